This is an optimization exercise on Yosys and OpenROAD, whose aim is small area and a short achievable clock period, not a production implementation. RTL that was checked went through simulation tests only; none was proved equivalent to the original. The runs stand in the order in which they began. Some may have run side by side, so a run need not build on the results above it, and the first need not be the original design. Not every run is shown, and edits may drop behaviour that the tests do not exercise. For runs 2 to 9, 11 to 18 and 25, only the layout was checked, not whether the RTL still works. Power is estimated from default activity; no workload was simulated.

==> design.v <==
`default_nettype none
module ecliptic_bitoperation
  (
   input wire          clk,
   input wire [31:0]   src1,
   input wire [31:0]   src2,
   input wire [1:0]    op,
   input wire          req,
   output logic [31:0] res,
   output logic        ack,
   input wire          nrst
   );
  logic [31:0]         sgnj_res, sgnjn_res, sgnjx_res;
  always_comb begin: bit_operation
    sgnj_res = {src2[$high(src2)], src1[$high(src1)-1:0]};
    sgnjn_res = {~src2[$high(src2)], src1[$high(src1)-1:0]};
    sgnjx_res = {src1[$high(src1)] ^ src2[$high(src2)], src1[$high(src1)-1:0]};
  end
  always_ff @(posedge clk) begin
    if (~nrst) begin
      res <= '0;
      ack <= '0;
    end else begin
      if (req) begin
        case (op)
          2'b00: res <= sgnj_res;
          2'b01: res <= sgnjn_res;
          2'b10: res <= sgnjx_res;
          default: res <= src1;
        endcase
        ack <= 'b1;
      end else begin
        res <= '0;
        ack <= '0;
      end
    end
  end
endmodule
`default_nettype wire
`default_nettype none
module ecliptic_classification
  (
   input wire         clk,
   input wire [31:0]  src,
   input wire         req,
   output logic [9:0] res,
   output logic       ack,
   input wire         nrst
   );
  logic               infinite, zero, subnormal, normal;
  logic               ninf, nnml, nsnml, nzero;
  logic               pzero, psnml, pnml, pinf;
  logic               snan, qnan;
  always_comb begin: fp_classification
    qnan = (&src[30:23]) & src[22];
    snan = (&src[30:23]) & ~src[22] & (|src[21:0]);
    infinite = (&src[30:23]) & ~(|src[22:0]);
    zero = ~(|src[30:0]);
    subnormal = ~(|src[30:23]) & (|src[22:0]);
    normal = (~zero & ~subnormal & ~infinite & ~qnan & ~snan);
    ninf  =  src[31] & infinite;
    pinf  = ~src[31] & infinite;
    nzero =  src[31] & zero;
    pzero = ~src[31] & zero;
    nsnml =  src[31] & subnormal;
    psnml = ~src[31] & subnormal;
    nnml  =  src[31] & normal;
    pnml  = ~src[31] & normal;
  end
  always_ff @(posedge clk) begin
    if (~nrst) begin
      ack <= '0;
      res <= '0;
    end else begin
      if (req) begin
        ack <= 'b1;
        res <= {qnan, snan, pinf, pnml, psnml, pzero, nzero, nsnml, nnml, ninf};
      end else begin
        ack <= '0;
        res <= '0;
      end
    end
  end
endmodule
`default_nettype wire
`default_nettype none
module ecliptic_comparison
  (
   input wire          clk,
   input wire [31:0]   src1,
   input wire [31:0]   src2,
   input wire          req,
   input wire [2:0]    op,
   output logic [31:0] res,
   output logic        invalid,
   output logic        ack,
   input wire          nrst
   );
  logic                nan_src1, nan_src2;
  logic                snan_src1, snan_src2;
  logic [31:0]         min_n, max_n;
  logic                lt_n, eq_n, le_n;
  always_comb begin: fp_comparison_min_max
    nan_src1 = (&src1[30:23]) & (|src1[22:0]);
    nan_src2 = (&src2[30:23]) & (|src2[22:0]);
    snan_src1 = (&src1[30:23]) & ~src1[22] & (|src1[21:0]);
    snan_src2 = (&src2[30:23]) & ~src2[22] & (|src2[21:0]);
    if (nan_src1 & nan_src2) begin
      min_n = 32'h7fc00000;
      max_n = 32'h7fc00000;
      lt_n = '0;
    end else if (nan_src1) begin
      min_n = src2;
      max_n = src2;
      lt_n = '0;
    end else if (nan_src2) begin
      min_n = src1;
      max_n = src1;
      lt_n = '0;
    end else begin
      case ({src1[$high(src1)], src2[$high(src2)]})
        2'b00, 2'b11: begin
          if (src1[30:23] == src2[30:23]) begin
            if (src1[22:0] < src2[22:0]) begin
              min_n = (src1[31]) ? src2 : src1;
              max_n = (src1[31]) ? src1 : src2;
              lt_n = (src1[31]) ? 'b0 : 'b1;
            end else begin
              min_n = (src1[31]) ? src1 : src2;
              max_n = (src1[31]) ? src2 : src1;
              lt_n = (src1[31]) ? 'b1 : 'b0;
            end
          end else begin
            if (src1[30:23] < src2[30:23]) begin
              min_n = (src1[31]) ? src2 : src1;
              max_n = (src1[31]) ? src1 : src2;
              lt_n = (src1[31]) ? 'b0 : 'b1;
            end else begin
              min_n = (src1[31]) ? src1 : src2;
              max_n = (src1[31]) ? src2 : src1;
              lt_n = (src1[31]) ? 'b1 : 'b0;
            end
          end
        end
        2'b01: begin
          min_n = src2;
          max_n = src1;
          lt_n = 'b0;
        end
        2'b10: begin
          min_n = src1;
          max_n = src2;
          lt_n = 'b1;
        end
      endcase
    end
    if (nan_src1 | nan_src2) begin
      eq_n = '0;
    end else begin
      if (~(|src1[30:0]) & ~(|src2[30:0])) begin: corner_case_zero
        eq_n = 'b1;
      end else if (~|(src1 ^ src2)) begin
        eq_n = 'b1;
      end else begin
        eq_n = 'b0;
      end
    end
    lt_n = lt_n & ~eq_n;
    le_n = lt_n;
  end
  always_ff @(posedge clk) begin
    if (~nrst) begin
      res <= '0;
      ack <= '0;
      invalid <= '0;
    end else begin
      if (req) begin
        case (op)
          3'b000: res <= {31'd0, le_n | eq_n};
          3'b001: res <= {31'd0, lt_n};
          3'b010: res <= {31'd0, eq_n};
          3'b100: res <= min_n;
          3'b101: res <= max_n;
          default: res <= '0;
        endcase
        ack <= 'b1;
        if (op == 3'b000 || op == 3'b001) begin
          invalid <= nan_src1 | nan_src2;
        end else if (op == 3'b010) begin
          invalid <= snan_src1 | snan_src2;
        end else if (op == 3'b100 || op == 3'b101) begin
          invalid <= snan_src1 | snan_src2;
        end else begin
          invalid <= '0;
        end
      end else begin
        res <= '0;
        ack <= '0;
        invalid <= '0;
      end
    end
  end
endmodule
`default_nettype wire
`default_nettype none
module ecliptic_converter_to_word
  (
   input wire          clk,
   input wire          req,
   input wire [31:0]   src,
   input wire [1:0]    rm,
   input wire          res_unsigned,
   output logic        ack,
   output logic [31:0] res,
   output logic        invalid,
   output logic        inexact,
   input wire          nrst
   );
  logic                signflag;
  logic [7:0]          exponent;
  logic [23:0]         mantissa;
  logic                NaN;
  logic [32:0]         int_part;
  logic                guard, sticky;
  logic                big;
  logic [7:0]          lshift, rshift;
  logic [49:0]         shifted;
  logic                round_up;
  logic [32:0]         magnitude;
  logic                OoR;  
  logic [31:0]         res_n;
  logic                invalid_n, inexact_n;
  always_comb begin
    signflag = src[31];
    exponent = src[30:23];
    mantissa = {(|exponent), src[22:0]};
    NaN = (&exponent) & (|src[22:0]);
    big = '0;
    int_part = '0;
    guard = '0;
    sticky = '0;
    lshift = exponent - 8'd150;
    rshift = 8'd150 - exponent;
    shifted = '0;
    if (exponent >= 8'd150) begin
      if (lshift > 8'd8) begin
        big = 'b1;
      end else begin
        int_part = {9'd0, mantissa} << lshift;
      end
    end else if (rshift >= 8'd26) begin
      sticky = |mantissa;
    end else begin
      shifted = {mantissa, 26'd0} >> rshift;
      int_part = {9'd0, shifted[49:26]};
      guard = shifted[25];
      sticky = |shifted[24:0];
    end
    case (rm)
      2'b00: round_up = guard & (sticky | int_part[0]);
      2'b01: round_up = 'b0;
      2'b10: round_up = signflag & (guard | sticky);
      default: round_up = ~signflag & (guard | sticky);
    endcase
    magnitude = int_part + {32'd0, round_up};
    if (big) begin
      OoR = 'b1;
    end else if (res_unsigned) begin
      OoR = (signflag) ? (|magnitude) : magnitude[32];
    end else begin
      OoR = (signflag) ? (magnitude > 33'h080000000) : (magnitude > 33'h07fffffff);
    end
    invalid_n = NaN | OoR;
    inexact_n = ~invalid_n & (guard | sticky);
    if (invalid_n) begin
      if (res_unsigned) begin
        res_n = (signflag & ~NaN) ? 32'h00000000 : 32'hffffffff;
      end else begin
        res_n = (signflag & ~NaN) ? 32'h80000000 : 32'h7fffffff;
      end
    end else if (signflag) begin
      res_n = -magnitude[31:0];
    end else begin
      res_n = magnitude[31:0];
    end
  end
  always_ff @(posedge clk) begin
    if (~nrst) begin
      ack <= '0;
      res <= '0;
      invalid <= '0;
      inexact <= '0;
    end else begin
      if (req) begin
        ack <= 'b1;
        res <= res_n;
        invalid <= invalid_n;
        inexact <= inexact_n;
      end else begin
        ack <= '0;
        res <= '0;
        invalid <= '0;
        inexact <= '0;
      end
    end
  end
endmodule
module ecliptic_converter_to_float
  (
   input wire          clk,
   input wire          req,
   input wire [31:0]   src,
   input wire [1:0]    rm,
   input wire          src_unsigned,
   output logic        ack,
   output logic [31:0] res,
   output logic        inexact,
   input wire          nrst
   );
  logic                signflag;
  logic [7:0]          exponent;
  logic [4:0]          msb;
  logic [22:0]         mantissa;
  logic [31:0]         src_abs;
  logic [31:0]         normalized;
  logic                guard, sticky, round_up;
  logic [24:0]         rounded;
  logic [31:0]         res_n;
  always_comb begin
    signflag = (src_unsigned) ? 'b0 : src[31];
    if (signflag) begin
      src_abs = -src;
    end else begin
      src_abs = src;
    end
    msb = '0;
    for (int i = 0; i < 32; i++) begin
      if (src_abs[i]) begin
        msb = i[4:0];
      end
    end
    normalized = src_abs << (5'd31 - msb);
    guard = normalized[7];
    sticky = |normalized[6:0];
    case (rm)
      2'b00: round_up = guard & (sticky | normalized[8]);
      2'b01: round_up = 'b0;
      2'b10: round_up = signflag & (guard | sticky);
      default: round_up = ~signflag & (guard | sticky);
    endcase
    rounded = {1'b0, normalized[31:8]} + {24'd0, round_up};
    if (rounded[24]) begin
      exponent = {3'd0, msb} + 8'd128;
      mantissa = rounded[23:1];
    end else begin
      exponent = {3'd0, msb} + 8'd127;
      mantissa = rounded[22:0];
    end
    if (src_abs == 32'd0) begin
      res_n = '0;
    end else begin
      res_n = {signflag, exponent, mantissa};
    end
  end
  always_ff @(posedge clk) begin
    if (~nrst) begin
      ack <= '0;
      res <= '0;
      inexact <= '0;
    end else begin
      if (req) begin
        ack <= 'b1;
        res <= res_n;
        inexact <= guard | sticky;
      end else begin
        ack <= '0;
        res <= '0;
        inexact <= '0;
      end
    end
  end
endmodule
`default_nettype wire
`default_nettype none
module ecliptic_top
  (
   input wire          clk,
   input wire          nrst,
   input wire [31:0]   src1,
   input wire [31:0]   src2,
   input wire          bop_req,
   input wire [1:0]    bop_op,
   output logic [31:0] bop_res,
   output logic        bop_ack,
   input wire          cls_req,
   output logic [9:0]  cls_res,
   output logic        cls_ack,
   input wire          cmp_req,
   input wire [2:0]    cmp_op,
   output logic [31:0] cmp_res,
   output logic        cmp_invalid,
   output logic        cmp_ack,
   input wire          cvtw_req,
   input wire [1:0]    cvtw_rm,
   input wire          cvtw_unsigned,
   output logic [31:0] cvtw_res,
   output logic        cvtw_invalid,
   output logic        cvtw_inexact,
   output logic        cvtw_ack,
   input wire          cvts_req,
   input wire [1:0]    cvts_rm,
   input wire          cvts_unsigned,
   output logic [31:0] cvts_res,
   output logic        cvts_inexact,
   output logic        cvts_ack
   );
  ecliptic_bitoperation BOP
    (
     .clk(clk),
     .req(bop_req),
     .src1(src1),
     .src2(src2),
     .op(bop_op),
     .ack(bop_ack),
     .res(bop_res),
     .nrst(nrst)
     );
  ecliptic_classification CLS
    (
     .clk(clk),
     .req(cls_req),
     .src(src1),
     .ack(cls_ack),
     .res(cls_res),
     .nrst(nrst)
     );
  ecliptic_comparison CMP
    (
     .clk(clk),
     .req(cmp_req),
     .src1(src1),
     .src2(src2),
     .op(cmp_op),
     .ack(cmp_ack),
     .res(cmp_res),
     .invalid(cmp_invalid),
     .nrst(nrst)
     );
  ecliptic_converter_to_word CVTW
    (
     .clk(clk),
     .req(cvtw_req),
     .src(src1),
     .rm(cvtw_rm),
     .res_unsigned(cvtw_unsigned),
     .ack(cvtw_ack),
     .res(cvtw_res),
     .invalid(cvtw_invalid),
     .inexact(cvtw_inexact),
     .nrst(nrst)
     );
  ecliptic_converter_to_float CVTS
    (
     .clk(clk),
     .req(cvts_req),
     .src(src1),
     .rm(cvts_rm),
     .src_unsigned(cvts_unsigned),
     .ack(cvts_ack),
     .res(cvts_res),
     .inexact(cvts_inexact),
     .nrst(nrst)
     );
endmodule
`default_nettype wire
==> run.sh <==
#!/bin/bash
# synth_recipe.tcl (not shown) runs the flow's synth.tcl, then flattens the netlist and writes it again
# the make line also repeats each setting of config.mk as NAME=value (left out here)
make -C /OpenROAD-flow-scripts/flow DESIGN_CONFIG=/design/flow/config.mk WORK_HOME=/design/flow/orfs CLKGATE_MAP_FILE= SYNTH_SCRIPT=/design/flow/synth_recipe.tcl finish
==> config.mk <==
export PLATFORM = sky130hd
export DESIGN_NAME = ecliptic_top
export DESIGN_NICKNAME = ecliptic_top
export VERILOG_FILES = /design/flow/design.v
export SDC_FILE = /design/flow/constraint.sdc
export NUM_CORES = 4
export LEC_CHECK = 0
export CAP_MARGIN = 20
export CORE_MARGIN = 2
export CORE_UTILIZATION = 40
export SETUP_SLACK_MARGIN = 0.2
export SLEW_MARGIN = 20
==> constraint.sdc <==
create_clock -name core_clock -period 7.5 [get_ports {clk}]
set_input_delay 1.5000 -clock core_clock [delete_from_list [all_inputs] [get_ports {clk}]]
set_output_delay 1.5000 -clock core_clock [all_outputs]
set_load 0.01 [all_outputs]
==> summary.txt, run 1 <==
Outcome
  • Status: no timing/DRC/antenna violations

Clocking
  • Htree depth: 4
  • Sink Count: 147
  • Reg clk slew, reported paths: 0.07 ns
  • CTS tree: yes
  • Total CTS buffers: 17
  • Maximum clock insertion buffer count: 2
  • Root Driver: clkbuf_16
  • Hold buffers post-CTS: 0

Power and ir drop
  • Logic pwr share: between 50% and 60%
  • Int Pwr: 2.17 mW
  • Leakage: approximately 11 nW
  • IR drop worst, VDD: 130 uV
  • Switching Share: between 40% and 50%
  • Sequential fraction of design power: a little over a fifth
  • Tot Pwr: between 3 and 4 mW
  • Switch Pwr: 1.63 mW
  • Clk network pwr share: a little under a quarter
  • P per Cell Area: roughly 140 nW/um^2

Min path
  • Worst hold path type: in2reg
  • Hold Path Origin: src1[24]

Yosys
  • Top-count cell post-synth: nand2_1
  • Yosys warns: 5
  • Sequential element share of the synthesized area: approximately 15%
  • Cell count after synthesis: around 2.7k
  • Synth top area share: approximately 15%
  • Post-Syn Area: around 20,000 um^2
  • Netlist cell types: 123
  • Ys flop type: dfxtp_1
  • EDFF count, synth: 0
  • Post-synthesis register bit count: 147
  • Asr flop ratio synth: 0%
  • Top cell type by total area after synthesis: dfxtp_1
  • List of most frequent post-synthesis cells: 245 x nand2_1, 232 x a21oi_1, 192 x nor2_1
  • Synth top area cells: dfxtp_1 15%, a21oi_1 5.9%, a22oi_1 4.8%
  • Syn Area/Cell: between 7 and 8 um^2

Timing
  • Post-route minimum period: between 7 and 8 ns
  • Pin slew with the least headroom to its limit: 1.11 ns
  • Peak Freq: between 100 and 150 MHz
  • Final setup vio count: 0
  • Fin crit share: 95.9%
  • Slew headroom: between 20% and 30%
  • Unrepaired setup endpoints after global routing: no
  • Max-slew violations: 0
  • Final hold vios: 0

Drt
  • Drt total wl: roughly 100,000 um
  • DR vias/cell: between 6 and 7
  • Met3 WL: around 8400 um
  • Vias: 25.4k
  • DRT iter0 DRCs: slightly below 3k
  • Wirelength per Cell: between 20 and 30 um
  • Routed wl met2: around 45,000 um
  • Wire length on met1: a little over 40,000 um
  • First-pass DRT Iterations: 8
  • # DRC: 0
  • Max Used Layer: met4
  • Antenna-violating nets left: 0

Cells and area
  • Final net count: 3,384
  • Non-Filler Instances: 3,929
  • Layout cells sized above 1: a little over a quarter
  • Layout area overhead: 38.4%
  • # fillers: 4,728

Setup path
  • Worst Path Arrival: 7.62 ns
  • Startpoint Class: primary input
  • Worst Setup End Kind: flip-flop
  • Kind of critical path: in2reg
  • Worst EP required: around 7.9 ns
  • Origin of the worst setup path: src1[18]
  • Crit path max fanout: 31

Die
  • I/O pin cnt: between 200 and 250
  • # rows: 81
  • Die Span X: approximately 230 um
  • Initial core utilization: between 40% and 50%
  • Core ar.: approximately 49,000 um^2
  • DIE HEIGHT: 226 um
  • Full die area: around 51,000 um^2

Global routing
  • GRT overflow: 0
  • Global Route Usage Sum: between 30% and 40%
  • Maximum number of pins on one net before global-route repair: around 100
  • Vias in the first global route: around 24k
  • Initial antenna violation count: 1
  • First-pass GRT wire length: 149,000 um

Run
  • Max Cap Violations: 0

Placement
  • Placed insts: just under 4k
  • I/O Buffers: about 230
  • Placer Congestion: 1.01
  • Post-DP HPWL: approximately 78,000 um
path summary, 6_finish.rpt:
path,to,cells past startpoint
hold / removal,BOP.res[24],4
setup / recovery,CVTW.res[0],28
cell families after synthesis:
family / after synthesis / synth area share [%]
muxes: 142 / 9.58
xor gates and xnor gates: 117 / 5.32
and+or+nand+nor: 909 / 24.0
AOI/OAI and AO/OA: 1012 / 36.0
adders and majority gates: 51 / 3.23
DFF: 147 / 14.9
buffers and inverters: 322 / 7.00
layout make-up:
class	instances	area (um^2)	share of cell area, %
diodes	1	2.50	0.00916
clock buffers	19	443	1.62
clock inverters	13	139	0.508
inverters	72	288	1.05
multi-input cells	2231	16100	58.8
flip-flops and latches	147	2940	10.8
well taps	664	831	3.04
repair buffers	782	6610	24.2
per-stage QoR:
stage          hold slack [ns]  setup TNS [ns]  utilization [%]  setup slack, ns  cell area [um^2]
3_5_place_dp              2.07          -23.77             53.2           -0.498             26000
2_1_floorplan             1.60               0                -            0.204             19800
3_3_place_gp              2.07          -21.09             53.2           -0.424             26000
5_1_grt                   1.57               0             55.9            0.149             27300
6_report                  1.58               0             55.9            0.308             27300
4_1_cts                   1.55               0             54.5            0.216             26600
state kept, by name, indices dropped and copies added, names as in the netlist:
signal / cells
CVTW.invalid: 1
CVTW.res: 32
CVTS.res: 32
CVTS.ack: 1
CVTS.inexact: 1
CMP.invalid: 1
BOP.ack: 1
CLS.ack: 1
BOP.res: 32
CVTW.ack: 1
CMP.res: 32
CVTW.inexact: 1
CLS.res: 10
CMP.ack: 1
power by group through the flow:
| stage | Clock [mW] | Combinational (mW) | Sequential [mW] |
|---|---|---|---|
| 2_1_floorplan | 0 | 1.06 | 0.875 |
| 3_3_place_gp | 0 | 1.92 | 0.855 |
| 3_5_place_dp | 0 | 1.93 | 0.855 |
| 4_1_cts | 0.924 | 1.94 | 0.837 |
| 5_1_grt | 0.953 | 2.18 | 0.840 |
| 6_report | 0.911 | 2.06 | 0.837 |
routing by layer:
layer  track usage, %  vias to the layer above
met4             18.5                        0
met1             48.5                    12300
li1                 -                    11500
met5                0                        -
met3             7.82                      288
met2             61.2                     1419
worst max-delay path, cell delays in order:
cell,delay [ns]
clkdlybuf4s50_1,0.44
buf_4,0.16
buf_4,0.19
mux2_2,0.29
mux4_2,0.52
and3_4,0.21
or3_1,0.38
nor4_4,0.33
a31oi_1,0.12
o211ai_1,0.32
buf_4,0.18
nand2b_1,0.05
a21oi_1,0.12
nor2_1,0.07
ha_2,0.17
ha_2,0.19
inv_1,0.08
nor2_2,0.05
a22o_1,0.26
and3_4,0.22
or4_4,0.45
a311oi_4,0.25
o22ai_2,0.17
a2111oi_4,0.20
o22a_2,0.25
o31ai_4,0.08
buf_12,0.18
a21oi_1,0.14
placed cells by master (no fill, tap or decap), types with 22 or more instances in the layout:
cell,netlist,routed
or3_1,22,22
a21o_1,25,25
xnor2_1,78,72
clkdlybuf4s50_1,0,223
dfxtp_1,147,147
nor3_1,79,72
o22ai_1,36,33
nor4_1,40,34
nand2b_1,25,24
buf_4,9,532
nand4_1,47,47
mux2i_1,54,52
mux2_2,56,56
ha_1,51,43
nand2_1,245,242
a2bb2oi_1,23,23
a21oi_2,31,34
a211oi_1,36,33
o211ai_1,36,36
nor2_1,192,187
mux4_2,32,32
xor2_1,37,36
a21oi_1,232,229
and3_1,31,28
o21ai_0,164,154
a22oi_1,127,125
inv_1,63,61
a31oi_1,45,40
nand3_1,87,84
repair_timing:
item / CTS / global route
pin swaps: 3 / 37
gates resized for setup: 2 / 129
setup endpoints to repair: 35 / 65
cloned: 0 / 2
setup buffers: 3 / 14
==> run 2: changes to the inputs <==
==> design.v (replaced) <==
`default_nettype none
module ecliptic_bitoperation
  (
   input wire          clk,
   input wire [31:0]   src1,
   input wire [31:0]   src2,
   input wire [1:0]    op,
   input wire          req,
   output logic [31:0] res,
   output logic        ack,
   input wire          nrst
   );
  logic sign;
  always_comb begin
    case (op)
      2'b00: sign = src2[31];
      2'b01: sign = ~src2[31];
      2'b10: sign = src1[31] ^ src2[31];
      default: sign = src1[31];
    endcase
  end
  always_ff @(posedge clk) begin
    if (~nrst | ~req) begin
      res <= '0;
      ack <= '0;
    end else begin
      res <= {sign, src1[30:0]};
      ack <= 1'b1;
    end
  end
endmodule
`default_nettype wire
`default_nettype none
module ecliptic_classification
  (
   input wire         clk,
   input wire [31:0]  src,
   input wire         req,
   output logic [9:0] res,
   output logic       ack,
   input wire         nrst
   );
  logic exp_ones, exp_zero, man_zero, s;
  logic [9:0] cls;
  always_comb begin
    s = src[31];
    exp_ones = &src[30:23];
    exp_zero = ~|src[30:23];
    man_zero = ~|src[22:0];
    cls[0] =  s & exp_ones & man_zero;
    cls[1] =  s & ~exp_ones & ~exp_zero;
    cls[2] =  s & exp_zero & ~man_zero;
    cls[3] =  s & exp_zero & man_zero;
    cls[4] = ~s & exp_zero & man_zero;
    cls[5] = ~s & exp_zero & ~man_zero;
    cls[6] = ~s & ~exp_ones & ~exp_zero;
    cls[7] = ~s & exp_ones & man_zero;
    cls[8] = exp_ones & ~src[22] & ~man_zero;
    cls[9] = exp_ones & src[22];
  end
  always_ff @(posedge clk) begin
    if (~nrst | ~req) begin
      ack <= '0;
      res <= '0;
    end else begin
      ack <= 1'b1;
      res <= cls;
    end
  end
endmodule
`default_nettype wire
`default_nettype none
module ecliptic_comparison
  (
   input wire          clk,
   input wire [31:0]   src1,
   input wire [31:0]   src2,
   input wire          req,
   input wire [2:0]    op,
   output logic [31:0] res,
   output logic        invalid,
   output logic        ack,
   input wire          nrst
   );
  logic s1, s2, ones1, ones2, man1, man2;
  logic nan1, nan2, snan1, snan2, any_nan;
  logic mag_lt, mag_eq, both_zero;
  logic eq, lt, src1_first, pick1;
  logic [31:0] res_n;
  logic inv_n;
  logic [31:0] lt_t [0:5];
  logic [31:0] eq_t [0:5];
  always_comb begin
    for (int i = 0; i < 32; i++) begin
      if (i < 31) begin
        lt_t[0][i] = ~src1[i] & src2[i];
        eq_t[0][i] = ~(src1[i] ^ src2[i]);
      end else begin
        lt_t[0][i] = 1'b0;
        eq_t[0][i] = 1'b1;
      end
    end
    for (int l = 0; l < 5; l++) begin
      lt_t[l+1] = '0;
      eq_t[l+1] = '0;
      for (int i = 0; i < (16 >> l); i++) begin
        lt_t[l+1][i] = lt_t[l][2*i+1] | (eq_t[l][2*i+1] & lt_t[l][2*i]);
        eq_t[l+1][i] = eq_t[l][2*i+1] & eq_t[l][2*i];
      end
    end
    mag_lt = lt_t[5][0];
    mag_eq = eq_t[5][0];
    s1 = src1[31];
    s2 = src2[31];
    ones1 = &src1[30:23];
    ones2 = &src2[30:23];
    man1 = |src1[22:0];
    man2 = |src2[22:0];
    nan1 = ones1 & man1;
    nan2 = ones2 & man2;
    snan1 = ones1 & ~src1[22] & man1;
    snan2 = ones2 & ~src2[22] & man2;
    any_nan = nan1 | nan2;
    both_zero = ~|{src1[30:0], src2[30:0]};
    eq = ~any_nan & (both_zero | (mag_eq & (s1 == s2)));
    if (s1 != s2) lt = s1 & ~both_zero;
    else lt = s1 ? ~mag_lt & ~mag_eq : mag_lt;
    lt = lt & ~any_nan;
    src1_first = (s1 != s2) ? s1 : (s1 ^ mag_lt);
    pick1 = nan2 | (~nan1 & (src1_first ^ op[0]));
    res_n = '0;
    inv_n = 1'b0;
    case (op)
      3'b000: begin res_n[0] = lt | eq; inv_n = any_nan; end
      3'b001: begin res_n[0] = lt; inv_n = any_nan; end
      3'b010: begin res_n[0] = eq; inv_n = snan1 | snan2; end
      3'b100, 3'b101: begin
        res_n = (nan1 & nan2) ? 32'h7fc00000 : (pick1 ? src1 : src2);
        inv_n = snan1 | snan2;
      end
      default: ;
    endcase
  end
  always_ff @(posedge clk) begin
    if (~nrst | ~req) begin
      res <= '0;
      ack <= '0;
      invalid <= '0;
    end else begin
      res <= res_n;
      ack <= 1'b1;
      invalid <= inv_n;
    end
  end
endmodule
`default_nettype wire
`default_nettype none
module ecliptic_converter_to_word
  (
   input wire          clk,
   input wire          req,
   input wire [31:0]   src,
   input wire [1:0]    rm,
   input wire          res_unsigned,
   output logic        ack,
   output logic [31:0] res,
   output logic        invalid,
   output logic        inexact,
   input wire          nrst
   );
  logic        s;
  logic [7:0]  e;
  logic [22:0] m;
  logic        ge127, e126, e158, ge159, nan, man_zero;
  logic [4:0]  k;
  logic [23:0] mg;
  logic [54:0] f;
  logic [31:0] ip;
  logic        guard, sticky, round_up;
  logic        inv_pre, force_zero, neg, inc;
  logic        satpos;
  logic [31:0] sat, q_n;
  logic        act_n, invalid_n, inexact_n;
  always_comb begin
    s = src[31];
    e = src[30:23];
    m = src[22:0];
    man_zero = ~|m;
    ge127 = e[7] | (&e[6:0]);
    e126 = (e == 8'd126);
    e158 = (e == 8'd158);
    ge159 = e[7] & ((|e[6:5]) | (&e[4:0]));
    nan = (&e) & ~man_zero;
    k[0] = ~e[0];
    k[1] = e[1] ^ e[0];
    k[2] = e[2] ^ (&e[1:0]);
    k[3] = e[3] ^ (&e[2:0]);
    k[4] = e[4] ^ (&e[3:0]);
    mg = ge127 ? {1'b1, m} : 24'd0;
    f = {31'd0, mg} << k;
    ip = f[54:23];
    guard = f[22] | e126;
    sticky = (|f[21:0]) | (~ge127 & (~man_zero | ((|e) & ~e126)));
    case (rm)
      2'b00: round_up = guard & (sticky | ip[0]);
      2'b01: round_up = 1'b0;
      2'b10: round_up = s & (guard | sticky);
      default: round_up = ~s & (guard | sticky);
    endcase
    inv_pre = nan | ge159 |
              (e158 & (res_unsigned ? s : ~(s & man_zero))) |
              (res_unsigned & s & ge127);
    force_zero = res_unsigned & s & ~ge127;
    invalid_n = inv_pre | (force_zero & round_up);
    inexact_n = ~invalid_n & (guard | sticky);
    satpos = ~s | nan;
    sat = {res_unsigned ? satpos : ~satpos, {31{satpos}}};
    neg = s & ~inv_pre & ~force_zero;
    inc = round_up & ~inv_pre & ~force_zero;
    q_n = inv_pre ? sat : (ip ^ {32{neg}});
    act_n = neg ^ inc;
  end
  logic [31:0] q;
  logic        act;
  always_ff @(posedge clk) begin
    if (~nrst | ~req) begin
      ack <= '0;
      q <= '0;
      act <= '0;
      invalid <= '0;
      inexact <= '0;
    end else begin
      ack <= 1'b1;
      q <= q_n;
      act <= act_n;
      invalid <= invalid_n;
      inexact <= inexact_n;
    end
  end
  logic [31:0] pa [0:5];
  always_comb begin
    pa[0] = q;
    for (int l = 0; l < 5; l++) begin
      for (int i = 0; i < 32; i++) begin
        if ((i >> l) & 1) pa[l+1][i] = pa[l][i] & pa[l][((i >> l) << l) - 1];
        else pa[l+1][i] = pa[l][i];
      end
    end
    res[0] = q[0] ^ act;
    for (int i = 1; i < 32; i++) res[i] = q[i] ^ (act & pa[5][i-1]);
  end
endmodule
module ecliptic_converter_to_float
  (
   input wire          clk,
   input wire          req,
   input wire [31:0]   src,
   input wire [1:0]    rm,
   input wire          src_unsigned,
   output logic        ack,
   output logic [31:0] res,
   output logic        inexact,
   input wire          nrst
   );
  logic        s, zero;
  logic [31:0] b, a;
  logic [31:0] po [0:5];
  logic [31:0] zv [0:5];
  logic [5:0]  zc [0:5][0:31];
  logic [5:0]  lz;
  logic [32:0] n;
  logic        guard, sticky, round_up;
  logic [7:0]  e_n;
  always_comb begin
    s = ~src_unsigned & src[31];
    zero = ~|src;
    po[0] = src;
    for (int l = 0; l < 5; l++) begin
      for (int i = 0; i < 32; i++) begin
        if ((i >> l) & 1) po[l+1][i] = po[l][i] | po[l][((i >> l) << l) - 1];
        else po[l+1][i] = po[l][i];
      end
    end
    a[0] = src[0];
    for (int i = 1; i < 32; i++) a[i] = src[i] ^ (s & po[5][i-1]);
    b = src ^ {32{s}};
    for (int i = 0; i < 32; i++) begin
      zv[0][i] = b[i];
      zc[0][i] = '0;
    end
    for (int l = 0; l < 5; l++) begin
      zv[l+1] = '0;
      for (int i = 0; i < 32; i++) zc[l+1][i] = '0;
      for (int i = 0; i < (16 >> l); i++) begin
        zv[l+1][i] = zv[l][2*i+1] | zv[l][2*i];
        zc[l+1][i] = zv[l][2*i+1] ? zc[l][2*i+1] : (zc[l][2*i] | 6'(1 << l));
      end
    end
    lz = zv[5][0] ? zc[5][0] : 6'd32;
    n = {1'b0, a} << lz;
    guard = n[7];
    sticky = |n[6:0];
    case (rm)
      2'b00: round_up = guard & (sticky | n[8]);
      2'b01: round_up = 1'b0;
      2'b10: round_up = s & (guard | sticky);
      default: round_up = ~s & (guard | sticky);
    endcase
    e_n = zero ? 8'd0 : 8'd158 - {2'd0, lz};
  end
  logic [22:0] man;
  logic [7:0]  ex;
  logic        c32, ru, sg;
  always_ff @(posedge clk) begin
    if (~nrst | ~req) begin
      ack <= '0;
      man <= '0;
      ex <= '0;
      c32 <= '0;
      ru <= '0;
      sg <= '0;
      inexact <= '0;
    end else begin
      ack <= 1'b1;
      man <= n[30:8];
      ex <= e_n;
      c32 <= n[32];
      ru <= round_up;
      sg <= s;
      inexact <= guard | sticky;
    end
  end
  logic [22:0] pm [0:5];
  logic [7:0]  pe [0:3];
  logic        ce;
  always_comb begin
    pm[0] = man;
    for (int l = 0; l < 5; l++) begin
      for (int i = 0; i < 23; i++) begin
        if ((i >> l) & 1) pm[l+1][i] = pm[l][i] & pm[l][((i >> l) << l) - 1];
        else pm[l+1][i] = pm[l][i];
      end
    end
    pe[0] = ex;
    for (int l = 0; l < 3; l++) begin
      for (int i = 0; i < 8; i++) begin
        if ((i >> l) & 1) pe[l+1][i] = pe[l][i] & pe[l][((i >> l) << l) - 1];
        else pe[l+1][i] = pe[l][i];
      end
    end
    ce = c32 | (ru & pm[5][22]);
    res[31] = sg;
    res[23] = ex[0] ^ ce;
    for (int i = 1; i < 8; i++) res[23+i] = ex[i] ^ (ce & pe[3][i-1]);
    res[0] = man[0] ^ ru;
    for (int i = 1; i < 23; i++) res[i] = man[i] ^ (ru & pm[5][i-1]);
  end
endmodule
`default_nettype wire
`default_nettype none
module ecliptic_top
  (
   input wire          clk,
   input wire          nrst,
   input wire [31:0]   src1,
   input wire [31:0]   src2,
   input wire          bop_req,
   input wire [1:0]    bop_op,
   output logic [31:0] bop_res,
   output logic        bop_ack,
   input wire          cls_req,
   output logic [9:0]  cls_res,
   output logic        cls_ack,
   input wire          cmp_req,
   input wire [2:0]    cmp_op,
   output logic [31:0] cmp_res,
   output logic        cmp_invalid,
   output logic        cmp_ack,
   input wire          cvtw_req,
   input wire [1:0]    cvtw_rm,
   input wire          cvtw_unsigned,
   output logic [31:0] cvtw_res,
   output logic        cvtw_invalid,
   output logic        cvtw_inexact,
   output logic        cvtw_ack,
   input wire          cvts_req,
   input wire [1:0]    cvts_rm,
   input wire          cvts_unsigned,
   output logic [31:0] cvts_res,
   output logic        cvts_inexact,
   output logic        cvts_ack
   );
  ecliptic_bitoperation BOP
    (
     .clk(clk),
     .req(bop_req),
     .src1(src1),
     .src2(src2),
     .op(bop_op),
     .ack(bop_ack),
     .res(bop_res),
     .nrst(nrst)
     );
  ecliptic_classification CLS
    (
     .clk(clk),
     .req(cls_req),
     .src(src1),
     .ack(cls_ack),
     .res(cls_res),
     .nrst(nrst)
     );
  ecliptic_comparison CMP
    (
     .clk(clk),
     .req(cmp_req),
     .src1(src1),
     .src2(src2),
     .op(cmp_op),
     .ack(cmp_ack),
     .res(cmp_res),
     .invalid(cmp_invalid),
     .nrst(nrst)
     );
  ecliptic_converter_to_word CVTW
    (
     .clk(clk),
     .req(cvtw_req),
     .src(src1),
     .rm(cvtw_rm),
     .res_unsigned(cvtw_unsigned),
     .ack(cvtw_ack),
     .res(cvtw_res),
     .invalid(cvtw_invalid),
     .inexact(cvtw_inexact),
     .nrst(nrst)
     );
  ecliptic_converter_to_float CVTS
    (
     .clk(clk),
     .req(cvts_req),
     .src(src1),
     .rm(cvts_rm),
     .src_unsigned(cvts_unsigned),
     .ack(cvts_ack),
     .res(cvts_res),
     .inexact(cvts_inexact),
     .nrst(nrst)
     );
endmodule
`default_nettype wire
==> summary.txt, run 2 <==
Yosys
  • Adder-Cell Fraction of Synth Area: 4.43% (+1.2 points)
  • Top-count cell post-synth: nand2_1
  • Sequential element share of the synthesized area: 25.9% (+11 points)
  • Post-Synth XOR/XNOR Area: 9.15% (+3.8 points)
  • Post-synthesis register bit count: 150 (+2.0%)
  • Cell count after synthesis: 1,563 (-42%)
  • EDFF count, synth: 0 (unchanged)
  • Top cell type by total area after synthesis: dfxtp_1
  • Netlist cell types: 87 (-29%)
  • Syn Area/Cell: 7.41 um^2 (+1.4%)
  • Multiplexer share of the synthesized area: 8.48% (-1.1 points)
  • Largest family of logic cells by synthesized area: simple AND/OR/NAND/NOR gates
  • Yosys warns: 13 (+8)
  • List of most frequent post-synthesis cells: 227 x nand2_1, 158 x nor2_1, 150 x dfxtp_1
  • Post-Syn Area: 11,600 um^2 (-41%)
  • Synth top area cells: dfxtp_1 26%, nand2_1 7.4%, xnor2_1 5.1%
  • Post-synthesis compound-gate area fraction: 21.6% (-14 points)
  • Synth top area share: 25.9% (+11 points)
  • Post-Synth Simple-Gate Area: 24.6% (+0.68 points)
  • Ys flop type: dfxtp_1
  • Asr flop ratio synth: 0% (unchanged)

Cells and area
  • Layout area overhead: 27.6%
  • Most common cell after layout, fill and taps aside: clkdlybuf4s50_1
  • Layout cells sized above 1: 7.55% (-20 points)
  • Area of the multi-input gates: 7940 um^2 (-51%)
  • Commonest cells after routing, fill and taps aside: 228 x clkdlybuf4s50_1, 227 x nand2_1, 158 x nor2_1
  • Non-Filler Instances: 2,132 (-46%)
  • Top flop regs: BOP.res: 32 flops, CMP.res: 32 flops, CVTW.q: 32 flops
  • # fillers: 2,813 (-41%)
  • Area taken by flip-flops and latches: 3000 um^2 (+2.0%)
  • Final net count: 1,858 (-45%)
  • Final Util: 51.6% (-4.3 points)
  • Ant diodes: 0 (-1)

Clocking
  • Htree depth: 4 (unchanged)
  • Reg clk slew, reported paths: 0.07 ns (about the same)
  • Maximum clock insertion buffer count: 2 (unchanged)
  • CTS tree: yes
  • Root Driver: clkbuf_16
  • Total CTS buffers: 17 (unchanged)
  • Hold buffers post-CTS: 0 (unchanged)
  • Sink Count: 150 (+2.0%)
  • Setup repair bufs after CTS: 0 (-3)
  • Cts repair resizes: 0 (-2)

Power and ir drop
  • IR drop worst, VDD: 111 uV (-15%)
  • Leakage: 5.82 nW (-45%)
  • P per Cell Area: 169 nW/um^2 (+21%)

Global routing
  • Initial antenna violation count: 0 (-1)
  • GRT overflow: 0 (unchanged)
  • Global Route Usage Sum: 28.6% (-9.5 points)
  • Vias in the first global route: 11.8k (-51%)
  • First-pass GRT wire length: 68,400 um (-54%)
  • Maximum number of pins on one net before global-route repair: 47 (-54%)

Drt
  • DR vias/cell: 5.87 (-9.3%)
  • # DRC: 0 (unchanged)
  • Antenna-violating nets left: 0 (unchanged)
  • DRT iter0 DRCs: 1,270 (-57%)
  • Drt total wl: 44,300 um (-56%)
  • First-pass DRT Iterations: 8 (unchanged)
  • Wirelength per Cell: 20.8 um (-18%)
  • Vias: 12.5k (-51%)

Timing
  • Unrepaired setup endpoints after global routing: no
  • Slew headroom: 31.6% (+5.6 points)
  • Final setup vio count: 0 (unchanged)
  • Final TNS setup: 0 ns (unchanged)
  • Max-slew violations: 0 (unchanged)
  • Fin crit share: 79.6% (-16 points)
  • Peak Freq: 168 MHz (+20%)
  • Pin slew with the least headroom to its limit: 1.03 ns (-0.0812 ns)
  • Post-route minimum period: 5.97 ns (-1.22 ns)
  • Final hold vios: 0 (unchanged)

Placement
  • I/O Buffers: 228 (unchanged)
  • Placer Congestion: 0.962 (-4.4%)
  • Post-DP HPWL: 33,400 um (-57%)
  • Placed insts: 2,099 (-46%)

Setup path
  • Kind of critical path: in2reg
  • Cell Chain, Critical Path: clkdlybuf4s50_1 -> or4_1 -> or3_1 -> a221o_1 -> o21a_1 -> o21a_4 -> nor2_8 -> inv_2 -> o41ai_1 -> o41ai_1 -> o22ai_1 -> nor2_1 -> nor4_1 -> a211oi_1
  • Delay of the slowest critical-path stage: 0.65 ns (+0.13 ns)
  • Critical path depth: 14 (-50%)
  • Startpoint Class: primary input
  • Worst EP required: 7.80 ns (-0.13 ns)
  • Origin of the worst setup path: src1[6]
  • Worst path top cell family by delay: compound AO/OA/AOI/OAI gates
  • Worst Setup End Kind: flip-flop
  • Buf/Inv on CP: 2 (-4)
  • CP Capture Point: CVTS.c32
  • Crit path max fanout: 31 (unchanged)
  • CP most frequent cell: o41ai_1
  • Worst Path Arrival: 6.27 ns (-1.35 ns)
  • Slowest CP cell: clkdlybuf4s50_1

Die
  • Full die area: 30,300 um^2 (-41%)
  • I/O pin cnt: 229 (unchanged)
  • # rows: 62 (-23%)
  • Core ar.: 28,600 um^2 (-41%)
  • Die Span X: 174 um (-23%)
  • DIE HEIGHT: 174 um (-23%)
  • Initial core utilization: 40.5% (+0.056 points)

Run
  • Max Cap Violations: 0 (unchanged)

Min path
  • Hold Path Origin: bop_op[0]
  • Worst hold path type: in2reg

Outcome
  • Status: no timing/DRC/antenna violations
## run 2: changes by cell type after synthesis, sizes merged, moves of 42 or more
cell	before	now
o21ai	178	106
mux2	56	14
a21oi	265	109
buf	107	31
a22oi	128	7
clkbuf	143	85
## run 2: metal layers
layer | global-route usage (%) | vias to the layer above | share of wire, %
li1 | - | 5935 | -
met1 | 39.7 | 5807 | 44
met2 | 44.0 | 683 | 43
met3 | 5.77 | 93 | 9.3
met4 | 10.0 | 0 | 3.0
met5 | 0 | - | 0
## run 2: power breakdown
group / internal, mW / switching, mW / total [mW]
Sequential: 0.835 / 0.0243 / 0.859
Clock: 0.440 / 0.385 / 0.825
Combinational: 0.332 / 0.478 / 0.810
## run 2: worst min path at each step
stage                     slack, ns  depth (start not counted)     endpoint
after global routing           1.67                          3  BOP.res[31]
final                          1.62                          3  BOP.res[31]
after detailed placement       2.08                          3  BOP.res[31]
after global placement         2.08                          3  BOP.res[31]
after CTS                      1.61                          3  BOP.res[31]
after floorplan                1.64                          2  BOP.res[31]
## run 2: cell type report
| cell class | count | share of cell area [%] |
|---|---|---|
| Sequential cell | 150 | 20.3 |
| Clock buffer | 18 | 2.97 |
| Timing Repair Buffer | 269 | 17.7 |
| Clock inverter | 14 | 0.770 |
| Multi-Input combinational cell | 1246 | 53.7 |
| Tap cell | 384 | 3.25 |
| Inverter | 51 | 1.30 |
## run 2: logic make-up (layout without fill, tap and decap cells)
kind of cell | after synthesis | after routing
AND/OR/NAND/NOR | 617 | 617
adder cells (fa/ha/maj) | 41 | 41
buffers and inverters | 167 | 352
XOR/XNOR | 121 | 121
multiplexers | 76 | 76
flip-flops | 150 | 150
AO/OA/AOI/OAI | 391 | 391
## run 2: worst min-delay path, delay by kind of cell
| family | cells | cell delay, ns |
|---|---|---|
| simple gates | 1 | 0.06 |
| compound gates | 1 | 0.05 |
| buf+inv | 1 | 0.41 |
## run 2: metrics by stage
| step | total power [mW] | instance area [um^2] | hold slack, ns | setup WS (ns) |
|---|---|---|---|---|
| 2_1_floorplan | 1.37 | 11600 | 1.64 | 1.99 |
| 3_3_place_gp | 1.67 | 14200 | 2.08 | 1.26 |
| 3_5_place_dp | 1.67 | 14200 | 2.08 | 1.22 |
| 4_1_cts | 2.49 | 14800 | 1.61 | 1.64 |
| 5_1_grt | 2.61 | 14800 | 1.67 | 1.23 |
| 6_report | 2.49 | 14800 | 1.62 | 1.53 |
==> run 3: changes to the inputs <==
--- a/config.mk
+++ b/config.mk
@@ -10,3 +10,3 @@
 export CORE_UTILIZATION = 40
-export SETUP_SLACK_MARGIN = 0.2
+export SETUP_SLACK_MARGIN = 3.5
 export SLEW_MARGIN = 20
==> summary.txt, run 3 <==
Min path
  • Min-Delay Endpoint: CMP.res[9]
  • Hold Path Origin: src1[9]
  • Hold Crit Depth: 3 (unchanged)
  • Worst hold path type: in2reg

Setup path
  • Kind of critical path: reg2out
  • Startpoint Class: flip-flop
  • Cell Chain, Critical Path: and4_4 -> and3_4 -> nand4_1 -> nor3_4 -> and4_4 -> nand3_4 -> nor2_4 -> and3_4 -> and3_4 -> nand4_1 -> or2_1 -> xnor2_2 -> buf_2
  • Slowest CP cell: dfxtp_2
  • CP most frequent cell: and3_4
  • Worst Path Arrival: 3.17 ns (-3.10 ns)
  • Worst path top cell family by delay: simple AND/OR/NAND/NOR gates
  • Delay of the slowest critical-path stage: 0.36 ns (-0.29 ns)
  • Worst EP required: 6.00 ns (-1.80 ns)
  • Critical path depth: 13 (-1)
  • Buf/Inv on CP: 1 (-1)
  • Crit path max fanout: 3 (-90%)
  • Worst Setup End Kind: output port

Die
  • Die Span X: 174 um (unchanged)
  • Core ar.: 28,600 um^2 (unchanged)
  • I/O pin cnt: 229 (unchanged)
  • Initial core utilization: 40.5% (unchanged)
  • # rows: 62 (unchanged)
  • DIE HEIGHT: 174 um (unchanged)
  • Full die area: 30,300 um^2 (unchanged)

Clocking
  • Root Driver: clkbuf_16
  • Maximum clock insertion buffer count: 2 (unchanged)
  • Htree depth: 4 (unchanged)
  • Reg clk slew, reported paths: 0.08 ns (about the same)
  • Total CTS buffers: 17 (unchanged)
  • CTS tree: yes
  • Sink Count: 150 (unchanged)

Cells and area
  • Layout cells sized above 1: 36.5% (+29 points)
  • Top flop regs: BOP.res: 32 flops, CMP.res: 32 flops, CVTW.q: 32 flops
  • Ant diodes: 0 (unchanged)
  • Final Util: 66.6% (+15 points)
  • Most common cell after layout, fill and taps aside: nand2_1
  • Commonest cells after routing, fill and taps aside: 182 x nand2_1, 162 x buf_4, 140 x clkdlybuf4s50_1
  • Layout area overhead: 64.6%
  • Final net count: 2,088 (+12%)

Global routing
  • GRT overflow: 0 (unchanged)
  • Maximum number of pins on one net before global-route repair: 47 (unchanged)
  • Initial antenna violation count: 0 (unchanged)
  • Vias in the first global route: 13.5k (+14%)
  • First-pass GRT wire length: 79,600 um (+16%)
  • Global Route Usage Sum: 33.6% (+5.0 points)

Power and ir drop
  • Clk network pwr share: 31.4% (-1.7 points)
  • P per Cell Area: 156 nW/um^2 (-7.6%)
  • Sequential fraction of design power: 29.1% (-5.4 points)
  • Int Pwr: 1.88 mW (+17%)
  • IR drop worst, VDD: 143 uV (+29%)
  • Switching Share: 36.7% (+1.2 points)
  • Switch Pwr: 1.09 mW (+23%)
  • Logic pwr share: 39.5% (+7.0 points)
  • Leakage: 7.91 nW (+36%)

Yosys
  • Asr flop ratio synth: 0% (unchanged)
  • Post-Syn Area: 11,600 um^2 (unchanged)
  • EDFF count, synth: 0 (unchanged)
  • Post-synthesis register bit count: 150 (unchanged)
  • Syn Area/Cell: 7.41 um^2 (unchanged)
  • Netlist cell types: 87 (unchanged)
  • Ys flop type: dfxtp_1
  • List of most frequent post-synthesis cells: 227 x nand2_1, 158 x nor2_1, 150 x dfxtp_1
  • Synth top area cells: dfxtp_1 26%, nand2_1 7.4%, xnor2_1 5.1%
  • Cell count after synthesis: 1,563 (unchanged)
  • Yosys warns: 13 (unchanged)
  • Sequential element share of the synthesized area: 25.9% (unchanged)
  • Synth top area share: 25.9% (unchanged)
  • Top-count cell post-synth: nand2_1
  • Top cell type by total area after synthesis: dfxtp_1

Run
  • Max Cap Violations: 0 (unchanged)

Timing
  • Final TNS setup: 0 ns (unchanged)
  • Post-route minimum period: 4.67 ns (-1.30 ns)
  • Pin slew with the least headroom to its limit: 1.00 ns (-0.0262 ns)
  • Unrepaired setup endpoints after global routing: yes
  • Fin crit share: 62.2% (-17 points)
  • Final hold vios: 0 (unchanged)
  • Peak Freq: 214 MHz (+28%)
  • Max-slew violations: 0 (unchanged)
  • Slew headroom: 33.1% (+1.5 points)
  • Final setup vio count: 0 (unchanged)

Drt
  • DRT iter0 DRCs: 1,357 (+6.9%)
  • Drt total wl: 54,200 um (+22%)
  • Wirelength per Cell: 22.9 um (+10%)
  • First-pass DRT Iterations: 6 (-2)
  • DR vias/cell: 6.04 (+2.8%)
  • # DRC: 0 (unchanged)
  • Antenna-violating nets left: 0 (unchanged)
  • Vias: 14.3k (+14%)

Outcome
  • Status: no timing/DRC/antenna violations

Placement
  • Post-DP HPWL: 34,800 um (+4.2%)
  • I/O Buffers: 228 (unchanged)
  • Placer Congestion: 0.947 (-1.6%)
-- run 3: cell count changes in the layout (fill, tap and decap cells not counted), moves of 18 or more --
cell / delta
buf_4: +122
clkdlybuf4s50_1: -88
buf_6: +76
o21ai_0: -52
nand2_1: -45
buf_2: +43
a21oi_1: -41
o21ai_1: +40
a21oi_2: +37
nor2_1: -29
nand2_2: +22
buf_12: +20
nand2_4: +20
nor3_1: -18
-- run 3: what timing repair did --
| action | CTS | global route |
|---|---|---|
| setup endpoints to repair | 148 | 147 |
| buffers inserted | 174 | 46 |
| pin swaps | 130 | 105 |
| resized for setup | 621 | 199 |
| hold buffers | 0 | 0 |
| cloned | 14 | 4 |
-- run 3: power groups by stage --
stage | clock, mW | sequential, mW | combinational [mW]
3_5_place_dp | 0 | 0.880 | 0.813
2_1_floorplan | 0 | 0.880 | 0.532
6_report | 0.935 | 0.866 | 1.17
5_1_grt | 0.976 | 0.870 | 1.23
4_1_cts | 0.943 | 0.863 | 1.05
3_3_place_gp | 0 | 0.879 | 0.810
-- run 3: final cells by class --
| type | count | area, um^2 |
|---|---|---|
| flip-flops and latches | 150 | 3020 |
| repair buffers | 490 | 4760 |
| clock inverters | 14 | 176 |
| multi-input cells | 1250 | 9860 |
| clock buffers | 18 | 439 |
| fillers | 2307 | 9560 |
| repair inverters | 5 | 52.6 |
| well taps | 384 | 480 |
| inverters | 51 | 280 |
-- run 3: how the worst max path moves through the flow --
stage / from / end / slack [ns]
after CTS: CVTW.q[2] / cvtw_res[31] / 2.83
after floorplan: cvts_unsigned / CVTS.man[12] / 2.70
after global routing: CVTW.q[1] / cvtw_res[31] / 2.70
after detailed placement: src1[26] / CVTS.man[17] / 1.20
final: CVTW.q[2] / cvtw_res[31] / 2.83
after global placement: src1[25] / CVTS.man[12] / 1.25
-- run 3: cell families after synthesis --
kind of cell	count (synthesis)	synth area share (%)
mux	76	8.48
fa+ha+maj	41	4.43
xor+xnor	121	9.15
flops	150	25.9
compound gates	391	21.6
buf+inv	167	5.76
simple gates	617	24.6
-- run 3: per-layer routing --
metal	global-route usage [%]	wire (um)
met2	51.8	23700
met1	45.5	22600
met5	0	0
met4	12.2	2110
met3	8.38	5750
-- run 3: through the flow --
stage	hold WS (ns)	setup WS (ns)	cells	total power, mW	cell area [um^2]
after detailed placement	2.08	1.20	2092	1.69	14500
after floorplan	1.64	2.70	1563	1.41	12200
final	1.37	2.83	2362	2.97	19100
after CTS	1.35	2.83	2312	2.86	18000
after global placement	2.08	1.25	2091	1.69	14500
after global routing	1.36	2.70	2362	3.08	19100
==> run 4: changes to the inputs <==
--- a/design.v
+++ b/design.v
@@ -42,6 +42,7 @@
    );
-  logic exp_ones, exp_zero, man_zero, s;
-  logic [9:0] cls;
+  localparam logic [2:0] K_ZERO = 3'd1, K_SUB = 3'd2, K_NORM = 3'd3,
+                         K_INF = 3'd4, K_SNAN = 3'd5, K_QNAN = 3'd6;
+  logic exp_ones, exp_zero, man_zero;
+  logic [2:0] kind_n;
   always_comb begin
-    s = src[31];
     exp_ones = &src[30:23];
@@ -49,22 +50,31 @@
     man_zero = ~|src[22:0];
-    cls[0] =  s & exp_ones & man_zero;
-    cls[1] =  s & ~exp_ones & ~exp_zero;
-    cls[2] =  s & exp_zero & ~man_zero;
-    cls[3] =  s & exp_zero & man_zero;
-    cls[4] = ~s & exp_zero & man_zero;
-    cls[5] = ~s & exp_zero & ~man_zero;
-    cls[6] = ~s & ~exp_ones & ~exp_zero;
-    cls[7] = ~s & exp_ones & man_zero;
-    cls[8] = exp_ones & ~src[22] & ~man_zero;
-    cls[9] = exp_ones & src[22];
+    if (exp_zero) kind_n = man_zero ? K_ZERO : K_SUB;
+    else if (~exp_ones) kind_n = K_NORM;
+    else if (man_zero) kind_n = K_INF;
+    else kind_n = src[22] ? K_QNAN : K_SNAN;
   end
+  logic       sg;
+  logic [2:0] kind;
   always_ff @(posedge clk) begin
     if (~nrst | ~req) begin
-      ack <= '0;
-      res <= '0;
+      sg <= '0;
+      kind <= '0;
     end else begin
-      ack <= 1'b1;
-      res <= cls;
+      sg <= src[31];
+      kind <= kind_n;
     end
   end
+  always_comb begin
+    ack = |kind;
+    res[0] =  sg & (kind == K_INF);
+    res[1] =  sg & (kind == K_NORM);
+    res[2] =  sg & (kind == K_SUB);
+    res[3] =  sg & (kind == K_ZERO);
+    res[4] = ~sg & (kind == K_ZERO);
+    res[5] = ~sg & (kind == K_SUB);
+    res[6] = ~sg & (kind == K_NORM);
+    res[7] = ~sg & (kind == K_INF);
+    res[8] = (kind == K_SNAN);
+    res[9] = (kind == K_QNAN);
+  end
 endmodule
@@ -91,3 +101,3 @@
   logic [31:0] lt_t [0:5];
-  logic [31:0] eq_t [0:5];
+  logic [31:0] gt_t [0:5];
   always_comb begin
@@ -96,6 +106,6 @@
         lt_t[0][i] = ~src1[i] & src2[i];
-        eq_t[0][i] = ~(src1[i] ^ src2[i]);
+        gt_t[0][i] = src1[i] & ~src2[i];
       end else begin
         lt_t[0][i] = 1'b0;
-        eq_t[0][i] = 1'b1;
+        gt_t[0][i] = 1'b0;
       end
@@ -104,6 +114,6 @@
       lt_t[l+1] = '0;
-      eq_t[l+1] = '0;
+      gt_t[l+1] = '0;
       for (int i = 0; i < (16 >> l); i++) begin
-        lt_t[l+1][i] = lt_t[l][2*i+1] | (eq_t[l][2*i+1] & lt_t[l][2*i]);
-        eq_t[l+1][i] = eq_t[l][2*i+1] & eq_t[l][2*i];
+        lt_t[l+1][i] = lt_t[l][2*i+1] | (~gt_t[l][2*i+1] & lt_t[l][2*i]);
+        gt_t[l+1][i] = gt_t[l][2*i+1] | (~lt_t[l][2*i+1] & gt_t[l][2*i]);
       end
@@ -111,3 +121,3 @@
     mag_lt = lt_t[5][0];
-    mag_eq = eq_t[5][0];
+    mag_eq = ~lt_t[5][0] & ~gt_t[5][0];
     s1 = src1[31];
@@ -177,2 +187,3 @@
   logic [54:0] f;
+  logic [21:0] smask;
   logic [31:0] ip;
@@ -202,3 +213,4 @@
     guard = f[22] | e126;
-    sticky = (|f[21:0]) | (~ge127 & (~man_zero | ((|e) & ~e126)));
+    smask = 22'h3fffff >> k;
+    sticky = (ge127 & |(m[21:0] & smask)) | (~ge127 & (~man_zero | ((|e) & ~e126)));
     case (rm)
@@ -239,14 +251,3 @@
   end
-  logic [31:0] pa [0:5];
-  always_comb begin
-    pa[0] = q;
-    for (int l = 0; l < 5; l++) begin
-      for (int i = 0; i < 32; i++) begin
-        if ((i >> l) & 1) pa[l+1][i] = pa[l][i] & pa[l][((i >> l) << l) - 1];
-        else pa[l+1][i] = pa[l][i];
-      end
-    end
-    res[0] = q[0] ^ act;
-    for (int i = 1; i < 32; i++) res[i] = q[i] ^ (act & pa[5][i-1]);
-  end
+  ecliptic_increment #(.W(32)) INC (.a(q), .cin(act), .y(res));
 endmodule
@@ -268,6 +269,8 @@
   logic [31:0] zv [0:5];
-  logic [5:0]  zc [0:5][0:31];
-  logic [5:0]  lz;
-  logic [32:0] n;
-  logic        guard, sticky, round_up;
+  logic [4:0]  zc [0:5][0:31];
+  logic [4:0]  lz;
+  logic [6:0]  smask;
+  logic [32:0] n [0:5];
+  logic        guard, sticky;
+  logic [7:0]  e_tab [0:31];
   logic [7:0]  e_n;
@@ -295,16 +298,13 @@
         zv[l+1][i] = zv[l][2*i+1] | zv[l][2*i];
-        zc[l+1][i] = zv[l][2*i+1] ? zc[l][2*i+1] : (zc[l][2*i] | 6'(1 << l));
+        zc[l+1][i] = zv[l][2*i+1] ? zc[l][2*i+1] : (zc[l][2*i] | 5'(1 << l));
       end
     end
-    lz = zv[5][0] ? zc[5][0] : 6'd32;
-    n = {1'b0, a} << lz;
-    guard = n[7];
-    sticky = |n[6:0];
-    case (rm)
-      2'b00: round_up = guard & (sticky | n[8]);
-      2'b01: round_up = 1'b0;
-      2'b10: round_up = s & (guard | sticky);
-      default: round_up = ~s & (guard | sticky);
-    endcase
-    e_n = zero ? 8'd0 : 8'd158 - {2'd0, lz};
+    lz = zc[5][0];
+    n[0] = {1'b0, a};
+    for (int l = 0; l < 5; l++) n[l+1] = lz[4-l] ? (n[l] << (16 >> l)) : n[l];
+    guard = n[5][7];
+    smask = 7'h7f >> lz;
+    sticky = |(a[6:0] & smask);
+    for (int i = 0; i < 32; i++) e_tab[i] = 8'(158 - i);
+    e_n = zero ? 8'd0 : e_tab[lz];
   end
@@ -312,3 +312,4 @@
   logic [7:0]  ex;
-  logic        c32, ru, sg;
+  logic        c32, g, st, sg;
+  logic [1:0]  mode;
   always_ff @(posedge clk) begin
@@ -319,15 +320,58 @@
       c32 <= '0;
-      ru <= '0;
+      g <= '0;
+      st <= '0;
       sg <= '0;
-      inexact <= '0;
+      mode <= '0;
     end else begin
       ack <= 1'b1;
-      man <= n[30:8];
+      man <= n[5][30:8];
       ex <= e_n;
-      c32 <= n[32];
-      ru <= round_up;
+      c32 <= n[5][32];
+      g <= guard;
+      st <= sticky;
       sg <= s;
-      inexact <= guard | sticky;
+      mode <= rm;
+    end
+  end
+  logic ru;
+  always_comb begin
+    case (mode)
+      2'b00: ru = g & (st | man[0]);
+      2'b01: ru = 1'b0;
+      2'b10: ru = sg & (g | st);
+      default: ru = ~sg & (g | st);
+    endcase
+    inexact = g | st;
+  end
+  ecliptic_float_round ROUND (.sg(sg), .ex(ex), .man(man), .ru(ru), .c32(c32), .res(res));
+endmodule
+module ecliptic_increment
+  #(parameter int W = 32)
+  (
+   input wire [W-1:0]  a,
+   input wire          cin,
+   output logic [W-1:0] y
+   );
+  logic [W-1:0] p [0:$clog2(W)];
+  always_comb begin
+    p[0] = a;
+    for (int l = 0; l < $clog2(W); l++) begin
+      for (int i = 0; i < W; i++) begin
+        if ((i >> l) & 1) p[l+1][i] = p[l][i] & p[l][((i >> l) << l) - 1];
+        else p[l+1][i] = p[l][i];
+      end
     end
+    y[0] = a[0] ^ cin;
+    for (int i = 1; i < W; i++) y[i] = a[i] ^ (cin & p[$clog2(W)][i-1]);
   end
+endmodule
+module ecliptic_float_round
+  (
+   input wire          sg,
+   input wire [7:0]    ex,
+   input wire [22:0]   man,
+   input wire          ru,
+   input wire          c32,
+   output logic [31:0] res
+   );
   logic [22:0] pm [0:5];
==> flow/run.sh (new file) <==
#!/bin/bash
# Standard ORFS layout, with plain buf_1 cells as the port buffers
# instead of the default clkdlybuf4s50_1 delay cells.
set -euo pipefail
export BUFFER_PORTS_ARGS="-buffer_cell sky130_fd_sc_hd__buf_1"
bash standard.sh > standard.log 2>&1
==> standard.sh (new file) <==
#!/bin/bash
# synth_recipe.tcl (not shown) runs the flow's synth.tcl, then flattens the netlist and writes it again
# the make line also repeats each setting of config.mk as NAME=value (left out here)
make -C /OpenROAD-flow-scripts/flow DESIGN_CONFIG=/design/flow/config.mk WORK_HOME=/design/flow/orfs CLKGATE_MAP_FILE= SYNTH_SCRIPT=/design/flow/synth_recipe.tcl "${@:-finish}"
--- a/config.mk
+++ b/config.mk
@@ -7,2 +7,3 @@
 export LEC_CHECK = 0
+export ABC_AREA = 1
 export CAP_MARGIN = 20
@@ -10,3 +11,4 @@
 export CORE_UTILIZATION = 40
-export SETUP_SLACK_MARGIN = 3.5
+export SETUP_SLACK_MARGIN = 4.0
 export SLEW_MARGIN = 20
+export SYNTH_HIERARCHICAL = 1
removed: run.sh
==> summary.txt, run 4 <==
Setup path
  • Kind of critical path: reg2out
  • Origin of the worst setup path: CVTS.g
  • Worst Setup End Kind: output port
  • Worst Path Arrival: 2.21 ns (-0.96 ns)
  • Crit path max fanout: 4 (+1)
  • Startpoint Class: flip-flop
  • Worst EP required: 6.00 ns (about the same)

Cells and area
  • Commonest cells after routing, fill and taps aside: 709 x nand2_1, 335 x nand3_1, 252 x inv_1
  • Ant diodes: 0 (unchanged)
  • Final Util: 52.7% (-14 points)
  • Post-route cell area: 18,100 um^2 (-5.2%)
  • Top flop regs: BOP.res: 32 flops, CMP.res: 32 flops, CVTW.q: 32 flops
  • Layout area overhead: 31.1%
  • # fillers: 3,489 (+51%)
  • Most common cell after layout, fill and taps aside: nand2_1
  • Final net count: 2,806 (+34%)
  • Non-Filler Instances: 3,179 (+35%)
  • Layout cells sized above 1: 22.0% (-15 points)

Global routing
  • Maximum number of pins on one net before global-route repair: 38 (-19%)
  • Initial antenna violation count: 1 (+1)
  • Global Route Usage Sum: 29.4% (-4.2 points)
  • Vias in the first global route: 15.3k (+13%)
  • GRT overflow: 0 (unchanged)
  • First-pass GRT wire length: 84,200 um (+5.7%)

Min path
  • Hold Crit Depth: 3 (unchanged)
  • Worst hold path type: in2reg
  • Hold Path Origin: cvts_rm[0]

Placement
  • I/O Buffers: 228 (unchanged)
  • Placed insts: 3,023 (+45%)
  • Post-DP HPWL: 36,900 um (+5.8%)
  • Placer Congestion: 0.900 (-5.0%)
  • Pre-CTS WS: 2.21 ns (+1.02 ns)
  • Placed Area: 14,900 um^2 (+3.3%)

Drt
  • # DRC: 0 (unchanged)
  • Drt total wl: 55,000 um (+1.6%)
  • Vias: 17.0k (+19%)
  • Antenna-violating nets left: 0 (unchanged)
  • DRT iter0 DRCs: 1,708 (+26%)
  • First-pass DRT Iterations: 6 (unchanged)
  • Wirelength per Cell: 17.3 um (-25%)
  • DR vias/cell: 5.34 (-11%)

Yosys
  • Synth top area cells: dfxtp_1 21%, nand2_1 21%, nand3_1 14%
  • Ys flop type: dfxtp_1
  • Netlist cell types: 60 (-31%)
  • Asr flop ratio synth: 0% (unchanged)
  • Syn Area/Cell: 5.77 um^2 (-22%)
  • List of most frequent post-synthesis cells: 758 x nand2_1, 378 x nand3_1, 265 x inv_1
  • Yosys warns: 23 (+10)
  • EDFF count, synth: 0 (unchanged)
  • Post-Syn Area: 13,800 um^2 (+19%)
  • Cell count after synthesis: 2,390 (+53%)
  • Top cell type by total area after synthesis: dfxtp_1
  • Top-count cell post-synth: nand2_1
  • Sequential element share of the synthesized area: 20.9% (-5.0 points)
  • Synth top area share: 20.9% (-5.0 points)
  • Post-synthesis register bit count: 144 (-4.0%)

Power and ir drop
  • IR drop worst, VDD: 144 uV (+1.0%)
  • Switch Pwr: 1.02 mW (-6.6%)
  • Logic pwr share: 36.7% (-2.8 points)
  • Tot Pwr: 2.67 mW (-10%)
  • Clk network pwr share: 32.0% (+0.6 points)
  • P per Cell Area: 147 nW/um^2 (-5.5%)
  • Sequential fraction of design power: 31.4% (+2.3 points)
  • Leakage: 8.68 nW (+9.7%)
  • Switching Share: 38.3% (+1.6 points)
  • Int Pwr: 1.64 mW (-13%)

Clocking
  • Maximum clock insertion buffer count: 2 (unchanged)
  • Sink Count: 144 (-4.0%)
  • Htree depth: 4 (unchanged)
  • Total CTS buffers: 17 (unchanged)
  • CTS tree: yes
  • Hold buffers post-CTS: 0 (unchanged)
  • Reg clk slew, reported paths: 0.06 ns (-0.02 ns)
  • Root Driver: clkbuf_16

Die
  • Core ar.: 34,300 um^2 (+20%)
  • DIE HEIGHT: 190 um (+8.9%)
  • Full die area: 36,000 um^2 (+19%)
  • I/O pin cnt: 229 (unchanged)
  • Initial core utilization: 40.2% (-0.24 points)
  • # rows: 68 (+9.7%)
  • Die Span X: 190 um (+8.9%)

Outcome
  • Status: no timing/DRC/antenna violations

Timing
  • Post-route minimum period: 3.71 ns (-0.953 ns)
  • Pin slew with the least headroom to its limit: 0.976 ns (-0.0245 ns)
  • Final hold vios: 0 (unchanged)
  • Final TNS setup: 0 ns (unchanged)
  • Slew headroom: 34.9% (+1.9 points)
  • Peak Freq: 269 MHz (+26%)
  • Final setup vio count: 0 (unchanged)
  • Unrepaired setup endpoints after global routing: yes
  • Worst setup margin: 3.79 ns (+0.953 ns)
  • Max-slew violations: 0 (unchanged)
  • Final hold slack: 1.24 ns (-0.125 ns)
  • Fin crit share: 49.5% (-13 points)

Run
  • Max Cap Violations: 0 (unchanged)
-- run 4: cell count changes after synthesis, sizes merged, moves of 45 or more --
| cell | previous run | this run |
|---|---|---|
| nand2 | 228 | 787 |
| nand3 | 61 | 430 |
| xnor2 | 68 | 6 |
| inv | 48 | 283 |
| clkbuf | 85 | 13 |
| mux2i | 46 | 0 |
| nor2 | 160 | 320 |
| buf | 31 | 76 |
-- run 4: Yosys stat by module (local to each module, per instance), a selection --
module | cells | cell area [um^2]
ecliptic_converter_to_float | 819 | 4190
ecliptic_comparison | 408 | 2500
ecliptic_classification | 67 | 375
ecliptic_converter_to_word | 654 | 3920
ecliptic_bitoperation | 113 | 1080
ecliptic_float_round | 135 | 744
-- run 4: worst paths after layout --
kind	end
setup / recovery	cvts_res[25]
hold / removal	CVTS.mode[0]
-- run 4: cell families after synthesis --
logic type,share of synthesized area [%]
and+or+nand+nor,54.4
buffers and inverters,12.1
AOI/OAI and AO/OA,9.94
DFF,20.9
xor gates and xnor gates,1.64
adders and majority gates,1.09
-- run 4: layout make-up --
cell class | instances | area (um^2) | area share (%)
clock buffers | 21 | 460 | 2.55
repair inverters | 3 | 25.0 | 0.138
multi-input cells | 1887 | 10300 | 56.9
flip-flops and latches | 144 | 2900 | 16.0
repair buffers | 373 | 2550 | 14.1
well taps | 455 | 569 | 3.15
inverters | 286 | 1170 | 6.48
clock inverters | 10 | 111 | 0.616
-- run 4: worst max-delay path: stages, from the launching register on --
cell and delay [ns]:
dfxtp_4 0.38, o21ai_2 0.07, o31ai_1 0.20, buf_4 0.17, nand2_2 0.05, inv_2 0.05
nand2_2 0.06, nor2_4 0.11, nand3_2 0.09, nand2_4 0.13, clkbuf_16 0.16, nand2_2 0.04
nand2_1 0.05, nand2_1 0.08, buf_2 0.15
-- run 4: metal layers --
layer / up-vias / global-route usage [%] / part of all wire [%]
met5: - / 0 / 0
met4: 0 / 9.45 / 2.3
met3: 95 / 5.15 / 8.2
met2: 814 / 44.6 / 44
met1: 7723 / 42.2 / 46
li1: 8357 / - / -
-- run 4: repair_timing --
action / CTS / global route
gates cloned: 15 / 13
setup buffers: 37 / 59
setup endpoints to repair: 148 / 148
pin swaps: 24 / 59
resized for setup: 148 / 238
-- run 4: power by group through the flow --
stage | logic, mW | clock network (mW) | registers [mW]
detailed placement | 0.776 | 0 | 0.851
finish | 0.977 | 0.852 | 0.836
global route | 1.07 | 0.892 | 0.840
global placement | 0.773 | 0 | 0.851
CTS | 0.863 | 0.866 | 0.835
floorplan | 0.546 | 0 | 0.848
==> run 5: changes to the inputs <==
--- a/config.mk
+++ b/config.mk
@@ -13,2 +13 @@
 export SLEW_MARGIN = 20
-export SYNTH_HIERARCHICAL = 1
==> summary.txt, run 5 <==
Global routing
  • GRT overflow: 0 (unchanged)
  • Global Route Usage Sum: 30.3% (+0.90 points)
  • Initial antenna violation count: 0 (-1)
  • Maximum number of pins on one net before global-route repair: 47 (+24%)
  • Vias in the first global route: 13.7k (-11%)
  • First-pass GRT wire length: 73,100 um (-13%)

Timing
  • Final TNS setup: 0 ns (unchanged)
  • Final hold slack: 1.26 ns (+0.0138 ns)
  • Final hold vios: 0 (unchanged)
  • Post-route minimum period: 4.03 ns (+0.319 ns)
  • Max-slew violations: 0 (unchanged)
  • Slew headroom: 35.2% (+0.27 points)
  • Unrepaired setup endpoints after global routing: yes
  • Fin crit share: 53.8% (+4.3 points)
  • Final setup vio count: 0 (unchanged)
  • Pin slew with the least headroom to its limit: 0.968 ns (-0.00758 ns)
  • Peak Freq: 248 MHz (-7.9%)
  • Worst setup margin: 3.47 ns (-0.319 ns)

Min path
  • Worst hold path type: in2reg
  • Min-Delay Endpoint: CVTS.mode[0]
  • Hold Crit Depth: 3 (unchanged)
  • Hold Path Origin: cvts_rm[0]

Drt
  • Wirelength per Cell: 19.0 um (+9.9%)
  • Vias: 15.7k (-7.7%)
  • Drt total wl: 53,000 um (-3.7%)
  • DR vias/cell: 5.63 (+5.3%)
  • DRT iter0 DRCs: 1,598 (-6.4%)
  • Antenna-violating nets left: 0 (unchanged)
  • First-pass DRT Iterations: 6 (unchanged)
  • # DRC: 0 (unchanged)

Cells and area
  • Most common cell after layout, fill and taps aside: nand2_1
  • Layout area overhead: 56.5%
  • Commonest cells after routing, fill and taps aside: 427 x nand2_1, 234 x nor2_1, 176 x buf_4
  • Top flop regs: BOP.res: 32 flops, CMP.res: 32 flops, CVTW.q: 32 flops
  • Layout cells sized above 1: 34.7% (+13 points)
  • Ant diodes: 0 (unchanged)
  • Post-route cell area: 18,000 um^2 (-0.26%)
  • # fillers: 2,657 (-24%)
  • Final net count: 2,487 (-11%)

Clocking
  • Total CTS buffers: 17 (unchanged)
  • Root Driver: clkbuf_16
  • Reg clk slew, reported paths: 0.06 ns (about the same)
  • Sink Count: 144 (unchanged)
  • Hold buffers post-CTS: 0 (unchanged)
  • CTS tree: yes
  • Maximum clock insertion buffer count: 2 (unchanged)
  • Htree depth: 4 (unchanged)

Yosys
  • EDFF count, synth: 0 (unchanged)
  • Post-Syn Area: 11,500 um^2 (-16%)
  • Sequential element share of the synthesized area: 25.0% (+4.1 points)
  • Synth top area share: 25.0% (+4.1 points)
  • Syn Area/Cell: 5.87 um^2 (+1.6%)
  • Netlist cell types: 56 (-6.7%)
  • Yosys warns: 17 (-26%)
  • Asr flop ratio synth: 0% (unchanged)
  • Cell count after synthesis: 1,965 (-18%)
  • Top-count cell post-synth: nand2_1
  • Ys flop type: dfxtp_1
  • Post-synthesis register bit count: 144 (unchanged)
  • Synth top area cells: dfxtp_1 25%, nand2_1 17%, nor2_1 9.3%
  • Top cell type by total area after synthesis: dfxtp_1
  • List of most frequent post-synthesis cells: 525 x nand2_1, 285 x nor2_1, 203 x nand3_1

Setup path
  • Worst Path Arrival: 2.53 ns (+0.32 ns)
  • Startpoint Class: flip-flop
  • Kind of critical path: reg2out
  • Worst EP required: 6.00 ns (about the same)
  • Worst Setup End Kind: output port
  • Crit path max fanout: 2 (-2)

Run
  • Max Cap Violations: 0 (unchanged)

Power and ir drop
  • Leakage: 8.21 nW (-5.4%)
  • P per Cell Area: 149 nW/um^2 (+1.1%)
  • IR drop worst, VDD: 120 uV (-17%)

Die
  • Initial core utilization: 40.4% (+0.14 points)
  • Full die area: 30,200 um^2 (-16%)
  • DIE HEIGHT: 174 um (-8.4%)
  • Core ar.: 28,500 um^2 (-17%)
  • Die Span X: 174 um (-8.4%)
  • # rows: 62 (-8.8%)
  • I/O pin cnt: 229 (unchanged)

Placement
  • Placer Congestion: 0.973 (+8.1%)
  • Post-DP HPWL: 32,800 um (-11%)
  • Pre-CTS WS: 1.83 ns (-0.379 ns)
  • I/O Buffers: 228 (unchanged)
  • Placed Area: 12,500 um^2 (-17%)

Outcome
  • Status: no timing/DRC/antenna violations
## run 5: changes by cell type after synthesis, moves of 16 or more
cell      before  now
or2_2          3   19
nand2_1      758  525
a211oi_1       1   22
nand3_1      378  203
clkbuf_1      13   37
inv_1        265  171
a211oi_2      16    0
o21ai_0       61  150
nand3_2       48    5
nor2_1       256  285
xor2_1        18   61
nor2_2        46    3
## run 5: critical path, cell delays in order (launching register included)
cell     delay [ns]
dfxtp_2        0.33
nand4_1        0.12
or3_4          0.38
buf_4          0.16
nor2_4         0.07
inv_1          0.05
nor2_2         0.09
inv_1          0.06
nor2_2         0.12
inv_2          0.07
nor3_4         0.15
nand2_2        0.11
nor2_4         0.10
xor2_1         0.15
buf_2          0.15
## run 5: how the worst max path moves through the flow
stage / endpoint / depth (start not counted) / slack (ns) / startpoint
6_report: cvtw_res[14] / 14 / 3.47 / CVTW.q[1]
5_1_grt: cvtw_res[31] / 13 / 3.32 / CVTW.q[1]
4_1_cts: cvtw_res[31] / 13 / 3.41 / CVTW.q[1]
3_5_place_dp: CVTS.man[1] / 21 / 1.83 / src1[31]
3_3_place_gp: CVTS.man[0] / 21 / 2.00 / src1[31]
2_1_floorplan: CVTS.ex[2] / 18 / 3.99 / src1[31]
## run 5: per-stage QoR
step / utilization (%) / instances / power, mW
global placement: 43.7 / 2488 / 1.50
finish: 63.2 / 2787 / 2.69
floorplan: - / 1965 / 1.31
global route: 63.2 / 2787 / 2.79
detailed placement: 43.7 / 2488 / 1.50
CTS: 52.4 / 2637 / 2.44
## run 5: what timing repair did
action | CTS | global route
pin swaps | 46 | 174
setup buffers | 102 | 137
gates cloned | 18 | 13
setup endpoints to repair | 148 | 151
resized for setup | 305 | 502
## run 5: cells by family (layout without fill, tap and decap cells)
group | Yosys count | in the layout | share of synthesized area (%)
mux | 3 | 3 | 0.261
compound gates | 324 | 324 | 15.8
fa+ha+maj | 12 | 12 | 1.30
simple gates | 1126 | 1142 | 41.9
flops | 144 | 144 | 25.0
xor+xnor | 70 | 70 | 5.32
buf+inv | 286 | 708 | 10.5
## run 5: metal layers
layer	part of all wire (%)	vias up	track usage, %
met5	0	-	0
met4	5.7	0	14.2
met3	10	232	5.92
met1	40	7116	39.8
met2	44	1043	48.0
li1	-	7287	-
## run 5: area by class of cell
| cell class | count | area, um^2 | area share (%) |
|---|---|---|---|
| inverter | 188 | 935 | 5.18 |
| multi-input combinational | 1551 | 9540 | 52.9 |
| timing repair inverter | 10 | 115 | 0.638 |
| sequential | 144 | 2910 | 16.1 |
| timing repair buffer | 481 | 3530 | 19.6 |
| tap | 384 | 480 | 2.66 |
| clock inverter | 6 | 60.1 | 0.333 |
| clock buffer | 23 | 478 | 2.65 |
## run 5: where the power goes
group	switching (mW)	internal (mW)	leakage (nW)	total [mW]
Combinational	0.650	0.387	6.76	1.04
Sequential	0.0277	0.808	1.19	0.836
Clock	0.341	0.475	0.261	0.815
==> run 6: changes to the inputs <==
--- a/config.mk
+++ b/config.mk
@@ -11,3 +11,4 @@
 export CORE_UTILIZATION = 40
-export SETUP_SLACK_MARGIN = 4.0
+export SETUP_SLACK_MARGIN = 3.0
 export SLEW_MARGIN = 20
+export SYNTH_HIERARCHICAL = 1
==> summary.txt, run 6 <==
Outcome
  • Status: no timing/DRC/antenna violations

Power and ir drop
  • Tot Pwr: 2.54 mW (-5.4%)
  • IR drop worst, VDD: 150 uV (+25%)
  • Leakage: 7.58 nW (-7.6%)
  • P per Cell Area: 162 nW/um^2 (+8.7%)

Cells and area
  • Top flop regs: BOP.res: 32 flops, CMP.res: 32 flops, CVTW.q: 32 flops
  • Layout area overhead: 13.8%
  • Layout cells sized above 1: 11.5% (-23 points)
  • # fillers: 3,785 (+42%)
  • Commonest cells after routing, fill and taps aside: 756 x nand2_1, 378 x nand3_1, 264 x inv_1
  • Most common cell after layout, fill and taps aside: nand2_1
  • Ant diodes: 0 (unchanged)
  • Final net count: 2,693 (+8.3%)

Setup path
  • Worst Setup End Kind: flip-flop
  • Crit path max fanout: 28 (+26)
  • Startpoint Class: primary input
  • Worst Path Arrival: 4.58 ns (+2.05 ns)
  • Worst EP required: 7.82 ns (+1.82 ns)
  • Kind of critical path: in2reg

Global routing
  • GRT overflow: 0 (unchanged)
  • Maximum number of pins on one net before global-route repair: 56 (+19%)
  • Vias in the first global route: 14.8k (+8.0%)
  • First-pass GRT wire length: 78,900 um (+7.9%)
  • Initial antenna violation count: 1 (+1)
  • Global Route Usage Sum: 27.4% (-2.9 points)

Min path
  • Hold Crit Depth: 3 (unchanged)
  • Worst hold path type: in2reg
  • Min-Delay Endpoint: CVTS.mode[0]
  • Hold Path Origin: cvts_rm[0]

Timing
  • Fin crit share: 56.7% (+2.9 points)
  • Final setup vio count: 0 (unchanged)
  • Post-route minimum period: 4.25 ns (+0.220 ns)
  • Peak Freq: 235 MHz (-5.2%)
  • Pin slew with the least headroom to its limit: 1.08 ns (+0.109 ns)
  • Final TNS setup: 0 ns (unchanged)
  • Worst setup margin: 3.25 ns (-0.220 ns)
  • Final hold vios: 0 (unchanged)
  • Unrepaired setup endpoints after global routing: yes
  • Max-slew violations: 0 (unchanged)
  • Slew headroom: 28.0% (-7.3 points)

Placement
  • Pre-CTS WS: 2.07 ns (+0.235 ns)
  • Placer Congestion: 0.948 (-2.5%)
  • I/O Buffers: 228 (unchanged)
  • Post-DP HPWL: 36,700 um (+12%)

Drt
  • First-pass DRT Iterations: 7 (+1)
  • Wirelength per Cell: 16.1 um (-16%)
  • Drt total wl: 49,300 um (-7.0%)
  • Antenna-violating nets left: 0 (unchanged)
  • DR vias/cell: 5.26 (-6.5%)
  • DRT iter0 DRCs: 1,390 (-13%)
  • # DRC: 0 (unchanged)
  • Vias: 16.1k (+2.9%)

Yosys
  • Top cell type by total area after synthesis: dfxtp_1
  • Asr flop ratio synth: 0% (unchanged)
  • Synth top area cells: dfxtp_1 21%, nand2_1 21%, nand3_1 14%
  • EDFF count, synth: 0 (unchanged)
  • Post-Syn Area: 13,800 um^2 (+20%)
  • Ys flop type: dfxtp_1
  • Yosys warns: 23 (+6)
  • Sequential element share of the synthesized area: 20.9% (-4.1 points)
  • Synth top area share: 20.9% (-4.1 points)
  • List of most frequent post-synthesis cells: 758 x nand2_1, 378 x nand3_1, 265 x inv_1
  • Post-synthesis register bit count: 144 (unchanged)
  • Netlist cell types: 60 (+7.1%)
  • Top-count cell post-synth: nand2_1
  • Cell count after synthesis: 2,390 (+22%)
  • Syn Area/Cell: 5.77 um^2 (-1.6%)

Die
  • Die Span X: 190 um (+9.2%)
  • Full die area: 36,000 um^2 (+19%)
  • # rows: 68 (+9.7%)
  • DIE HEIGHT: 190 um (+9.2%)
  • Initial core utilization: 40.2% (-0.14 points)
  • Core ar.: 34,300 um^2 (+20%)
  • I/O pin cnt: 229 (unchanged)

Run
  • Max Cap Violations: 0 (unchanged)

Clocking
  • Total CTS buffers: 17 (unchanged)
  • CTS tree: yes
  • Root Driver: clkbuf_16
  • Maximum clock insertion buffer count: 2 (unchanged)
  • Htree depth: 4 (unchanged)
  • Reg clk slew, reported paths: 0.06 ns (about the same)
  • Sink Count: 144 (unchanged)
## run 6: kinds of logic (layout without fill, tap and decap cells)
| group | Yosys count | after routing | synth area share, % |
|---|---|---|---|
| AO/OA/AOI/OAI | 214 | 215 | 9.94 |
| XOR/XNOR | 25 | 25 | 1.64 |
| adder cells (fa/ha/maj) | 12 | 12 | 1.09 |
| buffers and inverters | 375 | 595 | 12.1 |
| flip-flops | 144 | 144 | 20.9 |
| AND/OR/NAND/NOR | 1620 | 1621 | 54.4 |
## run 6: worst max path at each step
stage / startpoint / endpoint / cells past startpoint
floorplan: src1[23] / CVTW.invalid / 16
global placement: src1[31] / CVTS.ex[2] / 18
detailed placement: src1[31] / CVTS.man[18] / 13
CTS: src1[31] / CVTS.ex[4] / 21
global route: src1[31] / CVTS.ex[4] / 21
finish: src1[23] / CVTW.invalid / 18
## run 6: Yosys stat by module, one instance, submodules excluded, excerpt
| module | copies in the design | flip-flops and latches | cells inside |
|---|---|---|---|
| ecliptic_converter_to_float | 1 | 37 | 819 |
| ecliptic_comparison | 1 | 34 | 408 |
| ecliptic_float_round | 1 | 0 | 135 |
| ecliptic_classification | 1 | 4 | 67 |
| ecliptic_converter_to_word | 1 | 36 | 654 |
| ecliptic_bitoperation | 1 | 33 | 113 |
## run 6: layout make-up
class,instances,area (um^2),share of cell area (%)
clock inverter,14,178,1.13
tap,455,569,3.63
multi-input combinational,1873,9310,59.3
clock buffer,18,439,2.80
timing repair buffer,277,1240,7.88
sequential,144,2880,18.4
inverter,286,1090,6.92
## run 6: report_power, final
group	switching, mW	internal (mW)	leakage (nW)
clock	0.374	0.538	0.302
combinational	0.558	0.238	6.10
sequential	0.0310	0.804	1.18
## run 6: per-stage QoR
step | cells | instance area, um^2 | util (%) | hold slack (ns)
finish | 3067 | 15700 | 45.8 | 1.26
global route | 3067 | 15700 | 45.8 | 1.26
CTS | 3060 | 15600 | 45.5 | 1.25
global placement | 3025 | 14900 | 43.6 | 1.72
detailed placement | 3025 | 14900 | 43.6 | 1.72
floorplan | 2390 | 13800 | - | 1.61
## run 6: what timing repair did
action | in CTS | in global routing
endpoints found under the setup margin | 51 | 48
pin swaps | 2 | 1
hold buffers | 0 | 0
resized for setup | 9 | 11
setup buffers | 1 | 7
gates cloned | 2 | 0
## run 6: per-layer routing
| layer | vias up | part of all wire [%] | track usage [%] |
|---|---|---|---|
| met1 | 7202 | 48 | 39.0 |
| met2 | 736 | 41 | 41.4 |
| met5 | - | 0.026 | 0 |
| li1 | 8105 | - | - |
| met4 | 2 | 2.4 | 9.18 |
| met3 | 86 | 8.6 | 5.00 |
## run 6: worst max-delay path: stages
cell and delay [ns]:
clkbuf_4 0.29, ha_1 0.35, ha_2 0.73, inv_2 0.36
nand3_1 0.18, nand3_1 0.09, nand2_1 0.07, inv_1 0.03
nor2_1 0.10, nand3_1 0.09, nand2_1 0.06, nand2_1 0.06
nand2_1 0.14, nand3_1 0.15, nand2_2 0.12, nand3_2 0.09
nand2_1 0.08, nor2_2 0.03
==> run 7: changes to the inputs <==
--- a/config.mk
+++ b/config.mk
@@ -11,3 +11,3 @@
 export CORE_UTILIZATION = 40
-export SETUP_SLACK_MARGIN = 3.0
+export SETUP_SLACK_MARGIN = 3.5
 export SLEW_MARGIN = 20
==> summary.txt, run 7 <==
Outcome
  • Status: no timing/DRC/antenna violations

Cells and area
  • Non-Filler Instances: 3,081 (+0.46%)
  • Ant diodes: 0 (unchanged)
  • Final Util: 46.6% (+0.79 points)
  • Top flop regs: BOP.res: 32 flops, CMP.res: 32 flops, CVTW.q: 32 flops
  • Layout cells sized above 1: 12.8% (+1.3 points)
  • # fillers: 3,754 (-0.82%)
  • Most common cell after layout, fill and taps aside: nand2_1
  • Commonest cells after routing, fill and taps aside: 753 x nand2_1, 377 x nand3_1, 263 x inv_1
  • Post-route cell area: 16,000 um^2 (+1.7%)
  • Layout area overhead: 15.8%
  • Final net count: 2,707 (+0.52%)

Global routing
  • First-pass GRT wire length: 79,000 um (about the same)
  • Global Route Usage Sum: 27.4% (about the same)
  • Vias in the first global route: 14.8k (+0.20%)
  • Initial antenna violation count: 2 (+1)
  • Maximum number of pins on one net before global-route repair: 56 (unchanged)
  • GRT overflow: 0 (unchanged)

Yosys
  • Top cell type by total area after synthesis: dfxtp_1
  • Yosys warns: 23 (unchanged)
  • Synth top area share: 20.9% (unchanged)
  • Netlist cell types: 60 (unchanged)
  • Post-synthesis register bit count: 144 (unchanged)
  • Post-Syn Area: 13,800 um^2 (unchanged)
  • Sequential element share of the synthesized area: 20.9% (unchanged)
  • Ys flop type: dfxtp_1
  • Asr flop ratio synth: 0% (unchanged)
  • Syn Area/Cell: 5.77 um^2 (unchanged)
  • Top-count cell post-synth: nand2_1
  • List of most frequent post-synthesis cells: 758 x nand2_1, 378 x nand3_1, 265 x inv_1
  • Synth top area cells: dfxtp_1 21%, nand2_1 21%, nand3_1 14%
  • EDFF count, synth: 0 (unchanged)
  • Cell count after synthesis: 2,390 (unchanged)

Clocking
  • Reg clk slew, reported paths: 0.06 ns (about the same)
  • Sink Count: 144 (unchanged)
  • Total CTS buffers: 17 (unchanged)
  • CTS tree: yes
  • Root Driver: clkbuf_16
  • Htree depth: 4 (unchanged)
  • Maximum clock insertion buffer count: 2 (unchanged)

Setup path
  • Startpoint Class: primary input
  • Kind of critical path: in2reg
  • Worst Path Arrival: 4.19 ns (-0.39 ns)
  • Crit path max fanout: 25 (-11%)
  • Worst EP required: 7.82 ns (about the same)
  • Origin of the worst setup path: src1[23]
  • Worst Setup End Kind: flip-flop

Placement
  • Placer Congestion: 0.948 (unchanged)
  • Placed insts: 3,025 (unchanged)
  • Post-DP HPWL: 36,700 um (unchanged)
  • Placed Area: 14,900 um^2 (unchanged)
  • I/O Buffers: 228 (unchanged)
  • Pre-CTS WS: 2.07 ns (unchanged)

Power and ir drop
  • Logic pwr share: 31.8% (+0.5 points)
  • P per Cell Area: 160 nW/um^2 (-0.95%)
  • Sequential fraction of design power: 32.6% (-0.2 points)
  • Leakage: 7.72 nW (+1.8%)
  • Clk network pwr share: 35.6% (-0.3 points)
  • Tot Pwr: 2.56 mW (+0.75%)
  • Switch Pwr: 973 uW (+0.93%)
  • Switching Share: 38.0% (+0.067 points)
  • IR drop worst, VDD: 149 uV (-0.80%)
  • Int Pwr: 1.59 mW (+0.64%)

Timing
  • Max-slew violations: 0 (unchanged)
  • Unrepaired setup endpoints after global routing: yes
  • Final hold vios: 0 (unchanged)
  • Post-route minimum period: 3.87 ns (-0.382 ns)
  • Peak Freq: 258 MHz (+9.9%)
  • Final hold slack: 1.27 ns (+0.00300 ns)
  • Pin slew with the least headroom to its limit: 1.08 ns (-0.000515 ns)
  • Final setup vio count: 0 (unchanged)
  • Fin crit share: 51.6% (-5.1 points)
  • Final TNS setup: 0 ns (unchanged)
  • Worst setup margin: 3.63 ns (+0.382 ns)
  • Slew headroom: 28.0% (+0.034 points)

Die
  • Die Span X: 190 um (unchanged)
  • Full die area: 36,000 um^2 (unchanged)
  • I/O pin cnt: 229 (unchanged)
  • Core ar.: 34,300 um^2 (unchanged)
  • DIE HEIGHT: 190 um (unchanged)
  • # rows: 68 (unchanged)
  • Initial core utilization: 40.2% (unchanged)

Drt
  • First-pass DRT Iterations: 5 (-2)
  • Vias: 16.2k (+0.64%)
  • Antenna-violating nets left: 0 (unchanged)
  • DR vias/cell: 5.27 (+0.19%)
  • Wirelength per Cell: 16.3 um (+1.2%)
  • # DRC: 0 (unchanged)
  • DRT iter0 DRCs: 1,346 (-3.2%)
  • Drt total wl: 50,100 um (+1.7%)

Min path
  • Worst hold path type: in2reg
  • Hold Path Origin: cvts_rm[1]
  • Hold Crit Depth: 3 (unchanged)

Run
  • Max Cap Violations: 0 (unchanged)
run 7: cell types whose count changed in the layout (fill, tap and decap cells not counted), sizes merged:
cell and delta:
clkinvlp -1, nand2 +1, inv +1, clkbuf +1
buf +12
run 7: routing by layer:
| metal | vias to the layer above | GRT usage, % | part of all wire (%) |
|---|---|---|---|
| li1 | 8145 | - | - |
| met1 | 7319 | 39.0 | 48 |
| met2 | 678 | 41.5 | 42 |
| met3 | 91 | 5.20 | 8.2 |
| met4 | 2 | 8.83 | 2.4 |
| met5 | - | 0 | 0.026 |
run 7: what timing repair did:
item,4_1_cts,5_1_grt
setup endpoints to repair,78,84
buffers inserted,4,15
hold buffers,0,0
resized for setup,31,36
pin swaps,3,8
cloned,2,3
run 7: worst max-delay path, stage by stage:
cell and delay (ns):
clkbuf_8 0.25, ha_1 0.29, nand2_2 0.12, nor2_4 0.17, ha_4 0.27, inv_1 0.19, buf_4 0.26, o21ai_0 0.22
nand3_1 0.09, nor2_1 0.09, nand2_1 0.07, nand2_1 0.14, nand3_1 0.15, nand2_2 0.12, nand3_2 0.09, nand2_1 0.08
nor2_2 0.03
run 7: cell type report:
cell class / instances / area [um^2] / share of cell area, %
clock inverters: 14 / 178 / 1.11
repair buffers: 290 / 1400 / 8.77
clock buffers: 18 / 439 / 2.75
multi-input cells: 1874 / 9400 / 58.8
well taps: 455 / 569 / 3.56
flip-flops and latches: 144 / 2890 / 18.1
inverters: 286 / 1090 / 6.84
run 7: final timing paths:
kind | end
worst min-delay path | CVTS.mode[1]
worst max-delay path | CVTW.invalid
run 7: cells by family (layout without fill, tap and decap cells):
family	count (synthesis)	count (layout)	share of synthesized area, %
simple gates	1620	1622	54.4
buf+inv	375	608	12.1
compound gates	214	215	9.94
flops	144	144	20.9
xor+xnor	25	25	1.64
fa+ha+maj	12	12	1.09
run 7: power groups by stage:
stage	registers, mW	logic, mW	clock network, mW
floorplan	0.848	0.543	0
global placement	0.851	0.766	0
detailed placement	0.852	0.771	0
CTS	0.835	0.785	0.929
global route	0.840	0.905	0.963
finish	0.835	0.816	0.912
run 7: Yosys stat by module (local to each module, per instance), a selection:
| module | flip-flops and latches | cells inside |
|---|---|---|
| ecliptic_float_round | 0 | 135 |
| ecliptic_converter_to_word | 36 | 654 |
| ecliptic_converter_to_float | 37 | 819 |
| ecliptic_bitoperation | 33 | 113 |
| ecliptic_classification | 4 | 67 |
| ecliptic_comparison | 34 | 408 |
==> run 8: changes to the inputs <==
==> design.v (replaced) <==
`default_nettype none
module ecliptic_classification
  (
   input wire         sg,
   input wire [2:0]   kind,
   output logic [9:0] res,
   output logic       ack
   );
  always_comb begin
    ack = |kind;
    res[0] =  sg & (kind == 3'd4);
    res[1] =  sg & (kind == 3'd3);
    res[2] =  sg & (kind == 3'd2);
    res[3] =  sg & (kind == 3'd1);
    res[4] = ~sg & (kind == 3'd1);
    res[5] = ~sg & (kind == 3'd2);
    res[6] = ~sg & (kind == 3'd3);
    res[7] = ~sg & (kind == 3'd4);
    res[8] = (kind == 3'd5);
    res[9] = (kind == 3'd6);
  end
endmodule
`default_nettype wire
`default_nettype none
module ecliptic_increment
  #(parameter int W = 32)
  (
   input wire [W-1:0]   a,
   input wire           cin,
   output logic [W-1:0] y
   );
  logic [W-1:0] p [0:$clog2(W)];
  always_comb begin
    p[0] = a;
    for (int l = 0; l < $clog2(W); l++) begin
      for (int i = 0; i < W; i++) begin
        if ((i >> l) & 1) p[l+1][i] = p[l][i] & p[l][((i >> l) << l) - 1];
        else p[l+1][i] = p[l][i];
      end
    end
    y[0] = a[0] ^ cin;
    for (int i = 1; i < W; i++) y[i] = a[i] ^ (cin & p[$clog2(W)][i-1]);
  end
endmodule
module ecliptic_converter_to_float
  (
   input wire          sg,
   input wire [7:0]    ex,
   input wire [22:0]   man,
   input wire          c32,
   input wire          g,
   input wire          st,
   input wire [1:0]    rm,
   output logic [31:0] res,
   output logic        inexact
   );
  logic        ru;
  logic [22:0] pm [0:5];
  logic [7:0]  pe [0:3];
  logic        ce;
  always_comb begin
    case (rm)
      2'b00: ru = g & (st | man[0]);
      2'b01: ru = 1'b0;
      2'b10: ru = sg & (g | st);
      default: ru = ~sg & (g | st);
    endcase
    inexact = g | st;
    pm[0] = man;
    for (int l = 0; l < 5; l++) begin
      for (int i = 0; i < 23; i++) begin
        if ((i >> l) & 1) pm[l+1][i] = pm[l][i] & pm[l][((i >> l) << l) - 1];
        else pm[l+1][i] = pm[l][i];
      end
    end
    pe[0] = ex;
    for (int l = 0; l < 3; l++) begin
      for (int i = 0; i < 8; i++) begin
        if ((i >> l) & 1) pe[l+1][i] = pe[l][i] & pe[l][((i >> l) << l) - 1];
        else pe[l+1][i] = pe[l][i];
      end
    end
    ce = c32 | (ru & pm[5][22]);
    res[31] = sg;
    res[23] = ex[0] ^ ce;
    for (int i = 1; i < 8; i++) res[23+i] = ex[i] ^ (ce & pe[3][i-1]);
    res[0] = man[0] ^ ru;
    for (int i = 1; i < 23; i++) res[i] = man[i] ^ (ru & pm[5][i-1]);
  end
endmodule
`default_nettype wire
`default_nettype none
module ecliptic_top
  (
   input wire          clk,
   input wire          nrst,
   input wire [31:0]   src1,
   input wire [31:0]   src2,
   input wire          bop_req,
   input wire [1:0]    bop_op,
   output logic [31:0] bop_res,
   output logic        bop_ack,
   input wire          cls_req,
   output logic [9:0]  cls_res,
   output logic        cls_ack,
   input wire          cmp_req,
   input wire [2:0]    cmp_op,
   output logic [31:0] cmp_res,
   output logic        cmp_invalid,
   output logic        cmp_ack,
   input wire          cvtw_req,
   input wire [1:0]    cvtw_rm,
   input wire          cvtw_unsigned,
   output logic [31:0] cvtw_res,
   output logic        cvtw_invalid,
   output logic        cvtw_inexact,
   output logic        cvtw_ack,
   input wire          cvts_req,
   input wire [1:0]    cvts_rm,
   input wire          cvts_unsigned,
   output logic [31:0] cvts_res,
   output logic        cvts_inexact,
   output logic        cvts_ack
   );
  logic bop_sign;
  always_comb begin
    case (bop_op)
      2'b00: bop_sign = src2[31];
      2'b01: bop_sign = ~src2[31];
      2'b10: bop_sign = src1[31] ^ src2[31];
      default: bop_sign = src1[31];
    endcase
  end
  always_ff @(posedge clk) begin
    if (~nrst | ~bop_req) begin
      bop_res <= '0;
      bop_ack <= '0;
    end else begin
      bop_res <= {bop_sign, src1[30:0]};
      bop_ack <= 1'b1;
    end
  end
  logic [2:0] cls_kind_n, cls_kind;
  logic       cls_sg;
  always_comb begin
    if (~|src1[30:23]) cls_kind_n = (~|src1[22:0]) ? 3'd1 : 3'd2;    
    else if (~&src1[30:23]) cls_kind_n = 3'd3;                        
    else if (~|src1[22:0]) cls_kind_n = 3'd4;                         
    else cls_kind_n = src1[22] ? 3'd6 : 3'd5;                         
  end
  always_ff @(posedge clk) begin
    if (~nrst | ~cls_req) begin
      cls_sg <= '0;
      cls_kind <= '0;
    end else begin
      cls_sg <= src1[31];
      cls_kind <= cls_kind_n;
    end
  end
  ecliptic_classification CLS (.sg(cls_sg), .kind(cls_kind), .res(cls_res), .ack(cls_ack));
  logic cmp_s1, cmp_s2, cmp_ones1, cmp_ones2, cmp_man1, cmp_man2;
  logic cmp_nan1, cmp_nan2, cmp_snan1, cmp_snan2, cmp_any_nan;
  logic cmp_mag_lt, cmp_mag_eq, cmp_both_zero;
  logic cmp_eq, cmp_lt, cmp_src1_first, cmp_pick1;
  logic [31:0] cmp_res_n;
  logic cmp_inv_n;
  logic [31:0] cmp_lt_t [0:5];
  logic [31:0] cmp_gt_t [0:5];
  always_comb begin
    for (int i = 0; i < 32; i++) begin
      if (i < 31) begin
        cmp_lt_t[0][i] = ~src1[i] & src2[i];
        cmp_gt_t[0][i] = src1[i] & ~src2[i];
      end else begin
        cmp_lt_t[0][i] = 1'b0;
        cmp_gt_t[0][i] = 1'b0;
      end
    end
    for (int l = 0; l < 5; l++) begin
      cmp_lt_t[l+1] = '0;
      cmp_gt_t[l+1] = '0;
      for (int i = 0; i < (16 >> l); i++) begin
        cmp_lt_t[l+1][i] = cmp_lt_t[l][2*i+1] | (~cmp_gt_t[l][2*i+1] & cmp_lt_t[l][2*i]);
        cmp_gt_t[l+1][i] = cmp_gt_t[l][2*i+1] | (~cmp_lt_t[l][2*i+1] & cmp_gt_t[l][2*i]);
      end
    end
    cmp_mag_lt = cmp_lt_t[5][0];
    cmp_mag_eq = ~cmp_lt_t[5][0] & ~cmp_gt_t[5][0];
    cmp_s1 = src1[31];
    cmp_s2 = src2[31];
    cmp_ones1 = &src1[30:23];
    cmp_ones2 = &src2[30:23];
    cmp_man1 = |src1[22:0];
    cmp_man2 = |src2[22:0];
    cmp_nan1 = cmp_ones1 & cmp_man1;
    cmp_nan2 = cmp_ones2 & cmp_man2;
    cmp_snan1 = cmp_ones1 & ~src1[22] & cmp_man1;
    cmp_snan2 = cmp_ones2 & ~src2[22] & cmp_man2;
    cmp_any_nan = cmp_nan1 | cmp_nan2;
    cmp_both_zero = ~|{src1[30:0], src2[30:0]};
    cmp_eq = ~cmp_any_nan & (cmp_both_zero | (cmp_mag_eq & (cmp_s1 == cmp_s2)));
    if (cmp_s1 != cmp_s2) cmp_lt = cmp_s1 & ~cmp_both_zero;
    else cmp_lt = cmp_s1 ? ~cmp_mag_lt & ~cmp_mag_eq : cmp_mag_lt;
    cmp_lt = cmp_lt & ~cmp_any_nan;
    cmp_src1_first = (cmp_s1 != cmp_s2) ? cmp_s1 : (cmp_s1 ^ cmp_mag_lt);
    cmp_pick1 = cmp_nan2 | (~cmp_nan1 & (cmp_src1_first ^ cmp_op[0]));
    cmp_res_n = '0;
    cmp_inv_n = 1'b0;
    case (cmp_op)
      3'b000: begin cmp_res_n[0] = cmp_lt | cmp_eq; cmp_inv_n = cmp_any_nan; end
      3'b001: begin cmp_res_n[0] = cmp_lt; cmp_inv_n = cmp_any_nan; end
      3'b010: begin cmp_res_n[0] = cmp_eq; cmp_inv_n = cmp_snan1 | cmp_snan2; end
      3'b100, 3'b101: begin
        cmp_res_n = (cmp_nan1 & cmp_nan2) ? 32'h7fc00000 : (cmp_pick1 ? src1 : src2);
        cmp_inv_n = cmp_snan1 | cmp_snan2;
      end
      default: ;
    endcase
  end
  always_ff @(posedge clk) begin
    if (~nrst | ~cmp_req) begin
      cmp_res <= '0;
      cmp_ack <= '0;
      cmp_invalid <= '0;
    end else begin
      cmp_res <= cmp_res_n;
      cmp_ack <= 1'b1;
      cmp_invalid <= cmp_inv_n;
    end
  end
  logic        w_s;
  logic [7:0]  w_e;
  logic [22:0] w_m;
  logic        w_ge127, w_e126, w_e158, w_ge159, w_nan, w_man_zero;
  logic [4:0]  w_k;
  logic [23:0] w_mg;
  logic [54:0] w_f;
  logic [21:0] w_smask;
  logic [31:0] w_ip;
  logic        w_guard, w_sticky, w_round_up;
  logic        w_inv_pre, w_force_zero, w_neg, w_inc;
  logic        w_satpos;
  logic [31:0] w_sat, w_q_n;
  logic        w_act_n, w_invalid_n, w_inexact_n;
  always_comb begin
    w_s = src1[31];
    w_e = src1[30:23];
    w_m = src1[22:0];
    w_man_zero = ~|w_m;
    w_ge127 = w_e[7] | (&w_e[6:0]);
    w_e126 = (w_e == 8'd126);
    w_e158 = (w_e == 8'd158);
    w_ge159 = w_e[7] & ((|w_e[6:5]) | (&w_e[4:0]));
    w_nan = (&w_e) & ~w_man_zero;
    w_k[0] = ~w_e[0];
    w_k[1] = w_e[1] ^ w_e[0];
    w_k[2] = w_e[2] ^ (&w_e[1:0]);
    w_k[3] = w_e[3] ^ (&w_e[2:0]);
    w_k[4] = w_e[4] ^ (&w_e[3:0]);
    w_mg = w_ge127 ? {1'b1, w_m} : 24'd0;
    w_f = {31'd0, w_mg} << w_k;
    w_ip = w_f[54:23];
    w_guard = w_f[22] | w_e126;
    w_smask = 22'h3fffff >> w_k;
    w_sticky = (w_ge127 & |(w_m[21:0] & w_smask)) |
               (~w_ge127 & (~w_man_zero | ((|w_e) & ~w_e126)));
    case (cvtw_rm)
      2'b00: w_round_up = w_guard & (w_sticky | w_ip[0]);
      2'b01: w_round_up = 1'b0;
      2'b10: w_round_up = w_s & (w_guard | w_sticky);
      default: w_round_up = ~w_s & (w_guard | w_sticky);
    endcase
    w_inv_pre = w_nan | w_ge159 |
                (w_e158 & (cvtw_unsigned ? w_s : ~(w_s & w_man_zero))) |
                (cvtw_unsigned & w_s & w_ge127);
    w_force_zero = cvtw_unsigned & w_s & ~w_ge127;
    w_invalid_n = w_inv_pre | (w_force_zero & w_round_up);
    w_inexact_n = ~w_invalid_n & (w_guard | w_sticky);
    w_satpos = ~w_s | w_nan;
    w_sat = {cvtw_unsigned ? w_satpos : ~w_satpos, {31{w_satpos}}};
    w_neg = w_s & ~w_inv_pre & ~w_force_zero;
    w_inc = w_round_up & ~w_inv_pre & ~w_force_zero;
    w_q_n = w_inv_pre ? w_sat : (w_ip ^ {32{w_neg}});
    w_act_n = w_neg ^ w_inc;
  end
  logic [31:0] cvtw_q;
  logic        cvtw_act;
  always_ff @(posedge clk) begin
    if (~nrst | ~cvtw_req) begin
      cvtw_ack <= '0;
      cvtw_q <= '0;
      cvtw_act <= '0;
      cvtw_invalid <= '0;
      cvtw_inexact <= '0;
    end else begin
      cvtw_ack <= 1'b1;
      cvtw_q <= w_q_n;
      cvtw_act <= w_act_n;
      cvtw_invalid <= w_invalid_n;
      cvtw_inexact <= w_inexact_n;
    end
  end
  ecliptic_increment #(.W(32)) CVTW_INC (.a(cvtw_q), .cin(cvtw_act), .y(cvtw_res));
  logic        f_s, f_zero;
  logic [31:0] f_b, f_a;
  logic [31:0] f_po [0:5];
  logic [31:0] f_zv [0:5];
  logic [4:0]  f_zc [0:5][0:31];
  logic [4:0]  f_lz;
  logic [6:0]  f_smask;
  logic [32:0] f_n [0:5];
  logic        f_guard, f_sticky;
  logic [7:0]  f_e_tab [0:31];
  logic [7:0]  f_e_n;
  always_comb begin
    f_s = ~cvts_unsigned & src1[31];
    f_zero = ~|src1;
    f_po[0] = src1;
    for (int l = 0; l < 5; l++) begin
      for (int i = 0; i < 32; i++) begin
        if ((i >> l) & 1) f_po[l+1][i] = f_po[l][i] | f_po[l][((i >> l) << l) - 1];
        else f_po[l+1][i] = f_po[l][i];
      end
    end
    f_a[0] = src1[0];
    for (int i = 1; i < 32; i++) f_a[i] = src1[i] ^ (f_s & f_po[5][i-1]);
    f_b = src1 ^ {32{f_s}};
    for (int i = 0; i < 32; i++) begin
      f_zv[0][i] = f_b[i];
      f_zc[0][i] = '0;
    end
    for (int l = 0; l < 5; l++) begin
      f_zv[l+1] = '0;
      for (int i = 0; i < 32; i++) f_zc[l+1][i] = '0;
      for (int i = 0; i < (16 >> l); i++) begin
        f_zv[l+1][i] = f_zv[l][2*i+1] | f_zv[l][2*i];
        f_zc[l+1][i] = f_zv[l][2*i+1] ? f_zc[l][2*i+1] : (f_zc[l][2*i] | 5'(1 << l));
      end
    end
    f_lz = f_zc[5][0];
    f_n[0] = {1'b0, f_a};
    for (int l = 0; l < 5; l++) f_n[l+1] = f_lz[4-l] ? (f_n[l] << (16 >> l)) : f_n[l];
    f_guard = f_n[5][7];
    f_smask = 7'h7f >> f_lz;
    f_sticky = |(f_a[6:0] & f_smask);
    for (int i = 0; i < 32; i++) f_e_tab[i] = 8'(158 - i);
    f_e_n = f_zero ? 8'd0 : f_e_tab[f_lz];
  end
  logic [22:0] cvts_man;
  logic [7:0]  cvts_ex;
  logic        cvts_c32, cvts_g, cvts_st, cvts_sg;
  logic [1:0]  cvts_mode;
  always_ff @(posedge clk) begin
    if (~nrst | ~cvts_req) begin
      cvts_ack <= '0;
      cvts_man <= '0;
      cvts_ex <= '0;
      cvts_c32 <= '0;
      cvts_g <= '0;
      cvts_st <= '0;
      cvts_sg <= '0;
      cvts_mode <= '0;
    end else begin
      cvts_ack <= 1'b1;
      cvts_man <= f_n[5][30:8];
      cvts_ex <= f_e_n;
      cvts_c32 <= f_n[5][32];
      cvts_g <= f_guard;
      cvts_st <= f_sticky;
      cvts_sg <= f_s;
      cvts_mode <= cvts_rm;
    end
  end
  ecliptic_converter_to_float CVTS
    (.sg(cvts_sg), .ex(cvts_ex), .man(cvts_man), .c32(cvts_c32), .g(cvts_g), .st(cvts_st),
     .rm(cvts_mode), .res(cvts_res), .inexact(cvts_inexact));
endmodule
`default_nettype wire
==> summary.txt, run 8 <==
Yosys
  • Top cell type by total area after synthesis: dfxtp_1
  • Post-Syn Area: 12,300 um^2 (-11%)
  • EDFF count, synth: 0 (unchanged)
  • Synth top area share: 23.5% (+2.6 points)
  • Cell count after synthesis: 2,096 (-12%)
  • Ys flop type: dfxtp_1
  • Yosys warns: 20 (-13%)
  • Synth top area cells: dfxtp_1 24%, nand2_1 18%, nand3_1 11%
  • Syn Area/Cell: 5.85 um^2 (+1.3%)
  • Netlist cell types: 55 (-8.3%)
  • Top-count cell post-synth: nand2_1
  • Asr flop ratio synth: 0% (unchanged)
  • Post-synthesis register bit count: 144 (unchanged)
  • List of most frequent post-synthesis cells: 583 x nand2_1, 270 x nor2_1, 259 x nand3_1
  • Sequential element share of the synthesized area: 23.5% (+2.6 points)

Power and ir drop
  • Switching Share: 37.4% (-0.57 points)
  • Int Pwr: 1.58 mW (-0.55%)
  • Logic pwr share: 31.6% (-0.2 points)
  • Switch Pwr: 944 uW (-2.9%)
  • Sequential fraction of design power: 33.1% (+0.5 points)
  • P per Cell Area: 173 nW/um^2 (+7.8%)
  • Tot Pwr: 2.53 mW (-1.4%)
  • IR drop worst, VDD: 143 uV (-3.6%)
  • Clk network pwr share: 35.3% (-0.3 points)
  • Leakage: 6.50 nW (-16%)

Setup path
  • Delay of the slowest critical-path stage: 0.57 ns (+0.28 ns)
  • Critical path depth: 13 (-4)
  • Startpoint Class: primary input
  • Slowest CP cell: nor4_2
  • Buf/Inv on CP: 4 (+1)
  • Kind of critical path: in2reg
  • Cell Chain, Critical Path: clkbuf_2 -> buf_12 -> inv_1 -> buf_8 -> ha_1 -> nand3_1 -> nor4_2 -> o21ai_0 -> o21ai_0 -> nand3_1 -> nand2_1 -> nand3_1 -> a21oi_1
  • CP most frequent cell: nand3_1
  • Crit path max fanout: 24 (-4.0%)
  • Worst path top cell family by delay: simple AND/OR/NAND/NOR gates
  • Worst Setup End Kind: flip-flop
  • Worst Path Arrival: 4.46 ns (+0.27 ns)
  • Worst EP required: 7.86 ns (+0.04 ns)

Min path
  • Worst hold path type: in2reg
  • Hold Crit Depth: 3 (unchanged)

Drt
  • Met3 WL: 4200 um (+2.7%)
  • Vias: 14.9k (-8.4%)
  • Wirelength per Cell: 17.3 um (+6.4%)
  • Max Used Layer: met4
  • Drt total wl: 47,000 um (-6.1%)
  • DR vias/cell: 5.47 (+3.8%)
  • Antenna-violating nets left: 0 (unchanged)
  • # DRC: 0 (unchanged)
  • Routed wl met2: 20,300 um (-2.8%)
  • First-pass DRT Iterations: 9 (+4)
  • DRT iter0 DRCs: 1,407 (+4.5%)
  • Wire length on met1: 20,900 um (-13%)

Cells and area
  • # fillers: 3,315 (-12%)
  • Commonest cells after routing, fill and taps aside: 577 x nand2_1, 267 x nor2_1, 257 x nand3_1
  • Post-route cell area: 14,600 um^2 (-8.5%)
  • Layout area overhead: 19.2%
  • Most common cell after layout, fill and taps aside: nand2_1
  • Area of the multi-input gates: 8370 um^2 (-11%)
  • Final Util: 48.1% (+1.6 points)
  • Layout cells sized above 1: 10.7% (-2.1 points)
  • Non-Filler Instances: 2,719 (-12%)
  • Area taken by flip-flops and latches: 2880 um^2 (-0.30%)
  • Final net count: 2,404 (-11%)
  • Top flop regs: bop_res: 32 flops, cmp_res: 32 flops, cvtw_q: 32 flops

Run
  • Max Cap Violations: 0 (unchanged)

Timing
  • Unrepaired setup endpoints after global routing: yes
  • Final setup vio count: 0 (unchanged)
  • Post-route minimum period: 4.09 ns (+0.220 ns)
  • Slew headroom: 49.6% (+22 points)
  • Final hold vios: 0 (unchanged)
  • Max-slew violations: 0 (unchanged)
  • Fin crit share: 54.5% (+2.9 points)
  • Pin slew with the least headroom to its limit: 0.755 ns (-0.321 ns)
  • Peak Freq: 244 MHz (-5.4%)
  • Final TNS setup: 0 ns (unchanged)

Clocking
  • Maximum clock insertion buffer count: 2 (unchanged)
  • Reg clk slew, reported paths: 0.06 ns (about the same)
  • Htree depth: 4 (unchanged)
  • Root Driver: clkbuf_16
  • CTS tree: yes
  • Total CTS buffers: 17 (unchanged)
  • Sink Count: 144 (unchanged)
  • Hold buffers post-CTS: 0 (unchanged)

Die
  • Full die area: 32,100 um^2 (-11%)
  • Initial core utilization: 40.4% (+0.16 points)
  • Die Span X: 179 um (-5.6%)
  • Core ar.: 30,300 um^2 (-11%)
  • I/O pin cnt: 229 (unchanged)
  • # rows: 64 (-5.9%)
  • DIE HEIGHT: 179 um (-5.6%)

Placement
  • Placed insts: 2,631 (-13%)
  • Placed Area: 13,200 um^2 (-12%)
  • Placer Congestion: 0.957 (+0.91%)
  • I/O Buffers: 228 (unchanged)
  • Post-DP HPWL: 34,300 um (-6.6%)

Global routing
  • Global Route Usage Sum: 28.2% (+0.84 points)
  • Initial antenna violation count: 1 (-1)
  • GRT overflow: 0 (unchanged)
  • Maximum number of pins on one net before global-route repair: 53 (-5.4%)
  • First-pass GRT wire length: 70,600 um (-11%)
  • Vias in the first global route: 13.1k (-12%)

Outcome
  • Status: no timing/DRC/antenna violations
[run 8: cell count changes after synthesis, sizes merged, moves of 21 or more]
cell	before	now
nand2	787	603
nand3	430	272
inv	283	200
o21ai	86	153
a21oi	76	107
nor2	320	294
clkbuf	13	37
xor2	19	40
[run 8: power groups by stage]
stage          logic, mW  registers (mW)  clock network (mW)
4_1_cts            0.737           0.836               0.903
2_1_floorplan      0.509           0.850                   0
5_1_grt            0.885           0.841               0.936
3_5_place_dp       0.713           0.853                   0
6_report           0.798           0.837               0.891
3_3_place_gp       0.708           0.852                   0
[run 8: worst paths after layout]
check | from | endpoint | slack [ns]
max | src1[23] | cvtw_inexact | 3.41
min | cvts_rm[0] | cvts_mode[0] | 1.26
[run 8: Yosys stat by module (local to each module, per instance), excerpt]
module,flops+latches,times used,cells inside,cell area (um^2)
ecliptic_top,144,1,1742,10400
ecliptic_converter_to_float,0,1,141,777
ecliptic_classification,0,1,19,80.1
[run 8: metal layers]
layer	GRT usage [%]	up-vias
met5	0	-
met4	11.3	0
met3	5.87	105
met2	42.7	709
met1	39.0	6784
li1	-	7277
[run 8: kinds of logic (layout without fill, tap and decap cells)]
| group | count (synthesis) | in the layout | synth area share [%] |
|---|---|---|---|
| adder cells (fa/ha/maj) | 13 | 13 | 1.33 |
| buffers and inverters | 309 | 527 | 10.9 |
| AO/OA/AOI/OAI | 323 | 324 | 15.0 |
| other | 0 | 1 | 0 |
| AND/OR/NAND/NOR | 1252 | 1259 | 45.2 |
| flip-flops | 144 | 144 | 23.5 |
| multiplexers | 4 | 4 | 0.327 |
| XOR/XNOR | 51 | 51 | 3.77 |
[run 8: repair_timing]
item                                    in CTS  in global routing
cloned                                       5                 10
buffers inserted                            11                 29
endpoints found under the setup margin     100                101
pin swaps                                    3                 11
resized for setup                           39                 71
[run 8: metrics by stage]
stage          worst slack, ns  hold WS (ns)
3_5_place_dp              1.88          1.71
2_1_floorplan             3.67          1.61
4_1_cts                   3.46          1.25
5_1_grt                   3.42          1.25
6_report                  3.41          1.26
3_3_place_gp              2.02          1.70
[run 8: area by class of cell]
class | instances | area share [%]
antenna | 1 | 0.0171
timing repair buffer | 283 | 9.44
tap | 396 | 3.39
sequential | 144 | 19.7
timing repair inverter | 5 | 0.274
clock inverter | 13 | 1.11
inverter | 207 | 5.71
multi-input combinational | 1651 | 57.3
clock buffer | 19 | 3.03
==> run 9: changes to the inputs <==
--- a/config.mk
+++ b/config.mk
@@ -11,3 +11,3 @@
 export CORE_UTILIZATION = 40
-export SETUP_SLACK_MARGIN = 3.5
+export SETUP_SLACK_MARGIN = 3.75
 export SLEW_MARGIN = 20
==> summary.txt, run 9 <==
Min path
  • Worst hold path type: in2reg
  • Hold Crit Depth: 3 (unchanged)
  • Min-Delay Endpoint: cvts_mode[0]
  • Hold Path Origin: cvts_rm[0]

Drt
  • First-pass DRT Iterations: 6 (-3)
  • # DRC: 0 (unchanged)
  • DRT iter0 DRCs: 1,524 (+8.3%)
  • Antenna-violating nets left: 0 (unchanged)
  • Vias: 15.0k (+0.64%)
  • Drt total wl: 48,400 um (+2.8%)
  • Wirelength per Cell: 17.7 um (+2.0%)
  • DR vias/cell: 5.46 (-0.13%)

Timing
  • Final hold vios: 0 (unchanged)
  • Fin crit share: 49.0% (-5.6 points)
  • Worst setup margin: 3.83 ns (+0.418 ns)
  • Max-slew violations: 0 (unchanged)
  • Final TNS setup: 0 ns (unchanged)
  • Final setup vio count: 0 (unchanged)
  • Post-route minimum period: 3.67 ns (-0.418 ns)
  • Pin slew with the least headroom to its limit: 0.712 ns (-0.0427 ns)
  • Slew headroom: 52.3% (+2.7 points)
  • Peak Freq: 272 MHz (+11%)
  • Unrepaired setup endpoints after global routing: yes

Die
  • DIE HEIGHT: 179 um (unchanged)
  • Core ar.: 30,300 um^2 (unchanged)
  • Initial core utilization: 40.4% (unchanged)
  • # rows: 64 (unchanged)
  • I/O pin cnt: 229 (unchanged)
  • Die Span X: 179 um (unchanged)
  • Full die area: 32,100 um^2 (unchanged)

Yosys
  • Synth top area cells: dfxtp_1 24%, nand2_1 18%, nand3_1 11%
  • Top-count cell post-synth: nand2_1
  • List of most frequent post-synthesis cells: 583 x nand2_1, 270 x nor2_1, 259 x nand3_1
  • EDFF count, synth: 0 (unchanged)
  • Ys flop type: dfxtp_1
  • Yosys warns: 20 (unchanged)
  • Post-Syn Area: 12,300 um^2 (unchanged)
  • Top cell type by total area after synthesis: dfxtp_1
  • Post-synthesis register bit count: 144 (unchanged)
  • Synth top area share: 23.5% (unchanged)
  • Cell count after synthesis: 2,096 (unchanged)
  • Syn Area/Cell: 5.85 um^2 (unchanged)
  • Netlist cell types: 55 (unchanged)
  • Sequential element share of the synthesized area: 23.5% (unchanged)
  • Asr flop ratio synth: 0% (unchanged)

Setup path
  • Buf/Inv on CP: 6 (+2)
  • CP most frequent cell: nand2_1
  • Delay of the slowest critical-path stage: 0.38 ns (-0.19 ns)
  • Worst path top cell family by delay: buffers and inverters
  • Worst Setup End Kind: flip-flop
  • Worst EP required: 7.81 ns (-0.05 ns)
  • Crit path max fanout: 9 (-63%)
  • Worst Path Arrival: 3.98 ns (-0.48 ns)
  • Startpoint Class: primary input
  • Cell Chain, Critical Path: clkbuf_4 -> buf_12 -> ha_4 -> nand3_2 -> nor3_4 -> nor2_4 -> buf_6 -> clkinvlp_4 -> nand2_1 -> o21ai_0 -> o21ai_1 -> buf_4 -> o22ai_1 -> inv_1 -> nand2_1 -> nand2_1 -> nand3_1 -> a21oi_1
  • Kind of critical path: in2reg
  • Slowest CP cell: o21ai_0

Cells and area
  • Most common cell after layout, fill and taps aside: nand2_1
  • Top flop regs: bop_res: 32 flops, cmp_res: 32 flops, cvtw_q: 32 flops
  • Ant diodes: 0 (-1)
  • Post-route cell area: 15,100 um^2 (+3.5%)
  • # fillers: 3,213 (-3.1%)
  • Final net count: 2,426 (+0.92%)
  • Layout cells sized above 1: 13.7% (+3.0 points)
  • Non-Filler Instances: 2,740 (+0.77%)
  • Commonest cells after routing, fill and taps aside: 567 x nand2_1, 255 x nor2_1, 254 x nand3_1
  • Final Util: 49.8% (+1.7 points)
  • Layout area overhead: 23.3%

Global routing
  • First-pass GRT wire length: 73,000 um (+3.4%)
  • Global Route Usage Sum: 29.4% (+1.1 points)
  • Vias in the first global route: 13.4k (+2.6%)
  • Initial antenna violation count: 0 (-1)
  • Maximum number of pins on one net before global-route repair: 36 (-32%)
  • GRT overflow: 0 (unchanged)

Power and ir drop
  • Leakage: 6.71 nW (+3.4%)
  • P per Cell Area: 166 nW/um^2 (-3.9%)
  • IR drop worst, VDD: 118 uV (-18%)

Clocking
  • Sink Count: 144 (unchanged)
  • CTS tree: yes
  • Maximum clock insertion buffer count: 2 (unchanged)
  • Total CTS buffers: 17 (unchanged)
  • Root Driver: clkbuf_16
  • Htree depth: 4 (unchanged)
  • Reg clk slew, reported paths: 0.07 ns (about the same)

Placement
  • Post-DP HPWL: 34,500 um (+0.62%)
  • Placed Area: 13,200 um^2 (about the same)
  • Pre-CTS WS: 1.91 ns (+0.0291 ns)
  • Placer Congestion: 0.959 (+0.28%)
  • Placed insts: 2,633 (+0.076%)
  • I/O Buffers: 228 (unchanged)

Run
  • Max Cap Violations: 0 (unchanged)

Outcome
  • Status: no timing/DRC/antenna violations
## run 9: cell types whose count changed in the layout (fill, tap and decap cells not counted), moves of 6 or more
cell,delta
nor2_1,-12
o21ai_1,+8
nand2_2,+7
o21ai_0,-13
o21ai_2,+7
nand2_1,-10
buf_4,+13
nand2_8,+6
buf_1,-12
nor2_4,+7
## run 9: routing by layer
layer | vias to the layer above | part of all wire (%) | track usage, %
met5 | - | 0 | 0
met4 | 0 | 3.7 | 11.7
met3 | 110 | 8.9 | 5.28
met2 | 723 | 44 | 45.5
met1 | 6819 | 44 | 40.1
li1 | 7318 | - | -
## run 9: cell type report
class	count	area, um^2	area share, %
multi-input cells	1650	8600	56.9
well taps	396	495	3.28
repair inverters	5	51.3	0.339
clock inverters	13	115	0.761
repair buffers	306	1670	11.0
flip-flops and latches	144	2880	19.1
inverters	207	867	5.74
clock buffers	19	433	2.86
## run 9: per-module statistics from Yosys (local to each module, per instance), excerpt
module	cell area, um^2	copies in the design
ecliptic_top	10400	1
ecliptic_converter_to_float	777	1
ecliptic_classification	80.1	1
## run 9: timing repair
item | CTS | global route
setup endpoints to repair | 108 | 100
hold endpoints to repair | 0 | 0
resized for setup | 81 | 139
pin swaps | 12 | 28
buffers inserted | 29 | 28
hold buffers | 0 | 0
cloned | 10 | 8
## run 9: worst max path at each step
stage	startpoint	to	slack (ns)	depth (start not counted)
after global routing	cvts_unsigned	cvts_man[22]	3.71	20
final	src1[23]	cvtw_q[13]	3.83	18
after detailed placement	src1[31]	cvts_man[3]	1.91	18
after floorplan	src1[23]	cvtw_q[1]	3.77	13
after CTS	src1[23]	cvtw_q[2]	3.71	17
after global placement	src1[31]	cvts_man[3]	1.89	18
## run 9: metrics by stage
stage                     total power [mW]  hold slack [ns]
final                                 2.51             1.24
after global routing                  2.64             1.25
after CTS                             2.44             1.23
after detailed placement              1.57             1.70
after global placement                1.56             1.70
after floorplan                       1.36             1.61
## run 9: cells by family (layout without fill, tap and decap cells)
family | count (synthesis) | count (layout) | synth area share (%)
buffers and inverters | 309 | 550 | 10.9
adders and majority gates | 13 | 13 | 1.33
xor gates and xnor gates | 51 | 51 | 3.77
AOI/OAI and AO/OA | 323 | 324 | 15.0
and+or+nand+nor | 1252 | 1258 | 45.2
muxes | 4 | 4 | 0.327
DFF | 144 | 144 | 23.5
## run 9: power breakdown
group          leakage, nW  switching, mW  internal [mW]
sequential            1.18         0.0305          0.806
clock                0.260          0.367          0.455
combinational         5.28          0.576          0.277
==> run 10: changes to the inputs <==
--- a/design.v
+++ b/design.v
@@ -25,13 +25,12 @@
 module ecliptic_increment
-  #(parameter int W = 32)
   (
-   input wire [W-1:0]   a,
-   input wire           cin,
-   output logic [W-1:0] y
+   input wire [31:0]   a,
+   input wire          cin,
+   output logic [31:0] y
    );
-  logic [W-1:0] p [0:$clog2(W)];
+  logic [31:0] p [0:5];
   always_comb begin
     p[0] = a;
-    for (int l = 0; l < $clog2(W); l++) begin
-      for (int i = 0; i < W; i++) begin
+    for (int l = 0; l < 5; l++) begin
+      for (int i = 0; i < 32; i++) begin
         if ((i >> l) & 1) p[l+1][i] = p[l][i] & p[l][((i >> l) << l) - 1];
@@ -41,3 +40,3 @@
     y[0] = a[0] ^ cin;
-    for (int i = 1; i < W; i++) y[i] = a[i] ^ (cin & p[$clog2(W)][i-1]);
+    for (int i = 1; i < 32; i++) y[i] = a[i] ^ (cin & p[5][i-1]);
   end
@@ -302,3 +301,3 @@
   end
-  ecliptic_increment #(.W(32)) CVTW_INC (.a(cvtw_q), .cin(cvtw_act), .y(cvtw_res));
+  ecliptic_increment CVTW_INC (.a(cvtw_q), .cin(cvtw_act), .y(cvtw_res));
   logic        f_s, f_zero;
==> summary.txt, run 10 <==
Outcome
  • Status: no timing/DRC/antenna violations

Clocking
  • Hold buffers post-CTS: 0 (unchanged)
  • Reg clk slew, reported paths: 0.07 ns (about the same)
  • CTS tree: yes
  • Htree depth: 4 (unchanged)
  • Sink Count: 144 (unchanged)
  • Root Driver: clkbuf_16
  • Maximum clock insertion buffer count: 2 (unchanged)
  • Total CTS buffers: 17 (unchanged)

Die
  • Full die area: 32,100 um^2 (unchanged)
  • DIE HEIGHT: 179 um (unchanged)
  • # rows: 64 (unchanged)
  • I/O pin cnt: 229 (unchanged)
  • Initial core utilization: 40.4% (unchanged)
  • Die Span X: 179 um (unchanged)
  • Core ar.: 30,300 um^2 (unchanged)

Drt
  • Drt total wl: 48,400 um (unchanged)
  • # DRC: 0 (unchanged)
  • Vias: 15.0k (unchanged)
  • Wirelength per Cell: 17.7 um (unchanged)
  • First-pass DRT Iterations: 6 (unchanged)
  • DR vias/cell: 5.46 (unchanged)
  • Antenna-violating nets left: 0 (unchanged)
  • DRT iter0 DRCs: 1,524 (unchanged)

Yosys
  • EDFF count, synth: 0 (unchanged)
  • Cell count after synthesis: 2,096 (unchanged)
  • Synth top area share: 23.5% (unchanged)
  • Top-count cell post-synth: nand2_1
  • Synth top area cells: dfxtp_1 24%, nand2_1 18%, nand3_1 11%
  • Yosys warns: 20 (unchanged)
  • List of most frequent post-synthesis cells: 583 x nand2_1, 270 x nor2_1, 259 x nand3_1
  • Syn Area/Cell: 5.85 um^2 (unchanged)
  • Post-synthesis register bit count: 144 (unchanged)
  • Sequential element share of the synthesized area: 23.5% (unchanged)
  • Netlist cell types: 55 (unchanged)
  • Post-Syn Area: 12,300 um^2 (unchanged)
  • Ys flop type: dfxtp_1
  • Asr flop ratio synth: 0% (unchanged)
  • Top cell type by total area after synthesis: dfxtp_1

Timing
  • Unrepaired setup endpoints after global routing: yes
  • Final TNS setup: 0 ns (unchanged)
  • Fin crit share: 49.0% (unchanged)
  • Max-slew violations: 0 (unchanged)
  • Slew headroom: 52.3% (unchanged)
  • Post-route minimum period: 3.67 ns (unchanged)
  • Pin slew with the least headroom to its limit: 0.712 ns (unchanged)
  • Final setup vio count: 0 (unchanged)
  • Final hold vios: 0 (unchanged)
  • Final hold slack: 1.24 ns (unchanged)
  • Peak Freq: 272 MHz (unchanged)

Cells and area
  • Layout cells sized above 1: 13.7% (unchanged)
  • Layout area overhead: 23.3% (unchanged)
  • Ant diodes: 0 (unchanged)
  • Final net count: 2,426 (unchanged)
  • Commonest cells after routing, fill and taps aside: 567 x nand2_1, 255 x nor2_1, 254 x nand3_1
  • Most common cell after layout, fill and taps aside: nand2_1
  • Top flop regs: bop_res: 32 flops, cmp_res: 32 flops, cvtw_q: 32 flops

Global routing
  • First-pass GRT wire length: 73,000 um (unchanged)
  • Vias in the first global route: 13.4k (unchanged)
  • Global Route Usage Sum: 29.4% (unchanged)
  • Initial antenna violation count: 0 (unchanged)
  • Maximum number of pins on one net before global-route repair: 36 (unchanged)
  • GRT overflow: 0 (unchanged)

Min path
  • Worst hold path type: in2reg

Setup path
  • Crit path max fanout: 9 (unchanged)
  • Worst Path Arrival: 3.98 ns (about the same)
  • CP most frequent cell: nand2_1
  • Startpoint Class: primary input
  • Worst EP required: 7.81 ns (about the same)
  • Kind of critical path: in2reg
  • Delay of the slowest critical-path stage: 0.38 ns (about the same)
  • Cell Chain, Critical Path: clkbuf_4 -> buf_12 -> ha_4 -> nand3_2 -> nor3_4 -> nor2_4 -> buf_6 -> clkinvlp_4 -> nand2_1 -> o21ai_0 -> o21ai_1 -> buf_4 -> o22ai_1 -> inv_1 -> nand2_1 -> nand2_1 -> nand3_1 -> a21oi_1
  • Worst Setup End Kind: flip-flop
  • Worst path top cell family by delay: buffers and inverters
  • Buf/Inv on CP: 6 (unchanged)
  • Slowest CP cell: o21ai_0

Power and ir drop
  • Leakage: 6.71 nW (unchanged)
  • IR drop worst, VDD: 118 uV (unchanged)
  • P per Cell Area: 166 nW/um^2 (unchanged)

Placement
  • Post-DP HPWL: 34,500 um (unchanged)
  • I/O Buffers: 228 (unchanged)
  • Placer Congestion: 0.959 (unchanged)

Run
  • Max Cap Violations: 0 (unchanged)
==> run 10: power by group <==
group	total (mW)	internal [mW]	switching (mW)
sequential	0.837	0.806	0.0305
combinational	0.853	0.277	0.576
clock	0.822	0.455	0.367
total	2.51	1.54	0.973
==> run 10: cell families (layout without fill, tap and decap cells) <==
kind of cell	count (synthesis)	in the layout	share of synthesized area, %
and+or+nand+nor	1252	1258	45.2
AOI/OAI and AO/OA	323	324	15.0
buffers and inverters	309	550	10.9
DFF	144	144	23.5
xor gates and xnor gates	51	51	3.77
adders and majority gates	13	13	1.33
muxes	4	4	0.327
==> run 10: final cells by class <==
class,instances,area (um^2)
clock inverters,13,115
flip-flops and latches,144,2880
repair buffers,306,1670
fillers,3213,15200
repair inverters,5,51.3
well taps,396,495
multi-input cells,1650,8600
inverters,207,867
clock buffers,19,433
==> run 10: through the flow <==
step           cells  instance area, um^2  total power, mW  setup WS (ns)  util, %
3_3_place_gp    2633                13200             1.56           1.89     43.4
4_1_cts         2704                14300             2.44           3.71     47.1
2_1_floorplan   2096                12300             1.36           3.77        -
3_5_place_dp    2633                13200             1.57           1.91     43.4
5_1_grt         2740                15100             2.64           3.71     49.8
6_report        2740                15100             2.51           3.83     49.8
==> run 10: final timing paths <==
kind       start            to  slack [ns]  cells past startpoint
min   cvts_rm[0]  cvts_mode[0]        1.24                      3
max     src1[23]    cvtw_q[13]        3.83                     18
==> run 10: timing repair <==
| item | CTS | global route |
|---|---|---|
| gates cloned | 10 | 8 |
| endpoints found under the setup margin | 108 | 100 |
| setup buffers | 29 | 28 |
| pin swaps | 12 | 28 |
| resized for setup | 81 | 139 |
==> run 10: tightest hold or removal path: stages <==
cell	delay, ns
buf_1	0.07
inv_1	0.04
nor2_1	0.03
==> run 10: per-layer routing <==
metal	share of wire (%)	global-route usage (%)	vias to the layer above
met5	0	0	-
met4	3.7	11.7	0
met3	8.9	5.28	110
met2	44	45.5	723
met1	44	40.1	6819
li1	-	-	7318
==> run 10: Yosys stat by module (local to each module, per instance) <==
module	area [um^2]	cells inside	times used
ecliptic_top	10400	1742	1
ecliptic_increment	988	194	1
ecliptic_converter_to_float	777	141	1
ecliptic_classification	80.1	19	1
==> run 11: changes to the inputs <==
--- a/design.v
+++ b/design.v
@@ -48,3 +48,3 @@
    input wire [22:0]   man,
-   input wire          c32,
+   input wire          c,
    input wire          g,
@@ -55,6 +55,5 @@
    );
-  logic        ru;
+  logic        ru, cin, ce;
   logic [22:0] pm [0:5];
   logic [7:0]  pe [0:3];
-  logic        ce;
   always_comb begin
@@ -67,2 +66,3 @@
     inexact = g | st;
+    cin = c | ru;
     pm[0] = man;
@@ -81,3 +81,3 @@
     end
-    ce = c32 | (ru & pm[5][22]);
+    ce = cin & pm[5][22];
     res[31] = sg;
@@ -85,4 +85,4 @@
     for (int i = 1; i < 8; i++) res[23+i] = ex[i] ^ (ce & pe[3][i-1]);
-    res[0] = man[0] ^ ru;
-    for (int i = 1; i < 23; i++) res[i] = man[i] ^ (ru & pm[5][i-1]);
+    res[0] = man[0] ^ cin;
+    for (int i = 1; i < 23; i++) res[i] = man[i] ^ (cin & pm[5][i-1]);
   end
@@ -233,5 +233,5 @@
   logic        w_ge127, w_e126, w_e158, w_ge159, w_nan, w_man_zero;
-  logic [4:0]  w_k;
+  logic        w_e127;
   logic [23:0] w_mg;
-  logic [54:0] w_f;
+  logic [55:0] w_f;
   logic [21:0] w_smask;
@@ -253,12 +253,8 @@
     w_nan = (&w_e) & ~w_man_zero;
-    w_k[0] = ~w_e[0];
-    w_k[1] = w_e[1] ^ w_e[0];
-    w_k[2] = w_e[2] ^ (&w_e[1:0]);
-    w_k[3] = w_e[3] ^ (&w_e[2:0]);
-    w_k[4] = w_e[4] ^ (&w_e[3:0]);
+    w_e127 = (w_e == 8'd127);
     w_mg = w_ge127 ? {1'b1, w_m} : 24'd0;
-    w_f = {31'd0, w_mg} << w_k;
-    w_ip = w_f[54:23];
-    w_guard = w_f[22] | w_e126;
-    w_smask = 22'h3fffff >> w_k;
+    w_f = {31'd0, w_mg, 1'b0} << w_e[4:0];
+    w_ip = w_e127 ? 32'd1 : w_f[54:23];
+    w_guard = w_e127 ? w_m[22] : (w_f[22] | w_e126);
+    w_smask = w_e127 ? 22'h3fffff : (22'h1fffff >> w_e[4:0]);
     w_sticky = (w_ge127 & |(w_m[21:0] & w_smask)) |
@@ -302,5 +298,4 @@
   ecliptic_increment CVTW_INC (.a(cvtw_q), .cin(cvtw_act), .y(cvtw_res));
-  logic        f_s, f_zero;
-  logic [31:0] f_b, f_a;
-  logic [31:0] f_po [0:5];
+  logic        f_s, f_zero, f_bzero;
+  logic [31:0] f_b;
   logic [31:0] f_zv [0:5];
@@ -308,6 +303,7 @@
   logic [4:0]  f_lz;
+  logic [31:0] f_t [0:5];
   logic [6:0]  f_smask;
-  logic [32:0] f_n [0:5];
-  logic        f_guard, f_sticky;
-  logic [7:0]  f_e_tab [0:31];
+  logic [7:0]  f_cmask;
+  logic        f_guard, f_sticky, f_carry;
+  logic [7:0]  f_ze [0:5][0:31];
   logic [7:0]  f_e_n;
@@ -316,11 +312,2 @@
     f_zero = ~|src1;
-    f_po[0] = src1;
-    for (int l = 0; l < 5; l++) begin
-      for (int i = 0; i < 32; i++) begin
-        if ((i >> l) & 1) f_po[l+1][i] = f_po[l][i] | f_po[l][((i >> l) << l) - 1];
-        else f_po[l+1][i] = f_po[l][i];
-      end
-    end
-    f_a[0] = src1[0];
-    for (int i = 1; i < 32; i++) f_a[i] = src1[i] ^ (f_s & f_po[5][i-1]);
     f_b = src1 ^ {32{f_s}};
@@ -339,9 +326,17 @@
     f_lz = f_zc[5][0];
-    f_n[0] = {1'b0, f_a};
-    for (int l = 0; l < 5; l++) f_n[l+1] = f_lz[4-l] ? (f_n[l] << (16 >> l)) : f_n[l];
-    f_guard = f_n[5][7];
+    f_bzero = ~f_zv[5][0];
+    f_t[0] = src1;
+    for (int l = 0; l < 5; l++) f_t[l+1] = f_lz[4-l] ? (f_t[l] << (16 >> l)) : f_t[l];
     f_smask = 7'h7f >> f_lz;
-    f_sticky = |(f_a[6:0] & f_smask);
-    for (int i = 0; i < 32; i++) f_e_tab[i] = 8'(158 - i);
-    f_e_n = f_zero ? 8'd0 : f_e_tab[f_lz];
+    f_cmask = 8'hff >> f_lz;
+    f_sticky = |(src1[6:0] & f_smask);
+    f_guard = ~f_lz[4] & ~f_lz[3] & (f_t[5][7] ^ (f_s & f_sticky));
+    f_carry = f_s & ~|(src1[7:0] & f_cmask);
+    for (int i = 0; i < 32; i++) f_ze[0][i] = 8'(127 + i);
+    for (int l = 0; l < 5; l++) begin
+      for (int i = 0; i < 32; i++) f_ze[l+1][i] = '0;
+      for (int i = 0; i < (16 >> l); i++)
+        f_ze[l+1][i] = f_zv[l][2*i+1] ? f_ze[l][2*i+1] : f_ze[l][2*i];
+    end
+    f_e_n = f_zero ? 8'd0 : (f_bzero ? 8'd126 : f_ze[5][0]);
   end
@@ -349,3 +344,3 @@
   logic [7:0]  cvts_ex;
-  logic        cvts_c32, cvts_g, cvts_st, cvts_sg;
+  logic        cvts_c, cvts_g, cvts_st, cvts_sg;
   logic [1:0]  cvts_mode;
@@ -356,3 +351,3 @@
       cvts_ex <= '0;
-      cvts_c32 <= '0;
+      cvts_c <= '0;
       cvts_g <= '0;
@@ -363,5 +358,5 @@
       cvts_ack <= 1'b1;
-      cvts_man <= f_n[5][30:8];
+      cvts_man <= f_t[5][30:8] ^ {23{f_s}};
       cvts_ex <= f_e_n;
-      cvts_c32 <= f_n[5][32];
+      cvts_c <= f_carry;
       cvts_g <= f_guard;
@@ -373,3 +368,3 @@
   ecliptic_converter_to_float CVTS
-    (.sg(cvts_sg), .ex(cvts_ex), .man(cvts_man), .c32(cvts_c32), .g(cvts_g), .st(cvts_st),
+    (.sg(cvts_sg), .ex(cvts_ex), .man(cvts_man), .c(cvts_c), .g(cvts_g), .st(cvts_st),
      .rm(cvts_mode), .res(cvts_res), .inexact(cvts_inexact));
--- a/config.mk
+++ b/config.mk
@@ -11,3 +11,4 @@
 export CORE_UTILIZATION = 40
-export SETUP_SLACK_MARGIN = 3.75
+export CTS_BUF_LIST = sky130_fd_sc_hd__clkbuf_8
+export SETUP_SLACK_MARGIN = 3.9
 export SLEW_MARGIN = 20
==> summary.txt, run 11 <==
Yosys
  • Syn Area/Cell: 5.67 um^2 (-3.1%)
  • Post-synthesis compound-gate area fraction: 15.2% (+0.20 points)
  • Adder-Cell Fraction of Synth Area: 0.306% (-1.0 points)
  • Multiplexer share of the synthesized area: 0.163% (-0.16 points)
  • Synth top area share: 23.5% (about the same)
  • List of most frequent post-synthesis cells: 658 x nand2_1, 281 x nand3_1, 255 x nor2_1
  • Yosys warns: 19 (-5.0%)
  • Post-synthesis register bit count: 144 (unchanged)
  • Synth top area cells: dfxtp_1 24%, nand2_1 20%, nand3_1 11%
  • Top-count cell post-synth: nand2_1
  • Ys flop type: dfxtp_1
  • Cell count after synthesis: 2,163 (+3.2%)
  • Sequential element share of the synthesized area: 23.5% (about the same)
  • Post-Synth Simple-Gate Area: 47.8% (+2.6 points)
  • Asr flop ratio synth: 0% (unchanged)
  • Netlist cell types: 58 (+5.5%)
  • Largest family of logic cells by synthesized area: simple AND/OR/NAND/NOR gates
  • Top cell type by total area after synthesis: dfxtp_1
  • Post-Syn Area: 12,300 um^2 (about the same)
  • Post-Synth XOR/XNOR Area: 2.20% (-1.6 points)
  • EDFF count, synth: 0 (unchanged)

Placement
  • I/O Buffers: 228 (unchanged)
  • Post-DP HPWL: 35,400 um (+2.6%)
  • Placed Area: 13,200 um^2 (+0.35%)
  • Placer Congestion: 0.988 (+2.9%)

Timing
  • Slew headroom: 38.3% (-14 points)
  • Pin slew with the least headroom to its limit: 0.922 ns (+0.209 ns)
  • Unrepaired setup endpoints after global routing: yes
  • Max-slew violations: 0 (unchanged)
  • Final TNS setup: 0 ns (unchanged)
  • Post-route minimum period: 3.54 ns (-0.136 ns)
  • Final hold vios: 0 (unchanged)
  • Final setup vio count: 0 (unchanged)
  • Peak Freq: 283 MHz (+3.9%)
  • Fin crit share: 47.2% (-1.8 points)

Clocking
  • Htree depth: 4 (unchanged)
  • Reg clk slew, reported paths: 0.09 ns (+0.02 ns)
  • Root Driver: clkbuf_8
  • Hold buffers post-CTS: 0 (unchanged)
  • CTS tree: yes
  • Sink Count: 144 (unchanged)
  • Maximum clock insertion buffer count: 2 (unchanged)
  • Total CTS buffers: 17 (unchanged)

Setup path
  • Worst Path Arrival: 3.90 ns (-0.08 ns)
  • Crit path max fanout: 8 (-1)
  • Worst Setup End Kind: flip-flop
  • Startpoint Class: primary input
  • Worst EP required: 7.87 ns (+0.06 ns)
  • Kind of critical path: in2reg

Power and ir drop
  • Tot Pwr: 2.27 mW (-9.8%)
  • P per Cell Area: 141 nW/um^2 (-15%)
  • Logic pwr share: 35.0% (+1.0 points)
  • Sequential fraction of design power: 36.5% (+3.2 points)
  • IR drop worst, VDD: 96.4 uV (-18%)
  • Clk network pwr share: 28.5% (-4.2 points)
  • Switching Share: 39.4% (+0.62 points)
  • Int Pwr: 1.37 mW (-11%)
  • Leakage: 7.21 nW (+7.4%)
  • Switch Pwr: 892 uW (-8.4%)

Global routing
  • GRT overflow: 0 (unchanged)
  • First-pass GRT wire length: 76,300 um (+4.5%)
  • Maximum number of pins on one net before global-route repair: 40 (+11%)
  • Global Route Usage Sum: 30.8% (+1.4 points)
  • Initial antenna violation count: 1 (+1)
  • Vias in the first global route: 14.0k (+4.5%)

Min path
  • Hold Crit Depth: 3 (unchanged)
  • Min-Delay Endpoint: cvts_mode[0]
  • Worst hold path type: in2reg
  • Hold Path Origin: cvts_rm[0]

Drt
  • DRT iter0 DRCs: 1,566 (+2.8%)
  • # DRC: 0 (unchanged)
  • First-pass DRT Iterations: 8 (+2)
  • Vias: 15.8k (+5.9%)
  • Drt total wl: 52,100 um (+7.7%)
  • Wirelength per Cell: 18.2 um (+3.0%)
  • Antenna-violating nets left: 0 (unchanged)
  • DR vias/cell: 5.54 (+1.3%)

Cells and area
  • Most common cell after layout, fill and taps aside: nand2_1
  • Post-route cell area: 16,100 um^2 (+6.2%)
  • Commonest cells after routing, fill and taps aside: 627 x nand2_1, 265 x nand3_1, 235 x nor2_1
  • Layout cells sized above 1: 17.9% (+4.2 points)
  • Top flop regs: bop_res: 32 flops, cmp_res: 32 flops, cvtw_q: 32 flops
  • Layout area overhead: 30.9%
  • Final net count: 2,538 (+4.6%)

Die
  • Initial core utilization: 40.4% (about the same)
  • DIE HEIGHT: 179 um (about the same)
  • Die Span X: 179 um (about the same)
  • Full die area: 32,100 um^2 (about the same)
  • I/O pin cnt: 229 (unchanged)
  • Core ar.: 30,300 um^2 (unchanged)
  • # rows: 64 (unchanged)

Run
  • Max Cap Violations: 0 (unchanged)

Outcome
  • Status: no timing/DRC/antenna violations
==> run 11: through the flow <==
| step | util, % | instances | hold slack, ns | worst slack (ns) |
|---|---|---|---|---|
| 3_3_place_gp | 43.6 | 2698 | 1.70 | 2.01 |
| 6_report | 52.9 | 2863 | 1.21 | 3.96 |
| 2_1_floorplan | - | 2163 | 1.61 | 3.93 |
| 5_1_grt | 52.9 | 2862 | 1.19 | 3.81 |
| 3_5_place_dp | 43.6 | 2698 | 1.70 | 1.90 |
| 4_1_cts | 48.7 | 2797 | 1.19 | 3.87 |
==> run 11: per-layer routing <==
metal,track usage [%],part of all wire [%],vias up
met1,42.1,44,7339
met2,47.1,44,722
met3,7.00,8.8,115
met5,0,0.015,-
met4,11.3,3.3,2
li1,-,-,7671
==> run 11: final cells by class <==
type / instances / area [um^2]
diodes: 1 / 2.50
well taps: 396 / 495
clock buffers: 20 / 275
fillers: 3208 / 14300
repair inverters: 8 / 48.8
multi-input cells: 1714 / 8840
inverters: 208 / 928
flip-flops and latches: 144 / 2910
clock inverters: 12 / 124
repair buffers: 360 / 2430
==> run 11: worst max-delay path: stages <==
cell and delay, ns:
clkbuf_2 0.11, buf_12 0.14, nand2_8 0.10, buf_16 0.17, xor2_2 0.16, nand2_2 0.15, nor3_4 0.05, buf_6 0.13
buf_6 0.13, buf_4 0.15, a21oi_4 0.26, buf_4 0.18, nand2_1 0.07, nand2_1 0.09, nand2_1 0.07, nand3_1 0.10
nand3_1 0.10, a21oi_1 0.17, nor2_1 0.07
==> run 11: power by group through the flow <==
stage | Sequential, mW | Combinational [mW] | Clock (mW)
after floorplan | 0.842 | 0.425 | 0
after global placement | 0.843 | 0.607 | 0
after detailed placement | 0.843 | 0.609 | 0
after CTS | 0.826 | 0.687 | 0.657
after global routing | 0.831 | 0.866 | 0.682
final | 0.827 | 0.793 | 0.646
==> run 11: kinds of logic after synthesis <==
| family | after synthesis |
|---|---|
| AND/OR/NAND/NOR | 1334 |
| adder cells (fa/ha/maj) | 3 |
| flip-flops | 144 |
| AO/OA/AOI/OAI | 333 |
| XOR/XNOR | 30 |
| multiplexers | 2 |
| buffers and inverters | 317 |
==> run 11: modules after synthesis (local to each module, per instance) <==
module | cells inside | copies in the design | area, um^2
ecliptic_classification | 19 | 1 | 80.1
ecliptic_converter_to_float | 190 | 1 | 947
ecliptic_increment | 194 | 1 | 988
ecliptic_top | 1760 | 1 | 10200
==> run 11: worst max path at each step <==
stage,start,end
after CTS,cvts_man[18],cvts_res[24]
after detailed placement,src1[31],cvts_man[3]
after global placement,src1[31],cvts_man[15]
after floorplan,src1[7],cvtw_q[12]
final,src1[31],cvts_man[19]
after global routing,src1[24],cvtw_invalid
==> run 11: timing repair <==
item                       4_1_cts  5_1_grt
setup endpoints to repair      147      125
gates resized for setup        166      194
pin swaps                       20       58
setup buffers                   50       50
gates cloned                    17       15
==> run 12: changes to the inputs <==
--- a/config.mk
+++ b/config.mk
@@ -12,3 +12,3 @@
 export CTS_BUF_LIST = sky130_fd_sc_hd__clkbuf_8
-export SETUP_SLACK_MARGIN = 3.9
+export SETUP_SLACK_MARGIN = 3.75
 export SLEW_MARGIN = 20
==> summary.txt, run 12 <==
Outcome
  • Status: no timing/DRC/antenna violations

Yosys
  • Top cell type by total area after synthesis: dfxtp_1
  • List of most frequent post-synthesis cells: 658 x nand2_1, 281 x nand3_1, 255 x nor2_1
  • Netlist cell types: 58 (unchanged)
  • Ys flop type: dfxtp_1
  • EDFF count, synth: 0 (unchanged)
  • Yosys warns: 19 (unchanged)
  • Sequential element share of the synthesized area: 23.5% (unchanged)
  • Asr flop ratio synth: 0% (unchanged)
  • Syn Area/Cell: 5.67 um^2 (unchanged)
  • Synth top area share: 23.5% (unchanged)
  • Post-Syn Area: 12,300 um^2 (unchanged)
  • Synth top area cells: dfxtp_1 24%, nand2_1 20%, nand3_1 11%
  • Post-synthesis register bit count: 144 (unchanged)
  • Top-count cell post-synth: nand2_1
  • Cell count after synthesis: 2,163 (unchanged)

Power and ir drop
  • P per Cell Area: 147 nW/um^2 (+4.0%)
  • Leakage: 6.88 nW (-4.5%)
  • IR drop worst, VDD: 115 uV (+20%)

Clocking
  • Hold buffers post-CTS: 0 (unchanged)
  • Root Driver: clkbuf_8
  • Total CTS buffers: 17 (unchanged)
  • Sink Count: 144 (unchanged)
  • Htree depth: 4 (unchanged)
  • Reg clk slew, reported paths: 0.09 ns (about the same)
  • CTS tree: yes
  • Maximum clock insertion buffer count: 2 (unchanged)

Drt
  • DR vias/cell: 5.43 (-1.9%)
  • First-pass DRT Iterations: 6 (-2)
  • Wirelength per Cell: 17.8 um (-2.4%)
  • Vias: 15.3k (-3.3%)
  • Drt total wl: 50,100 um (-3.9%)
  • # DRC: 0 (unchanged)
  • DRT iter0 DRCs: 1,295 (-17%)
  • Antenna-violating nets left: 0 (unchanged)

Cells and area
  • Ant diodes: 0 (-1)
  • Final net count: 2,496 (-1.7%)
  • Top flop regs: bop_res: 32 flops, cmp_res: 32 flops, cvtw_q: 32 flops
  • Area of the multi-input gates: 8510 um^2 (-3.7%)
  • Layout cells sized above 1: 13.9% (-4.0 points)
  • Commonest cells after routing, fill and taps aside: 640 x nand2_1, 275 x nand3_1, 240 x nor2_1
  • # fillers: 3,283 (+2.3%)
  • Most common cell after layout, fill and taps aside: nand2_1
  • Area taken by flip-flops and latches: 2900 um^2 (-0.13%)
  • Layout area overhead: 23.7%
  • Final Util: 50.0% (-2.9 points)

Placement
  • Placer Congestion: 1.01 (+2.4%)
  • Pre-CTS WS: 1.82 ns (-0.0808 ns)
  • I/O Buffers: 228 (unchanged)
  • Post-DP HPWL: 35,600 um (+0.63%)

Timing
  • Slew headroom: 43.2% (+4.9 points)
  • Final TNS setup: 0 ns (unchanged)
  • Fin crit share: 49.0% (+1.9 points)
  • Final hold vios: 0 (unchanged)
  • Final hold slack: 1.19 ns (-0.0145 ns)
  • Peak Freq: 272 MHz (-3.8%)
  • Post-route minimum period: 3.68 ns (+0.141 ns)
  • Max-slew violations: 0 (unchanged)
  • Final setup vio count: 0 (unchanged)
  • Unrepaired setup endpoints after global routing: yes
  • Pin slew with the least headroom to its limit: 0.849 ns (-0.0730 ns)
  • Worst setup margin: 3.82 ns (-0.141 ns)

Global routing
  • Vias in the first global route: 13.7k (-2.7%)
  • First-pass GRT wire length: 75,000 um (-1.8%)
  • GRT overflow: 0 (unchanged)
  • Initial antenna violation count: 1 (unchanged)
  • Global Route Usage Sum: 30.2% (-0.51 points)
  • Maximum number of pins on one net before global-route repair: 49 (+23%)

Setup path
  • Delay of the slowest critical-path stage: 0.37 ns (+0.11 ns)
  • Kind of critical path: in2reg
  • Worst Setup End Kind: flip-flop
  • Startpoint Class: primary input
  • Cell Chain, Critical Path: clkbuf_2 -> clkinvlp_4 -> buf_4 -> nand4_1 -> nor3_1 -> nand4_1 -> nor2_4 -> inv_1 -> nand2_2 -> nand3_1 -> nor2_2 -> buf_8 -> xor2_1 -> nand2_1 -> a21oi_1
  • Worst Path Arrival: 4.00 ns (+0.10 ns)
  • Worst EP required: 7.83 ns (-0.04 ns)
  • CP most frequent cell: nand4_1
  • Slowest CP cell: a21oi_1
  • Crit path max fanout: 26 (+18)

Die
  • I/O pin cnt: 229 (unchanged)
  • Full die area: 32,100 um^2 (unchanged)
  • Core ar.: 30,300 um^2 (unchanged)
  • # rows: 64 (unchanged)
  • DIE HEIGHT: 179 um (unchanged)
  • Initial core utilization: 40.4% (unchanged)
  • Die Span X: 179 um (unchanged)

Min path
  • Hold Crit Depth: 3 (unchanged)
  • Worst hold path type: in2reg
  • Hold Path Origin: cvts_rm[0]
  • Min-Delay Endpoint: cvts_mode[0]

Run
  • Max Cap Violations: 0 (unchanged)
## run 12: cell counts after synthesis
No cell type changed its count.
## run 12: worst max-delay path by stage
stage            startpoint           end  slack (ns)
3_5_place_dp       src1[31]   cvts_man[5]        1.82
3_3_place_gp       src1[31]  cvts_man[16]        1.84
5_1_grt        cvts_man[17]  cvts_res[24]        3.67
4_1_cts        cvts_mode[0]  cvts_res[24]        3.75
6_report            src1[1]    cvtw_q[31]        3.82
2_1_floorplan      src1[24]  cvts_man[20]        3.85
## run 12: timing repair
action,in CTS,in global routing
pin swaps,9,27
setup buffers,28,46
gates resized for setup,101,124
cloned,8,7
hold endpoints to repair,0,0
setup endpoints to repair,125,106
## run 12: layer usage
metal / vias to the layer above / wire (um) / track usage (%)
met2: 712 / 22200 / 47.2
met5: - / 0 / 0
met3: 91 / 4400 / 6.91
met1: 6960 / 22200 / 40.9
met4: 0 / 1330 / 10.2
li1: 7559 / - / -
## run 12: final cells by class
class                           instances  area share (%)
Sequential cell                       144            19.1
Timing Repair Buffer                  328            12.7
Inverter                              208            5.85
Clock buffer                           18            1.63
Tap cell                              396            3.27
Multi-Input combinational cell       1707            56.1
Timing Repair inverter                  5           0.182
Clock inverter                         14            1.19
## run 12: worst max-delay path, delay by kind of cell
kind / cells / cell delay, ns
AOI/OAI and AO/OA: 1 / 0.37
xor gates and xnor gates: 1 / 0.16
buffers and inverters: 5 / 0.86
and+or+nand+nor: 8 / 1.11
## run 12: cell families (layout without fill, tap and decap cells)
kind of cell,Yosys count,after routing,synth area share [%]
and+or+nand+nor,1334,1338,47.8
AOI/OAI and AO/OA,333,334,15.2
buffers and inverters,317,573,10.8
DFF,144,144,23.5
xor gates and xnor gates,30,30,2.20
adders and majority gates,3,3,0.306
muxes,2,2,0.163
## run 12: report_power, final
group	internal (mW)	switching [mW]	total, mW	leakage [nW]
sequential	0.801	0.0260	0.827	1.18
combinational	0.225	0.484	0.709	5.48
clock	0.344	0.346	0.690	0.216
total	1.37	0.856	2.23	6.88
## run 12: through the flow
| step | area [um^2] | power, mW | cells |
|---|---|---|---|
| after floorplan | 12300 | 1.27 | 2163 |
| after global placement | 13200 | 1.45 | 2699 |
| after detailed placement | 13200 | 1.45 | 2699 |
| after CTS | 14200 | 2.17 | 2767 |
| after global routing | 15200 | 2.34 | 2820 |
| final | 15200 | 2.23 | 2820 |
## run 12: per-module statistics from Yosys, one instance, submodules excluded
module,cells inside,flops+latches
ecliptic_converter_to_float,190,0
ecliptic_increment,194,0
ecliptic_classification,19,0
ecliptic_top,1760,144
==> run 13: changes to the inputs <==
--- a/design.v
+++ b/design.v
@@ -30,13 +30,11 @@
    );
-  logic [31:0] p [0:5];
+  logic [31:0] p;
   always_comb begin
-    p[0] = a;
-    for (int l = 0; l < 5; l++) begin
-      for (int i = 0; i < 32; i++) begin
-        if ((i >> l) & 1) p[l+1][i] = p[l][i] & p[l][((i >> l) << l) - 1];
-        else p[l+1][i] = p[l][i];
-      end
-    end
+    p = a;
+    for (int d = 1; d < 32; d = d * 2)
+      for (int i = 2 * d - 1; i < 32; i = i + 2 * d) p[i] = p[i] & p[i-d];
+    for (int d = 8; d >= 1; d = d / 2)
+      for (int i = 3 * d - 1; i < 32; i = i + 2 * d) p[i] = p[i] & p[i-d];
     y[0] = a[0] ^ cin;
-    for (int i = 1; i < 32; i++) y[i] = a[i] ^ (cin & p[5][i-1]);
+    for (int i = 1; i < 32; i++) y[i] = a[i] ^ (cin & p[i-1]);
   end
@@ -55,5 +53,4 @@
    );
-  logic        ru, cin, ce;
-  logic [22:0] pm [0:5];
-  logic [7:0]  pe [0:3];
+  logic        ru, cin;
+  logic [30:0] p;
   always_comb begin
@@ -67,22 +64,10 @@
     cin = c | ru;
-    pm[0] = man;
-    for (int l = 0; l < 5; l++) begin
-      for (int i = 0; i < 23; i++) begin
-        if ((i >> l) & 1) pm[l+1][i] = pm[l][i] & pm[l][((i >> l) << l) - 1];
-        else pm[l+1][i] = pm[l][i];
-      end
-    end
-    pe[0] = ex;
-    for (int l = 0; l < 3; l++) begin
-      for (int i = 0; i < 8; i++) begin
-        if ((i >> l) & 1) pe[l+1][i] = pe[l][i] & pe[l][((i >> l) << l) - 1];
-        else pe[l+1][i] = pe[l][i];
-      end
-    end
-    ce = cin & pm[5][22];
+    p = {ex, man};
+    for (int d = 1; d < 31; d = d * 2)
+      for (int i = 2 * d - 1; i < 31; i = i + 2 * d) p[i] = p[i] & p[i-d];
+    for (int d = 8; d >= 1; d = d / 2)
+      for (int i = 3 * d - 1; i < 31; i = i + 2 * d) p[i] = p[i] & p[i-d];
     res[31] = sg;
-    res[23] = ex[0] ^ ce;
-    for (int i = 1; i < 8; i++) res[23+i] = ex[i] ^ (ce & pe[3][i-1]);
     res[0] = man[0] ^ cin;
-    for (int i = 1; i < 23; i++) res[i] = man[i] ^ (cin & pm[5][i-1]);
+    for (int i = 1; i < 31; i++) res[i] = (i < 23 ? man[i] : ex[i-23]) ^ (cin & p[i-1]);
   end
==> summary.txt, run 13 <==
Yosys
  • Synth top area share: 24.3% (+0.79 points)
  • Syn Area/Cell: 5.74 um^2 (+1.3%)
  • Top cell type by total area after synthesis: dfxtp_1
  • Yosys warns: 16 (-3)
  • Asr flop ratio synth: 0% (unchanged)
  • Synth top area cells: dfxtp_1 24%, nand2_1 19%, nand3_1 11%
  • EDFF count, synth: 0 (unchanged)
  • Post-synthesis register bit count: 144 (unchanged)
  • Netlist cell types: 57 (-1.7%)
  • Cell count after synthesis: 2,067 (-4.4%)
  • Top-count cell post-synth: nand2_1
  • Sequential element share of the synthesized area: 24.3% (+0.79 points)
  • List of most frequent post-synthesis cells: 605 x nand2_1, 270 x nor2_1, 262 x nand3_1
  • Ys flop type: dfxtp_1
  • Post-Syn Area: 11,900 um^2 (-3.2%)

Drt
  • DR vias/cell: 5.49 (+1.1%)
  • Drt total wl: 49,600 um (-1.0%)
  • First-pass DRT Iterations: 8 (+2)
  • Antenna-violating nets left: 0 (unchanged)
  • Wirelength per Cell: 18.1 um (+2.1%)
  • DRT iter0 DRCs: 1,488 (+15%)
  • Vias: 15.0k (-2.0%)
  • # DRC: 0 (unchanged)

Clocking
  • Reg clk slew, reported paths: 0.08 ns (about the same)
  • Hold buffers post-CTS: 0 (unchanged)
  • CTS tree: yes
  • Htree depth: 4 (unchanged)
  • Root Driver: clkbuf_8
  • Sink Count: 144 (unchanged)
  • Total CTS buffers: 17 (unchanged)
  • Maximum clock insertion buffer count: 2 (unchanged)

Power and ir drop
  • Leakage: 6.72 nW (-2.4%)
  • IR drop worst, VDD: 81.0 uV (-30%)
  • Tot Pwr: 2.29 mW (+2.7%)
  • P per Cell Area: 153 nW/um^2 (+4.5%)

Placement
  • Placed insts: 2,606 (-3.4%)
  • I/O Buffers: 228 (unchanged)
  • Placer Congestion: 0.981 (-3.0%)
  • Pre-CTS WS: 1.94 ns (+0.120 ns)
  • Placed Area: 12,900 um^2 (-2.4%)
  • Post-DP HPWL: 35,500 um (-0.35%)

Cells and area
  • Ant diodes: 0 (unchanged)
  • Final net count: 2,415 (-3.2%)
  • Final Util: 50.7% (+0.74 points)
  • Non-Filler Instances: 2,734 (-3.0%)
  • Layout cells sized above 1: 13.7% (-0.21 points)
  • Top flop regs: bop_res: 32 flops, cmp_res: 32 flops, cvtw_q: 32 flops
  • Commonest cells after routing, fill and taps aside: 590 x nand2_1, 260 x nand3_1, 260 x nor2_1
  • Post-route cell area: 14,900 um^2 (-1.7%)
  • Layout area overhead: 25.7%
  • Most common cell after layout, fill and taps aside: nand2_1
  • # fillers: 3,132 (-4.6%)

Global routing
  • Met3 Use GR: 5.66% (-1.2 points)
  • GRT overflow: 0 (unchanged)
  • Global Route Usage Sum: 30.6% (+0.40 points)
  • Initial antenna violation count: 1 (unchanged)
  • Maximum number of pins on one net before global-route repair: 42 (-14%)
  • First-pass GRT wire length: 74,300 um (-0.86%)
  • Vias in the first global route: 13.2k (-3.6%)
  • Grt met2 use: 46.8% (-0.43 points)
  • Most Crowded Layer GR: met2
  • Met1 Use GR: 42.8% (+1.9 points)

Outcome
  • Status: no timing/DRC/antenna violations

Setup path
  • CP Capture Point: cvts_man[5]
  • Worst Setup End Kind: flip-flop
  • Crit path max fanout: 14 (-46%)
  • Startpoint Class: primary input
  • Worst Path Arrival: 4.04 ns (+0.04 ns)
  • Kind of critical path: in2reg
  • Origin of the worst setup path: src1[25]
  • Worst EP required: 7.88 ns (+0.05 ns)

Min path
  • Hold Path Origin: cvts_rm[0]
  • Worst hold path type: in2reg

Die
  • DIE HEIGHT: 176 um (-1.6%)
  • Die Span X: 176 um (-1.6%)
  • I/O pin cnt: 229 (unchanged)
  • Core ar.: 29,400 um^2 (-3.1%)
  • Initial core utilization: 40.4% (-0.048 points)
  • Full die area: 31,100 um^2 (-3.2%)
  • # rows: 63 (-1.6%)

Timing
  • Unrepaired setup endpoints after global routing: yes
  • Final setup vio count: 0 (unchanged)
  • Worst setup margin: 3.84 ns (+0.0141 ns)
  • Fin crit share: 48.8% (-0.19 points)
  • Final hold slack: 1.20 ns (+0.0122 ns)
  • Max-slew violations: 0 (unchanged)
  • Final TNS setup: 0 ns (unchanged)
  • Final hold vios: 0 (unchanged)
  • Slew headroom: 44.3% (+1.1 points)
  • Post-route minimum period: 3.66 ns (-0.0141 ns)
  • Pin slew with the least headroom to its limit: 0.833 ns (-0.0159 ns)
  • Peak Freq: 273 MHz (+0.39%)

Run
  • Max Cap Violations: 0 (unchanged)
[run 13: changes by cell type in the layout (fill, tap and decap cells not counted), moves of 10 or more]
cell     change
inv_1       -33
nand3_1     -15
dfxtp_1     +10
o21ai_1     +13
nand2_1     -50
nor2_1      +20
o21ai_0     -18
nand4_1     -20
[run 13: kinds of logic (layout without fill, tap and decap cells)]
| group | Yosys count | after routing | share of synthesized area (%) |
|---|---|---|---|
| AOI/OAI and AO/OA | 339 | 341 | 16.0 |
| adders and majority gates | 2 | 2 | 0.211 |
| and+or+nand+nor | 1258 | 1264 | 46.4 |
| DFF | 144 | 144 | 24.3 |
| xor gates and xnor gates | 44 | 44 | 3.25 |
| buffers and inverters | 278 | 547 | 9.66 |
| muxes | 2 | 2 | 0.169 |
[run 13: report_power, final]
group          total, mW  internal (mW)  switching [mW]  leakage [nW]
Combinational      0.725          0.241           0.484          5.30
Clock              0.737          0.401           0.335         0.235
Sequential         0.824          0.800          0.0238          1.18
[run 13: modules after synthesis, one instance, submodules excluded]
| module | area (um^2) | copies in the design | cells inside | flops+latches |
|---|---|---|---|---|
| ecliptic_increment | 732 | 1 | 127 | 0 |
| ecliptic_converter_to_float | 807 | 1 | 161 | 0 |
| ecliptic_classification | 80.1 | 1 | 19 | 0 |
| ecliptic_top | 10200 | 1 | 1760 | 144 |
[run 13: how the worst min path moves through the flow]
stage / depth (start not counted) / endpoint
after floorplan: 2 / cvts_mode[0]
after global placement: 3 / cvts_mode[1]
after detailed placement: 3 / cvts_mode[0]
after CTS: 3 / cvts_mode[0]
after global routing: 3 / cvts_mode[0]
final: 3 / cvts_mode[0]
[run 13: final cells by class]
class | count | area (um^2) | share of cell area, %
well taps | 390 | 488 | 3.27
clock buffers | 21 | 289 | 1.94
repair inverters | 4 | 26.3 | 0.176
inverters | 173 | 753 | 5.05
multi-input cells | 1653 | 8250 | 55.3
flip-flops and latches | 144 | 2880 | 19.3
clock inverters | 11 | 175 | 1.17
repair buffers | 338 | 2050 | 13.7
[run 13: repair_timing]
| item | in CTS | in global routing |
|---|---|---|
| cloned | 11 | 7 |
| pin swaps | 9 | 17 |
| resized for setup | 99 | 92 |
| setup endpoints to repair | 100 | 107 |
| setup buffers | 32 | 46 |
[run 13: per-layer routing]
metal  share of wire, %  vias to the layer above
met5              0.085                        -
met4                3.7                        2
met3                9.5                      125
met2                 42                      743
met1                 44                     6834
li1                   -                     7311
[run 13: critical path: stages]
cell and delay (ns):
clkbuf_2 0.18, buf_12 0.18, clkinvlp_4 0.12, nand2_1 0.22, o21ai_1 0.17, nand3_4 0.18, inv_12 0.04, buf_4 0.13
o21ai_4 0.29, inv_4 0.10, a21oi_4 0.17, buf_4 0.17, nand2_1 0.06, o21ai_0 0.10, nand2_1 0.11, nand2_1 0.07
nand2_1 0.06, a21oi_1 0.14, nor2_1 0.06
==> run 14: changes to the inputs <==
--- a/config.mk
+++ b/config.mk
@@ -12,3 +12,3 @@
 export CTS_BUF_LIST = sky130_fd_sc_hd__clkbuf_8
-export SETUP_SLACK_MARGIN = 3.75
+export SETUP_SLACK_MARGIN = 3.6
 export SLEW_MARGIN = 20
==> summary.txt, run 14 <==
Power and ir drop
  • Tot Pwr: 2.25 mW (-1.8%)
  • IR drop worst, VDD: 77.4 uV (-4.4%)
  • Sequential fraction of design power: 36.7% (+0.6 points)
  • P per Cell Area: 156 nW/um^2 (+1.8%)
  • Switch Pwr: 828 uW (-1.8%)
  • Int Pwr: 1.42 mW (-1.8%)
  • Logic pwr share: 30.6% (-1.1 points)
  • Switching Share: 36.9% (about the same)
  • Clk network pwr share: 32.7% (+0.5 points)
  • Leakage: 6.47 nW (-3.7%)

Timing
  • Final hold slack: 1.20 ns (-0.000520 ns)
  • Final setup vio count: 0 (unchanged)
  • Slew headroom: 41.8% (-2.5 points)
  • Pin slew with the least headroom to its limit: 0.869 ns (+0.0367 ns)
  • Peak Freq: 265 MHz (-3.1%)
  • Post-route minimum period: 3.78 ns (+0.115 ns)
  • Fin crit share: 50.4% (+1.5 points)
  • Final hold vios: 0 (unchanged)
  • Final TNS setup: 0 ns (unchanged)
  • Worst setup margin: 3.72 ns (-0.115 ns)
  • Max-slew violations: 0 (unchanged)
  • Unrepaired setup endpoints after global routing: yes

Clocking
  • CTS tree: yes
  • Hold buffers post-CTS: 0 (unchanged)
  • Total CTS buffers: 17 (unchanged)
  • Root Driver: clkbuf_8
  • Reg clk slew, reported paths: 0.09 ns (about the same)
  • Htree depth: 4 (unchanged)
  • Maximum clock insertion buffer count: 2 (unchanged)
  • Sink Count: 144 (unchanged)

Min path
  • Hold Path Origin: cvts_rm[0]
  • Worst hold path type: in2reg

Setup path
  • Kind of critical path: in2reg
  • Cell Chain, Critical Path: buf_1 -> clkinv_2 -> nand4_1 -> nor3_1 -> nand4_1 -> nor2_4 -> inv_1 -> nand2_2 -> nor2_1 -> nor2_1 -> nand2_1 -> a211oi_1
  • Buf/Inv on CP: 3 (-4)
  • Delay of the slowest critical-path stage: 0.52 ns (+0.23 ns)
  • Worst Setup End Kind: flip-flop
  • CP Capture Point: cmp_res[31]
  • Slowest CP cell: nand2_1
  • Worst Path Arrival: 4.16 ns (+0.12 ns)
  • Worst path top cell family by delay: simple AND/OR/NAND/NOR gates
  • Startpoint Class: primary input
  • Origin of the worst setup path: src1[2]
  • Critical path depth: 12 (-7)
  • Crit path max fanout: 22 (+8)
  • Worst EP required: 7.88 ns (about the same)

Cells and area
  • Top flop regs: bop_res: 32 flops, cmp_res: 32 flops, cvtw_q: 32 flops
  • Final Util: 48.9% (-1.8 points)
  • Non-Filler Instances: 2,702 (-1.2%)
  • # fillers: 3,155 (+0.73%)
  • Area of the multi-input gates: 8130 um^2 (-1.5%)
  • Area taken by flip-flops and latches: 2880 um^2 (unchanged)
  • Post-route cell area: 14,400 um^2 (-3.5%)
  • Commonest cells after routing, fill and taps aside: 596 x nand2_1, 263 x nor2_1, 261 x nand3_1
  • Ant diodes: 0 (unchanged)
  • Final net count: 2,383 (-1.3%)
  • Layout area overhead: 21.3%
  • Most common cell after layout, fill and taps aside: nand2_1
  • Layout cells sized above 1: 11.2% (-2.5 points)

Drt
  • # DRC: 0 (unchanged)
  • DRT iter0 DRCs: 1,499 (+0.74%)
  • Vias: 14.8k (-1.7%)
  • DR vias/cell: 5.46 (-0.58%)
  • Wirelength per Cell: 17.9 um (-1.1%)
  • Drt total wl: 48,500 um (-2.2%)
  • First-pass DRT Iterations: 6 (-2)
  • Antenna-violating nets left: 0 (unchanged)

Placement
  • Pre-CTS WS: 1.94 ns (unchanged)
  • Placer Congestion: 0.981 (unchanged)
  • Post-DP HPWL: 35,500 um (unchanged)
  • Placed insts: 2,606 (unchanged)
  • Placed Area: 12,900 um^2 (unchanged)
  • I/O Buffers: 228 (unchanged)

Yosys
  • Netlist cell types: 57 (unchanged)
  • Cell count after synthesis: 2,067 (unchanged)
  • Synth top area share: 24.3% (unchanged)
  • List of most frequent post-synthesis cells: 605 x nand2_1, 270 x nor2_1, 262 x nand3_1
  • Asr flop ratio synth: 0% (unchanged)
  • Yosys warns: 16 (unchanged)
  • Sequential element share of the synthesized area: 24.3% (unchanged)
  • EDFF count, synth: 0 (unchanged)
  • Post-Syn Area: 11,900 um^2 (unchanged)
  • Synth top area cells: dfxtp_1 24%, nand2_1 19%, nand3_1 11%
  • Top-count cell post-synth: nand2_1
  • Ys flop type: dfxtp_1
  • Top cell type by total area after synthesis: dfxtp_1
  • Syn Area/Cell: 5.74 um^2 (unchanged)
  • Post-synthesis register bit count: 144 (unchanged)

Global routing
  • Global Route Usage Sum: 30.1% (-0.51 points)
  • First-pass GRT wire length: 72,900 um (-1.9%)
  • Initial antenna violation count: 1 (unchanged)
  • Vias in the first global route: 13.1k (-0.80%)
  • GRT overflow: 0 (unchanged)
  • Maximum number of pins on one net before global-route repair: 43 (+2.4%)

Die
  • Core ar.: 29,400 um^2 (unchanged)
  • I/O pin cnt: 229 (unchanged)
  • Initial core utilization: 40.4% (unchanged)
  • DIE HEIGHT: 176 um (unchanged)
  • Full die area: 31,100 um^2 (unchanged)
  • Die Span X: 176 um (unchanged)
  • # rows: 63 (unchanged)

Run
  • Max Cap Violations: 0 (unchanged)

Outcome
  • Status: no timing/DRC/antenna violations
## run 14: cell types whose count changed in the layout (fill, tap and decap cells not counted), moves of 5 or more
cell     before  now
o21ai_1      21   16
nand2_2      23   17
buf_4        81   63
o21ai_0     105  114
buf_12       13    7
nand2_1     590  596
## run 14: worst min-delay path, cell delays in order
cell and delay [ns]:
buf_1 0.07, inv_1 0.04, nor2_1 0.03
## run 14: logic make-up after synthesis
logic type	after synthesis	synth area share [%]
fa+ha+maj	2	0.211
xor+xnor	44	3.25
mux	2	0.169
flops	144	24.3
simple gates	1258	46.4
compound gates	339	16.0
buf+inv	278	9.66
## run 14: worst min-delay path by stage
stage | depth (start not counted) | end | slack, ns
detailed placement | 3 | cvts_mode[0] | 1.70
global route | 3 | cvts_mode[0] | 1.21
floorplan | 2 | cvts_mode[0] | 1.61
global placement | 3 | cvts_mode[1] | 1.70
finish | 3 | cvts_mode[0] | 1.20
CTS | 3 | cvts_mode[0] | 1.18
## run 14: repair_timing
item	in CTS	in global routing
endpoints found under the setup margin	99	93
resized for setup	63	71
pin swaps	6	7
gates cloned	7	6
buffers inserted	19	32
## run 14: per-layer routing
| layer | up-vias | global-route usage [%] | share of wire (%) |
|---|---|---|---|
| met5 | - | 0 | 0.068 |
| met4 | 2 | 12.0 | 3.5 |
| met3 | 117 | 6.93 | 9.1 |
| met2 | 711 | 45.7 | 43 |
| met1 | 6674 | 41.2 | 45 |
| li1 | 7249 | - | - |
## run 14: Yosys stat by module (local to each module, per instance)
module | times used | flip-flops and latches | area [um^2] | cells inside
ecliptic_converter_to_float | 1 | 0 | 807 | 161
ecliptic_classification | 1 | 0 | 80.1 | 19
ecliptic_increment | 1 | 0 | 732 | 127
ecliptic_top | 1 | 144 | 10200 | 1760
## run 14: power groups by stage
| stage | logic, mW | registers (mW) | clock network (mW) |
|---|---|---|---|
| finish | 0.687 | 0.824 | 0.735 |
| global route | 0.757 | 0.829 | 0.777 |
| CTS | 0.640 | 0.824 | 0.744 |
| detailed placement | 0.609 | 0.842 | 0 |
| global placement | 0.608 | 0.841 | 0 |
| floorplan | 0.419 | 0.842 | 0 |
## run 14: final cells by class
class	instances	share of cell area, %
repair inverters	4	0.157
clock inverters	11	1.22
flip-flops and latches	144	20.0
multi-input cells	1651	56.5
inverters	173	5.11
clock buffers	21	2.01
repair buffers	308	11.6
well taps	390	3.39
==> run 15: changes to the inputs <==
--- a/design.v
+++ b/design.v
@@ -220,7 +220,9 @@
   logic [23:0] w_mg;
+  logic [87:0] w_y;
   logic [55:0] w_f;
+  logic [31:0] w_ipx;
+  logic        w_ip0;
   logic [21:0] w_smask;
-  logic [31:0] w_ip;
   logic        w_guard, w_sticky, w_round_up;
-  logic        w_inv_pre, w_force_zero, w_neg, w_inc;
+  logic        w_inv_pre, w_force_zero, w_inc;
   logic        w_satpos;
@@ -240,5 +242,7 @@
     w_mg = w_ge127 ? {1'b1, w_m} : 24'd0;
-    w_f = {31'd0, w_mg, 1'b0} << w_e[4:0];
-    w_ip = w_e127 ? 32'd1 : w_f[54:23];
-    w_guard = w_e127 ? w_m[22] : (w_f[22] | w_e126);
+    w_y = {{31{w_s}}, w_mg ^ {24{w_s}}, w_s, {32{w_s}}} << w_e[4:0];
+    w_f = w_y[87:32];
+    w_ipx = w_e127 ? {{31{w_s}}, ~w_s} : w_f[54:23];
+    w_ip0 = w_ipx[0] ^ w_s;
+    w_guard = w_e127 ? w_m[22] : ((w_f[22] ^ w_s) | w_e126);
     w_smask = w_e127 ? 22'h3fffff : (22'h1fffff >> w_e[4:0]);
@@ -247,3 +251,3 @@
     case (cvtw_rm)
-      2'b00: w_round_up = w_guard & (w_sticky | w_ip[0]);
+      2'b00: w_round_up = w_guard & (w_sticky | w_ip0);
       2'b01: w_round_up = 1'b0;
@@ -260,6 +264,5 @@
     w_sat = {cvtw_unsigned ? w_satpos : ~w_satpos, {31{w_satpos}}};
-    w_neg = w_s & ~w_inv_pre & ~w_force_zero;
-    w_inc = w_round_up & ~w_inv_pre & ~w_force_zero;
-    w_q_n = w_inv_pre ? w_sat : (w_ip ^ {32{w_neg}});
-    w_act_n = w_neg ^ w_inc;
+    w_inc = w_round_up & ~w_force_zero;
+    w_q_n = w_inv_pre ? w_sat : w_ipx;
+    w_act_n = ~w_inv_pre & (w_s ^ w_inc);
   end
==> summary.txt, run 15 <==
Drt
  • Wirelength per Cell: 17.7 um (-1.2%)
  • Drt total wl: 46,800 um (-3.4%)
  • Antenna-violating nets left: 0 (unchanged)
  • First-pass DRT Iterations: 6 (unchanged)
  • DR vias/cell: 5.50 (+0.67%)
  • # DRC: 0 (unchanged)
  • Vias: 14.5k (-1.6%)
  • DRT iter0 DRCs: 1,427 (-4.8%)

Yosys
  • Asr flop ratio synth: 0% (unchanged)
  • Synth top area share: 24.5% (+0.20 points)
  • EDFF count, synth: 0 (unchanged)
  • Ys flop type: dfxtp_1
  • Yosys warns: 16 (unchanged)
  • Top-count cell post-synth: nand2_1
  • Sequential element share of the synthesized area: 24.5% (+0.20 points)
  • Post-synthesis register bit count: 144 (unchanged)
  • Post-Syn Area: 11,800 um^2 (-0.82%)
  • Synth top area cells: dfxtp_1 25%, nand2_1 16%, nand3_1 12%
  • Cell count after synthesis: 2,012 (-2.7%)
  • Netlist cell types: 54 (-5.3%)
  • Syn Area/Cell: 5.85 um^2 (+1.9%)
  • Top cell type by total area after synthesis: dfxtp_1
  • List of most frequent post-synthesis cells: 513 x nand2_1, 272 x nand3_1, 260 x nor2_1

Cells and area
  • Top flop regs: bop_res: 32 flops, cmp_res: 32 flops, cvtw_q: 32 flops
  • Most common cell after layout, fill and taps aside: nand2_1
  • Final net count: 2,327 (-2.3%)
  • Layout cells sized above 1: 11.9% (+0.72 points)
  • Non-Filler Instances: 2,642 (-2.2%)
  • Commonest cells after routing, fill and taps aside: 503 x nand2_1, 265 x nand3_1, 255 x nor2_1
  • Layout area overhead: 21.2% (about the same)

Clocking
  • Reg clk slew, reported paths: 0.09 ns (about the same)
  • Maximum clock insertion buffer count: 2 (unchanged)
  • Root Driver: clkbuf_8
  • Sink Count: 144 (unchanged)
  • Total CTS buffers: 17 (unchanged)
  • Htree depth: 4 (unchanged)
  • Hold buffers post-CTS: 0 (unchanged)
  • CTS tree: yes

Global routing
  • First-pass GRT wire length: 70,700 um (-3.1%)
  • Global Route Usage Sum: 29.0% (-1.1 points)
  • Vias in the first global route: 13.0k (-0.34%)
  • Maximum number of pins on one net before global-route repair: 40 (-7.0%)
  • Initial antenna violation count: 3 (+2)
  • GRT overflow: 0 (unchanged)

Timing
  • Final TNS setup: 0 ns (unchanged)
  • Final setup vio count: 0 (unchanged)
  • Post-route minimum period: 3.82 ns (+0.0373 ns)
  • Peak Freq: 262 MHz (-0.98%)
  • Final hold vios: 0 (unchanged)
  • Pin slew with the least headroom to its limit: 1.09 ns (+0.222 ns)
  • Fin crit share: 50.9% (+0.50 points)
  • Worst setup margin: 3.68 ns (-0.0373 ns)
  • Slew headroom: 26.5% (-15 points)
  • Max-slew violations: 0 (unchanged)
  • Unrepaired setup endpoints after global routing: no

Die
  • Die Span X: 176 um (-0.40%)
  • Initial core utilization: 40.8% (+0.42 points)
  • DIE HEIGHT: 176 um (-0.40%)
  • I/O pin cnt: 229 (unchanged)
  • # rows: 62 (-1.6%)
  • Core ar.: 28,900 um^2 (-1.9%)
  • Full die area: 30,800 um^2 (-0.80%)

Power and ir drop
  • Leakage: 6.37 nW (-1.6%)
  • Switching Share: 37.1% (+0.24 points)
  • Switch Pwr: 851 uW (+2.8%)
  • Sequential fraction of design power: 36.2% (-0.5 points)
  • IR drop worst, VDD: 134 uV (+73%)
  • Int Pwr: 1.44 mW (+1.7%)
  • P per Cell Area: 161 nW/um^2 (+3.0%)
  • Tot Pwr: 2.29 mW (+2.1%)
  • Logic pwr share: 31.7% (+1.1 points)
  • Clk network pwr share: 32.1% (-0.6 points)

Setup path
  • Worst EP required: 7.79 ns (-0.09 ns)
  • Crit path max fanout: 8 (-64%)
  • Kind of critical path: in2reg
  • Startpoint Class: primary input
  • Worst Path Arrival: 4.11 ns (-0.05 ns)
  • Worst Setup End Kind: flip-flop

Run
  • Max Cap Violations: 0 (unchanged)

Min path
  • Hold Path Origin: cvts_rm[0]
  • Min-Delay Endpoint: cvts_mode[0]
  • Hold Crit Depth: 3 (unchanged)
  • Worst hold path type: in2reg

Placement
  • Placed insts: 2,539 (-2.6%)
  • I/O Buffers: 228 (unchanged)
  • Pre-CTS WS: 2.04 ns (+0.101 ns)
  • Placer Congestion: 0.964 (-1.8%)
  • Post-DP HPWL: 33,500 um (-5.7%)

Outcome
  • Status: no timing/DRC/antenna violations
==> run 15: cell types whose count changed in the layout (fill, tap and decap cells not counted), sizes merged, moves of 7 or more <==
cell / previous run / this run
nor3: 17 / 25
nand4: 26 / 12
nand2: 628 / 533
o21ai: 139 / 173
or2: 7 / 14
nand3: 267 / 277
a21oi: 132 / 95
xor2: 37 / 27
inv: 159 / 174
a31oi: 3 / 20
buf: 297 / 289
==> run 15: routing by layer <==
metal,vias to the layer above,GRT usage [%],share of wire [%]
met4,0,11.6,3.7
met2,773,43.2,42
li1,7151,-,-
met5,-,0,0
met3,135,8.38,11
met1,6463,39.4,44
==> run 15: per-module statistics from Yosys (local to each module, per instance) <==
module                       flip-flops and latches  area (um^2)
ecliptic_top                                    144        10100
ecliptic_increment                                0          732
ecliptic_converter_to_float                       0          807
ecliptic_classification                           0         80.1
==> run 15: stage by stage <==
stage	instance area [um^2]	utilization (%)	hold slack (ns)
finish	14300	49.4	1.22
global placement	12700	44.2	1.73
floorplan	11800	-	1.61
CTS	13600	47.1	1.20
global route	14300	49.4	1.22
detailed placement	12700	44.2	1.74
==> run 15: cell families after synthesis <==
logic type,Yosys count,synth area share (%)
buffers and inverters,285,10.0
AND/OR/NAND/NOR,1168,44.1
adder cells (fa/ha/maj),2,0.213
XOR/XNOR,34,2.53
AO/OA/AOI/OAI,376,18.3
flip-flops,144,24.5
multiplexers,3,0.255
==> run 15: worst max-delay path by stage <==
stage	start	end	slack, ns	depth (start not counted)
2_1_floorplan	src1[25]	cvtw_invalid	3.91	22
3_3_place_gp	src1[26]	cvts_man[0]	2.09	19
3_5_place_dp	src1[26]	cvts_man[0]	2.04	19
4_1_cts	src1[27]	cmp_res[26]	3.63	18
5_1_grt	src1[11]	cvts_man[9]	3.57	19
6_report	src1[15]	cvts_ex[1]	3.68	9
==> run 15: final cells by class <==
type | instances | area [um^2]
clock buffer | 18 | 248
fill | 3153 | 14600
multi-input combinational | 1593 | 8060
timing repair inverter | 3 | 17.5
antenna | 2 | 5.00
timing repair buffer | 302 | 1600
tap | 384 | 480
inverter | 182 | 756
sequential | 144 | 2880
clock inverter | 14 | 213
==> run 15: power by group through the flow <==
stage	registers, mW	clock network [mW]	logic (mW)
3_3_place_gp	0.848	0	0.634
6_report	0.831	0.735	0.727
4_1_cts	0.830	0.748	0.665
2_1_floorplan	0.847	0	0.448
3_5_place_dp	0.848	0	0.636
5_1_grt	0.835	0.778	0.799
==> run 15: worst max-delay path, cell delays in order <==
cell,delay (ns)
clkbuf_2,0.18
inv_2,0.25
nand2_1,0.14
nor4_1,0.37
nand4_1,0.16
nor2_1,0.17
nand2_1,0.18
o21ai_0,0.89
a31oi_1,0.26
==> run 15: repair_timing <==
| action | CTS | global route |
|---|---|---|
| buffers inserted | 16 | 37 |
| hold endpoints to repair | 0 | 0 |
| endpoints found under the setup margin | 125 | 108 |
| resized for setup | 61 | 81 |
| cloned | 9 | 7 |
| pin swaps | 8 | 11 |
==> run 16: changes to the inputs <==
--- a/config.mk
+++ b/config.mk
@@ -10,3 +10,3 @@
 export CORE_MARGIN = 2
-export CORE_UTILIZATION = 40
+export CORE_UTILIZATION = 60
 export CTS_BUF_LIST = sky130_fd_sc_hd__clkbuf_8
==> summary.txt, run 16 <==
Power and ir drop
  • Leakage: 6.41 nW (+0.64%)
  • IR drop worst, VDD: 116 uV (-13%)
  • Tot Pwr: 2.17 mW (-5.4%)
  • P per Cell Area: 153 nW/um^2 (-4.9%)

Cells and area
  • Layout area overhead: 20.7%
  • Commonest cells after routing, fill and taps aside: 504 x nand2_1, 263 x nand3_1, 253 x nor2_1
  • Non-Filler Instances: 2,530 (-4.2%)
  • # fillers: 1,714 (-46%)
  • Final Util: 73.4% (+24 points)
  • Final net count: 2,337 (+0.43%)
  • Area taken by flip-flops and latches: 2880 um^2 (unchanged)
  • Post-route cell area: 14,200 um^2 (-0.45%)
  • Top flop regs: bop_res: 32 flops, cmp_res: 32 flops, cvtw_q: 32 flops
  • Area of the multi-input gates: 8130 um^2 (+0.85%)
  • Layout cells sized above 1: 12.6% (+0.75 points)
  • Ant diodes: 0 (-2)
  • Most common cell after layout, fill and taps aside: nand2_1

Placement
  • Placer Congestion: 1.06 (+10%)
  • Placed insts: 2,416 (-4.8%)
  • Pre-CTS WS: 1.92 ns (-0.124 ns)
  • Post-DP HPWL: 30,300 um (-9.5%)
  • I/O Buffers: 228 (unchanged)
  • Placed Area: 12,600 um^2 (-1.4%)

Min path
  • Worst hold path type: in2reg
  • Hold Crit Depth: 3 (unchanged)
  • Hold Path Origin: cvts_rm[0]

Die
  • DIE HEIGHT: 144 um (-18%)
  • # rows: 51 (-18%)
  • Full die area: 20,700 um^2 (-33%)
  • Core ar.: 19,300 um^2 (-33%)
  • Die Span X: 144 um (-18%)
  • Initial core utilization: 60.9% (+20 points)
  • I/O pin cnt: 229 (unchanged)

Clocking
  • Root Driver: clkbuf_8
  • Htree depth: 4 (unchanged)
  • CTS tree: yes
  • Reg clk slew, reported paths: 0.09 ns (about the same)
  • Hold buffers post-CTS: 0 (unchanged)
  • Total CTS buffers: 17 (unchanged)
  • Maximum clock insertion buffer count: 2 (unchanged)
  • Sink Count: 144 (unchanged)

Yosys
  • Netlist cell types: 54 (unchanged)
  • Synth top area cells: dfxtp_1 25%, nand2_1 16%, nand3_1 12%
  • Post-Syn Area: 11,800 um^2 (unchanged)
  • EDFF count, synth: 0 (unchanged)
  • Cell count after synthesis: 2,012 (unchanged)
  • Top-count cell post-synth: nand2_1
  • Yosys warns: 16 (unchanged)
  • Sequential element share of the synthesized area: 24.5% (unchanged)
  • List of most frequent post-synthesis cells: 513 x nand2_1, 272 x nand3_1, 260 x nor2_1
  • Top cell type by total area after synthesis: dfxtp_1
  • Ys flop type: dfxtp_1
  • Syn Area/Cell: 5.85 um^2 (unchanged)
  • Post-synthesis register bit count: 144 (unchanged)
  • Synth top area share: 24.5% (unchanged)
  • Asr flop ratio synth: 0% (unchanged)

Timing
  • Peak Freq: 258 MHz (-1.4%)
  • Slew headroom: 45.0% (+19 points)
  • Final hold slack: 1.26 ns (+0.0353 ns)
  • Fin crit share: 51.6% (+0.75 points)
  • Post-route minimum period: 3.87 ns (+0.0559 ns)
  • Max-slew violations: 0 (unchanged)
  • Pin slew with the least headroom to its limit: 0.819 ns (-0.272 ns)
  • Final hold vios: 0 (unchanged)
  • Final TNS setup: 0 ns (unchanged)
  • Final setup vio count: 0 (unchanged)
  • Worst setup margin: 3.63 ns (-0.0559 ns)
  • Unrepaired setup endpoints after global routing: yes

Drt
  • DR vias/cell: 6.03 (+9.7%)
  • Vias: 15.2k (+5.0%)
  • Wirelength per Cell: 17.4 um (-1.7%)
  • Antenna-violating nets left: 0 (unchanged)
  • # DRC: 0 (unchanged)
  • Drt total wl: 44,100 um (-5.8%)
  • First-pass DRT Iterations: 8 (+2)
  • DRT iter0 DRCs: 2,232 (+56%)

Setup path
  • Crit path max fanout: 17 (+9)
  • Kind of critical path: in2reg
  • Startpoint Class: primary input
  • Worst EP required: 7.92 ns (+0.13 ns)
  • Origin of the worst setup path: src1[31]
  • Worst Path Arrival: 4.29 ns (+0.18 ns)
  • Worst Setup End Kind: flip-flop

Run
  • Max Cap Violations: 0 (unchanged)

Global routing
  • First-pass GRT wire length: 64,000 um (-9.5%)
  • Global Route Usage Sum: 39.2% (+10 points)
  • Maximum number of pins on one net before global-route repair: 36 (-10%)
  • Vias in the first global route: 12.7k (-2.4%)
  • Initial antenna violation count: 0 (-3)
  • GRT overflow: 0 (unchanged)

Outcome
  • Status: no timing/DRC/antenna violations
[run 16: cell counts after synthesis]
No cell type changed its count.
[run 16: final cells by class]
class	count	area share, %
Multi-Input combinational cell	1598	57.2
Sequential cell	144	20.3
Timing Repair Buffer	307	12.2
Inverter	182	5.32
Tap cell	265	2.34
Clock buffer	18	1.74
Clock inverter	13	0.811
Timing Repair inverter	3	0.106
[run 16: final timing paths]
check | endpoint | slack (ns)
max | cvts_man[20] | 3.63
min | cvts_mode[0] | 1.26
[run 16: metal layers]
metal | routed length, um | share of wire (%) | global-route usage [%] | up-vias
met5 | 0 | 0 | 0 | -
met4 | 2500 | 5.7 | 19.2 | 0
met3 | 5850 | 13 | 9.11 | 232
met2 | 18800 | 43 | 60.9 | 1165
met1 | 17000 | 39 | 51.3 | 6667
li1 | - | - | - | 7185
[run 16: critical path, stage by stage]
cell and delay (ns):
buf_4 0.19, inv_8 0.11, nor2_4 0.13, buf_12 0.15, nor2_1 0.06, a21oi_2 0.20
nand2_1 0.15, nor2_4 0.23, nand2_8 0.13, nor2_8 0.19, buf_4 0.15, nand2_1 0.05
o21ai_1 0.16, or2_1 0.16, nand3_1 0.14, nand3_1 0.15, nand3_1 0.12, nand3_1 0.10
nand2_1 0.06, nor2_1 0.13
[run 16: cells by family (layout without fill, tap and decap cells)]
| group | Yosys count | count (layout) | share of synthesized area [%] |
|---|---|---|---|
| xor+xnor | 34 | 34 | 2.53 |
| compound gates | 376 | 376 | 18.3 |
| flops | 144 | 144 | 24.5 |
| buf+inv | 285 | 523 | 10.0 |
| mux | 3 | 3 | 0.255 |
| fa+ha+maj | 2 | 2 | 0.213 |
| simple gates | 1168 | 1183 | 44.1 |
[run 16: report_power, final]
group | switching (mW) | total (mW) | internal (mW)
Clock | 0.331 | 0.600 | 0.268
Sequential | 0.0247 | 0.828 | 0.804
Combinational | 0.500 | 0.742 | 0.242
[run 16: Yosys stat by module, one instance, submodules excluded]
module | copies in the design | flip-flops and latches | cells inside
ecliptic_top | 1 | 144 | 1705
ecliptic_converter_to_float | 1 | 0 | 161
ecliptic_increment | 1 | 0 | 127
ecliptic_classification | 1 | 0 | 19
[run 16: what timing repair did]
action                                  CTS  global route
pin swaps                                 8            13
resized for setup                        55            86
cloned                                    9            13
setup buffers                            12            49
endpoints found under the setup margin  117            95
==> run 17: changes to the inputs <==
--- a/config.mk
+++ b/config.mk
@@ -8,8 +8,8 @@
 export ABC_AREA = 1
-export CAP_MARGIN = 20
+export CAP_MARGIN = 5
 export CORE_MARGIN = 2
-export CORE_UTILIZATION = 60
+export CORE_UTILIZATION = 40
 export CTS_BUF_LIST = sky130_fd_sc_hd__clkbuf_8
 export SETUP_SLACK_MARGIN = 3.6
-export SLEW_MARGIN = 20
+export SLEW_MARGIN = 5
 export SYNTH_HIERARCHICAL = 1
==> summary.txt, run 17 <==
Timing
  • Max-slew violations: 0 (unchanged)
  • Final TNS setup: 0 ns (unchanged)
  • Fin crit share: 50.9% (-0.75 points)
  • Post-route minimum period: 3.82 ns (-0.0559 ns)
  • Peak Freq: 262 MHz (+1.5%)
  • Slew headroom: 26.5% (-19 points)
  • Unrepaired setup endpoints after global routing: no
  • Pin slew with the least headroom to its limit: 1.09 ns (+0.272 ns)
  • Worst setup margin: 3.68 ns (+0.0559 ns)
  • Final setup vio count: 0 (unchanged)
  • Final hold vios: 0 (unchanged)

Clocking
  • Htree depth: 4 (unchanged)
  • Root Driver: clkbuf_8
  • Total CTS buffers: 17 (unchanged)
  • CTS tree: yes
  • Sink Count: 144 (unchanged)
  • Hold buffers post-CTS: 0 (unchanged)
  • Maximum clock insertion buffer count: 2 (unchanged)
  • Reg clk slew, reported paths: 0.09 ns (about the same)

Yosys
  • Post-Syn Area: 11,800 um^2 (unchanged)
  • Top cell type by total area after synthesis: dfxtp_1
  • List of most frequent post-synthesis cells: 513 x nand2_1, 272 x nand3_1, 260 x nor2_1
  • Cell count after synthesis: 2,012 (unchanged)
  • Ys flop type: dfxtp_1
  • Post-synthesis register bit count: 144 (unchanged)
  • Yosys warns: 16 (unchanged)
  • Synth top area share: 24.5% (unchanged)
  • Netlist cell types: 54 (unchanged)
  • Asr flop ratio synth: 0% (unchanged)
  • Top-count cell post-synth: nand2_1
  • Sequential element share of the synthesized area: 24.5% (unchanged)
  • Synth top area cells: dfxtp_1 25%, nand2_1 16%, nand3_1 12%
  • Syn Area/Cell: 5.85 um^2 (unchanged)
  • EDFF count, synth: 0 (unchanged)

Global routing
  • Maximum number of pins on one net before global-route repair: 40 (+11%)
  • Global Route Usage Sum: 29.0% (-10 points)
  • First-pass GRT wire length: 70,700 um (+11%)
  • Initial antenna violation count: 3 (+3)
  • Vias in the first global route: 13.0k (+2.5%)
  • GRT overflow: 0 (unchanged)

Power and ir drop
  • Leakage: 6.37 nW (-0.63%)
  • Switch Pwr: 851 uW (-0.59%)
  • Clk network pwr share: 32.1% (+4.5 points)
  • Logic pwr share: 31.7% (-2.5 points)
  • P per Cell Area: 161 nW/um^2 (+5.2%)
  • IR drop worst, VDD: 134 uV (+16%)
  • Sequential fraction of design power: 36.2% (-2.0 points)
  • Switching Share: 37.1% (-2.3 points)
  • Int Pwr: 1.44 mW (+9.7%)

Placement
  • Placed insts: 2,539 (+5.1%)
  • I/O Buffers: 228 (unchanged)
  • Post-DP HPWL: 33,500 um (+10%)
  • Pre-CTS WS: 2.04 ns (+0.124 ns)
  • Placer Congestion: 0.964 (-9.1%)

Drt
  • # DRC: 0 (unchanged)
  • Vias: 14.5k (-4.8%)
  • DR vias/cell: 5.50 (-8.8%)
  • Drt total wl: 46,800 um (+6.2%)
  • DRT iter0 DRCs: 1,427 (-36%)
  • Antenna-violating nets left: 0 (unchanged)
  • First-pass DRT Iterations: 6 (-2)
  • Wirelength per Cell: 17.7 um (+1.7%)

Die
  • DIE HEIGHT: 176 um (+22%)
  • Full die area: 30,800 um^2 (+48%)
  • # rows: 62 (+22%)
  • I/O pin cnt: 229 (unchanged)
  • Core ar.: 28,900 um^2 (+49%)
  • Initial core utilization: 40.8% (-20 points)
  • Die Span X: 176 um (+22%)

Setup path
  • Startpoint Class: primary input
  • Origin of the worst setup path: src1[15]
  • CP Capture Point: cvts_ex[1]
  • Worst EP required: 7.79 ns (-0.13 ns)
  • Crit path max fanout: 8 (-9)
  • Worst Path Arrival: 4.11 ns (-0.18 ns)
  • Kind of critical path: in2reg
  • Worst Setup End Kind: flip-flop

Cells and area
  • Commonest cells after routing, fill and taps aside: 503 x nand2_1, 265 x nand3_1, 255 x nor2_1
  • Layout area overhead: 21.2%
  • Layout cells sized above 1: 11.9% (-0.75 points)
  • Final net count: 2,327 (-0.43%)
  • Non-Filler Instances: 2,642 (+4.4%)
  • # fillers: 3,153 (+84%)
  • Top flop regs: bop_res: 32 flops, cmp_res: 32 flops, cvtw_q: 32 flops
  • Most common cell after layout, fill and taps aside: nand2_1

Run
  • Max Cap Violations: 0 (unchanged)

Min path
  • Worst hold path type: in2reg

Outcome
  • Status: no timing/DRC/antenna violations
## run 17: cell counts after synthesis
No cell type changed its count.
## run 17: power by group through the flow
stage	Combinational, mW	Clock [mW]	Sequential [mW]
after floorplan	0.448	0	0.847
after global placement	0.634	0	0.848
after detailed placement	0.636	0	0.848
after CTS	0.665	0.748	0.830
after global routing	0.799	0.778	0.835
final	0.727	0.735	0.831
## run 17: layout make-up
| type | count | area (um^2) | area share, % |
|---|---|---|---|
| multi-input cells | 1593 | 8060 | 56.5 |
| flip-flops and latches | 144 | 2880 | 20.2 |
| repair buffers | 302 | 1600 | 11.2 |
| inverters | 182 | 756 | 5.30 |
| well taps | 384 | 480 | 3.37 |
| clock buffers | 18 | 248 | 1.74 |
| clock inverters | 14 | 213 | 1.49 |
| repair inverters | 3 | 17.5 | 0.123 |
| diodes | 2 | 5.00 | 0.0351 |
## run 17: how the worst min path moves through the flow
stage / start / to / slack [ns] / depth (start not counted)
2_1_floorplan: cvts_rm[0] / cvts_mode[0] / 1.61 / 2
3_3_place_gp: cvts_rm[0] / cvts_mode[0] / 1.73 / 3
3_5_place_dp: cvts_rm[0] / cvts_mode[0] / 1.74 / 3
4_1_cts: cvts_rm[0] / cvts_mode[0] / 1.20 / 3
5_1_grt: cvts_rm[0] / cvts_mode[0] / 1.22 / 3
6_report: cvts_rm[0] / cvts_mode[0] / 1.22 / 3
## run 17: critical path: stages
cell	delay, ns
clkbuf_2	0.18
inv_2	0.25
nand2_1	0.14
nor4_1	0.37
nand4_1	0.16
nor2_1	0.17
nand2_1	0.18
o21ai_0	0.89
a31oi_1	0.26
## run 17: cells by family (layout without fill, tap and decap cells)
group | count (synthesis) | in the layout | synth area share [%]
AND/OR/NAND/NOR | 1168 | 1178 | 44.1
AO/OA/AOI/OAI | 376 | 376 | 18.3
buffers and inverters | 285 | 519 | 10.0
flip-flops | 144 | 144 | 24.5
XOR/XNOR | 34 | 34 | 2.53
multiplexers | 3 | 3 | 0.255
adder cells (fa/ha/maj) | 2 | 2 | 0.213
other | 0 | 2 | 0
## run 17: timing repair
item | 4_1_cts | 5_1_grt
setup buffers | 16 | 37
endpoints found under the hold margin | 0 | 0
gates resized for setup | 61 | 81
gates cloned | 9 | 7
pin swaps | 8 | 11
endpoints found under the setup margin | 125 | 108
## run 17: layer usage
metal | up-vias | wire length (um) | track usage [%]
li1 | 7151 | - | -
met1 | 6463 | 20500 | 39.4
met2 | 773 | 19600 | 43.2
met3 | 135 | 5000 | 8.38
met4 | 0 | 1740 | 11.6
met5 | - | 0 | 0
## run 17: Yosys stat by module, one instance, submodules excluded
module / times used / cell area [um^2] / cells
ecliptic_converter_to_float: 1 / 807 / 161
ecliptic_top: 1 / 10100 / 1705
ecliptic_classification: 1 / 80.1 / 19
ecliptic_increment: 1 / 732 / 127
## run 17: per-stage QoR
stage | utilization [%] | power (mW) | hold WS, ns | cell area [um^2]
2_1_floorplan | - | 1.30 | 1.61 | 11800
6_report | 49.4 | 2.29 | 1.22 | 14300
3_5_place_dp | 44.2 | 1.48 | 1.74 | 12700
4_1_cts | 47.1 | 2.24 | 1.20 | 13600
5_1_grt | 49.4 | 2.41 | 1.22 | 14300
3_3_place_gp | 44.2 | 1.48 | 1.73 | 12700
==> run 18: changes to the inputs <==
--- a/design.v
+++ b/design.v
@@ -25,49 +25,22 @@
 module ecliptic_increment
+  #(parameter int W = 32)
   (
-   input wire [31:0]   a,
-   input wire          cin,
-   output logic [31:0] y
+   input wire [W-1:0]   a,
+   input wire           cin,
+   output logic [W-1:0] y
    );
-  logic [31:0] p;
+  logic [W-1:0] p;
   always_comb begin
     p = a;
-    for (int d = 1; d < 32; d = d * 2)
-      for (int i = 2 * d - 1; i < 32; i = i + 2 * d) p[i] = p[i] & p[i-d];
-    for (int d = 8; d >= 1; d = d / 2)
-      for (int i = 3 * d - 1; i < 32; i = i + 2 * d) p[i] = p[i] & p[i-d];
+    p[0] = a[0] & cin;
+    for (int d = 1; d < W; d = d * 2)
+      for (int i = 2 * d - 1; i < W; i = i + 2 * d) p[i] = p[i] & p[i-d];
+    for (int d = 16; d >= 2; d = d / 2)
+      for (int i = 3 * d - 1; i < W; i = i + 2 * d) p[i] = p[i] & p[i-d];
     y[0] = a[0] ^ cin;
-    for (int i = 1; i < 32; i++) y[i] = a[i] ^ (cin & p[i-1]);
-  end
-endmodule
-module ecliptic_converter_to_float
-  (
-   input wire          sg,
-   input wire [7:0]    ex,
-   input wire [22:0]   man,
-   input wire          c,
-   input wire          g,
-   input wire          st,
-   input wire [1:0]    rm,
-   output logic [31:0] res,
-   output logic        inexact
-   );
-  logic        ru, cin;
-  logic [30:0] p;
-  always_comb begin
-    case (rm)
-      2'b00: ru = g & (st | man[0]);
-      2'b01: ru = 1'b0;
-      2'b10: ru = sg & (g | st);
-      default: ru = ~sg & (g | st);
-    endcase
-    inexact = g | st;
-    cin = c | ru;
-    p = {ex, man};
-    for (int d = 1; d < 31; d = d * 2)
-      for (int i = 2 * d - 1; i < 31; i = i + 2 * d) p[i] = p[i] & p[i-d];
-    for (int d = 8; d >= 1; d = d / 2)
-      for (int i = 3 * d - 1; i < 31; i = i + 2 * d) p[i] = p[i] & p[i-d];
-    res[31] = sg;
-    res[0] = man[0] ^ cin;
-    for (int i = 1; i < 31; i++) res[i] = (i < 23 ? man[i] : ex[i-23]) ^ (cin & p[i-1]);
+    y[1] = cin ? (a[1] ^ a[0]) : a[1];
+    for (int i = 2; i < W; i++) begin
+      if (i % 2 == 0) y[i] = a[i] ^ p[i-1];
+      else y[i] = p[i-2] ? (a[i] ^ a[i-1]) : a[i];
+    end
   end
@@ -285,3 +258,3 @@
   end
-  ecliptic_increment CVTW_INC (.a(cvtw_q), .cin(cvtw_act), .y(cvtw_res));
+  ecliptic_increment #(.W(32)) CVTW_INC (.a(cvtw_q), .cin(cvtw_act), .y(cvtw_res));
   logic        f_s, f_zero, f_bzero;
@@ -330,6 +303,15 @@
   end
-  logic [22:0] cvts_man;
-  logic [7:0]  cvts_ex;
-  logic        cvts_c, cvts_g, cvts_st, cvts_sg;
-  logic [1:0]  cvts_mode;
+  logic f_lsb, f_round_up, f_cin;
+  always_comb begin
+    f_lsb = f_t[5][8] ^ f_s;
+    case (cvts_rm)
+      2'b00: f_round_up = f_guard & (f_sticky | f_lsb);
+      2'b01: f_round_up = 1'b0;
+      2'b10: f_round_up = f_s & (f_guard | f_sticky);
+      default: f_round_up = ~f_s & (f_guard | f_sticky);
+    endcase
+    f_cin = f_carry | f_round_up;
+  end
+  logic [30:0] cvts_mag;
+  logic        cvts_cin, cvts_sg;
   always_ff @(posedge clk) begin
@@ -337,23 +319,16 @@
       cvts_ack <= '0;
-      cvts_man <= '0;
-      cvts_ex <= '0;
-      cvts_c <= '0;
-      cvts_g <= '0;
-      cvts_st <= '0;
+      cvts_mag <= '0;
+      cvts_cin <= '0;
       cvts_sg <= '0;
-      cvts_mode <= '0;
+      cvts_inexact <= '0;
     end else begin
       cvts_ack <= 1'b1;
-      cvts_man <= f_t[5][30:8] ^ {23{f_s}};
-      cvts_ex <= f_e_n;
-      cvts_c <= f_carry;
-      cvts_g <= f_guard;
-      cvts_st <= f_sticky;
+      cvts_mag <= {f_e_n, f_t[5][30:8] ^ {23{f_s}}};
+      cvts_cin <= f_cin;
       cvts_sg <= f_s;
-      cvts_mode <= cvts_rm;
+      cvts_inexact <= f_guard | f_sticky;
     end
   end
-  ecliptic_converter_to_float CVTS
-    (.sg(cvts_sg), .ex(cvts_ex), .man(cvts_man), .c(cvts_c), .g(cvts_g), .st(cvts_st),
-     .rm(cvts_mode), .res(cvts_res), .inexact(cvts_inexact));
+  ecliptic_increment #(.W(31)) CVTS_INC (.a(cvts_mag), .cin(cvts_cin), .y(cvts_res[30:0]));
+  assign cvts_res[31] = cvts_sg;
 endmodule
--- a/config.mk
+++ b/config.mk
@@ -8,3 +8,3 @@
 export ABC_AREA = 1
-export CAP_MARGIN = 5
+export CAP_MARGIN = 20
 export CORE_MARGIN = 2
@@ -13,3 +13,3 @@
 export SETUP_SLACK_MARGIN = 3.6
-export SLEW_MARGIN = 5
+export SLEW_MARGIN = 20
 export SYNTH_HIERARCHICAL = 1
==> summary.txt, run 18 <==
Outcome
  • Status: no timing/DRC/antenna violations

Cells and area
  • Ant diodes: 0 (-2)
  • Top flop regs: bop_res: 32 flops, cmp_res: 32 flops, cvtw_q: 32 flops
  • Layout cells sized above 1: 13.5% (+1.6 points)
  • Final Util: 49.8% (+0.33 points)
  • Commonest cells after routing, fill and taps aside: 575 x nand2_1, 229 x nand3_1, 205 x buf_1
  • Layout area overhead: 22.0%
  • Non-Filler Instances: 2,562 (-3.0%)
  • Final net count: 2,277 (-2.1%)
  • Most common cell after layout, fill and taps aside: nand2_1
  • # fillers: 3,040 (-3.6%)

Drt
  • DRT iter0 DRCs: 1,471 (+3.1%)
  • # DRC: 0 (unchanged)
  • Antenna-violating nets left: 0 (unchanged)
  • Drt total wl: 46,700 um (-0.19%)
  • Wirelength per Cell: 18.2 um (+2.9%)
  • First-pass DRT Iterations: 6 (unchanged)
  • DR vias/cell: 5.65 (+2.8%)
  • Vias: 14.5k (-0.34%)

Placement
  • Placed insts: 2,467 (-2.8%)
  • Placer Congestion: 0.955 (-0.88%)
  • I/O Buffers: 228 (unchanged)
  • Post-DP HPWL: 32,700 um (-2.4%)

Timing
  • Final TNS setup: 0 ns (unchanged)
  • Final hold slack: 1.26 ns (+0.0374 ns)
  • Final hold vios: 0 (unchanged)
  • Unrepaired setup endpoints after global routing: yes
  • Pin slew with the least headroom to its limit: 0.920 ns (-0.172 ns)
  • Max-slew violations: 0 (unchanged)
  • Final setup vio count: 0 (unchanged)
  • Fin crit share: 50.7% (-0.14 points)
  • Slew headroom: 38.6% (+12 points)
  • Peak Freq: 263 MHz (+0.28%)
  • Post-route minimum period: 3.81 ns (-0.0107 ns)

Die
  • # rows: 62 (unchanged)
  • Core ar.: 28,800 um^2 (-0.27%)
  • Full die area: 30,700 um^2 (-0.27%)
  • Die Span X: 175 um (-0.14%)
  • Initial core utilization: 40.8% (about the same)
  • DIE HEIGHT: 175 um (-0.14%)
  • I/O pin cnt: 229 (unchanged)

Yosys
  • Yosys warns: 16 (unchanged)
  • Post-Syn Area: 11,700 um^2 (-0.28%)
  • Cell count after synthesis: 1,946 (-3.3%)
  • Syn Area/Cell: 6.03 um^2 (+3.1%)
  • EDFF count, synth: 0 (unchanged)
  • Synth top area cells: dfxtp_1 24%, nand2_1 19%, nand3_1 9.9%
  • Ys flop type: dfxtp_1
  • Sequential element share of the synthesized area: 24.1% (-0.44 points)
  • Post-synthesis register bit count: 141 (-2.1%)
  • Asr flop ratio synth: 0% (unchanged)
  • List of most frequent post-synthesis cells: 585 x nand2_1, 233 x nand3_1, 198 x nor2_1
  • Netlist cell types: 61 (+13%)
  • Synth top area share: 24.1% (-0.44 points)
  • Top-count cell post-synth: nand2_1
  • Top cell type by total area after synthesis: dfxtp_1

Setup path
  • Slowest CP cell: buf_1
  • Delay of the slowest critical-path stage: 0.51 ns (-0.38 ns)
  • Cell Chain, Critical Path: buf_1 -> nand2_1 -> nand2_1 -> nand2_1 -> nor2_2 -> inv_2 -> nor2_4 -> buf_4 -> nor2_4 -> inv_4 -> nand2_4 -> buf_4 -> a31oi_2 -> o21ai_1 -> o21ai_1 -> nand2_1 -> nand3_1 -> nand2_1 -> nor2_2
  • Worst Setup End Kind: flip-flop
  • Kind of critical path: in2reg
  • CP most frequent cell: nand2_1
  • Crit path max fanout: 9 (+1)
  • Worst Path Arrival: 4.22 ns (+0.11 ns)
  • Worst EP required: 7.91 ns (+0.12 ns)
  • Startpoint Class: primary input

Global routing
  • GRT overflow: 0 (unchanged)
  • Initial antenna violation count: 0 (-3)
  • Global Route Usage Sum: 28.5% (-0.56 points)
  • Vias in the first global route: 12.7k (-2.5%)
  • First-pass GRT wire length: 69,400 um (-1.8%)
  • Maximum number of pins on one net before global-route repair: 51 (+28%)

Clocking
  • Htree depth: 4 (unchanged)
  • Sink Count: 141 (-2.1%)
  • CTS tree: yes
  • Maximum clock insertion buffer count: 2 (unchanged)
  • Root Driver: clkbuf_8
  • Total CTS buffers: 17 (unchanged)
  • Hold buffers post-CTS: 0 (unchanged)
  • Reg clk slew, reported paths: 0.08 ns (about the same)

Power and ir drop
  • Clk network pwr share: 31.4% (-0.7 points)
  • Switching Share: 37.4% (+0.33 points)
  • Tot Pwr: 2.24 mW (-2.5%)
  • Int Pwr: 1.40 mW (-3.0%)
  • Leakage: 6.57 nW (+3.3%)
  • P per Cell Area: 156 nW/um^2 (-2.9%)
  • Logic pwr share: 32.5% (+0.8 points)
  • Switch Pwr: 837 uW (-1.6%)
  • Sequential fraction of design power: 36.1% (about the same)
  • IR drop worst, VDD: 123 uV (-7.9%)

Min path
  • Worst hold path type: in2reg
  • Hold Crit Depth: 3 (unchanged)

Run
  • Max Cap Violations: 0 (unchanged)
[run 18: cell types whose count changed in the layout (fill, tap and decap cells not counted), moves of 10 or more]
cell	previous run	this run
inv_1	142	101
o21ai_2	6	16
ha_1	2	30
nand2_1	503	575
a21oi_1	89	74
nor2_1	255	193
nand3_1	265	229
[run 18: per-module statistics from Yosys, one instance, submodules excluded, excerpt]
module	area [um^2]	flip-flops and latches
ecliptic_classification	80.1	0
ecliptic_top	10100	141
[run 18: per-stage QoR]
step / worst slack [ns] / cell area, um^2
6_report: 3.69 / 14300
3_5_place_dp: 1.82 / 12700
4_1_cts: 3.59 / 13500
3_3_place_gp: 1.97 / 12700
2_1_floorplan: 3.84 / 11700
5_1_grt: 3.54 / 14300
[run 18: layout make-up]
cell class                      count  area (um^2)  area share [%]
Clock buffer                       18          248            1.73
Multi-Input combinational cell   1563         8210            57.3
Inverter                          138          617            4.31
Tap cell                          384          480            3.36
Sequential cell                   141         2820            19.7
Timing Repair Buffer              302         1750            12.2
Clock inverter                     14          191            1.34
Timing Repair inverter              2         10.0          0.0699
[run 18: routing by layer]
layer | vias to the layer above | GRT usage [%] | share of wire (%)
met1 | 6575 | 41.0 | 44
met2 | 838 | 41.7 | 41
met4 | 0 | 10.3 | 3.3
met3 | 114 | 5.80 | 11
met5 | - | 0 | 0
li1 | 6946 | - | -
[run 18: final timing paths]
check                 start     endpoint  slack, ns
setup / recovery   src1[22]  cvts_mag[5]       3.69
hold / removal    bop_op[0]  bop_res[31]       1.26
[run 18: worst max-delay path: cells and delay by family]
family	cells	cell delay, ns
AND/OR/NAND/NOR	11	1.17
buffers and inverters	5	1.02
AO/OA/AOI/OAI	3	0.50
[run 18: power groups by stage]
stage / logic, mW / clock network, mW / registers, mW
CTS: 0.652 / 0.713 / 0.807
global placement: 0.619 / 0 / 0.824
detailed placement: 0.622 / 0 / 0.824
finish: 0.727 / 0.703 / 0.807
floorplan: 0.438 / 0 / 0.826
global route: 0.798 / 0.742 / 0.811
[run 18: timing repair]
| action | CTS | global route |
|---|---|---|
| pin swaps | 4 | 18 |
| hold endpoints to repair | 0 | 0 |
| setup buffers | 8 | 38 |
| gates cloned | 6 | 11 |
| resized for setup | 64 | 113 |
| setup endpoints to repair | 93 | 97 |
[run 18: kinds of logic after synthesis]
family	synth area share, %
and+or+nand+nor	41.8
AOI/OAI and AO/OA	18.2
buffers and inverters	9.08
DFF	24.1
xor gates and xnor gates	2.83
adders and majority gates	3.20
muxes	0.896
==> run 19: changes to the inputs <==
--- a/design.v
+++ b/design.v
@@ -37,10 +37,6 @@
       for (int i = 2 * d - 1; i < W; i = i + 2 * d) p[i] = p[i] & p[i-d];
-    for (int d = 16; d >= 2; d = d / 2)
+    for (int d = 16; d >= 1; d = d / 2)
       for (int i = 3 * d - 1; i < W; i = i + 2 * d) p[i] = p[i] & p[i-d];
     y[0] = a[0] ^ cin;
-    y[1] = cin ? (a[1] ^ a[0]) : a[1];
-    for (int i = 2; i < W; i++) begin
-      if (i % 2 == 0) y[i] = a[i] ^ p[i-1];
-      else y[i] = p[i-2] ? (a[i] ^ a[i-1]) : a[i];
-    end
+    for (int i = 1; i < W; i++) y[i] = a[i] ^ p[i-1];
   end
==> summary.txt, run 19 <==
Outcome
  • Status: no timing/DRC/antenna violations

Setup path
  • Crit path max fanout: 19 (+10)
  • Delay of the slowest critical-path stage: 0.67 ns (+0.16 ns)
  • Startpoint Class: primary input
  • Worst Setup End Kind: flip-flop
  • CP most frequent cell: nand2_1
  • Kind of critical path: in2reg
  • Worst EP required: 7.80 ns (-0.11 ns)
  • Worst Path Arrival: 4.18 ns (-0.04 ns)
  • Slowest CP cell: o21ai_0
  • Cell Chain, Critical Path: clkbuf_2 -> buf_12 -> inv_1 -> nand2_1 -> nor2_1 -> nand2_1 -> nor4_1 -> nand2_1 -> o21ai_0 -> a21oi_1

Yosys
  • Synth top area share: 24.8% (+0.70 points)
  • Syn Area/Cell: 6.05 um^2 (+0.28%)
  • Ys flop type: dfxtp_1
  • Sequential element share of the synthesized area: 24.8% (+0.70 points)
  • Netlist cell types: 58 (-4.9%)
  • Yosys warns: 16 (unchanged)
  • List of most frequent post-synthesis cells: 525 x nand2_1, 229 x nand3_1, 214 x nor2_1
  • Asr flop ratio synth: 0% (unchanged)
  • Post-synthesis register bit count: 141 (unchanged)
  • Top cell type by total area after synthesis: dfxtp_1
  • Synth top area cells: dfxtp_1 25%, nand2_1 17%, nand3_1 10%
  • Top-count cell post-synth: nand2_1
  • Post-Syn Area: 11,400 um^2 (-2.8%)
  • Cell count after synthesis: 1,886 (-3.1%)
  • EDFF count, synth: 0 (unchanged)

Global routing
  • First-pass GRT wire length: 68,300 um (-1.6%)
  • Global Route Usage Sum: 28.6% (+0.11 points)
  • GRT overflow: 0 (unchanged)
  • Initial antenna violation count: 1 (+1)
  • Maximum number of pins on one net before global-route repair: 54 (+5.9%)
  • Vias in the first global route: 12.4k (-2.6%)

Min path
  • Min-Delay Endpoint: bop_res[31]
  • Hold Crit Depth: 3 (unchanged)
  • Worst hold path type: in2reg
  • Hold Path Origin: bop_op[0]

Timing
  • Post-route minimum period: 3.88 ns (+0.0775 ns)
  • Max-slew violations: 0 (unchanged)
  • Pin slew with the least headroom to its limit: 0.829 ns (-0.0909 ns)
  • Final setup vio count: 0 (unchanged)
  • Final hold slack: 1.28 ns (+0.0183 ns)
  • Peak Freq: 258 MHz (-2.0%)
  • Slew headroom: 44.2% (+5.6 points)
  • Unrepaired setup endpoints after global routing: yes
  • Final TNS setup: 0 ns (unchanged)
  • Final hold vios: 0 (unchanged)
  • Fin crit share: 51.8% (+1.0 points)

Clocking
  • Hold buffers post-CTS: 0 (unchanged)
  • Maximum clock insertion buffer count: 2 (unchanged)
  • CTS tree: yes
  • Reg clk slew, reported paths: 0.09 ns (about the same)
  • Sink Count: 141 (unchanged)
  • Root Driver: clkbuf_8
  • Total CTS buffers: 17 (unchanged)
  • Htree depth: 4 (unchanged)

Placement
  • Post-DP HPWL: 32,300 um (-1.1%)
  • Placer Congestion: 0.962 (+0.67%)
  • I/O Buffers: 228 (unchanged)

Drt
  • Wirelength per Cell: 18.3 um (+0.62%)
  • DR vias/cell: 5.61 (-0.73%)
  • # DRC: 0 (unchanged)
  • Antenna-violating nets left: 0 (unchanged)
  • DRT iter0 DRCs: 1,367 (-7.1%)
  • First-pass DRT Iterations: 5 (-1)
  • Vias: 14.0k (-3.6%)
  • Drt total wl: 45,700 um (-2.3%)

Die
  • # rows: 61 (-1.6%)
  • DIE HEIGHT: 173 um (-1.4%)
  • Initial core utilization: 40.8% (+0.052 points)
  • Die Span X: 173 um (-1.4%)
  • Core ar.: 27,900 um^2 (-2.9%)
  • I/O pin cnt: 229 (unchanged)
  • Full die area: 29,900 um^2 (-2.7%)

Cells and area
  • Layout area overhead: 22.7%
  • Layout cells sized above 1: 13.6% (+0.11 points)
  • Commonest cells after routing, fill and taps aside: 512 x nand2_1, 228 x nand3_1, 209 x nor2_1
  • Final net count: 2,208 (-3.0%)
  • Top flop regs: bop_res: 32 flops, cmp_res: 32 flops, cvtw_q: 32 flops
  • Most common cell after layout, fill and taps aside: nand2_1

Run
  • Max Cap Violations: 0 (unchanged)

Power and ir drop
  • IR drop worst, VDD: 97.4 uV (-21%)
  • P per Cell Area: 162 nW/um^2 (+3.9%)
  • Leakage: 6.46 nW (-1.7%)
run 19: report_power, final:
group	switching, mW	leakage [nW]	internal (mW)
Clock	0.334	0.229	0.416
Combinational	0.479	5.08	0.234
Sequential	0.0217	1.16	0.786
run 19: routing by layer:
| layer | wire, um | GRT usage, % | vias up |
|---|---|---|---|
| met5 | 0 | 0 | - |
| met4 | 1580 | 10.3 | 0 |
| met3 | 4530 | 6.27 | 101 |
| met2 | 19400 | 43.2 | 764 |
| met1 | 20100 | 39.8 | 6356 |
| li1 | - | - | 6732 |
run 19: timing repair:
item	in CTS	in global routing
pin swaps	4	16
setup endpoints to repair	99	96
gates resized for setup	71	114
cloned	6	12
setup buffers	8	31
run 19: area by class of cell:
class	instances	area, um^2
Fill cell	2964	13900
Multi-Input combinational cell	1514	7920
Sequential cell	141	2820
Timing Repair Buffer	292	1700
Inverter	128	578
Tap cell	378	473
Clock buffer	19	262
Clock inverter	12	209
Timing Repair inverter	3	20.0
Antenna cell	1	2.50
run 19: worst max-delay path by stage:
stage                     slack [ns]            to          start
after floorplan                 3.84  cvts_mag[10]       src1[30]
after global placement          1.80      cvts_cin  cvts_unsigned
after detailed placement        1.71      cvts_cin  cvts_unsigned
after CTS                       3.57      cvts_cin       src1[31]
after global routing            3.52      cvts_cin       src1[27]
final                           3.62  cvts_mag[24]       src1[25]
run 19: worst max-delay path, delay by kind of cell:
family                 cells  cell delay, ns
buffers and inverters      3            0.47
AND/OR/NAND/NOR            5            1.40
AO/OA/AOI/OAI              2            0.81
run 19: metrics by stage:
stage / util, % / power (mW) / instance area, um^2 / setup slack (ns) / instances
final: 50.1 / 2.27 / 14000 / 3.62 / 2488
after global routing: 50.1 / 2.39 / 14000 / 3.52 / 2487
after CTS: 47.1 / 2.21 / 13200 / 3.57 / 2444
after detailed placement: 44.1 / 1.43 / 12300 / 1.71 / 2399
after global placement: 44.1 / 1.43 / 12300 / 1.80 / 2399
after floorplan: - / 1.25 / 11400 / 3.84 / 1886
run 19: logic make-up (layout without fill, tap and decap cells):
kind of cell | count (synthesis) | after routing | share of synthesized area, %
compound gates | 356 | 356 | 18.4
xor+xnor | 40 | 40 | 3.07
fa+ha+maj | 29 | 29 | 3.18
buf+inv | 239 | 454 | 9.00
flops | 141 | 141 | 24.8
mux | 6 | 6 | 0.527
other cells | 0 | 1 | 0
simple gates | 1075 | 1083 | 41.1
run 19: Yosys stat by module, one instance, submodules excluded, a selection:
| module | flip-flops and latches | cell area (um^2) |
|---|---|---|
| ecliptic_top | 141 | 10100 |
| ecliptic_classification | 0 | 80.1 |
==> run 20: changes to the inputs <==
--- a/config.mk
+++ b/config.mk
@@ -12,2 +12,3 @@
 export CTS_BUF_LIST = sky130_fd_sc_hd__clkbuf_8
+export GPL_TIMING_DRIVEN = 0
 export SETUP_SLACK_MARGIN = 3.6
==> summary.txt, run 20 <==
Outcome
  • Status: no timing/DRC/antenna violations

Yosys
  • Cell count after synthesis: 1,886 (unchanged)
  • Synth top area share: 24.8% (unchanged)
  • Post-synthesis register bit count: 141 (unchanged)
  • Post-Syn Area: 11,400 um^2 (unchanged)
  • Sequential element share of the synthesized area: 24.8% (unchanged)
  • List of most frequent post-synthesis cells: 525 x nand2_1, 229 x nand3_1, 214 x nor2_1
  • Syn Area/Cell: 6.05 um^2 (unchanged)
  • Synth top area cells: dfxtp_1 25%, nand2_1 17%, nand3_1 10%
  • Top-count cell post-synth: nand2_1
  • Ys flop type: dfxtp_1
  • Netlist cell types: 58 (unchanged)
  • EDFF count, synth: 0 (unchanged)
  • Asr flop ratio synth: 0% (unchanged)
  • Top cell type by total area after synthesis: dfxtp_1
  • Yosys warns: 16 (unchanged)

Drt
  • First-pass DRT Iterations: 6 (+1)
  • DR vias/cell: 5.53 (-1.5%)
  • Vias: 14.0k (+0.54%)
  • Wirelength per Cell: 18.4 um (+0.36%)
  • DRT iter0 DRCs: 1,368 (+0.073%)
  • Antenna-violating nets left: 0 (unchanged)
  • Drt total wl: 46,800 um (+2.4%)
  • # DRC: 0 (unchanged)

Placement
  • I/O Buffers: 217 (-4.8%)
  • Post-DP HPWL: 36,700 um (+14%)
  • Placer Congestion: 0.969 (+0.74%)

Cells and area
  • Top flop regs: bop_res: 32 flops, cmp_res: 32 flops, cvtw_q: 32 flops
  • Area of the multi-input gates: 7720 um^2 (-2.5%)
  • Area taken by flip-flops and latches: 2820 um^2 (about the same)
  • Most common cell after layout, fill and taps aside: nand2_1
  • # fillers: 3,116 (+5.1%)
  • Layout cells sized above 1: 13.1% (-0.46 points)
  • Layout area overhead: 18.8%
  • Commonest cells after routing, fill and taps aside: 518 x nand2_1, 220 x buf_1, 216 x nand3_1
  • Final net count: 2,258 (+2.3%)

Die
  • I/O pin cnt: 229 (unchanged)
  • Full die area: 29,900 um^2 (unchanged)
  • # rows: 61 (unchanged)
  • Initial core utilization: 40.8% (unchanged)
  • DIE HEIGHT: 173 um (unchanged)
  • Die Span X: 173 um (unchanged)
  • Core ar.: 27,900 um^2 (unchanged)

Timing
  • Final setup vio count: 0 (unchanged)
  • Final hold slack: 1.26 ns (-0.0145 ns)
  • Pin slew with the least headroom to its limit: 0.893 ns (+0.0637 ns)
  • Post-route minimum period: 3.82 ns (-0.0654 ns)
  • Unrepaired setup endpoints after global routing: yes
  • Final TNS setup: 0 ns (unchanged)
  • Peak Freq: 262 MHz (+1.7%)
  • Max-slew violations: 0 (unchanged)
  • Slew headroom: 40.5% (-3.7 points)
  • Fin crit share: 50.9% (-0.87 points)
  • Final hold vios: 0 (unchanged)

Global routing
  • GRT overflow: 0 (unchanged)
  • Global Route Usage Sum: 30.6% (+2.0 points)
  • First-pass GRT wire length: 72,200 um (+5.8%)
  • Maximum number of pins on one net before global-route repair: 17 (-69%)
  • Initial antenna violation count: 2 (+1)
  • Vias in the first global route: 13.0k (+5.4%)

Min path
  • Worst hold path type: in2reg

Power and ir drop
  • Switch Pwr: 840 uW (+0.70%)
  • Clk network pwr share: 29.1% (-3.9 points)
  • Leakage: 6.34 nW (-1.9%)
  • Int Pwr: 1.26 mW (-12%)
  • P per Cell Area: 155 nW/um^2 (-4.3%)
  • IR drop worst, VDD: 99.0 uV (+1.7%)
  • Logic pwr share: 32.6% (+1.2 points)
  • Sequential fraction of design power: 38.4% (+2.8 points)
  • Switching Share: 39.9% (+3.2 points)

Clocking
  • Htree depth: 4 (unchanged)
  • Maximum clock insertion buffer count: 2 (unchanged)
  • Root Driver: clkbuf_8
  • Hold buffers post-CTS: 0 (unchanged)
  • Sink Count: 141 (unchanged)
  • Total CTS buffers: 17 (unchanged)
  • Reg clk slew, reported paths: 0.09 ns (about the same)
  • CTS tree: yes

Setup path
  • Kind of critical path: in2reg
  • Worst Setup End Kind: flip-flop
  • Startpoint Class: primary input
  • Worst EP required: 7.88 ns (+0.08 ns)
  • Crit path max fanout: 10 (-9)
  • Worst Path Arrival: 4.20 ns (+0.02 ns)

Run
  • Max Cap Violations: 0 (unchanged)
==> run 20: cell counts after synthesis <==
No cell type changed its count.
==> run 20: layer usage <==
layer / track usage [%] / share of wire, % / vias up / wire (um)
li1: - / - / 6827 / -
met1: 41.8 / 45 / 6390 / 20800
met2: 46.3 / 42 / 704 / 19800
met3: 7.23 / 9.5 / 106 / 4440
met4: 12.3 / 3.6 / 2 / 1670
met5: 0 / 0.028 / - / 13
==> run 20: kinds of logic (layout without fill, tap and decap cells) <==
logic type / count (synthesis) / in the layout / share of synthesized area [%]
AOI/OAI and AO/OA: 356 / 356 / 18.4
xor gates and xnor gates: 40 / 40 / 3.07
adders and majority gates: 29 / 29 / 3.18
buffers and inverters: 239 / 513 / 9.00
DFF: 141 / 141 / 24.8
muxes: 6 / 6 / 0.527
other: 0 / 1 / 0
and+or+nand+nor: 1075 / 1075 / 41.1
==> run 20: final timing paths <==
check,start,endpoint,slack (ns),cells past startpoint
setup / recovery,src1[29],cvts_mag[22],3.68,18
hold / removal,bop_op[0],bop_res[31],1.26,3
==> run 20: critical path, cell delays in order <==
cell and delay, ns:
clkbuf_2 0.19, inv_4 0.12, nand2_1 0.09, o21ai_2 0.23, nand2_2 0.15, inv_2 0.11
nand2_1 0.08, inv_1 0.11, nand2_4 0.10, clkbuf_2 0.21, o21ai_0 0.44, nand2_1 0.12
o211ai_2 0.07, nand2_1 0.11, o21ai_2 0.23, nand2_1 0.11, a21oi_1 0.15, nor2_1 0.07
==> run 20: timing repair <==
action	in CTS	in global routing
gates cloned	0	0
resized for setup	20	110
buffers inserted	3	22
endpoints found under the setup margin	83	96
pin swaps	0	12
==> run 20: area by class of cell <==
| class | instances | share of cell area (%) |
|---|---|---|
| antenna | 1 | 0.0185 |
| buffer | 111 | 4.45 |
| clock buffer | 17 | 1.73 |
| clock inverter | 15 | 1.03 |
| inverter | 128 | 3.85 |
| multi-input combinational | 1506 | 57.0 |
| sequential | 141 | 20.8 |
| tap | 378 | 3.49 |
| timing repair buffer | 242 | 7.58 |
==> run 20: stage by stage <==
stage | worst slack [ns] | total power [mW] | utilization, % | instance area (um^2) | std cells
after floorplan | 3.84 | 1.25 | - | 11400 | 1886
after global placement | 2.82 | 1.46 | 45.4 | 12700 | 2481
after detailed placement | 2.81 | 1.46 | 45.4 | 12700 | 2481
after CTS | 3.60 | 2.07 | 47.0 | 13100 | 2516
after global routing | 3.56 | 2.22 | 48.5 | 13500 | 2538
final | 3.68 | 2.10 | 48.5 | 13500 | 2539
==> run 20: modules after synthesis (local to each module, per instance), excerpt <==
module / flip-flops and latches / cell area (um^2) / cells inside / copies in the design
ecliptic_top: 141 / 10100 / 1694 / 1
ecliptic_classification: 0 / 80.1 / 19 / 1
==> run 20: power groups by stage <==
stage	clock network [mW]	registers, mW	logic, mW
6_report	0.611	0.807	0.685
5_1_grt	0.651	0.812	0.754
4_1_cts	0.619	0.807	0.647
3_5_place_dp	0	0.824	0.640
3_3_place_gp	0	0.823	0.638
2_1_floorplan	0	0.826	0.427
==> run 21: changes to the inputs <==
--- a/config.mk
+++ b/config.mk
@@ -12,3 +12,3 @@
 export CTS_BUF_LIST = sky130_fd_sc_hd__clkbuf_8
-export GPL_TIMING_DRIVEN = 0
+export CTS_CLUSTER_SIZE = 30
 export SETUP_SLACK_MARGIN = 3.6
==> summary.txt, run 21 <==
Global routing
  • Grt met2 use: 43.2% (-3.2 points)
  • Most Crowded Layer GR: met2
  • First-pass GRT wire length: 68,300 um (-5.5%)
  • Global Route Usage Sum: 28.6% (-2.0 points)
  • Vias in the first global route: 12.4k (-5.1%)
  • GRT overflow: 0 (unchanged)
  • Initial antenna violation count: 1 (-1)
  • Met3 Use GR: 6.27% (-0.97 points)
  • Met1 Use GR: 39.8% (-1.9 points)
  • Maximum number of pins on one net before global-route repair: 54 (+37)

Outcome
  • Status: no timing/DRC/antenna violations

Power and ir drop
  • IR drop worst, VDD: 97.4 uV (-1.7%)
  • P per Cell Area: 162 nW/um^2 (+4.5%)
  • Switching Share: 36.8% (-3.2 points)
  • Clk network pwr share: 33.0% (+3.9 points)
  • Switch Pwr: 834 uW (-0.69%)
  • Leakage: 6.46 nW (+2.0%)
  • Logic pwr share: 31.4% (-1.2 points)
  • Int Pwr: 1.44 mW (+14%)
  • Sequential fraction of design power: 35.6% (-2.8 points)

Yosys
  • Top-count cell post-synth: nand2_1
  • Post-Synth XOR/XNOR Area: 3.07% (unchanged)
  • Asr flop ratio synth: 0% (unchanged)
  • EDFF count, synth: 0 (unchanged)
  • Ys flop type: dfxtp_1
  • Largest family of logic cells by synthesized area: simple AND/OR/NAND/NOR gates
  • Post-synthesis compound-gate area fraction: 18.4% (unchanged)
  • Adder-Cell Fraction of Synth Area: 3.18% (unchanged)
  • Netlist cell types: 58 (unchanged)
  • Sequential element share of the synthesized area: 24.8% (unchanged)
  • Post-Syn Area: 11,400 um^2 (unchanged)
  • List of most frequent post-synthesis cells: 525 x nand2_1, 229 x nand3_1, 214 x nor2_1
  • Top cell type by total area after synthesis: dfxtp_1
  • Post-Synth Simple-Gate Area: 41.1% (unchanged)
  • Multiplexer share of the synthesized area: 0.527% (unchanged)
  • Post-synthesis register bit count: 141 (unchanged)
  • Synth top area share: 24.8% (unchanged)
  • Cell count after synthesis: 1,886 (unchanged)
  • Synth top area cells: dfxtp_1 25%, nand2_1 17%, nand3_1 10%
  • Yosys warns: 16 (unchanged)
  • Syn Area/Cell: 6.05 um^2 (unchanged)

Drt
  • Antenna-violating nets left: 0 (unchanged)
  • First-pass DRT Iterations: 5 (-1)
  • Wirelength per Cell: 18.3 um (-0.36%)
  • Vias: 14.0k (-0.54%)
  • DR vias/cell: 5.61 (+1.5%)
  • DRT iter0 DRCs: 1,367 (-0.073%)
  • Drt total wl: 45,700 um (-2.4%)
  • # DRC: 0 (unchanged)

Setup path
  • Worst Setup End Kind: flip-flop
  • Startpoint Class: primary input
  • Worst Path Arrival: 4.18 ns (-0.02 ns)
  • Crit path max fanout: 19 (+9)
  • Worst EP required: 7.80 ns (-0.08 ns)
  • Kind of critical path: in2reg

Clocking
  • Hold buffers post-CTS: 0 (unchanged)
  • Htree depth: 4 (unchanged)
  • CTS tree: yes
  • Total CTS buffers: 17 (unchanged)
  • Reg clk slew, reported paths: 0.09 ns (about the same)
  • Maximum clock insertion buffer count: 2 (unchanged)
  • Root Driver: clkbuf_8
  • Sink Count: 141 (unchanged)

Timing
  • Unrepaired setup endpoints after global routing: yes
  • Max-slew violations: 0 (unchanged)
  • Final setup vio count: 0 (unchanged)
  • Pin slew with the least headroom to its limit: 0.829 ns (-0.0637 ns)
  • Final TNS setup: 0 ns (unchanged)
  • Worst setup margin: 3.62 ns (-0.0654 ns)
  • Post-route minimum period: 3.88 ns (+0.0654 ns)
  • Peak Freq: 258 MHz (-1.7%)
  • Slew headroom: 44.2% (+3.7 points)
  • Final hold slack: 1.28 ns (+0.0145 ns)
  • Final hold vios: 0 (unchanged)
  • Fin crit share: 51.8% (+0.87 points)

Die
  • Full die area: 29,900 um^2 (unchanged)
  • Initial core utilization: 40.8% (unchanged)
  • # rows: 61 (unchanged)
  • DIE HEIGHT: 173 um (unchanged)
  • I/O pin cnt: 229 (unchanged)
  • Die Span X: 173 um (unchanged)
  • Core ar.: 27,900 um^2 (unchanged)

Min path
  • Worst hold path type: in2reg
  • Hold Path Origin: bop_op[0]
  • Hold Crit Depth: 3 (unchanged)
  • Min-Delay Endpoint: bop_res[31]

Cells and area
  • Layout area overhead: 22.7%
  • Commonest cells after routing, fill and taps aside: 512 x nand2_1, 228 x nand3_1, 209 x nor2_1
  • Final net count: 2,208 (-2.2%)
  • Top flop regs: bop_res: 32 flops, cmp_res: 32 flops, cvtw_q: 32 flops
  • # fillers: 2,964 (-4.9%)
  • Most common cell after layout, fill and taps aside: nand2_1
  • Layout cells sized above 1: 13.6% (+0.46 points)

Run
  • Max Cap Violations: 0 (unchanged)

Placement
  • Placer Congestion: 0.962 (-0.73%)
  • Pre-CTS WS: 1.71 ns (-1.10 ns)
  • I/O Buffers: 228 (+5.1%)
  • Post-DP HPWL: 32,300 um (-12%)
==> run 21: cell count changes in the layout (fill, tap and decap cells not counted), moves of 8 or more <==
cell / change
clkbuf_2: -12
nand3_1: +12
nand3_2: -14
buf_1: -17
buf_12: +13
clkbuf_1: -31
nand2_4: +8
buf_2: -16
==> run 21: metal layers <==
layer / wire length [um] / vias up
met1: 20100 / 6356
met3: 4530 / 101
li1: - / 6732
met4: 1580 / 0
met5: 0 / -
met2: 19400 / 764
==> run 21: cell type report <==
class / instances / area (um^2) / share of cell area, %
Clock buffer: 19 / 262 / 1.87
Clock inverter: 12 / 209 / 1.49
Timing Repair inverter: 3 / 20.0 / 0.143
Sequential cell: 141 / 2820 / 20.2
Multi-Input combinational cell: 1514 / 7920 / 56.6
Inverter: 128 / 578 / 4.13
Tap cell: 378 / 473 / 3.38
Timing Repair Buffer: 292 / 1700 / 12.2
Antenna cell: 1 / 2.50 / 0.0179
==> run 21: metrics by stage <==
stage	instances	instance area [um^2]	power (mW)	util (%)
3_5_place_dp	2399	12300	1.43	44.1
3_3_place_gp	2399	12300	1.43	44.1
6_report	2488	14000	2.27	50.1
4_1_cts	2444	13200	2.21	47.1
2_1_floorplan	1886	11400	1.25	-
5_1_grt	2487	14000	2.39	50.1
==> run 21: kinds of logic after synthesis <==
kind of cell | Yosys count
AND/OR/NAND/NOR | 1075
buffers and inverters | 239
multiplexers | 6
AO/OA/AOI/OAI | 356
flip-flops | 141
XOR/XNOR | 40
adder cells (fa/ha/maj) | 29
==> run 21: power by group through the flow <==
stage               logic [mW]  registers [mW]  clock network, mW
floorplan                0.427           0.826                  0
global placement         0.605           0.825                  0
detailed placement       0.607           0.825                  0
CTS                      0.634           0.808              0.764
global route             0.782           0.812              0.791
finish                   0.713           0.808              0.750
==> run 21: how the worst max path moves through the flow <==
stage	startpoint	end	slack, ns
final	src1[25]	cvts_mag[24]	3.62
after global routing	src1[27]	cvts_cin	3.52
after CTS	src1[31]	cvts_cin	3.57
after detailed placement	cvts_unsigned	cvts_cin	1.71
after global placement	cvts_unsigned	cvts_cin	1.80
after floorplan	src1[30]	cvts_mag[10]	3.84
==> run 21: critical path, stage by stage <==
cell and delay [ns]:
clkbuf_2 0.16, buf_12 0.19, inv_1 0.12, nand2_1 0.11, nor2_1 0.20, nand2_1 0.08
nor4_1 0.64, nand2_1 0.37, o21ai_0 0.67, a21oi_1 0.14
==> run 21: modules after synthesis, one instance, submodules excluded, a selection <==
module,flip-flops and latches,cells
ecliptic_classification,0,19
ecliptic_top,141,1694
==> run 21: timing repair <==
| item | CTS | global route |
|---|---|---|
| gates cloned | 6 | 12 |
| setup endpoints to repair | 99 | 96 |
| resized for setup | 71 | 114 |
| pin swaps | 4 | 16 |
| setup buffers | 8 | 31 |
==> run 22: changes to the inputs <==
--- a/config.mk
+++ b/config.mk
@@ -12,4 +12,4 @@
 export CTS_BUF_LIST = sky130_fd_sc_hd__clkbuf_8
-export CTS_CLUSTER_SIZE = 30
-export SETUP_SLACK_MARGIN = 3.6
+export GPL_TIMING_DRIVEN = 0
+export SETUP_SLACK_MARGIN = 3.8
 export SLEW_MARGIN = 20
==> summary.txt, run 22 <==
Yosys
  • EDFF count, synth: 0 (unchanged)
  • Post-synthesis compound-gate area fraction: 18.4% (unchanged)
  • Asr flop ratio synth: 0% (unchanged)
  • Syn Area/Cell: 6.05 um^2 (unchanged)
  • Synth top area share: 24.8% (unchanged)
  • Ys flop type: dfxtp_1
  • Netlist cell types: 58 (unchanged)
  • Adder-Cell Fraction of Synth Area: 3.18% (unchanged)
  • Synth top area cells: dfxtp_1 25%, nand2_1 17%, nand3_1 10%
  • List of most frequent post-synthesis cells: 525 x nand2_1, 229 x nand3_1, 214 x nor2_1
  • Largest family of logic cells by synthesized area: simple AND/OR/NAND/NOR gates
  • Sequential element share of the synthesized area: 24.8% (unchanged)
  • Cell count after synthesis: 1,886 (unchanged)
  • Top cell type by total area after synthesis: dfxtp_1
  • Multiplexer share of the synthesized area: 0.527% (unchanged)
  • Post-Synth Simple-Gate Area: 41.1% (unchanged)
  • Post-Syn Area: 11,400 um^2 (unchanged)
  • Post-synthesis register bit count: 141 (unchanged)
  • Post-Synth XOR/XNOR Area: 3.07% (unchanged)
  • Top-count cell post-synth: nand2_1
  • Yosys warns: 16 (unchanged)

Timing
  • Slew headroom: 38.2% (-6.0 points)
  • Peak Freq: 270 MHz (+4.8%)
  • Max-slew violations: 0 (unchanged)
  • Fin crit share: 49.4% (-2.4 points)
  • Unrepaired setup endpoints after global routing: yes
  • Post-route minimum period: 3.71 ns (-0.177 ns)
  • Final hold vios: 0 (unchanged)
  • Worst setup margin: 3.79 ns (+0.177 ns)
  • Pin slew with the least headroom to its limit: 0.927 ns (+0.0983 ns)
  • Final TNS setup: 0 ns (unchanged)
  • Final setup vio count: 0 (unchanged)

Die
  • I/O pin cnt: 229 (unchanged)
  • Die Span X: 173 um (unchanged)
  • Initial core utilization: 40.8% (unchanged)
  • Core ar.: 27,900 um^2 (unchanged)
  • DIE HEIGHT: 173 um (unchanged)
  • Full die area: 29,900 um^2 (unchanged)
  • # rows: 61 (unchanged)

Setup path
  • Kind of critical path: in2reg
  • Origin of the worst setup path: src1[31]
  • Cell Chain, Critical Path: buf_12 -> clkinv_8 -> nor2_4 -> buf_4 -> nand3_1 -> o21ai_2 -> nand2_2 -> inv_2 -> nand2_1 -> inv_2 -> nand2_4 -> buf_2 -> o21ai_0 -> nand2_2 -> o211ai_2 -> nand2_2 -> o21ai_4 -> nand2_2 -> nand3_1 -> nand2_1 -> nor2_1
  • Worst EP required: 7.91 ns (+0.11 ns)
  • Startpoint Class: primary input
  • Slowest CP cell: o21ai_0
  • Buf/Inv on CP: 6 (+3)
  • Worst path top cell family by delay: simple AND/OR/NAND/NOR gates
  • Crit path max fanout: 10 (-9)
  • CP most frequent cell: nand2_2
  • Worst Setup End Kind: flip-flop
  • Delay of the slowest critical-path stage: 0.48 ns (-0.19 ns)
  • Worst Path Arrival: 4.12 ns (-0.06 ns)

Clocking
  • Root Driver: clkbuf_8
  • CTS tree: yes
  • Hold buffers post-CTS: 0 (unchanged)
  • Maximum clock insertion buffer count: 2 (unchanged)
  • Total CTS buffers: 17 (unchanged)
  • Sink Count: 141 (unchanged)
  • Htree depth: 4 (unchanged)
  • Reg clk slew, reported paths: 0.09 ns (about the same)

Drt
  • Antenna-violating nets left: 0 (unchanged)
  • Wirelength per Cell: 18.7 um (+2.1%)
  • First-pass DRT Iterations: 6 (+1)
  • DRT iter0 DRCs: 1,311 (-4.1%)
  • DR vias/cell: 5.54 (-1.2%)
  • # DRC: 0 (unchanged)
  • Drt total wl: 48,400 um (+5.9%)
  • Vias: 14.3k (+2.6%)

Cells and area
  • Area taken by flip-flops and latches: 2830 um^2 (+0.18%)
  • Layout cells sized above 1: 21.7% (+8.2 points)
  • # fillers: 2,993 (+0.98%)
  • Final net count: 2,302 (+4.3%)
  • Non-Filler Instances: 2,582 (+3.8%)
  • Top flop regs: bop_res: 32 flops, cmp_res: 32 flops, cvtw_q: 32 flops
  • Layout area overhead: 29.9%
  • Commonest cells after routing, fill and taps aside: 493 x nand2_1, 201 x buf_1, 200 x nor2_1
  • Ant diodes: 0 (-1)
  • Area of the multi-input gates: 8410 um^2 (+6.2%)
  • Most common cell after layout, fill and taps aside: nand2_1

Global routing
  • GRT overflow: 0 (unchanged)
  • Global Route Usage Sum: 30.7% (+2.2 points)
  • Initial antenna violation count: 0 (-1)
  • First-pass GRT wire length: 72,600 um (+6.4%)
  • Maximum number of pins on one net before global-route repair: 17 (-69%)
  • Vias in the first global route: 13.1k (+6.1%)

Outcome
  • Status: no timing/DRC/antenna violations

Power and ir drop
  • Leakage: 6.82 nW (+5.5%)
  • IR drop worst, VDD: 98.1 uV (+0.77%)
  • P per Cell Area: 147 nW/um^2 (-9.4%)

Placement
  • Placer Congestion: 0.969 (+0.74%)
  • Placed insts: 2,481 (+3.4%)
  • Post-DP HPWL: 36,700 um (+14%)
  • Pre-CTS WS: 2.81 ns (+1.10 ns)
  • I/O Buffers: 217 (-4.8%)

Min path
  • Worst hold path type: in2reg
  • Hold Path Origin: bop_op[0]

Run
  • Max Cap Violations: 0 (unchanged)
-- run 22: path summary, 6_finish.rpt --
| kind | end | depth (start not counted) |
|---|---|---|
| max | cvts_mag[22] | 21 |
| min | bop_res[31] | 3 |
-- run 22: timing repair --
action	CTS	global route
gates cloned	0	4
buffers inserted	14	51
resized for setup	81	329
endpoints found under the setup margin	109	110
pin swaps	9	82
endpoints found under the hold margin	0	0
-- run 22: cells by family (layout without fill, tap and decap cells) --
| family | count (synthesis) | after routing |
|---|---|---|
| XOR/XNOR | 40 | 40 |
| AO/OA/AOI/OAI | 356 | 356 |
| flip-flops | 141 | 141 |
| multiplexers | 6 | 6 |
| buffers and inverters | 239 | 557 |
| adder cells (fa/ha/maj) | 29 | 29 |
| AND/OR/NAND/NOR | 1075 | 1075 |
-- run 22: per-module statistics from Yosys (local to each module, per instance), a selection --
module | cells inside | copies in the design
ecliptic_classification | 19 | 1
ecliptic_top | 1694 | 1
-- run 22: layout make-up --
type | count | area share (%)
clock inverters | 15 | 0.946
multi-input cells | 1506 | 56.7
well taps | 378 | 3.19
repair buffers | 286 | 9.76
inverters | 128 | 3.79
clock buffers | 17 | 1.58
plain buffers | 111 | 4.91
flip-flops and latches | 141 | 19.1
-- run 22: tightest hold or removal path: stages --
cell and delay [ns]:
buf_1 0.08, nand2_1 0.06, a31oi_1 0.06
-- run 22: report_power, final --
part	internal [mW]	switching, mW	leakage (nW)	total [mW]
combinational	0.250	0.510	5.48	0.760
clock	0.267	0.341	0.185	0.608
sequential	0.786	0.0236	1.16	0.810
total	1.30	0.875	6.82	2.18
-- run 22: metrics by stage --
stage	hold slack [ns]	utilization, %	area, um^2	power (mW)
4_1_cts	1.25	47.8	13400	2.08
5_1_grt	1.28	53.0	14800	2.29
6_report	1.27	53.0	14800	2.18
3_3_place_gp	1.75	45.4	12700	1.46
3_5_place_dp	1.76	45.4	12700	1.46
2_1_floorplan	1.64	-	11400	1.25
-- run 22: metal layers --
| layer | up-vias | GRT usage, % | wire [um] |
|---|---|---|---|
| met2 | 740 | 46.6 | 20800 |
| met1 | 6541 | 42.2 | 21300 |
| met3 | 115 | 6.66 | 4420 |
| met5 | - | 0 | 0 |
| li1 | 6916 | - | - |
| met4 | 0 | 12.7 | 1860 |
==> run 23: changes to the inputs <==
--- a/config.mk
+++ b/config.mk
@@ -12,4 +12,5 @@
 export CTS_BUF_LIST = sky130_fd_sc_hd__clkbuf_8
+export GPL_ROUTABILITY_DRIVEN = 0
 export GPL_TIMING_DRIVEN = 0
-export SETUP_SLACK_MARGIN = 3.8
+export SETUP_SLACK_MARGIN = 3.6
 export SLEW_MARGIN = 20
==> summary.txt, run 23 <==
Outcome
  • Status: no timing/DRC/antenna violations

Timing
  • Final setup vio count: 0 (unchanged)
  • Slew headroom: 45.5% (+7.3 points)
  • Fin crit share: 50.6% (+1.1 points)
  • Final TNS setup: 0 ns (unchanged)
  • Unrepaired setup endpoints after global routing: yes
  • Peak Freq: 264 MHz (-2.2%)
  • Pin slew with the least headroom to its limit: 0.818 ns (-0.109 ns)
  • Post-route minimum period: 3.79 ns (+0.0851 ns)
  • Max-slew violations: 0 (unchanged)
  • Worst setup margin: 3.71 ns (-0.0851 ns)
  • Final hold vios: 0 (unchanged)

Global routing
  • GRT overflow: 0 (unchanged)
  • Global Route Usage Sum: 29.2% (-1.5 points)
  • First-pass GRT wire length: 70,000 um (-3.7%)
  • Maximum number of pins on one net before global-route repair: 17 (unchanged)
  • Initial antenna violation count: 1 (+1)
  • Vias in the first global route: 13.0k (-0.78%)

Die
  • # rows: 61 (unchanged)
  • Initial core utilization: 40.8% (unchanged)
  • Die Span X: 173 um (unchanged)
  • DIE HEIGHT: 173 um (unchanged)
  • I/O pin cnt: 229 (unchanged)
  • Core ar.: 27,900 um^2 (unchanged)
  • Full die area: 29,900 um^2 (unchanged)

Setup path
  • Worst Path Arrival: 4.16 ns (+0.04 ns)
  • Startpoint Class: primary input
  • Worst EP required: 7.86 ns (-0.05 ns)
  • Crit path max fanout: 10 (unchanged)
  • Kind of critical path: in2reg
  • Worst Setup End Kind: flip-flop

Cells and area
  • Final Util: 48.3% (-4.8 points)
  • Final net count: 2,255 (-2.0%)
  • Area taken by flip-flops and latches: 2820 um^2 (-0.18%)
  • Commonest cells after routing, fill and taps aside: 520 x nand2_1, 225 x nand3_1, 222 x buf_1
  • Top flop regs: bop_res: 32 flops, cmp_res: 32 flops, cvtw_q: 32 flops
  • Layout cells sized above 1: 12.0% (-9.8 points)
  • Ant diodes: 0 (unchanged)
  • Layout area overhead: 18.3%
  • # fillers: 3,028 (+1.2%)
  • Area of the multi-input gates: 7670 um^2 (-8.7%)
  • Most common cell after layout, fill and taps aside: nand2_1
  • Non-Filler Instances: 2,534 (-1.9%)

Placement
  • Pre-CTS WS: 2.82 ns (+0.00867 ns)
  • Placed insts: 2,481 (unchanged)
  • I/O Buffers: 217 (unchanged)
  • Post-DP HPWL: 35,400 um (-3.5%)

Drt
  • Wirelength per Cell: 17.8 um (-4.9%)
  • Antenna-violating nets left: 0 (unchanged)
  • # DRC: 0 (unchanged)
  • Met3 WL: 4660 um (+5.2%)
  • First-pass DRT Iterations: 6 (unchanged)
  • Vias: 14.1k (-1.6%)
  • Routed wl met2: 18,800 um (-9.7%)
  • Wire length on met1: 19,800 um (-6.8%)
  • DRT iter0 DRCs: 1,462 (+12%)
  • Max Used Layer: met4
  • Drt total wl: 45,100 um (-6.7%)
  • DR vias/cell: 5.56 (+0.27%)

Clocking
  • Htree depth: 4 (unchanged)
  • CTS tree: yes
  • Maximum clock insertion buffer count: 2 (unchanged)
  • Reg clk slew, reported paths: 0.09 ns (about the same)
  • Sink Count: 141 (unchanged)
  • Hold buffers post-CTS: 0 (unchanged)
  • Root Driver: clkbuf_8
  • Total CTS buffers: 17 (unchanged)

Yosys
  • Cell count after synthesis: 1,886 (unchanged)
  • List of most frequent post-synthesis cells: 525 x nand2_1, 229 x nand3_1, 214 x nor2_1
  • Synth top area share: 24.8% (unchanged)
  • Post-Syn Area: 11,400 um^2 (unchanged)
  • Synth top area cells: dfxtp_1 25%, nand2_1 17%, nand3_1 10%
  • Asr flop ratio synth: 0% (unchanged)
  • Top-count cell post-synth: nand2_1
  • Syn Area/Cell: 6.05 um^2 (unchanged)
  • Sequential element share of the synthesized area: 24.8% (unchanged)
  • Post-synthesis register bit count: 141 (unchanged)
  • EDFF count, synth: 0 (unchanged)
  • Netlist cell types: 58 (unchanged)
  • Yosys warns: 16 (unchanged)
  • Ys flop type: dfxtp_1
  • Top cell type by total area after synthesis: dfxtp_1

Power and ir drop
  • Leakage: 6.31 nW (-7.4%)
  • Tot Pwr: 2.12 mW (-2.6%)
  • P per Cell Area: 157 nW/um^2 (+7.0%)
  • IR drop worst, VDD: 97.5 uV (-0.60%)

Min path
  • Worst hold path type: in2reg

Run
  • Max Cap Violations: 0 (unchanged)
## run 23: cell types whose count changed in the layout (fill, tap and decap cells not counted), moves of 14 or more
| cell | change |
|---|---|
| o21ai_2 | -18 |
| buf_4 | -41 |
| buf_2 | -14 |
| nand3_2 | -33 |
| buf_1 | +21 |
| ha_1 | +14 |
| nand3_1 | +36 |
| nand2_2 | -19 |
| nand2_1 | +27 |
## run 23: report_power, final
part	switching, mW	leakage [nW]	internal (mW)
Combinational	0.468	4.97	0.209
Sequential	0.0210	1.16	0.786
Clock	0.334	0.185	0.304
Total	0.823	6.31	1.30
## run 23: cells by family (layout without fill, tap and decap cells)
group                      after synthesis  after routing  synth area share, %
and+or+nand+nor                       1075           1075                 41.1
AOI/OAI and AO/OA                      356            356                 18.4
buffers and inverters                  239            509                 9.00
DFF                                    141            141                 24.8
xor gates and xnor gates                40             40                 3.07
adders and majority gates               29             29                 3.18
muxes                                    6              6                0.527
## run 23: Yosys stat by module (local to each module, per instance), a selection
module / flip-flops and latches / cells / copies in the design
ecliptic_classification: 0 / 19 / 1
ecliptic_top: 141 / 1694 / 1
## run 23: timing repair
item / 4_1_cts / 5_1_grt
setup endpoints to repair: 62 / 91
endpoints found under the hold margin: 0 / 0
pin swaps: 0 / 12
gates resized for setup: 19 / 94
buffers inserted: 3 / 19
## run 23: final timing paths
| check | cells after the start | slack, ns | start | to |
|---|---|---|---|---|
| setup / recovery | 21 | 3.71 | src1[29] | cvts_mag[21] |
| hold / removal | 3 | 1.27 | bop_op[0] | bop_res[31] |
## run 23: metal layers
| layer | vias to the layer above | track usage, % |
|---|---|---|
| met5 | - | 0 |
| met4 | 0 | 13.9 |
| met3 | 119 | 6.13 |
| met2 | 809 | 43.8 |
| met1 | 6338 | 39.8 |
| li1 | 6818 | - |
## run 23: area by class of cell
type | instances | share of cell area [%]
flip-flops and latches | 141 | 20.9
repair buffers | 239 | 7.41
well taps | 378 | 3.51
multi-input cells | 1506 | 56.9
clock buffers | 18 | 1.84
inverters | 128 | 3.80
plain buffers | 111 | 4.56
clock inverters | 13 | 1.05
## run 23: stage by stage
step                      cell area (um^2)  hold WS (ns)
after global routing                 13500          1.30
after detailed placement             12700          1.77
final                                13500          1.27
after floorplan                      11400          1.64
after CTS                            13100          1.27
after global placement               12700          1.75
## run 23: worst max-delay path, cell delays in order
cell	delay (ns)
clkbuf_2	0.18
inv_4	0.12
nand2_1	0.09
o21ai_2	0.23
nand2_2	0.14
inv_2	0.11
nand2_1	0.07
clkbuf_4	0.22
nor2_4	0.18
inv_2	0.10
nand2_4	0.14
inv_4	0.07
buf_6	0.15
o211ai_1	0.13
nand3_1	0.14
o211ai_1	0.12
o21ai_2	0.12
inv_2	0.06
nand2_1	0.06
a21oi_1	0.15
nor2_1	0.06
==> run 24: changes to the inputs <==
--- a/config.mk
+++ b/config.mk
@@ -14,3 +14,3 @@
 export GPL_TIMING_DRIVEN = 0
-export SETUP_SLACK_MARGIN = 3.6
+export SETUP_SLACK_MARGIN = 3.45
 export SLEW_MARGIN = 20
==> summary.txt, run 24 <==
Setup path
  • Kind of critical path: in2reg
  • Delay of the slowest critical-path stage: 0.26 ns (+0.03 ns)
  • Worst EP required: 7.88 ns (+0.02 ns)
  • Slowest CP cell: o21ai_2
  • Worst Path Arrival: 4.33 ns (+0.17 ns)
  • Startpoint Class: primary input
  • Worst Setup End Kind: flip-flop
  • Cell Chain, Critical Path: clkbuf_2 -> inv_2 -> nand2_1 -> o21ai_2 -> nand2_2 -> inv_2 -> nand2_1 -> buf_2 -> nor2_4 -> inv_2 -> nand2_4 -> inv_4 -> buf_6 -> o21ai_1 -> nand2_1 -> nand3_1 -> nand3_1 -> nand3_1 -> nand2_1 -> nor2_1
  • CP most frequent cell: nand2_1
  • Crit path max fanout: 10 (unchanged)

Timing
  • Max-slew violations: 0 (unchanged)
  • Slew headroom: 42.9% (-2.6 points)
  • Post-route minimum period: 3.95 ns (+0.160 ns)
  • Peak Freq: 253 MHz (-4.0%)
  • Pin slew with the least headroom to its limit: 0.857 ns (+0.0388 ns)
  • Final TNS setup: 0 ns (unchanged)
  • Final hold vios: 0 (unchanged)
  • Final setup vio count: 0 (unchanged)
  • Unrepaired setup endpoints after global routing: yes
  • Fin crit share: 52.7% (+2.1 points)

Yosys
  • Synth top area cells: dfxtp_1 25%, nand2_1 17%, nand3_1 10%
  • Post-Syn Area: 11,400 um^2 (unchanged)
  • Ys flop type: dfxtp_1
  • Syn Area/Cell: 6.05 um^2 (unchanged)
  • Yosys warns: 16 (unchanged)
  • Top cell type by total area after synthesis: dfxtp_1
  • List of most frequent post-synthesis cells: 525 x nand2_1, 229 x nand3_1, 214 x nor2_1
  • Sequential element share of the synthesized area: 24.8% (unchanged)
  • Asr flop ratio synth: 0% (unchanged)
  • EDFF count, synth: 0 (unchanged)
  • Cell count after synthesis: 1,886 (unchanged)
  • Synth top area share: 24.8% (unchanged)
  • Post-synthesis register bit count: 141 (unchanged)
  • Netlist cell types: 58 (unchanged)
  • Top-count cell post-synth: nand2_1

Cells and area
  • Top flop regs: bop_res: 32 flops, cmp_res: 32 flops, cvtw_q: 32 flops
  • Final net count: 2,242 (-0.58%)
  • Area taken by flip-flops and latches: 2820 um^2 (unchanged)
  • Post-route cell area: 13,300 um^2 (-1.7%)
  • # fillers: 3,050 (+0.73%)
  • Layout area overhead: 16.3%
  • Non-Filler Instances: 2,522 (-0.47%)
  • Commonest cells after routing, fill and taps aside: 522 x nand2_1, 228 x buf_1, 227 x nand3_1
  • Most common cell after layout, fill and taps aside: nand2_1
  • Final Util: 47.5% (-0.83 points)
  • Area of the multi-input gates: 7590 um^2 (-1.1%)
  • Layout cells sized above 1: 9.99% (-2.0 points)

Die
  • Core ar.: 27,900 um^2 (unchanged)
  • # rows: 61 (unchanged)
  • Initial core utilization: 40.8% (unchanged)
  • DIE HEIGHT: 173 um (unchanged)
  • Full die area: 29,900 um^2 (unchanged)
  • Die Span X: 173 um (unchanged)
  • I/O pin cnt: 229 (unchanged)

Power and ir drop
  • Leakage: 6.21 nW (-1.7%)
  • IR drop worst, VDD: 96.0 uV (-1.6%)
  • P per Cell Area: 159 nW/um^2 (+0.98%)

Drt
  • Max Used Layer: met4
  • # DRC: 0 (unchanged)
  • DRT iter0 DRCs: 1,530 (+4.7%)
  • Wire length on met1: 19,800 um (about the same)
  • First-pass DRT Iterations: 7 (+1)
  • Vias: 14.1k (-0.11%)
  • Antenna-violating nets left: 0 (unchanged)
  • Wirelength per Cell: 17.8 um (+0.18%)
  • Met3 WL: 4610 um (-0.90%)
  • Drt total wl: 45,000 um (-0.29%)
  • DR vias/cell: 5.58 (+0.37%)
  • Routed wl met2: 18,600 um (-0.87%)

Global routing
  • First-pass GRT wire length: 70,000 um (about the same)
  • GRT overflow: 0 (unchanged)
  • Vias in the first global route: 13.0k (-0.21%)
  • Maximum number of pins on one net before global-route repair: 17 (unchanged)
  • Initial antenna violation count: 1 (unchanged)
  • Global Route Usage Sum: 29.2% (about the same)

Clocking
  • Total CTS buffers: 17 (unchanged)
  • Root Driver: clkbuf_8
  • CTS tree: yes
  • Hold buffers post-CTS: 0 (unchanged)
  • Reg clk slew, reported paths: 0.09 ns (about the same)
  • Htree depth: 4 (unchanged)
  • Maximum clock insertion buffer count: 2 (unchanged)
  • Sink Count: 141 (unchanged)

Placement
  • Placed Area: 12,700 um^2 (unchanged)
  • I/O Buffers: 217 (unchanged)
  • Placed insts: 2,481 (unchanged)
  • Post-DP HPWL: 35,400 um (unchanged)

Min path
  • Worst hold path type: in2reg
  • Hold Crit Depth: 3 (unchanged)
  • Min-Delay Endpoint: bop_res[31]
  • Hold Path Origin: bop_op[0]

Run
  • Max Cap Violations: 0 (unchanged)

Outcome
  • Status: no timing/DRC/antenna violations
[run 24: cell counts after synthesis]
Identical to the previous run, type by type.
[run 24: layer usage]
metal / GRT usage (%) / vias to the layer above
met5: 0 / -
met4: 14.0 / 0
met3: 6.02 / 128
met2: 43.6 / 818
met1: 40.0 / 6327
li1: - / 6796
[run 24: final cells by class]
cell class	count	share of cell area (%)
Antenna cell	1	0.0189
Buffer	111	4.34
Clock buffer	18	1.87
Clock inverter	13	1.07
Inverter	128	3.80
Multi-Input combinational cell	1506	57.3
Sequential cell	141	21.3
Tap cell	378	3.57
Timing Repair Buffer	226	6.76
[run 24: how the worst max path moves through the flow]
stage | startpoint | to | slack, ns | cells past startpoint
final | src1[28] | cvts_mag[22] | 3.55 | 20
after global routing | src1[23] | cvtw_invalid | 3.41 | 23
after CTS | src1[29] | cvts_mag[22] | 3.46 | 20
after detailed placement | src1[1] | cmp_res[10] | 2.82 | 17
after global placement | src1[13] | cmp_res[10] | 2.87 | 17
after floorplan | src1[30] | cvts_mag[10] | 3.84 | 20
[run 24: power by group]
| part | leakage (nW) | internal (mW) | switching [mW] |
|---|---|---|---|
| Sequential | 1.16 | 0.786 | 0.0208 |
| Clock | 0.185 | 0.304 | 0.331 |
| Combinational | 4.87 | 0.201 | 0.463 |
| Total | 6.21 | 1.29 | 0.815 |
[run 24: per-module statistics from Yosys, one instance, submodules excluded, excerpt]
module                   flip-flops and latches  times used  cell area, um^2  cells inside
ecliptic_classification                       0           1             80.1            19
ecliptic_top                                141           1            10100          1694
[run 24: critical path: cells and delay by family]
| family | cells | cell delay (ns) |
|---|---|---|
| simple gates | 11 | 1.37 |
| buf+inv | 7 | 0.98 |
| compound gates | 2 | 0.46 |
[run 24: kinds of logic after synthesis]
| group | Yosys count | share of synthesized area, % |
|---|---|---|
| flops | 141 | 24.8 |
| buf+inv | 239 | 9.00 |
| fa+ha+maj | 29 | 3.18 |
| mux | 6 | 0.527 |
| compound gates | 356 | 18.4 |
| xor+xnor | 40 | 3.07 |
| simple gates | 1075 | 41.1 |
[run 24: what timing repair did]
action	4_1_cts	5_1_grt
pin swaps	0	1
setup endpoints to repair	22	87
setup buffers	0	9
resized for setup	5	53
[run 24: stage by stage]
stage	worst slack (ns)	hold slack [ns]	total power, mW
2_1_floorplan	3.84	1.64	1.25
3_3_place_gp	2.87	1.75	1.45
3_5_place_dp	2.82	1.77	1.46
4_1_cts	3.46	1.27	2.09
5_1_grt	3.41	1.30	2.22
6_report	3.55	1.28	2.11
==> run 25: changes to the inputs <==
--- a/design.v
+++ b/design.v
@@ -37,6 +37,10 @@
       for (int i = 2 * d - 1; i < W; i = i + 2 * d) p[i] = p[i] & p[i-d];
-    for (int d = 16; d >= 1; d = d / 2)
+    for (int d = 16; d >= 2; d = d / 2)
       for (int i = 3 * d - 1; i < W; i = i + 2 * d) p[i] = p[i] & p[i-d];
     y[0] = a[0] ^ cin;
-    for (int i = 1; i < W; i++) y[i] = a[i] ^ p[i-1];
+    y[1] = cin ? (a[1] ^ a[0]) : a[1];
+    for (int i = 2; i < W; i++) begin
+      if (i % 2 == 0) y[i] = a[i] ^ p[i-1];
+      else y[i] = p[i-2] ? (a[i] ^ a[i-1]) : a[i];
+    end
   end
@@ -238,3 +242,5 @@
   logic [31:0] cvtw_q;
-  logic        cvtw_act;
+  logic        cvtw_act, cvtw_mid;
+  logic        w_mid_n;
+  assign w_mid_n = w_act_n & (&w_q_n[15:0]);
   always_ff @(posedge clk) begin
@@ -244,2 +250,3 @@
       cvtw_act <= '0;
+      cvtw_mid <= '0;
       cvtw_invalid <= '0;
@@ -250,2 +257,3 @@
       cvtw_act <= w_act_n;
+      cvtw_mid <= w_mid_n;
       cvtw_invalid <= w_invalid_n;
@@ -254,3 +262,4 @@
   end
-  ecliptic_increment #(.W(32)) CVTW_INC (.a(cvtw_q), .cin(cvtw_act), .y(cvtw_res));
+  ecliptic_increment #(.W(16)) CVTW_INC_LO (.a(cvtw_q[15:0]), .cin(cvtw_act), .y(cvtw_res[15:0]));
+  ecliptic_increment #(.W(16)) CVTW_INC_HI (.a(cvtw_q[31:16]), .cin(cvtw_mid), .y(cvtw_res[31:16]));
   logic        f_s, f_zero, f_bzero;
@@ -310,4 +319,7 @@
   end
-  logic [30:0] cvts_mag;
-  logic        cvts_cin, cvts_sg;
+  logic [30:0] cvts_mag, f_mag;
+  logic        cvts_cin, cvts_mid, cvts_sg;
+  logic        f_mid;
+  assign f_mag = {f_e_n, f_t[5][30:8] ^ {23{f_s}}};
+  assign f_mid = f_cin & (&f_mag[15:0]);
   always_ff @(posedge clk) begin
@@ -317,2 +329,3 @@
       cvts_cin <= '0;
+      cvts_mid <= '0;
       cvts_sg <= '0;
@@ -321,4 +334,5 @@
       cvts_ack <= 1'b1;
-      cvts_mag <= {f_e_n, f_t[5][30:8] ^ {23{f_s}}};
+      cvts_mag <= f_mag;
       cvts_cin <= f_cin;
+      cvts_mid <= f_mid;
       cvts_sg <= f_s;
@@ -327,3 +341,4 @@
   end
-  ecliptic_increment #(.W(31)) CVTS_INC (.a(cvts_mag), .cin(cvts_cin), .y(cvts_res[30:0]));
+  ecliptic_increment #(.W(16)) CVTS_INC_LO (.a(cvts_mag[15:0]), .cin(cvts_cin), .y(cvts_res[15:0]));
+  ecliptic_increment #(.W(15)) CVTS_INC_HI (.a(cvts_mag[30:16]), .cin(cvts_mid), .y(cvts_res[30:16]));
   assign cvts_res[31] = cvts_sg;
--- a/config.mk
+++ b/config.mk
@@ -14,3 +14,3 @@
 export GPL_TIMING_DRIVEN = 0
-export SETUP_SLACK_MARGIN = 3.45
+export SETUP_SLACK_MARGIN = 3.6
 export SLEW_MARGIN = 20
==> summary.txt, run 25 <==
Outcome
  • Status: no timing/DRC/antenna violations

Timing
  • Post-route minimum period: 3.78 ns (-0.173 ns)
  • Max-slew violations: 0 (unchanged)
  • Final TNS setup: 0 ns (unchanged)
  • Peak Freq: 265 MHz (+4.6%)
  • Pin slew with the least headroom to its limit: 0.749 ns (-0.108 ns)
  • Unrepaired setup endpoints after global routing: yes
  • Final setup vio count: 0 (unchanged)
  • Final hold vios: 0 (unchanged)
  • Fin crit share: 50.4% (-2.3 points)
  • Slew headroom: 49.5% (+6.6 points)

Cells and area
  • Most common cell after layout, fill and taps aside: nand2_1
  • # fillers: 3,211 (+5.3%)
  • Layout cells sized above 1: 11.7% (+1.8 points)
  • Area of the multi-input gates: 8400 um^2 (+11%)
  • Commonest cells after routing, fill and taps aside: 655 x nand2_1, 328 x nand3_1, 212 x buf_1
  • Area taken by flip-flops and latches: 2860 um^2 (+1.4%)
  • Layout area overhead: 19.3%
  • Post-route cell area: 14,600 um^2 (+9.8%)
  • Top flop regs: bop_res: 32 flops, cmp_res: 32 flops, cvtw_q: 32 flops
  • Final net count: 2,448 (+9.2%)

Die
  • Core ar.: 29,800 um^2 (+6.7%)
  • # rows: 63 (+3.3%)
  • Full die area: 31,900 um^2 (+6.8%)
  • DIE HEIGHT: 179 um (+3.3%)
  • Initial core utilization: 40.9% (+0.10 points)
  • Die Span X: 179 um (+3.3%)
  • I/O pin cnt: 229 (unchanged)

Drt
  • Drt total wl: 48,200 um (+7.0%)
  • DRT iter0 DRCs: 1,631 (+6.6%)
  • # DRC: 0 (unchanged)
  • DR vias/cell: 5.58 (+0.10%)
  • Antenna-violating nets left: 0 (unchanged)
  • Wirelength per Cell: 17.6 um (-1.6%)
  • First-pass DRT Iterations: 6 (-1)
  • Vias: 15.3k (+8.8%)

Placement
  • I/O Buffers: 213 (-1.8%)
  • Placed Area: 13,500 um^2 (+6.3%)
  • Post-DP HPWL: 37,400 um (+5.5%)

Setup path
  • Worst Setup End Kind: flip-flop
  • Kind of critical path: in2reg
  • Crit path max fanout: 10 (unchanged)
  • Startpoint Class: primary input
  • Worst Path Arrival: 4.20 ns (-0.13 ns)
  • Worst EP required: 7.92 ns (+0.04 ns)

Yosys
  • Post-synthesis register bit count: 143 (+1.4%)
  • Syn Area/Cell: 5.88 um^2 (-2.8%)
  • Top-count cell post-synth: nand2_1
  • Cell count after synthesis: 2,074 (+10%)
  • Yosys warns: 16 (unchanged)
  • Sequential element share of the synthesized area: 23.5% (-1.3 points)
  • List of most frequent post-synthesis cells: 661 x nand2_1, 337 x nand3_1, 179 x nor2_1
  • Ys flop type: dfxtp_1
  • Top cell type by total area after synthesis: dfxtp_1
  • Asr flop ratio synth: 0% (unchanged)
  • Synth top area cells: dfxtp_1 23%, nand2_1 20%, nand3_1 14%
  • Post-Syn Area: 12,200 um^2 (+6.9%)
  • EDFF count, synth: 0 (unchanged)
  • Netlist cell types: 60 (+3.4%)
  • Synth top area share: 23.5% (-1.3 points)

Clocking
  • CTS tree: yes
  • Maximum clock insertion buffer count: 2 (unchanged)
  • Sink Count: 143 (+1.4%)
  • Htree depth: 4 (unchanged)
  • Hold buffers post-CTS: 0 (unchanged)
  • Root Driver: clkbuf_8
  • Total CTS buffers: 17 (unchanged)
  • Reg clk slew, reported paths: 0.09 ns (about the same)

Global routing
  • First-pass GRT wire length: 73,100 um (+4.4%)
  • Initial antenna violation count: 1 (unchanged)
  • Maximum number of pins on one net before global-route repair: 17 (unchanged)
  • Global Route Usage Sum: 29.4% (+0.26 points)
  • GRT overflow: 0 (unchanged)
  • Vias in the first global route: 13.6k (+4.5%)

Power and ir drop
  • Leakage: 6.90 nW (+11%)
  • IR drop worst, VDD: 95.4 uV (-0.61%)
  • P per Cell Area: 156 nW/um^2 (-1.7%)

Min path
  • Worst hold path type: in2reg

Run
  • Max Cap Violations: 0 (unchanged)
run 25: cell types whose count changed after synthesis, sizes merged, moves of 7 or more:
| cell | delta |
|---|---|
| a21oi | +10 |
| buf | -15 |
| clkbuf | +14 |
| inv | +31 |
| nand2 | +136 |
| nand3 | +112 |
| nand4 | +12 |
| nor2 | -37 |
| nor3 | -10 |
| o21ai | -33 |
| o22ai | -7 |
| xnor2 | +10 |
| xor2 | -21 |
run 25: cell type report:
| class | count | area share, % |
|---|---|---|
| multi-input cells | 1662 | 57.8 |
| flip-flops and latches | 143 | 19.7 |
| repair buffers | 245 | 7.55 |
| inverters | 159 | 4.43 |
| plain buffers | 110 | 4.37 |
| well taps | 390 | 3.35 |
| clock buffers | 18 | 1.70 |
| clock inverters | 14 | 1.14 |
| diodes | 1 | 0.0172 |
run 25: power by group:
part / switching, mW / total (mW) / internal, mW
combinational: 0.530 / 0.780 / 0.250
clock: 0.336 / 0.673 / 0.338
sequential: 0.0205 / 0.817 / 0.797
total: 0.886 / 2.27 / 1.38
run 25: what timing repair did:
item | 4_1_cts | 5_1_grt
hold endpoints to repair | 0 | 0
pin swaps | 0 | 26
gates resized for setup | 42 | 116
gates cloned | 0 | 3
endpoints found under the setup margin | 65 | 63
buffers inserted | 1 | 28
run 25: worst max-delay path, cell delays in order:
cell and delay (ns):
buf_4 0.19, nand2_1 0.14, nor2_2 0.14, nand2_1 0.11
nand2_4 0.14, buf_4 0.19, nand2_1 0.06, nand2_1 0.08
nand3_1 0.10, nand3_1 0.17, nand3_1 0.12, nand3_2 0.13
nand3_1 0.15, nand2_1 0.14, nand2_1 0.11, nand2_1 0.09
nand2_1 0.06, nand3_1 0.10, nand2_1 0.07, nand2_1 0.07
nand3_2 0.11, nor2_2 0.19
run 25: layer usage:
metal / vias to the layer above / part of all wire, % / GRT usage (%) / wire (um)
met2: 848 / 42 / 45.0 / 20500
met1: 6943 / 44 / 40.7 / 21100
met5: - / 0 / 0 / 0
met3: 118 / 11 / 7.01 / 5280
li1: 7403 / - / - / -
met4: 0 / 2.8 / 9.32 / 1360
run 25: worst paths after layout:
check	start	endpoint	slack (ns)	cells past startpoint
max	src1[25]	cvtw_mid	3.72	22
min	bop_op[0]	bop_res[31]	1.26	3
run 25: cell families after synthesis:
family	after synthesis	synth area share, %
AO/OA/AOI/OAI	311	15.2
XOR/XNOR	29	2.14
adder cells (fa/ha/maj)	28	2.87
buffers and inverters	269	9.31
flip-flops	143	23.5
multiplexers	4	0.369
AND/OR/NAND/NOR	1290	46.6
run 25: through the flow:
step / std cells / total power [mW] / utilization, % / hold WS [ns] / worst slack, ns
2_1_floorplan: 2074 / 1.33 / - / 1.65 / 3.72
3_3_place_gp: 2677 / 1.54 / 45.2 / 1.77 / 2.65
3_5_place_dp: 2677 / 1.55 / 45.3 / 1.77 / 2.59
4_1_cts: 2710 / 2.22 / 46.9 / 1.25 / 3.54
5_1_grt: 2742 / 2.40 / 48.8 / 1.29 / 3.54
6_report: 2742 / 2.27 / 48.8 / 1.26 / 3.72
run 25: modules after synthesis, one instance, submodules excluded, excerpt:
module                   cells  copies in the design  flops+latches  cell area [um^2]
ecliptic_classification     19                     1              0              80.1
ecliptic_top              1806                     1            143             10600
==> run 26: changes to the inputs <==
--- a/design.v
+++ b/design.v
@@ -37,10 +37,6 @@
       for (int i = 2 * d - 1; i < W; i = i + 2 * d) p[i] = p[i] & p[i-d];
-    for (int d = 16; d >= 2; d = d / 2)
+    for (int d = 16; d >= 1; d = d / 2)
       for (int i = 3 * d - 1; i < W; i = i + 2 * d) p[i] = p[i] & p[i-d];
     y[0] = a[0] ^ cin;
-    y[1] = cin ? (a[1] ^ a[0]) : a[1];
-    for (int i = 2; i < W; i++) begin
-      if (i % 2 == 0) y[i] = a[i] ^ p[i-1];
-      else y[i] = p[i-2] ? (a[i] ^ a[i-1]) : a[i];
-    end
+    for (int i = 1; i < W; i++) y[i] = a[i] ^ p[i-1];
   end
@@ -242,5 +238,3 @@
   logic [31:0] cvtw_q;
-  logic        cvtw_act, cvtw_mid;
-  logic        w_mid_n;
-  assign w_mid_n = w_act_n & (&w_q_n[15:0]);
+  logic        cvtw_act;
   always_ff @(posedge clk) begin
@@ -250,3 +244,2 @@
       cvtw_act <= '0;
-      cvtw_mid <= '0;
       cvtw_invalid <= '0;
@@ -257,3 +250,2 @@
       cvtw_act <= w_act_n;
-      cvtw_mid <= w_mid_n;
       cvtw_invalid <= w_invalid_n;
@@ -262,4 +254,3 @@
   end
-  ecliptic_increment #(.W(16)) CVTW_INC_LO (.a(cvtw_q[15:0]), .cin(cvtw_act), .y(cvtw_res[15:0]));
-  ecliptic_increment #(.W(16)) CVTW_INC_HI (.a(cvtw_q[31:16]), .cin(cvtw_mid), .y(cvtw_res[31:16]));
+  ecliptic_increment #(.W(32)) CVTW_INC (.a(cvtw_q), .cin(cvtw_act), .y(cvtw_res));
   logic        f_s, f_zero, f_bzero;
@@ -319,7 +310,4 @@
   end
-  logic [30:0] cvts_mag, f_mag;
-  logic        cvts_cin, cvts_mid, cvts_sg;
-  logic        f_mid;
-  assign f_mag = {f_e_n, f_t[5][30:8] ^ {23{f_s}}};
-  assign f_mid = f_cin & (&f_mag[15:0]);
+  logic [30:0] cvts_mag;
+  logic        cvts_cin, cvts_sg;
   always_ff @(posedge clk) begin
@@ -329,3 +317,2 @@
       cvts_cin <= '0;
-      cvts_mid <= '0;
       cvts_sg <= '0;
@@ -334,5 +321,4 @@
       cvts_ack <= 1'b1;
-      cvts_mag <= f_mag;
+      cvts_mag <= {f_e_n, f_t[5][30:8] ^ {23{f_s}}};
       cvts_cin <= f_cin;
-      cvts_mid <= f_mid;
       cvts_sg <= f_s;
@@ -341,4 +327,3 @@
   end
-  ecliptic_increment #(.W(16)) CVTS_INC_LO (.a(cvts_mag[15:0]), .cin(cvts_cin), .y(cvts_res[15:0]));
-  ecliptic_increment #(.W(15)) CVTS_INC_HI (.a(cvts_mag[30:16]), .cin(cvts_mid), .y(cvts_res[30:16]));
+  ecliptic_increment #(.W(31)) CVTS_INC (.a(cvts_mag), .cin(cvts_cin), .y(cvts_res[30:0]));
   assign cvts_res[31] = cvts_sg;
==> flow/run.sh (replaced) <==
#!/bin/bash
# Standard ORFS layout, with plain buf_1 cells as the port buffers
# instead of the default clkdlybuf4s50_1 delay cells, and the buffers
# that synthesis (ABC) inserted removed at floorplan.
set -euo pipefail
export BUFFER_PORTS_ARGS="-buffer_cell sky130_fd_sc_hd__buf_1"
export REMOVE_ABC_BUFFERS=1
bash standard.sh > standard.log 2>&1
==> summary.txt, run 26 <==
Cells and area
  • Final net count: 2,243 (-8.4%)
  • # fillers: 2,919 (-9.1%)
  • Most common cell after layout, fill and taps aside: nand2_1
  • Layout cells sized above 1: 16.6% (+4.9 points)
  • Top flop regs: bop_res: 32 flops, cmp_res: 32 flops, cvtw_q: 32 flops
  • Commonest cells after routing, fill and taps aside: 510 x nand2_1, 222 x nand3_1, 201 x nor2_1
  • Final Util: 51.2% (+2.3 points)
  • Ant diodes: 0 (-1)
  • Layout area overhead: 25.3%

Power and ir drop
  • P per Cell Area: 156 nW/um^2 (-0.21%)
  • Leakage: 6.56 nW (-5.0%)
  • Logic pwr share: 32.2% (-2.2 points)
  • Tot Pwr: 2.23 mW (-2.0%)
  • IR drop worst, VDD: 93.0 uV (-2.5%)
  • Switching Share: 38.7% (-0.30 points)
  • Int Pwr: 1.36 mW (-1.5%)
  • Clk network pwr share: 31.5% (+1.8 points)
  • Switch Pwr: 862 uW (-2.7%)
  • Sequential fraction of design power: 36.2% (+0.2 points)

Timing
  • Fin crit share: 51.7% (+1.3 points)
  • Worst setup margin: 3.63 ns (-0.0957 ns)
  • Final setup vio count: 0 (unchanged)
  • Final hold vios: 0 (unchanged)
  • Post-route minimum period: 3.87 ns (+0.0957 ns)
  • Final TNS setup: 0 ns (unchanged)
  • Unrepaired setup endpoints after global routing: yes
  • Max-slew violations: 0 (unchanged)
  • Final hold slack: 1.25 ns (-0.0111 ns)
  • Pin slew with the least headroom to its limit: 0.789 ns (+0.0402 ns)
  • Peak Freq: 258 MHz (-2.5%)
  • Slew headroom: 47.3% (-2.2 points)

Yosys
  • Sequential element share of the synthesized area: 24.8% (+1.3 points)
  • EDFF count, synth: 0 (unchanged)
  • Yosys warns: 16 (unchanged)
  • Top-count cell post-synth: nand2_1
  • Top cell type by total area after synthesis: dfxtp_1
  • Post-Synth Simple-Gate Area: 41.1% (-5.5 points)
  • List of most frequent post-synthesis cells: 525 x nand2_1, 229 x nand3_1, 214 x nor2_1
  • Cell count after synthesis: 1,886 (-9.1%)
  • Post-Syn Area: 11,400 um^2 (-6.5%)
  • Netlist cell types: 58 (-3.3%)
  • Multiplexer share of the synthesized area: 0.527% (+0.16 points)
  • Post-Synth XOR/XNOR Area: 3.07% (+0.93 points)
  • Post-synthesis compound-gate area fraction: 18.4% (+3.2 points)
  • Adder-Cell Fraction of Synth Area: 3.18% (+0.31 points)
  • Post-synthesis register bit count: 141 (-1.4%)
  • Synth top area share: 24.8% (+1.3 points)
  • Syn Area/Cell: 6.05 um^2 (+2.8%)
  • Synth top area cells: dfxtp_1 25%, nand2_1 17%, nand3_1 10%
  • Ys flop type: dfxtp_1
  • Largest family of logic cells by synthesized area: simple AND/OR/NAND/NOR gates
  • Asr flop ratio synth: 0% (unchanged)

Placement
  • Post-DP HPWL: 30,700 um (-18%)
  • I/O Buffers: 228 (+7.0%)
  • Pre-CTS WS: 0.0861 ns (-2.50 ns)

Drt
  • # DRC: 0 (unchanged)
  • Antenna-violating nets left: 0 (unchanged)
  • Drt total wl: 45,400 um (-5.8%)
  • Wirelength per Cell: 18.0 um (+2.4%)
  • First-pass DRT Iterations: 7 (+1)
  • DR vias/cell: 5.64 (+0.95%)
  • Vias: 14.2k (-7.1%)
  • DRT iter0 DRCs: 1,545 (-5.3%)

Clocking
  • Total CTS buffers: 17 (unchanged)
  • Hold buffers post-CTS: 0 (unchanged)
  • Maximum clock insertion buffer count: 2 (unchanged)
  • CTS tree: yes
  • Sink Count: 141 (-1.4%)
  • Root Driver: clkbuf_8
  • Reg clk slew, reported paths: 0.10 ns (about the same)
  • Htree depth: 4 (unchanged)

Die
  • Die Span X: 173 um (-3.2%)
  • Full die area: 29,900 um^2 (-6.3%)
  • Core ar.: 27,900 um^2 (-6.2%)
  • # rows: 61 (-3.2%)
  • I/O pin cnt: 229 (unchanged)
  • Initial core utilization: 40.8% (-0.10 points)
  • DIE HEIGHT: 173 um (-3.2%)

Setup path
  • Crit path max fanout: 16 (+6)
  • Worst Setup End Kind: flip-flop
  • Kind of critical path: in2reg
  • Startpoint Class: primary input
  • Worst EP required: 7.91 ns (about the same)
  • Worst Path Arrival: 4.28 ns (+0.08 ns)

Global routing
  • Maximum number of pins on one net before global-route repair: 51 (+34)
  • Vias in the first global route: 12.4k (-8.9%)
  • First-pass GRT wire length: 67,500 um (-7.7%)
  • Initial antenna violation count: 0 (-1)
  • GRT overflow: 0 (unchanged)
  • Global Route Usage Sum: 28.0% (-1.4 points)

Outcome
  • Status: no timing/DRC/antenna violations

Run
  • Max Cap Violations: 0 (unchanged)

Min path
  • Worst hold path type: in2reg
==> run 26: area by class of cell <==
cell class	instances	area, um^2	area share [%]
multi-input cells	1519	8150	57.0
repair inverters	7	47.5	0.333
inverters	128	629	4.40
clock inverters	15	198	1.38
repair buffers	318	1740	12.2
flip-flops and latches	141	2820	19.7
well taps	378	473	3.31
clock buffers	17	234	1.64
==> run 26: layer usage <==
layer	GRT usage, %	vias to the layer above	share of wire (%)
met4	9.00	0	3.7
met5	0	-	0
met3	6.90	144	11
met2	41.8	839	42
met1	39.4	6421	43
li1	-	6819	-
==> run 26: path summary, 6_finish.rpt <==
| path | cells after the start | to | startpoint |
|---|---|---|---|
| setup / recovery | 22 | cvts_mag[21] | cvts_unsigned |
| hold / removal | 3 | bop_res[31] | bop_op[0] |
==> run 26: modules after synthesis (local to each module, per instance), a selection <==
module                   cells inside  times used
ecliptic_top                     1694           1
ecliptic_classification            19           1
==> run 26: worst max-delay path: stages <==
cell	delay (ns)
clkbuf_4	0.21
inv_8	0.13
nand2_8	0.12
o21ai_4	0.23
nand2_4	0.11
inv_2	0.13
nand2_4	0.08
buf_4	0.20
nor2_4	0.20
clkinv_4	0.14
nand2_8	0.15
clkinv_8	0.08
buf_4	0.13
o211ai_1	0.09
nand3_1	0.11
o211ai_1	0.11
o21ai_2	0.13
inv_2	0.06
nand2_1	0.06
nand3_1	0.07
nand2_1	0.05
nor2_1	0.15
==> run 26: cell families after synthesis <==
| group | count (synthesis) |
|---|---|
| buffers and inverters | 239 |
| flip-flops | 141 |
| AO/OA/AOI/OAI | 356 |
| XOR/XNOR | 40 |
| multiplexers | 6 |
| adder cells (fa/ha/maj) | 29 |
| AND/OR/NAND/NOR | 1075 |
==> run 26: power groups by stage <==
stage	Combinational, mW	Sequential, mW	Clock, mW
floorplan	0.387	0.827	0
global placement	0.588	0.823	0
detailed placement	0.596	0.823	0
CTS	0.627	0.806	0.715
global route	0.785	0.812	0.744
finish	0.717	0.807	0.702
==> run 26: timing repair <==
item                                    in CTS  in global routing
pin swaps                                    6                 37
endpoints found under the setup margin     100                108
gates resized for setup                     75                145
setup buffers                               12                 73
hold endpoints to repair                     0                  0
cloned                                      11                 11
==> run 26: through the flow <==
step,instances,instance area [um^2]
after floorplan,1775,10900
after global placement,2381,12200
after detailed placement,2384,12300
after CTS,2439,13100
after global routing,2523,14300
final,2523,14300
==> run 27: changes to the inputs <==
==> flow/run.sh (replaced) <==
#!/bin/bash
# Standard ORFS layout, with plain buf_1 cells as the port buffers
# instead of the default clkdlybuf4s50_1 delay cells.
set -euo pipefail
export BUFFER_PORTS_ARGS="-buffer_cell sky130_fd_sc_hd__buf_1"
bash standard.sh > standard.log 2>&1
--- a/config.mk
+++ b/config.mk
@@ -17 +17,2 @@
 export SYNTH_HIERARCHICAL = 1
+export TNS_END_PERCENT = 5
==> summary.txt, run 27 <==
Clocking
  • Total CTS buffers: 17 (unchanged)
  • Hold buffers post-CTS: 0 (unchanged)
  • Sink Count: 141 (unchanged)
  • CTS tree: yes
  • Root Driver: clkbuf_8
  • Htree depth: 4 (unchanged)
  • Maximum clock insertion buffer count: 2 (unchanged)
  • Reg clk slew, reported paths: 0.09 ns (about the same)

Yosys
  • Synth top area cells: dfxtp_1 25%, nand2_1 17%, nand3_1 10%
  • Yosys warns: 16 (unchanged)
  • Top cell type by total area after synthesis: dfxtp_1
  • EDFF count, synth: 0 (unchanged)
  • Ys flop type: dfxtp_1
  • Top-count cell post-synth: nand2_1
  • Asr flop ratio synth: 0% (unchanged)
  • Synth top area share: 24.8% (unchanged)
  • List of most frequent post-synthesis cells: 525 x nand2_1, 229 x nand3_1, 214 x nor2_1
  • Post-Syn Area: 11,400 um^2 (unchanged)
  • Cell count after synthesis: 1,886 (unchanged)
  • Post-synthesis register bit count: 141 (unchanged)
  • Syn Area/Cell: 6.05 um^2 (unchanged)
  • Sequential element share of the synthesized area: 24.8% (unchanged)
  • Netlist cell types: 58 (unchanged)

Drt
  • DRT iter0 DRCs: 1,428 (-7.6%)
  • Vias: 14.1k (-0.81%)
  • DR vias/cell: 5.59 (-0.93%)
  • Antenna-violating nets left: 0 (unchanged)
  • First-pass DRT Iterations: 7 (unchanged)
  • Drt total wl: 45,100 um (-0.67%)
  • Wirelength per Cell: 17.8 um (-0.78%)
  • # DRC: 0 (unchanged)

Power and ir drop
  • Int Pwr: 1.29 mW (-5.1%)
  • Switching Share: 38.7% (-0.057 points)
  • Logic pwr share: 31.7% (-0.5 points)
  • P per Cell Area: 158 nW/um^2 (+1.5%)
  • Tot Pwr: 2.11 mW (-5.2%)
  • Clk network pwr share: 30.0% (-1.5 points)
  • IR drop worst, VDD: 95.0 uV (+2.1%)
  • Leakage: 6.26 nW (-4.6%)
  • Sequential fraction of design power: 38.2% (+2.0 points)
  • Switch Pwr: 816 uW (-5.3%)

Global routing
  • Maximum number of pins on one net before global-route repair: 17 (-67%)
  • Global Route Usage Sum: 29.2% (+1.2 points)
  • Vias in the first global route: 13.0k (+5.0%)
  • First-pass GRT wire length: 70,000 um (+3.7%)
  • Initial antenna violation count: 1 (+1)
  • GRT overflow: 0 (unchanged)

Timing
  • Fin crit share: 51.4% (-0.28 points)
  • Final TNS setup: 0 ns (unchanged)
  • Final hold slack: 1.28 ns (+0.0278 ns)
  • Final hold vios: 0 (unchanged)
  • Pin slew with the least headroom to its limit: 0.833 ns (+0.0437 ns)
  • Peak Freq: 260 MHz (+0.55%)
  • Post-route minimum period: 3.85 ns (-0.0213 ns)
  • Final setup vio count: 0 (unchanged)
  • Unrepaired setup endpoints after global routing: yes
  • Worst setup margin: 3.65 ns (+0.0213 ns)
  • Slew headroom: 44.5% (-2.9 points)
  • Max-slew violations: 0 (unchanged)

Cells and area
  • # fillers: 3,042 (+4.2%)
  • Final net count: 2,247 (+0.18%)
  • Area of the multi-input gates: 7620 um^2 (-6.5%)
  • Most common cell after layout, fill and taps aside: nand2_1
  • Post-route cell area: 13,400 um^2 (-6.6%)
  • Non-Filler Instances: 2,526 (+0.12%)
  • Final Util: 47.8% (-3.4 points)
  • Ant diodes: 0 (unchanged)
  • Top flop regs: bop_res: 32 flops, cmp_res: 32 flops, cvtw_q: 32 flops
  • Commonest cells after routing, fill and taps aside: 520 x nand2_1, 225 x nand3_1, 224 x buf_1
  • Area taken by flip-flops and latches: 2820 um^2 (unchanged)
  • Layout area overhead: 17.1%
  • Layout cells sized above 1: 11.0% (-5.6 points)

Min path
  • Worst hold path type: in2reg

Die
  • DIE HEIGHT: 173 um (unchanged)
  • I/O pin cnt: 229 (unchanged)
  • Initial core utilization: 40.8% (unchanged)
  • Full die area: 29,900 um^2 (unchanged)
  • # rows: 61 (unchanged)
  • Core ar.: 27,900 um^2 (unchanged)
  • Die Span X: 173 um (unchanged)

Setup path
  • Worst Path Arrival: 4.21 ns (-0.07 ns)
  • Worst EP required: 7.86 ns (-0.05 ns)
  • Startpoint Class: primary input
  • Crit path max fanout: 10 (-6)
  • Worst Setup End Kind: flip-flop
  • Kind of critical path: in2reg

Placement
  • Post-DP HPWL: 35,400 um (+15%)
  • Placed insts: 2,481 (+4.1%)
  • Pre-CTS WS: 2.82 ns (+2.74 ns)
  • Placed Area: 12,700 um^2 (+3.5%)
  • I/O Buffers: 217 (-4.8%)

Outcome
  • Status: no timing/DRC/antenna violations

Run
  • Max Cap Violations: 0 (unchanged)
-- run 27: layer usage --
| layer | GRT usage [%] | part of all wire [%] | vias to the layer above | wire length (um) |
|---|---|---|---|---|
| li1 | - | - | 6797 | - |
| met1 | 39.9 | 44 | 6326 | 19800 |
| met2 | 43.7 | 41 | 853 | 18700 |
| met3 | 6.13 | 10 | 132 | 4670 |
| met4 | 13.9 | 4.4 | 0 | 1970 |
| met5 | 0 | 0 | - | 0 |
-- run 27: area by class of cell --
class / count / area share, %
Buffer: 111 / 4.48
Clock inverter: 13 / 1.06
Sequential cell: 141 / 21.1
Multi-Input combinational cell: 1506 / 57.1
Tap cell: 378 / 3.54
Timing Repair Buffer: 231 / 7.02
Inverter: 128 / 3.86
Clock buffer: 18 / 1.86
-- run 27: cell families (layout without fill, tap and decap cells) --
logic type / after synthesis / in the layout / synth area share, %
AO/OA/AOI/OAI: 356 / 356 / 18.4
XOR/XNOR: 40 / 40 / 3.07
buffers and inverters: 239 / 501 / 9.00
AND/OR/NAND/NOR: 1075 / 1075 / 41.1
multiplexers: 6 / 6 / 0.527
flip-flops: 141 / 141 / 24.8
adder cells (fa/ha/maj): 29 / 29 / 3.18
-- run 27: worst paths after layout --
kind / from / endpoint / slack, ns / cells past startpoint
max: cvts_unsigned / cvts_cin / 3.65 / 22
min: bop_op[0] / bop_res[31] / 1.28 / 3
-- run 27: Yosys stat by module, one instance, submodules excluded, excerpt --
module	cells	copies in the design
ecliptic_top	1694	1
ecliptic_classification	19	1
-- run 27: critical path, cell delays in order --
cell and delay (ns):
clkbuf_2 0.14, inv_2 0.08, nand2_4 0.08, buf_6 0.16
o22ai_1 0.29, nor2_1 0.13, nand2_1 0.09, inv_1 0.07
clkbuf_4 0.19, a21oi_1 0.23, nand2_1 0.16, buf_4 0.20
nor2_1 0.10, nor2_1 0.06, nor2_1 0.10, nand4_1 0.22
nand2_1 0.12, nand2_1 0.05, nand2_1 0.06, nor2_1 0.05
nor2_1 0.08, nor2_1 0.04
-- run 27: what timing repair did --
| action | CTS | global route |
|---|---|---|
| buffers inserted | 0 | 14 |
| gates resized for setup | 13 | 79 |
| pin swaps | 0 | 7 |
| setup endpoints to repair | 62 | 102 |
-- run 27: power by group through the flow --
stage	combinational (mW)	clock, mW	sequential [mW]
6_report	0.670	0.634	0.807
5_1_grt	0.738	0.675	0.811
4_1_cts	0.638	0.646	0.807
3_5_place_dp	0.632	0	0.824
3_3_place_gp	0.629	0	0.824
2_1_floorplan	0.427	0	0.826
==> run 28: changes to the inputs <==
--- a/config.mk
+++ b/config.mk
@@ -14,2 +14,3 @@
 export GPL_TIMING_DRIVEN = 0
+export PLACE_DENSITY = 0.8
 export SETUP_SLACK_MARGIN = 3.6
@@ -17,2 +18,2 @@
 export SYNTH_HIERARCHICAL = 1
-export TNS_END_PERCENT = 5
+export TNS_END_PERCENT = 20
==> summary.txt, run 28 <==
Cells and area
  • # fillers: 2,884 (-5.2%)
  • Top flop regs: bop_res: 32 flops, cmp_res: 32 flops, cvtw_q: 32 flops
  • Final net count: 2,246 (-0.045%)
  • Layout area overhead: 17.2% (about the same)
  • Commonest cells after routing, fill and taps aside: 519 x nand2_1, 223 x buf_1, 221 x nand3_1
  • Ant diodes: 0 (unchanged)
  • Layout cells sized above 1: 11.2% (+0.24 points)
  • Most common cell after layout, fill and taps aside: nand2_1

Global routing
  • Initial antenna violation count: 0 (-1)
  • GRT overflow: 0 (unchanged)
  • Global Route Usage Sum: 27.8% (-1.4 points)
  • Met1 Use GR: 35.5% (-4.4 points)
  • Grt met2 use: 43.6% (-0.067 points)
  • First-pass GRT wire length: 67,900 um (-3.0%)
  • Vias in the first global route: 13.4k (+3.0%)
  • Met3 Use GR: 7.28% (+1.1 points)
  • Most Crowded Layer GR: met2
  • Maximum number of pins on one net before global-route repair: 17 (unchanged)

Setup path
  • Crit path max fanout: 10 (unchanged)
  • Worst Path Arrival: 4.24 ns (+0.03 ns)
  • Worst EP required: 7.88 ns (+0.02 ns)
  • Kind of critical path: in2reg
  • Startpoint Class: primary input
  • Worst Setup End Kind: flip-flop

Clocking
  • Total CTS buffers: 17 (unchanged)
  • Sink Count: 141 (unchanged)
  • Htree depth: 4 (unchanged)
  • Maximum clock insertion buffer count: 2 (unchanged)
  • Reg clk slew, reported paths: 0.10 ns (about the same)
  • Root Driver: clkbuf_8
  • Hold buffers post-CTS: 0 (unchanged)
  • CTS tree: yes

Yosys
  • Synth top area share: 24.8% (unchanged)
  • Post-Synth XOR/XNOR Area: 3.07% (unchanged)
  • Post-Syn Area: 11,400 um^2 (unchanged)
  • Largest family of logic cells by synthesized area: simple AND/OR/NAND/NOR gates
  • Netlist cell types: 58 (unchanged)
  • Yosys warns: 16 (unchanged)
  • Synth top area cells: dfxtp_1 25%, nand2_1 17%, nand3_1 10%
  • Adder-Cell Fraction of Synth Area: 3.18% (unchanged)
  • Sequential element share of the synthesized area: 24.8% (unchanged)
  • Cell count after synthesis: 1,886 (unchanged)
  • Post-synthesis register bit count: 141 (unchanged)
  • Multiplexer share of the synthesized area: 0.527% (unchanged)
  • Post-Synth Simple-Gate Area: 41.1% (unchanged)
  • Asr flop ratio synth: 0% (unchanged)
  • Top-count cell post-synth: nand2_1
  • Ys flop type: dfxtp_1
  • List of most frequent post-synthesis cells: 525 x nand2_1, 229 x nand3_1, 214 x nor2_1
  • Post-synthesis compound-gate area fraction: 18.4% (unchanged)
  • EDFF count, synth: 0 (unchanged)
  • Syn Area/Cell: 6.05 um^2 (unchanged)
  • Top cell type by total area after synthesis: dfxtp_1

Power and ir drop
  • P per Cell Area: 156 nW/um^2 (-1.4%)
  • IR drop worst, VDD: 101 uV (+6.7%)
  • Clk network pwr share: 29.2% (-0.8 points)
  • Tot Pwr: 2.08 mW (-1.3%)
  • Sequential fraction of design power: 38.8% (+0.6 points)
  • Switch Pwr: 818 uW (+0.17%)
  • Int Pwr: 1.26 mW (-2.3%)
  • Logic pwr share: 32.0% (+0.3 points)
  • Switching Share: 39.3% (+0.59 points)
  • Leakage: 6.26 nW (about the same)

Timing
  • Final hold slack: 1.24 ns (-0.0400 ns)
  • Slew headroom: 43.0% (-1.5 points)
  • Fin crit share: 51.5% (+0.11 points)
  • Unrepaired setup endpoints after global routing: yes
  • Max-slew violations: 0 (unchanged)
  • Pin slew with the least headroom to its limit: 0.847 ns (+0.0140 ns)
  • Final TNS setup: 0 ns (unchanged)
  • Peak Freq: 259 MHz (-0.21%)
  • Final hold vios: 0 (unchanged)
  • Post-route minimum period: 3.86 ns (+0.00792 ns)
  • Final setup vio count: 0 (unchanged)

Drt
  • First-pass DRT Iterations: 7 (unchanged)
  • Wirelength per Cell: 17.3 um (-3.2%)
  • Antenna-violating nets left: 0 (unchanged)
  • # DRC: 0 (unchanged)
  • DRT iter0 DRCs: 2,225 (+56%)
  • Drt total wl: 43,600 um (-3.3%)
  • Vias: 14.7k (+4.2%)
  • DR vias/cell: 5.82 (+4.3%)

Min path
  • Worst hold path type: in2reg

Die
  • DIE HEIGHT: 173 um (unchanged)
  • I/O pin cnt: 229 (unchanged)
  • # rows: 61 (unchanged)
  • Full die area: 29,900 um^2 (unchanged)
  • Initial core utilization: 40.8% (unchanged)
  • Die Span X: 173 um (unchanged)
  • Core ar.: 27,900 um^2 (unchanged)

Run
  • Max Cap Violations: 0 (unchanged)

Placement
  • I/O Buffers: 217 (unchanged)
  • Post-DP HPWL: 33,700 um (-4.9%)

Outcome
  • Status: no timing/DRC/antenna violations
[run 28: repair_timing]
item / 4_1_cts / 5_1_grt
setup buffers: 0 / 13
setup endpoints to repair: 61 / 100
resized for setup: 6 / 83
pin swaps: 0 / 7
[run 28: critical path, stage by stage]
cell and delay, ns:
clkbuf_2 0.19, inv_4 0.17, nand2_1 0.11, o21ai_2 0.22, nand2_2 0.14, inv_2 0.11, nand2_1 0.07, inv_1 0.11
nand2_4 0.09, clkbuf_1 0.22, nand2_1 0.10, o21ai_0 0.15, o22ai_1 0.31, nand2_1 0.11, o21ai_2 0.08, nand2_1 0.07
o21ai_1 0.14, nand2_1 0.11, a21oi_1 0.15, nor2_1 0.06
[run 28: logic make-up after synthesis]
| family | Yosys count |
|---|---|
| AO/OA/AOI/OAI | 356 |
| XOR/XNOR | 40 |
| adder cells (fa/ha/maj) | 29 |
| buffers and inverters | 239 |
| flip-flops | 141 |
| multiplexers | 6 |
| AND/OR/NAND/NOR | 1075 |
[run 28: worst paths after layout]
check | from | endpoint | slack, ns | cells after the start
hold / removal | bop_op[0] | bop_res[31] | 1.24 | 3
setup / recovery | src1[29] | cvts_mag[13] | 3.64 | 20
[run 28: power groups by stage]
stage | Clock (mW) | Combinational [mW] | Sequential, mW
detailed placement | 0 | 0.619 | 0.825
global placement | 0 | 0.607 | 0.824
global route | 0.649 | 0.724 | 0.813
CTS | 0.616 | 0.624 | 0.808
floorplan | 0 | 0.427 | 0.826
finish | 0.608 | 0.667 | 0.808
[run 28: cell type report]
cell class | instances | area (um^2) | area share, %
clock inverter | 13 | 129 | 0.964
sequential | 141 | 2820 | 21.1
timing repair buffer | 230 | 932 | 6.98
multi-input combinational | 1506 | 7670 | 57.4
clock buffer | 18 | 248 | 1.85
buffer | 111 | 581 | 4.34
inverter | 128 | 509 | 3.81
tap | 378 | 473 | 3.54
[run 28: through the flow]
stage          instances  cell area [um^2]  worst slack (ns)  util, %
6_report            2525             13400              3.64     47.8
3_5_place_dp        2481             12700              2.87     45.4
4_1_cts             2512             13100              3.56     46.8
2_1_floorplan       1886             11400              3.84        -
5_1_grt             2525             13400              3.55     47.8
3_3_place_gp        2481             12700              3.00     45.4
[run 28: per-module statistics from Yosys, one instance, submodules excluded, a selection]
module | area, um^2 | cells | flip-flops and latches | copies in the design
ecliptic_classification | 80.1 | 19 | 0 | 1
ecliptic_top | 10100 | 1694 | 141 | 1
[run 28: metal layers]
layer	part of all wire, %	vias up
met2	42	1126
met5	0	-
met3	13	250
li1	-	6800
met1	39	6531
met4	6.3	0
==> run 29: changes to the inputs <==
--- a/config.mk
+++ b/config.mk
@@ -14,4 +14,3 @@
 export GPL_TIMING_DRIVEN = 0
-export PLACE_DENSITY = 0.8
-export SETUP_SLACK_MARGIN = 3.6
+export SETUP_SLACK_MARGIN = 3.7
 export SLEW_MARGIN = 20
==> summary.txt, run 29 <==
Yosys
  • Syn Area/Cell: 6.05 um^2 (unchanged)
  • Synth top area share: 24.8% (unchanged)
  • Synth top area cells: dfxtp_1 25%, nand2_1 17%, nand3_1 10%
  • Netlist cell types: 58 (unchanged)
  • Post-Syn Area: 11,400 um^2 (unchanged)
  • Top cell type by total area after synthesis: dfxtp_1
  • Sequential element share of the synthesized area: 24.8% (unchanged)
  • Top-count cell post-synth: nand2_1
  • Post-synthesis register bit count: 141 (unchanged)
  • EDFF count, synth: 0 (unchanged)
  • Cell count after synthesis: 1,886 (unchanged)
  • Asr flop ratio synth: 0% (unchanged)
  • Yosys warns: 16 (unchanged)
  • List of most frequent post-synthesis cells: 525 x nand2_1, 229 x nand3_1, 214 x nor2_1
  • Ys flop type: dfxtp_1

Setup path
  • Startpoint Class: primary input
  • Worst EP required: 7.86 ns (-0.02 ns)
  • Crit path max fanout: 10 (unchanged)
  • Worst Setup End Kind: flip-flop
  • Worst Path Arrival: 4.08 ns (-0.16 ns)
  • Kind of critical path: in2reg

Drt
  • DR vias/cell: 5.60 (-3.9%)
  • # DRC: 0 (unchanged)
  • First-pass DRT Iterations: 9 (+2)
  • Antenna-violating nets left: 0 (unchanged)
  • Vias: 14.3k (-3.0%)
  • DRT iter0 DRCs: 1,476 (-34%)
  • Drt total wl: 45,900 um (+5.3%)
  • Wirelength per Cell: 18.0 um (+4.3%)

Clocking
  • Total CTS buffers: 17 (unchanged)
  • Maximum clock insertion buffer count: 2 (unchanged)
  • Reg clk slew, reported paths: 0.09 ns (about the same)
  • Sink Count: 141 (unchanged)
  • Htree depth: 4 (unchanged)
  • Hold buffers post-CTS: 0 (unchanged)
  • Root Driver: clkbuf_8
  • CTS tree: yes

Cells and area
  • Most common cell after layout, fill and taps aside: nand2_1
  • Ant diodes: 0 (unchanged)
  • Top flop regs: bop_res: 32 flops, cmp_res: 32 flops, cvtw_q: 32 flops
  • # fillers: 2,996 (+3.9%)
  • Non-Filler Instances: 2,548 (+0.91%)
  • Post-route cell area: 13,900 um^2 (+3.9%)
  • Layout cells sized above 1: 14.6% (+3.3 points)
  • Final net count: 2,269 (+1.0%)
  • Layout area overhead: 21.7%
  • Commonest cells after routing, fill and taps aside: 513 x nand2_1, 219 x buf_1, 218 x nand3_1

Run
  • Max Cap Violations: 0 (unchanged)

Timing
  • Final hold vios: 0 (unchanged)
  • Peak Freq: 268 MHz (+3.6%)
  • Slew headroom: 41.8% (-1.2 points)
  • Post-route minimum period: 3.73 ns (-0.135 ns)
  • Final setup vio count: 0 (unchanged)
  • Final TNS setup: 0 ns (unchanged)
  • Worst setup margin: 3.77 ns (+0.135 ns)
  • Pin slew with the least headroom to its limit: 0.873 ns (+0.0262 ns)
  • Max-slew violations: 0 (unchanged)
  • Fin crit share: 49.7% (-1.8 points)
  • Final hold slack: 1.28 ns (+0.0418 ns)
  • Unrepaired setup endpoints after global routing: yes

Outcome
  • Status: no timing/DRC/antenna violations

Global routing
  • Global Route Usage Sum: 29.2% (+1.4 points)
  • Vias in the first global route: 13.0k (-2.6%)
  • GRT overflow: 0 (unchanged)
  • Maximum number of pins on one net before global-route repair: 17 (unchanged)
  • Initial antenna violation count: 0 (unchanged)
  • First-pass GRT wire length: 70,100 um (+3.2%)

Die
  • Initial core utilization: 40.8% (unchanged)
  • # rows: 61 (unchanged)
  • Full die area: 29,900 um^2 (unchanged)
  • Core ar.: 27,900 um^2 (unchanged)
  • DIE HEIGHT: 173 um (unchanged)
  • Die Span X: 173 um (unchanged)
  • I/O pin cnt: 229 (unchanged)

Placement
  • I/O Buffers: 217 (unchanged)
  • Placed Area: 12,700 um^2 (unchanged)
  • Post-DP HPWL: 35,400 um (+5.1%)
  • Placed insts: 2,481 (unchanged)
  • Pre-CTS WS: 2.82 ns (-0.0480 ns)

Power and ir drop
  • IR drop worst, VDD: 97.3 uV (-4.0%)
  • Leakage: 6.46 nW (+3.2%)
  • P per Cell Area: 154 nW/um^2 (-0.92%)

Min path
  • Worst hold path type: in2reg
-- run 29: cell counts after synthesis --
No cell type changed its count.
-- run 29: power by group --
part           internal [mW]  switching [mW]  total (mW)
Clock                  0.304           0.330       0.633
Sequential             0.786          0.0213       0.807
Combinational          0.223           0.480       0.703
Total                   1.31           0.831        2.14
-- run 29: metal layers --
metal / vias to the layer above / global-route usage [%] / routed length (um)
li1: 6859 / - / -
met1: 6391 / 40.0 / 19800
met2: 863 / 43.5 / 19000
met3: 146 / 6.27 / 5010
met4: 0 / 14.4 / 2120
met5: - / 0 / 0
-- run 29: Yosys stat by module (local to each module, per instance), a selection --
module	flops+latches	times used	cells
ecliptic_classification	0	1	19
ecliptic_top	141	1	1694
-- run 29: cell families after synthesis --
family | share of synthesized area (%)
flip-flops | 24.8
adder cells (fa/ha/maj) | 3.18
multiplexers | 0.527
AO/OA/AOI/OAI | 18.4
AND/OR/NAND/NOR | 41.1
XOR/XNOR | 3.07
buffers and inverters | 9.00
-- run 29: area by class of cell --
type	instances	area (um^2)	area share [%]
clock inverter	13	141	1.02
multi-input combinational	1506	7860	56.6
buffer	111	649	4.68
sequential	141	2820	20.3
timing repair buffer	253	1160	8.39
clock buffer	18	248	1.78
tap	378	473	3.41
inverter	128	523	3.77
-- run 29: repair_timing --
item,in CTS,in global routing
setup endpoints to repair,89,107
pin swaps,1,40
hold endpoints to repair,0,0
gates cloned,0,3
resized for setup,29,165
setup buffers,6,27
-- run 29: through the flow --
stage	power, mW	utilization, %
global route	2.26	49.7
floorplan	1.25	-
CTS	2.10	47.1
detailed placement	1.46	45.4
finish	2.14	49.7
global placement	1.45	45.4
-- run 29: path summary, 6_finish.rpt --
| kind | to | slack, ns | cells past startpoint | startpoint |
|---|---|---|---|---|
| setup / recovery | cvts_cin | 3.77 | 19 | src1[12] |
| hold / removal | bop_res[31] | 1.28 | 3 | bop_op[0] |
-- run 29: critical path: stages --
cell and delay (ns):
buf_2 0.27, clkinvlp_4 0.29, buf_4 0.21, nand3_1 0.12
o21ai_4 0.09, nand2_1 0.14, nor2_4 0.06, nand2_2 0.07
nand2_2 0.08, nand3_4 0.09, nand2_4 0.06, buf_8 0.15
buf_6 0.14, o21ai_2 0.13, nand4_1 0.25, nand4_1 0.18
o21ai_1 0.07, nor2_1 0.11, nor2_1 0.05
==> run 30: changes to the inputs <==
--- a/design.v
+++ b/design.v
@@ -260,3 +260,3 @@
   logic [4:0]  f_lz;
-  logic [31:0] f_t [0:5];
+  logic [63:0] f_t [0:5];
   logic [6:0]  f_smask;
@@ -284,3 +284,3 @@
     f_bzero = ~f_zv[5][0];
-    f_t[0] = src1;
+    f_t[0] = {f_b, {32{f_s}}};
     for (int l = 0; l < 5; l++) f_t[l+1] = f_lz[4-l] ? (f_t[l] << (16 >> l)) : f_t[l];
@@ -289,3 +289,3 @@
     f_sticky = |(src1[6:0] & f_smask);
-    f_guard = ~f_lz[4] & ~f_lz[3] & (f_t[5][7] ^ (f_s & f_sticky));
+    f_guard = ~f_lz[4] & ~f_lz[3] & (f_t[5][39] ^ (f_s & ~f_sticky));
     f_carry = f_s & ~|(src1[7:0] & f_cmask);
@@ -301,3 +301,3 @@
   always_comb begin
-    f_lsb = f_t[5][8] ^ f_s;
+    f_lsb = f_t[5][40];
     case (cvts_rm)
@@ -321,3 +321,3 @@
       cvts_ack <= 1'b1;
-      cvts_mag <= {f_e_n, f_t[5][30:8] ^ {23{f_s}}};
+      cvts_mag <= {f_e_n, f_t[5][62:40]};
       cvts_cin <= f_cin;
--- a/config.mk
+++ b/config.mk
@@ -14,3 +14,3 @@
 export GPL_TIMING_DRIVEN = 0
-export SETUP_SLACK_MARGIN = 3.7
+export SETUP_SLACK_MARGIN = 3.6
 export SLEW_MARGIN = 20
==> summary.txt, run 30 <==
Outcome
  • Status: no timing/DRC/antenna violations

Timing
  • Final hold vios: 0 (unchanged)
  • Max-slew violations: 0 (unchanged)
  • Fin crit share: 51.6% (+2.0 points)
  • Peak Freq: 258 MHz (-3.8%)
  • Slew headroom: 39.2% (-2.6 points)
  • Final TNS setup: 0 ns (unchanged)
  • Pin slew with the least headroom to its limit: 0.889 ns (+0.0161 ns)
  • Post-route minimum period: 3.87 ns (+0.147 ns)
  • Unrepaired setup endpoints after global routing: yes
  • Final setup vio count: 0 (unchanged)

Drt
  • Vias: 13.4k (-5.8%)
  • Antenna-violating nets left: 0 (unchanged)
  • Met3 WL: 4200 um (-16%)
  • # DRC: 0 (unchanged)
  • Wirelength per Cell: 17.7 um (-1.6%)
  • Drt total wl: 43,300 um (-5.8%)
  • DRT iter0 DRCs: 1,472 (-0.27%)
  • Wire length on met1: 18,900 um (-4.1%)
  • DR vias/cell: 5.51 (-1.6%)
  • Routed wl met2: 18,800 um (-1.4%)
  • Max Used Layer: met5
  • First-pass DRT Iterations: 7 (-2)

Cells and area
  • Non-Filler Instances: 2,439 (-4.3%)
  • # fillers: 2,990 (-0.20%)
  • Area of the multi-input gates: 7510 um^2 (-4.4%)
  • Top flop regs: bop_res: 32 flops, cmp_res: 32 flops, cvtw_q: 32 flops
  • Final net count: 2,159 (-4.8%)
  • Ant diodes: 0 (unchanged)
  • Final Util: 47.9% (-1.7 points)
  • Commonest cells after routing, fill and taps aside: 417 x nand2_1, 219 x nand3_1, 218 x buf_1
  • Most common cell after layout, fill and taps aside: nand2_1
  • Area taken by flip-flops and latches: 2820 um^2 (about the same)
  • Layout area overhead: 18.5%
  • Layout cells sized above 1: 11.5% (-3.1 points)

Yosys
  • Sequential element share of the synthesized area: 25.2% (+0.42 points)
  • Netlist cell types: 63 (+8.6%)
  • List of most frequent post-synthesis cells: 424 x nand2_1, 220 x nand3_1, 209 x nor2_1
  • Syn Area/Cell: 6.25 um^2 (+3.4%)
  • Synth top area share: 25.2% (+0.42 points)
  • Synth top area cells: dfxtp_1 25%, nand2_1 14%, nand3_1 9.8%
  • Top-count cell post-synth: nand2_1
  • EDFF count, synth: 0 (unchanged)
  • Post-Syn Area: 11,200 um^2 (-1.7%)
  • Cell count after synthesis: 1,794 (-4.9%)
  • Asr flop ratio synth: 0% (unchanged)
  • Top cell type by total area after synthesis: dfxtp_1
  • Ys flop type: dfxtp_1
  • Post-synthesis register bit count: 141 (unchanged)
  • Yosys warns: 16 (unchanged)

Clocking
  • CTS tree: yes
  • Htree depth: 4 (unchanged)
  • Total CTS buffers: 17 (unchanged)
  • Maximum clock insertion buffer count: 2 (unchanged)
  • Sink Count: 141 (unchanged)
  • Reg clk slew, reported paths: 0.09 ns (about the same)
  • Root Driver: clkbuf_8

Setup path
  • Worst EP required: 7.90 ns (+0.04 ns)
  • Startpoint Class: primary input
  • Kind of critical path: in2reg
  • Worst Setup End Kind: flip-flop
  • Worst Path Arrival: 4.27 ns (+0.19 ns)
  • Crit path max fanout: 10 (unchanged)

Global routing
  • Initial antenna violation count: 1 (+1)
  • Global Route Usage Sum: 28.9% (-0.37 points)
  • Vias in the first global route: 12.3k (-5.9%)
  • GRT overflow: 0 (unchanged)
  • First-pass GRT wire length: 66,100 um (-5.7%)
  • Maximum number of pins on one net before global-route repair: 17 (unchanged)

Die
  • Initial core utilization: 40.5% (-0.35 points)
  • DIE HEIGHT: 171 um (-0.82%)
  • # rows: 61 (unchanged)
  • Core ar.: 27,700 um^2 (-0.82%)
  • Full die area: 29,400 um^2 (-1.6%)
  • Die Span X: 171 um (-0.82%)
  • I/O pin cnt: 229 (unchanged)

Min path
  • Worst hold path type: in2reg

Placement
  • Placed insts: 2,394 (-3.5%)
  • Post-DP HPWL: 34,200 um (-3.3%)
  • I/O Buffers: 222 (+2.3%)

Power and ir drop
  • IR drop worst, VDD: 101 uV (+4.1%)
  • Leakage: 6.10 nW (-5.7%)
  • P per Cell Area: 162 nW/um^2 (+4.8%)

Run
  • Max Cap Violations: 0 (unchanged)
## run 30: cell types whose count changed after synthesis, moves of 9 or more
| cell | change |
|---|---|
| buf_2 | -12 |
| inv_1 | +28 |
| a21oi_1 | -16 |
| o21ai_0 | +18 |
| xor2_2 | +9 |
| o21ai_2 | -10 |
| nand2_1 | -101 |
| nand3_1 | -9 |
## run 30: Yosys stat by module (local to each module, per instance), a selection
| module | copies in the design | flip-flops and latches | cells inside |
|---|---|---|---|
| ecliptic_top | 1 | 141 | 1602 |
| ecliptic_classification | 1 | 0 | 19 |
## run 30: final cells by class
class | instances | area share (%)
Buffer | 92 | 3.90
Sequential cell | 141 | 21.2
Clock buffer | 18 | 1.86
Inverter | 152 | 4.50
Multi-Input combinational cell | 1409 | 56.5
Tap cell | 378 | 3.56
Clock inverter | 14 | 1.13
Timing Repair Buffer | 235 | 7.25
## run 30: critical path, cell delays in order
cell and delay (ns):
buf_1 0.12, inv_2 0.15, nand2_8 0.13, inv_2 0.18
nor2_1 0.06, a21oi_1 0.29, nand3_2 0.15, nor2_4 0.22
nand2_4 0.11, buf_2 0.21, o21ai_0 0.33, nand2_1 0.15
nand2_1 0.10, nand2_1 0.05, o21ai_1 0.12, nand2_1 0.07
nand2_1 0.09, nand2_1 0.06, a21oi_1 0.17
## run 30: metrics by stage
step | hold WS [ns] | instance area, um^2 | setup WS, ns | power [mW]
4_1_cts | 1.26 | 12900 | 3.41 | 2.12
3_3_place_gp | 1.76 | 12500 | 2.56 | 1.47
2_1_floorplan | 1.63 | 11200 | 3.87 | 1.27
3_5_place_dp | 1.77 | 12500 | 2.57 | 1.48
5_1_grt | 1.29 | 13300 | 3.47 | 2.26
6_report | 1.27 | 13300 | 3.63 | 2.15
## run 30: path summary, 6_finish.rpt
path                        to  cells past startpoint          start
hold / removal        cvts_cin                      3     cvts_rm[1]
setup / recovery  cvts_mag[18]                     19  cvts_unsigned
## run 30: metal layers
metal	vias to the layer above	global-route usage [%]
met2	722	44.5
met1	6109	39.5
met4	2	10.8
met5	-	0
li1	6484	-
met3	111	6.07
## run 30: timing repair
action / 4_1_cts / 5_1_grt
pin swaps: 0 / 4
hold buffers: 0 / 0
gates resized for setup: 1 / 118
gates cloned: 0 / 0
endpoints found under the setup margin: 63 / 106
buffers inserted: 3 / 10
endpoints found under the hold margin: 0 / 0
## run 30: cell families (layout without fill, tap and decap cells)
logic type / after synthesis / in the layout / synth area share [%]
flops: 141 / 141 / 25.2
mux: 12 / 12 / 1.07
simple gates: 957 / 957 / 37.7
xor+xnor: 59 / 59 / 5.55
buf+inv: 244 / 511 / 9.17
fa+ha+maj: 29 / 29 / 3.24
compound gates: 352 / 352 / 18.1
## run 30: where the power goes
group          internal (mW)  switching, mW
clock                  0.285          0.361
combinational          0.211          0.482
sequential             0.788         0.0223
==> run 31: changes to the inputs <==
--- a/design.v
+++ b/design.v
@@ -260,3 +260,3 @@
   logic [4:0]  f_lz;
-  logic [63:0] f_t [0:5];
+  logic [31:0] f_t [0:5];
   logic [6:0]  f_smask;
@@ -284,3 +284,3 @@
     f_bzero = ~f_zv[5][0];
-    f_t[0] = {f_b, {32{f_s}}};
+    f_t[0] = src1;
     for (int l = 0; l < 5; l++) f_t[l+1] = f_lz[4-l] ? (f_t[l] << (16 >> l)) : f_t[l];
@@ -289,3 +289,3 @@
     f_sticky = |(src1[6:0] & f_smask);
-    f_guard = ~f_lz[4] & ~f_lz[3] & (f_t[5][39] ^ (f_s & ~f_sticky));
+    f_guard = ~f_lz[4] & ~f_lz[3] & (f_t[5][7] ^ (f_s & f_sticky));
     f_carry = f_s & ~|(src1[7:0] & f_cmask);
@@ -301,3 +301,3 @@
   always_comb begin
-    f_lsb = f_t[5][40];
+    f_lsb = f_t[5][8] ^ f_s;
     case (cvts_rm)
@@ -321,3 +321,3 @@
       cvts_ack <= 1'b1;
-      cvts_mag <= {f_e_n, f_t[5][62:40]};
+      cvts_mag <= {f_e_n, f_t[5][30:8] ^ {23{f_s}}};
       cvts_cin <= f_cin;
==> summary.txt, run 31 <==
Timing
  • Fin crit share: 50.3% (-1.3 points)
  • Final TNS setup: 0 ns (unchanged)
  • Final hold vios: 0 (unchanged)
  • Peak Freq: 265 MHz (+2.6%)
  • Final setup vio count: 0 (unchanged)
  • Slew headroom: 42.7% (+3.5 points)
  • Max-slew violations: 0 (unchanged)
  • Post-route minimum period: 3.77 ns (-0.0996 ns)
  • Pin slew with the least headroom to its limit: 0.860 ns (-0.0297 ns)
  • Worst setup margin: 3.73 ns (+0.0996 ns)
  • Unrepaired setup endpoints after global routing: yes
  • Final hold slack: 1.28 ns (+0.0144 ns)

Run
  • Max Cap Violations: 0 (unchanged)

Setup path
  • Worst Setup End Kind: output port
  • Worst EP required: 6.00 ns (-1.90 ns)
  • CP most frequent cell: ha_1
  • Worst Path Arrival: 2.27 ns (-2.00 ns)
  • Crit path max fanout: 3 (-7)
  • Cell Chain, Critical Path: ha_1 -> ha_1 -> nand3_1 -> inv_2 -> nand2_2 -> inv_1 -> nand3_1 -> nor3_1 -> ha_1 -> xor2_1 -> buf_1
  • Kind of critical path: reg2out
  • Startpoint Class: flip-flop
  • Delay of the slowest critical-path stage: 0.33 ns (about the same)
  • Slowest CP cell: dfxtp_1

Placement
  • Post-DP HPWL: 35,400 um (+3.4%)
  • I/O Buffers: 217 (-2.3%)
  • Placed Area: 12,700 um^2 (+1.4%)
  • Placed insts: 2,481 (+3.6%)
  • Pre-CTS WS: 2.82 ns (+0.249 ns)

Drt
  • Antenna-violating nets left: 0 (unchanged)
  • Max Used Layer: met4
  • # DRC: 0 (unchanged)
  • Drt total wl: 45,100 um (+4.2%)
  • Routed wl met2: 18,700 um (-0.41%)
  • DRT iter0 DRCs: 1,497 (+1.7%)
  • Wire length on met1: 19,800 um (+4.6%)
  • Met3 WL: 4630 um (+10%)
  • Wirelength per Cell: 17.8 um (+0.33%)
  • Vias: 14.1k (+5.1%)
  • DR vias/cell: 5.57 (+1.2%)
  • First-pass DRT Iterations: 10 (+3)

Yosys
  • Synth top area share: 24.8% (-0.42 points)
  • Cell count after synthesis: 1,886 (+5.1%)
  • Synth top area cells: dfxtp_1 25%, nand2_1 17%, nand3_1 10%
  • Post-Syn Area: 11,400 um^2 (+1.7%)
  • Post-synthesis register bit count: 141 (unchanged)
  • Netlist cell types: 58 (-7.9%)
  • Top-count cell post-synth: nand2_1
  • Ys flop type: dfxtp_1
  • List of most frequent post-synthesis cells: 525 x nand2_1, 229 x nand3_1, 214 x nor2_1
  • Asr flop ratio synth: 0% (unchanged)
  • Yosys warns: 16 (unchanged)
  • Top cell type by total area after synthesis: dfxtp_1
  • Sequential element share of the synthesized area: 24.8% (-0.42 points)
  • Syn Area/Cell: 6.05 um^2 (-3.3%)
  • EDFF count, synth: 0 (unchanged)

Outcome
  • Status: no timing/DRC/antenna violations

Power and ir drop
  • Clk network pwr share: 29.9% (-0.2 points)
  • IR drop worst, VDD: 95.2 uV (-6.1%)
  • Leakage: 6.30 nW (+3.4%)
  • Switching Share: 38.6% (-1.6 points)
  • Sequential fraction of design power: 38.2% (+0.5 points)
  • P per Cell Area: 157 nW/um^2 (-3.0%)
  • Int Pwr: 1.30 mW (+1.0%)
  • Logic pwr share: 31.9% (-0.3 points)
  • Switch Pwr: 817 uW (-5.7%)

Global routing
  • Initial antenna violation count: 1 (unchanged)
  • Maximum number of pins on one net before global-route repair: 17 (unchanged)
  • First-pass GRT wire length: 70,000 um (+5.9%)
  • Global Route Usage Sum: 29.2% (+0.33 points)
  • GRT overflow: 0 (unchanged)
  • Vias in the first global route: 13.0k (+6.0%)

Clocking
  • Htree depth: 4 (unchanged)
  • CTS tree: yes
  • Maximum clock insertion buffer count: 2 (unchanged)
  • Sink Count: 141 (unchanged)
  • Total CTS buffers: 17 (unchanged)
  • Reg clk slew, reported paths: 0.09 ns (about the same)
  • Hold buffers post-CTS: 0 (unchanged)
  • Root Driver: clkbuf_8

Cells and area
  • Layout area overhead: 18.1%
  • Non-Filler Instances: 2,534 (+3.9%)
  • # fillers: 3,040 (+1.7%)
  • Ant diodes: 0 (unchanged)
  • Layout cells sized above 1: 11.7% (+0.24 points)
  • Most common cell after layout, fill and taps aside: nand2_1
  • Final net count: 2,255 (+4.4%)
  • Post-route cell area: 13,500 um^2 (+1.4%)
  • Top flop regs: bop_res: 32 flops, cmp_res: 32 flops, cvtw_q: 32 flops
  • Commonest cells after routing, fill and taps aside: 520 x nand2_1, 225 x nand3_1, 224 x buf_1

Die
  • # rows: 61 (unchanged)
  • Die Span X: 173 um (+0.83%)
  • I/O pin cnt: 229 (unchanged)
  • Full die area: 29,900 um^2 (+1.7%)
  • Initial core utilization: 40.8% (+0.35 points)
  • Core ar.: 27,900 um^2 (+0.83%)
  • DIE HEIGHT: 173 um (+0.83%)

Min path
  • Worst hold path type: in2reg
## run 31: routing by layer
layer	up-vias	track usage (%)
li1	6806	-
met1	6380	39.9
met2	801	43.7
met3	131	6.13
met4	0	13.9
met5	-	0
## run 31: what timing repair did
action,CTS,global route
setup buffers,0,22
gates cloned,0,0
endpoints found under the setup margin,62,102
pin swaps,0,11
resized for setup,13,94
## run 31: stage by stage
stage | utilization (%) | power [mW]
floorplan | - | 1.25
global placement | 45.4 | 1.45
detailed placement | 45.4 | 1.46
CTS | 46.9 | 2.09
global route | 48.2 | 2.23
finish | 48.2 | 2.11
## run 31: kinds of logic (layout without fill, tap and decap cells)
family          count (synthesis)  after routing  share of synthesized area [%]
simple gates                 1075           1075                           41.1
compound gates                356            356                           18.4
buf+inv                       239            509                           9.00
flops                         141            141                           24.8
xor+xnor                       40             40                           3.07
fa+ha+maj                      29             29                           3.18
mux                             6              6                          0.527
## run 31: power groups by stage
stage | Sequential, mW | Combinational, mW | Clock (mW)
global route | 0.811 | 0.744 | 0.675
CTS | 0.807 | 0.638 | 0.646
global placement | 0.824 | 0.629 | 0
floorplan | 0.826 | 0.427 | 0
finish | 0.807 | 0.675 | 0.633
detailed placement | 0.824 | 0.632 | 0
## run 31: path summary, 6_finish.rpt
| path | from | end | slack [ns] | depth (start not counted) |
|---|---|---|---|---|
| setup / recovery | cvts_mag[0] | cvts_res[15] | 3.73 | 11 |
| hold / removal | bop_op[0] | bop_res[31] | 1.28 | 3 |
## run 31: Yosys stat by module, one instance, submodules excluded, excerpt
module,flip-flops and latches,cells inside,area [um^2]
ecliptic_top,141,1694,10100
ecliptic_classification,0,19,80.1
## run 31: area by class of cell
class	instances	area [um^2]	area share, %
clock buffer	18	248	1.84
multi-input combinational	1506	7650	56.8
timing repair buffer	239	997	7.40
sequential	141	2820	21.0
tap	378	473	3.51
clock inverter	13	141	1.05
inverter	128	520	3.86
buffer	111	611	4.53
## run 31: worst max-delay path, delay by kind of cell, from the launching register on
kind / cells / cell delay [ns]
XOR/XNOR: 1 / 0.13
adder cells (fa/ha/maj): 3 / 0.54
flip-flops: 1 / 0.33
AND/OR/NAND/NOR: 4 / 0.48
buffers and inverters: 3 / 0.34
==> run 32: changes to the inputs <==
--- a/config.mk
+++ b/config.mk
@@ -10,3 +10,3 @@
 export CORE_MARGIN = 2
-export CORE_UTILIZATION = 40
+export CORE_UTILIZATION = 50
 export CTS_BUF_LIST = sky130_fd_sc_hd__clkbuf_8
==> summary.txt, run 32 <==
Setup path
  • Kind of critical path: in2reg
  • Worst path top cell family by delay: simple AND/OR/NAND/NOR gates
  • CP most frequent cell: nand2_2
  • Delay of the slowest critical-path stage: 0.36 ns (+0.03 ns)
  • Crit path max fanout: 10 (+7)
  • Startpoint Class: primary input
  • Cell Chain, Critical Path: clkbuf_2 -> inv_1 -> nand3_1 -> o21ai_2 -> inv_2 -> nor2_4 -> nand2_2 -> nor2_4 -> nand2_2 -> nand3_2 -> nand2_2 -> buf_6 -> buf_6 -> o21ai_1 -> nand4_1 -> nand4_1 -> o21ai_1 -> nor2_1 -> nor2_1
  • Buf/Inv on CP: 5 (+2)
  • Worst Setup End Kind: flip-flop
  • Slowest CP cell: inv_1
  • Worst EP required: 7.84 ns (+1.84 ns)
  • Worst Path Arrival: 4.20 ns (+1.93 ns)

Cells and area
  • Final net count: 2,253 (-0.089%)
  • Layout cells sized above 1: 11.5% (-0.18 points)
  • Ant diodes: 0 (unchanged)
  • Top flop regs: bop_res: 32 flops, cmp_res: 32 flops, cvtw_q: 32 flops
  • # fillers: 2,353 (-23%)
  • Layout area overhead: 16.5%
  • Most common cell after layout, fill and taps aside: nand2_1
  • Non-Filler Instances: 2,440 (-3.7%)
  • Commonest cells after routing, fill and taps aside: 520 x nand2_1, 225 x nand3_1, 225 x buf_1
  • Post-route cell area: 13,300 um^2 (-1.4%)

Placement
  • Placed insts: 2,388 (-3.7%)
  • Placed Area: 12,600 um^2 (-0.92%)
  • Post-DP HPWL: 33,400 um (-5.7%)
  • I/O Buffers: 217 (unchanged)

Yosys
  • Asr flop ratio synth: 0% (unchanged)
  • Cell count after synthesis: 1,886 (unchanged)
  • Yosys warns: 16 (unchanged)
  • Sequential element share of the synthesized area: 24.8% (unchanged)
  • Post-Syn Area: 11,400 um^2 (unchanged)
  • Synth top area cells: dfxtp_1 25%, nand2_1 17%, nand3_1 10%
  • Syn Area/Cell: 6.05 um^2 (unchanged)
  • Post-synthesis register bit count: 141 (unchanged)
  • Top-count cell post-synth: nand2_1
  • Ys flop type: dfxtp_1
  • Synth top area share: 24.8% (unchanged)
  • EDFF count, synth: 0 (unchanged)
  • List of most frequent post-synthesis cells: 525 x nand2_1, 229 x nand3_1, 214 x nor2_1
  • Top cell type by total area after synthesis: dfxtp_1
  • Netlist cell types: 58 (unchanged)

Drt
  • Wirelength per Cell: 17.8 um (-0.23%)
  • Antenna-violating nets left: 0 (unchanged)
  • DR vias/cell: 5.77 (+3.6%)
  • DRT iter0 DRCs: 1,609 (+7.5%)
  • Drt total wl: 43,300 um (-3.9%)
  • First-pass DRT Iterations: 9 (-1)
  • Vias: 14.1k (-0.26%)
  • # DRC: 0 (unchanged)

Die
  • Core ar.: 22,500 um^2 (-19%)
  • # rows: 55 (-9.8%)
  • Full die area: 24,000 um^2 (-20%)
  • I/O pin cnt: 229 (unchanged)
  • DIE HEIGHT: 155 um (-10%)
  • Die Span X: 155 um (-10%)
  • Initial core utilization: 50.7% (+9.9 points)

Clocking
  • Maximum clock insertion buffer count: 2 (unchanged)
  • Reg clk slew, reported paths: 0.09 ns (about the same)
  • CTS tree: yes
  • Htree depth: 4 (unchanged)
  • Root Driver: clkbuf_8
  • Hold buffers post-CTS: 0 (unchanged)
  • Sink Count: 141 (unchanged)
  • Total CTS buffers: 17 (unchanged)

Timing
  • Pin slew with the least headroom to its limit: 0.878 ns (+0.0184 ns)
  • Unrepaired setup endpoints after global routing: yes
  • Final hold vios: 0 (unchanged)
  • Fin crit share: 51.5% (+1.2 points)
  • Slew headroom: 41.5% (-1.2 points)
  • Post-route minimum period: 3.86 ns (+0.0885 ns)
  • Final setup vio count: 0 (unchanged)
  • Max-slew violations: 0 (unchanged)
  • Final TNS setup: 0 ns (unchanged)
  • Peak Freq: 259 MHz (-2.3%)

Power and ir drop
  • P per Cell Area: 157 nW/um^2 (+0.17%)
  • IR drop worst, VDD: 118 uV (+24%)
  • Leakage: 6.30 nW (about the same)

Global routing
  • Global Route Usage Sum: 35.1% (+5.9 points)
  • GRT overflow: 0 (unchanged)
  • Vias in the first global route: 12.7k (-2.4%)
  • Maximum number of pins on one net before global-route repair: 17 (unchanged)
  • Initial antenna violation count: 0 (-1)
  • First-pass GRT wire length: 67,000 um (-4.3%)

Run
  • Max Cap Violations: 0 (unchanged)

Min path
  • Worst hold path type: in2reg

Outcome
  • Status: no timing/DRC/antenna violations
==> run 32: path summary, 6_finish.rpt <==
check / start / endpoint / slack [ns] / cells after the start
min: bop_op[0] / bop_res[31] / 1.28 / 3
max: src1[12] / cvts_cin / 3.64 / 19
==> run 32: cell type report <==
cell class / instances / area, um^2 / share of cell area [%]
Buffer: 111 / 604 / 4.55
Multi-Input combinational cell: 1506 / 7630 / 57.4
Clock buffer: 18 / 248 / 1.87
Sequential cell: 141 / 2820 / 21.3
Timing Repair Buffer: 237 / 981 / 7.39
Inverter: 128 / 504 / 3.80
Clock inverter: 14 / 135 / 1.02
Tap cell: 285 / 357 / 2.68
==> run 32: per-module statistics from Yosys (local to each module, per instance), a selection <==
module,flops+latches,cells inside,times used,area [um^2]
ecliptic_classification,0,19,1,80.1
ecliptic_top,141,1694,1,10100
==> run 32: what timing repair did <==
item                                    CTS  global route
gates cloned                              0             0
resized for setup                        14            83
endpoints found under the setup margin   85           104
endpoints found under the hold margin     0             0
buffers inserted                          3            17
pin swaps                                 0             6
==> run 32: cell families after synthesis <==
group	count (synthesis)	synth area share, %
compound gates	356	18.4
xor+xnor	40	3.07
fa+ha+maj	29	3.18
buf+inv	239	9.00
flops	141	24.8
mux	6	0.527
simple gates	1075	41.1
==> run 32: per-layer routing <==
metal,part of all wire (%),wire length [um],vias up,global-route usage [%]
met2,42,18200,902,54.9
met1,42,18000,6198,46.8
li1,-,-,6805,-
met3,11,4790,176,6.96
met5,0,0,-,0
met4,5.3,2290,0,16.2
==> run 32: per-stage QoR <==
step                setup slack, ns  hold WS [ns]  power (mW)  utilization [%]
finish                         3.64          1.28        2.09             59.0
global route                   3.52          1.30        2.19             59.0
global placement               2.92          1.76        1.45             55.9
detailed placement             2.92          1.77        1.45             55.9
CTS                            3.56          1.28        2.06             57.8
floorplan                      3.84          1.64        1.25                -
==> run 32: report_power, final <==
group          internal, mW  switching, mW  total (mW)
sequential            0.786         0.0200       0.806
combinational         0.207          0.465       0.672
clock                 0.276          0.335       0.611
total                  1.27          0.820        2.09
==> run 33: changes to the inputs <==
--- a/design.v
+++ b/design.v
@@ -260,3 +260,3 @@
   logic [4:0]  f_lz;
-  logic [31:0] f_t [0:5];
+  logic [63:0] f_t [0:5];
   logic [6:0]  f_smask;
@@ -284,3 +284,3 @@
     f_bzero = ~f_zv[5][0];
-    f_t[0] = src1;
+    f_t[0] = {f_b, {32{f_s}}};
     for (int l = 0; l < 5; l++) f_t[l+1] = f_lz[4-l] ? (f_t[l] << (16 >> l)) : f_t[l];
@@ -289,3 +289,3 @@
     f_sticky = |(src1[6:0] & f_smask);
-    f_guard = ~f_lz[4] & ~f_lz[3] & (f_t[5][7] ^ (f_s & f_sticky));
+    f_guard = ~f_lz[4] & ~f_lz[3] & (f_t[5][39] ^ (f_s & ~f_sticky));
     f_carry = f_s & ~|(src1[7:0] & f_cmask);
@@ -301,3 +301,3 @@
   always_comb begin
-    f_lsb = f_t[5][8] ^ f_s;
+    f_lsb = f_t[5][40];
     case (cvts_rm)
@@ -321,3 +321,3 @@
       cvts_ack <= 1'b1;
-      cvts_mag <= {f_e_n, f_t[5][30:8] ^ {23{f_s}}};
+      cvts_mag <= {f_e_n, f_t[5][62:40]};
       cvts_cin <= f_cin;
--- a/config.mk
+++ b/config.mk
@@ -10,3 +10,3 @@
 export CORE_MARGIN = 2
-export CORE_UTILIZATION = 50
+export CORE_UTILIZATION = 40
 export CTS_BUF_LIST = sky130_fd_sc_hd__clkbuf_8
@@ -14,3 +14,3 @@
 export GPL_TIMING_DRIVEN = 0
-export SETUP_SLACK_MARGIN = 3.6
+export SETUP_SLACK_MARGIN = 3.8
 export SLEW_MARGIN = 20
==> summary.txt, run 33 <==
Setup path
  • Worst Setup End Kind: output port
  • Startpoint Class: flip-flop
  • Origin of the worst setup path: cvts_mag[0]
  • Worst EP required: 6.00 ns (-1.84 ns)
  • Delay of the slowest critical-path stage: 0.36 ns (about the same)
  • Worst path top cell family by delay: simple AND/OR/NAND/NOR gates
  • Cell Chain, Critical Path: ha_4 -> ha_4 -> nand3_2 -> inv_2 -> nand2_2 -> nor2_4 -> nand2_1 -> nor2_1 -> ha_2 -> xor2_1 -> buf_2
  • Buf/Inv on CP: 2 (-3)
  • Kind of critical path: reg2out
  • Critical path depth: 11 (-8)
  • CP most frequent cell: ha_4
  • CP Capture Point: cvts_res[23]
  • Crit path max fanout: 5 (-5)
  • Slowest CP cell: dfxtp_2
  • Worst Path Arrival: 2.24 ns (-1.96 ns)

Global routing
  • Global Route Usage Sum: 29.0% (-6.1 points)
  • Initial antenna violation count: 2 (+2)
  • GRT overflow: 0 (unchanged)
  • First-pass GRT wire length: 66,300 um (-0.97%)
  • Vias in the first global route: 12.3k (-2.8%)
  • Maximum number of pins on one net before global-route repair: 17 (unchanged)

Power and ir drop
  • Int Pwr: 1.32 mW (+3.7%)
  • Switch Pwr: 895 uW (+9.2%)
  • P per Cell Area: 157 nW/um^2 (-0.28%)
  • Tot Pwr: 2.21 mW (+5.8%)
  • Switching Share: 40.5% (+1.3 points)
  • Sequential fraction of design power: 36.8% (-1.8 points)
  • Logic pwr share: 33.9% (+1.7 points)
  • Leakage: 6.41 nW (+1.6%)
  • IR drop worst, VDD: 101 uV (-14%)
  • Clk network pwr share: 29.3% (about the same)

Cells and area
  • Area of the multi-input gates: 7960 um^2 (+4.3%)
  • Post-route cell area: 14,100 um^2 (+6.1%)
  • Top flop regs: bop_res: 32 flops, cmp_res: 32 flops, cvtw_q: 32 flops
  • # fillers: 2,907 (+24%)
  • Commonest cells after routing, fill and taps aside: 406 x nand2_1, 207 x nand3_1, 205 x buf_1
  • Layout area overhead: 25.7%
  • Layout cells sized above 1: 17.7% (+6.2 points)
  • Most common cell after layout, fill and taps aside: nand2_1
  • Final net count: 2,188 (-2.9%)
  • Area taken by flip-flops and latches: 2830 um^2 (about the same)

Drt
  • Wirelength per Cell: 17.9 um (+0.68%)
  • DRT iter0 DRCs: 1,498 (-6.9%)
  • DR vias/cell: 5.55 (-3.8%)
  • Antenna-violating nets left: 0 (unchanged)
  • Vias: 13.7k (-2.7%)
  • # DRC: 0 (unchanged)
  • Drt total wl: 44,100 um (+1.9%)
  • First-pass DRT Iterations: 6 (-3)

Yosys
  • Post-synthesis register bit count: 141 (unchanged)
  • Cell count after synthesis: 1,794 (-4.9%)
  • Synth top area cells: dfxtp_1 25%, nand2_1 14%, nand3_1 9.8%
  • EDFF count, synth: 0 (unchanged)
  • Top-count cell post-synth: nand2_1
  • Sequential element share of the synthesized area: 25.2% (+0.42 points)
  • Post-Syn Area: 11,200 um^2 (-1.7%)
  • Top cell type by total area after synthesis: dfxtp_1
  • Netlist cell types: 63 (+8.6%)
  • Syn Area/Cell: 6.25 um^2 (+3.4%)
  • Ys flop type: dfxtp_1
  • Yosys warns: 16 (unchanged)
  • List of most frequent post-synthesis cells: 424 x nand2_1, 220 x nand3_1, 209 x nor2_1
  • Synth top area share: 25.2% (+0.42 points)
  • Asr flop ratio synth: 0% (unchanged)

Die
  • I/O pin cnt: 229 (unchanged)
  • Core ar.: 27,700 um^2 (+23%)
  • # rows: 61 (+11%)
  • Initial core utilization: 40.5% (-10 points)
  • Full die area: 29,400 um^2 (+22%)
  • Die Span X: 171 um (+11%)
  • DIE HEIGHT: 171 um (+11%)

Min path
  • Hold Crit Depth: 3 (unchanged)
  • Hold Path Origin: cvts_rm[1]
  • Worst hold path type: in2reg

Placement
  • I/O Buffers: 222 (+2.3%)
  • Post-DP HPWL: 34,200 um (+2.5%)
  • Pre-CTS WS: 2.57 ns (-0.350 ns)
  • Placed Area: 12,500 um^2 (-0.45%)

Clocking
  • Sink Count: 141 (unchanged)
  • Maximum clock insertion buffer count: 2 (unchanged)
  • Htree depth: 4 (unchanged)
  • Total CTS buffers: 17 (unchanged)
  • Hold buffers post-CTS: 0 (unchanged)
  • Root Driver: clkbuf_8
  • CTS tree: yes
  • Reg clk slew, reported paths: 0.10 ns (about the same)

Timing
  • Final hold vios: 0 (unchanged)
  • Pin slew with the least headroom to its limit: 0.728 ns (-0.150 ns)
  • Final hold slack: 1.25 ns (-0.0257 ns)
  • Unrepaired setup endpoints after global routing: yes
  • Fin crit share: 49.9% (-1.6 points)
  • Final setup vio count: 0 (unchanged)
  • Final TNS setup: 0 ns (unchanged)
  • Post-route minimum period: 3.74 ns (-0.117 ns)
  • Max-slew violations: 0 (unchanged)
  • Worst setup margin: 3.76 ns (+0.117 ns)
  • Slew headroom: 51.4% (+9.9 points)
  • Peak Freq: 267 MHz (+3.1%)

Run
  • Max Cap Violations: 0 (unchanged)

Outcome
  • Status: no timing/DRC/antenna violations
run 33: worst min path at each step:
stage	to	slack (ns)
after floorplan	cmp_res[27]	1.63
after detailed placement	cvts_cin	1.77
after global placement	cvts_cin	1.76
after global routing	bop_res[31]	1.29
final	cvts_cin	1.25
after CTS	bop_res[31]	1.26
run 33: metrics by stage:
step                      utilization (%)  cells
after global placement               45.2   2394
after floorplan                         -   1794
after detailed placement             45.2   2394
final                                50.9   2469
after CTS                            47.1   2430
after global routing                 50.9   2468
run 33: per-module statistics from Yosys, one instance, submodules excluded, a selection:
module / cells / cell area [um^2] / times used / flops+latches
ecliptic_top: 1602 / 9920 / 1 / 141
ecliptic_classification: 19 / 80.1 / 1 / 0
run 33: timing repair:
action | in CTS | in global routing
endpoints found under the setup margin | 115 | 125
buffers inserted | 4 | 34
resized for setup | 49 | 246
pin swaps | 6 | 32
gates cloned | 0 | 4
run 33: layout make-up:
class | instances | area share, %
antenna | 1 | 0.0178
buffer | 92 | 4.04
clock buffer | 18 | 1.76
clock inverter | 14 | 1.07
inverter | 152 | 4.38
multi-input combinational | 1409 | 56.5
sequential | 141 | 20.0
tap | 378 | 3.36
timing repair buffer | 264 | 8.86
run 33: kinds of logic after synthesis:
logic type,synth area share [%]
multiplexers,1.07
AO/OA/AOI/OAI,18.1
adder cells (fa/ha/maj),3.24
AND/OR/NAND/NOR,37.7
flip-flops,25.2
buffers and inverters,9.17
XOR/XNOR,5.55
run 33: power by group through the flow:
stage / sequential [mW] / combinational (mW) / clock [mW]
after floorplan: 0.830 / 0.435 / 0
after global placement: 0.827 / 0.644 / 0
after detailed placement: 0.828 / 0.647 / 0
after CTS: 0.812 / 0.656 / 0.654
after global routing: 0.817 / 0.822 / 0.685
final: 0.813 / 0.749 / 0.649
run 33: metal layers:
| metal | track usage (%) | wire length, um | vias to the layer above | part of all wire, % |
|---|---|---|---|---|
| met3 | 7.18 | 4680 | 119 | 11 |
| met2 | 44.3 | 19000 | 826 | 43 |
| met4 | 11.3 | 1610 | 2 | 3.6 |
| met5 | 0 | 9 | - | 0.020 |
| li1 | - | - | 6546 | - |
| met1 | 39.1 | 18800 | 6209 | 43 |
==> run 34: changes to the inputs <==
--- a/config.mk
+++ b/config.mk
@@ -14,5 +14,5 @@
 export GPL_TIMING_DRIVEN = 0
-export SETUP_SLACK_MARGIN = 3.8
+export SETUP_SLACK_MARGIN = 3.7
 export SLEW_MARGIN = 20
 export SYNTH_HIERARCHICAL = 1
-export TNS_END_PERCENT = 20
+export TNS_END_PERCENT = 10
==> summary.txt, run 34 <==
Clocking
  • Reg clk slew, reported paths: 0.10 ns (about the same)
  • Root Driver: clkbuf_8
  • Sink Count: 141 (unchanged)
  • Total CTS buffers: 17 (unchanged)
  • CTS tree: yes
  • Htree depth: 4 (unchanged)
  • Maximum clock insertion buffer count: 2 (unchanged)

Timing
  • Unrepaired setup endpoints after global routing: yes
  • Post-route minimum period: 3.79 ns (+0.0489 ns)
  • Peak Freq: 264 MHz (-1.3%)
  • Fin crit share: 50.6% (+0.65 points)
  • Max-slew violations: 0 (unchanged)
  • Pin slew with the least headroom to its limit: 0.930 ns (+0.202 ns)
  • Slew headroom: 36.4% (-15 points)
  • Worst setup margin: 3.71 ns (-0.0489 ns)
  • Final setup vio count: 0 (unchanged)
  • Final hold vios: 0 (unchanged)
  • Final TNS setup: 0 ns (unchanged)

Yosys
  • EDFF count, synth: 0 (unchanged)
  • Netlist cell types: 63 (unchanged)
  • Post-synthesis register bit count: 141 (unchanged)
  • Yosys warns: 16 (unchanged)
  • Syn Area/Cell: 6.25 um^2 (unchanged)
  • Synth top area cells: dfxtp_1 25%, nand2_1 14%, nand3_1 9.8%
  • List of most frequent post-synthesis cells: 424 x nand2_1, 220 x nand3_1, 209 x nor2_1
  • Asr flop ratio synth: 0% (unchanged)
  • Sequential element share of the synthesized area: 25.2% (unchanged)
  • Post-Syn Area: 11,200 um^2 (unchanged)
  • Top cell type by total area after synthesis: dfxtp_1
  • Top-count cell post-synth: nand2_1
  • Synth top area share: 25.2% (unchanged)
  • Cell count after synthesis: 1,794 (unchanged)
  • Ys flop type: dfxtp_1

Power and ir drop
  • P per Cell Area: 162 nW/um^2 (+3.0%)
  • Logic pwr share: 32.3% (-1.6 points)
  • IR drop worst, VDD: 102 uV (+0.29%)
  • Switching Share: 40.4% (-0.13 points)
  • Tot Pwr: 2.16 mW (-2.4%)
  • Switch Pwr: 871 uW (-2.7%)
  • Int Pwr: 1.29 mW (-2.2%)
  • Sequential fraction of design power: 37.6% (+0.8 points)
  • Leakage: 6.13 nW (-4.3%)
  • Clk network pwr share: 30.1% (+0.8 points)

Setup path
  • CP most frequent cell: nand2_1
  • Worst path top cell family by delay: simple AND/OR/NAND/NOR gates
  • Worst Path Arrival: 4.18 ns (+1.94 ns)
  • Kind of critical path: in2reg
  • Delay of the slowest critical-path stage: 0.34 ns (-0.02 ns)
  • Worst EP required: 7.89 ns (+1.89 ns)
  • Buf/Inv on CP: 4 (+2)
  • Slowest CP cell: o21ai_0
  • Worst Setup End Kind: flip-flop
  • Crit path max fanout: 10 (+5)
  • Startpoint Class: primary input
  • Cell Chain, Critical Path: buf_2 -> inv_1 -> xor2_1 -> nor2_1 -> nand2_1 -> inv_2 -> nand2_2 -> nor2_4 -> nand2_4 -> buf_2 -> o21ai_0 -> nand2_1 -> nand2_1 -> nand2_1 -> o21ai_1 -> nand2_1 -> nand2_1 -> nand2_1 -> a21oi_1

Min path
  • Hold Path Origin: cvts_rm[1]
  • Min-Delay Endpoint: cvts_cin
  • Worst hold path type: in2reg
  • Hold Crit Depth: 3 (unchanged)

Die
  • Full die area: 29,400 um^2 (unchanged)
  • Die Span X: 171 um (unchanged)
  • DIE HEIGHT: 171 um (unchanged)
  • I/O pin cnt: 229 (unchanged)
  • # rows: 61 (unchanged)
  • Initial core utilization: 40.5% (unchanged)
  • Core ar.: 27,700 um^2 (unchanged)

Outcome
  • Status: no timing/DRC/antenna violations

Cells and area
  • Most common cell after layout, fill and taps aside: nand2_1
  • Final net count: 2,153 (-1.6%)
  • Ant diodes: 0 (-1)
  • Layout area overhead: 19.1%
  • Layout cells sized above 1: 12.7% (-5.0 points)
  • Commonest cells after routing, fill and taps aside: 414 x nand2_1, 215 x nand3_1, 208 x buf_1
  • Area taken by flip-flops and latches: 2820 um^2 (about the same)
  • Area of the multi-input gates: 7610 um^2 (-4.4%)
  • Top flop regs: bop_res: 32 flops, cmp_res: 32 flops, cvtw_q: 32 flops
  • # fillers: 2,979 (+2.5%)

Run
  • Max Cap Violations: 0 (unchanged)

Placement
  • Post-DP HPWL: 34,200 um (unchanged)
  • I/O Buffers: 222 (unchanged)
  • Pre-CTS WS: 2.57 ns (unchanged)

Global routing
  • Initial antenna violation count: 1 (-1)
  • GRT overflow: 0 (unchanged)
  • First-pass GRT wire length: 66,100 um (-0.28%)
  • Maximum number of pins on one net before global-route repair: 17 (unchanged)
  • Vias in the first global route: 12.3k (-0.24%)
  • Global Route Usage Sum: 28.9% (-0.10 points)

Drt
  • Antenna-violating nets left: 0 (unchanged)
  • DRT iter0 DRCs: 1,450 (-3.2%)
  • Drt total wl: 43,400 um (-1.6%)
  • First-pass DRT Iterations: 6 (unchanged)
  • Wirelength per Cell: 17.8 um (-0.13%)
  • DR vias/cell: 5.55 (about the same)
  • Vias: 13.5k (-1.5%)
  • # DRC: 0 (unchanged)
run 34: what timing repair did:
| item | in CTS | in global routing |
|---|---|---|
| buffers inserted | 3 | 4 |
| gates resized for setup | 18 | 147 |
| setup endpoints to repair | 96 | 115 |
| hold buffers | 0 | 0 |
| pin swaps | 0 | 10 |
run 34: worst min-delay path, cell delays in order:
cell and delay (ns):
buf_1 0.08, nand3b_1 0.07, nand2_1 0.05
run 34: power groups by stage:
| stage | Sequential (mW) | Combinational (mW) | Clock [mW] |
|---|---|---|---|
| 6_report | 0.811 | 0.697 | 0.648 |
| 5_1_grt | 0.816 | 0.768 | 0.683 |
| 4_1_cts | 0.811 | 0.652 | 0.654 |
| 3_5_place_dp | 0.828 | 0.647 | 0 |
| 3_3_place_gp | 0.827 | 0.644 | 0 |
| 2_1_floorplan | 0.830 | 0.435 | 0 |
run 34: modules after synthesis, one instance, submodules excluded, a selection:
module                   copies in the design  flops+latches  cells inside
ecliptic_classification                     1              0            19
ecliptic_top                                1            141          1602
run 34: cell type report:
cell class                 instances  area share [%]
buffer                            92            3.98
clock inverter                    14            1.12
clock buffer                      18            1.86
sequential                       141            21.1
tap                              378            3.54
inverter                         152            4.40
timing repair buffer             229            6.95
multi-input combinational       1409            57.0
run 34: cells by family after synthesis:
kind of cell / Yosys count / share of synthesized area (%)
compound gates: 352 / 18.1
simple gates: 957 / 37.7
fa+ha+maj: 29 / 3.24
flops: 141 / 25.2
buf+inv: 244 / 9.17
xor+xnor: 59 / 5.55
mux: 12 / 1.07
run 34: worst max path at each step:
stage	startpoint	cells after the start	to
CTS	src1[5]	19	cmp_res[20]
floorplan	src1[31]	20	cvts_mag[4]
global route	cvts_unsigned	19	cvts_mag[13]
finish	src1[22]	19	cvts_mag[18]
detailed placement	src1[2]	14	cvtw_q[15]
global placement	src1[0]	14	cvtw_q[15]
run 34: stage by stage:
step	instance area (um^2)	hold slack, ns	util (%)	cells
after CTS	13000	1.26	46.8	2429
final	13400	1.27	48.2	2433
after global placement	12500	1.76	45.2	2394
after global routing	13400	1.30	48.2	2433
after floorplan	11200	1.63	-	1794
after detailed placement	12500	1.77	45.2	2394
run 34: metal layers:
layer,share of wire (%),GRT usage [%],vias to the layer above
met5,0.021,0,-
met4,3.6,11.9,2
met3,11,6.37,121
met2,43,44.1,834
met1,43,39.2,6075
li1,-,-,6469
==> run 35: changes to the inputs <==
--- a/config.mk
+++ b/config.mk
@@ -17,2 +17,2 @@
 export SYNTH_HIERARCHICAL = 1
-export TNS_END_PERCENT = 10
+export TNS_END_PERCENT = 20
==> summary.txt, run 35 <==
Outcome
  • Status: no timing/DRC/antenna violations

Drt
  • # DRC: 0 (unchanged)
  • First-pass DRT Iterations: 6 (unchanged)
  • Antenna-violating nets left: 0 (unchanged)
  • Wirelength per Cell: 17.8 um (about the same)
  • DR vias/cell: 5.51 (-0.67%)
  • DRT iter0 DRCs: 1,441 (-0.62%)
  • Vias: 13.4k (-0.63%)
  • Drt total wl: 43,400 um (about the same)

Cells and area
  • Ant diodes: 0 (unchanged)
  • Post-route cell area: 13,400 um^2 (+0.18%)
  • Layout area overhead: 19.3%
  • # fillers: 2,978 (-0.034%)
  • Layout cells sized above 1: 13.0% (+0.24 points)
  • Commonest cells after routing, fill and taps aside: 413 x nand2_1, 215 x nand3_1, 208 x buf_1
  • Most common cell after layout, fill and taps aside: nand2_1
  • Final net count: 2,154 (+0.046%)
  • Non-Filler Instances: 2,434 (+0.041%)
  • Top flop regs: bop_res: 32 flops, cmp_res: 32 flops, cvtw_q: 32 flops
  • Final Util: 48.3% (+0.086 points)

Setup path
  • Slowest CP cell: o21ai_0
  • Worst Setup End Kind: flip-flop
  • Kind of critical path: in2reg
  • Cell Chain, Critical Path: buf_2 -> inv_1 -> xor2_1 -> nor2_1 -> nand2_1 -> inv_2 -> nand2_2 -> nor2_4 -> nand2_4 -> buf_2 -> o21ai_0 -> nand2_1 -> nand2_1 -> nand2_1 -> o21ai_1 -> nand2_1 -> nand2_1 -> nand2_1 -> a21oi_1
  • Buf/Inv on CP: 4 (unchanged)
  • Worst EP required: 7.89 ns (about the same)
  • CP most frequent cell: nand2_1
  • Worst Path Arrival: 4.17 ns (about the same)
  • Worst path top cell family by delay: simple AND/OR/NAND/NOR gates
  • Startpoint Class: primary input
  • Crit path max fanout: 10 (unchanged)
  • Delay of the slowest critical-path stage: 0.32 ns (-0.02 ns)

Clocking
  • Hold buffers post-CTS: 0 (unchanged)
  • Htree depth: 4 (unchanged)
  • Reg clk slew, reported paths: 0.10 ns (about the same)
  • Total CTS buffers: 17 (unchanged)
  • CTS tree: yes
  • Root Driver: clkbuf_8
  • Maximum clock insertion buffer count: 2 (unchanged)
  • Sink Count: 141 (unchanged)

Timing
  • Max-slew violations: 0 (unchanged)
  • Worst setup margin: 3.72 ns (+0.0138 ns)
  • Peak Freq: 265 MHz (+0.37%)
  • Post-route minimum period: 3.78 ns (-0.0138 ns)
  • Unrepaired setup endpoints after global routing: yes
  • Slew headroom: 35.9% (-0.49 points)
  • Final hold slack: 1.26 ns (-0.00259 ns)
  • Fin crit share: 50.4% (-0.18 points)
  • Final hold vios: 0 (unchanged)
  • Pin slew with the least headroom to its limit: 0.937 ns (+0.00722 ns)
  • Final TNS setup: 0 ns (unchanged)
  • Final setup vio count: 0 (unchanged)

Min path
  • Worst hold path type: in2reg

Placement
  • Pre-CTS WS: 2.57 ns (unchanged)
  • Placed Area: 12,500 um^2 (unchanged)
  • Placed insts: 2,394 (unchanged)
  • Post-DP HPWL: 34,200 um (unchanged)
  • I/O Buffers: 222 (unchanged)

Global routing
  • Vias in the first global route: 12.3k (unchanged)
  • Initial antenna violation count: 1 (unchanged)
  • Global Route Usage Sum: 28.9% (unchanged)
  • Maximum number of pins on one net before global-route repair: 17 (unchanged)
  • GRT overflow: 0 (unchanged)
  • First-pass GRT wire length: 66,100 um (unchanged)

Yosys
  • Syn Area/Cell: 6.25 um^2 (unchanged)
  • Top-count cell post-synth: nand2_1
  • Post-Syn Area: 11,200 um^2 (unchanged)
  • List of most frequent post-synthesis cells: 424 x nand2_1, 220 x nand3_1, 209 x nor2_1
  • Post-synthesis register bit count: 141 (unchanged)
  • EDFF count, synth: 0 (unchanged)
  • Synth top area share: 25.2% (unchanged)
  • Asr flop ratio synth: 0% (unchanged)
  • Ys flop type: dfxtp_1
  • Synth top area cells: dfxtp_1 25%, nand2_1 14%, nand3_1 9.8%
  • Cell count after synthesis: 1,794 (unchanged)
  • Sequential element share of the synthesized area: 25.2% (unchanged)
  • Netlist cell types: 63 (unchanged)
  • Top cell type by total area after synthesis: dfxtp_1
  • Yosys warns: 16 (unchanged)

Die
  • Core ar.: 27,700 um^2 (unchanged)
  • I/O pin cnt: 229 (unchanged)
  • # rows: 61 (unchanged)
  • Initial core utilization: 40.5% (unchanged)
  • Full die area: 29,400 um^2 (unchanged)
  • Die Span X: 171 um (unchanged)
  • DIE HEIGHT: 171 um (unchanged)

Run
  • Max Cap Violations: 0 (unchanged)

Power and ir drop
  • Leakage: 6.14 nW (+0.14%)
  • P per Cell Area: 161 nW/um^2 (-0.12%)
  • Tot Pwr: 2.16 mW (about the same)
  • IR drop worst, VDD: 101 uV (-0.22%)
==> run 35: cell counts after synthesis <==
Identical to the previous run, type by type.
==> run 35: per-layer routing <==
layer / GRT usage, % / up-vias / routed length [um] / share of wire, %
li1: - / 6473 / - / -
met1: 39.2 / 6064 / 18800 / 43
met2: 44.1 / 758 / 18700 / 43
met3: 6.37 / 119 / 4400 / 10
met4: 11.9 / 2 / 1560 / 3.6
met5: 0 / - / 9 / 0.021
==> run 35: kinds of logic after synthesis <==
| kind of cell | Yosys count | synth area share (%) |
|---|---|---|
| buffers and inverters | 244 | 9.17 |
| AOI/OAI and AO/OA | 352 | 18.1 |
| muxes | 12 | 1.07 |
| DFF | 141 | 25.2 |
| and+or+nand+nor | 957 | 37.7 |
| adders and majority gates | 29 | 3.24 |
| xor gates and xnor gates | 59 | 5.55 |
==> run 35: path summary, 6_finish.rpt <==
check | slack [ns] | from | end | cells after the start
hold / removal | 1.26 | cvts_rm[1] | cvts_cin | 3
setup / recovery | 3.72 | src1[22] | cvts_mag[18] | 19
==> run 35: worst min-delay path: stages <==
cell      delay [ns]
buf_1           0.08
nand3b_1        0.07
nand2_1         0.05
==> run 35: per-module statistics from Yosys, one instance, submodules excluded, excerpt <==
module,copies in the design,cells inside,cell area (um^2),flip-flops and latches
ecliptic_top,1,1602,9920,141
ecliptic_classification,1,19,80.1,0
==> run 35: timing repair <==
item / in CTS / in global routing
endpoints found under the setup margin: 96 / 115
buffers inserted: 3 / 5
hold endpoints to repair: 0 / 0
gates resized for setup: 18 / 153
pin swaps: 0 / 10
==> run 35: power by group <==
group | switching (mW) | total [mW] | internal, mW
sequential | 0.0230 | 0.811 | 0.788
clock | 0.362 | 0.647 | 0.285
combinational | 0.486 | 0.700 | 0.214
==> run 35: final cells by class <==
class	count	area, um^2	share of cell area, %
tap	378	473	3.54
clock buffer	18	248	1.85
buffer	92	532	3.98
clock inverter	14	150	1.12
inverter	152	588	4.40
timing repair buffer	230	936	7.00
multi-input combinational	1409	7630	57.0
sequential	141	2820	21.1
==> run 36: changes to the inputs <==
--- a/config.mk
+++ b/config.mk
@@ -17,2 +17,2 @@
 export SYNTH_HIERARCHICAL = 1
-export TNS_END_PERCENT = 20
+export TNS_END_PERCENT = 30
==> summary.txt, run 36 <==
Timing
  • Peak Freq: 264 MHz (about the same)
  • Pin slew with the least headroom to its limit: 0.915 ns (-0.0225 ns)
  • Max-slew violations: 0 (unchanged)
  • Final TNS setup: 0 ns (unchanged)
  • Unrepaired setup endpoints after global routing: yes
  • Slew headroom: 37.4% (+1.5 points)
  • Post-route minimum period: 3.78 ns (+0.00217 ns)
  • Final hold vios: 0 (unchanged)
  • Fin crit share: 50.4% (about the same)
  • Final setup vio count: 0 (unchanged)

Run
  • Max Cap Violations: 0 (unchanged)

Drt
  • Max Used Layer: met5
  • DRT iter0 DRCs: 1,452 (+0.76%)
  • Antenna-violating nets left: 0 (unchanged)
  • Wirelength per Cell: 17.9 um (+0.18%)
  • First-pass DRT Iterations: 8 (+2)
  • DR vias/cell: 5.52 (+0.13%)
  • Routed wl met2: 18,700 um (+0.32%)
  • Met3 WL: 4600 um (+4.5%)
  • # DRC: 0 (unchanged)
  • Drt total wl: 43,700 um (+0.59%)
  • Wire length on met1: 18,800 um (+0.18%)
  • Vias: 13.5k (+0.54%)

Yosys
  • Post-Synth XOR/XNOR Area: 5.55% (unchanged)
  • Post-Syn Area: 11,200 um^2 (unchanged)
  • Netlist cell types: 63 (unchanged)
  • Ys flop type: dfxtp_1
  • Top cell type by total area after synthesis: dfxtp_1
  • Top-count cell post-synth: nand2_1
  • Sequential element share of the synthesized area: 25.2% (unchanged)
  • Post-Synth Simple-Gate Area: 37.7% (unchanged)
  • Synth top area share: 25.2% (unchanged)
  • Post-synthesis compound-gate area fraction: 18.1% (unchanged)
  • List of most frequent post-synthesis cells: 424 x nand2_1, 220 x nand3_1, 209 x nor2_1
  • Multiplexer share of the synthesized area: 1.07% (unchanged)
  • Post-synthesis register bit count: 141 (unchanged)
  • Synth top area cells: dfxtp_1 25%, nand2_1 14%, nand3_1 9.8%
  • Adder-Cell Fraction of Synth Area: 3.24% (unchanged)
  • Asr flop ratio synth: 0% (unchanged)
  • Syn Area/Cell: 6.25 um^2 (unchanged)
  • Yosys warns: 16 (unchanged)
  • Largest family of logic cells by synthesized area: simple AND/OR/NAND/NOR gates
  • EDFF count, synth: 0 (unchanged)
  • Cell count after synthesis: 1,794 (unchanged)

Power and ir drop
  • Logic pwr share: 32.8% (+0.4 points)
  • P per Cell Area: 161 nW/um^2 (-0.51%)
  • Sequential fraction of design power: 37.3% (-0.3 points)
  • Int Pwr: 1.29 mW (+0.57%)
  • Clk network pwr share: 29.8% (-0.2 points)
  • Switching Share: 40.4% (+0.062 points)
  • Switch Pwr: 878 uW (+0.83%)
  • IR drop worst, VDD: 101 uV (-0.30%)
  • Leakage: 6.20 nW (+0.99%)

Setup path
  • Crit path max fanout: 10 (unchanged)
  • Worst Setup End Kind: flip-flop
  • Kind of critical path: in2reg
  • Worst Path Arrival: 4.14 ns (-0.03 ns)
  • Startpoint Class: primary input
  • Worst EP required: 7.86 ns (-0.03 ns)

Die
  • DIE HEIGHT: 171 um (unchanged)
  • # rows: 61 (unchanged)
  • Full die area: 29,400 um^2 (unchanged)
  • Initial core utilization: 40.5% (unchanged)
  • Die Span X: 171 um (unchanged)
  • I/O pin cnt: 229 (unchanged)
  • Core ar.: 27,700 um^2 (unchanged)

Global routing
  • Maximum number of pins on one net before global-route repair: 17 (unchanged)
  • First-pass GRT wire length: 66,100 um (unchanged)
  • GRT overflow: 0 (unchanged)
  • Initial antenna violation count: 1 (unchanged)
  • Global Route Usage Sum: 28.9% (unchanged)
  • Vias in the first global route: 12.3k (unchanged)

Clocking
  • Sink Count: 141 (unchanged)
  • Maximum clock insertion buffer count: 2 (unchanged)
  • Reg clk slew, reported paths: 0.10 ns (about the same)
  • Root Driver: clkbuf_8
  • Total CTS buffers: 17 (unchanged)
  • Hold buffers post-CTS: 0 (unchanged)
  • CTS tree: yes
  • Htree depth: 4 (unchanged)

Placement
  • Post-DP HPWL: 34,200 um (unchanged)
  • I/O Buffers: 222 (unchanged)
  • Placed Area: 12,500 um^2 (unchanged)

Cells and area
  • Post-route cell area: 13,500 um^2 (+1.2%)
  • Top flop regs: bop_res: 32 flops, cmp_res: 32 flops, cvtw_q: 32 flops
  • Layout cells sized above 1: 13.7% (+0.76 points)
  • Layout area overhead: 20.7%
  • Ant diodes: 0 (unchanged)
  • Most common cell after layout, fill and taps aside: nand2_1
  • Final net count: 2,164 (+0.46%)
  • Commonest cells after routing, fill and taps aside: 413 x nand2_1, 215 x nand3_1, 208 x buf_1

Min path
  • Hold Path Origin: cvts_rm[1]
  • Min-Delay Endpoint: cvts_cin
  • Worst hold path type: in2reg
  • Hold Crit Depth: 3 (unchanged)

Outcome
  • Status: no timing/DRC/antenna violations
## run 36: cell types whose count changed in the layout (fill, tap and decap cells not counted), moves of 2 or more
cell and delta:
buf_4 +9, inv_1 -2, clkinvlp_4 +2, o21ai_2 +4, o21ai_0 -5, xor2_4 +2
## run 36: cells by family (layout without fill, tap and decap cells)
kind of cell	count (synthesis)	after routing
and+or+nand+nor	957	958
AOI/OAI and AO/OA	352	352
buffers and inverters	244	515
DFF	141	141
xor gates and xnor gates	59	59
adders and majority gates	29	29
muxes	12	12
## run 36: per-layer routing
metal	GRT usage (%)	vias to the layer above
li1	-	6498
met1	39.2	6081
met2	44.1	790
met3	6.37	117
met4	11.9	2
met5	0	-
## run 36: power groups by stage
stage | sequential, mW | combinational (mW) | clock, mW
2_1_floorplan | 0.830 | 0.435 | 0
3_3_place_gp | 0.827 | 0.644 | 0
3_5_place_dp | 0.828 | 0.647 | 0
4_1_cts | 0.811 | 0.652 | 0.654
5_1_grt | 0.816 | 0.784 | 0.683
6_report | 0.811 | 0.713 | 0.648
## run 36: final cells by class
| class | instances | area, um^2 |
|---|---|---|
| fill | 2947 | 14200 |
| multi-input combinational | 1410 | 7690 |
| sequential | 141 | 2820 |
| timing repair buffer | 239 | 1020 |
| inverter | 152 | 598 |
| buffer | 92 | 534 |
| tap | 378 | 473 |
| clock buffer | 18 | 248 |
| clock inverter | 14 | 150 |
## run 36: stage by stage
step	instances	worst slack (ns)	util, %	power (mW)	hold slack [ns]
after floorplan	1794	3.87	-	1.27	1.63
after global placement	2394	2.56	45.2	1.47	1.76
after detailed placement	2394	2.57	45.2	1.48	1.77
after CTS	2429	3.64	46.8	2.12	1.26
after global routing	2444	3.59	48.9	2.28	1.30
final	2444	3.72	48.9	2.17	1.26
## run 36: per-module statistics from Yosys (local to each module, per instance), a selection
module,cells inside,times used
ecliptic_top,1602,1
ecliptic_classification,19,1
## run 36: worst max-delay path by stage
stage | to | slack [ns] | depth (start not counted) | from
final | cvtw_q[2] | 3.72 | 11 | src1[24]
after global routing | cvts_res[15] | 3.59 | 11 | cvts_mag[0]
after CTS | cmp_res[20] | 3.64 | 19 | src1[5]
after detailed placement | cvtw_q[15] | 2.57 | 14 | src1[2]
after global placement | cvtw_q[15] | 2.56 | 14 | src1[0]
after floorplan | cvts_mag[4] | 3.87 | 20 | src1[31]
## run 36: worst max-delay path, cell delays in order
cell,delay (ns)
clkbuf_2,0.19
clkbuf_1,0.50
buf_1,0.45
clkbuf_2,0.37
nand3_1,0.15
a31oi_1,0.31
nand2_1,0.10
o21ai_0,0.11
o21ai_0,0.18
o21ai_0,0.21
nand2_1,0.07
## run 36: timing repair
item / CTS / global route
setup buffers: 3 / 13
gates cloned: 0 / 2
pin swaps: 0 / 16
gates resized for setup: 18 / 171
endpoints found under the setup margin: 96 / 115

static timing again, ports no longer ideal:
The flow's constraints put no driver on any port. The routed layouts listed below were extracted and timed again, unchanged, in two steps. Step 1: set_driving_cell puts a clkbuf_16 on clk and a buf_2 on each other input, an assumption about the parent block. Step 2 moves the port delays by t, midway between the first and last clock arrival at a register: inputs arrive t later, outputs are due t later. That takes back most of the time a late clock gives input paths. a / b / c = no drivers / after step 1 / after step 2; a / b = the first two.
run | shift t [ns] | setup slack, ns | worst hold slack (ns)
run 1 | 0.568 | 0.308 / 0.347 / -0.221 | 1.575 / 1.538 / 2.106
run 2 | 0.488 | 1.530 / 1.553 / 1.064 | 1.616 / 1.589 / 2.077
run 3 | 0.484 | 2.834 / 2.785 / 2.391 | 1.370 / 1.354 / 1.838
run 4 | 0.499 | 3.787 / 3.732 / 3.525 | 1.245 / 1.211 / 1.710
run 5 | 0.491 | 3.468 / 3.414 / 3.338 | 1.259 / 1.228 / 1.720
run 6 | 0.499 | 3.247 / 3.266 / 2.767 | 1.262 / 1.229 / 1.728
run 7 | 0.498 | 3.629 / 3.634 / 3.136 | 1.265 / 1.233 / 1.731
run 8 | 0.496 | 3.409 / 3.439 / 2.942 | 1.259 / 1.226 / 1.722
run 9 | 0.492 | 3.827 / 3.839 / 3.346 | 1.237 / 1.210 / 1.703
run 10 | 0.492 | 3.827 / 3.839 / 3.346 | 1.237 / 1.210 / 1.703
run 11 | 0.516 | 3.963 / 3.925 / 3.463 | 1.206 / 1.178 / 1.695
run 12 | 0.526 | 3.822 / 3.783 / 3.325 | 1.191 / 1.161 / 1.687
run 13 | 0.524 | 3.836 / 3.857 / 3.333 | 1.203 / 1.179 / 1.703
run 14 | 0.526 | 3.721 / 3.734 / 3.208 | 1.203 / 1.179 / 1.705
run 15 | 0.534 | 3.684 / 3.715 / 3.181 | 1.223 / 1.193 / 1.727
run 16 | 0.524 | 3.628 / 3.623 / 3.099 | 1.259 / 1.233 / 1.757
run 17 | 0.534 | 3.684 / 3.715 / 3.181 | 1.223 / 1.193 / 1.727
run 18 | 0.522 | 3.694 / 3.708 / 3.185 | 1.261 / 1.243 / 1.765
run 19 | 0.503 | 3.617 / 3.623 / 3.120 | 1.279 / 1.253 / 1.756
run 20 | 0.530 | 3.682 / 3.667 / 3.163 | 1.265 / 1.238 / 1.768
run 21 | 0.503 | 3.617 / 3.623 / 3.120 | 1.279 / 1.253 / 1.756
run 22 | 0.533 | 3.794 / 3.752 / 3.219 | 1.265 / 1.236 / 1.769
run 23 | 0.516 | 3.709 / 3.711 / 3.195 | 1.274 / 1.247 / 1.763
run 24 | 0.513 | 3.549 / 3.571 / 3.058 | 1.279 / 1.249 / 1.762
run 25 | 0.540 | 3.722 / 3.691 / 3.151 | 1.263 / 1.238 / 1.778
run 26 | 0.522 | 3.626 / 3.599 / 3.076 | 1.252 / 1.229 / 1.751
run 27 | 0.512 | 3.647 / 3.659 / 3.147 | 1.279 / 1.250 / 1.762
run 28 | 0.530 | 3.640 / 3.615 / 3.085 | 1.239 / 1.211 / 1.741
run 29 | 0.510 | 3.774 / 3.744 / 3.259 | 1.281 / 1.252 / 1.762
run 30 | 0.518 | 3.627 / 3.621 / 3.102 | 1.265 / 1.238 / 1.757
run 31 | 0.513 | 3.727 / 3.678 / 3.220 | 1.280 / 1.250 / 1.763
run 32 | 0.499 | 3.638 / 3.659 / 3.159 | 1.277 / 1.254 / 1.753
run 33 | 0.522 | 3.756 / 3.708 / 3.236 | 1.251 / 1.223 / 1.745
run 34 | 0.514 | 3.707 / 3.702 / 3.188 | 1.266 / 1.239 / 1.753
run 35 | 0.516 | 3.721 / 3.703 / 3.189 | 1.264 / 1.237 / 1.752
run 36 | 0.518 | 3.718 / 3.691 / 3.222 | 1.263 / 1.236 / 1.754
Met with ideal ports but missed after step 2: setup timing in run 1. For run 22, which loses most, drivers alone change the setup slack by -0.042 ns; drivers and shift together by -0.575 ns.
